Source: an optimization exercise on an open RTL-to-GDS flow (aim: small area and a short achievable clock period). Production flows keep margins and buffers that such runs may drop. RTL that was checked went through simulation tests only; none was proved equivalent to the original. The runs stand in the order in which they began. Some may have run side by side, so a run need not build on the results above it, and the first need not be the original design. Not every run is shown, and edits may drop behaviour that the tests do not exercise. Function not checked in runs 9 to 18, 21, 25, 27, 29 and 31: the RTL went through the layout flow alone.

--- config.mk ---
export PLATFORM = sky130hd
export DESIGN_NAME = bist
export DESIGN_NICKNAME = bist
export VERILOG_FILES = /design/flow/design.v
export SDC_FILE = /design/flow/constraint.sdc
export NUM_CORES = 4
export LEC_CHECK = 0
export CAP_MARGIN = 20
export CORE_MARGIN = 2
export CORE_UTILIZATION = 45
export SLEW_MARGIN = 20
--- constraint.sdc ---
create_clock -name core_clock -period 5.0 [get_ports {clk}]
set_input_delay 1.0000 -clock core_clock [delete_from_list [all_inputs] [get_ports {clk}]]
set_output_delay 1.0000 -clock core_clock [all_outputs]
set_load 0.01 [all_outputs]
--- design.v ---
module controller (
    input  logic start,
    input  logic rst,
    input  logic clk,
    input  logic cout,
    output logic NbarT,
    output logic ld
);
    typedef enum logic {RESET, TEST} state_t;
    state_t state;
    always_ff @(posedge clk or posedge rst) begin
        if (rst) state <= RESET;
        else begin
            case (state)
                RESET: if (start) state <= TEST;
                TEST: if (cout) state <= RESET;
            endcase
        end
    end
    assign NbarT = (state == TEST);
    assign ld = (state == RESET);
endmodule
module counter #(parameter length = 10) (
    input  logic clk,
    input  logic ld,
    input  logic u_d,
    input  logic cen,
    input  logic [length-1:0] d_in,
    output logic [length-1:0] q,
    output logic cout
);
    always_ff @(posedge clk) begin
        cout <= 0;  
        if (cen) begin
            if (ld) begin
                q <= d_in;
            end else if (u_d) begin
                if (q == {length{1'b1}}) begin
                    cout <= 1;
                    q <= q;  
                end else begin
                    q <= q + 1;
                end
            end else begin
                if (q == {length{1'b0}}) begin
                    cout <= 1;
                    q <= q;  
                end else begin
                    q <= q - 1;
                end
            end
        end
    end
endmodule
module decoder (
    input  logic [2:0] q,
    output logic [7:0] data_t
);
    always_comb begin
        case (q)
            3'b000: data_t = 8'b10101010;
            3'b001: data_t = 8'b01010101;
            3'b010: data_t = 8'b11110000;
            3'b011: data_t = 8'b00001111;
            3'b100: data_t = 8'b00000000;
            3'b101: data_t = 8'b11111111;
            3'b110: data_t = 8'b00110011;
            default: data_t = 8'b11001100;
        endcase
    end
endmodule
module comparator (
    input  logic [7:0] data_t,
    input  logic [7:0] ramout,
    output logic gt,
    output logic eq,
    output logic lt
);
    always_comb begin
        gt = (data_t > ramout);
        eq = (data_t == ramout);
        lt = (data_t < ramout);
    end
endmodule
module multiplexer #(parameter WIDTH = 8) (
    input  logic [WIDTH-1:0] normal_in,
    input  logic [WIDTH-1:0] bist_in,
    input  logic NbarT,
    output logic [WIDTH-1:0] out
);
    assign out = (NbarT) ? bist_in : normal_in;
endmodule
module sram (
    input  logic clk,
    input  logic cs,
    input  logic rwbar,
    input  logic [5:0] ramaddr,
    input  logic [7:0] ramin,
    output logic [7:0] ramout
);
    logic [7:0] ram [0:63];
    logic [5:0] addr_reg;
    always_ff @(posedge clk) begin
        if (cs) begin
            addr_reg <= ramaddr;
            if (!rwbar) begin
                ram[ramaddr] <= ramin;  
            end
        end
    end
    always_comb begin
        if (cs && rwbar)
            ramout = ram[addr_reg];
        else
            ramout = 8'b0;
    end
endmodule
module bist #(parameter size = 6, length = 8) (
    input  logic clk,
    input  logic rst,
    input  logic start,
    input  logic csin,
    input  logic rwbarin,
    input  logic opr,
    input  logic [size-1:0] address,
    input  logic [length-1:0] datain,
    output logic [length-1:0] dataout,
    output logic fail
);
    logic NbarT, ld;
    logic [9:0] count;
    logic cout;
    logic [7:0] data_t;
    logic [7:0] ramout;
    logic gt, eq, lt;
    logic [size-1:0] addr_mux_out;
    logic [length-1:0] data_mux_out;
    logic rwbar_mux, cs_mux, test_rw;
    logic q6_input;
    controller u_ctrl (.start(start), .rst(rst), .clk(clk), .cout(cout), .NbarT(NbarT), .ld(ld));
    counter #(10) u_cnt (.clk(clk), .ld(ld), .u_d(1'b1), .cen(1'b1), .d_in(10'b0), .q(count), .cout(cout));
    decoder u_dec (.q(count[9:7]), .data_t(data_t));
    comparator u_cmp (.data_t(data_t), .ramout(ramout), .gt(gt), .eq(eq), .lt(lt));
    multiplexer #(6) u_mux_addr (.normal_in(address), .bist_in(count[5:0]), .NbarT(NbarT), .out(addr_mux_out));
    multiplexer #(8) u_mux_data (.normal_in(datain), .bist_in(data_t), .NbarT(NbarT), .out(data_mux_out));
    always_ff @(posedge clk or posedge rst) begin
        if (rst)
            q6_input <= 1'b0;
        else
            q6_input <= count[6];
    end
    assign rwbar_mux = (NbarT) ? count[6] : rwbarin;
    assign cs_mux    = (NbarT) ? 1'b1       : csin;
    assign test_rw   = (NbarT) ? q6_input : rwbarin;
    always_ff @(posedge clk or posedge rst) begin
        if (rst) 
            fail <= 0;
        else if (NbarT && opr && test_rw && ~eq)
            fail <= 1;
        else
            fail <= 0;
    end
    sram u_ram (
        .clk(clk),
        .cs(cs_mux),
        .rwbar(rwbar_mux),
        .ramaddr(addr_mux_out),
        .ramin(data_mux_out),
        .ramout(ramout)
    );
    assign dataout = ramout;
endmodule
--- run.sh ---
#!/bin/bash
# synth_recipe.tcl (not shown) runs the flow's synth.tcl, then flattens the netlist and writes it again
# the make line also repeats each setting of config.mk as NAME=value (left out here)
make -C /OpenROAD-flow-scripts/flow DESIGN_CONFIG=/design/flow/config.mk WORK_HOME=/design/flow/orfs CLKGATE_MAP_FILE= SYNTH_SCRIPT=/design/flow/synth_recipe.tcl finish
==> results of run 1 <==
-- metrics by stage --
step	util, %	cells	hold WS [ps]
floorplan	-	1077	381
global placement	48.6	1714	445
detailed placement	48.7	1715	454
CTS	52.2	1811	449
global route	52.3	1813	476
finish	52.3	1813	442
-- final cells by class --
cell class	count	area, sq um
inverter	17	63.8
sequential	538	16000
tap	607	759
clock buffer	65	1410
clock inverter	31	253
fill	3649	22300
timing repair buffer	80	818
multi-input combinational	475	5180
-- how the worst max path moves through the flow --
stage	slack, ps	cells past startpoint	end	start
CTS	330	8	dataout[6]	flip-flop
global route	220	7	dataout[1]	flip-flop
finish	370	8	dataout[6]	flip-flop
floorplan	940	3	u_ram.ram[0][7]	u_cnt.q[7]
global placement	650	6	dataout[3]	csin
detailed placement	570	6	dataout[3]	csin
-- cells by family (layout without fill, tap and decap cells) --
logic type,count (synthesis),in the layout,share of synthesized area [%]
DFF,538,538,74.5
and+or+nand+nor,209,209,4.15
muxes,183,183,16.9
AOI/OAI and AO/OA,69,69,2.21
buffers and inverters,64,193,1.66
xor gates and xnor gates,12,12,0.490
adders and majority gates,2,2,0.117
-- synthesized netlist by cell type, types with 2 or more instances --
| library cell | count | area, sq um |
|---|---|---|
| a211oi_1 | 4 | 30.0 |
| o2bb2ai_1 | 2 | 17.5 |
| o21ai_0 | 10 | 50.1 |
| nor3_1 | 3 | 15.0 |
| a21oi_1 | 17 | 85.1 |
| mux2i_1 | 35 | 350 |
| nand3_1 | 15 | 75.1 |
| nor2_1 | 112 | 420 |
| and3_1 | 5 | 31.3 |
| inv_1 | 11 | 41.3 |
| o211ai_1 | 4 | 30.0 |
| o22ai_1 | 6 | 37.5 |
| buf_6 | 5 | 56.3 |
| dfrtp_1 | 3 | 75.1 |
| nand2_1 | 51 | 191 |
| o21ai_1 | 2 | 10.0 |
| dfxtp_1 | 17 | 340 |
| ha_1 | 2 | 25.0 |
| clkbuf_1 | 12 | 45.0 |
| buf_2 | 10 | 50.1 |
| or2_2 | 3 | 18.8 |
| nand2b_1 | 2 | 12.5 |
| xnor2_1 | 6 | 52.6 |
| clkinv_1 | 3 | 11.3 |
| buf_1 | 6 | 22.5 |
| a22oi_1 | 4 | 30.0 |
| buf_4 | 13 | 97.6 |
| mux2_2 | 6 | 67.6 |
| nor4_1 | 3 | 18.8 |
| inv_2 | 3 | 11.3 |
| a31oi_1 | 5 | 31.3 |
| mux4_2 | 142 | 3200 |
| edfxtp_1 | 518 | 15600 |
| nand4_1 | 3 | 18.8 |
| nand3b_1 | 3 | 22.5 |
| o22a_1 | 2 | 17.5 |
| xor2_1 | 6 | 52.6 |
-- critical path, stage by stage (launching register included) --
cell and delay (ps):
dfxtp_4 510, buf_12 260, buf_12 200, mux4_2 500, mux2i_1 420, a2111oi_0 240, a41oi_2 310, inv_2 90
clkdlybuf4s50_1 490
-- layer usage --
layer	global-route usage, %	up-vias	share of wire (%)
met5	0	-	0
met4	6.21	0	2.9
met3	3.89	79	5.9
met2	32.9	377	48
met1	29.7	5654	43
li1	-	4578	-
==> reports/metrics.cfg, run 1 <==
[logic_synthesis]
synth_cells=1077
netlist_area_sq_um=21400
syn_area_per_cell_sq_um=19.9
async_flop_share_pct=0.558
seq_area_frac_synth_pct=74.5
yosys_warnings=6
syn_nets=1099
synth_ff_type=edfxtp_1
synth_cell_types=60
synth_edf_count=518
ys_seq_elements=538

[sta]
finalSetupViolCount=0
period_share_pct=92.7
max_slew_margin_pct=31.3
finalSetupTns_ps=0
finalHoldViolCount=0
rsz0062_at_grt=no
skew_ps=19.0
slew_violations=0
setup_ws_ps=366
tightest_slew_ps=1030
clock.fmax_mhz=216
min_period_ps=4630

[detailed_routing]
drt_wl_total_um=50300
drtPass1Iterations=5
wire_per_inst_um=27.7
drc=0
via_count=10688
avgViaCountPerCell=5.90
ant_nets=0
drtIter0Drc=1115

[cells_and_area]
post-route-cell-area_sq_um=24500
finish.net_count=1189
drive_gt1_share_pct=24.5
largest_register_ffs=512
n_antenna_cell=0
syn2layout_area_growth_pct=14.2
final_cell_mix=518 x edfxtp_1, 142 x mux4_2, 112 x nor2_1
final_common_cell=edfxtp_1

[grt]
grt_pass1_vias=10793
antenna_found_initial=0
grt_max_degree=65
grt_pass1_wl_um=74300
grt_overflow=0
grt.total_usage_pct=20.8

[place]
dpl_cell_area_sq_um=22800
detailed_place_hpwl_um=32100
pre_cts_ws_ps=574
io_buffer_count=28
place.gp.congestion=0.872

[clock_network]
htree_levels=2
root_buffer=clkbuf_16
cts-hold-fix-buffers=0
cts_repair_resize_count=0
cts_tree=built
cts_setup_buffers=0
clk_latency_ps=600
path_clk_slew_ps=60
numCtsBuffers=55
clk_path_buf_depth=3
cts.sink_count=538

[critical_path]
timing.rr.end=u_ram.ram[45][7]
required_ps=4000
critPathMaxFanout=20
end_kind=output port
r2r_setup_slack_ps=1460
r2r_cells=6
critPathLaunchType=flip-flop
crit_type=flip-flop to output port
cp.arrival_ps=3630
r2r_start=u_ctrl.state

[hold_path]
holdPathStages=1
hold_path_class=flip-flop to flip-flop
worstHoldStart=u_cnt.cout
holdPathEnd=u_ctrl.state

[die]
fp.dieArea_sq_um=49400
die_y_um=222
rows=79
start_util_pct=45.8
io_pins=29
coreArea_sq_um=46800
die_w_um=222

[run_status]
status=timing/DRC/antenna clean

[run]
max_cap_viol_count=0

Power of run 1 is not shown: the default activity estimate is doubtful for this run.
==> run 2, diff against run 1 <==
==> design.v (replaced) <==
module bist #(parameter size = 6, length = 8) (
    input  logic clk,
    input  logic rst,
    input  logic start,
    input  logic csin,
    input  logic rwbarin,
    input  logic opr,
    input  logic [size-1:0] address,
    input  logic [length-1:0] datain,
    output logic [length-1:0] dataout,
    output logic fail
);
    logic        test;       
    logic [9:0]  cnt;        
    logic        cout;       
    logic        h;          
    logic [7:0]  rdata_q;    
    logic [7:0]  mem [0:63];
    logic [7:0] pat;
    always_comb begin
        case (cnt[9:7])
            3'd0: pat = 8'hAA;
            3'd1: pat = 8'h55;
            3'd2: pat = 8'hF0;
            3'd3: pat = 8'h0F;
            3'd4: pat = 8'h00;
            3'd5: pat = 8'hFF;
            3'd6: pat = 8'h33;
            default: pat = 8'hCC;
        endcase
    end
    logic       cs, rw;
    logic [5:0] a;
    logic [7:0] d;
    assign cs = test | csin;
    assign rw = test ? cnt[6] : rwbarin;
    assign a  = test ? cnt[5:0] : address;
    assign d  = test ? pat : datain;
    logic [7:0]  dhi, dlo;
    logic [63:0] sel, wen;
    logic        wr;
    assign wr = cs & ~rw;
    always_comb begin
        for (int i = 0; i < 8; i++) begin
            dhi[i] = (a[5:3] == i[2:0]);
            dlo[i] = (a[2:0] == i[2:0]);
        end
        for (int i = 0; i < 64; i++) begin
            sel[i] = dhi[i/8] & dlo[i%8];
            wen[i] = dhi[i/8] & wr & dlo[i%8];
        end
    end
    logic [7:0] rsel;
    always_comb begin
        rsel = 8'b0;
        for (int i = 0; i < 64; i++)
            rsel = rsel | (mem[i] & {8{sel[i]}});
    end
    always_ff @(posedge clk) begin
        for (int i = 0; i < 64; i++)
            if (wen[i]) mem[i] <= d;
    end
    always_ff @(posedge clk) begin
        if (cs) rdata_q <= rw ? rsel : d;
    end
    assign dataout = (cs & rw) ? rdata_q : 8'b0;
    always_ff @(posedge clk or posedge rst) begin
        if (rst) test <= 1'b0;
        else if (!test) test <= start;
        else if (cout) test <= 1'b0;
    end
    always_ff @(posedge clk) begin
        if (!test) begin
            cnt  <= 10'd0;
            cout <= 1'b0;
        end else begin
            cout <= &cnt;
            if (!(&cnt)) cnt <= cnt + 10'd1;
        end
    end
    always_ff @(posedge clk or posedge rst) begin
        if (rst) begin
            h    <= 1'b0;
            fail <= 1'b0;
        end else begin
            h    <= cnt[6];
            fail <= test & opr & h & (pat != dataout);
        end
    end
endmodule
==> reports/metrics.cfg, run 2 <==
[run_status]
status=timing/DRC/antenna clean  ; unchanged

[detailed_routing]
ant_nets=0  ; unchanged
wire_per_inst_um=40.4  ; was 27.7 um
drt_wl_total_um=85600  ; was 50300 um
via_count=14868  ; was 10.7k
drc=0  ; unchanged
drtIter0Drc=3081  ; was 1115
avgViaCountPerCell=7.01  ; was 5.90
drtPass1Iterations=9  ; was 5

[clock_network]
htree_levels=2  ; unchanged
clk_path_buf_depth=3  ; unchanged
cts-hold-fix-buffers=0  ; unchanged
numCtsBuffers=54  ; was 55
cts_repair_resize_count=0  ; unchanged
cts_setup_buffers=0  ; unchanged
cts.sink_count=534  ; was 538
path_clk_slew_ps=70  ; was 60 ps
cts_tree=built  ; unchanged
clk_latency_ps=620  ; was 600 ps
root_buffer=clkbuf_16  ; unchanged

[logic_synthesis]
seq_area_frac_synth_pct=75.2  ; was 74.5%
syn_area_per_cell_sq_um=15.8  ; was 19.9 sq um
synth_edf_count=520  ; was 518
yosys_warnings=2  ; was 6
synth_top_area_share_pct=73.8  ; was 72.6%
async_flop_share_pct=0.562  ; was 0.558%
synth_area_leader_cell=edfxtp_1  ; unchanged
syn_nets=1357  ; was 1099
synthTopCellsByArea=edfxtp_1 74%, a22oi_1 3.2%, a221oi_1 1.4%, a32oi_1 1.4%, nand4_1 1.4%  ; was edfxtp_1 73%, mux4_2 15%, nor2_1 2.0%, mux2i_1 1.6%, dfxtp_1 1.6%
ys_seq_elements=534  ; was 538
synth_cell_types=67  ; was 60
synth_common_cells=520 x edfxtp_1, 89 x a22oi_1, 72 x nand2_1  ; was 518 x edfxtp_1, 142 x mux4_2, 112 x nor2_1
synth_cells=1335  ; was 1077
yosysMostFrequentCell=edfxtp_1  ; unchanged
synth_ff_type=edfxtp_1  ; unchanged
netlist_area_sq_um=21200  ; was 21400 sq um

[sta]
min_period_ps=4210  ; was 4630 ps
finalHoldViolCount=0  ; unchanged
max_slew_margin_pct=17.6  ; was 31.3%
skew_ps=25.4  ; was 19.0 ps
slew_violations=0  ; unchanged
rsz0062_at_grt=no  ; unchanged
clock.fmax_mhz=238  ; was 216 MHz
finalSetupViolCount=0  ; unchanged
period_share_pct=84.2  ; was 92.7%
tightest_slew_ps=1230  ; was 1030 ps
finalSetupTns_ps=0  ; unchanged

[place]
place.gp.congestion=1.03  ; was 0.872
detailed_place_hpwl_um=59100  ; was 32100 um
io_buffer_count=28  ; unchanged

[critical_path]
critPathLaunchType=primary input  ; was flip-flop
cp_slowest_stage_delay_ps=770  ; was 510 ps
critPathMaxFanout=21  ; was 20
crit_type=primary input to flip-flop  ; was flip-flop to output port
crit_family=simple AND/OR/NAND/NOR gates  ; was buffers and inverters
path_cells=clkdlybuf4s50_1 -> or3_1 -> nand2_1 -> buf_4 -> and3_1 -> a32oi_1 -> nand4_1 -> nor4_2 -> a31oi_1  ; was buf_12 -> buf_12 -> mux4_2 -> mux2i_1 -> a2111oi_0 -> a41oi_2 -> inv_2 -> clkdlybuf4s50_1
end_kind=flip-flop  ; was output port
cp.arrival_ps=4540  ; was 3630 ps
worst-path-buf-inv=2  ; was 4
crit_slowest_cell=nor4_2  ; was dfxtp_4
required_ps=5330  ; was 4000 ps

[cells_and_area]
final-seq-area_sq_um=15900  ; was 16000 sq um
drive_gt1_share_pct=17.1  ; was 24.5%
largest_register_ffs=512  ; unchanged
layout.core_utilization_pct=53.2  ; was 52.3%
final_common_cell=edfxtp_1  ; unchanged
n_antenna_cell=0  ; unchanged
syn2layout_area_growth_pct=16.8  ; was 14.2%
top_register=mem
fill_cells=3808  ; was 3649
finish.net_count=1492  ; was 1189
multi_input_area_sq_um=4860  ; was 5180 sq um
final_cell_mix=520 x edfxtp_1, 136 x buf_4, 89 x a22oi_1  ; was 518 x edfxtp_1, 142 x mux4_2, 112 x nor2_1

[grt]
grt_max_degree=66  ; was 65
grt_pass1_wl_um=117000  ; was 74300 um
grt_pass1_vias=14149  ; was 10.8k
grt_overflow=0  ; unchanged
grt.total_usage_pct=34.7  ; was 20.8%
antenna_found_initial=3  ; was 0

[die]
rows=79  ; unchanged
coreArea_sq_um=46500  ; was 46800 sq um
fp.dieArea_sq_um=48800  ; was 49400 sq um
die_w_um=221  ; was 222 um
start_util_pct=45.5  ; was 45.8%
io_pins=29  ; unchanged
die_y_um=221  ; was 222 um

[run]
max_cap_viol_count=0  ; unchanged

[hold_path]
hold_path_class=flip-flop to flip-flop  ; unchanged

run 2: changes by cell type in the layout (fill, tap and decap cells not counted), moves of 35 or more:
| cell | before | now |
|---|---|---|
| a221oi_1 | 0 | 35 |
| a22oi_1 | 4 | 89 |
| buf_4 | 42 | 136 |
| mux4_2 | 142 | 0 |
| nand4_1 | 3 | 49 |
| nor2_1 | 112 | 70 |
run 2: stage by stage:
step | worst slack (ps) | hold WS, ps | instances | cell area [sq um]
after floorplan | 841 | 367 | 1335 | 21200
after global placement | 80.3 | 390 | 2021 | 23000
after detailed placement | 395 | 410 | 2021 | 23000
after CTS | 1030 | 407 | 2122 | 24700
after global routing | 862 | 441 | 2122 | 24700
final | 791 | 403 | 2122 | 24700
run 2: worst register-to-register path, cell delays in order (launching register included):
cell and delay (ps):
dfrtp_2 700, inv_1 450, a21boi_1 310, and2_0 160
buf_4 420, nand2_1 570, nor2_1 1100
run 2: worst paths after layout:
| check | slack (ps) | startpoint | depth (start not counted) | end |
|---|---|---|---|---|
| worst max-delay path | 790 | address[2] | 9 | rdata_q[4] |
| worst min-delay path | 400 | cout | 1 | test |
| worst max register to register | 900 | test | 6 | mem[27][5] |
| worst min register to register | 400 | cout | 1 | test |
| max in group asynchronous | 4300 | rst | 2 | test |
| min in group asynchronous | 560 | rst | 2 | test |
run 2: cell type report:
type | instances | area share (%)
Clock inverter | 40 | 1.42
Tap cell | 607 | 3.07
Sequential cell | 534 | 64.4
Clock buffer | 61 | 5.57
Multi-Input combinational cell | 697 | 19.7
Inverter | 14 | 0.213
Timing Repair Buffer | 169 | 5.67
run 2: cell families after synthesis:
logic type | Yosys count | synth area share, %
compound gates | 319 | 12.5
xor+xnor | 16 | 0.662
fa+ha+maj | 2 | 0.118
buf+inv | 104 | 2.19
flops | 534 | 75.2
mux | 5 | 0.254
simple gates | 355 | 9.05
run 2: routing by layer:
metal	GRT usage (%)	vias to the layer above	share of wire (%)
li1	-	5797	-
met5	0	-	0.028
met4	21.0	4	7.2
met3	9.16	267	14
met2	50.4	1327	43
met1	47.0	7473	36
Power of run 2 is not shown: the default activity estimate is doubtful for this run.
==> run 3, diff against run 2 <==
==> design.v (replaced) <==
module bist #(parameter size = 6, length = 8) (
    input  logic clk,
    input  logic rst,
    input  logic start,
    input  logic csin,
    input  logic rwbarin,
    input  logic opr,
    input  logic [size-1:0] address,
    input  logic [length-1:0] datain,
    output logic [length-1:0] dataout,
    output logic fail
);
    logic        test;       
    logic [9:0]  cnt;        
    logic        cout;       
    logic        h;          
    logic [7:0]  rdata_q;    
    logic [63:0][7:0] mem;
    logic [7:0] pat;
    always_comb begin
        case (cnt[9:7])
            3'd0: pat = 8'hAA;
            3'd1: pat = 8'h55;
            3'd2: pat = 8'hF0;
            3'd3: pat = 8'h0F;
            3'd4: pat = 8'h00;
            3'd5: pat = 8'hFF;
            3'd6: pat = 8'h33;
            default: pat = 8'hCC;
        endcase
    end
    logic       cs, rw, wr;
    logic [5:0] a;
    logic [7:0] d;
    assign cs = test | csin;
    assign rw = test ? cnt[6] : rwbarin;
    assign wr = cs & ~rw;
    assign a  = test ? cnt[5:0] : address;
    assign d  = test ? pat : datain;
    logic [7:0] lo, hir, hiw;
    always_comb begin
        for (int i = 0; i < 8; i++) begin
            lo[i]  = (a[2:0] == i[2:0]);
            hir[i] = (a[5:3] == i[2:0]) & rw;
            hiw[i] = (a[5:3] == i[2:0]) & wr;
        end
    end
    genvar g, j, b;
    generate
        for (g = 0; g < 8; g++) begin : g_grp
            for (j = 0; j < 8; j++) begin : g_row
                logic we, wen;
                logic [7:0] nxt;
                cell_nand2 u_wen (.a(hiw[g]), .b(lo[j]), .y(wen));
                cell_inv   u_we  (.a(wen), .y(we));
                for (b = 0; b < 8; b++) begin : g_bit
                    cell_ao22 u_hold (.a1(mem[8*g+j][b]), .a2(wen), .b1(d[b]), .b2(we), .y(nxt[b]));
                end
                always_ff @(posedge clk) mem[8*g+j] <= nxt;
            end
        end
    endgenerate
    logic [7:0][7:0] grp;    
    logic [7:0] rdout;
    generate
        for (b = 0; b < 8; b++) begin : g_rbit
            for (g = 0; g < 8; g++) begin : g_rgrp
                logic t0, t1, t2;
                cell_aoi222 u_t0 (.a1(lo[0]), .a2(mem[8*g+0][b]), .b1(lo[1]), .b2(mem[8*g+1][b]),
                                  .c1(lo[2]), .c2(mem[8*g+2][b]), .y(t0));
                cell_aoi222 u_t1 (.a1(lo[3]), .a2(mem[8*g+3][b]), .b1(lo[4]), .b2(mem[8*g+4][b]),
                                  .c1(lo[5]), .c2(mem[8*g+5][b]), .y(t1));
                cell_aoi22  u_t2 (.a1(lo[6]), .a2(mem[8*g+6][b]), .b1(lo[7]), .b2(mem[8*g+7][b]), .y(t2));
                cell_nand3  u_g  (.a(t0), .b(t1), .c(t2), .y(grp[g][b]));
            end
            logic s0, s1, s2;
            cell_aoi222 u_s0 (.a1(hir[0]), .a2(grp[0][b]), .b1(hir[1]), .b2(grp[1][b]),
                              .c1(hir[2]), .c2(grp[2][b]), .y(s0));
            cell_aoi222 u_s1 (.a1(hir[3]), .a2(grp[3][b]), .b1(hir[4]), .b2(grp[4][b]),
                              .c1(hir[5]), .c2(grp[5][b]), .y(s1));
            cell_aoi222 u_s2 (.a1(hir[6]), .a2(grp[6][b]), .b1(hir[7]), .b2(grp[7][b]),
                              .c1(~rw), .c2(d[b]), .y(s2));
            cell_nand3  u_s  (.a(s0), .b(s1), .c(s2), .y(rdout[b]));
        end
    endgenerate
    always_ff @(posedge clk) begin
        if (cs) rdata_q <= rdout;
    end
    logic [7:0] rq_idle, rq_test;
    assign rq_idle = rdata_q & {8{~test}};
    assign rq_test = rdata_q & {8{test & cnt[6]}};
    generate
        for (b = 0; b < 8; b++) begin : g_out
            cell_a31o u_o (.a1(rq_idle[b]), .a2(csin), .a3(rwbarin), .b1(rq_test[b]), .y(dataout[b]));
        end
    endgenerate
    always_ff @(posedge clk or posedge rst) begin
        if (rst) test <= 1'b0;
        else if (!test) test <= start;
        else if (cout) test <= 1'b0;
    end
    always_ff @(posedge clk) begin
        if (!test) begin
            cnt  <= 10'd0;
            cout <= 1'b0;
        end else begin
            cout <= &cnt;
            if (!(&cnt)) cnt <= cnt + 10'd1;
        end
    end
    logic mism;
    assign mism = cnt[6] ? (pat != rdata_q) : (pat != 8'h00);
    always_ff @(posedge clk or posedge rst) begin
        if (rst) begin
            h    <= 1'b0;
            fail <= 1'b0;
        end else begin
            h    <= cnt[6];
            fail <= test & opr & h & mism;
        end
    end
endmodule
module cell_inv (input logic a, output logic y);
    assign y = ~a;
endmodule
module cell_nand2 (input logic a, b, output logic y);
    assign y = ~(a & b);
endmodule
module cell_nand3 (input logic a, b, c, output logic y);
    assign y = ~(a & b & c);
endmodule
module cell_ao22 (input logic a1, a2, b1, b2, output logic y);
    assign y = (a1 & a2) | (b1 & b2);
endmodule
module cell_aoi22 (input logic a1, a2, b1, b2, output logic y);
    assign y = ~((a1 & a2) | (b1 & b2));
endmodule
module cell_aoi222 (input logic a1, a2, b1, b2, c1, c2, output logic y);
    assign y = ~((a1 & a2) | (b1 & b2) | (c1 & c2));
endmodule
module cell_a31o (input logic a1, a2, a3, b1, output logic y);
    assign y = (a1 & a2 & a3) | b1;
endmodule
--- a/config.mk
+++ b/config.mk
@@ -9,3 +9,4 @@
 export CORE_MARGIN = 2
 export CORE_UTILIZATION = 45
 export SLEW_MARGIN = 20
+export SYNTH_HIERARCHICAL = 1
==> reports/metrics.cfg, run 3 <==
[logic_synthesis]
async_flop_share_pct=0.562  ; unchanged
synth_ff_type=dfxtp_1  ; was edfxtp_1
yosys_warnings=7  ; was 2
synthTopCellsByArea=dfxtp_1 53%, a22o_1 23%, a222oi_1 7.7%, a22oi_2 4.1%, nand3_1 1.9%  ; was edfxtp_1 74%, a22oi_1 3.2%, a221oi_1 1.4%, a32oi_1 1.4%, nand4_1 1.4%
netlist_area_sq_um=19600  ; was 21200 sq um
yosysMostFrequentCell=dfxtp_1  ; was edfxtp_1
ys_seq_elements=534  ; unchanged
synth_edf_count=8  ; was 520
synth_area_leader_cell=dfxtp_1  ; was edfxtp_1
syn_area_per_cell_sq_um=11.8  ; was 15.8 sq um
syn_nets=1690  ; was 1357
synth_top_area_share_pct=53.3  ; was 73.8%
synth_cells=1668  ; was 1335
synth_cell_types=46  ; was 67
synth_common_cells=523 x dfxtp_1, 512 x a22o_1, 152 x a222oi_1  ; was 520 x edfxtp_1, 89 x a22oi_1, 72 x nand2_1
seq_area_frac_synth_pct=54.9  ; was 75.2%

[detailed_routing]
ant_nets=0  ; unchanged
drtIter0Drc=2319  ; was 3081
drtPass1Iterations=9  ; unchanged
avgViaCountPerCell=6.56  ; was 7.01
wire_per_inst_um=24.8  ; was 40.4 um
via_count=15882  ; was 14.9k
drc=0  ; unchanged
drt_wl_total_um=60000  ; was 85600 um

[sta]
tightest_slew_ps=1070  ; was 1230 ps
max_slew_margin_pct=26.7  ; was 17.6%
min_period_ps=3980  ; was 4210 ps
setup_ws_ps=1020  ; was 791 ps
finalHoldViolCount=0  ; unchanged
period_share_pct=79.7  ; was 84.2%
slew_violations=0  ; unchanged
skew_ps=10.4  ; was 25.4 ps
finalSetupViolCount=0  ; unchanged
rsz0062_at_grt=no  ; unchanged
clock.fmax_mhz=251  ; was 238 MHz

[critical_path]
cp.arrival_ps=4300  ; was 4540 ps
r2r_start=test  ; unchanged
end_kind=flip-flop  ; unchanged
crit_type=primary input to flip-flop  ; unchanged
critPathMaxFanout=44  ; was 21
critPathLaunchType=primary input  ; unchanged
r2r_setup_slack_ps=1300  ; was 900 ps
required_ps=5320  ; was 5330 ps
r2r_cells=7  ; was 6
critPathLaunch=address[2]  ; unchanged
timing.rr.end=rdata_q[6]  ; was mem[27][5]

[grt]
busiest_layer=met1  ; was met2
grt_max_degree=46  ; was 66
grt.total_usage_pct=25.9  ; was 34.7%
use_met3_pct=5.68  ; was 9.16%
grt_pass1_vias=14852  ; was 14.1k
grt.met1_usage_pct=38.7  ; was 47.0%
antenna_found_initial=1  ; was 3
grt_overflow=0  ; unchanged
use_met2_pct=37.0  ; was 50.4%
grt_pass1_wl_um=91000  ; was 117000 um

[die]
io_pins=29  ; unchanged
die_w_um=213  ; was 221 um
coreArea_sq_um=43100  ; was 46500 sq um
rows=76  ; was 79
die_y_um=213  ; was 221 um
fp.dieArea_sq_um=45400  ; was 48800 sq um
start_util_pct=45.6  ; was 45.5%

[run]
max_cap_viol_count=0  ; unchanged

[clock_network]
cts.sink_count=534  ; unchanged
cts_tree=built  ; unchanged
cts-hold-fix-buffers=0  ; unchanged
clk_latency_ps=590  ; was 620 ps
cts_setup_buffers=0  ; unchanged
root_buffer=clkbuf_16  ; unchanged
numCtsBuffers=54  ; unchanged
path_clk_slew_ps=60  ; was 70 ps
cts_repair_resize_count=0  ; unchanged
clk_path_buf_depth=3  ; unchanged
htree_levels=2  ; unchanged

[cells_and_area]
drive_gt1_share_pct=12.8  ; was 17.1%
final_cell_mix=523 x dfxtp_1, 512 x a22o_1, 152 x a222oi_1  ; was 520 x edfxtp_1, 136 x buf_4, 89 x a22oi_1
n_antenna_cell=0  ; unchanged
final_common_cell=dfxtp_1  ; was edfxtp_1
top_register=mem  ; unchanged
largest_register_ffs=512  ; unchanged
finish.net_count=1812  ; was 1492
syn2layout_area_growth_pct=17.5  ; was 16.8%

[place]
place.gp.congestion=0.857  ; was 1.03
io_buffer_count=28  ; unchanged
pre_cts_ws_ps=399  ; was 395 ps
detailed_place_hpwl_um=38600  ; was 59100 um

[hold_path]
hold_path_class=flip-flop to flip-flop  ; unchanged
holdPathStages=1  ; unchanged
worstHoldStart=cout  ; unchanged
holdPathEnd=test  ; unchanged

[run_status]
status=timing/DRC/antenna clean  ; unchanged

==> run 3: cell types whose count changed after synthesis, moves of 57 or more <==
cell / delta
dfxtp_1: +512
edfxtp_1: -512
a22o_1: +484
a222oi_1: +132
a22oi_1: -89
a22oi_2: +60
inv_1: +57
==> run 3: cells by family after synthesis <==
group / Yosys count / share of synthesized area (%)
compound gates: 768 / 36.0
simple gates: 255 / 6.09
buf+inv: 83 / 1.62
mux: 14 / 0.751
xor+xnor: 12 / 0.535
fa+ha+maj: 2 / 0.127
flops: 534 / 54.9
==> run 3: modules after synthesis, one instance, submodules excluded <==
module | copies in the design | flip-flops and latches
bist | 1 | 534
cell_a31o | 8 | 0
cell_ao22 | 512 | 0
cell_aoi22 | 64 | 0
cell_aoi222 | 152 | 0
cell_inv | 64 | 0
cell_nand2 | 64 | 0
cell_nand3 | 72 | 0
==> run 3: cell type report <==
type                    instances  area, sq um
fillers                      3800        20000
flip-flops and latches        534        10800
multi-input cells            1051         8690
clock buffers                  82         1670
repair buffers                 79          761
well taps                     585          732
inverters                      70          263
clock inverters                19          198
==> run 3: layer usage <==
layer  vias up  part of all wire [%]  wire length, um
li1       7238                     -                -
met1      7831                    46            27800
met2       717                    42            25200
met3        94                   9.3             5570
met4         2                   2.3             1380
met5         -                 0.018               11
==> run 3: through the flow <==
stage | area [sq um] | utilization, % | setup TNS, ps | cells | hold WS, ps
after floorplan | 19700 | - | -5360 | 1668 | 384
after global placement | 21200 | 49.1 | 0 | 2316 | 393
after detailed placement | 21200 | 49.1 | 0 | 2316 | 399
after CTS | 23000 | 53.5 | 0 | 2417 | 401
after global routing | 23100 | 53.6 | 0 | 2420 | 407
final | 23100 | 53.6 | 0 | 2420 | 398
==> run 3: worst max-delay path by stage <==
stage                 endpoint  slack, ps
CTS                 rdata_q[2]       1020
finish              rdata_q[6]       1020
detailed placement  rdata_q[2]        400
global placement    rdata_q[6]        500
global route        rdata_q[6]        860
floorplan              mem[11]        -90
==> run 3: critical path: stages <==
cell             delay, ps
clkdlybuf4s50_1        400
mux2i_1                800
nor2_4                 370
buf_12                 310
a222oi_1               380
nand3_1                130
a222oi_1               730
nand3_1                150
Power of run 3 is not shown: the default activity estimate is doubtful for this run.
==> run 4, diff against run 3 <==
--- a/config.mk
+++ b/config.mk
@@ -8,5 +8,7 @@
 export CAP_MARGIN = 20
 export CORE_MARGIN = 2
 export CORE_UTILIZATION = 45
+export CTS_BUF_LIST = sky130_fd_sc_hd__clkbuf_4 sky130_fd_sc_hd__clkbuf_8
+export SETUP_SLACK_MARGIN = 2.5
 export SLEW_MARGIN = 20
 export SYNTH_HIERARCHICAL = 1
==> reports/metrics.cfg, run 4 <==
[critical_path]
required_ps=5370  ; was 5320 ps
crit_type=flip-flop to flip-flop  ; was primary input to flip-flop
cp_common_cell=buf_6
cp.arrival_ps=3580  ; was 4300 ps
crit_slowest_cell=a222oi_1  ; was mux2i_1
timing.rr.end=rdata_q[7]  ; was rdata_q[6]
critPathMaxFanout=6  ; was 44
cp_slowest_stage_delay_ps=500  ; was 800 ps
path_cells=buf_6 -> mux2i_4 -> buf_6 -> nand2_8 -> nor2_4 -> buf_6 -> buf_8 -> buf_8 -> a222oi_1 -> nand3_1 -> a222oi_1 -> nand3_1  ; was clkdlybuf4s50_1 -> mux2i_1 -> nor2_4 -> buf_12 -> a222oi_1 -> nand3_1 -> a222oi_1 -> nand3_1
r2r_start=test  ; unchanged
critPathLaunchType=flip-flop  ; was primary input
r2r_cells=12  ; was 7
end_kind=flip-flop  ; unchanged
r2r_setup_slack_ps=1800  ; was 1300 ps

[logic_synthesis]
seq_area_frac_synth_pct=54.9  ; unchanged
syn_area_per_cell_sq_um=11.8  ; unchanged
async_flop_share_pct=0.562  ; unchanged
synthTopCellsByArea=dfxtp_1 53%, a22o_1 23%, a222oi_1 7.7%, a22oi_2 4.1%, nand3_1 1.9%  ; unchanged
synth_area_leader_cell=dfxtp_1  ; unchanged
synth_top_area_share_pct=53.3  ; unchanged
yosys_warnings=7  ; unchanged
synth_edf_count=8  ; unchanged
netlist_area_sq_um=19600  ; unchanged
syn_nets=1690  ; unchanged
ys_seq_elements=534  ; unchanged
synth_cell_types=46  ; unchanged
synth_ff_type=dfxtp_1  ; unchanged
synth_cells=1668  ; unchanged
synth_common_cells=523 x dfxtp_1, 512 x a22o_1, 152 x a222oi_1  ; unchanged
yosysMostFrequentCell=dfxtp_1  ; unchanged

[sta]
finalSetupViolCount=0  ; unchanged
period_share_pct=64.1  ; was 79.7%
clock.fmax_mhz=312  ; was 251 MHz
min_period_ps=3200  ; was 3980 ps
max_slew_margin_pct=20.6  ; was 26.7%
slew_violations=0  ; unchanged
rsz0062_at_grt=yes  ; was no
skew_ps=27.7  ; was 10.4 ps
tightest_slew_ps=1180  ; was 1070 ps
finalSetupTns_ps=0  ; unchanged
finalHoldViolCount=0  ; unchanged

[hold_path]
holdPathStages=1  ; unchanged
hold_path_class=flip-flop to flip-flop  ; unchanged
holdPathEnd=test  ; unchanged
worstHoldStart=cout  ; unchanged

[grt]
busiest_layer=met2  ; was met1
grt_pass1_wl_um=103000  ; was 91000 um
grt.met1_usage_pct=43.7  ; was 38.7%
grt_pass1_vias=16024  ; was 14.9k
use_met3_pct=6.59  ; was 5.68%
grt_overflow=0  ; unchanged
grt_max_degree=66  ; was 46
grt.total_usage_pct=30.2  ; was 25.9%
use_met2_pct=43.9  ; was 37.0%
antenna_found_initial=2  ; was 1

[clock_network]
cts.sink_count=534  ; unchanged
numCtsBuffers=90  ; was 54
clk_path_buf_depth=3  ; unchanged
cts-hold-fix-buffers=0  ; unchanged
clk_latency_ps=670  ; was 590 ps
path_clk_slew_ps=60  ; about the same
htree_levels=3  ; was 2
root_buffer=clkbuf_8  ; was clkbuf_16
cts_tree=built  ; unchanged

[die]
fp.dieArea_sq_um=45400  ; unchanged
coreArea_sq_um=43100  ; unchanged
rows=76  ; unchanged
start_util_pct=45.6  ; unchanged
io_pins=29  ; unchanged
die_y_um=213  ; unchanged
die_w_um=213  ; unchanged

[place]
detailed_place_hpwl_um=39300  ; was 38600 um
io_buffer_count=28  ; unchanged
place.gp.congestion=0.858  ; was 0.857
dpl_cell_area_sq_um=21200  ; about the same

[detailed_routing]
wire_per_inst_um=27.4  ; was 24.8 um
drc=0  ; unchanged
ant_nets=0  ; unchanged
drt_wl_total_um=70300  ; was 60000 um
avgViaCountPerCell=6.71  ; was 6.56
drtIter0Drc=2736  ; was 2319
drtPass1Iterations=9  ; unchanged
via_count=17188  ; was 15.9k

[cells_and_area]
finish.net_count=1927  ; was 1812
post-route-cell-area_sq_um=24500  ; was 23100 sq um
largest_register_ffs=512  ; unchanged
final_common_cell=dfxtp_1  ; unchanged
fill_cells=3567  ; was 3800
layout.core_utilization_pct=56.9  ; was 53.6%
syn2layout_area_growth_pct=24.8  ; was 17.5%
final_cell_mix=519 x dfxtp_1, 512 x a22o_1, 152 x a222oi_1  ; was 523 x dfxtp_1, 512 x a22o_1, 152 x a222oi_1
drive_gt1_share_pct=26.6  ; was 12.8%
top_register=mem  ; unchanged

[run_status]
status=timing/DRC/antenna clean  ; unchanged

[run]
max_cap_viol_count=0  ; unchanged

run 4: changes by cell type in the layout (fill, tap and decap cells not counted), sizes merged, moves of 2 or more:
| cell | before | now |
|---|---|---|
| buf | 51 | 116 |
| bufinv | 4 | 2 |
| dlygate4sd2 | 0 | 8 |
| clkinvlp | 1 | 8 |
| clkbuf | 82 | 156 |
| clkdlybuf4s50 | 28 | 14 |
| a21oi | 11 | 14 |
| nor2 | 38 | 41 |
| clkinv | 14 | 5 |
| clkdlybuf4s15 | 0 | 3 |
| diode | 0 | 2 |
| inv | 70 | 64 |
| and3 | 11 | 17 |
run 4: per-module statistics from Yosys (local to each module, per instance), excerpt:
module / flip-flops and latches / times used
cell_nand2: 0 / 64
cell_aoi22: 0 / 64
cell_aoi222: 0 / 152
cell_ao22: 0 / 512
cell_nand3: 0 / 72
cell_a31o: 0 / 8
cell_inv: 0 / 64
run 4: routing by layer:
| metal | vias to the layer above | part of all wire (%) |
|---|---|---|
| met2 | 996 | 42 |
| met5 | - | 0 |
| li1 | 7567 | - |
| met1 | 8473 | 44 |
| met4 | 0 | 3.1 |
| met3 | 152 | 10 |
run 4: worst max-delay path, delay by kind of cell, from the launching register on:
family	cells	cell delay, ps
muxes	1	210
AOI/OAI and AO/OA	2	1000
DFF	1	440
buffers and inverters	5	740
and+or+nand+nor	4	510
run 4: worst max path at each step:
stage | startpoint | to | slack, ps | cells past startpoint
finish | test | rdata_q[7] | 1800 | 12
global route | test | rdata_q[2] | 1770 | 11
CTS | test | rdata_q[4] | 1940 | 9
detailed placement | address[1] | rdata_q[4] | 560 | 8
global placement | address[1] | rdata_q[1] | 520 | 8
floorplan | address[0] | mem[120] | 590 | 5
run 4: final cells by class:
| class | count | area [sq um] | area share (%) |
|---|---|---|---|
| clock inverter | 9 | 101 | 0.413 |
| inverter | 70 | 294 | 1.20 |
| timing repair buffer | 145 | 1580 | 6.46 |
| clock buffer | 152 | 1850 | 7.56 |
| sequential | 534 | 10800 | 44.0 |
| tap | 585 | 732 | 2.98 |
| antenna | 2 | 5.00 | 0.0204 |
| multi-input combinational | 1064 | 9160 | 37.3 |
run 4: cells by family after synthesis:
group / share of synthesized area, %
compound gates: 36.0
xor+xnor: 0.535
fa+ha+maj: 0.127
buf+inv: 1.62
flops: 54.9
mux: 0.751
simple gates: 6.09
run 4: what timing repair did:
item / in CTS / in global routing
endpoints found under the setup margin: 530 / 424
cloned: 18 / 3
gates resized for setup: 114 / 83
pin swaps: 46 / 36
buffers inserted: 42 / 26
run 4: metrics by stage:
step           hold WS (ps)  setup WS, ps  std cells
2_1_floorplan           384           585       1668
3_3_place_gp            388           516       2308
3_5_place_dp            412           565       2309
4_1_cts                 377          1940       2530
5_1_grt                 389          1770       2560
6_report                381          1800       2561
Power of run 4 is not shown: the default activity estimate is doubtful for this run.
==> run 5, diff against run 4 <==
--- a/design.v
+++ b/design.v
@@ -14,7 +14,6 @@
     logic [9:0]  cnt;        
     logic        cout;       
     logic        h;          
-    logic [7:0]  rdata_q;    
     logic [63:0][7:0] mem;
     logic [7:0] pat;
     always_comb begin
@@ -61,34 +60,28 @@
         end
     endgenerate
     logic [7:0][7:0] grp;    
-    logic [7:0] rdout;
+    logic [7:0] rsel, rdn_d, rdata_n;
+    logic [7:0] wd;
+    assign wd = d & {8{~rw}};
     generate
         for (b = 0; b < 8; b++) begin : g_rbit
             for (g = 0; g < 8; g++) begin : g_rgrp
-                logic t0, t1, t2;
-                cell_aoi222 u_t0 (.a1(lo[0]), .a2(mem[8*g+0][b]), .b1(lo[1]), .b2(mem[8*g+1][b]),
-                                  .c1(lo[2]), .c2(mem[8*g+2][b]), .y(t0));
-                cell_aoi222 u_t1 (.a1(lo[3]), .a2(mem[8*g+3][b]), .b1(lo[4]), .b2(mem[8*g+4][b]),
-                                  .c1(lo[5]), .c2(mem[8*g+5][b]), .y(t1));
-                cell_aoi22  u_t2 (.a1(lo[6]), .a2(mem[8*g+6][b]), .b1(lo[7]), .b2(mem[8*g+7][b]), .y(t2));
-                cell_nand3  u_g  (.a(t0), .b(t1), .c(t2), .y(grp[g][b]));
+                logic [7:0] col;
+                for (j = 0; j < 8; j++) begin : g_col
+                    assign col[j] = mem[8*g+j][b];
+                end
+                cell_ao8 u_g (.s(lo), .q(col), .y(grp[b][g]));
             end
-            logic s0, s1, s2;
-            cell_aoi222 u_s0 (.a1(hir[0]), .a2(grp[0][b]), .b1(hir[1]), .b2(grp[1][b]),
-                              .c1(hir[2]), .c2(grp[2][b]), .y(s0));
-            cell_aoi222 u_s1 (.a1(hir[3]), .a2(grp[3][b]), .b1(hir[4]), .b2(grp[4][b]),
-                              .c1(hir[5]), .c2(grp[5][b]), .y(s1));
-            cell_aoi222 u_s2 (.a1(hir[6]), .a2(grp[6][b]), .b1(hir[7]), .b2(grp[7][b]),
-                              .c1(~rw), .c2(d[b]), .y(s2));
-            cell_nand3  u_s  (.a(s0), .b(s1), .c(s2), .y(rdout[b]));
+            cell_ao8  u_s (.s(hir), .q(grp[b]), .y(rsel[b]));
+            cell_nor2 u_n (.a(rsel[b]), .b(wd[b]), .y(rdn_d[b]));
         end
     endgenerate
     always_ff @(posedge clk) begin
-        if (cs) rdata_q <= rdout;
+        if (cs) rdata_n <= rdn_d;
     end
     logic [7:0] rq_idle, rq_test;
-    assign rq_idle = rdata_q & {8{~test}};
-    assign rq_test = rdata_q & {8{test & cnt[6]}};
+    assign rq_idle = ~rdata_n & {8{~test}};
+    assign rq_test = ~rdata_n & {8{test & cnt[6]}};
     generate
         for (b = 0; b < 8; b++) begin : g_out
             cell_a31o u_o (.a1(rq_idle[b]), .a2(csin), .a3(rwbarin), .b1(rq_test[b]), .y(dataout[b]));
@@ -109,7 +102,7 @@
         end
     end
     logic mism;
-    assign mism = cnt[6] ? (pat != rdata_q) : (pat != 8'h00);
+    assign mism = cnt[6] ? (pat != ~rdata_n) : (pat != 8'h00);
     always_ff @(posedge clk or posedge rst) begin
         if (rst) begin
             h    <= 1'b0;
@@ -126,17 +119,14 @@
 module cell_nand2 (input logic a, b, output logic y);
     assign y = ~(a & b);
 endmodule
-module cell_nand3 (input logic a, b, c, output logic y);
-    assign y = ~(a & b & c);
+module cell_nor2 (input logic a, b, output logic y);
+    assign y = ~(a | b);
 endmodule
 module cell_ao22 (input logic a1, a2, b1, b2, output logic y);
     assign y = (a1 & a2) | (b1 & b2);
 endmodule
-module cell_aoi22 (input logic a1, a2, b1, b2, output logic y);
-    assign y = ~((a1 & a2) | (b1 & b2));
-endmodule
-module cell_aoi222 (input logic a1, a2, b1, b2, c1, c2, output logic y);
-    assign y = ~((a1 & a2) | (b1 & b2) | (c1 & c2));
+module cell_ao8 (input logic [7:0] s, q, output logic y);
+    assign y = |(s & q);
 endmodule
 module cell_a31o (input logic a1, a2, a3, b1, output logic y);
     assign y = (a1 & a2 & a3) | b1;
==> reports/metrics.cfg, run 5 <==
[logic_synthesis]
synth_cells=1756  ; was 1668
syn_area_per_cell_sq_um=11.2  ; was 11.8 sq um
synth_cell_types=55  ; was 46
ys_seq_elements=534  ; unchanged
async_flop_share_pct=0.562  ; unchanged
synth_top_area_share_pct=53.3  ; about the same
yosys_warnings=7  ; unchanged
yosysMostFrequentCell=dfxtp_1  ; unchanged
seq_area_frac_synth_pct=54.9  ; about the same
syn_nets=1778  ; was 1690
netlist_area_sq_um=19700  ; was 19600 sq um
synth_edf_count=8  ; unchanged
synthTopCellsByArea=dfxtp_1 53%, a22o_1 23%, a22oi_1 11%, nand4_1 2.4%, nand2_1 1.5%  ; was dfxtp_1 53%, a22o_1 23%, a222oi_1 7.7%, a22oi_2 4.1%, nand3_1 1.9%
synth_area_leader_cell=dfxtp_1  ; unchanged
synth_ff_type=dfxtp_1  ; unchanged
synth_common_cells=523 x dfxtp_1, 512 x a22o_1, 288 x a22oi_1  ; was 523 x dfxtp_1, 512 x a22o_1, 152 x a222oi_1

[cells_and_area]
final_cell_mix=519 x dfxtp_1, 512 x a22o_1, 193 x a22oi_1  ; was 519 x dfxtp_1, 512 x a22o_1, 152 x a222oi_1
n_antenna_cell=0  ; was 2
finish.net_count=2070  ; was 1927
top_register=mem  ; unchanged
drive_gt1_share_pct=30.7  ; was 26.6%
finalNonFillerCells=2697  ; was 2561
final_common_cell=dfxtp_1  ; unchanged
largest_register_ffs=512  ; unchanged
post-route-cell-area_sq_um=26600  ; was 24500 sq um
syn2layout_area_growth_pct=35.4  ; was 24.8%

[sta]
slew_violations=0  ; unchanged
min_period_ps=2960  ; was 3200 ps
fin_hold_ws_ps=470  ; was 381 ps
period_share_pct=59.3  ; was 64.1%
finalSetupTns_ps=0  ; unchanged
clock.fmax_mhz=337  ; was 312 MHz
skew_ps=30.0  ; was 27.7 ps
max_slew_margin_pct=34.5  ; was 20.6%
finalSetupViolCount=0  ; unchanged
rsz0062_at_grt=yes  ; unchanged
finalHoldViolCount=0  ; unchanged
tightest_slew_ps=974  ; was 1180 ps

[clock_network]
clk_path_buf_depth=3  ; unchanged
cts_tree=built  ; unchanged
numCtsBuffers=87  ; was 90
cts-hold-fix-buffers=0  ; unchanged
path_clk_slew_ps=70  ; was 60 ps
root_buffer=clkbuf_8  ; unchanged
htree_levels=3  ; unchanged
cts.sink_count=534  ; unchanged
clk_latency_ps=670  ; about the same

[die]
fp.dieArea_sq_um=45400  ; about the same
die_w_um=213  ; about the same
coreArea_sq_um=43100  ; unchanged
die_y_um=213  ; about the same
io_pins=29  ; unchanged
start_util_pct=45.6  ; about the same
rows=76  ; unchanged

[place]
detailed_place_hpwl_um=40900  ; was 39300 um
io_buffer_count=28  ; unchanged
dp_cells=2390  ; was 2309
place.gp.congestion=0.888  ; was 0.858
dpl_cell_area_sq_um=21300  ; was 21200 sq um

[detailed_routing]
drc=0  ; unchanged
drt_wl_total_um=73700  ; was 70300 um
avgViaCountPerCell=6.61  ; was 6.71
drtIter0Drc=1758  ; was 2736
drtPass1Iterations=5  ; was 9
ant_nets=0  ; unchanged
via_count=17835  ; was 17.2k
wire_per_inst_um=27.3  ; was 27.4 um

[critical_path]
r2r_setup_slack_ps=2040  ; was 1800 ps
end_kind=flip-flop  ; unchanged
critPathLaunch=test  ; unchanged
cp.arrival_ps=3460  ; was 3580 ps
r2r_start=test  ; unchanged
crit_type=flip-flop to flip-flop  ; unchanged
r2r_cells=12  ; unchanged
timing.rr.end=rdata_n[7]  ; was rdata_q[7]
required_ps=5500  ; was 5370 ps
endpoint=rdata_n[7]  ; was rdata_q[7]
critPathLaunchType=flip-flop  ; unchanged
critPathMaxFanout=7  ; was 6

[hold_path]
hold_path_class=flip-flop to flip-flop  ; unchanged

[grt]
grt_pass1_vias=16795  ; was 16.0k
grt_overflow=0  ; unchanged
antenna_found_initial=0  ; was 2
grt_max_degree=52  ; was 66
grt.total_usage_pct=30.6  ; was 30.2%
grt_pass1_wl_um=105000  ; was 103000 um

[run_status]
status=timing/DRC/antenna clean  ; unchanged

[run]
max_cap_viol_count=0  ; unchanged

## run 5: cell count changes in the layout (fill, tap and decap cells not counted), sizes merged, moves of 5 or more
cell	change
inv	+9
a22oi	+224
nand4	+73
nor3	-12
a222oi	-152
clkbuf	-16
buf	+58
and3	-15
clkinv	+10
nand3	-72
nor2	+28
clkinvlp	-5
## run 5: worst max-delay path, stage by stage (launching register included)
cell and delay [ps]:
dfrtp_4 570, buf_12 170, buf_12 120, mux2i_4 270, buf_6 160, nor2_4 90, buf_12 160, clkbuf_16 150
a22oi_2 160, nand4_1 200, a22oi_2 400, nand4_1 150, nor2_1 180
## run 5: layer usage
| metal | track usage, % | routed length (um) | part of all wire (%) |
|---|---|---|---|
| met1 | 41.8 | 31400 | 43 |
| met5 | 0 | 0 | 0 |
| met2 | 46.1 | 32400 | 44 |
| met4 | 14.4 | 3800 | 5.2 |
| met3 | 6.84 | 6090 | 8.3 |
## run 5: layout make-up
type / instances / area [sq um]
fill: 3495 / 16500
sequential: 534 / 10800
multi-input combinational: 1151 / 10300
timing repair buffer: 200 / 2510
clock buffer: 135 / 1710
tap: 585 / 732
inverter: 74 / 405
clock inverter: 18 / 123
## run 5: kinds of logic after synthesis
| family | Yosys count | share of synthesized area, % |
|---|---|---|
| xor gates and xnor gates | 10 | 0.446 |
| DFF | 534 | 54.9 |
| AOI/OAI and AO/OA | 849 | 35.5 |
| and+or+nand+nor | 261 | 6.65 |
| adders and majority gates | 2 | 0.127 |
| muxes | 11 | 0.586 |
| buffers and inverters | 89 | 1.81 |
## run 5: timing repair
action,4_1_cts,5_1_grt
setup buffers,50,72
endpoints found under the setup margin,529,421
hold endpoints to repair,0,0
cloned,13,19
pin swaps,71,70
gates resized for setup,266,231
## run 5: through the flow
stage / setup WS, ps / util (%)
6_report: 2040 / 61.8
5_1_grt: 1960 / 61.8
4_1_cts: 2190 / 57.1
3_5_place_dp: 817 / 49.5
3_3_place_gp: 802 / 49.4
2_1_floorplan: 2020 / -
## run 5: how the worst min path moves through the flow
stage / start / endpoint / slack [ps] / cells after the start
global placement: cout / test / 390 / 1
global route: cout / test / 470 / 1
CTS: cout / test / 400 / 1
floorplan: cnt[6] / h / 330 / 0
detailed placement: cout / test / 390 / 1
finish: cout / test / 470 / 1
## run 5: modules after synthesis, one instance, submodules excluded
module / cells / flops+latches / area, sq um
cell_ao8: 5 / 0 / 36.3
cell_inv: 1 / 0 / 3.75
bist: 740 / 534 / 12000
cell_nand2: 1 / 0 / 3.75
cell_nor2: 1 / 0 / 3.75
cell_a31o: 1 / 0 / 8.76
cell_ao22: 1 / 0 / 8.76
Power of run 5 is not shown: the default activity estimate is doubtful for this run.
==> run 6, diff against run 5 <==
--- a/config.mk
+++ b/config.mk
@@ -9,6 +9,6 @@
 export CORE_MARGIN = 2
 export CORE_UTILIZATION = 45
 export CTS_BUF_LIST = sky130_fd_sc_hd__clkbuf_4 sky130_fd_sc_hd__clkbuf_8
-export SETUP_SLACK_MARGIN = 2.5
+export SETUP_SLACK_MARGIN = 3.0
 export SLEW_MARGIN = 20
 export SYNTH_HIERARCHICAL = 1
==> reports/metrics.cfg, run 6 <==
[run_status]
status=timing/DRC/antenna clean  ; unchanged

[critical_path]
crit_family=flip-flops  ; was buffers and inverters
crit_slowest_cell=dfrtp_4  ; unchanged
critPathLaunch=test  ; unchanged
crit_type=flip-flop to output port  ; was flip-flop to flip-flop
critPathLaunchType=flip-flop  ; unchanged
r2r_start=test  ; unchanged
r2r_cells=12  ; unchanged
cp.arrival_ps=1830  ; was 3460 ps
critPathMaxFanout=6  ; was 7
cp_slowest_stage_delay_ps=510  ; was 570 ps
required_ps=4000  ; was 5500 ps
path_cells=buf_12 -> nand2_8 -> nor2_1 -> a31o_4 -> buf_6  ; was buf_12 -> buf_12 -> mux2i_4 -> buf_6 -> nor2_4 -> buf_12 -> clkbuf_16 -> a22oi_2 -> nand4_1 -> a22oi_2 -> nand4_1 -> nor2_1
worst-path-buf-inv=2  ; was 5
end_kind=output port  ; was flip-flop
cp.depth=5  ; was 12

[place]
io_buffer_count=28  ; unchanged
dp_cells=2396  ; was 2390
dpl_cell_area_sq_um=21400  ; was 21300 sq um
place.gp.congestion=0.855  ; was 0.888
detailed_place_hpwl_um=39400  ; was 40900 um

[cells_and_area]
finish.net_count=2173  ; was 2070
top_register=mem  ; unchanged
largest_register_ffs=512  ; unchanged
post-route-cell-area_sq_um=29200  ; was 26600 sq um
finalNonFillerCells=2799  ; was 2697
final_cell_mix=519 x dfxtp_1, 512 x a22o_1, 153 x a22oi_1  ; was 519 x dfxtp_1, 512 x a22o_1, 193 x a22oi_1
final_common_cell=dfxtp_1  ; unchanged
drive_gt1_share_pct=36.8  ; was 30.7%
syn2layout_area_growth_pct=48.6  ; was 35.4%
n_antenna_cell=0  ; unchanged

[hold_path]
hold_path_class=flip-flop to flip-flop  ; unchanged
worstHoldStart=cout  ; unchanged
holdPathStages=1  ; unchanged

[logic_synthesis]
synth_cell_types=55  ; unchanged
synth_cells=1756  ; unchanged
synthTopCellsByArea=dfxtp_1 53%, a22o_1 23%, a22oi_1 11%, nand4_1 2.4%, nand2_1 1.5%  ; unchanged
yosysMostFrequentCell=dfxtp_1  ; unchanged
synth_edf_count=8  ; unchanged
seq_area_frac_synth_pct=54.9  ; unchanged
ys_seq_elements=534  ; unchanged
synth_common_cells=523 x dfxtp_1, 512 x a22o_1, 288 x a22oi_1  ; unchanged
synth_ff_type=dfxtp_1  ; unchanged
netlist_area_sq_um=19700  ; unchanged
yosys_warnings=7  ; unchanged
syn_area_per_cell_sq_um=11.2  ; unchanged
synth_area_leader_cell=dfxtp_1  ; unchanged
async_flop_share_pct=0.562  ; unchanged
synth_top_area_share_pct=53.3  ; unchanged
syn_nets=1778  ; unchanged

[detailed_routing]
via_count=18718  ; was 17.8k
drc=0  ; unchanged
avgViaCountPerCell=6.69  ; was 6.61
drtPass1Iterations=6  ; was 5
wire_per_inst_um=28.2  ; was 27.3 um
drt_wl_total_um=78900  ; was 73700 um
drtIter0Drc=2143  ; was 1758
ant_nets=0  ; unchanged

[sta]
fin_hold_ws_ps=420  ; was 470 ps
rsz0062_at_grt=yes  ; unchanged
tightest_slew_ps=1220  ; was 974 ps
finalHoldViolCount=0  ; unchanged
min_period_ps=2830  ; was 2960 ps
max_slew_margin_pct=19.0  ; was 34.5%
period_share_pct=56.5  ; was 59.3%
skew_ps=33.1  ; was 30.0 ps
finalSetupViolCount=0  ; unchanged
slew_violations=0  ; unchanged
clock.fmax_mhz=354  ; was 337 MHz
finalSetupTns_ps=0  ; unchanged

[clock_network]
cts-hold-fix-buffers=0  ; unchanged
htree_levels=3  ; unchanged
root_buffer=clkbuf_8  ; unchanged
cts.sink_count=534  ; unchanged
numCtsBuffers=89  ; was 87
clk_path_buf_depth=3  ; unchanged
cts_tree=built  ; unchanged
clk_latency_ps=680  ; was 670 ps
path_clk_slew_ps=60  ; was 70 ps

[grt]
grt_overflow=0  ; unchanged
grt.total_usage_pct=32.4  ; was 30.6%
grt_pass1_vias=17285  ; was 16.8k
antenna_found_initial=1  ; was 0
grt_pass1_wl_um=110000  ; was 105000 um
grt_max_degree=37  ; was 52

[die]
fp.dieArea_sq_um=45400  ; unchanged
rows=76  ; unchanged
coreArea_sq_um=43100  ; unchanged
start_util_pct=45.6  ; unchanged
die_w_um=213  ; unchanged
io_pins=29  ; unchanged
die_y_um=213  ; unchanged

[run]
max_cap_viol_count=0  ; unchanged

-- run 6: changes by cell type in the layout (fill, tap and decap cells not counted), moves of 12 or more --
cell	previous run	this run
nand2_8	32	75
buf_6	26	58
buf_16	8	28
a22oi_1	193	153
inv_6	4	19
a22oi_2	95	135
buf_8	8	21
nand2_2	16	4
inv_2	20	1
-- run 6: path summary, 6_finish.rpt --
path | to | slack, ps
max reg2reg | rdata_n[6] | 2210
max in group asynchronous | test | 4340
min | test | 420
min in group asynchronous | h | 490
max | dataout[1] | 2170
min reg2reg | test | 420
-- run 6: repair_timing --
| item | 4_1_cts | 5_1_grt |
|---|---|---|
| endpoints found under the setup margin | 538 | 531 |
| setup buffers | 105 | 68 |
| resized for setup | 526 | 240 |
| pin swaps | 108 | 132 |
| gates cloned | 32 | 44 |
-- run 6: final cells by class --
cell class	instances	area (sq um)
clock buffers	139	1730
clock inverters	15	100
fillers	3098	13900
inverters	74	502
multi-input cells	1178	11500
flip-flops and latches	534	10800
well taps	585	732
repair buffers	274	3840
-- run 6: cell families after synthesis --
| group | count (synthesis) | share of synthesized area [%] |
|---|---|---|
| mux | 11 | 0.586 |
| buf+inv | 89 | 1.81 |
| simple gates | 261 | 6.65 |
| xor+xnor | 10 | 0.446 |
| flops | 534 | 54.9 |
| compound gates | 849 | 35.5 |
| fa+ha+maj | 2 | 0.127 |
-- run 6: routing by layer --
metal	wire length, um	up-vias	track usage (%)
met5	12	-	0
li1	-	8125	-
met1	32700	9296	45.2
met3	7760	229	6.94
met2	35200	1066	49.1
met4	3330	2	12.5
-- run 6: modules after synthesis, one instance, submodules excluded --
module	times used	flip-flops and latches	cells inside
bist	1	534	740
cell_ao8	72	0	5
cell_a31o	8	0	1
cell_ao22	512	0	1
cell_inv	64	0	1
cell_nand2	64	0	1
cell_nor2	8	0	1
-- run 6: per-stage QoR --
| stage | setup WS [ps] | util (%) |
|---|---|---|
| detailed placement | 938 | 49.7 |
| CTS | 2200 | 62.2 |
| floorplan | 2020 | - |
| global placement | 1000 | 49.7 |
| global route | 2130 | 67.8 |
| finish | 2170 | 67.8 |
Power of run 6 is not shown: the default activity estimate is doubtful for this run.
==> run 7, diff against run 6 <==
--- a/design.v
+++ b/design.v
@@ -28,13 +28,17 @@
             default: pat = 8'hCC;
         endcase
     end
+    logic       idle_a;      
+    logic       idle_o;      
+    logic       trd;         
+    logic       twr;         
     logic       cs, rw, wr;
     logic [5:0] a;
     logic [7:0] d;
     assign cs = test | csin;
-    assign rw = test ? cnt[6] : rwbarin;
-    assign wr = cs & ~rw;
-    assign a  = test ? cnt[5:0] : address;
+    assign rw = trd | (idle_a & rwbarin);
+    assign wr = twr | (idle_a & csin & ~rwbarin);
+    assign a  = idle_a ? address : cnt[5:0];
     assign d  = test ? pat : datain;
     logic [7:0] lo, hir, hiw;
     always_comb begin
@@ -80,18 +84,30 @@
         if (cs) rdata_n <= rdn_d;
     end
     logic [7:0] rq_idle, rq_test;
-    assign rq_idle = ~rdata_n & {8{~test}};
-    assign rq_test = ~rdata_n & {8{test & cnt[6]}};
+    assign rq_idle = ~rdata_n & {8{idle_o}};
+    assign rq_test = ~rdata_n & {8{trd}};
     generate
         for (b = 0; b < 8; b++) begin : g_out
             cell_a31o u_o (.a1(rq_idle[b]), .a2(csin), .a3(rwbarin), .b1(rq_test[b]), .y(dataout[b]));
         end
     endgenerate
+    logic       test_nx;
+    logic [9:0] cnt_nx;
+    assign test_nx = test ? ~cout : start;
+    assign cnt_nx  = !test ? 10'd0 : (&cnt) ? cnt : cnt + 10'd1;
     always_ff @(posedge clk or posedge rst) begin
-        if (rst) test <= 1'b0;
-        else if (!test) test <= start;
-        else if (cout) test <= 1'b0;
+        if (rst) begin
+            test <= 1'b0;
+            trd  <= 1'b0;
+            twr  <= 1'b0;
+        end else begin
+            test <= test_nx;
+            trd  <= test_nx & cnt_nx[6];
+            twr  <= test_nx & ~cnt_nx[6];
+        end
     end
+    cell_dffs u_idle_a (.clk(clk), .set(rst), .d(~test_nx), .q(idle_a));
+    cell_dffs u_idle_o (.clk(clk), .set(rst), .d(~test_nx), .q(idle_o));
     always_ff @(posedge clk) begin
         if (!test) begin
             cnt  <= 10'd0;
@@ -131,3 +147,9 @@
 module cell_a31o (input logic a1, a2, a3, b1, output logic y);
     assign y = (a1 & a2 & a3) | b1;
 endmodule
+module cell_dffs (input logic clk, set, d, output logic q);
+    always_ff @(posedge clk or posedge set) begin
+        if (set) q <= 1'b1;
+        else     q <= d;
+    end
+endmodule
--- a/config.mk
+++ b/config.mk
@@ -9,6 +9,6 @@
 export CORE_MARGIN = 2
 export CORE_UTILIZATION = 45
 export CTS_BUF_LIST = sky130_fd_sc_hd__clkbuf_4 sky130_fd_sc_hd__clkbuf_8
-export SETUP_SLACK_MARGIN = 3.0
+export SETUP_SLACK_MARGIN = 2.0
 export SLEW_MARGIN = 20
 export SYNTH_HIERARCHICAL = 1
==> reports/metrics.cfg, run 7 <==
[logic_synthesis]
yosys_warnings=8  ; was 7
syn_nets=1776  ; was 1778
synth_cells=1754  ; was 1756
synth_xor_area_share_pct=0.658  ; was 0.446%
synth_top_area_share_pct=52.9  ; was 53.3%
yosysMostFrequentCell=dfxtp_1  ; unchanged
syn_area_per_cell_sq_um=11.3  ; was 11.2 sq um
async_flop_share_pct=1.30  ; was 0.562%
synthAdderAreaFrac_pct=0.127  ; about the same
synthTopCellsByArea=dfxtp_1 53%, a22o_1 23%, a22oi_1 11%, nand4_1 2.4%, inv_1 1.5%  ; was dfxtp_1 53%, a22o_1 23%, a22oi_1 11%, nand4_1 2.4%, nand2_1 1.5%
synth_top_family_by_area=compound AO/OA/AOI/OAI gates  ; unchanged
netlist_area_sq_um=19800  ; was 19700 sq um
synth_ff_type=dfxtp_1  ; unchanged
synth_area_leader_cell=dfxtp_1  ; unchanged
synth_common_cells=523 x dfxtp_1, 512 x a22o_1, 288 x a22oi_1  ; unchanged
synth-simple-area-share_pct=6.47  ; was 6.65%
ys_seq_elements=538  ; was 534
synth_compound_area_share_pct=35.5  ; about the same
seq_area_frac_synth_pct=55.1  ; was 54.9%
synth_edf_count=8  ; unchanged
synth_cell_types=50  ; was 55
muxShareOfSynthArea_pct=0.342  ; was 0.586%

[hold_path]
holdPathEnd=h  ; was test
worstHoldStart=cnt[6]  ; was cout
hold_path_class=flip-flop to flip-flop  ; unchanged
holdPathStages=0  ; was 1

[critical_path]
end_kind=flip-flop  ; was output port
timing.rr.end=mem[491]  ; was rdata_n[6]
r2r_setup_slack_ps=2030  ; was 2210 ps
cp.arrival_ps=3530  ; was 1830 ps
r2r_start=u_idle_a.q  ; was test
crit_type=primary input to flip-flop  ; was flip-flop to output port
critPathLaunchType=primary input  ; was flip-flop
r2r_cells=8  ; was 12
required_ps=5520  ; was 4000 ps
critPathMaxFanout=54  ; was 6

[sta]
setup_ws_ps=1990  ; was 2170 ps
min_period_ps=3010  ; was 2830 ps
max_slew_margin_pct=20.8  ; was 19.0%
finalSetupTns_ps=0  ; unchanged
slew_violations=0  ; unchanged
rsz0062_at_grt=yes  ; unchanged
period_share_pct=60.3  ; was 56.5%
clock.fmax_mhz=332  ; was 354 MHz
skew_ps=36.9  ; was 33.1 ps
finalSetupViolCount=0  ; unchanged
finalHoldViolCount=0  ; unchanged
tightest_slew_ps=1190  ; was 1220 ps

[die]
start_util_pct=45.7  ; was 45.6%
die_y_um=214  ; was 213 um
fp.dieArea_sq_um=45600  ; was 45400 sq um
die_w_um=214  ; was 213 um
io_pins=29  ; unchanged
rows=76  ; unchanged
coreArea_sq_um=43300  ; was 43100 sq um

[place]
place.gp.congestion=0.840  ; was 0.855
dpl_cell_area_sq_um=21200  ; was 21400 sq um
pre_cts_ws_ps=1010  ; was 938 ps
detailed_place_hpwl_um=40300  ; was 39400 um
dp_cells=2389  ; was 2396
io_buffer_count=28  ; unchanged

[cells_and_area]
finish.net_count=1936  ; was 2173
finalNonFillerCells=2566  ; was 2799
largest_register_ffs=512  ; unchanged
syn2layout_area_growth_pct=18.4  ; was 48.6%
final_cell_mix=523 x dfxtp_1, 512 x a22o_1, 276 x a22oi_1  ; was 519 x dfxtp_1, 512 x a22o_1, 153 x a22oi_1
fill_cells=3813  ; was 3098
post-route-cell-area_sq_um=23400  ; was 29200 sq um
top_register=mem  ; unchanged
n_antenna_cell=0  ; unchanged
drive_gt1_share_pct=13.1  ; was 36.8%
final_common_cell=dfxtp_1  ; unchanged

[clock_network]
clk_latency_ps=690  ; was 680 ps
cts.sink_count=538  ; was 534
numCtsBuffers=88  ; was 89
htree_levels=3  ; unchanged
clk_path_buf_depth=3  ; unchanged
root_buffer=clkbuf_8  ; unchanged
cts_tree=built  ; unchanged
cts-hold-fix-buffers=0  ; unchanged
path_clk_slew_ps=60  ; about the same

[grt]
grt_pass1_wl_um=97800  ; was 110000 um
grt_pass1_vias=15845  ; was 17.3k
grt_overflow=0  ; unchanged
grt.total_usage_pct=27.9  ; was 32.4%
antenna_found_initial=0  ; was 1
grt_max_degree=66  ; was 37

[detailed_routing]
via_count=16688  ; was 18.7k
drt_wl_total_um=64200  ; was 78900 um
ant_nets=0  ; unchanged
wire_per_inst_um=25.0  ; was 28.2 um
avgViaCountPerCell=6.50  ; was 6.69
drtPass1Iterations=6  ; unchanged
drc=0  ; unchanged
drtIter0Drc=1714  ; was 2143

[run]
max_cap_viol_count=0  ; unchanged

[run_status]
status=timing/DRC/antenna clean  ; unchanged

-- run 7: cell count changes in the layout (fill, tap and decap cells not counted), moves of 19 or more --
cell     delta
inv_1      +69
nand2_8    -75
a22oi_1   +123
buf_4      -51
nand2_4    -28
buf_12     -40
a22oi_2   -123
nor2_4     -19
buf_6      -57
buf_8      -21
nand2_1    +65
buf_16     -28
inv_4      -45
-- run 7: kinds of logic (layout without fill, tap and decap cells) --
family	count (synthesis)	count (layout)
fa+ha+maj	2	2
mux	6	6
flops	538	538
simple gates	250	255
buf+inv	90	312
xor+xnor	14	14
compound gates	854	854
-- run 7: critical path, stage by stage --
cell and delay [ps]:
clkdlybuf4s50_1 590, inv_1 110, a31oi_4 270, nor2_4 150
buf_12 220, a22oi_1 320, nand4_1 200, a22oi_1 320
nand4_1 200, nor2_1 120
-- run 7: worst max-delay path by stage --
stage / slack [ps] / end / from / cells past startpoint
after floorplan: 1980 / mem[0] / address[2] / 5
after global routing: 1960 / rdata_n[0] / address[2] / 10
final: 1990 / rdata_n[4] / address[0] / 10
after detailed placement: 1010 / rdata_n[1] / address[0] / 10
after global placement: 960 / rdata_n[1] / address[0] / 10
after CTS: 1840 / dataout[6] / u_idle_o.q / 3
-- run 7: cell type report --
type | instances | area [sq um] | area share (%)
timing repair buffer | 77 | 781 | 3.33
tap | 585 | 732 | 3.13
multi-input combinational | 1131 | 8800 | 37.6
clock inverter | 18 | 135 | 0.577
clock buffer | 139 | 1780 | 7.61
sequential | 538 | 10900 | 46.5
inverter | 78 | 293 | 1.25
-- run 7: repair_timing --
item                                    4_1_cts  5_1_grt
pin swaps                                     6        4
endpoints found under the setup margin      299      185
buffers inserted                              9        6
cloned                                        5        0
resized for setup                            26       13
-- run 7: Yosys stat by module (local to each module, per instance), excerpt --
module	cells inside	copies in the design	flip-flops and latches	area, sq um
cell_nand2	1	64	0	3.75
cell_nor2	1	8	0	3.75
cell_inv	1	64	0	3.75
cell_ao8	5	72	0	36.3
cell_dffs	2	2	1	30.0
cell_ao22	1	512	0	8.76
cell_a31o	1	8	0	8.76
-- run 7: per-layer routing --
| layer | global-route usage, % | vias up | routed length [um] |
|---|---|---|---|
| li1 | - | 7507 | - |
| met1 | 40.4 | 8355 | 29600 |
| met2 | 41.6 | 704 | 28000 |
| met3 | 5.01 | 122 | 4710 |
| met4 | 10.3 | 0 | 1840 |
| met5 | 0 | - | 0 |
-- run 7: stage by stage --
step	hold WS [ps]	utilization, %
3_5_place_dp	444	49.0
6_report	448	54.1
2_1_floorplan	390	-
5_1_grt	467	54.1
3_3_place_gp	434	49.0
4_1_cts	452	53.9
Power of run 7 is not shown: the default activity estimate is doubtful for this run.
==> run 8, diff against run 7 <==
--- a/config.mk
+++ b/config.mk
@@ -9,6 +9,6 @@
 export CORE_MARGIN = 2
 export CORE_UTILIZATION = 45
 export CTS_BUF_LIST = sky130_fd_sc_hd__clkbuf_4 sky130_fd_sc_hd__clkbuf_8
-export SETUP_SLACK_MARGIN = 2.0
+export SETUP_SLACK_MARGIN = 2.5
 export SLEW_MARGIN = 20
 export SYNTH_HIERARCHICAL = 1
==> reports/metrics.cfg, run 8 <==
[grt]
use_met2_pct=46.4  ; was 41.6%
grt.total_usage_pct=30.4  ; was 27.9%
busiest_layer=met2  ; unchanged
grt_pass1_wl_um=105000  ; was 97800 um
grt.met1_usage_pct=41.9  ; was 40.4%
grt_pass1_vias=16594  ; was 15.8k
grt_max_degree=66  ; unchanged
antenna_found_initial=1  ; was 0
use_met3_pct=7.07  ; was 5.01%
grt_overflow=0  ; unchanged

[die]
fp.dieArea_sq_um=45600  ; unchanged
rows=76  ; unchanged
die_w_um=214  ; unchanged
start_util_pct=45.7  ; unchanged
coreArea_sq_um=43300  ; unchanged
io_pins=29  ; unchanged
die_y_um=214  ; unchanged

[detailed_routing]
drc=0  ; unchanged
drtPass1Iterations=6  ; unchanged
drt_wl_total_um=72100  ; was 64200 um
ant_nets=0  ; unchanged
drtIter0Drc=1920  ; was 1714
wire_per_inst_um=27.5  ; was 25.0 um
avgViaCountPerCell=6.63  ; was 6.50
via_count=17385  ; was 16.7k

[clock_network]
cts-hold-fix-buffers=0  ; unchanged
numCtsBuffers=86  ; was 88
root_buffer=clkbuf_8  ; unchanged
cts.sink_count=538  ; unchanged
path_clk_slew_ps=70  ; was 60 ps
cts_tree=built  ; unchanged
htree_levels=3  ; unchanged
clk_latency_ps=660  ; was 690 ps
clk_path_buf_depth=3  ; unchanged

[logic_synthesis]
netlist_area_sq_um=19800  ; unchanged
synth_cell_types=50  ; unchanged
seq_area_frac_synth_pct=55.1  ; unchanged
synthTopCellsByArea=dfxtp_1 53%, a22o_1 23%, a22oi_1 11%, nand4_1 2.4%, inv_1 1.5%  ; unchanged
async_flop_share_pct=1.30  ; unchanged
synth_cells=1754  ; unchanged
synth_area_leader_cell=dfxtp_1  ; unchanged
syn_nets=1776  ; unchanged
ys_seq_elements=538  ; unchanged
syn_area_per_cell_sq_um=11.3  ; unchanged
synth_ff_type=dfxtp_1  ; unchanged
synth_top_area_share_pct=52.9  ; unchanged
synth_common_cells=523 x dfxtp_1, 512 x a22o_1, 288 x a22oi_1  ; unchanged
yosysMostFrequentCell=dfxtp_1  ; unchanged
yosys_warnings=8  ; unchanged
synth_edf_count=8  ; unchanged

[critical_path]
cp.depth=10  ; unchanged
critPathLaunch=u_idle_a.q  ; was address[0]
cp.arrival_ps=3440  ; was 3530 ps
critPathLaunchType=flip-flop  ; was primary input
r2r_start=u_idle_a.q  ; unchanged
path_cells=buf_12 -> mux2i_4 -> buf_6 -> nor2_4 -> buf_12 -> a22oi_1 -> nand4_1 -> a22oi_2 -> nand4_1 -> nor2_1  ; was clkdlybuf4s50_1 -> inv_1 -> a31oi_4 -> nor2_4 -> buf_12 -> a22oi_1 -> nand4_1 -> a22oi_1 -> nand4_1 -> nor2_1
crit_family=flip-flops  ; was buffers and inverters
r2r_cells=10  ; was 8
required_ps=5520  ; about the same
critPathMaxFanout=17  ; was 54
worst-path-buf-inv=3  ; unchanged
cp_slowest_stage_delay_ps=690  ; was 590 ps
crit_slowest_cell=dfstp_4  ; was clkdlybuf4s50_1
crit_type=flip-flop to flip-flop  ; was primary input to flip-flop
end_kind=flip-flop  ; unchanged

[place]
detailed_place_hpwl_um=40200  ; was 40300 um
io_buffer_count=28  ; unchanged
pre_cts_ws_ps=798  ; was 1010 ps
place.gp.congestion=0.907  ; was 0.840
dp_cells=2385  ; was 2389

[cells_and_area]
finish.net_count=1994  ; was 1936
largest_register_ffs=512  ; unchanged
top_register=mem  ; unchanged
finalNonFillerCells=2622  ; was 2566
final_cell_mix=521 x dfxtp_1, 512 x a22o_1, 227 x a22oi_1  ; was 523 x dfxtp_1, 512 x a22o_1, 276 x a22oi_1
syn2layout_area_growth_pct=25.4  ; was 18.4%
final_common_cell=dfxtp_1  ; unchanged
drive_gt1_share_pct=24.9  ; was 13.1%

[hold_path]
hold_path_class=flip-flop to flip-flop  ; unchanged
holdPathStages=0  ; unchanged
worstHoldStart=cnt[6]  ; unchanged

[sta]
finalHoldViolCount=0  ; unchanged
skew_ps=15.2  ; was 36.9 ps
setup_ws_ps=2070  ; was 1990 ps
max_slew_margin_pct=22.5  ; was 20.8%
min_period_ps=2930  ; was 3010 ps
tightest_slew_ps=1160  ; was 1190 ps
clock.fmax_mhz=342  ; was 332 MHz
period_share_pct=58.5  ; was 60.3%
rsz0062_at_grt=yes  ; unchanged
finalSetupTns_ps=0  ; unchanged
finalSetupViolCount=0  ; unchanged
slew_violations=0  ; unchanged

[run]
max_cap_viol_count=0  ; unchanged

[run_status]
status=timing/DRC/antenna clean  ; unchanged

## run 8: cell counts after synthesis
Identical to the previous run, type by type.
## run 8: area by class of cell
cell class | instances | area, sq um
multi-input cells | 1133 | 9430
clock inverters | 12 | 120
flip-flops and latches | 538 | 10900
diodes | 1 | 2.50
clock buffers | 140 | 1700
repair buffers | 135 | 1590
fillers | 3671 | 18500
inverters | 78 | 330
well taps | 585 | 732
## run 8: metal layers
metal	part of all wire (%)	up-vias
met5	0	-
met1	43	8783
met4	3.6	0
met3	9.0	143
met2	44	805
li1	-	7654
## run 8: path summary, 6_finish.rpt
kind / slack (ps) / to
worst max-delay path: 2070 / rdata_n[5]
worst min-delay path: 460 / h
worst max register to register: 2070 / rdata_n[5]
worst min register to register: 460 / h
max in group asynchronous: 4180 / test
min in group asynchronous: 630 / trd
## run 8: per-module statistics from Yosys, one instance, submodules excluded
| module | cell area [sq um] | flops+latches |
|---|---|---|
| cell_a31o | 8.76 | 0 |
| cell_ao8 | 36.3 | 0 |
| cell_ao22 | 8.76 | 0 |
| cell_inv | 3.75 | 0 |
| cell_nor2 | 3.75 | 0 |
| cell_dffs | 30.0 | 1 |
| cell_nand2 | 3.75 | 0 |
| bist | 12000 | 536 |
## run 8: kinds of logic after synthesis
| kind of cell | Yosys count | share of synthesized area, % |
|---|---|---|
| compound gates | 854 | 35.5 |
| flops | 538 | 55.1 |
| xor+xnor | 14 | 0.658 |
| fa+ha+maj | 2 | 0.127 |
| simple gates | 250 | 6.47 |
| buf+inv | 90 | 1.88 |
| mux | 6 | 0.342 |
## run 8: what timing repair did
action                     4_1_cts  5_1_grt
buffers inserted                42       21
setup endpoints to repair      521      391
cloned                          12        9
pin swaps                       44       41
resized for setup              153      121
## run 8: metrics by stage
stage	hold slack [ps]	utilization, %	area, sq um
3_3_place_gp	440	49.1	21300
6_report	463	57.3	24800
3_5_place_dp	444	49.1	21300
4_1_cts	458	55.6	24100
2_1_floorplan	390	-	20000
5_1_grt	490	57.3	24800
Power of run 8 is not shown: the default activity estimate is doubtful for this run.
==> run 9, diff against run 8 <==
--- a/design.v
+++ b/design.v
@@ -28,17 +28,17 @@
             default: pat = 8'hCC;
         endcase
     end
-    logic       idle_a;      
-    logic       idle_o;      
+    logic       test_a;      
+    logic       test_o;      
     logic       trd;         
     logic       twr;         
     logic       cs, rw, wr;
     logic [5:0] a;
     logic [7:0] d;
     assign cs = test | csin;
-    assign rw = trd | (idle_a & rwbarin);
-    assign wr = twr | (idle_a & csin & ~rwbarin);
-    assign a  = idle_a ? address : cnt[5:0];
+    assign rw = trd | (~test_a & rwbarin);
+    assign wr = twr | (~test_a & csin & ~rwbarin);
+    assign a  = test_a ? cnt[5:0] : address;
     assign d  = test ? pat : datain;
     logic [7:0] lo, hir, hiw;
     always_comb begin
@@ -84,7 +84,7 @@
         if (cs) rdata_n <= rdn_d;
     end
     logic [7:0] rq_idle, rq_test;
-    assign rq_idle = ~rdata_n & {8{idle_o}};
+    assign rq_idle = ~rdata_n & {8{~test_o}};
     assign rq_test = ~rdata_n & {8{trd}};
     generate
         for (b = 0; b < 8; b++) begin : g_out
@@ -106,8 +106,8 @@
             twr  <= test_nx & ~cnt_nx[6];
         end
     end
-    cell_dffs u_idle_a (.clk(clk), .set(rst), .d(~test_nx), .q(idle_a));
-    cell_dffs u_idle_o (.clk(clk), .set(rst), .d(~test_nx), .q(idle_o));
+    cell_dffr u_test_a (.clk(clk), .rst(rst), .d(test_nx), .q(test_a));
+    cell_dffr u_test_o (.clk(clk), .rst(rst), .d(test_nx), .q(test_o));
     always_ff @(posedge clk) begin
         if (!test) begin
             cnt  <= 10'd0;
@@ -147,9 +147,9 @@
 module cell_a31o (input logic a1, a2, a3, b1, output logic y);
     assign y = (a1 & a2 & a3) | b1;
 endmodule
-module cell_dffs (input logic clk, set, d, output logic q);
-    always_ff @(posedge clk or posedge set) begin
-        if (set) q <= 1'b1;
+module cell_dffr (input logic clk, rst, d, output logic q);
+    always_ff @(posedge clk or posedge rst) begin
+        if (rst) q <= 1'b0;
         else     q <= d;
     end
 endmodule
==> flow/run.sh (new file) <==
#!/bin/bash
# Layout flow: the standard ORFS flow (standard.sh), with the port
# buffers made of buf_4 cells instead of the default delay-buffer cells.
set -euo pipefail
bash standard.sh 'BUFFER_PORTS_ARGS=-buffer_cell sky130_fd_sc_hd__buf_4' ${EXTRA_MAKE_ARGS:-} RECOVER_POWER=100 finish > flow_make.log 2>&1
==> standard.sh (new file) <==
#!/bin/bash
# synth_recipe.tcl (not shown) runs the flow's synth.tcl, then flattens the netlist and writes it again
# the make line also repeats each setting of config.mk as NAME=value (left out here)
make -C /OpenROAD-flow-scripts/flow DESIGN_CONFIG=/design/flow/config.mk WORK_HOME=/design/flow/orfs CLKGATE_MAP_FILE= SYNTH_SCRIPT=/design/flow/synth_recipe.tcl "${@:-finish}"
--- a/config.mk
+++ b/config.mk
@@ -9,6 +9,6 @@
 export CORE_MARGIN = 2
 export CORE_UTILIZATION = 45
 export CTS_BUF_LIST = sky130_fd_sc_hd__clkbuf_4 sky130_fd_sc_hd__clkbuf_8
-export SETUP_SLACK_MARGIN = 2.5
+export SETUP_SLACK_MARGIN = 2.0
 export SLEW_MARGIN = 20
 export SYNTH_HIERARCHICAL = 1
removed: run.sh
==> reports/metrics.cfg, run 9 <==
[critical_path]
crit_type=flip-flop to flip-flop  ; unchanged
critPathLaunchType=flip-flop  ; unchanged
endpoint=rdata_n[0]  ; was rdata_n[5]
cp.arrival_ps=4250  ; was 3440 ps
r2r_start=u_test_a.q  ; was u_idle_a.q
r2r_cells=9  ; was 10
required_ps=5420  ; was 5520 ps
critPathMaxFanout=45  ; was 17
critPathLaunch=u_test_a.q  ; was u_idle_a.q
end_kind=flip-flop  ; unchanged
r2r_setup_slack_ps=1170  ; was 2070 ps
timing.rr.end=rdata_n[0]  ; was rdata_n[5]

[sta]
clock.fmax_mhz=261  ; was 342 MHz
finalSetupTns_ps=0  ; unchanged
period_share_pct=76.7  ; was 58.5%
max_slew_margin_pct=-15.9  ; was 22.5%
tightest_slew_ps=1730  ; was 1160 ps
skew_ps=21.3  ; was 15.2 ps
rsz0062_at_grt=no  ; was yes
finalSetupViolCount=0  ; unchanged
slew_violations=14  ; was 0
min_period_ps=3830  ; was 2930 ps
fin_hold_ws_ps=174  ; was 463 ps
finalHoldViolCount=0  ; unchanged

[detailed_routing]
drt_wl_total_um=64300  ; was 72100 um
avgViaCountPerCell=6.54  ; was 6.63
drtIter0Drc=1780  ; was 1920
drc=0  ; unchanged
wire_per_inst_um=25.1  ; was 27.5 um
drtPass1Iterations=6  ; unchanged
via_count=16778  ; was 17.4k
ant_nets=0  ; unchanged

[logic_synthesis]
synth_area_leader_cell=dfxtp_1  ; unchanged
synth_common_cells=523 x dfxtp_1, 512 x a22o_1, 288 x a22oi_1  ; unchanged
synth_top_area_share_pct=53.2  ; was 52.9%
yosys_warnings=8  ; unchanged
synth_cell_types=48  ; was 50
yosysMostFrequentCell=dfxtp_1  ; unchanged
syn_nets=1774  ; was 1776
synth_ff_type=dfxtp_1  ; unchanged
synthTopCellsByArea=dfxtp_1 53%, a22o_1 23%, a22oi_1 11%, nand4_1 2.4%, inv_1 1.4%  ; was dfxtp_1 53%, a22o_1 23%, a22oi_1 11%, nand4_1 2.4%, inv_1 1.5%
syn_area_per_cell_sq_um=11.2  ; was 11.3 sq um
netlist_area_sq_um=19700  ; was 19800 sq um
ys_seq_elements=538  ; unchanged
synth_edf_count=8  ; unchanged
async_flop_share_pct=1.30  ; unchanged
synth_cells=1752  ; was 1754
seq_area_frac_synth_pct=55.3  ; was 55.1%

[cells_and_area]
final_common_cell=dfxtp_1  ; unchanged
top_register=mem  ; unchanged
n_antenna_cell=0  ; was 1
drive_gt1_share_pct=12.0  ; was 24.9%
syn2layout_area_growth_pct=17.3  ; was 25.4%
final_cell_mix=523 x dfxtp_1, 512 x a22o_1, 287 x a22oi_1  ; was 521 x dfxtp_1, 512 x a22o_1, 227 x a22oi_1
largest_register_ffs=512  ; unchanged
finish.net_count=1928  ; was 1994

[run_status]
status=failed layout checks  ; was timing/DRC/antenna clean
violations=max-capacitance violations, max-slew violations

[die]
fp.dieArea_sq_um=45500  ; was 45600 sq um
rows=76  ; unchanged
start_util_pct=45.6  ; was 45.7%
io_pins=29  ; unchanged
die_w_um=213  ; was 214 um
coreArea_sq_um=43200  ; was 43300 sq um
die_y_um=213  ; was 214 um

[grt]
grt_max_degree=73  ; was 66
grt_overflow=0  ; unchanged
grt.total_usage_pct=27.7  ; was 30.4%
grt_pass1_vias=15956  ; was 16.6k
grt_pass1_wl_um=97000  ; was 105000 um
antenna_found_initial=0  ; was 1

[place]
place.gp.congestion=0.871  ; was 0.907
detailed_place_hpwl_um=39800  ; was 40200 um
io_buffer_count=28  ; unchanged

[clock_network]
cts.sink_count=538  ; unchanged
path_clk_slew_ps=70  ; about the same
clk_path_buf_depth=3  ; unchanged
cts-hold-fix-buffers=0  ; unchanged
cts_tree=built  ; unchanged
numCtsBuffers=89  ; was 86
clk_latency_ps=660  ; about the same
htree_levels=3  ; unchanged
root_buffer=clkbuf_8  ; unchanged

[hold_path]
hold_path_class=primary input to asynchronous set/reset pin  ; was flip-flop to flip-flop

[run]
max_cap_viol_count=1  ; was 0

==> run 9: changes by cell type after synthesis, moves of 3 or more <==
cell,change
a31oi_1,-3
and3_1,+3
nand3_1,+4
nor2_1,+7
nor2b_1,-10
nor3_1,+3
nor3b_1,-3
o21ai_0,+3
xnor2_1,-4
xor2_1,+3
==> run 9: how the worst min path moves through the flow <==
| stage | slack [ps] | startpoint | endpoint |
|---|---|---|---|
| 2_1_floorplan | 380 | cnt[6] | h |
| 3_3_place_gp | 420 | cnt[6] | h |
| 3_5_place_dp | 420 | cnt[6] | h |
| 4_1_cts | 150 | rst | u_test_o.q |
| 5_1_grt | 160 | rst | u_test_o.q |
| 6_report | 170 | rst | u_test_o.q |
==> run 9: stage by stage <==
step	instances	instance area (sq um)	util, %	setup slack (ps)
2_1_floorplan	1752	19900	-	1530
3_3_place_gp	2383	21100	49.0	1240
3_5_place_dp	2383	21100	49.0	1210
4_1_cts	2557	23300	54.1	2000
5_1_grt	2564	23100	53.5	1050
6_report	2564	23100	53.5	1170
==> run 9: worst max-delay path, stage by stage, from the launching register on <==
cell and delay (ps):
dfrtp_1 790, mux2i_1 550, clkbuf_1 180, and3_1 1010
buf_12 320, a22oi_1 200, nand4_1 160, a22oi_1 130
nand4_1 150, nor2_1 50
==> run 9: kinds of logic after synthesis <==
kind of cell,Yosys count,synth area share (%)
AOI/OAI and AO/OA,847,35.3
DFF,538,55.3
and+or+nand+nor,259,6.65
xor gates and xnor gates,12,0.534
muxes,7,0.368
buffers and inverters,87,1.77
adders and majority gates,2,0.127
==> run 9: cell type report <==
class / count / area (sq um)
clock inverter: 8 / 93.8
sequential: 538 / 10900
multi-input combinational: 1130 / 8600
timing repair buffer: 71 / 557
inverter: 76 / 287
tap: 585 / 732
fill: 3906 / 20100
clock buffer: 156 / 1950
==> run 9: per-layer routing <==
layer  global-route usage (%)  routed length [um]  vias to the layer above  part of all wire (%)
met3                     4.81                4710                      127                   7.3
met5                        0                   0                        -                     0
li1                         -                   -                     7496                     -
met4                     9.03                1710                        0                   2.7
met2                     42.3               28600                      725                    44
met1                     39.7               29300                     8430                    46
==> run 9: repair_timing <==
action | in CTS | in global routing
setup buffers | 8 | 5
pin swaps | 3 | 2
setup endpoints to repair | 320 | 184
resized for setup | 8 | 8
cloned | 2 | 2
==> run 9: per-module statistics from Yosys, one instance, submodules excluded <==
module / copies in the design / cell area (sq um)
cell_inv: 64 / 3.75
cell_ao8: 72 / 36.3
cell_dffr: 2 / 28.8
cell_ao22: 512 / 8.76
cell_a31o: 8 / 8.76
bist: 1 / 12000
cell_nand2: 64 / 3.75
cell_nor2: 8 / 3.75
Power of run 9 is not shown: the default activity estimate is doubtful for this run.
==> run 10, diff against run 9 <==
==> flow/run.sh (replaced) <==
#!/bin/bash
# Layout flow: the standard ORFS flow (standard.sh), with the port
# buffers made of buf_4 cells instead of the default delay-buffer cells.
set -euo pipefail
bash standard.sh 'BUFFER_PORTS_ARGS=-buffer_cell sky130_fd_sc_hd__buf_4' ${EXTRA_MAKE_ARGS:-} finish > flow_make.log 2>&1
==> reports/metrics.cfg, run 10 <==
[clock_network]
clk_path_buf_depth=3  ; unchanged
clk_latency_ps=660  ; about the same
path_clk_slew_ps=60  ; was 70 ps
cts.sink_count=538  ; unchanged
numCtsBuffers=89  ; unchanged
htree_levels=3  ; unchanged
cts_tree=built  ; unchanged
root_buffer=clkbuf_8  ; unchanged

[detailed_routing]
wirelength_met1_um=29300  ; about the same
ant_nets=0  ; unchanged
via_count=16770  ; about the same
drtPass1Iterations=8  ; was 6
routed.top_layer=met4  ; unchanged
wl_met3_um=4670  ; was 4710 um
route.met2.wl_um=28800  ; was 28600 um
drc=0  ; unchanged
wire_per_inst_um=25.1  ; about the same
drtIter0Drc=1773  ; was 1780
avgViaCountPerCell=6.54  ; about the same
drt_wl_total_um=64500  ; was 64300 um

[critical_path]
crit_type=flip-flop to flip-flop  ; unchanged
critPathLaunchType=flip-flop  ; unchanged
r2r_cells=10  ; was 9
timing.rr.end=rdata_n[3]  ; was rdata_n[0]
end_kind=flip-flop  ; unchanged
cp.arrival_ps=3460  ; was 4250 ps
r2r_start=u_test_a.q  ; unchanged
endpoint=rdata_n[3]  ; was rdata_n[0]
critPathLaunch=u_test_a.q  ; unchanged
required_ps=5520  ; was 5420 ps
critPathMaxFanout=72  ; was 45
r2r_setup_slack_ps=2050  ; was 1170 ps

[cells_and_area]
drive_gt1_share_pct=16.3  ; was 12.0%
final_cell_mix=523 x dfxtp_1, 512 x a22o_1, 287 x a22oi_1  ; unchanged
top_register=mem  ; unchanged
syn2layout_area_growth_pct=19.0  ; was 17.3%
largest_register_ffs=512  ; unchanged
finish.net_count=1928  ; unchanged
final_common_cell=dfxtp_1  ; unchanged
n_antenna_cell=0  ; unchanged

[sta]
finalSetupTns_ps=0  ; unchanged
period_share_pct=59.0  ; was 76.7%
tightest_slew_ps=1090  ; was 1730 ps
slew_violations=0  ; was 14
max_slew_margin_pct=27.3  ; was -15.9%
clock.fmax_mhz=339  ; was 261 MHz
skew_ps=23.8  ; was 21.3 ps
finalHoldViolCount=0  ; unchanged
min_period_ps=2950  ; was 3830 ps
finalSetupViolCount=0  ; unchanged
rsz0062_at_grt=no  ; unchanged

[die]
rows=76  ; unchanged
coreArea_sq_um=43200  ; unchanged
fp.dieArea_sq_um=45500  ; unchanged
start_util_pct=45.6  ; unchanged
io_pins=29  ; unchanged
die_y_um=213  ; unchanged
die_w_um=213  ; unchanged

[run]
max_cap_viol_count=0  ; was 1

[logic_synthesis]
netlist_area_sq_um=19700  ; unchanged
synth_top_area_share_pct=53.2  ; unchanged
ys_seq_elements=538  ; unchanged
seq_area_frac_synth_pct=55.3  ; unchanged
synth_cell_types=48  ; unchanged
synthTopCellsByArea=dfxtp_1 53%, a22o_1 23%, a22oi_1 11%, nand4_1 2.4%, inv_1 1.4%  ; unchanged
synth_edf_count=8  ; unchanged
syn_area_per_cell_sq_um=11.2  ; unchanged
syn_nets=1774  ; unchanged
yosys_warnings=8  ; unchanged
async_flop_share_pct=1.30  ; unchanged
synth_common_cells=523 x dfxtp_1, 512 x a22o_1, 288 x a22oi_1  ; unchanged
synth_cells=1752  ; unchanged
synth_area_leader_cell=dfxtp_1  ; unchanged
synth_ff_type=dfxtp_1  ; unchanged
yosysMostFrequentCell=dfxtp_1  ; unchanged

[grt]
grt.total_usage_pct=27.7  ; unchanged
antenna_found_initial=0  ; unchanged
grt_overflow=0  ; unchanged
grt_max_degree=73  ; unchanged
grt_pass1_wl_um=97000  ; unchanged
grt_pass1_vias=15956  ; unchanged

[hold_path]
hold_path_class=primary input to asynchronous set/reset pin  ; unchanged

[place]
place.gp.congestion=0.871  ; unchanged
io_buffer_count=28  ; unchanged
detailed_place_hpwl_um=39800  ; unchanged

[run_status]
status=timing/DRC/antenna clean  ; was failed layout checks

## run 10: changes by cell type in the layout (fill, tap and decap cells not counted), moves of 3 or more
| cell | change |
|---|---|
| nand2_4 | +16 |
| buf_4 | +19 |
| inv_2 | +32 |
| nor3_1 | -3 |
| nand2_1 | -16 |
| nor2_1 | -4 |
| buf_12 | +3 |
| inv_1 | -32 |
| clkbuf_1 | -21 |
## run 10: routing by layer
metal | up-vias | track usage, %
met5 | - | 0
met4 | 0 | 9.03
met1 | 8376 | 39.7
li1 | 7507 | -
met3 | 121 | 4.81
met2 | 766 | 42.3
## run 10: what timing repair did
action,CTS,global route
hold buffers,0,0
cloned,2,2
gates resized for setup,8,8
pin swaps,3,2
hold endpoints to repair,0,0
setup buffers,8,5
setup endpoints to repair,320,184
## run 10: cell families (layout without fill, tap and decap cells)
logic type | count (synthesis) | after routing | synth area share (%)
adder cells (fa/ha/maj) | 2 | 2 | 0.127
multiplexers | 7 | 7 | 0.368
flip-flops | 538 | 538 | 55.3
XOR/XNOR | 12 | 12 | 0.534
buffers and inverters | 87 | 311 | 1.77
AND/OR/NAND/NOR | 259 | 260 | 6.65
AO/OA/AOI/OAI | 847 | 849 | 35.3
## run 10: how the worst min path moves through the flow
| stage | endpoint | slack [ps] | cells after the start |
|---|---|---|---|
| 3_5_place_dp | h | 420 | 0 |
| 2_1_floorplan | h | 380 | 0 |
| 3_3_place_gp | h | 420 | 0 |
| 5_1_grt | u_test_o.q | 160 | 2 |
| 6_report | u_test_o.q | 190 | 2 |
| 4_1_cts | u_test_o.q | 150 | 2 |
## run 10: critical path: stages (launching register included)
cell     delay [ps]
dfrtp_4         580
mux2i_4         400
buf_4           190
buf_12          120
nor3_4           40
buf_12          220
a22oi_1         450
nand4_1         150
a22oi_1         340
nand4_1         150
nor2_1          110
## run 10: cell type report
type	instances	area, sq um
Fill cell	3856	19700
Sequential cell	538	10900
Multi-Input combinational cell	1130	8810
Clock buffer	156	1950
Tap cell	585	732
Timing Repair Buffer	71	671
Inverter	76	289
Clock inverter	8	93.8
## run 10: through the flow
step	setup WS [ps]	cell area (sq um)	utilization, %	std cells	hold slack (ps)
5_1_grt	2010	23400	54.3	2564	165
6_report	2050	23400	54.3	2564	187
4_1_cts	2000	23300	54.1	2557	150
3_3_place_gp	1240	21100	49.0	2383	419
3_5_place_dp	1210	21100	49.0	2383	422
2_1_floorplan	1530	19900	-	1752	377
## run 10: per-module statistics from Yosys (local to each module, per instance)
| module | cell area (sq um) | flops+latches | copies in the design |
|---|---|---|---|
| cell_ao8 | 36.3 | 0 | 72 |
| cell_ao22 | 8.76 | 0 | 512 |
| bist | 12000 | 536 | 1 |
| cell_nor2 | 3.75 | 0 | 8 |
| cell_inv | 3.75 | 0 | 64 |
| cell_dffr | 28.8 | 1 | 2 |
| cell_nand2 | 3.75 | 0 | 64 |
| cell_a31o | 8.76 | 0 | 8 |
Power of run 10 is not shown: the default activity estimate is doubtful for this run.
==> run 11, diff against run 10 <==
--- a/config.mk
+++ b/config.mk
@@ -8,7 +8,9 @@
 export CAP_MARGIN = 20
 export CORE_MARGIN = 2
 export CORE_UTILIZATION = 45
-export CTS_BUF_LIST = sky130_fd_sc_hd__clkbuf_4 sky130_fd_sc_hd__clkbuf_8
+export CTS_BUF_LIST = sky130_fd_sc_hd__clkbuf_16
+export CTS_CLUSTER_DIAMETER = 80
+export CTS_CLUSTER_SIZE = 30
 export SETUP_SLACK_MARGIN = 2.0
 export SLEW_MARGIN = 20
 export SYNTH_HIERARCHICAL = 1
==> reports/metrics.cfg, run 11 <==
[clock_network]
root_buffer=clkbuf_16  ; was clkbuf_8
cts_tree=built  ; unchanged
cts-hold-fix-buffers=0  ; unchanged
numCtsBuffers=26  ; was 89
clk_latency_ps=610  ; was 660 ps
path_clk_slew_ps=110  ; was 60 ps
clk_path_buf_depth=3  ; unchanged
cts.sink_count=538  ; unchanged
htree_levels=1  ; was 3

[sta]
fin_hold_ws_ps=239  ; was 187 ps
rsz0062_at_grt=yes  ; was no
setup_ws_ps=2090  ; was 2050 ps
clock.fmax_mhz=344  ; was 339 MHz
finalSetupViolCount=0  ; unchanged
finalSetupTns_ps=0  ; unchanged
tightest_slew_ps=1080  ; was 1090 ps
max_slew_margin_pct=27.9  ; was 27.3%
period_share_pct=58.2  ; was 59.0%
slew_violations=0  ; unchanged
min_period_ps=2910  ; was 2950 ps
finalHoldViolCount=0  ; unchanged
skew_ps=25.5  ; was 23.8 ps

[logic_synthesis]
synth_area_leader_cell=dfxtp_1  ; unchanged
synthTopCellsByArea=dfxtp_1 53%, a22o_1 23%, a22oi_1 11%, nand4_1 2.4%, inv_1 1.4%  ; unchanged
synth_common_cells=523 x dfxtp_1, 512 x a22o_1, 288 x a22oi_1  ; unchanged
async_flop_share_pct=1.30  ; unchanged
synth_cells=1752  ; unchanged
seq_area_frac_synth_pct=55.3  ; unchanged
syn_nets=1774  ; unchanged
synth_ff_type=dfxtp_1  ; unchanged
ys_seq_elements=538  ; unchanged
netlist_area_sq_um=19700  ; unchanged
yosys_warnings=8  ; unchanged
synth_cell_types=48  ; unchanged
syn_area_per_cell_sq_um=11.2  ; unchanged
synth_edf_count=8  ; unchanged
synth_top_area_share_pct=53.2  ; unchanged
yosysMostFrequentCell=dfxtp_1  ; unchanged

[cells_and_area]
final_common_cell=dfxtp_1  ; unchanged
post-route-cell-area_sq_um=22300  ; was 23400 sq um
top_register=mem  ; unchanged
final_cell_mix=523 x dfxtp_1, 512 x a22o_1, 287 x a22oi_1  ; unchanged
n_antenna_cell=0  ; unchanged
syn2layout_area_growth_pct=13.1  ; was 19.0%
drive_gt1_share_pct=10.8  ; was 16.3%
finish.net_count=1864  ; was 1928
fill_cells=3937  ; was 3856
largest_register_ffs=512  ; unchanged

[die]
coreArea_sq_um=43200  ; unchanged
die_w_um=213  ; unchanged
start_util_pct=45.6  ; unchanged
rows=76  ; unchanged
io_pins=29  ; unchanged
fp.dieArea_sq_um=45500  ; unchanged
die_y_um=213  ; unchanged

[place]
io_buffer_count=28  ; unchanged
place.gp.congestion=0.871  ; unchanged
detailed_place_hpwl_um=39800  ; unchanged
pre_cts_ws_ps=1210  ; unchanged
dpl_cell_area_sq_um=21100  ; unchanged

[detailed_routing]
drtIter0Drc=1703  ; was 1773
ant_nets=0  ; unchanged
avgViaCountPerCell=6.61  ; was 6.54
via_count=16142  ; was 16.8k
drtPass1Iterations=6  ; was 8
wire_per_inst_um=25.7  ; was 25.1 um
drc=0  ; unchanged
drt_wl_total_um=62700  ; was 64500 um

[grt]
grt.total_usage_pct=26.8  ; was 27.7%
grt_pass1_wl_um=94800  ; was 97000 um
antenna_found_initial=0  ; unchanged
grt_pass1_vias=15184  ; was 16.0k
grt_max_degree=73  ; unchanged
grt_overflow=0  ; unchanged

[critical_path]
crit_type=flip-flop to flip-flop  ; unchanged
required_ps=5460  ; was 5520 ps
critPathLaunchType=flip-flop  ; unchanged
end_kind=flip-flop  ; unchanged
critPathMaxFanout=72  ; unchanged
cp.arrival_ps=3370  ; was 3460 ps

[hold_path]
hold_path_class=primary input to asynchronous set/reset pin  ; unchanged

[run]
max_cap_viol_count=0  ; unchanged

[run_status]
status=timing/DRC/antenna clean  ; unchanged

-- run 11: through the flow --
stage	instances	util [%]
finish	2443	51.6
global route	2443	51.6
CTS	2440	51.4
detailed placement	2383	49.0
global placement	2383	49.0
floorplan	1752	-
-- run 11: per-module statistics from Yosys (local to each module, per instance) --
module      times used  cell area, sq um
cell_dffr            2              28.8
cell_ao22          512              8.76
cell_a31o            8              8.76
bist                 1             12000
cell_ao8            72              36.3
cell_nand2          64              3.75
cell_inv            64              3.75
cell_nor2            8              3.75
-- run 11: area by class of cell --
class / count / area, sq um / share of cell area, %
Tap cell: 585 / 732 / 3.29
Clock inverter: 17 / 193 / 0.865
Timing Repair Buffer: 70 / 679 / 3.05
Clock buffer: 27 / 676 / 3.03
Multi-Input combinational cell: 1130 / 8820 / 39.6
Sequential cell: 538 / 10900 / 48.9
Inverter: 76 / 289 / 1.30
-- run 11: logic make-up (layout without fill, tap and decap cells) --
family                     count (synthesis)  in the layout  share of synthesized area (%)
adders and majority gates                  2              2                          0.127
and+or+nand+nor                          259            260                           6.65
buffers and inverters                     87            190                           1.77
AOI/OAI and AO/OA                        847            849                           35.3
muxes                                      7              7                          0.368
xor gates and xnor gates                  12             12                          0.534
DFF                                      538            538                           55.3
-- run 11: repair_timing --
action                                  CTS  global route
gates cloned                              2             2
setup buffers                            11             1
endpoints found under the setup margin  331           187
pin swaps                                 3             1
resized for setup                         9            11
-- run 11: critical path: stages (launching register included) --
cell	delay (ps)
dfrtp_4	590
mux2i_4	370
buf_4	180
buf_12	110
nor3_4	40
buf_12	220
a22oi_1	440
nand4_1	150
a22oi_1	350
nand4_1	160
nor2_1	130
-- run 11: layer usage --
| metal | GRT usage (%) | wire [um] |
|---|---|---|
| met4 | 6.54 | 1480 |
| met1 | 40.4 | 29600 |
| met2 | 41.2 | 27600 |
| met5 | 0 | 0 |
| met3 | 2.66 | 3910 |
-- run 11: path summary, 6_finish.rpt --
kind                                  from         end  slack [ps]  depth (start not counted)
worst max-delay path            u_test_a.q  rdata_n[3]        2090                         10
worst min-delay path                   rst  u_test_o.q         240                          2
worst max register to register  u_test_a.q  rdata_n[3]        2090                         10
worst min register to register      cnt[6]           h         440                          0
max in group asynchronous              rst        fail        4520                          2
min in group core_clock             cnt[6]           h         440                          0
Power of run 11 is not shown: the default activity estimate is doubtful for this run.
==> run 12, diff against run 11 <==
--- a/config.mk
+++ b/config.mk
@@ -8,9 +8,9 @@
 export CAP_MARGIN = 20
 export CORE_MARGIN = 2
 export CORE_UTILIZATION = 45
-export CTS_BUF_LIST = sky130_fd_sc_hd__clkbuf_16
-export CTS_CLUSTER_DIAMETER = 80
-export CTS_CLUSTER_SIZE = 30
+export CTS_BUF_LIST = sky130_fd_sc_hd__clkbuf_8 sky130_fd_sc_hd__clkbuf_16
+export CTS_CLUSTER_DIAMETER = 60
+export CTS_CLUSTER_SIZE = 20
 export SETUP_SLACK_MARGIN = 2.0
 export SLEW_MARGIN = 20
 export SYNTH_HIERARCHICAL = 1
==> reports/metrics.cfg, run 12 <==
[cells_and_area]
layout.core_utilization_pct=52.7  ; was 51.6%
final_cell_mix=522 x dfxtp_1, 512 x a22o_1, 288 x a22oi_1  ; was 523 x dfxtp_1, 512 x a22o_1, 287 x a22oi_1
largest_register_ffs=512  ; unchanged
syn2layout_area_growth_pct=15.6  ; was 13.1%
n_antenna_cell=0  ; unchanged
finish.net_count=1877  ; was 1864
final_common_cell=dfxtp_1  ; unchanged
drive_gt1_share_pct=11.7  ; was 10.8%
fill_cells=3892  ; was 3937
top_register=mem  ; unchanged

[detailed_routing]
ant_nets=0  ; unchanged
wire_per_inst_um=25.6  ; was 25.7 um
drtIter0Drc=1800  ; was 1703
drc=0  ; unchanged
drt_wl_total_um=63300  ; was 62700 um
via_count=16356  ; was 16.1k
avgViaCountPerCell=6.63  ; was 6.61
drtPass1Iterations=6  ; unchanged

[logic_synthesis]
synthAdderAreaFrac_pct=0.127  ; unchanged
synth_area_leader_cell=dfxtp_1  ; unchanged
synth_cells=1752  ; unchanged
yosysMostFrequentCell=dfxtp_1  ; unchanged
synth_cell_types=48  ; unchanged
synth_top_area_share_pct=53.2  ; unchanged
synth_xor_area_share_pct=0.534  ; unchanged
synth_ff_type=dfxtp_1  ; unchanged
synth_common_cells=523 x dfxtp_1, 512 x a22o_1, 288 x a22oi_1  ; unchanged
synthTopCellsByArea=dfxtp_1 53%, a22o_1 23%, a22oi_1 11%, nand4_1 2.4%, inv_1 1.4%  ; unchanged
seq_area_frac_synth_pct=55.3  ; unchanged
netlist_area_sq_um=19700  ; unchanged
synth-simple-area-share_pct=6.65  ; unchanged
syn_area_per_cell_sq_um=11.2  ; unchanged
ys_seq_elements=538  ; unchanged
syn_nets=1774  ; unchanged
synth_edf_count=8  ; unchanged
synth_compound_area_share_pct=35.3  ; unchanged
yosys_warnings=8  ; unchanged
synth_top_family_by_area=compound AO/OA/AOI/OAI gates  ; unchanged
async_flop_share_pct=1.30  ; unchanged
muxShareOfSynthArea_pct=0.368  ; unchanged

[sta]
clock.fmax_mhz=339  ; was 344 MHz
finalSetupViolCount=0  ; unchanged
min_period_ps=2950  ; was 2910 ps
slew_violations=0  ; unchanged
rsz0062_at_grt=yes  ; unchanged
skew_ps=12.3  ; was 25.5 ps
period_share_pct=59.0  ; was 58.2%
max_slew_margin_pct=26.6  ; was 27.9%
tightest_slew_ps=1100  ; was 1080 ps
finalHoldViolCount=0  ; unchanged
finalSetupTns_ps=0  ; unchanged

[critical_path]
critPathLaunchType=primary input  ; was flip-flop
required_ps=5510  ; was 5460 ps
critPathMaxFanout=10  ; was 72
end_kind=flip-flop  ; unchanged
endpoint=mem[34]  ; was rdata_n[3]
timing.rr.end=mem[34]  ; was rdata_n[3]
cp.arrival_ps=3470  ; was 3370 ps
crit_type=primary input to flip-flop  ; was flip-flop to flip-flop
critPathLaunch=rwbarin  ; was u_test_a.q
r2r_cells=5  ; was 10
r2r_start=u_test_a.q  ; unchanged
r2r_setup_slack_ps=2080  ; was 2090 ps

[clock_network]
numCtsBuffers=40  ; was 26
cts.sink_count=538  ; unchanged
cts-hold-fix-buffers=0  ; unchanged
root_buffer=clkbuf_16  ; unchanged
clk_latency_ps=580  ; was 610 ps
clk_path_buf_depth=3  ; unchanged
path_clk_slew_ps=80  ; was 110 ps
cts_tree=built  ; unchanged
htree_levels=2  ; was 1

[run]
max_cap_viol_count=0  ; unchanged

[grt]
grt.total_usage_pct=27.3  ; was 26.8%
antenna_found_initial=0  ; unchanged
busiest_layer=met2  ; unchanged
grt_pass1_vias=15343  ; was 15.2k
grt_max_degree=73  ; unchanged
grt.met1_usage_pct=40.2  ; was 40.4%
use_met3_pct=3.35  ; was 2.66%
grt_overflow=0  ; unchanged
grt_pass1_wl_um=95400  ; was 94800 um
use_met2_pct=41.8  ; was 41.2%

[die]
io_pins=29  ; unchanged
start_util_pct=45.6  ; unchanged
fp.dieArea_sq_um=45500  ; unchanged
coreArea_sq_um=43200  ; unchanged
rows=76  ; unchanged
die_w_um=213  ; unchanged
die_y_um=213  ; unchanged

[place]
detailed_place_hpwl_um=39800  ; unchanged
place.gp.congestion=0.871  ; unchanged
io_buffer_count=28  ; unchanged

[run_status]
status=timing/DRC/antenna clean  ; unchanged

[hold_path]
hold_path_class=primary input to asynchronous set/reset pin  ; unchanged

run 12: cell counts after synthesis:
Identical to the previous run, type by type.
run 12: modules after synthesis, one instance, submodules excluded:
module,flip-flops and latches,cells
cell_a31o,0,1
cell_nand2,0,1
cell_ao22,0,1
bist,536,732
cell_nor2,0,1
cell_ao8,0,5
cell_inv,0,1
cell_dffr,1,2
run 12: worst min path at each step:
stage | start | end | slack (ps) | cells after the start
after global placement | cnt[6] | h | 420 | 0
after global routing | rst | u_test_o.q | 250 | 2
after floorplan | cnt[6] | h | 380 | 0
final | rst | u_test_o.q | 270 | 2
after CTS | rst | u_test_o.q | 250 | 2
after detailed placement | cnt[6] | h | 420 | 0
run 12: layout make-up:
cell class	count	area (sq um)	area share, %
clock buffers	43	1080	4.73
clock inverters	27	325	1.43
inverters	76	289	1.27
multi-input cells	1129	8790	38.6
flip-flops and latches	538	10900	47.8
well taps	585	732	3.21
repair buffers	70	667	2.93
run 12: per-stage QoR:
stage | setup slack (ps) | instance area (sq um) | hold WS [ps] | cells
after floorplan | 1530 | 19900 | 377 | 1752
after global placement | 1240 | 21100 | 419 | 2383
after detailed placement | 1210 | 21100 | 422 | 2383
after CTS | 2010 | 22700 | 249 | 2463
after global routing | 1930 | 22800 | 254 | 2468
final | 2050 | 22800 | 269 | 2468
run 12: logic make-up after synthesis:
group | after synthesis
compound gates | 847
flops | 538
simple gates | 259
buf+inv | 87
xor+xnor | 12
mux | 7
fa+ha+maj | 2
run 12: what timing repair did:
item | 4_1_cts | 5_1_grt
setup endpoints to repair | 307 | 191
gates cloned | 2 | 1
pin swaps | 3 | 1
setup buffers | 8 | 4
resized for setup | 6 | 10
run 12: worst max-delay path: stages:
cell and delay [ps]:
buf_4 150, inv_1 60, a21oi_1 70, o32a_1 470
nor2_1 760, nand2_1 420, inv_1 340, a22o_1 190
run 12: routing by layer:
metal,wire (um),vias up
li1,-,7370
met1,29300,8238
met2,28200,652
met3,4300,96
met4,1510,0
met5,0,-
Power of run 12 is not shown: the default activity estimate is doubtful for this run.
==> run 13, diff against run 12 <==
--- a/design.v
+++ b/design.v
@@ -15,6 +15,7 @@
     logic        cout;       
     logic        h;          
     logic [63:0][7:0] mem;
+    genvar g, j, b;
     logic [7:0] pat;
     always_comb begin
         case (cnt[9:7])
@@ -28,27 +29,39 @@
             default: pat = 8'hCC;
         endcase
     end
-    logic       test_a;      
+    logic       test_l;      
+    logic       test_h;      
     logic       test_o;      
     logic       trd;         
     logic       twr;         
-    logic       cs, rw, wr;
-    logic [5:0] a;
+    logic       cs, nrw;
     logic [7:0] d;
-    assign cs = test | csin;
-    assign rw = trd | (~test_a & rwbarin);
-    assign wr = twr | (~test_a & csin & ~rwbarin);
-    assign a  = test_a ? cnt[5:0] : address;
-    assign d  = test ? pat : datain;
+    assign cs  = test | csin;
+    assign nrw = twr | (~test_h & ~rwbarin);
+    assign d   = test ? pat : datain;
+    logic [7:0] alo, ahir, ahiw, tlo, thir, thiw;
     logic [7:0] lo, hir, hiw;
     always_comb begin
         for (int i = 0; i < 8; i++) begin
-            lo[i]  = (a[2:0] == i[2:0]);
-            hir[i] = (a[5:3] == i[2:0]) & rw;
-            hiw[i] = (a[5:3] == i[2:0]) & wr;
+            alo[i]  = (address[2:0] == i[2:0]);
+            ahir[i] = (address[5:3] == i[2:0]) & rwbarin;
+            ahiw[i] = (address[5:3] == i[2:0]) & csin & ~rwbarin;
+            tlo[i]  = (cnt[2:0] == i[2:0]);
+            thir[i] = (cnt[5:3] == i[2:0]) & cnt[6];
+            thiw[i] = (cnt[5:3] == i[2:0]) & ~cnt[6];
         end
     end
-    genvar g, j, b;
+    logic [7:0] tlo_x, thir_x, thiw_x;
+    assign tlo_x  = tlo  | {8{~test}};
+    assign thir_x = thir | {8{~test}};
+    assign thiw_x = thiw | {8{~test}};
+    generate
+        for (g = 0; g < 8; g++) begin : g_dec
+            cell_o21a u_lo  (.a1(alo[g]),  .a2(test_l), .b1(tlo_x[g]),  .y(lo[g]));
+            cell_o21a u_hir (.a1(ahir[g]), .a2(test_h), .b1(thir_x[g]), .y(hir[g]));
+            cell_o21a u_hiw (.a1(ahiw[g]), .a2(test_h), .b1(thiw_x[g]), .y(hiw[g]));
+        end
+    endgenerate
     generate
         for (g = 0; g < 8; g++) begin : g_grp
             for (j = 0; j < 8; j++) begin : g_row
@@ -66,7 +79,7 @@
     logic [7:0][7:0] grp;    
     logic [7:0] rsel, rdn_d, rdata_n;
     logic [7:0] wd;
-    assign wd = d & {8{~rw}};
+    assign wd = d & {8{nrw}};
     generate
         for (b = 0; b < 8; b++) begin : g_rbit
             for (g = 0; g < 8; g++) begin : g_rgrp
@@ -106,7 +119,8 @@
             twr  <= test_nx & ~cnt_nx[6];
         end
     end
-    cell_dffr u_test_a (.clk(clk), .rst(rst), .d(test_nx), .q(test_a));
+    cell_dffr u_test_l (.clk(clk), .rst(rst), .d(test_nx), .q(test_l));
+    cell_dffr u_test_h (.clk(clk), .rst(rst), .d(test_nx), .q(test_h));
     cell_dffr u_test_o (.clk(clk), .rst(rst), .d(test_nx), .q(test_o));
     always_ff @(posedge clk) begin
         if (!test) begin
@@ -153,3 +167,6 @@
         else     q <= d;
     end
 endmodule
+module cell_o21a (input logic a1, a2, b1, output logic y);
+    assign y = (a1 | a2) & b1;
+endmodule
==> config.mk (replaced) <==
export PLATFORM = sky130hd
export DESIGN_NAME = bist
export DESIGN_NICKNAME = bist
export VERILOG_FILES = /design/flow/design.v
export SDC_FILE = /design/flow/constraint.sdc
export NUM_CORES = 4
export LEC_CHECK = 0
export CAP_MARGIN = 20
export CORE_MARGIN = 2
export CORE_UTILIZATION = 60
export CTS_BUF_LIST = sky130_fd_sc_hd__clkbuf_16
export CTS_CLUSTER_DIAMETER = 80
export CTS_CLUSTER_SIZE = 30
export PLACE_DENSITY = 0.72
export SETUP_SLACK_MARGIN = 2.0
export SLEW_MARGIN = 20
export SYNTH_HIERARCHICAL = 1
==> reports/metrics.cfg, run 13 <==
[run_status]
status=timing/DRC/antenna clean  ; unchanged

[sta]
max_slew_margin_pct=21.8  ; was 26.6%
skew_ps=10.3  ; was 12.3 ps
min_period_ps=2920  ; was 2950 ps
finalHoldViolCount=0  ; unchanged
slew_violations=0  ; unchanged
finalSetupTns_ps=0  ; unchanged
finalSetupViolCount=0  ; unchanged
rsz0062_at_grt=no  ; was yes
clock.fmax_mhz=342  ; was 339 MHz
period_share_pct=58.4  ; was 59.0%
tightest_slew_ps=1170  ; was 1100 ps

[logic_synthesis]
synth_area_leader_cell=dfxtp_1  ; unchanged
synth_ff_type=dfxtp_1  ; unchanged
synth_top_area_share_pct=52.2  ; was 53.2%
synth_cell_types=50  ; was 48
synth_common_cells=523 x dfxtp_1, 512 x a22o_1, 288 x a22oi_1  ; unchanged
async_flop_share_pct=1.48  ; was 1.30%
yosysMostFrequentCell=dfxtp_1  ; unchanged
yosys_warnings=8  ; unchanged
synth_cells=1800  ; was 1752
syn_nets=1827  ; was 1774
seq_area_frac_synth_pct=54.4  ; was 55.3%
synth_edf_count=8  ; unchanged
netlist_area_sq_um=20100  ; was 19700 sq um
synthTopCellsByArea=dfxtp_1 52%, a22o_1 22%, a22oi_1 11%, nand4_1 2.3%, inv_1 1.5%  ; was dfxtp_1 53%, a22o_1 23%, a22oi_1 11%, nand4_1 2.4%, inv_1 1.4%
syn_area_per_cell_sq_um=11.1  ; was 11.2 sq um
ys_seq_elements=539  ; was 538

[place]
io_buffer_count=28  ; unchanged
detailed_place_hpwl_um=38900  ; was 39800 um
place.gp.congestion=0.951  ; was 0.871
dp_cells=2281  ; was 2383

[cells_and_area]
layout.core_utilization_pct=66.6  ; was 52.7%
drive_gt1_share_pct=6.36  ; was 11.7%
finalNonFillerCells=2313  ; was 2468
largest_register_ffs=512  ; unchanged
top_register=mem  ; unchanged
finish.net_count=1892  ; was 1877
n_antenna_cell=0  ; unchanged
syn2layout_area_growth_pct=8.60  ; was 15.6%
final_cell_mix=522 x dfxtp_1, 512 x a22o_1, 277 x a22oi_1  ; was 522 x dfxtp_1, 512 x a22o_1, 288 x a22oi_1
final_common_cell=dfxtp_1  ; unchanged

[critical_path]
critPathLaunchType=flip-flop  ; was primary input
required_ps=5430  ; was 5510 ps
path_cells=buf_4 -> o21ai_0 -> o21a_2 -> buf_4 -> a22oi_1 -> nand4_1 -> a22oi_2 -> nand4_1 -> nor2_1  ; was buf_4 -> inv_1 -> a21oi_1 -> o32a_1 -> nor2_1 -> nand2_1 -> inv_1 -> a22o_1
critPathMaxFanout=72  ; was 10
crit_slowest_cell=dfrtp_4  ; was nor2_1
end_kind=flip-flop  ; unchanged
cp_slowest_stage_delay_ps=540  ; was 760 ps
cp.arrival_ps=3350  ; was 3470 ps
crit_type=flip-flop to flip-flop  ; was primary input to flip-flop

[hold_path]
hold_path_class=primary input to asynchronous set/reset pin  ; unchanged

[clock_network]
root_buffer=clkbuf_16  ; unchanged
numCtsBuffers=22  ; was 40
cts.sink_count=539  ; was 538
clk_path_buf_depth=3  ; unchanged
clk_latency_ps=570  ; was 580 ps
path_clk_slew_ps=110  ; was 80 ps
htree_levels=1  ; was 2
cts_tree=built  ; unchanged

[die]
fp.dieArea_sq_um=34900  ; was 45500 sq um
start_util_pct=61.3  ; was 45.6%
die_w_um=187  ; was 213 um
io_pins=29  ; unchanged
rows=66  ; was 76
coreArea_sq_um=32700  ; was 43200 sq um
die_y_um=187  ; was 213 um

[detailed_routing]
drc=0  ; unchanged
drt_wl_total_um=59600  ; was 63300 um
drtPass1Iterations=6  ; unchanged
ant_nets=0  ; unchanged
avgViaCountPerCell=7.07  ; was 6.63
wire_per_inst_um=25.8  ; was 25.6 um
via_count=16353  ; about the same
drtIter0Drc=2035  ; was 1800

[grt]
grt_pass1_vias=15273  ; about the same
grt_overflow=0  ; unchanged
grt_pass1_wl_um=91300  ; was 95400 um
grt.total_usage_pct=32.8  ; was 27.3%
grt_max_degree=73  ; unchanged
antenna_found_initial=1  ; was 0

[run]
max_cap_viol_count=0  ; unchanged

## run 13: per-layer routing
metal / global-route usage [%] / part of all wire (%) / vias to the layer above
met5: 0 / 0 / -
met2: 50.3 / 44 / 719
met3: 4.47 / 7.5 / 130
met1: 47.4 / 44 / 8102
li1: - / - / 7402
met4: 12.4 / 4.1 / 0
## run 13: cell type report
type,count,area [sq um]
Tap cell,442,553
Clock inverter,6,40.0
Sequential cell,539,10900
Multi-Input combinational cell,1170,8950
Inverter,80,300
Clock buffer,24,601
Fill cell,2620,10900
Timing Repair Buffer,52,424
## run 13: worst paths after layout
path / startpoint / end / slack [ps] / cells past startpoint
worst min-delay path: rst / u_test_l.q / 290 / 2
min in group core_clock: mem[207] / mem[207] / 490 / 1
worst min register to register: mem[207] / mem[207] / 490 / 1
worst max register to register: test / rdata_n[2] / 2080 / 9
worst max-delay path: test / rdata_n[2] / 2080 / 9
max in group asynchronous: rst / test / 4430 / 2
## run 13: modules after synthesis (local to each module, per instance)
module | cells | area [sq um] | times used
cell_nor2 | 1 | 3.75 | 8
cell_a31o | 1 | 8.76 | 8
cell_inv | 1 | 3.75 | 64
cell_dffr | 2 | 28.8 | 3
cell_nand2 | 1 | 3.75 | 64
bist | 754 | 12100 | 1
cell_o21a | 1 | 7.51 | 24
cell_ao22 | 1 | 8.76 | 512
cell_ao8 | 5 | 36.3 | 72
## run 13: cell families (layout without fill, tap and decap cells)
family / Yosys count / count (layout) / share of synthesized area [%]
flip-flops: 539 / 539 / 54.4
AO/OA/AOI/OAI: 886 / 887 / 36.0
buffers and inverters: 92 / 162 / 1.87
XOR/XNOR: 13 / 13 / 0.568
adder cells (fa/ha/maj): 7 / 7 / 0.437
AND/OR/NAND/NOR: 260 / 260 / 6.60
multiplexers: 3 / 3 / 0.168
## run 13: stage by stage
step / hold WS, ps / setup WS, ps / cell area, sq um
finish: 286 / 2080 / 21800
global route: 274 / 2030 / 21800
CTS: 277 / 2000 / 21700
detailed placement: 471 / 1440 / 21000
global placement: 466 / 1420 / 21000
floorplan: 329 / 2120 / 20100
## run 13: worst max-delay path, delay by kind of cell (launching register included)
kind / cells / cell delay [ps]
and+or+nand+nor: 3 / 510
DFF: 1 / 540
AOI/OAI and AO/OA: 4 / 1050
buffers and inverters: 2 / 640
## run 13: timing repair
action,4_1_cts,5_1_grt
hold buffers,0,0
gates resized for setup,12,11
pin swaps,1,0
setup endpoints to repair,95,100
gates cloned,1,0
setup buffers,0,1
Power of run 13 is not shown: the default activity estimate is doubtful for this run.
==> run 14, diff against run 13 <==
--- a/config.mk
+++ b/config.mk
@@ -7,11 +7,10 @@
 export LEC_CHECK = 0
 export CAP_MARGIN = 20
 export CORE_MARGIN = 2
-export CORE_UTILIZATION = 60
+export CORE_UTILIZATION = 45
 export CTS_BUF_LIST = sky130_fd_sc_hd__clkbuf_16
 export CTS_CLUSTER_DIAMETER = 80
 export CTS_CLUSTER_SIZE = 30
-export PLACE_DENSITY = 0.72
 export SETUP_SLACK_MARGIN = 2.0
 export SLEW_MARGIN = 20
 export SYNTH_HIERARCHICAL = 1
==> reports/metrics.cfg, run 14 <==
[run_status]
status=timing/DRC/antenna clean  ; unchanged

[sta]
finalSetupTns_ps=0  ; unchanged
skew_ps=22.8  ; was 10.3 ps
finalHoldViolCount=0  ; unchanged
max_slew_margin_pct=26.1  ; was 21.8%
finalSetupViolCount=0  ; unchanged
rsz0062_at_grt=no  ; unchanged
clock.fmax_mhz=339  ; was 342 MHz
setup_ws_ps=2050  ; was 2080 ps
tightest_slew_ps=1110  ; was 1170 ps
slew_violations=0  ; unchanged
min_period_ps=2950  ; was 2920 ps
period_share_pct=59.0  ; was 58.4%

[cells_and_area]
drive_gt1_share_pct=7.17  ; was 6.36%
top_register=mem  ; unchanged
syn2layout_area_growth_pct=11.5  ; was 8.60%
n_antenna_cell=0  ; unchanged
layout.core_utilization_pct=50.7  ; was 66.6%
final_common_cell=dfxtp_1  ; unchanged
finish.net_count=1901  ; was 1892
largest_register_ffs=512  ; unchanged
final_cell_mix=522 x dfxtp_1, 512 x a22o_1, 286 x a22oi_1  ; was 522 x dfxtp_1, 512 x a22o_1, 277 x a22oi_1

[logic_synthesis]
yosysMostFrequentCell=dfxtp_1  ; unchanged
netlist_area_sq_um=20100  ; unchanged
yosys_warnings=8  ; unchanged
syn_nets=1827  ; unchanged
synth_area_leader_cell=dfxtp_1  ; unchanged
async_flop_share_pct=1.48  ; unchanged
synthTopCellsByArea=dfxtp_1 52%, a22o_1 22%, a22oi_1 11%, nand4_1 2.3%, inv_1 1.5%  ; unchanged
syn_area_per_cell_sq_um=11.1  ; unchanged
synth_edf_count=8  ; unchanged
synth_top_area_share_pct=52.2  ; unchanged
synth_cells=1800  ; unchanged
ys_seq_elements=539  ; unchanged
synth_cell_types=50  ; unchanged
seq_area_frac_synth_pct=54.4  ; unchanged
synth_common_cells=523 x dfxtp_1, 512 x a22o_1, 288 x a22oi_1  ; unchanged
synth_ff_type=dfxtp_1  ; unchanged

[clock_network]
cts_tree=built  ; unchanged
clk_path_buf_depth=3  ; unchanged
numCtsBuffers=28  ; was 22
root_buffer=clkbuf_16  ; unchanged
htree_levels=1  ; unchanged
cts.sink_count=539  ; unchanged
cts_setup_buffers=0  ; unchanged
clk_latency_ps=610  ; was 570 ps
path_clk_slew_ps=110  ; about the same

[detailed_routing]
ant_nets=0  ; unchanged
drt_wl_total_um=64000  ; was 59600 um
wire_per_inst_um=25.7  ; was 25.8 um
drtIter0Drc=1984  ; was 2035
drtPass1Iterations=6  ; unchanged
via_count=16522  ; was 16.4k
avgViaCountPerCell=6.64  ; was 7.07
drc=0  ; unchanged

[critical_path]
path_cells=o21ai_0 -> o21a_4 -> buf_4 -> a22oi_1 -> nand4_1 -> a22oi_1 -> nand4_1 -> nor2_1  ; was buf_4 -> o21ai_0 -> o21a_2 -> buf_4 -> a22oi_1 -> nand4_1 -> a22oi_2 -> nand4_1 -> nor2_1
crit_type=flip-flop to flip-flop  ; unchanged
r2r_cells=8  ; was 9
cp.arrival_ps=3420  ; was 3350 ps
cp_slowest_stage_delay_ps=700  ; was 540 ps
required_ps=5470  ; was 5430 ps
crit_slowest_cell=dfrtp_2  ; was dfrtp_4
r2r_setup_slack_ps=2050  ; was 2080 ps
critPathMaxFanout=43  ; was 72
end_kind=flip-flop  ; unchanged
timing.rr.end=rdata_n[5]  ; was rdata_n[2]
critPathLaunchType=flip-flop  ; unchanged
r2r_start=test  ; unchanged

[place]
io_buffer_count=28  ; unchanged
pre_cts_ws_ps=1530  ; was 1440 ps
place.gp.congestion=0.891  ; was 0.951
detailed_place_hpwl_um=40200  ; was 38900 um

[die]
io_pins=29  ; unchanged
start_util_pct=45.5  ; was 61.3%
fp.dieArea_sq_um=46300  ; was 34900 sq um
rows=77  ; was 66
coreArea_sq_um=44100  ; was 32700 sq um
die_y_um=215  ; was 187 um
die_w_um=215  ; was 187 um

[hold_path]
hold_path_class=primary input to asynchronous set/reset pin  ; unchanged

[grt]
grt_pass1_wl_um=94300  ; was 91300 um
antenna_found_initial=0  ; was 1
grt.total_usage_pct=25.9  ; was 32.8%
grt_overflow=0  ; unchanged
grt_max_degree=73  ; unchanged
grt_pass1_vias=15141  ; was 15.3k

[run]
max_cap_viol_count=0  ; unchanged

run 14: cell counts after synthesis:
No cell type changed its count.
run 14: worst max path at each step:
| stage | from | to | depth (start not counted) |
|---|---|---|---|
| floorplan | datain[1] | rdata_n[1] | 4 |
| global placement | address[2] | rdata_n[4] | 9 |
| detailed placement | address[1] | rdata_n[6] | 10 |
| CTS | cnt[0] | rdata_n[4] | 10 |
| global route | test | rdata_n[5] | 8 |
| finish | test | rdata_n[5] | 8 |
run 14: worst max-delay path: cells and delay by family (launching register included):
| family | cells | cell delay (ps) |
|---|---|---|
| AOI/OAI and AO/OA | 4 | 1340 |
| buffers and inverters | 1 | 290 |
| DFF | 1 | 700 |
| and+or+nand+nor | 3 | 480 |
run 14: cell type report:
| class | count | area, sq um |
|---|---|---|
| multi-input combinational | 1171 | 8930 |
| clock inverter | 23 | 320 |
| tap | 592 | 741 |
| fill | 3967 | 21800 |
| clock buffer | 29 | 726 |
| inverter | 80 | 304 |
| sequential | 539 | 10900 |
| timing repair buffer | 54 | 425 |
run 14: Yosys stat by module (local to each module, per instance):
module | flops+latches | area [sq um]
cell_nand2 | 0 | 3.75
cell_dffr | 1 | 28.8
cell_o21a | 0 | 7.51
cell_ao8 | 0 | 36.3
bist | 536 | 12100
cell_nor2 | 0 | 3.75
cell_ao22 | 0 | 8.76
cell_a31o | 0 | 8.76
cell_inv | 0 | 3.75
run 14: kinds of logic after synthesis:
logic type	share of synthesized area, %
AO/OA/AOI/OAI	36.0
AND/OR/NAND/NOR	6.60
multiplexers	0.168
flip-flops	54.4
adder cells (fa/ha/maj)	0.437
XOR/XNOR	0.568
buffers and inverters	1.87
run 14: repair_timing:
item | in CTS | in global routing
hold buffers | 0 | 0
endpoints found under the setup margin | 80 | 205
pin swaps | 0 | 1
gates cloned | 0 | 2
resized for setup | 2 | 14
run 14: routing by layer:
layer / vias to the layer above / part of all wire [%] / GRT usage [%]
met2: 744 / 42 / 37.3
met3: 115 / 9.1 / 4.73
met5: - / 0 / 0
met4: 0 / 2.9 / 7.56
met1: 8204 / 46 / 39.2
li1: 7459 / - / -
run 14: per-stage QoR:
step	hold slack, ps	cells	area [sq um]
finish	237	2488	22400
global route	216	2488	22400
CTS	211	2486	22300
detailed placement	471	2434	21200
global placement	466	2434	21200
floorplan	329	1800	20100
Power of run 14 is not shown: the default activity estimate is doubtful for this run.
==> run 15, diff against run 14 <==
--- a/design.v
+++ b/design.v
@@ -29,15 +29,13 @@
             default: pat = 8'hCC;
         endcase
     end
-    logic       test_l;      
-    logic       test_h;      
     logic       test_o;      
     logic       trd;         
     logic       twr;         
     logic       cs, nrw;
     logic [7:0] d;
     assign cs  = test | csin;
-    assign nrw = twr | (~test_h & ~rwbarin);
+    assign nrw = twr | (~test_o & ~rwbarin);
     assign d   = test ? pat : datain;
     logic [7:0] alo, ahir, ahiw, tlo, thir, thiw;
     logic [7:0] lo, hir, hiw;
@@ -51,15 +49,18 @@
             thiw[i] = (cnt[5:3] == i[2:0]) & ~cnt[6];
         end
     end
-    logic [7:0] tlo_x, thir_x, thiw_x;
-    assign tlo_x  = tlo  | {8{~test}};
-    assign thir_x = thir | {8{~test}};
-    assign thiw_x = thiw | {8{~test}};
+    logic t_lo, n_lo, t_hr, n_hr, t_hw, n_hw;
+    cell_dffr u_t_lo (.clk(clk), .rst(rst), .d(test_nx),  .q(t_lo));
+    cell_dffs u_n_lo (.clk(clk), .set(rst), .d(~test_nx), .q(n_lo));
+    cell_dffr u_t_hr (.clk(clk), .rst(rst), .d(test_nx),  .q(t_hr));
+    cell_dffs u_n_hr (.clk(clk), .set(rst), .d(~test_nx), .q(n_hr));
+    cell_dffr u_t_hw (.clk(clk), .rst(rst), .d(test_nx),  .q(t_hw));
+    cell_dffs u_n_hw (.clk(clk), .set(rst), .d(~test_nx), .q(n_hw));
     generate
         for (g = 0; g < 8; g++) begin : g_dec
-            cell_o21a u_lo  (.a1(alo[g]),  .a2(test_l), .b1(tlo_x[g]),  .y(lo[g]));
-            cell_o21a u_hir (.a1(ahir[g]), .a2(test_h), .b1(thir_x[g]), .y(hir[g]));
-            cell_o21a u_hiw (.a1(ahiw[g]), .a2(test_h), .b1(thiw_x[g]), .y(hiw[g]));
+            cell_ao22 u_lo  (.a1(alo[g]),  .a2(n_lo), .b1(tlo[g]),  .b2(t_lo), .y(lo[g]));
+            cell_ao22 u_hir (.a1(ahir[g]), .a2(n_hr), .b1(thir[g]), .b2(t_hr), .y(hir[g]));
+            cell_ao22 u_hiw (.a1(ahiw[g]), .a2(n_hw), .b1(thiw[g]), .b2(t_hw), .y(hiw[g]));
         end
     endgenerate
     generate
@@ -119,8 +120,6 @@
             twr  <= test_nx & ~cnt_nx[6];
         end
     end
-    cell_dffr u_test_l (.clk(clk), .rst(rst), .d(test_nx), .q(test_l));
-    cell_dffr u_test_h (.clk(clk), .rst(rst), .d(test_nx), .q(test_h));
     cell_dffr u_test_o (.clk(clk), .rst(rst), .d(test_nx), .q(test_o));
     always_ff @(posedge clk) begin
         if (!test) begin
@@ -167,6 +166,9 @@
         else     q <= d;
     end
 endmodule
-module cell_o21a (input logic a1, a2, b1, output logic y);
-    assign y = (a1 | a2) & b1;
+module cell_dffs (input logic clk, set, d, output logic q);
+    always_ff @(posedge clk or posedge set) begin
+        if (set) q <= 1'b1;
+        else     q <= d;
+    end
 endmodule
--- a/config.mk
+++ b/config.mk
@@ -7,10 +7,11 @@
 export LEC_CHECK = 0
 export CAP_MARGIN = 20
 export CORE_MARGIN = 2
-export CORE_UTILIZATION = 45
+export CORE_UTILIZATION = 60
 export CTS_BUF_LIST = sky130_fd_sc_hd__clkbuf_16
 export CTS_CLUSTER_DIAMETER = 80
 export CTS_CLUSTER_SIZE = 30
+export PLACE_DENSITY = 0.72
 export SETUP_SLACK_MARGIN = 2.0
 export SLEW_MARGIN = 20
 export SYNTH_HIERARCHICAL = 1
==> reports/metrics.cfg, run 15 <==
[run_status]
status=timing/DRC/antenna clean  ; unchanged

[clock_network]
cts-hold-fix-buffers=0  ; unchanged
path_clk_slew_ps=110  ; about the same
cts_setup_buffers=0  ; unchanged
htree_levels=1  ; unchanged
root_buffer=clkbuf_16  ; unchanged
clk_latency_ps=590  ; was 610 ps
numCtsBuffers=24  ; was 28
cts.sink_count=543  ; was 539
clk_path_buf_depth=3  ; unchanged
cts_tree=built  ; unchanged

[logic_synthesis]
synth_common_cells=536 x a22o_1, 523 x dfxtp_1, 288 x a22oi_1  ; was 523 x dfxtp_1, 512 x a22o_1, 288 x a22oi_1
synth_ff_type=dfxtp_1  ; unchanged
synth_top_area_share_pct=51.7  ; was 52.2%
syn_nets=1830  ; was 1827
syn_area_per_cell_sq_um=11.2  ; was 11.1 sq um
synth_cell_types=53  ; was 50
synth_area_leader_cell=dfxtp_1  ; unchanged
netlist_area_sq_um=20200  ; was 20100 sq um
seq_area_frac_synth_pct=54.4  ; about the same
ys_seq_elements=543  ; was 539
synth_edf_count=8  ; unchanged
async_flop_share_pct=2.21  ; was 1.48%
yosys_warnings=9  ; was 8
synthTopCellsByArea=dfxtp_1 52%, a22o_1 23%, a22oi_1 11%, nand4_1 2.3%, inv_1 1.5%  ; was dfxtp_1 52%, a22o_1 22%, a22oi_1 11%, nand4_1 2.3%, inv_1 1.5%
synth_cells=1803  ; was 1800
yosysMostFrequentCell=a22o_1  ; was dfxtp_1

[die]
coreArea_sq_um=33400  ; was 44100 sq um
rows=67  ; was 77
die_w_um=188  ; was 215 um
io_pins=29  ; unchanged
fp.dieArea_sq_um=35200  ; was 46300 sq um
start_util_pct=60.7  ; was 45.5%
die_y_um=188  ; was 215 um

[sta]
finalHoldViolCount=0  ; unchanged
finalSetupViolCount=0  ; unchanged
tightest_slew_ps=1100  ; was 1110 ps
finalSetupTns_ps=0  ; unchanged
max_slew_margin_pct=26.6  ; was 26.1%
skew_ps=43.5  ; was 22.8 ps
min_period_ps=2940  ; was 2950 ps
clock.fmax_mhz=340  ; was 339 MHz
rsz0062_at_grt=yes  ; was no
period_share_pct=58.9  ; was 59.0%
slew_violations=0  ; unchanged
setup_ws_ps=2060  ; was 2050 ps

[place]
pre_cts_ws_ps=1340  ; was 1530 ps
dpl_cell_area_sq_um=21100  ; was 21200 sq um
detailed_place_hpwl_um=39500  ; was 40200 um
place.gp.congestion=0.934  ; was 0.891
io_buffer_count=28  ; unchanged

[grt]
antenna_found_initial=1  ; was 0
grt_max_degree=66  ; was 73
grt_overflow=0  ; unchanged
grt_pass1_vias=15596  ; was 15.1k
grt.total_usage_pct=33.6  ; was 25.9%
grt_pass1_wl_um=94000  ; was 94300 um

[cells_and_area]
final-seq-area_sq_um=11000  ; was 10900 sq um
drive_gt1_share_pct=6.66  ; was 7.17%
multi_input_area_sq_um=8980  ; was 8930 sq um
post-route-cell-area_sq_um=22000  ; was 22400 sq um
finish.net_count=1894  ; was 1901
final_common_cell=a22o_1  ; was dfxtp_1
final_cell_mix=528 x a22o_1, 523 x dfxtp_1, 280 x a22oi_1  ; was 522 x dfxtp_1, 512 x a22o_1, 286 x a22oi_1
syn2layout_area_growth_pct=8.82  ; was 11.5%
largest_register_ffs=512  ; unchanged
fill_cells=2722  ; was 3967
top_register=mem  ; unchanged

[critical_path]
critPathMaxFanout=24  ; was 43
cp.arrival_ps=3440  ; was 3420 ps
critPathLaunch=cnt[7]  ; was test
r2r_cells=5  ; was 8
critPathLaunchType=flip-flop  ; unchanged
required_ps=5500  ; was 5470 ps
crit_slowest_cell=a21oi_4  ; was dfrtp_2
timing.rr.end=mem[161]  ; was rdata_n[5]
r2r_start=cnt[7]  ; was test
crit_type=flip-flop to flip-flop  ; unchanged
r2r_setup_slack_ps=2060  ; was 2050 ps
end_kind=flip-flop  ; unchanged
cp_slowest_stage_delay_ps=870  ; was 700 ps
path_cells=xnor2_4 -> xnor2_1 -> a21oi_4 -> buf_4 -> a22o_1  ; was o21ai_0 -> o21a_4 -> buf_4 -> a22oi_1 -> nand4_1 -> a22oi_1 -> nand4_1 -> nor2_1

[detailed_routing]
drtPass1Iterations=7  ; was 6
drtIter0Drc=2052  ; was 1984
drt_wl_total_um=61300  ; was 64000 um
via_count=16672  ; was 16.5k
ant_nets=0  ; unchanged
drc=0  ; unchanged
wire_per_inst_um=26.4  ; was 25.7 um
avgViaCountPerCell=7.16  ; was 6.64

[run]
max_cap_viol_count=0  ; unchanged

[hold_path]
hold_path_class=primary input to asynchronous set/reset pin  ; unchanged

run 15: changes by cell type after synthesis, moves of 5 or more:
cell,previous run,this run
a22o_1,512,536
buf_6,3,9
nor2_1,55,63
nor3_1,8,13
o21a_1,24,0
o21ai_0,28,8
run 15: per-module statistics from Yosys, one instance, submodules excluded, a selection:
module / cells inside / flip-flops and latches
cell_dffr: 2 / 1
cell_a31o: 1 / 0
cell_ao22: 1 / 0
cell_inv: 1 / 0
cell_nand2: 1 / 0
cell_nor2: 1 / 0
run 15: area by class of cell:
type	count	share of cell area, %
Clock buffer	25	2.84
Clock inverter	12	0.687
Tap cell	448	2.55
Antenna cell	1	0.0114
Inverter	82	1.40
Multi-Input combinational cell	1166	40.8
Timing Repair Buffer	50	1.72
Sequential cell	543	50.0
run 15: critical path, delay by kind of cell (launching register included):
| family | cells | cell delay (ps) |
|---|---|---|
| buffers and inverters | 1 | 510 |
| flip-flops | 1 | 860 |
| XOR/XNOR | 2 | 420 |
| AO/OA/AOI/OAI | 2 | 1070 |
run 15: metrics by stage:
stage / std cells / hold slack [ps] / utilization, %
2_1_floorplan: 1803 / 413 / -
3_3_place_gp: 2287 / 466 / 63.3
3_5_place_dp: 2287 / 471 / 63.3
4_1_cts: 2324 / 319 / 65.8
5_1_grt: 2327 / 330 / 66.0
6_report: 2327 / 331 / 66.0
run 15: logic make-up (layout without fill, tap and decap cells):
kind of cell | count (synthesis) | count (layout) | synth area share [%]
AO/OA/AOI/OAI | 863 | 865 | 35.1
XOR/XNOR | 13 | 13 | 0.655
adder cells (fa/ha/maj) | 7 | 7 | 0.433
buffers and inverters | 96 | 169 | 2.14
flip-flops | 543 | 543 | 54.4
multiplexers | 3 | 3 | 0.167
other | 0 | 1 | 0
AND/OR/NAND/NOR | 278 | 278 | 7.04
run 15: worst max path at each step:
stage                  to  slack [ps]  depth (start not counted)
2_1_floorplan  rdata_n[4]        2120                          4
3_3_place_gp   rdata_n[7]        1310                         10
3_5_place_dp   rdata_n[7]        1340                         10
4_1_cts        rdata_n[0]        2030                          9
5_1_grt        rdata_n[0]        1990                          9
6_report         mem[161]        2060                          5
run 15: what timing repair did:
action / 4_1_cts / 5_1_grt
pin swaps: 0 / 1
gates resized for setup: 9 / 7
setup endpoints to repair: 8 / 32
gates cloned: 0 / 2
run 15: metal layers:
metal	GRT usage [%]	routed length, um
met5	0	0
met1	48.2	26700
met4	11.8	2510
met2	51.8	26900
met3	5.17	5260
Power of run 15 is not shown: the default activity estimate is doubtful for this run.
==> run 16, diff against run 15 <==
--- a/config.mk
+++ b/config.mk
@@ -7,11 +7,11 @@
 export LEC_CHECK = 0
 export CAP_MARGIN = 20
 export CORE_MARGIN = 2
-export CORE_UTILIZATION = 60
+export CORE_UTILIZATION = 70
 export CTS_BUF_LIST = sky130_fd_sc_hd__clkbuf_16
 export CTS_CLUSTER_DIAMETER = 80
 export CTS_CLUSTER_SIZE = 30
-export PLACE_DENSITY = 0.72
+export PLACE_DENSITY = 0.8
 export SETUP_SLACK_MARGIN = 2.0
 export SLEW_MARGIN = 20
 export SYNTH_HIERARCHICAL = 1
==> reports/metrics.cfg, run 16 <==
[run_status]
status=timing/DRC/antenna clean  ; unchanged

[cells_and_area]
syn2layout_area_growth_pct=7.85  ; was 8.82%
top_register=mem  ; unchanged
final_cell_mix=528 x a22o_1, 522 x dfxtp_1, 287 x a22oi_1  ; was 528 x a22o_1, 523 x dfxtp_1, 280 x a22oi_1
final_common_cell=a22o_1  ; unchanged
largest_register_ffs=512  ; unchanged
layout.core_utilization_pct=76.5  ; was 66.0%
drive_gt1_share_pct=6.08  ; was 6.66%
finish.net_count=1895  ; was 1894

[detailed_routing]
ant_nets=0  ; unchanged
wire_per_inst_um=26.0  ; was 26.4 um
wirelength_met1_um=24400  ; was 26700 um
routed.top_layer=met4  ; unchanged
via_count=16714  ; about the same
drc=0  ; unchanged
avgViaCountPerCell=7.40  ; was 7.16
drt_wl_total_um=58800  ; was 61300 um
wl_met3_um=5580  ; was 5260 um
drtPass1Iterations=6  ; was 7
route.met2.wl_um=27100  ; was 26900 um
drtIter0Drc=2227  ; was 2052

[die]
coreArea_sq_um=28500  ; was 33400 sq um
die_w_um=174  ; was 188 um
die_y_um=174  ; was 188 um
rows=62  ; was 67
fp.dieArea_sq_um=30300  ; was 35200 sq um
io_pins=29  ; unchanged
start_util_pct=70.9  ; was 60.7%

[sta]
period_share_pct=58.9  ; about the same
fin_hold_ws_ps=322  ; was 331 ps
slew_violations=0  ; unchanged
rsz0062_at_grt=no  ; was yes
max_slew_margin_pct=24.3  ; was 26.6%
skew_ps=33.3  ; was 43.5 ps
finalSetupViolCount=0  ; unchanged
finalHoldViolCount=0  ; unchanged
finalSetupTns_ps=0  ; unchanged
min_period_ps=2940  ; about the same
tightest_slew_ps=1130  ; was 1100 ps
clock.fmax_mhz=340  ; about the same

[clock_network]
cts.sink_count=543  ; unchanged
cts_tree=built  ; unchanged
clk_path_buf_depth=3  ; unchanged
numCtsBuffers=22  ; was 24
htree_levels=1  ; unchanged
clk_latency_ps=580  ; was 590 ps
root_buffer=clkbuf_16  ; unchanged
path_clk_slew_ps=120  ; was 110 ps

[run]
max_cap_viol_count=0  ; unchanged

[logic_synthesis]
synth_edf_count=8  ; unchanged
synth_common_cells=536 x a22o_1, 523 x dfxtp_1, 288 x a22oi_1  ; unchanged
synth_area_leader_cell=dfxtp_1  ; unchanged
synth_cells=1803  ; unchanged
synth_top_area_share_pct=51.7  ; unchanged
synth_top_family_by_area=compound AO/OA/AOI/OAI gates  ; unchanged
netlist_area_sq_um=20200  ; unchanged
syn_nets=1830  ; unchanged
syn_area_per_cell_sq_um=11.2  ; unchanged
synthTopCellsByArea=dfxtp_1 52%, a22o_1 23%, a22oi_1 11%, nand4_1 2.3%, inv_1 1.5%  ; unchanged
synth_cell_types=53  ; unchanged
seq_area_frac_synth_pct=54.4  ; unchanged
yosys_warnings=9  ; unchanged
yosysMostFrequentCell=a22o_1  ; unchanged
muxShareOfSynthArea_pct=0.167  ; unchanged
synth-simple-area-share_pct=7.04  ; unchanged
synth_compound_area_share_pct=35.1  ; unchanged
synth_ff_type=dfxtp_1  ; unchanged
synthAdderAreaFrac_pct=0.433  ; unchanged
synth_xor_area_share_pct=0.655  ; unchanged
async_flop_share_pct=2.21  ; unchanged
ys_seq_elements=543  ; unchanged

[grt]
grt_pass1_wl_um=91300  ; was 94000 um
grt_overflow=0  ; unchanged
grt.total_usage_pct=37.8  ; was 33.6%
antenna_found_initial=1  ; unchanged
grt_pass1_vias=15444  ; was 15.6k
grt_max_degree=73  ; was 66

[place]
place.gp.congestion=0.942  ; was 0.934
detailed_place_hpwl_um=38900  ; was 39500 um
io_buffer_count=28  ; unchanged

[critical_path]
end_kind=flip-flop  ; unchanged
required_ps=5430  ; was 5500 ps
critPathMaxFanout=41  ; was 24
crit_type=flip-flop to flip-flop  ; unchanged
cp.arrival_ps=3380  ; was 3440 ps
critPathLaunchType=flip-flop  ; unchanged

[hold_path]
hold_path_class=primary input to asynchronous set/reset pin  ; unchanged

[run 16: cell counts after synthesis]
No cell type changed its count.
[run 16: logic make-up (layout without fill, tap and decap cells)]
group	after synthesis	in the layout
flip-flops	543	543
multiplexers	3	3
AO/OA/AOI/OAI	863	863
AND/OR/NAND/NOR	278	278
adder cells (fa/ha/maj)	7	7
buffers and inverters	96	168
other	0	1
XOR/XNOR	13	13
[run 16: routing by layer]
layer / up-vias / track usage, %
li1: 7421 / -
met1: 8254 / 54.2
met2: 906 / 58.8
met3: 133 / 6.26
met4: 0 / 11.8
met5: - / 0
[run 16: layout make-up]
class / count / area (sq um)
fillers: 1998 / 6720
well taps: 384 / 480
clock buffers: 23 / 576
clock inverters: 8 / 96.3
repair buffers: 55 / 453
multi-input cells: 1164 / 8890
diodes: 1 / 2.50
inverters: 82 / 308
flip-flops and latches: 543 / 11000
[run 16: path summary, 6_finish.rpt]
kind	slack, ps	depth (start not counted)	to	from
max	2060	10	rdata_n[0]	cnt[1]
min	320	2	u_t_hw.q	rst
max reg2reg	2060	10	rdata_n[0]	cnt[1]
min reg2reg	490	1	mem[88]	mem[88]
max in group asynchronous	4440	2	test	rst
min in group core_clock	490	1	mem[88]	mem[88]
[run 16: modules after synthesis, one instance, submodules excluded]
module,copies in the design,flops+latches,cells inside,cell area (sq um)
cell_ao8,72,0,5,36.3
cell_dffs,3,1,2,30.0
cell_inv,64,0,1,3.75
cell_dffr,4,1,2,28.8
cell_nand2,64,0,1,3.75
cell_nor2,8,0,1,3.75
cell_a31o,8,0,1,8.76
bist,1,536,749,12100
cell_ao22,536,0,1,8.76
[run 16: repair_timing]
action | 4_1_cts | 5_1_grt
buffers inserted | 0 | 0
hold buffers | 0 | 0
gates resized for setup | 0 | 7
setup endpoints to repair | 0 | 92
[run 16: worst max-delay path, stage by stage (launching register included)]
cell and delay, ps:
dfxtp_1 400, inv_1 90, ha_1 200, and2b_1 150
a22o_2 470, buf_6 320, a22oi_1 310, nand4_1 300
a22oi_1 290, nand4_1 120, nor2_1 100
[run 16: per-stage QoR]
step                      setup WS, ps  instances  area (sq um)
final                             2060       2260         21800
after detailed placement          1490       2227         21100
after CTS                         2050       2258         21800
after floorplan                   2120       1803         20300
after global placement            1480       2227         21100
after global routing              2010       2260         21800
Power of run 16 is not shown: the default activity estimate is doubtful for this run.
==> run 17, diff against run 16 <==
--- a/design.v
+++ b/design.v
@@ -29,13 +29,14 @@
             default: pat = 8'hCC;
         endcase
     end
-    logic       test_o;      
+    logic       n_o;         
+    logic       en_n;        
     logic       trd;         
     logic       twr;         
     logic       cs, nrw;
     logic [7:0] d;
     assign cs  = test | csin;
-    assign nrw = twr | (~test_o & ~rwbarin);
+    assign nrw = twr | (n_o & ~rwbarin);
     assign d   = test ? pat : datain;
     logic [7:0] alo, ahir, ahiw, tlo, thir, thiw;
     logic [7:0] lo, hir, hiw;
@@ -97,12 +98,11 @@
     always_ff @(posedge clk) begin
         if (cs) rdata_n <= rdn_d;
     end
-    logic [7:0] rq_idle, rq_test;
-    assign rq_idle = ~rdata_n & {8{~test_o}};
-    assign rq_test = ~rdata_n & {8{trd}};
+    cell_dffs  u_n_o (.clk(clk), .set(rst), .d(~test_nx), .q(n_o));
+    cell_a31oi u_en  (.a1(n_o), .a2(csin), .a3(rwbarin), .b1(trd), .y(en_n));
     generate
         for (b = 0; b < 8; b++) begin : g_out
-            cell_a31o u_o (.a1(rq_idle[b]), .a2(csin), .a3(rwbarin), .b1(rq_test[b]), .y(dataout[b]));
+            cell_nor2 u_o (.a(rdata_n[b]), .b(en_n), .y(dataout[b]));
         end
     endgenerate
     logic       test_nx;
@@ -120,7 +120,6 @@
             twr  <= test_nx & ~cnt_nx[6];
         end
     end
-    cell_dffr u_test_o (.clk(clk), .rst(rst), .d(test_nx), .q(test_o));
     always_ff @(posedge clk) begin
         if (!test) begin
             cnt  <= 10'd0;
@@ -157,8 +156,8 @@
 module cell_ao8 (input logic [7:0] s, q, output logic y);
     assign y = |(s & q);
 endmodule
-module cell_a31o (input logic a1, a2, a3, b1, output logic y);
-    assign y = (a1 & a2 & a3) | b1;
+module cell_a31oi (input logic a1, a2, a3, b1, output logic y);
+    assign y = ~((a1 & a2 & a3) | b1);
 endmodule
 module cell_dffr (input logic clk, rst, d, output logic q);
     always_ff @(posedge clk or posedge rst) begin
--- a/config.mk
+++ b/config.mk
@@ -7,11 +7,11 @@
 export LEC_CHECK = 0
 export CAP_MARGIN = 20
 export CORE_MARGIN = 2
-export CORE_UTILIZATION = 70
+export CORE_UTILIZATION = 60
 export CTS_BUF_LIST = sky130_fd_sc_hd__clkbuf_16
 export CTS_CLUSTER_DIAMETER = 80
 export CTS_CLUSTER_SIZE = 30
-export PLACE_DENSITY = 0.8
+export PLACE_DENSITY = 0.72
 export SETUP_SLACK_MARGIN = 2.0
 export SLEW_MARGIN = 20
 export SYNTH_HIERARCHICAL = 1
==> reports/metrics.cfg, run 17 <==
[logic_synthesis]
synth_top_area_share_pct=52.3  ; was 51.7%
synth_common_cells=536 x a22o_1, 523 x dfxtp_1, 288 x a22oi_1  ; unchanged
seq_area_frac_synth_pct=55.1  ; was 54.4%
yosys_warnings=9  ; unchanged
ys_seq_elements=543  ; unchanged
synth_cell_types=43  ; was 53
syn_nets=1806  ; was 1830
syn_area_per_cell_sq_um=11.2  ; about the same
yosysMostFrequentCell=a22o_1  ; unchanged
synth_area_leader_cell=dfxtp_1  ; unchanged
async_flop_share_pct=2.21  ; unchanged
synth_edf_count=8  ; unchanged
synth_cells=1779  ; was 1803
netlist_area_sq_um=20000  ; was 20200 sq um
synth_ff_type=dfxtp_1  ; unchanged
synthTopCellsByArea=dfxtp_1 52%, a22o_1 23%, a22oi_1 11%, nand4_1 2.3%, inv_1 1.5%  ; unchanged

[cells_and_area]
finish.net_count=1872  ; was 1895
drive_gt1_share_pct=6.36  ; was 6.08%
largest_register_ffs=512  ; unchanged
top_register=mem  ; unchanged
final_common_cell=a22o_1  ; unchanged
post-route-cell-area_sq_um=21800  ; about the same
syn2layout_area_growth_pct=8.86  ; was 7.85%
layout.core_utilization_pct=66.6  ; was 76.5%
final_cell_mix=528 x a22o_1, 522 x dfxtp_1, 282 x a22oi_1  ; was 528 x a22o_1, 522 x dfxtp_1, 287 x a22oi_1
n_antenna_cell=0  ; was 1

[detailed_routing]
drtPass1Iterations=6  ; unchanged
via_count=16553  ; was 16.7k
drc=0  ; unchanged
avgViaCountPerCell=7.21  ; was 7.40
drtIter0Drc=2006  ; was 2227
drt_wl_total_um=59200  ; was 58800 um
wire_per_inst_um=25.8  ; was 26.0 um
ant_nets=0  ; unchanged

[place]
dpl_cell_area_sq_um=21000  ; was 21100 sq um
place.gp.congestion=0.931  ; was 0.942
detailed_place_hpwl_um=39000  ; was 38900 um
io_buffer_count=28  ; unchanged

[critical_path]
end_kind=flip-flop  ; unchanged
cp.arrival_ps=3320  ; was 3380 ps
r2r_start=cnt[1]  ; unchanged
required_ps=5450  ; was 5430 ps
path_cells=inv_1 -> ha_1 -> and2_1 -> a22o_4 -> buf_4 -> a22oi_1 -> nand4_1 -> a22oi_1 -> nand4_1 -> nor2_1  ; was inv_1 -> ha_1 -> and2b_1 -> a22o_2 -> buf_6 -> a22oi_1 -> nand4_1 -> a22oi_1 -> nand4_1 -> nor2_1
critPathLaunch=cnt[1]  ; unchanged
critPathMaxFanout=37  ; was 41
crit_type=flip-flop to flip-flop  ; unchanged
r2r_setup_slack_ps=2130  ; was 2060 ps
crit_slowest_cell=dfxtp_1  ; was a22o_2
critPathLaunchType=flip-flop  ; unchanged
cp_slowest_stage_delay_ps=420  ; was 470 ps

[grt]
grt_overflow=0  ; unchanged
grt.total_usage_pct=32.4  ; was 37.8%
grt_pass1_vias=14956  ; was 15.4k
antenna_found_initial=0  ; was 1
grt_max_degree=66  ; was 73
grt_pass1_wl_um=90700  ; was 91300 um

[clock_network]
clk_path_buf_depth=3  ; unchanged
cts-hold-fix-buffers=0  ; unchanged
path_clk_slew_ps=110  ; was 120 ps
cts_setup_buffers=0  ; unchanged
numCtsBuffers=23  ; was 22
cts.sink_count=543  ; unchanged
clk_latency_ps=580  ; about the same
cts_tree=built  ; unchanged
htree_levels=1  ; unchanged
cts_repair_resize_count=9  ; was 0
root_buffer=clkbuf_16  ; unchanged

[sta]
period_share_pct=57.5  ; was 58.9%
max_slew_margin_pct=25.5  ; was 24.3%
min_period_ps=2870  ; was 2940 ps
finalSetupTns_ps=0  ; unchanged
finalSetupViolCount=0  ; unchanged
clock.fmax_mhz=348  ; was 340 MHz
finalHoldViolCount=0  ; unchanged
fin_hold_ws_ps=306  ; was 322 ps
tightest_slew_ps=1110  ; was 1130 ps
skew_ps=33.5  ; was 33.3 ps
rsz0062_at_grt=yes  ; was no
slew_violations=0  ; unchanged

[die]
die_w_um=187  ; was 174 um
rows=66  ; was 62
start_util_pct=61.2  ; was 70.9%
io_pins=29  ; unchanged
fp.dieArea_sq_um=34800  ; was 30300 sq um
die_y_um=187  ; was 174 um
coreArea_sq_um=32700  ; was 28500 sq um

[hold_path]
hold_path_class=primary input to asynchronous set/reset pin  ; unchanged

[run]
max_cap_viol_count=0  ; unchanged

[run_status]
status=timing/DRC/antenna clean  ; unchanged

## run 17: changes by cell type after synthesis, moves of 5 or more
cell | before | now
a21oi_1 | 13 | 8
nor2_1 | 63 | 56
a31o_1 | 8 | 0
buf_6 | 9 | 1
## run 17: area by class of cell
type                            instances  area (sq um)
Clock buffer                           23           576
Clock inverter                         11          90.1
Fill cell                            2617         10900
Inverter                               82           308
Multi-Input combinational cell       1143          8820
Sequential cell                       543         11000
Tap cell                              442           553
Timing Repair Buffer                   52           419
## run 17: kinds of logic (layout without fill, tap and decap cells)
family                   after synthesis  count (layout)  synth area share [%]
multiplexers                           4               4                 0.213
adder cells (fa/ha/maj)                7               7                 0.438
AO/OA/AOI/OAI                        848             848                  35.0
XOR/XNOR                              14              14                 0.613
flip-flops                           543             543                  55.1
AND/OR/NAND/NOR                      270             270                  6.84
buffers and inverters                 93             168                  1.83
## run 17: Yosys stat by module (local to each module, per instance)
module | copies in the design | cells | flops+latches
bist | 1 | 724 | 536
cell_nand2 | 64 | 1 | 0
cell_ao8 | 72 | 5 | 0
cell_nor2 | 16 | 1 | 0
cell_a31oi | 1 | 1 | 0
cell_dffr | 3 | 2 | 1
cell_dffs | 4 | 2 | 1
cell_inv | 64 | 1 | 0
cell_ao22 | 536 | 1 | 0
## run 17: worst max-delay path, delay by kind of cell (launching register included)
family | cells | cell delay (ps)
compound gates | 3 | 1060
simple gates | 4 | 610
buf+inv | 2 | 420
flops | 1 | 420
fa+ha+maj | 1 | 190
## run 17: through the flow
step                      cells  setup WS, ps
after global routing       2296          1960
final                      2296          2130
after floorplan            1779          1860
after global placement     2262          1420
after detailed placement   2262          1410
after CTS                  2296          2060
## run 17: metal layers
metal	wire length, um	part of all wire [%]	track usage [%]	up-vias
li1	-	-	-	7338
met1	26800	45	50.0	8198
met2	24900	42	46.8	905
met3	5820	9.8	5.15	112
met4	1730	2.9	8.97	0
met5	0	0	0	-
## run 17: final timing paths
| path | end | depth (start not counted) |
|---|---|---|
| max | rdata_n[7] | 10 |
| min | u_t_lo.q | 2 |
| max reg2reg | rdata_n[7] | 10 |
| min reg2reg | mem[335] | 1 |
| max in group asynchronous | twr | 2 |
| min in group core_clock | mem[335] | 1 |
Power of run 17 is not shown: the default activity estimate is doubtful for this run.
==> run 18, diff against run 17 <==
--- a/design.v
+++ b/design.v
@@ -11,33 +11,35 @@
     output logic fail
 );
     logic        test;       
-    logic [9:0]  cnt;        
+    logic [7:0]  rlo, rhi;
+    logic [3:0]  cup;
     logic        cout;       
     logic        h;          
     logic [63:0][7:0] mem;
     genvar g, j, b;
-    logic [7:0] pat;
-    always_comb begin
-        case (cnt[9:7])
-            3'd0: pat = 8'hAA;
-            3'd1: pat = 8'h55;
-            3'd2: pat = 8'hF0;
-            3'd3: pat = 8'h0F;
-            3'd4: pat = 8'h00;
-            3'd5: pat = 8'hFF;
-            3'd6: pat = 8'h33;
-            default: pat = 8'hCC;
+    function automatic logic [7:0] pattern(input logic [2:0] p);
+        case (p)
+            3'd0: pattern = 8'hAA;
+            3'd1: pattern = 8'h55;
+            3'd2: pattern = 8'hF0;
+            3'd3: pattern = 8'h0F;
+            3'd4: pattern = 8'h00;
+            3'd5: pattern = 8'hFF;
+            3'd6: pattern = 8'h33;
+            default: pattern = 8'hCC;
         endcase
-    end
+    endfunction
     logic       n_o;         
     logic       en_n;        
     logic       trd;         
     logic       twr;         
+    logic       n_d;         
+    logic [7:0] tpat;        
     logic       cs, nrw;
     logic [7:0] d;
     assign cs  = test | csin;
     assign nrw = twr | (n_o & ~rwbarin);
-    assign d   = test ? pat : datain;
+    assign d   = tpat | (datain & {8{n_d}});
     logic [7:0] alo, ahir, ahiw, tlo, thir, thiw;
     logic [7:0] lo, hir, hiw;
     always_comb begin
@@ -45,9 +47,9 @@
             alo[i]  = (address[2:0] == i[2:0]);
             ahir[i] = (address[5:3] == i[2:0]) & rwbarin;
             ahiw[i] = (address[5:3] == i[2:0]) & csin & ~rwbarin;
-            tlo[i]  = (cnt[2:0] == i[2:0]);
-            thir[i] = (cnt[5:3] == i[2:0]) & cnt[6];
-            thiw[i] = (cnt[5:3] == i[2:0]) & ~cnt[6];
+            tlo[i]  = rlo[i];
+            thir[i] = rhi[i] & cup[0];
+            thiw[i] = rhi[i] & ~cup[0];
         end
     end
     logic t_lo, n_lo, t_hr, n_hr, t_hw, n_hw;
@@ -99,44 +101,61 @@
         if (cs) rdata_n <= rdn_d;
     end
     cell_dffs  u_n_o (.clk(clk), .set(rst), .d(~test_nx), .q(n_o));
+    cell_dffs  u_n_d (.clk(clk), .set(rst), .d(~test_nx), .q(n_d));
     cell_a31oi u_en  (.a1(n_o), .a2(csin), .a3(rwbarin), .b1(trd), .y(en_n));
     generate
         for (b = 0; b < 8; b++) begin : g_out
             cell_nor2 u_o (.a(rdata_n[b]), .b(en_n), .y(dataout[b]));
         end
     endgenerate
+    logic       full;        
     logic       test_nx;
-    logic [9:0] cnt_nx;
+    logic [7:0] rlo_nx, rhi_nx;
+    logic [3:0] cup_nx;
+    assign full    = rlo[7] & rhi[7] & (&cup);
     assign test_nx = test ? ~cout : start;
-    assign cnt_nx  = !test ? 10'd0 : (&cnt) ? cnt : cnt + 10'd1;
+    always_comb begin
+        if (!test) begin
+            rlo_nx = 8'd1;
+            rhi_nx = 8'd1;
+            cup_nx = 4'd0;
+        end else if (full) begin
+            rlo_nx = rlo;
+            rhi_nx = rhi;
+            cup_nx = cup;
+        end else begin
+            rlo_nx = {rlo[6:0], rlo[7]};
+            rhi_nx = rlo[7] ? {rhi[6:0], rhi[7]} : rhi;
+            cup_nx = (rlo[7] & rhi[7]) ? cup + 4'd1 : cup;
+        end
+    end
     always_ff @(posedge clk or posedge rst) begin
         if (rst) begin
             test <= 1'b0;
             trd  <= 1'b0;
             twr  <= 1'b0;
+            tpat <= 8'd0;
         end else begin
             test <= test_nx;
-            trd  <= test_nx & cnt_nx[6];
-            twr  <= test_nx & ~cnt_nx[6];
+            trd  <= test_nx & cup_nx[0];
+            twr  <= test_nx & ~cup_nx[0];
+            tpat <= test_nx ? pattern(cup_nx[3:1]) : 8'd0;
         end
     end
     always_ff @(posedge clk) begin
-        if (!test) begin
-            cnt  <= 10'd0;
-            cout <= 1'b0;
-        end else begin
-            cout <= &cnt;
-            if (!(&cnt)) cnt <= cnt + 10'd1;
-        end
+        rlo  <= rlo_nx;
+        rhi  <= rhi_nx;
+        cup  <= cup_nx;
+        cout <= test & full;
     end
     logic mism;
-    assign mism = cnt[6] ? (pat != ~rdata_n) : (pat != 8'h00);
+    assign mism = cup[0] ? (tpat != ~rdata_n) : (tpat != 8'h00);
     always_ff @(posedge clk or posedge rst) begin
         if (rst) begin
             h    <= 1'b0;
             fail <= 1'b0;
         end else begin
-            h    <= cnt[6];
+            h    <= cup[0];
             fail <= test & opr & h & mism;
         end
     end
==> reports/metrics.cfg, run 18 <==
[place]
dp_cells=2293  ; was 2262
detailed_place_hpwl_um=39400  ; was 39000 um
pre_cts_ws_ps=1410  ; about the same
io_buffer_count=28  ; unchanged
place.gp.congestion=0.877  ; was 0.931

[critical_path]
required_ps=5450  ; about the same
crit_type=primary input to flip-flop  ; was flip-flop to flip-flop
critPathMaxFanout=40  ; was 37
critPathLaunch=address[1]  ; was cnt[1]
r2r_cells=7  ; was 10
end_kind=flip-flop  ; unchanged
cp.arrival_ps=3380  ; was 3320 ps
r2r_setup_slack_ps=2090  ; was 2130 ps
critPathLaunchType=primary input  ; was flip-flop
endpoint=rdata_n[0]  ; was rdata_n[7]
r2r_start=u_n_lo.q  ; was cnt[1]
timing.rr.end=rdata_n[6]  ; was rdata_n[7]

[clock_network]
clk_path_buf_depth=3  ; unchanged
clk_latency_ps=600  ; was 580 ps
cts-hold-fix-buffers=0  ; unchanged
cts_tree=built  ; unchanged
htree_levels=1  ; unchanged
cts.sink_count=562  ; was 543
root_buffer=clkbuf_16  ; unchanged
path_clk_slew_ps=110  ; about the same
numCtsBuffers=25  ; was 23

[cells_and_area]
final_cell_mix=532 x dfxtp_1, 528 x a22o_1, 286 x a22oi_1  ; was 528 x a22o_1, 522 x dfxtp_1, 282 x a22oi_1
top_register=mem  ; unchanged
layout.core_utilization_pct=66.5  ; was 66.6%
final_common_cell=dfxtp_1  ; was a22o_1
drive_gt1_share_pct=6.73  ; was 6.36%
largest_register_ffs=512  ; unchanged
finalNonFillerCells=2337  ; was 2296
finish.net_count=1897  ; was 1872
fill_cells=2704  ; was 2617
syn2layout_area_growth_pct=8.85  ; was 8.86%

[logic_synthesis]
ys_seq_elements=562  ; was 543
synth_area_leader_cell=dfxtp_1  ; unchanged
yosys_warnings=9  ; unchanged
synth_edf_count=8  ; unchanged
synth_cell_types=46  ; was 43
syn_area_per_cell_sq_um=11.4  ; was 11.2 sq um
syn_nets=1829  ; was 1806
netlist_area_sq_um=20500  ; was 20000 sq um
synth_common_cells=536 x a22o_1, 533 x dfxtp_1, 288 x a22oi_1  ; was 536 x a22o_1, 523 x dfxtp_1, 288 x a22oi_1
yosysMostFrequentCell=a22o_1  ; unchanged
async_flop_share_pct=3.74  ; was 2.21%
synth_top_area_share_pct=52.0  ; was 52.3%
seq_area_frac_synth_pct=55.7  ; was 55.1%
synth_ff_type=dfxtp_1  ; unchanged
synth_cells=1804  ; was 1779
synthTopCellsByArea=dfxtp_1 52%, a22o_1 23%, a22oi_1 11%, nand4_1 2.3%, dfrtp_1 2.0%  ; was dfxtp_1 52%, a22o_1 23%, a22oi_1 11%, nand4_1 2.3%, inv_1 1.5%

[detailed_routing]
via_count=16552  ; about the same
drtIter0Drc=2026  ; was 2006
drt_wl_total_um=60800  ; was 59200 um
avgViaCountPerCell=7.08  ; was 7.21
drtPass1Iterations=6  ; unchanged
ant_nets=0  ; unchanged
drc=0  ; unchanged
wire_per_inst_um=26.0  ; was 25.8 um

[die]
start_util_pct=61.1  ; was 61.2%
fp.dieArea_sq_um=35700  ; was 34800 sq um
rows=67  ; was 66
die_y_um=189  ; was 187 um
die_w_um=189  ; was 187 um
io_pins=29  ; unchanged
coreArea_sq_um=33600  ; was 32700 sq um

[hold_path]
hold_path_class=primary input to asynchronous set/reset pin  ; unchanged

[run]
max_cap_viol_count=0  ; unchanged

[sta]
finalSetupViolCount=0  ; unchanged
period_share_pct=58.7  ; was 57.5%
rsz0062_at_grt=no  ; was yes
max_slew_margin_pct=25.7  ; was 25.5%
skew_ps=25.6  ; was 33.5 ps
finalHoldViolCount=0  ; unchanged
clock.fmax_mhz=341  ; was 348 MHz
setup_ws_ps=2070  ; was 2130 ps
tightest_slew_ps=1110  ; about the same
slew_violations=0  ; unchanged
min_period_ps=2930  ; was 2870 ps
finalSetupTns_ps=0  ; unchanged

[grt]
grt.total_usage_pct=33.2  ; was 32.4%
grt_pass1_vias=15541  ; was 15.0k
antenna_found_initial=0  ; unchanged
grt_pass1_wl_um=93900  ; was 90700 um
grt_overflow=0  ; unchanged
grt_max_degree=56  ; was 66

[run_status]
status=timing/DRC/antenna clean  ; unchanged

-- run 18: cell types whose count changed after synthesis, moves of 8 or more --
| cell | delta |
|---|---|
| dfrtp_1 | +8 |
| nor2_1 | -18 |
| dfxtp_1 | +10 |
| nor2b_1 | +10 |
| nand3_1 | +9 |
| nand2_1 | +8 |
-- run 18: logic make-up after synthesis --
family	count (synthesis)	share of synthesized area, %
muxes	7	0.341
AOI/OAI and AO/OA	859	34.8
xor gates and xnor gates	9	0.384
buffers and inverters	90	1.73
DFF	562	55.7
and+or+nand+nor	272	6.75
adders and majority gates	5	0.305
-- run 18: cell type report --
| type | instances | area [sq um] | area share (%) |
|---|---|---|---|
| Sequential cell | 562 | 11400 | 51.2 |
| Multi-Input combinational cell | 1152 | 8800 | 39.4 |
| Clock buffer | 26 | 651 | 2.91 |
| Tap cell | 448 | 561 | 2.51 |
| Timing Repair Buffer | 51 | 415 | 1.86 |
| Inverter | 80 | 300 | 1.34 |
| Clock inverter | 17 | 166 | 0.745 |
| Antenna cell | 1 | 2.50 | 0.0112 |
-- run 18: worst max-delay path, stage by stage --
cell and delay [ps]:
buf_4 130, and3_1 170, a22o_2 520, buf_6 330, a22oi_1 360, nand4_1 220, a22oi_1 360, nand4_1 120
nor2_1 100
-- run 18: layer usage --
metal / up-vias / wire length (um) / share of wire, % / GRT usage, %
met5: - / 0 / 0 / 0
li1: 7453 / - / - / -
met3: 92 / 4420 / 7.3 / 4.15
met4: 0 / 1640 / 2.7 / 8.11
met2: 693 / 27600 / 45 / 51.7
met1: 8314 / 27100 / 45 / 49.3
-- run 18: worst min path at each step --
stage | startpoint | to | slack (ps) | depth (start not counted)
2_1_floorplan | cup[0] | h | 370 | 0
3_3_place_gp | mem[324] | mem[324] | 470 | 1
3_5_place_dp | mem[27] | mem[27] | 470 | 1
4_1_cts | rst | u_t_lo.q | 270 | 2
5_1_grt | rst | u_t_hw.q | 290 | 2
6_report | rst | u_t_lo.q | 290 | 2
-- run 18: modules after synthesis, one instance, submodules excluded --
module      times used  cells inside
cell_dffr            3             2
cell_dffs            5             2
bist                 1           747
cell_ao8            72             5
cell_inv            64             1
cell_ao22          536             1
cell_a31oi           1             1
cell_nand2          64             1
cell_nor2           16             1
-- run 18: timing repair --
action,in CTS,in global routing
endpoints found under the setup margin,15,37
gates resized for setup,2,10
buffers inserted,0,0
hold endpoints to repair,0,0
-- run 18: stage by stage --
step / instance area [sq um] / hold WS, ps
global placement: 21500 / 466
finish: 22300 / 290
CTS: 22300 / 275
floorplan: 20500 / 368
detailed placement: 21500 / 471
global route: 22300 / 289
Power of run 18 is not shown: the default activity estimate is doubtful for this run.
==> run 19, diff against run 18 <==
--- a/design.v
+++ b/design.v
@@ -40,30 +40,30 @@
     assign cs  = test | csin;
     assign nrw = twr | (n_o & ~rwbarin);
     assign d   = tpat | (datain & {8{n_d}});
-    logic [7:0] alo, ahir, ahiw, tlo, thir, thiw;
-    logic [7:0] lo, hir, hiw;
+    logic n_lo, n_hr, n_hw;
+    cell_dffs u_n_lo (.clk(clk), .set(rst), .d(~test_nx), .q(n_lo));
+    cell_dffs u_n_hr (.clk(clk), .set(rst), .d(~test_nx), .q(n_hr));
+    cell_dffs u_n_hw (.clk(clk), .set(rst), .d(~test_nx), .q(n_hw));
+    logic [7:0] alo, ahir, ahiw, thir, thiw;
+    logic [7:0] lo_w, hir, hiw;
+    logic [3:0][7:0] lo_r;
     always_comb begin
         for (int i = 0; i < 8; i++) begin
-            alo[i]  = (address[2:0] == i[2:0]);
-            ahir[i] = (address[5:3] == i[2:0]) & rwbarin;
-            ahiw[i] = (address[5:3] == i[2:0]) & csin & ~rwbarin;
-            tlo[i]  = rlo[i];
+            alo[i]  = (address[2:0] == i[2:0]) & n_lo;
+            ahir[i] = (address[5:3] == i[2:0]) & rwbarin & n_hr;
+            ahiw[i] = (address[5:3] == i[2:0]) & csin & ~rwbarin & n_hw;
             thir[i] = rhi[i] & cup[0];
             thiw[i] = rhi[i] & ~cup[0];
         end
     end
-    logic t_lo, n_lo, t_hr, n_hr, t_hw, n_hw;
-    cell_dffr u_t_lo (.clk(clk), .rst(rst), .d(test_nx),  .q(t_lo));
-    cell_dffs u_n_lo (.clk(clk), .set(rst), .d(~test_nx), .q(n_lo));
-    cell_dffr u_t_hr (.clk(clk), .rst(rst), .d(test_nx),  .q(t_hr));
-    cell_dffs u_n_hr (.clk(clk), .set(rst), .d(~test_nx), .q(n_hr));
-    cell_dffr u_t_hw (.clk(clk), .rst(rst), .d(test_nx),  .q(t_hw));
-    cell_dffs u_n_hw (.clk(clk), .set(rst), .d(~test_nx), .q(n_hw));
     generate
         for (g = 0; g < 8; g++) begin : g_dec
-            cell_ao22 u_lo  (.a1(alo[g]),  .a2(n_lo), .b1(tlo[g]),  .b2(t_lo), .y(lo[g]));
-            cell_ao22 u_hir (.a1(ahir[g]), .a2(n_hr), .b1(thir[g]), .b2(t_hr), .y(hir[g]));
-            cell_ao22 u_hiw (.a1(ahiw[g]), .a2(n_hw), .b1(thiw[g]), .b2(t_hw), .y(hiw[g]));
+            for (j = 0; j < 4; j++) begin : g_lor
+                cell_or2 u_lo_r (.a(alo[g]), .b(rlo[g]), .y(lo_r[j][g]));
+            end
+            cell_or2 u_lo_w (.a(alo[g]),  .b(rlo[g]),  .y(lo_w[g]));
+            cell_or2 u_hir  (.a(ahir[g]), .b(thir[g]), .y(hir[g]));
+            cell_or2 u_hiw  (.a(ahiw[g]), .b(thiw[g]), .y(hiw[g]));
         end
     endgenerate
     generate
@@ -71,7 +71,7 @@
             for (j = 0; j < 8; j++) begin : g_row
                 logic we, wen;
                 logic [7:0] nxt;
-                cell_nand2 u_wen (.a(hiw[g]), .b(lo[j]), .y(wen));
+                cell_nand2 u_wen (.a(hiw[g]), .b(lo_w[j]), .y(wen));
                 cell_inv   u_we  (.a(wen), .y(we));
                 for (b = 0; b < 8; b++) begin : g_bit
                     cell_ao22 u_hold (.a1(mem[8*g+j][b]), .a2(wen), .b1(d[b]), .b2(we), .y(nxt[b]));
@@ -91,7 +91,7 @@
                 for (j = 0; j < 8; j++) begin : g_col
                     assign col[j] = mem[8*g+j][b];
                 end
-                cell_ao8 u_g (.s(lo), .q(col), .y(grp[b][g]));
+                cell_ao8 u_g (.s(lo_r[b/2]), .q(col), .y(grp[b][g]));
             end
             cell_ao8  u_s (.s(hir), .q(grp[b]), .y(rsel[b]));
             cell_nor2 u_n (.a(rsel[b]), .b(wd[b]), .y(rdn_d[b]));
@@ -116,12 +116,12 @@
     assign test_nx = test ? ~cout : start;
     always_comb begin
         if (!test) begin
-            rlo_nx = 8'd1;
-            rhi_nx = 8'd1;
+            rlo_nx = {7'd0, test_nx};
+            rhi_nx = {7'd0, test_nx};
             cup_nx = 4'd0;
         end else if (full) begin
-            rlo_nx = rlo;
-            rhi_nx = rhi;
+            rlo_nx = test_nx ? rlo : 8'd0;
+            rhi_nx = test_nx ? rhi : 8'd0;
             cup_nx = cup;
         end else begin
             rlo_nx = {rlo[6:0], rlo[7]};
@@ -142,9 +142,16 @@
             tpat <= test_nx ? pattern(cup_nx[3:1]) : 8'd0;
         end
     end
+    always_ff @(posedge clk or posedge rst) begin
+        if (rst) begin
+            rlo <= 8'd0;
+            rhi <= 8'd0;
+        end else begin
+            rlo <= rlo_nx;
+            rhi <= rhi_nx;
+        end
+    end
     always_ff @(posedge clk) begin
-        rlo  <= rlo_nx;
-        rhi  <= rhi_nx;
         cup  <= cup_nx;
         cout <= test & full;
     end
@@ -165,6 +172,9 @@
 endmodule
 module cell_nand2 (input logic a, b, output logic y);
     assign y = ~(a & b);
+endmodule
+module cell_or2 (input logic a, b, output logic y);
+    assign y = a | b;
 endmodule
 module cell_nor2 (input logic a, b, output logic y);
     assign y = ~(a | b);
==> reports/metrics.cfg, run 19 <==
[logic_synthesis]
synthTopCellsByArea=dfxtp_1 50%, a22o_1 22%, a22oi_1 11%, dfrtp_1 3.5%, nand4_1 2.3%  ; was dfxtp_1 52%, a22o_1 23%, a22oi_1 11%, nand4_1 2.3%, dfrtp_1 2.0%
synth_cells=1814  ; was 1804
syn_nets=1839  ; was 1829
seq_area_frac_synth_pct=55.8  ; was 55.7%
synth_ff_type=dfxtp_1  ; unchanged
ys_seq_elements=559  ; was 562
synth_edf_count=8  ; unchanged
synth_cell_types=42  ; was 46
async_flop_share_pct=6.08  ; was 3.74%
synth_common_cells=525 x a22o_1, 517 x dfxtp_1, 288 x a22oi_1  ; was 536 x a22o_1, 533 x dfxtp_1, 288 x a22oi_1
netlist_area_sq_um=20500  ; about the same
synth_top_area_share_pct=50.4  ; was 52.0%
yosysMostFrequentCell=a22o_1  ; unchanged
synth_area_leader_cell=dfxtp_1  ; unchanged
yosys_warnings=8  ; was 9
syn_area_per_cell_sq_um=11.3  ; was 11.4 sq um

[sta]
finalSetupTns_ps=0  ; unchanged
period_share_pct=63.3  ; was 58.7%
rsz0062_at_grt=yes  ; was no
finalSetupViolCount=0  ; unchanged
fin_hold_ws_ps=429  ; was 290 ps
setup_ws_ps=1840  ; was 2070 ps
tightest_slew_ps=1290  ; was 1110 ps
clock.fmax_mhz=316  ; was 341 MHz
finalHoldViolCount=0  ; unchanged
min_period_ps=3170  ; was 2930 ps
max_slew_margin_pct=13.9  ; was 25.7%
slew_violations=0  ; unchanged
skew_ps=24.0  ; was 25.6 ps

[grt]
grt_max_degree=55  ; was 56
grt_overflow=0  ; unchanged
grt_pass1_wl_um=107000  ; was 93900 um
grt_pass1_vias=16378  ; was 15.5k
grt.total_usage_pct=39.6  ; was 33.2%
antenna_found_initial=1  ; was 0

[cells_and_area]
n_antenna_cell=0  ; was 1
final_cell_mix=525 x a22o_1, 516 x dfxtp_1, 287 x a22oi_1  ; was 532 x dfxtp_1, 528 x a22o_1, 286 x a22oi_1
final_common_cell=a22o_1  ; was dfxtp_1
top_register=mem  ; unchanged
fill_cells=2651  ; was 2704
largest_register_ffs=512  ; unchanged
syn2layout_area_growth_pct=7.97  ; was 8.85%
finish.net_count=1905  ; was 1897
drive_gt1_share_pct=5.82  ; was 6.73%

[place]
place.gp.congestion=0.989  ; was 0.877
pre_cts_ws_ps=1380  ; was 1410 ps
detailed_place_hpwl_um=47500  ; was 39400 um
io_buffer_count=28  ; unchanged

[run]
max_cap_viol_count=0  ; unchanged

[clock_network]
root_buffer=clkbuf_16  ; unchanged
cts_tree=built  ; unchanged
cts-hold-fix-buffers=0  ; unchanged
clk_path_buf_depth=3  ; unchanged
clk_latency_ps=590  ; was 600 ps
htree_levels=1  ; unchanged
cts.sink_count=559  ; was 562
numCtsBuffers=24  ; was 25
path_clk_slew_ps=120  ; was 110 ps

[die]
die_w_um=189  ; about the same
fp.dieArea_sq_um=35700  ; about the same
rows=67  ; unchanged
die_y_um=189  ; about the same
coreArea_sq_um=33600  ; unchanged
io_pins=29  ; unchanged
start_util_pct=61.1  ; about the same

[detailed_routing]
via_count=17478  ; was 16.6k
ant_nets=0  ; unchanged
wire_per_inst_um=31.2  ; was 26.0 um
drt_wl_total_um=73000  ; was 60800 um
drtIter0Drc=2159  ; was 2026
avgViaCountPerCell=7.47  ; was 7.08
drtPass1Iterations=6  ; unchanged
drc=0  ; unchanged

[critical_path]
end_kind=flip-flop  ; unchanged
critPathMaxFanout=9  ; was 40
required_ps=5440  ; was 5450 ps
r2r_setup_slack_ps=1890  ; was 2090 ps
crit_type=primary input to flip-flop  ; unchanged
critPathLaunchType=primary input  ; unchanged
cp.arrival_ps=3610  ; was 3380 ps

[hold_path]
hold_path_class=primary input to asynchronous set/reset pin  ; unchanged

[run_status]
status=timing/DRC/antenna clean  ; unchanged

run 19: critical path, stage by stage:
cell and delay [ps]:
buf_4 90, nand2b_1 170, nor2_1 100, or2_1 500, buf_4 340, a22oi_1 310
nand4_1 170, a22oi_1 570, nand4_1 180, nor2_1 160
run 19: per-module statistics from Yosys (local to each module, per instance):
module      cell area, sq um  cells inside
bist                   12400           731
cell_a31oi              6.26             1
cell_ao22               8.76             1
cell_ao8                36.3             5
cell_dffs               30.0             2
cell_inv                3.75             1
cell_nand2              3.75             1
cell_nor2               3.75             1
cell_or2                6.26             1
run 19: kinds of logic (layout without fill, tap and decap cells):
group	Yosys count	after routing	synth area share [%]
adders and majority gates	5	5	0.305
buffers and inverters	84	161	1.60
DFF	559	559	55.8
AOI/OAI and AO/OA	840	840	33.8
xor gates and xnor gates	9	9	0.384
muxes	2	2	0.104
and+or+nand+nor	315	315	8.04
run 19: cell type report:
cell class              instances  area, sq um  share of cell area, %
multi-input cells            1171         8790                   39.6
repair buffers                 46          345                   1.56
well taps                     448          561                   2.53
clock buffers                  25          626                   2.82
inverters                      78          298                   1.34
flip-flops and latches        559        11400                   51.7
clock inverters                12          101                  0.457
run 19: worst paths after layout:
| kind | startpoint | endpoint | cells past startpoint |
|---|---|---|---|
| min | rst | u_n_d.q | 2 |
| min in group core_clock | mem[478] | mem[478] | 1 |
| max reg2reg | u_n_lo.q | rdata_n[1] | 8 |
| min reg2reg | mem[478] | mem[478] | 1 |
| max | address[2] | rdata_n[1] | 10 |
| max in group asynchronous | rst | rlo[3] | 2 |
run 19: per-layer routing:
layer  part of all wire, %  vias to the layer above  global-route usage [%]
li1                      -                     7416                       -
met1                    39                     8599                    52.7
met2                    43                     1183                    60.0
met3                    12                      276                    10.5
met4                   6.0                        4                    19.3
met5                 0.099                        -                       0
run 19: what timing repair did:
action                                  4_1_cts  5_1_grt
setup buffers                                 0        0
endpoints found under the setup margin        1       15
gates resized for setup                       1        8
run 19: through the flow:
| stage | area (sq um) | std cells | utilization (%) |
|---|---|---|---|
| 6_report | 22200 | 2339 | 65.9 |
| 5_1_grt | 22200 | 2339 | 65.9 |
| 4_1_cts | 22100 | 2339 | 65.9 |
| 3_5_place_dp | 21400 | 2302 | 63.7 |
| 3_3_place_gp | 21400 | 2302 | 63.7 |
| 2_1_floorplan | 20500 | 1814 | - |
Power of run 19 is not shown: the default activity estimate is doubtful for this run.
==> run 20, diff against run 19 <==
--- a/config.mk
+++ b/config.mk
@@ -12,6 +12,6 @@
 export CTS_CLUSTER_DIAMETER = 80
 export CTS_CLUSTER_SIZE = 30
 export PLACE_DENSITY = 0.72
-export SETUP_SLACK_MARGIN = 2.0
+export SETUP_SLACK_MARGIN = 2.4
 export SLEW_MARGIN = 20
 export SYNTH_HIERARCHICAL = 1
==> reports/metrics.cfg, run 20 <==
[run_status]
status=timing/DRC/antenna clean  ; unchanged

[critical_path]
crit_slowest_cell=or2_2  ; was a22oi_1
path_cells=buf_4 -> nand2_1 -> nor3_1 -> or2_2 -> a22oi_1 -> nand4_1 -> a22oi_2 -> nand4_1 -> nor2_1  ; was buf_4 -> nand2b_1 -> nor2_1 -> or2_1 -> buf_4 -> a22oi_1 -> nand4_1 -> a22oi_1 -> nand4_1 -> nor2_1
crit_type=primary input to flip-flop  ; unchanged
end_kind=flip-flop  ; unchanged
r2r_setup_slack_ps=2330  ; was 1890 ps
required_ps=5440  ; about the same
critPathMaxFanout=16  ; was 9
cp_common_cell=nand4_1
r2r_start=u_n_lo.q  ; unchanged
cp.arrival_ps=3200  ; was 3610 ps
cp_slowest_stage_delay_ps=550  ; was 570 ps
critPathLaunch=address[2]  ; unchanged
critPathLaunchType=primary input  ; unchanged
endpoint=rdata_n[1]  ; unchanged
timing.rr.end=rdata_n[1]  ; unchanged
r2r_cells=8  ; unchanged

[logic_synthesis]
synth_area_leader_cell=dfxtp_1  ; unchanged
yosysMostFrequentCell=a22o_1  ; unchanged
synth_edf_count=8  ; unchanged
yosys_warnings=8  ; unchanged
async_flop_share_pct=6.08  ; unchanged
ys_seq_elements=559  ; unchanged
syn_area_per_cell_sq_um=11.3  ; unchanged
synth_cell_types=42  ; unchanged
netlist_area_sq_um=20500  ; unchanged
seq_area_frac_synth_pct=55.8  ; unchanged
synthTopCellsByArea=dfxtp_1 50%, a22o_1 22%, a22oi_1 11%, dfrtp_1 3.5%, nand4_1 2.3%  ; unchanged
synth_ff_type=dfxtp_1  ; unchanged
syn_nets=1839  ; unchanged
synth_cells=1814  ; unchanged
synth_common_cells=525 x a22o_1, 517 x dfxtp_1, 288 x a22oi_1  ; unchanged
synth_top_area_share_pct=50.4  ; unchanged

[cells_and_area]
largest_register_ffs=512  ; unchanged
top_register=mem  ; unchanged
drive_gt1_share_pct=8.34  ; was 5.82%
finish.net_count=1909  ; was 1905
syn2layout_area_growth_pct=8.83  ; was 7.97%
n_antenna_cell=0  ; unchanged
finalNonFillerCells=2343  ; was 2339
final_cell_mix=525 x a22o_1, 516 x dfxtp_1, 270 x a22oi_1  ; was 525 x a22o_1, 516 x dfxtp_1, 287 x a22oi_1
fill_cells=2641  ; was 2651
final_common_cell=a22o_1  ; unchanged

[grt]
grt_pass1_wl_um=107000  ; about the same
grt.total_usage_pct=39.6  ; about the same
grt_overflow=0  ; unchanged
grt_max_degree=55  ; unchanged
antenna_found_initial=1  ; unchanged
grt_pass1_vias=16406  ; about the same

[clock_network]
root_buffer=clkbuf_16  ; unchanged
numCtsBuffers=24  ; unchanged
cts.sink_count=559  ; unchanged
clk_path_buf_depth=3  ; unchanged
cts_tree=built  ; unchanged
path_clk_slew_ps=120  ; about the same
clk_latency_ps=590  ; about the same
htree_levels=1  ; unchanged

[place]
dp_cells=2302  ; unchanged
detailed_place_hpwl_um=47500  ; unchanged
io_buffer_count=28  ; unchanged
place.gp.congestion=0.989  ; unchanged

[detailed_routing]
drtPass1Iterations=5  ; was 6
drc=0  ; unchanged
avgViaCountPerCell=7.53  ; was 7.47
drtIter0Drc=2303  ; was 2159
via_count=17636  ; was 17.5k
wire_per_inst_um=31.2  ; about the same
ant_nets=0  ; unchanged
drt_wl_total_um=73100  ; was 73000 um

[sta]
rsz0062_at_grt=yes  ; unchanged
finalHoldViolCount=0  ; unchanged
max_slew_margin_pct=24.5  ; was 13.9%
min_period_ps=2760  ; was 3170 ps
tightest_slew_ps=1130  ; was 1290 ps
clock.fmax_mhz=362  ; was 316 MHz
period_share_pct=55.3  ; was 63.3%
finalSetupViolCount=0  ; unchanged
skew_ps=26.9  ; was 24.0 ps
slew_violations=0  ; unchanged
finalSetupTns_ps=0  ; unchanged

[die]
start_util_pct=61.1  ; unchanged
die_w_um=189  ; unchanged
die_y_um=189  ; unchanged
rows=67  ; unchanged
io_pins=29  ; unchanged
fp.dieArea_sq_um=35700  ; unchanged
coreArea_sq_um=33600  ; unchanged

[hold_path]
hold_path_class=primary input to asynchronous set/reset pin  ; unchanged

[run]
max_cap_viol_count=0  ; unchanged

-- run 20: cell counts after synthesis --
No cell type changed its count.
-- run 20: cell families after synthesis --
family | synth area share [%]
compound gates | 33.8
xor+xnor | 0.384
fa+ha+maj | 0.305
buf+inv | 1.60
flops | 55.8
mux | 0.104
simple gates | 8.04
-- run 20: per-layer routing --
layer / GRT usage [%] / wire (um) / up-vias
met5: 0 / 9 / -
li1: - / - / 7424
met4: 18.8 / 4160 / 2
met2: 60.1 / 31800 / 1262
met1: 53.2 / 28600 / 8673
met3: 9.88 / 8540 / 275
-- run 20: worst min-delay path by stage --
stage,from,end,slack (ps),cells after the start
after floorplan,cup[0],h,370,0
after global placement,mem[257],mem[257],470,1
after detailed placement,mem[473],mem[473],470,1
after CTS,rst,u_n_d.q,420,2
after global routing,rst,u_n_d.q,430,2
final,rst,u_n_d.q,430,2
-- run 20: layout make-up --
cell class                      count  area [sq um]  share of cell area, %
Sequential cell                   559         11500                   51.3
Multi-Input combinational cell   1171          8910                   39.9
Clock inverter                     12           101                  0.454
Clock buffer                       25           626                   2.80
Tap cell                          448           561                   2.51
Inverter                           78           298                   1.33
Timing Repair Buffer               50           394                   1.76
-- run 20: critical path, delay by kind of cell --
family / cells / cell delay (ps)
buffers and inverters: 1 / 120
AOI/OAI and AO/OA: 2 / 800
and+or+nand+nor: 6 / 1270
-- run 20: per-module statistics from Yosys (local to each module, per instance) --
module | cells inside | flip-flops and latches
cell_inv | 1 | 0
cell_nor2 | 1 | 0
cell_ao8 | 5 | 0
cell_a31oi | 1 | 0
cell_ao22 | 1 | 0
cell_nand2 | 1 | 0
bist | 731 | 554
cell_or2 | 1 | 0
cell_dffs | 2 | 1
-- run 20: timing repair --
action                                  CTS  global route
hold buffers                              0             0
endpoints found under the setup margin   98           206
buffers inserted                          1             3
pin swaps                                12             6
gates resized for setup                  46            25
-- run 20: stage by stage --
| step | util (%) | instance area (sq um) | worst slack [ps] | hold WS (ps) |
|---|---|---|---|---|
| 5_1_grt | 66.5 | 22300 | 2280 | 428 |
| 3_3_place_gp | 63.7 | 21400 | 1430 | 466 |
| 6_report | 66.5 | 22300 | 2240 | 428 |
| 3_5_place_dp | 63.7 | 21400 | 1380 | 471 |
| 4_1_cts | 66.2 | 22200 | 2320 | 420 |
| 2_1_floorplan | - | 20500 | 2460 | 372 |
Power of run 20 is not shown: the default activity estimate is doubtful for this run.
==> run 21, diff against run 20 <==
--- a/design.v
+++ b/design.v
@@ -30,7 +30,7 @@
         endcase
     endfunction
     logic       n_o;         
-    logic       en_n;        
+    logic [1:0] en_n;        
     logic       trd;         
     logic       twr;         
     logic       n_d;         
@@ -102,10 +102,12 @@
     end
     cell_dffs  u_n_o (.clk(clk), .set(rst), .d(~test_nx), .q(n_o));
     cell_dffs  u_n_d (.clk(clk), .set(rst), .d(~test_nx), .q(n_d));
-    cell_a31oi u_en  (.a1(n_o), .a2(csin), .a3(rwbarin), .b1(trd), .y(en_n));
-    generate
+    generate
+        for (b = 0; b < 2; b++) begin : g_en
+            cell_a31oi u_en (.a1(n_o), .a2(csin), .a3(rwbarin), .b1(trd), .y(en_n[b]));
+        end
         for (b = 0; b < 8; b++) begin : g_out
-            cell_nor2 u_o (.a(rdata_n[b]), .b(en_n), .y(dataout[b]));
+            cell_nor2 u_o (.a(rdata_n[b]), .b(en_n[b/4]), .y(dataout[b]));
         end
     endgenerate
     logic       full;        
--- a/config.mk
+++ b/config.mk
@@ -9,9 +9,9 @@
 export CORE_MARGIN = 2
 export CORE_UTILIZATION = 60
 export CTS_BUF_LIST = sky130_fd_sc_hd__clkbuf_16
-export CTS_CLUSTER_DIAMETER = 80
-export CTS_CLUSTER_SIZE = 30
+export CTS_CLUSTER_DIAMETER = 70
+export CTS_CLUSTER_SIZE = 25
 export PLACE_DENSITY = 0.72
-export SETUP_SLACK_MARGIN = 2.4
+export SETUP_SLACK_MARGIN = 2.7
 export SLEW_MARGIN = 20
 export SYNTH_HIERARCHICAL = 1
==> reports/metrics.cfg, run 21 <==
[sta]
tightest_slew_ps=895  ; was 1130 ps
clock.fmax_mhz=382  ; was 362 MHz
rsz0062_at_grt=yes  ; unchanged
finalSetupTns_ps=0  ; unchanged
fin_hold_ws_ps=401  ; was 428 ps
finalSetupViolCount=0  ; unchanged
slew_violations=0  ; unchanged
min_period_ps=2620  ; was 2760 ps
period_share_pct=52.3  ; was 55.3%
skew_ps=22.6  ; was 26.9 ps
max_slew_margin_pct=40.3  ; was 24.5%
finalHoldViolCount=0  ; unchanged

[die]
rows=67  ; unchanged
die_y_um=189  ; about the same
fp.dieArea_sq_um=35700  ; about the same
start_util_pct=61.1  ; about the same
coreArea_sq_um=33600  ; unchanged
io_pins=29  ; unchanged
die_w_um=189  ; about the same

[logic_synthesis]
ys_seq_elements=559  ; unchanged
synth_top_family_by_area=compound AO/OA/AOI/OAI gates  ; unchanged
synth-simple-area-share_pct=8.04  ; about the same
synth_common_cells=525 x a22o_1, 517 x dfxtp_1, 288 x a22oi_1  ; unchanged
synth_top_area_share_pct=50.4  ; about the same
synth_ff_type=dfxtp_1  ; unchanged
synthTopCellsByArea=dfxtp_1 50%, a22o_1 22%, a22oi_1 11%, dfrtp_1 3.5%, nand4_1 2.3%  ; unchanged
synth_area_leader_cell=dfxtp_1  ; unchanged
syn_area_per_cell_sq_um=11.3  ; about the same
synth_compound_area_share_pct=33.8  ; about the same
synth_cells=1815  ; was 1814
yosys_warnings=8  ; unchanged
synthAdderAreaFrac_pct=0.305  ; about the same
netlist_area_sq_um=20500  ; about the same
seq_area_frac_synth_pct=55.7  ; was 55.8%
synth_edf_count=8  ; unchanged
yosysMostFrequentCell=a22o_1  ; unchanged
synth_xor_area_share_pct=0.384  ; about the same
synth_cell_types=42  ; unchanged
async_flop_share_pct=6.08  ; unchanged
syn_nets=1840  ; was 1839
muxShareOfSynthArea_pct=0.104  ; about the same

[grt]
antenna_found_initial=1  ; unchanged
grt_pass1_wl_um=108000  ; was 107000 um
grt_max_degree=44  ; was 55
grt_pass1_vias=16523  ; was 16.4k
grt_overflow=0  ; unchanged
grt.total_usage_pct=40.0  ; was 39.6%

[critical_path]
crit_type=flip-flop to output port  ; was primary input to flip-flop
cp.arrival_ps=1620  ; was 3200 ps
worst-path-buf-inv=1  ; unchanged
required_ps=4000  ; was 5440 ps
end_kind=output port  ; was flip-flop
path_cells=a31oi_4 -> nor2_1 -> buf_4  ; was buf_4 -> nand2_1 -> nor3_1 -> or2_2 -> a22oi_1 -> nand4_1 -> a22oi_2 -> nand4_1 -> nor2_1
crit_family=flip-flops  ; was simple AND/OR/NAND/NOR gates
crit_slowest_cell=dfstp_2  ; was or2_2
critPathLaunchType=flip-flop  ; was primary input
cp_slowest_stage_delay_ps=600  ; was 550 ps
critPathMaxFanout=4  ; was 16

[clock_network]
cts-hold-fix-buffers=0  ; unchanged
numCtsBuffers=31  ; was 24
cts_tree=built  ; unchanged
clk_latency_ps=620  ; was 590 ps
clk_path_buf_depth=3  ; unchanged
path_clk_slew_ps=100  ; was 120 ps
cts.sink_count=559  ; unchanged
root_buffer=clkbuf_16  ; unchanged
htree_levels=1  ; unchanged

[run_status]
status=timing/DRC/antenna clean  ; unchanged

[cells_and_area]
fill_cells=2498  ; was 2641
final_cell_mix=525 x a22o_1, 515 x dfxtp_1, 201 x a22oi_1  ; was 525 x a22o_1, 516 x dfxtp_1, 270 x a22oi_1
largest_register_ffs=512  ; unchanged
post-route-cell-area_sq_um=23700  ; was 22300 sq um
finish.net_count=1956  ; was 1909
final_common_cell=a22o_1  ; unchanged
finalNonFillerCells=2398  ; was 2343
n_antenna_cell=0  ; unchanged
syn2layout_area_growth_pct=15.5  ; was 8.83%
top_register=mem  ; unchanged
drive_gt1_share_pct=16.7  ; was 8.34%

[run]
max_cap_viol_count=0  ; unchanged

[hold_path]
hold_path_class=primary input to asynchronous set/reset pin  ; unchanged

[detailed_routing]
drt_wl_total_um=77000  ; was 73100 um
drc=0  ; unchanged
drtPass1Iterations=6  ; was 5
avgViaCountPerCell=7.48  ; was 7.53
via_count=17945  ; was 17.6k
ant_nets=0  ; unchanged
wire_per_inst_um=32.1  ; was 31.2 um
drtIter0Drc=2818  ; was 2303

[place]
dpl_cell_area_sq_um=21500  ; was 21400 sq um
io_buffer_count=28  ; unchanged
place.gp.congestion=0.954  ; was 0.989
dp_cells=2296  ; was 2302
detailed_place_hpwl_um=46400  ; was 47500 um

==> run 21: final timing paths <==
kind                          start          to  slack (ps)  depth (start not counted)
hold / removal                  rst    u_n_lo.q         400                          2
min in group core_clock    mem[381]    mem[381]         490                          1
hold reg to reg            mem[381]    mem[381]         490                          1
max in group asynchronous       rst      rhi[7]        4040                          2
setup reg to reg           u_n_lo.q  rdata_n[2]        2620                         10
setup / recovery            u_n_o.q  dataout[5]        2380                          3
==> run 21: timing repair <==
item | 4_1_cts | 5_1_grt
gates cloned | 2 | 9
endpoints found under the setup margin | 550 | 417
gates resized for setup | 63 | 138
pin swaps | 14 | 52
buffers inserted | 10 | 29
==> run 21: area by class of cell <==
cell class	count	area, sq um	share of cell area (%)
flip-flops and latches	559	11500	48.3
repair inverters	1	7.51	0.0316
multi-input cells	1182	9590	40.4
clock buffers	31	776	3.27
inverters	78	302	1.27
repair buffers	78	838	3.53
well taps	448	561	2.36
clock inverters	21	193	0.812
==> run 21: kinds of logic after synthesis <==
| logic type | after synthesis |
|---|---|
| compound gates | 841 |
| flops | 559 |
| simple gates | 315 |
| buf+inv | 84 |
| xor+xnor | 9 |
| fa+ha+maj | 5 |
| mux | 2 |
==> run 21: stage by stage <==
step                worst slack [ps]  utilization [%]
global route                    2340             70.6
finish                          2380             70.6
CTS                             2410             67.7
detailed placement              1630             63.9
global placement                1630             63.9
floorplan                       2660                -
==> run 21: per-module statistics from Yosys, one instance, submodules excluded <==
module      cells inside  copies in the design
bist                 731                     1
cell_a31oi             1                     2
cell_ao22              1                   512
cell_ao8               5                    72
cell_dffs              2                     5
cell_inv               1                    64
cell_nand2             1                    64
cell_nor2              1                    16
cell_or2               1                    56
==> run 21: layer usage <==
layer,wire (um),global-route usage (%),vias to the layer above,share of wire [%]
met2,32800,58.9,1257,43
met3,9800,8.54,281,13
met1,29600,55.7,8845,38
li1,-,-,7562,-
met4,4820,20.5,0,6.3
met5,0,0,-,0
Power of run 21 is not shown: the default activity estimate is doubtful for this run.
==> run 22, diff against run 21 <==
--- a/design.v
+++ b/design.v
@@ -46,7 +46,7 @@
     cell_dffs u_n_hw (.clk(clk), .set(rst), .d(~test_nx), .q(n_hw));
     logic [7:0] alo, ahir, ahiw, thir, thiw;
     logic [7:0] lo_w, hir, hiw;
-    logic [3:0][7:0] lo_r;
+    logic [7:0][7:0] lo_r;
     always_comb begin
         for (int i = 0; i < 8; i++) begin
             alo[i]  = (address[2:0] == i[2:0]) & n_lo;
@@ -58,7 +58,7 @@
     end
     generate
         for (g = 0; g < 8; g++) begin : g_dec
-            for (j = 0; j < 4; j++) begin : g_lor
+            for (j = 0; j < 8; j++) begin : g_lor
                 cell_or2 u_lo_r (.a(alo[g]), .b(rlo[g]), .y(lo_r[j][g]));
             end
             cell_or2 u_lo_w (.a(alo[g]),  .b(rlo[g]),  .y(lo_w[g]));
@@ -91,7 +91,7 @@
                 for (j = 0; j < 8; j++) begin : g_col
                     assign col[j] = mem[8*g+j][b];
                 end
-                cell_ao8 u_g (.s(lo_r[b/2]), .q(col), .y(grp[b][g]));
+                cell_ao8 u_g (.s(lo_r[b]), .q(col), .y(grp[b][g]));
             end
             cell_ao8  u_s (.s(hir), .q(grp[b]), .y(rsel[b]));
             cell_nor2 u_n (.a(rsel[b]), .b(wd[b]), .y(rdn_d[b]));
--- a/config.mk
+++ b/config.mk
@@ -10,8 +10,8 @@
 export CORE_UTILIZATION = 60
 export CTS_BUF_LIST = sky130_fd_sc_hd__clkbuf_16
 export CTS_CLUSTER_DIAMETER = 70
-export CTS_CLUSTER_SIZE = 25
+export CTS_CLUSTER_SIZE = 30
 export PLACE_DENSITY = 0.72
-export SETUP_SLACK_MARGIN = 2.7
+export SETUP_SLACK_MARGIN = 2.55
 export SLEW_MARGIN = 20
 export SYNTH_HIERARCHICAL = 1
==> reports/metrics.cfg, run 22 <==
[cells_and_area]
final-seq-area_sq_um=11500  ; about the same
final_common_cell=a22o_1  ; unchanged
largest_register_ffs=512  ; unchanged
multi_input_area_sq_um=9590  ; about the same
final_cell_mix=525 x a22o_1, 516 x dfxtp_1, 203 x a22oi_1  ; was 525 x a22o_1, 515 x dfxtp_1, 201 x a22oi_1
finish.net_count=1943  ; was 1956
drive_gt1_share_pct=15.5  ; was 16.7%
top_register=mem  ; unchanged
syn2layout_area_growth_pct=12.7  ; was 15.5%
fill_cells=2576  ; was 2498
post-route-cell-area_sq_um=23400  ; was 23700 sq um

[hold_path]
hold_path_class=primary input to asynchronous set/reset pin  ; unchanged

[place]
dpl_cell_area_sq_um=21600  ; was 21500 sq um
detailed_place_hpwl_um=59500  ; was 46400 um
place.gp.congestion=1.11  ; was 0.954
io_buffer_count=28  ; unchanged
pre_cts_ws_ps=1540  ; was 1630 ps

[critical_path]
critPathLaunchType=flip-flop  ; unchanged
path_cells=a31oi_4 -> nor2_1 -> buf_4  ; unchanged
crit_type=flip-flop to output port  ; unchanged
cp.arrival_ps=1630  ; was 1620 ps
crit_family=flip-flops  ; unchanged
cp_slowest_stage_delay_ps=610  ; was 600 ps
crit_slowest_cell=dfstp_2  ; unchanged
worst-path-buf-inv=1  ; unchanged
required_ps=4000  ; about the same
end_kind=output port  ; unchanged
critPathMaxFanout=4  ; unchanged

[logic_synthesis]
synth_cells=1847  ; was 1815
synthTopCellsByArea=dfxtp_1 50%, a22o_1 22%, a22oi_1 10%, dfrtp_1 3.5%, or2_1 2.7%  ; was dfxtp_1 50%, a22o_1 22%, a22oi_1 11%, dfrtp_1 3.5%, nand4_1 2.3%
seq_area_frac_synth_pct=55.2  ; was 55.7%
syn_nets=1872  ; was 1840
synth_cell_types=42  ; unchanged
synth_area_leader_cell=dfxtp_1  ; unchanged
synth_common_cells=525 x a22o_1, 517 x dfxtp_1, 288 x a22oi_1  ; unchanged
syn_area_per_cell_sq_um=11.2  ; was 11.3 sq um
async_flop_share_pct=6.08  ; unchanged
yosys_warnings=8  ; unchanged
synth_top_area_share_pct=49.9  ; was 50.4%
synth_ff_type=dfxtp_1  ; unchanged
ys_seq_elements=559  ; unchanged
netlist_area_sq_um=20700  ; was 20500 sq um
synth_edf_count=8  ; unchanged
yosysMostFrequentCell=a22o_1  ; unchanged

[sta]
min_period_ps=2630  ; was 2620 ps
finalHoldViolCount=0  ; unchanged
period_share_pct=52.5  ; was 52.3%
finalSetupTns_ps=0  ; unchanged
tightest_slew_ps=1070  ; was 895 ps
skew_ps=28.3  ; was 22.6 ps
max_slew_margin_pct=28.8  ; was 40.3%
finalSetupViolCount=0  ; unchanged
slew_violations=0  ; unchanged
rsz0062_at_grt=yes  ; unchanged
setup_ws_ps=2370  ; was 2380 ps
clock.fmax_mhz=381  ; was 382 MHz

[grt]
grt_overflow=0  ; unchanged
grt.total_usage_pct=45.7  ; was 40.0%
grt_pass1_wl_um=119000  ; was 108000 um
grt_pass1_vias=16300  ; was 16.5k
grt_max_degree=66  ; was 44
antenna_found_initial=2  ; was 1

[die]
coreArea_sq_um=34300  ; was 33600 sq um
io_pins=29  ; unchanged
die_w_um=190  ; was 189 um
rows=68  ; was 67
die_y_um=190  ; was 189 um
start_util_pct=60.5  ; was 61.1%
fp.dieArea_sq_um=36100  ; was 35700 sq um

[detailed_routing]
avgViaCountPerCell=7.59  ; was 7.48
wire_per_inst_um=35.3  ; was 32.1 um
ant_nets=0  ; unchanged
via_count=18177  ; was 17.9k
drtPass1Iterations=6  ; unchanged
drtIter0Drc=3028  ; was 2818
drt_wl_total_um=84600  ; was 77000 um
drc=0  ; unchanged

[clock_network]
cts_tree=built  ; unchanged
numCtsBuffers=31  ; unchanged
clk_path_buf_depth=3  ; unchanged
htree_levels=1  ; unchanged
path_clk_slew_ps=110  ; was 100 ps
cts-hold-fix-buffers=0  ; unchanged
clk_latency_ps=640  ; was 620 ps
cts.sink_count=559  ; unchanged
root_buffer=clkbuf_16  ; unchanged

[run_status]
status=timing/DRC/antenna clean  ; unchanged

[run]
max_cap_viol_count=0  ; unchanged

[run 22: changes by cell type in the layout (fill, tap and decap cells not counted), sizes merged]
cell / before / now
buf: 78 / 44
or2: 69 / 91
clkinv: 8 / 13
inv: 90 / 85
diode: 0 / 2
clkinvlp: 2 / 3
[run 22: per-layer routing]
metal	vias up	track usage, %	wire length (um)
li1	7569	-	-
met1	8934	63.7	32800
met2	1411	63.5	34400
met3	261	14.9	12100
met4	2	22.3	5240
met5	-	0	13
[run 22: cells by family (layout without fill, tap and decap cells)]
family	after synthesis	count (layout)	synth area share, %
DFF	559	559	55.2
buffers and inverters	84	176	1.58
other	0	2	0
adders and majority gates	5	5	0.302
xor gates and xnor gates	9	9	0.380
muxes	2	2	0.103
AOI/OAI and AO/OA	841	841	33.5
and+or+nand+nor	347	347	8.92
[run 22: through the flow]
step	utilization (%)	instances	hold WS, ps
3_5_place_dp	63.0	2338	471
3_3_place_gp	63.0	2338	466
6_report	68.2	2396	388
4_1_cts	66.7	2393	384
5_1_grt	68.2	2394	387
2_1_floorplan	-	1847	372
[run 22: Yosys stat by module (local to each module, per instance)]
module      flops+latches  cells inside  copies in the design
bist                  554           731                     1
cell_a31oi              0             1                     2
cell_ao22               0             1                   512
cell_ao8                0             5                    72
cell_dffs               1             2                     5
cell_inv                0             1                    64
cell_nand2              0             1                    64
cell_nor2               0             1                    16
cell_or2                0             1                    88
[run 22: area by class of cell]
class | count | area share [%]
timing repair buffer | 44 | 1.43
clock inverter | 23 | 1.48
multi-input combinational | 1204 | 41.0
antenna | 2 | 0.0214
sequential | 559 | 49.0
clock buffer | 31 | 3.32
inverter | 78 | 1.31
tap | 455 | 2.44
[run 22: path summary, 6_finish.rpt]
kind / start / end / slack, ps / cells past startpoint
min: rst / u_n_lo.q / 390 / 2
max reg2reg: u_n_lo.q / rdata_n[1] / 2430 / 9
max: u_n_o.q / dataout[7] / 2370 / 3
min reg2reg: mem[481] / mem[481] / 500 / 1
max in group asynchronous: rst / rlo[7] / 4100 / 2
min in group core_clock: mem[481] / mem[481] / 500 / 1
[run 22: what timing repair did]
action | CTS | global route
endpoints found under the setup margin | 325 | 436
gates resized for setup | 43 | 160
pin swaps | 8 | 20
buffers inserted | 1 | 1
[run 22: worst register-to-register path, delay by kind of cell (launching register included)]
family / cells / cell delay, ps
DFF: 1 / 580
buffers and inverters: 1 / 190
AOI/OAI and AO/OA: 2 / 300
and+or+nand+nor: 6 / 1250
Power of run 22 is not shown: the default activity estimate is doubtful for this run.
==> run 23, diff against run 22 <==
--- a/config.mk
+++ b/config.mk
@@ -12,6 +12,6 @@
 export CTS_CLUSTER_DIAMETER = 70
 export CTS_CLUSTER_SIZE = 30
 export PLACE_DENSITY = 0.72
-export SETUP_SLACK_MARGIN = 2.55
+export SETUP_SLACK_MARGIN = 2.4
 export SLEW_MARGIN = 20
 export SYNTH_HIERARCHICAL = 1
==> reports/metrics.cfg, run 23 <==
[clock_network]
cts_tree=built  ; unchanged
cts-hold-fix-buffers=0  ; unchanged
clk_latency_ps=620  ; was 640 ps
path_clk_slew_ps=110  ; about the same
htree_levels=1  ; unchanged
numCtsBuffers=30  ; was 31
root_buffer=clkbuf_16  ; unchanged
cts.sink_count=559  ; unchanged
clk_path_buf_depth=3  ; unchanged

[cells_and_area]
finish.net_count=1942  ; was 1943
finalNonFillerCells=2399  ; was 2396
syn2layout_area_growth_pct=11.1  ; was 12.7%
drive_gt1_share_pct=10.8  ; was 15.5%
final_cell_mix=525 x a22o_1, 516 x dfxtp_1, 237 x a22oi_1  ; was 525 x a22o_1, 516 x dfxtp_1, 203 x a22oi_1
top_register=mem  ; unchanged
final_common_cell=a22o_1  ; unchanged
fill_cells=2615  ; was 2576
largest_register_ffs=512  ; unchanged

[detailed_routing]
ant_nets=0  ; unchanged
via_count=18591  ; was 18.2k
drc=0  ; unchanged
drtIter0Drc=3169  ; was 3028
avgViaCountPerCell=7.75  ; was 7.59
wire_per_inst_um=35.8  ; was 35.3 um
drtPass1Iterations=6  ; unchanged
drt_wl_total_um=85900  ; was 84600 um

[die]
start_util_pct=60.5  ; unchanged
die_y_um=190  ; unchanged
fp.dieArea_sq_um=36100  ; unchanged
rows=68  ; unchanged
coreArea_sq_um=34300  ; unchanged
die_w_um=190  ; unchanged
io_pins=29  ; unchanged

[sta]
rsz0062_at_grt=yes  ; unchanged
period_share_pct=56.3  ; was 52.5%
finalSetupViolCount=0  ; unchanged
min_period_ps=2810  ; was 2630 ps
finalHoldViolCount=0  ; unchanged
skew_ps=32.0  ; was 28.3 ps
max_slew_margin_pct=29.6  ; was 28.8%
slew_violations=0  ; unchanged
clock.fmax_mhz=355  ; was 381 MHz
tightest_slew_ps=1060  ; was 1070 ps
setup_ws_ps=2190  ; was 2370 ps
finalSetupTns_ps=0  ; unchanged

[critical_path]
crit_slowest_cell=nor2_1  ; was dfstp_2
path_cells=buf_4 -> nand2b_1 -> nor2_1 -> or2_1 -> a22oi_1 -> nand4_1 -> a22oi_1 -> nand4_1 -> nor2_1  ; was a31oi_4 -> nor2_1 -> buf_4
worst-path-buf-inv=1  ; unchanged
r2r_setup_slack_ps=2210  ; was 2430 ps
endpoint=rdata_n[2]  ; was dataout[7]
r2r_start=u_n_lo.q  ; unchanged
crit_type=primary input to flip-flop  ; was flip-flop to output port
end_kind=flip-flop  ; was output port
cp.depth=9  ; was 3
required_ps=5360  ; was 4000 ps
cp_slowest_stage_delay_ps=510  ; was 610 ps
r2r_cells=8  ; was 9
critPathMaxFanout=9  ; was 4
crit_family=simple AND/OR/NAND/NOR gates  ; was flip-flops
cp.arrival_ps=3170  ; was 1630 ps
timing.rr.end=rdata_n[2]  ; was rdata_n[1]
critPathLaunch=address[2]  ; was u_n_o.q
critPathLaunchType=primary input  ; was flip-flop

[logic_synthesis]
synth_top_area_share_pct=49.9  ; unchanged
synthAdderAreaFrac_pct=0.302  ; unchanged
syn_nets=1872  ; unchanged
synth_top_family_by_area=compound AO/OA/AOI/OAI gates  ; unchanged
yosys_warnings=8  ; unchanged
synth_cells=1847  ; unchanged
syn_area_per_cell_sq_um=11.2  ; unchanged
yosysMostFrequentCell=a22o_1  ; unchanged
synth_compound_area_share_pct=33.5  ; unchanged
synth_xor_area_share_pct=0.380  ; unchanged
synthTopCellsByArea=dfxtp_1 50%, a22o_1 22%, a22oi_1 10%, dfrtp_1 3.5%, or2_1 2.7%  ; unchanged
synth_cell_types=42  ; unchanged
synth_ff_type=dfxtp_1  ; unchanged
netlist_area_sq_um=20700  ; unchanged
synth_area_leader_cell=dfxtp_1  ; unchanged
synth_edf_count=8  ; unchanged
seq_area_frac_synth_pct=55.2  ; unchanged
muxShareOfSynthArea_pct=0.103  ; unchanged
synth-simple-area-share_pct=8.92  ; unchanged
async_flop_share_pct=6.08  ; unchanged
ys_seq_elements=559  ; unchanged
synth_common_cells=525 x a22o_1, 517 x dfxtp_1, 288 x a22oi_1  ; unchanged

[grt]
grt_pass1_wl_um=120000  ; was 119000 um
antenna_found_initial=5  ; was 2
grt_overflow=0  ; unchanged
grt.total_usage_pct=46.1  ; was 45.7%
grt_pass1_vias=16378  ; was 16.3k
grt_max_degree=65  ; was 66

[place]
io_buffer_count=28  ; unchanged
place.gp.congestion=1.12  ; was 1.11
pre_cts_ws_ps=1600  ; was 1540 ps
dp_cells=2339  ; was 2338
detailed_place_hpwl_um=60200  ; was 59500 um

[hold_path]
hold_path_class=primary input to asynchronous set/reset pin  ; unchanged

[run]
max_cap_viol_count=0  ; unchanged

[run_status]
status=timing/DRC/antenna clean  ; unchanged

## run 23: cell counts after synthesis
No cell type changed its count.
## run 23: layer usage
metal	part of all wire (%)	track usage, %	vias up	routed length (um)
li1	-	-	7561	-
met1	37	62.2	9094	32000
met2	41	66.0	1614	35100
met3	14	12.9	320	12000
met4	7.9	26.8	2	6790
met5	0.015	0	-	13
## run 23: area by class of cell
cell class | count | area [sq um] | share of cell area [%]
multi-input cells | 1204 | 9290 | 40.3
clock inverters | 25 | 309 | 1.34
repair buffers | 44 | 334 | 1.45
diodes | 3 | 7.51 | 0.0326
clock buffers | 31 | 776 | 3.37
inverters | 78 | 298 | 1.29
flip-flops and latches | 559 | 11500 | 49.7
well taps | 455 | 569 | 2.47
## run 23: what timing repair did
item	in CTS	in global routing
buffers inserted	0	1
pin swaps	0	15
setup endpoints to repair	68	149
resized for setup	30	64
## run 23: logic make-up after synthesis
group           Yosys count
buf+inv                  84
simple gates            347
xor+xnor                  9
mux                       2
fa+ha+maj                 5
compound gates          841
flops                   559
## run 23: per-stage QoR
stage          utilization [%]  hold WS, ps  instance area, sq um
2_1_floorplan                -          372                 20700
3_3_place_gp              63.0          466                 21600
3_5_place_dp              63.0          471                 21600
4_1_cts                   66.5          403                 22800
5_1_grt                   67.2          422                 23000
6_report                  67.2          421                 23000
## run 23: Yosys stat by module (local to each module, per instance)
module	cells	flops+latches	times used	area [sq um]
cell_dffs	2	1	5	30.0
cell_nor2	1	0	16	3.75
bist	731	554	1	12400
cell_inv	1	0	64	3.75
cell_nand2	1	0	64	3.75
cell_ao22	1	0	512	8.76
cell_or2	1	0	88	6.26
cell_ao8	5	0	72	36.3
cell_a31oi	1	0	2	6.26
## run 23: worst min-delay path by stage
stage	cells past startpoint	to	slack, ps	startpoint
final	2	u_n_hr.q	420	rst
after global routing	2	u_n_hr.q	420	rst
after CTS	2	u_n_hr.q	400	rst
after detailed placement	1	mem[12]	470	mem[12]
after global placement	1	mem[45]	470	mem[45]
after floorplan	0	h	370	cup[0]
Power of run 23 is not shown: the default activity estimate is doubtful for this run.
==> run 24, diff against run 23 <==
--- a/config.mk
+++ b/config.mk
@@ -9,9 +9,9 @@
 export CORE_MARGIN = 2
 export CORE_UTILIZATION = 60
 export CTS_BUF_LIST = sky130_fd_sc_hd__clkbuf_16
-export CTS_CLUSTER_DIAMETER = 70
+export CTS_CLUSTER_DIAMETER = 80
 export CTS_CLUSTER_SIZE = 30
 export PLACE_DENSITY = 0.72
-export SETUP_SLACK_MARGIN = 2.4
+export SETUP_SLACK_MARGIN = 2.7
 export SLEW_MARGIN = 20
 export SYNTH_HIERARCHICAL = 1
==> reports/metrics.cfg, run 24 <==
[sta]
rsz0062_at_grt=yes  ; unchanged
finalSetupTns_ps=0  ; unchanged
skew_ps=38.3  ; was 32.0 ps
min_period_ps=2590  ; was 2810 ps
slew_violations=0  ; unchanged
period_share_pct=51.8  ; was 56.3%
clock.fmax_mhz=386  ; was 355 MHz
tightest_slew_ps=1120  ; was 1060 ps
max_slew_margin_pct=25.3  ; was 29.6%
finalSetupViolCount=0  ; unchanged
finalHoldViolCount=0  ; unchanged

[critical_path]
critPathMaxFanout=4  ; was 9
r2r_setup_slack_ps=2500  ; was 2210 ps
crit_slowest_cell=dfstp_2  ; was nor2_1
crit_type=flip-flop to output port  ; was primary input to flip-flop
cp.arrival_ps=1590  ; was 3170 ps
required_ps=4000  ; was 5360 ps
crit_family=flip-flops  ; was simple AND/OR/NAND/NOR gates
path_cells=a31oi_4 -> nor2_1 -> buf_4  ; was buf_4 -> nand2b_1 -> nor2_1 -> or2_1 -> a22oi_1 -> nand4_1 -> a22oi_1 -> nand4_1 -> nor2_1
r2r_start=rlo[3]  ; was u_n_lo.q
cp_slowest_stage_delay_ps=610  ; was 510 ps
worst-path-buf-inv=1  ; unchanged
critPathLaunchType=flip-flop  ; was primary input
timing.rr.end=rdata_n[0]  ; was rdata_n[2]
end_kind=output port  ; was flip-flop
r2r_cells=6  ; was 8

[cells_and_area]
largest_register_ffs=512  ; unchanged
final_cell_mix=525 x a22o_1, 515 x dfxtp_1, 152 x a22oi_1  ; was 525 x a22o_1, 516 x dfxtp_1, 237 x a22oi_1
multi_input_area_sq_um=10000  ; was 9290 sq um
final_common_cell=a22o_1  ; unchanged
drive_gt1_share_pct=18.6  ; was 10.8%
finish.net_count=1946  ; was 1942
syn2layout_area_growth_pct=14.0  ; was 11.1%
post-route-cell-area_sq_um=23600  ; was 23000 sq um
top_register=mem  ; unchanged
fill_cells=2487  ; was 2615
final-seq-area_sq_um=11500  ; about the same

[clock_network]
clk_path_buf_depth=3  ; unchanged
root_buffer=clkbuf_16  ; unchanged
numCtsBuffers=25  ; was 30
cts_tree=built  ; unchanged
htree_levels=1  ; unchanged
cts-hold-fix-buffers=0  ; unchanged
clk_latency_ps=620  ; about the same
path_clk_slew_ps=110  ; about the same
cts.sink_count=559  ; unchanged

[logic_synthesis]
synth_area_leader_cell=dfxtp_1  ; unchanged
async_flop_share_pct=6.08  ; unchanged
yosys_warnings=8  ; unchanged
seq_area_frac_synth_pct=55.2  ; unchanged
syn_area_per_cell_sq_um=11.2  ; unchanged
synth_cells=1847  ; unchanged
synthTopCellsByArea=dfxtp_1 50%, a22o_1 22%, a22oi_1 10%, dfrtp_1 3.5%, or2_1 2.7%  ; unchanged
synth_cell_types=42  ; unchanged
netlist_area_sq_um=20700  ; unchanged
synth_common_cells=525 x a22o_1, 517 x dfxtp_1, 288 x a22oi_1  ; unchanged
ys_seq_elements=559  ; unchanged
syn_nets=1872  ; unchanged
synth_top_area_share_pct=49.9  ; unchanged
synth_edf_count=8  ; unchanged
yosysMostFrequentCell=a22o_1  ; unchanged
synth_ff_type=dfxtp_1  ; unchanged

[grt]
grt_max_degree=44  ; was 65
grt.total_usage_pct=46.8  ; was 46.1%
antenna_found_initial=6  ; was 5
grt_pass1_wl_um=121000  ; was 120000 um
grt_pass1_vias=16758  ; was 16.4k
grt_overflow=0  ; unchanged

[detailed_routing]
drtPass1Iterations=7  ; was 6
drtIter0Drc=2769  ; was 3169
drt_wl_total_um=86700  ; was 85900 um
via_count=18509  ; was 18.6k
drc=0  ; unchanged
avgViaCountPerCell=7.74  ; was 7.75
wire_per_inst_um=36.3  ; was 35.8 um
ant_nets=0  ; unchanged

[die]
die_w_um=190  ; unchanged
io_pins=29  ; unchanged
start_util_pct=60.5  ; unchanged
coreArea_sq_um=34300  ; unchanged
die_y_um=190  ; unchanged
fp.dieArea_sq_um=36100  ; unchanged
rows=68  ; unchanged

[place]
place.gp.congestion=1.08  ; was 1.12
io_buffer_count=28  ; unchanged
detailed_place_hpwl_um=61800  ; was 60200 um
dpl_cell_area_sq_um=21600  ; about the same

[run_status]
status=timing/DRC/antenna clean  ; unchanged

[hold_path]
hold_path_class=primary input to asynchronous set/reset pin  ; unchanged

[run]
max_cap_viol_count=0  ; unchanged

-- run 24: cell counts after synthesis --
Identical to the previous run, type by type.
-- run 24: kinds of logic after synthesis --
kind of cell | count (synthesis) | share of synthesized area, %
AO/OA/AOI/OAI | 841 | 33.5
flip-flops | 559 | 55.2
AND/OR/NAND/NOR | 347 | 8.92
buffers and inverters | 84 | 1.58
XOR/XNOR | 9 | 0.380
adder cells (fa/ha/maj) | 5 | 0.302
multiplexers | 2 | 0.103
-- run 24: layer usage --
metal / up-vias / GRT usage, % / part of all wire (%)
li1: 7551 / - / -
met2: 1559 / 68.4 / 42
met1: 9076 / 63.5 / 37
met3: 317 / 13.4 / 14
met5: - / 0 / 0.048
met4: 6 / 23.2 / 6.6
-- run 24: cell type report --
class | count | share of cell area (%)
antenna | 2 | 0.0212
clock buffer | 25 | 2.65
clock inverter | 15 | 0.868
inverter | 78 | 1.28
multi-input combinational | 1205 | 42.4
sequential | 559 | 48.5
tap | 455 | 2.41
timing repair buffer | 51 | 1.82
timing repair inverter | 1 | 0.0318
-- run 24: per-stage QoR --
step | hold WS, ps | utilization (%) | instances | setup WS, ps
4_1_cts | 415 | 67.3 | 2376 | 2430
5_1_grt | 438 | 68.9 | 2389 | 2340
6_report | 425 | 68.9 | 2391 | 2410
2_1_floorplan | 372 | - | 1847 | 2680
3_3_place_gp | 466 | 63.1 | 2332 | 1450
3_5_place_dp | 471 | 63.1 | 2332 | 1510
-- run 24: per-module statistics from Yosys, one instance, submodules excluded --
module      copies in the design  cell area [sq um]  flops+latches  cells inside
cell_a31oi                     2               6.26              0             1
cell_ao8                      72               36.3              0             5
cell_nor2                     16               3.75              0             1
cell_nand2                    64               3.75              0             1
cell_or2                      88               6.26              0             1
cell_ao22                    512               8.76              0             1
cell_dffs                      5               30.0              1             2
cell_inv                      64               3.75              0             1
bist                           1              12400            554           731
-- run 24: worst max-delay path by stage --
stage / from / to / slack (ps) / cells past startpoint
after detailed placement: address[1] / rdata_n[0] / 1510 / 9
after global placement: address[1] / rdata_n[0] / 1450 / 9
after CTS: u_n_o.q / dataout[1] / 2430 / 3
final: u_n_o.q / dataout[6] / 2410 / 3
after global routing: u_n_o.q / dataout[6] / 2340 / 3
after floorplan: address[2] / rdata_n[0] / 2680 / 8
-- run 24: timing repair --
item,4_1_cts,5_1_grt
pin swaps,24,34
cloned,1,1
endpoints found under the setup margin,545,413
resized for setup,153,120
setup buffers,3,12
Power of run 24 is not shown: the default activity estimate is doubtful for this run.
==> run 25, diff against run 24 <==
--- a/design.v
+++ b/design.v
@@ -104,7 +104,9 @@
     cell_dffs  u_n_d (.clk(clk), .set(rst), .d(~test_nx), .q(n_d));
     generate
         for (b = 0; b < 2; b++) begin : g_en
-            cell_a31oi u_en (.a1(n_o), .a2(csin), .a3(rwbarin), .b1(trd), .y(en_n[b]));
+            logic nwr;
+            cell_inv   u_nwr (.a(twr), .y(nwr));
+            cell_a31oi u_en  (.a1(nwr), .a2(csin), .a3(rwbarin), .b1(trd), .y(en_n[b]));
         end
         for (b = 0; b < 8; b++) begin : g_out
             cell_nor2 u_o (.a(rdata_n[b]), .b(en_n[b/4]), .y(dataout[b]));
--- a/config.mk
+++ b/config.mk
@@ -9,8 +9,8 @@
 export CORE_MARGIN = 2
 export CORE_UTILIZATION = 60
 export CTS_BUF_LIST = sky130_fd_sc_hd__clkbuf_16
-export CTS_CLUSTER_DIAMETER = 80
-export CTS_CLUSTER_SIZE = 30
+export CTS_CLUSTER_DIAMETER = 70
+export CTS_CLUSTER_SIZE = 25
 export PLACE_DENSITY = 0.72
 export SETUP_SLACK_MARGIN = 2.7
 export SLEW_MARGIN = 20
==> reports/metrics.cfg, run 25 <==
[run_status]
status=timing/DRC/antenna clean  ; unchanged

[detailed_routing]
routed.top_layer=met5  ; unchanged
route.met2.wl_um=35200  ; was 36400 um
wire_per_inst_um=35.9  ; was 36.3 um
ant_nets=0  ; unchanged
drtPass1Iterations=6  ; was 7
drt_wl_total_um=86600  ; was 86700 um
via_count=18706  ; was 18.5k
wl_met3_um=11800  ; was 12100 um
wirelength_met1_um=32700  ; was 32500 um
drc=0  ; unchanged
avgViaCountPerCell=7.77  ; was 7.74
drtIter0Drc=3029  ; was 2769

[grt]
grt_overflow=0  ; unchanged
grt.total_usage_pct=47.1  ; was 46.8%
antenna_found_initial=2  ; was 6
grt_max_degree=44  ; unchanged
grt_pass1_wl_um=123000  ; was 121000 um
grt_pass1_vias=16945  ; was 16.8k

[logic_synthesis]
synth_area_leader_cell=dfxtp_1  ; unchanged
syn_area_per_cell_sq_um=11.2  ; about the same
synth_edf_count=8  ; unchanged
synth_cell_types=42  ; unchanged
synthTopCellsByArea=dfxtp_1 50%, a22o_1 22%, a22oi_1 10%, dfrtp_1 3.5%, or2_1 2.7%  ; unchanged
synth_cells=1849  ; was 1847
syn_nets=1874  ; was 1872
synth_ff_type=dfxtp_1  ; unchanged
synth_common_cells=525 x a22o_1, 517 x dfxtp_1, 288 x a22oi_1  ; unchanged
netlist_area_sq_um=20700  ; about the same
async_flop_share_pct=6.08  ; unchanged
synth_top_area_share_pct=49.9  ; about the same
seq_area_frac_synth_pct=55.2  ; about the same
ys_seq_elements=559  ; unchanged
yosysMostFrequentCell=a22o_1  ; unchanged
yosys_warnings=8  ; unchanged

[place]
detailed_place_hpwl_um=60400  ; was 61800 um
place.gp.congestion=1.06  ; was 1.08
io_buffer_count=28  ; unchanged
dpl_cell_area_sq_um=21700  ; was 21600 sq um

[cells_and_area]
final-seq-area_sq_um=11500  ; about the same
largest_register_ffs=512  ; unchanged
syn2layout_area_growth_pct=16.1  ; was 14.0%
drive_gt1_share_pct=21.9  ; was 18.6%
n_antenna_cell=0  ; was 2
layout.core_utilization_pct=70.2  ; was 68.9%
post-route-cell-area_sq_um=24100  ; was 23600 sq um
fill_cells=2511  ; was 2487
multi_input_area_sq_um=10200  ; was 10000 sq um
finish.net_count=1959  ; was 1946
final_cell_mix=525 x a22o_1, 516 x dfxtp_1, 148 x a22oi_1  ; was 525 x a22o_1, 515 x dfxtp_1, 152 x a22oi_1
final_common_cell=a22o_1  ; unchanged
top_register=mem  ; unchanged

[clock_network]
cts_tree=built  ; unchanged
path_clk_slew_ps=90  ; was 110 ps
clk_latency_ps=550  ; was 620 ps
htree_levels=2  ; was 1
cts.sink_count=559  ; unchanged
root_buffer=clkbuf_16  ; unchanged
numCtsBuffers=34  ; was 25
clk_path_buf_depth=3  ; unchanged

[die]
start_util_pct=60.5  ; about the same
die_y_um=190  ; about the same
coreArea_sq_um=34300  ; unchanged
io_pins=29  ; unchanged
rows=68  ; unchanged
fp.dieArea_sq_um=36100  ; about the same
die_w_um=190  ; about the same

[sta]
clock.fmax_mhz=382  ; was 386 MHz
slew_violations=0  ; unchanged
rsz0062_at_grt=yes  ; unchanged
min_period_ps=2620  ; was 2590 ps
max_slew_margin_pct=41.7  ; was 25.3%
skew_ps=18.1  ; was 38.3 ps
finalSetupTns_ps=0  ; unchanged
finalSetupViolCount=0  ; unchanged
period_share_pct=52.4  ; was 51.8%
finalHoldViolCount=0  ; unchanged
tightest_slew_ps=870  ; was 1120 ps

[critical_path]
crit_type=primary input to flip-flop  ; was flip-flop to output port
path_cells=buf_8 -> nand2b_4 -> buf_4 -> nor2_4 -> or2_4 -> a22oi_2 -> nand4_1 -> a22oi_2 -> nand4_1 -> nor2_1  ; was a31oi_4 -> nor2_1 -> buf_4
crit_slowest_cell=a22oi_2  ; was dfstp_2
cp.arrival_ps=3030  ; was 1590 ps
end_kind=flip-flop  ; was output port
timing.rr.end=rdata_n[3]  ; was rdata_n[0]
critPathMaxFanout=9  ; was 4
r2r_start=u_n_lo.q  ; was rlo[3]
r2r_setup_slack_ps=2550  ; was 2500 ps
required_ps=5400  ; was 4000 ps
critPathLaunchType=primary input  ; was flip-flop
cp_slowest_stage_delay_ps=330  ; was 610 ps
r2r_cells=9  ; was 6

[run]
max_cap_viol_count=0  ; unchanged

[hold_path]
hold_path_class=primary input to asynchronous set/reset pin  ; unchanged

==> run 25: cell types whose count changed after synthesis, sizes merged <==
cell	previous run	this run
inv	77	79
==> run 25: how the worst max path moves through the flow <==
stage,start,endpoint
after floorplan,address[2],rdata_n[0]
after global placement,address[0],rdata_n[2]
after detailed placement,address[0],rdata_n[2]
after CTS,csin,dataout[2]
after global routing,csin,dataout[3]
final,address[2],rdata_n[3]
==> run 25: per-layer routing <==
layer,global-route usage [%],vias to the layer above
li1,-,7600
met1,64.0,9197
met2,66.9,1583
met3,13.1,322
met4,28.0,4
met5,0,-
==> run 25: what timing repair did <==
item,in CTS,in global routing
hold buffers,0,0
setup endpoints to repair,513,484
pin swaps,48,18
cloned,1,1
setup buffers,10,3
resized for setup,262,74
==> run 25: final cells by class <==
class                      count  area share (%)
clock buffer                  35            3.64
clock inverter                21            1.02
inverter                      80            1.33
multi-input combinational   1205            42.2
sequential                   559            47.6
tap                          455            2.36
timing repair buffer          53            1.81
timing repair inverter         1          0.0208
==> run 25: kinds of logic after synthesis <==
group / Yosys count / share of synthesized area (%)
XOR/XNOR: 9 / 0.380
buffers and inverters: 86 / 1.62
flip-flops: 559 / 55.2
adder cells (fa/ha/maj): 5 / 0.302
AND/OR/NAND/NOR: 347 / 8.92
AO/OA/AOI/OAI: 841 / 33.5
multiplexers: 2 / 0.103
==> run 25: through the flow <==
step / instances / setup slack, ps / hold WS, ps
3_5_place_dp: 2338 / 1560 / 471
4_1_cts: 2405 / 2420 / 485
2_1_floorplan: 1849 / 2680 / 372
6_report: 2409 / 2380 / 490
3_3_place_gp: 2338 / 1580 / 466
5_1_grt: 2409 / 2400 / 482
==> run 25: modules after synthesis (local to each module, per instance) <==
module	area, sq um	cells inside
cell_dffs	30.0	2
cell_ao8	36.3	5
cell_or2	6.26	1
cell_inv	3.75	1
bist	12400	731
cell_nor2	3.75	1
cell_ao22	8.76	1
cell_a31oi	6.26	1
cell_nand2	3.75	1
==> run 25: critical path: cells and delay by family <==
kind | cells | cell delay, ps
AOI/OAI and AO/OA | 2 | 590
and+or+nand+nor | 6 | 1190
buffers and inverters | 2 | 240
Power of run 25 is not shown: the default activity estimate is doubtful for this run.
==> run 26, diff against run 25 <==
--- a/design.v
+++ b/design.v
@@ -104,9 +104,7 @@
     cell_dffs  u_n_d (.clk(clk), .set(rst), .d(~test_nx), .q(n_d));
     generate
         for (b = 0; b < 2; b++) begin : g_en
-            logic nwr;
-            cell_inv   u_nwr (.a(twr), .y(nwr));
-            cell_a31oi u_en  (.a1(nwr), .a2(csin), .a3(rwbarin), .b1(trd), .y(en_n[b]));
+            cell_a31oi u_en (.a1(n_o), .a2(csin), .a3(rwbarin), .b1(trd), .y(en_n[b]));
         end
         for (b = 0; b < 8; b++) begin : g_out
             cell_nor2 u_o (.a(rdata_n[b]), .b(en_n[b/4]), .y(dataout[b]));
==> reports/metrics.cfg, run 26 <==
[critical_path]
worst-path-buf-inv=1  ; was 2
crit_family=flip-flops  ; was simple AND/OR/NAND/NOR gates
cp.arrival_ps=1580  ; was 3030 ps
critPathLaunchType=flip-flop  ; was primary input
required_ps=4000  ; was 5400 ps
path_cells=a31oi_4 -> nor2_1 -> buf_4  ; was buf_8 -> nand2b_4 -> buf_4 -> nor2_4 -> or2_4 -> a22oi_2 -> nand4_1 -> a22oi_2 -> nand4_1 -> nor2_1
crit_slowest_cell=dfstp_2  ; was a22oi_2
crit_type=flip-flop to output port  ; was primary input to flip-flop
critPathMaxFanout=4  ; was 9
cp_slowest_stage_delay_ps=600  ; was 330 ps
end_kind=output port  ; was flip-flop

[grt]
grt_pass1_vias=16780  ; was 16.9k
grt.total_usage_pct=46.8  ; was 47.1%
grt_overflow=0  ; unchanged
grt_pass1_wl_um=121000  ; was 123000 um
antenna_found_initial=4  ; was 2
grt_max_degree=44  ; unchanged

[logic_synthesis]
ys_seq_elements=559  ; unchanged
synth_cell_types=42  ; unchanged
syn_area_per_cell_sq_um=11.2  ; about the same
synth_xor_area_share_pct=0.380  ; about the same
synth-simple-area-share_pct=8.92  ; about the same
syn_nets=1872  ; was 1874
synth_area_leader_cell=dfxtp_1  ; unchanged
synthAdderAreaFrac_pct=0.302  ; about the same
yosysMostFrequentCell=a22o_1  ; unchanged
async_flop_share_pct=6.08  ; unchanged
yosys_warnings=8  ; unchanged
muxShareOfSynthArea_pct=0.103  ; about the same
synth_edf_count=8  ; unchanged
synth_common_cells=525 x a22o_1, 517 x dfxtp_1, 288 x a22oi_1  ; unchanged
synth_cells=1847  ; was 1849
synthTopCellsByArea=dfxtp_1 50%, a22o_1 22%, a22oi_1 10%, dfrtp_1 3.5%, or2_1 2.7%  ; unchanged
synth_top_area_share_pct=49.9  ; about the same
seq_area_frac_synth_pct=55.2  ; about the same
synth_top_family_by_area=compound AO/OA/AOI/OAI gates  ; unchanged
synth_compound_area_share_pct=33.5  ; about the same
netlist_area_sq_um=20700  ; about the same
synth_ff_type=dfxtp_1  ; unchanged

[sta]
skew_ps=33.5  ; was 18.1 ps
max_slew_margin_pct=22.4  ; was 41.7%
rsz0062_at_grt=yes  ; unchanged
finalSetupTns_ps=0  ; unchanged
min_period_ps=2580  ; was 2620 ps
finalSetupViolCount=0  ; unchanged
slew_violations=0  ; unchanged
period_share_pct=51.7  ; was 52.4%
tightest_slew_ps=1160  ; was 870 ps
clock.fmax_mhz=387  ; was 382 MHz
finalHoldViolCount=0  ; unchanged

[place]
io_buffer_count=28  ; unchanged
place.gp.congestion=1.08  ; was 1.06
detailed_place_hpwl_um=61800  ; was 60400 um

[die]
start_util_pct=60.5  ; about the same
fp.dieArea_sq_um=36100  ; about the same
rows=68  ; unchanged
die_y_um=190  ; about the same
die_w_um=190  ; about the same
coreArea_sq_um=34300  ; unchanged
io_pins=29  ; unchanged

[clock_network]
cts_tree=built  ; unchanged
numCtsBuffers=30  ; was 34
cts-hold-fix-buffers=0  ; unchanged
clk_latency_ps=630  ; was 550 ps
clk_path_buf_depth=3  ; unchanged
htree_levels=1  ; was 2
cts.sink_count=559  ; unchanged
path_clk_slew_ps=100  ; was 90 ps
root_buffer=clkbuf_16  ; unchanged

[detailed_routing]
drt_wl_total_um=87400  ; was 86600 um
via_count=18520  ; was 18.7k
drtPass1Iterations=8  ; was 6
wire_per_inst_um=36.6  ; was 35.9 um
ant_nets=0  ; unchanged
drtIter0Drc=2849  ; was 3029
drc=0  ; unchanged
avgViaCountPerCell=7.74  ; was 7.77

[run]
max_cap_viol_count=0  ; unchanged

[hold_path]
hold_path_class=primary input to asynchronous set/reset pin  ; unchanged

[run_status]
status=timing/DRC/antenna clean  ; unchanged

[cells_and_area]
layout.core_utilization_pct=69.5  ; was 70.2%
finish.net_count=1948  ; was 1959
drive_gt1_share_pct=19.1  ; was 21.9%
syn2layout_area_growth_pct=14.9  ; was 16.1%
largest_register_ffs=512  ; unchanged
final_cell_mix=525 x a22o_1, 515 x dfxtp_1, 152 x a22oi_2  ; was 525 x a22o_1, 516 x dfxtp_1, 148 x a22oi_1
top_register=mem  ; unchanged
final_common_cell=a22o_1  ; unchanged

-- run 26: cell types whose count changed in the layout (fill, tap and decap cells not counted), moves of 7 or more --
cell / before / now
inv_2: 22 / 8
inv_1: 54 / 71
a22oi_1: 148 / 136
nand2_1: 39 / 74
buf_4: 47 / 40
a22oi_2: 140 / 152
nand2_2: 33 / 2
-- run 26: path summary, 6_finish.rpt --
kind                       depth (start not counted)  slack (ps)  startpoint         end
max                                                3        2420     u_n_o.q  dataout[1]
min                                                2         410         rst     u_n_o.q
max reg2reg                                        9        2580    u_n_lo.q  rdata_n[0]
min reg2reg                                        1         490    mem[454]    mem[454]
min in group core_clock                            1         490    mem[454]    mem[454]
max in group asynchronous                          2        4120         rst      rlo[7]
-- run 26: modules after synthesis, one instance, submodules excluded --
module | copies in the design | cell area [sq um]
cell_a31oi | 2 | 6.26
cell_nor2 | 16 | 3.75
cell_ao8 | 72 | 36.3
cell_inv | 64 | 3.75
cell_nand2 | 64 | 3.75
bist | 1 | 12400
cell_dffs | 5 | 30.0
cell_ao22 | 512 | 8.76
cell_or2 | 88 | 6.26
-- run 26: logic make-up (layout without fill, tap and decap cells) --
family                   after synthesis  count (layout)
buffers and inverters                 84             173
multiplexers                           2               2
adder cells (fa/ha/maj)                5               5
flip-flops                           559             559
AND/OR/NAND/NOR                      347             347
AO/OA/AOI/OAI                        841             841
other                                  0               1
XOR/XNOR                               9               9
-- run 26: repair_timing --
item | in CTS | in global routing
setup buffers | 9 | 4
pin swaps | 32 | 43
setup endpoints to repair | 541 | 430
gates resized for setup | 142 | 134
gates cloned | 1 | 0
-- run 26: area by class of cell --
type | count | area (sq um)
antenna | 1 | 2.50
fill | 2462 | 10500
inverter | 78 | 302
clock buffer | 32 | 801
clock inverter | 13 | 144
timing repair buffer | 49 | 444
multi-input combinational | 1204 | 10100
tap | 455 | 569
sequential | 559 | 11500
timing repair inverter | 1 | 7.51
-- run 26: metal layers --
metal  global-route usage [%]  share of wire, %  vias up
met2                     67.8                41     1621
met3                     13.7                15      315
li1                         -                 -     7558
met1                     63.5                37     9022
met5                        0             0.035        -
met4                     24.1               7.0        4
-- run 26: per-stage QoR --
| stage | worst slack [ps] | instance area, sq um | hold WS, ps | std cells |
|---|---|---|---|---|
| 6_report | 2420 | 23800 | 406 | 2392 |
| 5_1_grt | 2360 | 23800 | 420 | 2391 |
| 4_1_cts | 2410 | 23200 | 397 | 2387 |
| 3_5_place_dp | 1510 | 21600 | 471 | 2332 |
| 3_3_place_gp | 1450 | 21600 | 466 | 2332 |
| 2_1_floorplan | 2680 | 20800 | 372 | 1847 |
Power of run 26 is not shown: the default activity estimate is doubtful for this run.
==> run 27, diff against run 26 <==
--- a/design.v
+++ b/design.v
@@ -29,17 +29,17 @@
             default: pattern = 8'hCC;
         endcase
     endfunction
-    logic       n_o;         
     logic [1:0] en_n;        
     logic       trd;         
     logic       twr;         
     logic       n_d;         
-    logic [7:0] tpat;        
+    logic [7:0] pat;         
     logic       cs, nrw;
     logic [7:0] d;
     assign cs  = test | csin;
-    assign nrw = twr | (n_o & ~rwbarin);
-    assign d   = tpat | (datain & {8{n_d}});
+    assign nrw = twr | (~trd & ~rwbarin);
+    assign pat = pattern(cup[3:1]);
+    assign d   = n_d ? datain : pat;
     logic n_lo, n_hr, n_hw;
     cell_dffs u_n_lo (.clk(clk), .set(rst), .d(~test_nx), .q(n_lo));
     cell_dffs u_n_hr (.clk(clk), .set(rst), .d(~test_nx), .q(n_hr));
@@ -100,11 +100,12 @@
     always_ff @(posedge clk) begin
         if (cs) rdata_n <= rdn_d;
     end
-    cell_dffs  u_n_o (.clk(clk), .set(rst), .d(~test_nx), .q(n_o));
     cell_dffs  u_n_d (.clk(clk), .set(rst), .d(~test_nx), .q(n_d));
     generate
         for (b = 0; b < 2; b++) begin : g_en
-            cell_a31oi u_en (.a1(n_o), .a2(csin), .a3(rwbarin), .b1(trd), .y(en_n[b]));
+            logic nwr;
+            cell_inv   u_nwr (.a(twr), .y(nwr));
+            cell_a31oi u_en  (.a1(nwr), .a2(csin), .a3(rwbarin), .b1(trd), .y(en_n[b]));
         end
         for (b = 0; b < 8; b++) begin : g_out
             cell_nor2 u_o (.a(rdata_n[b]), .b(en_n[b/4]), .y(dataout[b]));
@@ -136,12 +137,10 @@
             test <= 1'b0;
             trd  <= 1'b0;
             twr  <= 1'b0;
-            tpat <= 8'd0;
         end else begin
             test <= test_nx;
             trd  <= test_nx & cup_nx[0];
             twr  <= test_nx & ~cup_nx[0];
-            tpat <= test_nx ? pattern(cup_nx[3:1]) : 8'd0;
         end
     end
     always_ff @(posedge clk or posedge rst) begin
@@ -158,7 +157,7 @@
         cout <= test & full;
     end
     logic mism;
-    assign mism = cup[0] ? (tpat != ~rdata_n) : (tpat != 8'h00);
+    assign mism = cup[0] ? (pat != ~rdata_n) : (pat != 8'h00);
     always_ff @(posedge clk or posedge rst) begin
         if (rst) begin
             h    <= 1'b0;
==> reports/metrics.cfg, run 27 <==
[grt]
grt.total_usage_pct=49.0  ; was 46.8%
grt_max_degree=66  ; was 44
grt_overflow=0  ; unchanged
grt_pass1_wl_um=127000  ; was 121000 um
antenna_found_initial=6  ; was 4
grt_pass1_vias=17258  ; was 16.8k

[logic_synthesis]
synth_top_area_share_pct=50.1  ; was 49.9%
synth_ff_type=dfxtp_1  ; unchanged
yosys_warnings=8  ; unchanged
async_flop_share_pct=4.55  ; was 6.08%
yosysMostFrequentCell=a22o_1  ; unchanged
synthTopCellsByArea=dfxtp_1 50%, a22o_1 22%, a22oi_1 10%, or2_1 2.7%, dfrtp_1 2.5%  ; was dfxtp_1 50%, a22o_1 22%, a22oi_1 10%, dfrtp_1 3.5%, or2_1 2.7%
synth_common_cells=518 x a22o_1, 517 x dfxtp_1, 288 x a22oi_1  ; was 525 x a22o_1, 517 x dfxtp_1, 288 x a22oi_1
seq_area_frac_synth_pct=54.4  ; was 55.2%
synth_area_leader_cell=dfxtp_1  ; unchanged
syn_nets=1874  ; was 1872
ys_seq_elements=550  ; was 559
synth_cells=1852  ; was 1847
synth_edf_count=8  ; unchanged
netlist_area_sq_um=20600  ; was 20700 sq um
syn_area_per_cell_sq_um=11.1  ; was 11.2 sq um
synth_cell_types=54  ; was 42

[detailed_routing]
avgViaCountPerCell=7.87  ; was 7.74
wire_per_inst_um=37.4  ; was 36.6 um
drtPass1Iterations=14  ; was 8
ant_nets=0  ; unchanged
drt_wl_total_um=90500  ; was 87400 um
drc=0  ; unchanged
drtIter0Drc=3095  ; was 2849
via_count=19049  ; was 18.5k

[run_status]
status=timing/DRC/antenna clean  ; unchanged

[clock_network]
cts.sink_count=550  ; was 559
cts_tree=built  ; unchanged
clk_latency_ps=630  ; about the same
root_buffer=clkbuf_16  ; unchanged
htree_levels=1  ; unchanged
path_clk_slew_ps=90  ; was 100 ps
numCtsBuffers=30  ; unchanged
clk_path_buf_depth=3  ; unchanged

[die]
rows=67  ; was 68
start_util_pct=61.3  ; was 60.5%
io_pins=29  ; unchanged
die_w_um=189  ; was 190 um
fp.dieArea_sq_um=35900  ; was 36100 sq um
die_y_um=189  ; was 190 um
coreArea_sq_um=33700  ; was 34300 sq um

[critical_path]
r2r_setup_slack_ps=2410  ; was 2580 ps
r2r_cells=8  ; was 9
critPathMaxFanout=9  ; was 4
critPathLaunchType=flip-flop  ; unchanged
cp.arrival_ps=2980  ; was 1580 ps
r2r_start=u_n_lo.q  ; unchanged
timing.rr.end=rdata_n[6]  ; was rdata_n[0]
end_kind=flip-flop  ; was output port
required_ps=5380  ; was 4000 ps
crit_type=flip-flop to flip-flop  ; was flip-flop to output port

[sta]
max_slew_margin_pct=40.0  ; was 22.4%
clock.fmax_mhz=386  ; was 387 MHz
tightest_slew_ps=897  ; was 1160 ps
skew_ps=18.2  ; was 33.5 ps
finalHoldViolCount=0  ; unchanged
min_period_ps=2590  ; was 2580 ps
slew_violations=0  ; unchanged
finalSetupViolCount=0  ; unchanged
finalSetupTns_ps=0  ; unchanged
period_share_pct=51.8  ; was 51.7%
rsz0062_at_grt=yes  ; unchanged

[place]
detailed_place_hpwl_um=63000  ; was 61800 um
place.gp.congestion=1.12  ; was 1.08
io_buffer_count=28  ; unchanged

[cells_and_area]
drive_gt1_share_pct=23.6  ; was 19.1%
largest_register_ffs=512  ; unchanged
layout.core_utilization_pct=71.2  ; was 69.5%
fill_cells=2361  ; was 2462
syn2layout_area_growth_pct=16.2  ; was 14.9%
final_common_cell=a22o_1  ; unchanged
top_register=mem  ; unchanged
final_cell_mix=518 x a22o_1, 513 x dfxtp_1, 148 x a22oi_1  ; was 525 x a22o_1, 515 x dfxtp_1, 152 x a22oi_2
finish.net_count=1974  ; was 1948

[run]
max_cap_viol_count=0  ; unchanged

[hold_path]
hold_path_class=primary input to asynchronous set/reset pin  ; unchanged

run 27: changes by cell type after synthesis, moves of 6 or more:
cell	previous run	this run
a22o_1	525	518
nand2_1	77	83
dfrtp_1	29	21
a21o_1	8	2
o21ai_0	3	9
a22o_2	0	7
run 27: Yosys stat by module (local to each module, per instance), excerpt:
module | times used | flops+latches | area, sq um
cell_dffs | 4 | 1 | 30.0
cell_inv | 66 | 0 | 3.75
cell_nand2 | 64 | 0 | 3.75
cell_or2 | 88 | 0 | 6.26
cell_a31oi | 2 | 0 | 6.26
cell_ao22 | 512 | 0 | 8.76
cell_ao8 | 72 | 0 | 36.3
run 27: cell families (layout without fill, tap and decap cells):
logic type | after synthesis | in the layout | synth area share (%)
xor gates and xnor gates | 15 | 15 | 0.636
AOI/OAI and AO/OA | 844 | 845 | 33.8
muxes | 4 | 4 | 0.224
adders and majority gates | 2 | 2 | 0.121
and+or+nand+nor | 350 | 352 | 9.21
buffers and inverters | 87 | 201 | 1.65
DFF | 550 | 550 | 54.4
other | 0 | 4 | 0
run 27: worst max-delay path: stages, from the launching register on:
cell	delay (ps)
dfstp_2	610
nand2b_4	110
nor3_4	350
or2_1	470
a22oi_1	270
nand4_1	170
a22oi_1	120
nand4_1	190
nor2_1	60
run 27: how the worst max path moves through the flow:
stage | from | to | slack (ps) | depth (start not counted)
after floorplan | address[2] | rdata_n[1] | 2680 | 8
after global placement | address[0] | rdata_n[6] | 1500 | 9
after detailed placement | address[0] | rdata_n[6] | 1480 | 9
after CTS | csin | dataout[1] | 2450 | 4
after global routing | trd | dataout[1] | 2410 | 3
final | u_n_lo.q | rdata_n[6] | 2410 | 8
run 27: what timing repair did:
item	CTS	global route
gates resized for setup	214	114
gates cloned	3	1
hold buffers	0	0
pin swaps	39	29
setup endpoints to repair	519	433
buffers inserted	20	7
run 27: layout make-up:
type	instances	area, sq um	area share [%]
antenna	4	10.0	0.0417
clock inverter	18	163	0.678
clock buffer	31	776	3.23
sequential	550	11200	46.8
multi-input combinational	1218	10300	42.9
tap	448	561	2.34
inverter	76	295	1.23
timing repair buffer	76	679	2.83
run 27: layer usage:
metal | up-vias | wire length, um | track usage, % | share of wire [%]
met3 | 414 | 12900 | 15.1 | 14
li1 | 7664 | - | - | -
met5 | - | 13 | 0 | 0.014
met2 | 1733 | 36900 | 70.4 | 41
met4 | 2 | 7660 | 30.5 | 8.5
met1 | 9236 | 33000 | 64.4 | 36
run 27: through the flow:
step / hold slack [ps] / setup WS (ps) / instance area, sq um / cells
after global routing: 399 / 2410 / 24000 / 2417
after global placement: 466 / 1500 / 21700 / 2337
after detailed placement: 471 / 1480 / 21700 / 2337
after CTS: 395 / 2450 / 23600 / 2409
after floorplan: 356 / 2680 / 20800 / 1852
final: 395 / 2410 / 24000 / 2421
Power of run 27 is not shown: the default activity estimate is doubtful for this run.
==> run 28, diff against run 27 <==
--- a/design.v
+++ b/design.v
@@ -29,17 +29,17 @@
             default: pattern = 8'hCC;
         endcase
     endfunction
+    logic       n_o;         
     logic [1:0] en_n;        
     logic       trd;         
     logic       twr;         
     logic       n_d;         
-    logic [7:0] pat;         
+    logic [7:0] tpat;        
     logic       cs, nrw;
     logic [7:0] d;
     assign cs  = test | csin;
-    assign nrw = twr | (~trd & ~rwbarin);
-    assign pat = pattern(cup[3:1]);
-    assign d   = n_d ? datain : pat;
+    assign nrw = twr | (n_o & ~rwbarin);
+    assign d   = tpat | (datain & {8{n_d}});
     logic n_lo, n_hr, n_hw;
     cell_dffs u_n_lo (.clk(clk), .set(rst), .d(~test_nx), .q(n_lo));
     cell_dffs u_n_hr (.clk(clk), .set(rst), .d(~test_nx), .q(n_hr));
@@ -100,12 +100,11 @@
     always_ff @(posedge clk) begin
         if (cs) rdata_n <= rdn_d;
     end
+    cell_dffs  u_n_o (.clk(clk), .set(rst), .d(~test_nx), .q(n_o));
     cell_dffs  u_n_d (.clk(clk), .set(rst), .d(~test_nx), .q(n_d));
     generate
         for (b = 0; b < 2; b++) begin : g_en
-            logic nwr;
-            cell_inv   u_nwr (.a(twr), .y(nwr));
-            cell_a31oi u_en  (.a1(nwr), .a2(csin), .a3(rwbarin), .b1(trd), .y(en_n[b]));
+            cell_a31oi u_en (.a1(n_o), .a2(csin), .a3(rwbarin), .b1(trd), .y(en_n[b]));
         end
         for (b = 0; b < 8; b++) begin : g_out
             cell_nor2 u_o (.a(rdata_n[b]), .b(en_n[b/4]), .y(dataout[b]));
@@ -137,10 +136,12 @@
             test <= 1'b0;
             trd  <= 1'b0;
             twr  <= 1'b0;
+            tpat <= 8'd0;
         end else begin
             test <= test_nx;
             trd  <= test_nx & cup_nx[0];
             twr  <= test_nx & ~cup_nx[0];
+            tpat <= test_nx ? pattern(cup_nx[3:1]) : 8'd0;
         end
     end
     always_ff @(posedge clk or posedge rst) begin
@@ -157,7 +158,7 @@
         cout <= test & full;
     end
     logic mism;
-    assign mism = cup[0] ? (pat != ~rdata_n) : (pat != 8'h00);
+    assign mism = cup[0] ? (tpat != ~rdata_n) : (tpat != 8'h00);
     always_ff @(posedge clk or posedge rst) begin
         if (rst) begin
             h    <= 1'b0;
--- a/config.mk
+++ b/config.mk
@@ -7,11 +7,11 @@
 export LEC_CHECK = 0
 export CAP_MARGIN = 20
 export CORE_MARGIN = 2
-export CORE_UTILIZATION = 60
+export CORE_UTILIZATION = 70
 export CTS_BUF_LIST = sky130_fd_sc_hd__clkbuf_16
 export CTS_CLUSTER_DIAMETER = 70
 export CTS_CLUSTER_SIZE = 25
-export PLACE_DENSITY = 0.72
+export PLACE_DENSITY = 0.82
 export SETUP_SLACK_MARGIN = 2.7
 export SLEW_MARGIN = 20
 export SYNTH_HIERARCHICAL = 1
==> reports/metrics.cfg, run 28 <==
[logic_synthesis]
syn_area_per_cell_sq_um=11.2  ; was 11.1 sq um
synth_top_area_share_pct=49.9  ; was 50.1%
syn_nets=1872  ; was 1874
yosysMostFrequentCell=a22o_1  ; unchanged
synthTopCellsByArea=dfxtp_1 50%, a22o_1 22%, a22oi_1 10%, dfrtp_1 3.5%, or2_1 2.7%  ; was dfxtp_1 50%, a22o_1 22%, a22oi_1 10%, or2_1 2.7%, dfrtp_1 2.5%
synth_cell_types=42  ; was 54
netlist_area_sq_um=20700  ; was 20600 sq um
async_flop_share_pct=6.08  ; was 4.55%
ys_seq_elements=559  ; was 550
synth_edf_count=8  ; unchanged
synth_cells=1847  ; was 1852
yosys_warnings=8  ; unchanged
synth_ff_type=dfxtp_1  ; unchanged
synth_area_leader_cell=dfxtp_1  ; unchanged
synth_common_cells=525 x a22o_1, 517 x dfxtp_1, 288 x a22oi_1  ; was 518 x a22o_1, 517 x dfxtp_1, 288 x a22oi_1
seq_area_frac_synth_pct=55.2  ; was 54.4%

[critical_path]
critPathLaunch=u_n_lo.q  ; unchanged
crit_type=flip-flop to flip-flop  ; unchanged
critPathLaunchType=flip-flop  ; unchanged
path_cells=nand2b_4 -> nor3_4 -> or2_1 -> a22oi_1 -> nand4_1 -> a22oi_2 -> nand4_1 -> nor2_1  ; was nand2b_4 -> nor3_4 -> or2_1 -> a22oi_1 -> nand4_1 -> a22oi_1 -> nand4_1 -> nor2_1
timing.rr.end=rdata_n[6]  ; unchanged
cp_common_cell=nand4_1
r2r_cells=8  ; unchanged
worst-path-buf-inv=0  ; unchanged
cp_slowest_stage_delay_ps=600  ; was 610 ps
cp.arrival_ps=3080  ; was 2980 ps
critPathMaxFanout=9  ; unchanged
crit_family=simple AND/OR/NAND/NOR gates  ; unchanged
required_ps=5360  ; was 5380 ps
r2r_setup_slack_ps=2280  ; was 2410 ps
r2r_start=u_n_lo.q  ; unchanged
crit_slowest_cell=dfstp_2  ; unchanged
end_kind=flip-flop  ; unchanged

[clock_network]
root_buffer=clkbuf_16  ; unchanged
cts_tree=built  ; unchanged
cts-hold-fix-buffers=0  ; unchanged
numCtsBuffers=31  ; was 30
clk_latency_ps=600  ; was 630 ps
cts.sink_count=559  ; was 550
path_clk_slew_ps=90  ; about the same
htree_levels=1  ; unchanged
clk_path_buf_depth=3  ; unchanged

[sta]
max_slew_margin_pct=28.1  ; was 40.0%
finalSetupTns_ps=0  ; unchanged
finalHoldViolCount=0  ; unchanged
finalSetupViolCount=0  ; unchanged
period_share_pct=54.4  ; was 51.8%
tightest_slew_ps=1080  ; was 897 ps
slew_violations=0  ; unchanged
skew_ps=20.2  ; was 18.2 ps
fin_hold_ws_ps=463  ; was 395 ps
rsz0062_at_grt=yes  ; unchanged
clock.fmax_mhz=367  ; was 386 MHz
min_period_ps=2720  ; was 2590 ps

[detailed_routing]
via_count=19398  ; was 19.0k
wire_per_inst_um=37.0  ; was 37.4 um
ant_nets=0  ; unchanged
drc=0  ; unchanged
drtIter0Drc=4406  ; was 3095
drt_wl_total_um=86400  ; was 90500 um
avgViaCountPerCell=8.30  ; was 7.87
drtPass1Iterations=11  ; was 14

[run_status]
status=timing/DRC/antenna clean  ; unchanged

[place]
io_buffer_count=28  ; unchanged
dpl_cell_area_sq_um=21600  ; was 21700 sq um
detailed_place_hpwl_um=57800  ; was 63000 um
dp_cells=2269  ; was 2337
place.gp.congestion=1.08  ; was 1.12

[die]
fp.dieArea_sq_um=31000  ; was 35900 sq um
die_w_um=176  ; was 189 um
start_util_pct=70.5  ; was 61.3%
coreArea_sq_um=29400  ; was 33700 sq um
die_y_um=176  ; was 189 um
rows=63  ; was 67
io_pins=29  ; unchanged

[grt]
grt_overflow=0  ; unchanged
grt_max_degree=65  ; was 66
grt_pass1_vias=17663  ; was 17.3k
grt.total_usage_pct=53.2  ; was 49.0%
antenna_found_initial=7  ; was 6
grt_pass1_wl_um=121000  ; was 127000 um

[run]
max_cap_viol_count=0  ; unchanged

[cells_and_area]
drive_gt1_share_pct=16.0  ; was 23.6%
finalNonFillerCells=2338  ; was 2421
top_register=mem  ; unchanged
final_cell_mix=525 x a22o_1, 515 x dfxtp_1, 202 x a22oi_1  ; was 518 x a22o_1, 513 x dfxtp_1, 148 x a22oi_1
final_common_cell=a22o_1  ; unchanged
syn2layout_area_growth_pct=12.9  ; was 16.2%
finish.net_count=1956  ; was 1974
largest_register_ffs=512  ; unchanged
post-route-cell-area_sq_um=23400  ; was 24000 sq um

[hold_path]
hold_path_class=primary input to asynchronous set/reset pin  ; unchanged

[run 28: cell types whose count changed in the layout (fill, tap and decap cells not counted), sizes merged, moves of 4 or more]
cell,delta
a21o,+5
buf,-21
dfrtp,+8
nand2,-7
nand4,+4
nor3,+4
o21ai,-4
xnor2,-5
[run 28: worst register-to-register path, delay by kind of cell (launching register included)]
kind	cells	cell delay, ps
AOI/OAI and AO/OA	2	390
DFF	1	600
and+or+nand+nor	6	1500
[run 28: worst max-delay path by stage]
stage,end,depth (start not counted)
after floorplan,rdata_n[0],8
after global placement,rdata_n[6],9
after detailed placement,rdata_n[6],9
after CTS,dataout[7],3
after global routing,rdata_n[6],9
final,rdata_n[6],8
[run 28: cell families (layout without fill, tap and decap cells)]
| logic type | Yosys count | in the layout | synth area share (%) |
|---|---|---|---|
| buffers and inverters | 84 | 179 | 1.58 |
| other | 0 | 5 | 0 |
| adder cells (fa/ha/maj) | 5 | 5 | 0.302 |
| flip-flops | 559 | 559 | 55.2 |
| XOR/XNOR | 9 | 9 | 0.380 |
| multiplexers | 2 | 2 | 0.103 |
| AO/OA/AOI/OAI | 841 | 841 | 33.5 |
| AND/OR/NAND/NOR | 347 | 348 | 8.92 |
[run 28: area by class of cell]
class	count	area, sq um
repair buffers	56	468
diodes	5	12.5
multi-input cells	1205	9700
flip-flops and latches	559	11500
clock buffers	32	801
inverters	78	302
clock inverters	13	194
well taps	390	488
fillers	1661	5980
[run 28: repair_timing]
| action | 4_1_cts | 5_1_grt |
|---|---|---|
| buffers inserted | 4 | 14 |
| pin swaps | 38 | 26 |
| endpoints found under the hold margin | 0 | 0 |
| setup endpoints to repair | 538 | 441 |
| gates cloned | 1 | 0 |
| resized for setup | 144 | 60 |
[run 28: per-stage QoR]
stage	setup WS, ps	utilization, %
6_report	2280	79.7
5_1_grt	2280	79.6
4_1_cts	2430	78.7
3_3_place_gp	1520	73.4
3_5_place_dp	1500	73.4
2_1_floorplan	2680	-
[run 28: routing by layer]
metal / track usage, % / routed length, um / vias up
met4: 34.6 / 7880 / 8
met1: 65.9 / 28900 / 9246
met3: 21.3 / 14300 / 488
li1: - / - / 7587
met5: 4.17 / 127 / -
met2: 76.5 / 35200 / 2069
[run 28: Yosys stat by module, one instance, submodules excluded]
module	copies in the design	flip-flops and latches	cells inside	area, sq um
cell_inv	64	0	1	3.75
cell_nor2	16	0	1	3.75
cell_ao22	512	0	1	8.76
cell_nand2	64	0	1	3.75
cell_dffs	5	1	2	30.0
cell_a31oi	2	0	1	6.26
bist	1	554	731	12400
cell_ao8	72	0	5	36.3
cell_or2	88	0	1	6.26
Power of run 28 is not shown: the default activity estimate is doubtful for this run.
==> run 29, diff against run 28 <==
--- a/design.v
+++ b/design.v
@@ -29,17 +29,16 @@
             default: pattern = 8'hCC;
         endcase
     endfunction
-    logic       n_o;         
-    logic [1:0] en_n;        
     logic       trd;         
     logic       twr;         
     logic       n_d;         
-    logic [7:0] tpat;        
+    logic [7:0] pat;         
     logic       cs, nrw;
     logic [7:0] d;
     assign cs  = test | csin;
-    assign nrw = twr | (n_o & ~rwbarin);
-    assign d   = tpat | (datain & {8{n_d}});
+    assign nrw = twr | (~trd & ~rwbarin);
+    assign pat = pattern(cup[3:1]);
+    assign d   = n_d ? datain : pat;
     logic n_lo, n_hr, n_hw;
     cell_dffs u_n_lo (.clk(clk), .set(rst), .d(~test_nx), .q(n_lo));
     cell_dffs u_n_hr (.clk(clk), .set(rst), .d(~test_nx), .q(n_hr));
@@ -100,14 +99,14 @@
     always_ff @(posedge clk) begin
         if (cs) rdata_n <= rdn_d;
     end
-    cell_dffs  u_n_o (.clk(clk), .set(rst), .d(~test_nx), .q(n_o));
-    cell_dffs  u_n_d (.clk(clk), .set(rst), .d(~test_nx), .q(n_d));
+    cell_dffs u_n_d (.clk(clk), .set(rst), .d(~test_nx), .q(n_d));
     generate
-        for (b = 0; b < 2; b++) begin : g_en
-            cell_a31oi u_en (.a1(n_o), .a2(csin), .a3(rwbarin), .b1(trd), .y(en_n[b]));
-        end
         for (b = 0; b < 8; b++) begin : g_out
-            cell_nor2 u_o (.a(rdata_n[b]), .b(en_n[b/4]), .y(dataout[b]));
+            logic p, q_n, r_n;
+            cell_nor2   u_p (.a(rdata_n[b]), .b(twr), .y(p));
+            cell_nand3  u_q (.a(csin), .b(rwbarin), .c(p), .y(q_n));
+            cell_nand2b u_r (.a_n(rdata_n[b]), .b(trd), .y(r_n));
+            cell_nand2  u_o (.a(q_n), .b(r_n), .y(dataout[b]));
         end
     endgenerate
     logic       full;        
@@ -136,12 +135,10 @@
             test <= 1'b0;
             trd  <= 1'b0;
             twr  <= 1'b0;
-            tpat <= 8'd0;
         end else begin
             test <= test_nx;
             trd  <= test_nx & cup_nx[0];
             twr  <= test_nx & ~cup_nx[0];
-            tpat <= test_nx ? pattern(cup_nx[3:1]) : 8'd0;
         end
     end
     always_ff @(posedge clk or posedge rst) begin
@@ -158,7 +155,7 @@
         cout <= test & full;
     end
     logic mism;
-    assign mism = cup[0] ? (tpat != ~rdata_n) : (tpat != 8'h00);
+    assign mism = cup[0] ? (pat != ~rdata_n) : (pat != 8'h00);
     always_ff @(posedge clk or posedge rst) begin
         if (rst) begin
             h    <= 1'b0;
@@ -187,14 +184,11 @@
 module cell_ao8 (input logic [7:0] s, q, output logic y);
     assign y = |(s & q);
 endmodule
-module cell_a31oi (input logic a1, a2, a3, b1, output logic y);
-    assign y = ~((a1 & a2 & a3) | b1);
+module cell_nand3 (input logic a, b, c, output logic y);
+    assign y = ~(a & b & c);
 endmodule
-module cell_dffr (input logic clk, rst, d, output logic q);
-    always_ff @(posedge clk or posedge rst) begin
-        if (rst) q <= 1'b0;
-        else     q <= d;
-    end
+module cell_nand2b (input logic a_n, b, output logic y);
+    assign y = a_n | ~b;
 endmodule
 module cell_dffs (input logic clk, set, d, output logic q);
     always_ff @(posedge clk or posedge set) begin
--- a/config.mk
+++ b/config.mk
@@ -7,11 +7,11 @@
 export LEC_CHECK = 0
 export CAP_MARGIN = 20
 export CORE_MARGIN = 2
-export CORE_UTILIZATION = 70
+export CORE_UTILIZATION = 60
 export CTS_BUF_LIST = sky130_fd_sc_hd__clkbuf_16
 export CTS_CLUSTER_DIAMETER = 70
 export CTS_CLUSTER_SIZE = 25
-export PLACE_DENSITY = 0.82
+export PLACE_DENSITY = 0.72
 export SETUP_SLACK_MARGIN = 2.7
 export SLEW_MARGIN = 20
 export SYNTH_HIERARCHICAL = 1
==> reports/metrics.cfg, run 29 <==
[run_status]
status=timing/DRC/antenna clean  ; unchanged

[logic_synthesis]
seq_area_frac_synth_pct=54.1  ; was 55.2%
synthTopCellsByArea=dfxtp_1 50%, a22o_1 22%, a22oi_1 10%, or2_1 2.7%, dfrtp_1 2.5%  ; was dfxtp_1 50%, a22o_1 22%, a22oi_1 10%, dfrtp_1 3.5%, or2_1 2.7%
ys_seq_elements=550  ; was 559
synth_cell_types=54  ; was 42
synth_cells=1872  ; was 1847
synth_ff_type=dfxtp_1  ; unchanged
yosysMostFrequentCell=a22o_1  ; unchanged
yosys_warnings=8  ; unchanged
syn_nets=1894  ; was 1872
synth_edf_count=8  ; unchanged
synth_top_area_share_pct=49.9  ; about the same
syn_area_per_cell_sq_um=11.1  ; was 11.2 sq um
synth_common_cells=518 x a22o_1, 517 x dfxtp_1, 288 x a22oi_1  ; was 525 x a22o_1, 517 x dfxtp_1, 288 x a22oi_1
async_flop_share_pct=4.55  ; was 6.08%
synth_area_leader_cell=dfxtp_1  ; unchanged
netlist_area_sq_um=20700  ; about the same

[clock_network]
path_clk_slew_ps=100  ; was 90 ps
cts.sink_count=550  ; was 559
root_buffer=clkbuf_16  ; unchanged
htree_levels=1  ; unchanged
clk_path_buf_depth=3  ; unchanged
cts_tree=built  ; unchanged
cts-hold-fix-buffers=0  ; unchanged
numCtsBuffers=31  ; unchanged
clk_latency_ps=620  ; was 600 ps

[die]
rows=68  ; was 63
die_w_um=190  ; was 176 um
start_util_pct=60.5  ; was 70.5%
fp.dieArea_sq_um=36100  ; was 31000 sq um
coreArea_sq_um=34300  ; was 29400 sq um
io_pins=29  ; unchanged
die_y_um=190  ; was 176 um

[detailed_routing]
drt_wl_total_um=85200  ; was 86400 um
wl_met3_um=12500  ; was 14300 um
avgViaCountPerCell=7.62  ; was 8.30
wire_per_inst_um=35.1  ; was 37.0 um
ant_nets=0  ; unchanged
drc=0  ; unchanged
drtIter0Drc=2972  ; was 4406
wirelength_met1_um=32100  ; was 28900 um
route.met2.wl_um=34400  ; was 35200 um
via_count=18519  ; was 19.4k
routed.top_layer=met5  ; unchanged
drtPass1Iterations=6  ; was 11

[sta]
min_period_ps=2670  ; was 2720 ps
slew_violations=0  ; unchanged
finalSetupViolCount=0  ; unchanged
tightest_slew_ps=801  ; was 1080 ps
clock.fmax_mhz=375  ; was 367 MHz
period_share_pct=53.3  ; was 54.4%
skew_ps=21.0  ; was 20.2 ps
max_slew_margin_pct=46.6  ; was 28.1%
rsz0062_at_grt=yes  ; unchanged
finalSetupTns_ps=0  ; unchanged
finalHoldViolCount=0  ; unchanged

[grt]
grt.total_usage_pct=46.4  ; was 53.2%
grt_pass1_wl_um=121000  ; about the same
grt_overflow=0  ; unchanged
grt_max_degree=66  ; was 65
antenna_found_initial=3  ; was 7
grt_pass1_vias=16844  ; was 17.7k

[cells_and_area]
drive_gt1_share_pct=19.4  ; was 16.0%
fill_cells=2519  ; was 1661
final_common_cell=a22o_1  ; unchanged
finish.net_count=1974  ; was 1956
syn2layout_area_growth_pct=14.4  ; was 12.9%
final_cell_mix=518 x a22o_1, 513 x dfxtp_1, 168 x a22oi_1  ; was 525 x a22o_1, 515 x dfxtp_1, 202 x a22oi_1
largest_register_ffs=512  ; unchanged
top_register=mem  ; unchanged

[place]
detailed_place_hpwl_um=58700  ; was 57800 um
place.gp.congestion=1.06  ; was 1.08
io_buffer_count=28  ; unchanged

[critical_path]
crit_slowest_cell=a22oi_1  ; was dfstp_2
critPathLaunchType=primary input  ; was flip-flop
crit_type=primary input to flip-flop  ; was flip-flop to flip-flop
cp.arrival_ps=3150  ; was 3080 ps
end_kind=flip-flop  ; unchanged
critPathMaxFanout=8  ; was 9
r2r_start=u_n_lo.q  ; unchanged
critPathLaunch=address[2]  ; was u_n_lo.q
cp_slowest_stage_delay_ps=530  ; was 600 ps
path_cells=buf_4 -> nand2b_4 -> nor3_4 -> or2_2 -> a22oi_1 -> nand4_1 -> a22oi_1 -> nand4_1 -> nor2_1  ; was nand2b_4 -> nor3_4 -> or2_1 -> a22oi_1 -> nand4_1 -> a22oi_2 -> nand4_1 -> nor2_1
crit_family=simple AND/OR/NAND/NOR gates  ; unchanged
required_ps=5480  ; was 5360 ps
worst-path-buf-inv=1  ; was 0

[run]
max_cap_viol_count=0  ; unchanged

[hold_path]
hold_path_class=primary input to asynchronous set/reset pin  ; unchanged

-- run 29: final timing paths --
path / to / slack (ps) / cells after the start
worst max-delay path: rdata_n[3] / 2330 / 9
worst min-delay path: u_n_d.q / 410 / 2
worst max register to register: rdata_n[3] / 2420 / 8
worst min register to register: mem[317] / 490 / 1
max in group asynchronous: twr / 3910 / 2
min in group core_clock: mem[317] / 490 / 1
-- run 29: modules after synthesis (local to each module, per instance) --
module       cells  cell area [sq um]
cell_dffs        2               30.0
bist           736              12300
cell_ao22        1               8.76
cell_nand2       1               3.75
cell_inv         1               3.75
cell_nand3       1               5.00
cell_ao8         5               36.3
cell_nand2b      1               6.26
cell_nor2        1               3.75
cell_or2         1               6.26
-- run 29: timing repair --
| item | 4_1_cts | 5_1_grt |
|---|---|---|
| buffers inserted | 11 | 5 |
| cloned | 1 | 0 |
| gates resized for setup | 164 | 87 |
| pin swaps | 9 | 27 |
| setup endpoints to repair | 530 | 253 |
-- run 29: worst reg2reg max path: cells and delay by family (launching register included) --
family | cells | cell delay (ps)
compound gates | 2 | 400
flops | 1 | 620
simple gates | 6 | 1320
-- run 29: routing by layer --
metal	global-route usage (%)	vias up
met2	64.9	1519
met5	0	-
met3	13.9	297
met1	64.2	9034
li1	-	7667
met4	25.3	2
-- run 29: cell type report --
class	count	area, sq um	share of cell area, %
Sequential cell	550	11200	47.3
Timing Repair Buffer	57	469	1.98
Inverter	74	278	1.17
Tap cell	455	569	2.40
Clock inverter	22	221	0.933
Antenna cell	1	2.50	0.0105
Clock buffer	32	801	3.37
Multi-Input combinational cell	1238	10200	42.8
-- run 29: cell families after synthesis --
group	Yosys count	share of synthesized area, %
and+or+nand+nor	374	9.74
xor gates and xnor gates	15	0.633
buffers and inverters	85	1.60
adders and majority gates	2	0.121
DFF	550	54.1
muxes	4	0.223
AOI/OAI and AO/OA	842	33.6
-- run 29: stage by stage --
step	hold slack, ps	cell area, sq um	instances	setup slack, ps	util, %
floorplan	356	20900	1872	2680	-
global placement	466	21700	2357	1670	63.2
detailed placement	471	21700	2357	1680	63.2
CTS	405	23400	2423	2430	68.3
global route	401	23700	2428	2370	69.2
finish	409	23700	2429	2330	69.2
Power of run 29 is not shown: the default activity estimate is doubtful for this run.
==> run 30, diff against run 29 <==
--- a/design.v
+++ b/design.v
@@ -44,8 +44,8 @@
     cell_dffs u_n_hr (.clk(clk), .set(rst), .d(~test_nx), .q(n_hr));
     cell_dffs u_n_hw (.clk(clk), .set(rst), .d(~test_nx), .q(n_hw));
     logic [7:0] alo, ahir, ahiw, thir, thiw;
-    logic [7:0] lo_w, hir, hiw;
-    logic [7:0][7:0] lo_r;
+    logic [7:0] hir, hiw;
+    logic [7:0][7:0] lo_g;   
     always_comb begin
         for (int i = 0; i < 8; i++) begin
             alo[i]  = (address[2:0] == i[2:0]) & n_lo;
@@ -58,9 +58,8 @@
     generate
         for (g = 0; g < 8; g++) begin : g_dec
             for (j = 0; j < 8; j++) begin : g_lor
-                cell_or2 u_lo_r (.a(alo[g]), .b(rlo[g]), .y(lo_r[j][g]));
+                cell_or2 u_lo (.a(alo[j]), .b(rlo[j]), .y(lo_g[g][j]));
             end
-            cell_or2 u_lo_w (.a(alo[g]),  .b(rlo[g]),  .y(lo_w[g]));
             cell_or2 u_hir  (.a(ahir[g]), .b(thir[g]), .y(hir[g]));
             cell_or2 u_hiw  (.a(ahiw[g]), .b(thiw[g]), .y(hiw[g]));
         end
@@ -70,7 +69,7 @@
             for (j = 0; j < 8; j++) begin : g_row
                 logic we, wen;
                 logic [7:0] nxt;
-                cell_nand2 u_wen (.a(hiw[g]), .b(lo_w[j]), .y(wen));
+                cell_nand2 u_wen (.a(hiw[g]), .b(lo_g[g][j]), .y(wen));
                 cell_inv   u_we  (.a(wen), .y(we));
                 for (b = 0; b < 8; b++) begin : g_bit
                     cell_ao22 u_hold (.a1(mem[8*g+j][b]), .a2(wen), .b1(d[b]), .b2(we), .y(nxt[b]));
@@ -90,7 +89,7 @@
                 for (j = 0; j < 8; j++) begin : g_col
                     assign col[j] = mem[8*g+j][b];
                 end
-                cell_ao8 u_g (.s(lo_r[b]), .q(col), .y(grp[b][g]));
+                cell_ao8 u_g (.s(lo_g[g]), .q(col), .y(grp[b][g]));
             end
             cell_ao8  u_s (.s(hir), .q(grp[b]), .y(rsel[b]));
             cell_nor2 u_n (.a(rsel[b]), .b(wd[b]), .y(rdn_d[b]));
==> reports/metrics.cfg, run 30 <==
[sta]
finalHoldViolCount=0  ; unchanged
setup_ws_ps=2470  ; was 2330 ps
finalSetupTns_ps=0  ; unchanged
rsz0062_at_grt=yes  ; unchanged
tightest_slew_ps=961  ; was 801 ps
clock.fmax_mhz=395  ; was 375 MHz
slew_violations=0  ; unchanged
period_share_pct=50.6  ; was 53.3%
min_period_ps=2530  ; was 2670 ps
max_slew_margin_pct=35.9  ; was 46.6%
finalSetupViolCount=0  ; unchanged
skew_ps=25.6  ; was 21.0 ps

[logic_synthesis]
synth_ff_type=dfxtp_1  ; unchanged
synth_cells=1864  ; was 1872
synth_cell_types=54  ; unchanged
synthTopCellsByArea=dfxtp_1 50%, a22o_1 22%, a22oi_1 10%, dfrtp_1 2.5%, or2_1 2.4%  ; was dfxtp_1 50%, a22o_1 22%, a22oi_1 10%, or2_1 2.7%, dfrtp_1 2.5%
yosys_warnings=8  ; unchanged
async_flop_share_pct=4.55  ; unchanged
syn_nets=1886  ; was 1894
synth_area_leader_cell=dfxtp_1  ; unchanged
synth_edf_count=8  ; unchanged
ys_seq_elements=550  ; unchanged
synth_top_area_share_pct=50.0  ; was 49.9%
syn_area_per_cell_sq_um=11.1  ; about the same
netlist_area_sq_um=20700  ; about the same
synth_common_cells=518 x a22o_1, 517 x dfxtp_1, 288 x a22oi_1  ; unchanged
seq_area_frac_synth_pct=54.2  ; was 54.1%
yosysMostFrequentCell=a22o_1  ; unchanged

[die]
fp.dieArea_sq_um=36000  ; was 36100 sq um
coreArea_sq_um=34300  ; unchanged
die_y_um=190  ; about the same
die_w_um=190  ; about the same
io_pins=29  ; unchanged
start_util_pct=60.4  ; was 60.5%
rows=68  ; unchanged

[grt]
grt.met1_usage_pct=53.0  ; was 64.2%
grt.total_usage_pct=35.8  ; was 46.4%
grt_overflow=0  ; unchanged
grt_pass1_wl_um=99700  ; was 121000 um
antenna_found_initial=1  ; was 3
busiest_layer=met2  ; unchanged
grt_pass1_vias=15918  ; was 16.8k
use_met2_pct=53.7  ; was 64.9%
use_met3_pct=5.13  ; was 13.9%
grt_max_degree=66  ; unchanged

[hold_path]
hold_path_class=primary input to asynchronous set/reset pin  ; unchanged

[detailed_routing]
drtPass1Iterations=6  ; unchanged
wire_per_inst_um=27.7  ; was 35.1 um
ant_nets=0  ; unchanged
drc=0  ; unchanged
drt_wl_total_um=67800  ; was 85200 um
via_count=17589  ; was 18.5k
avgViaCountPerCell=7.20  ; was 7.62
drtIter0Drc=2045  ; was 2972

[critical_path]
critPathMaxFanout=3  ; was 8
path_cells=nor2_1 -> nand3_1 -> nand2_1 -> buf_4  ; was buf_4 -> nand2b_4 -> nor3_4 -> or2_2 -> a22oi_1 -> nand4_1 -> a22oi_1 -> nand4_1 -> nor2_1
cp.arrival_ps=1530  ; was 3150 ps
r2r_setup_slack_ps=2680  ; was 2420 ps
crit_slowest_cell=edfxtp_1  ; was a22oi_1
crit_type=flip-flop to output port  ; was primary input to flip-flop
required_ps=4000  ; was 5480 ps
end_kind=output port  ; was flip-flop
critPathLaunchType=flip-flop  ; was primary input
worst-path-buf-inv=1  ; unchanged
cp_slowest_stage_delay_ps=520  ; was 530 ps
crit_family=flip-flops  ; was simple AND/OR/NAND/NOR gates

[cells_and_area]
final_cell_mix=518 x a22o_1, 513 x dfxtp_1, 175 x a22oi_1  ; was 518 x a22o_1, 513 x dfxtp_1, 168 x a22oi_1
largest_register_ffs=512  ; unchanged
drive_gt1_share_pct=20.2  ; was 19.4%
finalNonFillerCells=2443  ; was 2429
syn2layout_area_growth_pct=15.9  ; was 14.4%
finish.net_count=1989  ; was 1974
top_register=mem  ; unchanged
final_common_cell=a22o_1  ; unchanged
post-route-cell-area_sq_um=24000  ; was 23700 sq um

[clock_network]
root_buffer=clkbuf_16  ; unchanged
cts_tree=built  ; unchanged
htree_levels=1  ; unchanged
clk_latency_ps=600  ; was 620 ps
clk_path_buf_depth=3  ; unchanged
numCtsBuffers=30  ; was 31
path_clk_slew_ps=100  ; about the same
cts-hold-fix-buffers=0  ; unchanged
cts.sink_count=550  ; unchanged

[place]
dpl_cell_area_sq_um=21700  ; about the same
place.gp.congestion=1.01  ; was 1.06
pre_cts_ws_ps=1690  ; was 1680 ps
dp_cells=2350  ; was 2357
io_buffer_count=28  ; unchanged
detailed_place_hpwl_um=42200  ; was 58700 um

[run]
max_cap_viol_count=0  ; unchanged

[run_status]
status=timing/DRC/antenna clean  ; unchanged

## run 30: cell types whose count changed after synthesis
cell   previous run  this run
or2_1            88        80
## run 30: logic make-up after synthesis
kind of cell,synth area share [%]
AO/OA/AOI/OAI,33.7
AND/OR/NAND/NOR,9.52
flip-flops,54.2
adder cells (fa/ha/maj),0.121
buffers and inverters,1.61
XOR/XNOR,0.635
multiplexers,0.224
## run 30: per-layer routing
layer | part of all wire [%] | vias to the layer above
met5 | 0 | -
met4 | 3.9 | 0
met2 | 44 | 977
met3 | 9.7 | 172
li1 | - | 7704
met1 | 43 | 8736
## run 30: per-stage QoR
stage / util (%) / hold WS (ps)
2_1_floorplan: - / 356
3_5_place_dp: 63.4 / 471
5_1_grt: 69.9 / 409
6_report: 69.9 / 415
3_3_place_gp: 63.3 / 466
4_1_cts: 68.2 / 405
## run 30: final cells by class
| class | count | area (sq um) |
|---|---|---|
| clock buffer | 31 | 776 |
| sequential | 550 | 11200 |
| multi-input combinational | 1244 | 10200 |
| clock inverter | 20 | 243 |
| inverter | 74 | 278 |
| tap | 455 | 569 |
| timing repair buffer | 67 | 626 |
| fill | 2586 | 10300 |
| antenna | 2 | 5.00 |
## run 30: repair_timing
action | CTS | global route
gates cloned | 4 | 12
pin swaps | 12 | 67
setup buffers | 16 | 8
endpoints found under the setup margin | 504 | 393
resized for setup | 107 | 119
## run 30: worst paths after layout
path                            startpoint          to  cells after the start
worst max register to register    u_n_lo.q  rdata_n[5]                      9
worst min-delay path                   rst    u_n_hr.q                      2
min in group core_clock            mem[99]     mem[99]                      1
worst max-delay path            rdata_n[7]  dataout[7]                      4
worst min register to register     mem[99]     mem[99]                      1
max in group asynchronous              rst         twr                      2
## run 30: modules after synthesis (local to each module, per instance)
module | times used | cells
bist | 1 | 736
cell_ao22 | 512 | 1
cell_ao8 | 72 | 5
cell_dffs | 4 | 2
cell_inv | 64 | 1
cell_nand2 | 72 | 1
cell_nand2b | 8 | 1
cell_nand3 | 8 | 1
cell_nor2 | 16 | 1
cell_or2 | 80 | 1
Power of run 30 is not shown: the default activity estimate is doubtful for this run.
==> run 31, diff against run 30 <==
--- a/design.v
+++ b/design.v
@@ -79,7 +79,7 @@
         end
     endgenerate
     logic [7:0][7:0] grp;    
-    logic [7:0] rsel, rdn_d, rdata_n;
+    logic [7:0] rsel, rdq_d, rdata_q;
     logic [7:0] wd;
     assign wd = d & {8{nrw}};
     generate
@@ -92,20 +92,20 @@
                 cell_ao8 u_g (.s(lo_g[g]), .q(col), .y(grp[b][g]));
             end
             cell_ao8  u_s (.s(hir), .q(grp[b]), .y(rsel[b]));
-            cell_nor2 u_n (.a(rsel[b]), .b(wd[b]), .y(rdn_d[b]));
+            cell_or2  u_n (.a(rsel[b]), .b(wd[b]), .y(rdq_d[b]));
         end
     endgenerate
     always_ff @(posedge clk) begin
-        if (cs) rdata_n <= rdn_d;
+        if (cs) rdata_q <= rdq_d;
     end
     cell_dffs u_n_d (.clk(clk), .set(rst), .d(~test_nx), .q(n_d));
     generate
         for (b = 0; b < 8; b++) begin : g_out
-            logic p, q_n, r_n;
-            cell_nor2   u_p (.a(rdata_n[b]), .b(twr), .y(p));
-            cell_nand3  u_q (.a(csin), .b(rwbarin), .c(p), .y(q_n));
-            cell_nand2b u_r (.a_n(rdata_n[b]), .b(trd), .y(r_n));
-            cell_nand2  u_o (.a(q_n), .b(r_n), .y(dataout[b]));
+            logic ntw, q_n, r_n;
+            cell_inv   u_t (.a(twr), .y(ntw));
+            cell_nand4 u_q (.a(csin), .b(rwbarin), .c(rdata_q[b]), .d(ntw), .y(q_n));
+            cell_nand2 u_r (.a(rdata_q[b]), .b(trd), .y(r_n));
+            cell_nand2 u_o (.a(q_n), .b(r_n), .y(dataout[b]));
         end
     endgenerate
     logic       full;        
@@ -154,7 +154,7 @@
         cout <= test & full;
     end
     logic mism;
-    assign mism = cup[0] ? (pat != ~rdata_n) : (pat != 8'h00);
+    assign mism = cup[0] ? (pat != rdata_q) : (pat != 8'h00);
     always_ff @(posedge clk or posedge rst) begin
         if (rst) begin
             h    <= 1'b0;
@@ -183,11 +183,8 @@
 module cell_ao8 (input logic [7:0] s, q, output logic y);
     assign y = |(s & q);
 endmodule
-module cell_nand3 (input logic a, b, c, output logic y);
-    assign y = ~(a & b & c);
-endmodule
-module cell_nand2b (input logic a_n, b, output logic y);
-    assign y = a_n | ~b;
+module cell_nand4 (input logic a, b, c, d, output logic y);
+    assign y = ~(a & b & c & d);
 endmodule
 module cell_dffs (input logic clk, set, d, output logic q);
     always_ff @(posedge clk or posedge set) begin
--- a/config.mk
+++ b/config.mk
@@ -12,6 +12,6 @@
 export CTS_CLUSTER_DIAMETER = 70
 export CTS_CLUSTER_SIZE = 25
 export PLACE_DENSITY = 0.72
-export SETUP_SLACK_MARGIN = 2.7
+export SETUP_SLACK_MARGIN = 2.5
 export SLEW_MARGIN = 20
 export SYNTH_HIERARCHICAL = 1
==> reports/metrics.cfg, run 31 <==
[logic_synthesis]
netlist_area_sq_um=20700  ; about the same
synth_edf_count=8  ; unchanged
synth_top_area_share_pct=49.9  ; was 50.0%
synthTopCellsByArea=dfxtp_1 50%, a22o_1 22%, a22oi_1 10%, or2_1 2.7%, dfrtp_1 2.5%  ; was dfxtp_1 50%, a22o_1 22%, a22oi_1 10%, dfrtp_1 2.5%, or2_1 2.4%
syn_area_per_cell_sq_um=11.1  ; about the same
yosysMostFrequentCell=a22o_1  ; unchanged
synth_ff_type=dfxtp_1  ; unchanged
synth_cells=1869  ; was 1864
synth_area_leader_cell=dfxtp_1  ; unchanged
seq_area_frac_synth_pct=54.2  ; about the same
async_flop_share_pct=4.55  ; unchanged
synth_common_cells=525 x a22o_1, 517 x dfxtp_1, 288 x a22oi_1  ; was 518 x a22o_1, 517 x dfxtp_1, 288 x a22oi_1
synth_cell_types=57  ; was 54
syn_nets=1891  ; was 1886
ys_seq_elements=550  ; unchanged
yosys_warnings=8  ; unchanged

[die]
coreArea_sq_um=34300  ; unchanged
rows=68  ; unchanged
start_util_pct=60.4  ; about the same
die_w_um=190  ; about the same
die_y_um=190  ; about the same
fp.dieArea_sq_um=36000  ; about the same
io_pins=29  ; unchanged

[cells_and_area]
final_cell_mix=525 x a22o_1, 513 x dfxtp_1, 228 x a22oi_1  ; was 518 x a22o_1, 513 x dfxtp_1, 175 x a22oi_1
top_register=mem  ; unchanged
drive_gt1_share_pct=15.1  ; was 20.2%
finish.net_count=1987  ; was 1989
final_common_cell=a22o_1  ; unchanged
final-seq-area_sq_um=11200  ; about the same
fill_cells=2648  ; was 2586
multi_input_area_sq_um=9820  ; was 10200 sq um
syn2layout_area_growth_pct=14.0  ; was 15.9%
largest_register_ffs=512  ; unchanged

[detailed_routing]
avgViaCountPerCell=7.17  ; was 7.20
drtPass1Iterations=6  ; unchanged
wire_per_inst_um=27.7  ; about the same
ant_nets=0  ; unchanged
via_count=17514  ; was 17.6k
drtIter0Drc=2186  ; was 2045
drt_wl_total_um=67700  ; was 67800 um
drc=0  ; unchanged

[place]
place.gp.congestion=0.936  ; was 1.01
pre_cts_ws_ps=1500  ; was 1690 ps
io_buffer_count=28  ; unchanged
detailed_place_hpwl_um=43500  ; was 42200 um

[run_status]
status=timing/DRC/antenna clean  ; unchanged

[critical_path]
path_cells=buf_8 -> nand2b_4 -> nor3_4 -> buf_6 -> or2_4 -> a22oi_2 -> nand4_1 -> a22oi_2 -> nand4_1 -> or2_1  ; was nor2_1 -> nand3_1 -> nand2_1 -> buf_4
critPathLaunchType=primary input  ; was flip-flop
end_kind=flip-flop  ; was output port
required_ps=5370  ; was 4000 ps
crit_type=primary input to flip-flop  ; was flip-flop to output port
cp_slowest_stage_delay_ps=400  ; was 520 ps
cp.arrival_ps=2980  ; was 1530 ps
critPathMaxFanout=5  ; was 3
crit_slowest_cell=a22oi_2  ; was edfxtp_1

[sta]
clock.fmax_mhz=383  ; was 395 MHz
min_period_ps=2610  ; was 2530 ps
period_share_pct=52.2  ; was 50.6%
skew_ps=16.4  ; was 25.6 ps
slew_violations=0  ; unchanged
finalSetupViolCount=0  ; unchanged
max_slew_margin_pct=26.9  ; was 35.9%
finalHoldViolCount=0  ; unchanged
tightest_slew_ps=1100  ; was 961 ps
setup_ws_ps=2390  ; was 2470 ps
rsz0062_at_grt=yes  ; unchanged
finalSetupTns_ps=0  ; unchanged

[grt]
grt_pass1_vias=16002  ; was 15.9k
antenna_found_initial=5  ; was 1
grt.total_usage_pct=36.6  ; was 35.8%
grt_overflow=0  ; unchanged
grt_pass1_wl_um=101000  ; was 99700 um
grt_max_degree=66  ; unchanged

[clock_network]
numCtsBuffers=31  ; was 30
clk_latency_ps=620  ; was 600 ps
root_buffer=clkbuf_16  ; unchanged
cts-hold-fix-buffers=0  ; unchanged
htree_levels=1  ; unchanged
path_clk_slew_ps=90  ; was 100 ps
cts_tree=built  ; unchanged
clk_path_buf_depth=3  ; unchanged
cts.sink_count=550  ; unchanged

[run]
max_cap_viol_count=0  ; unchanged

[hold_path]
hold_path_class=primary input to asynchronous set/reset pin  ; unchanged

run 31: changes by cell type after synthesis, moves of 8 or more:
cell | previous run | this run
or2_1 | 80 | 88
nand2_1 | 91 | 100
nand3_1 | 12 | 1
inv_1 | 72 | 81
nor2_1 | 44 | 28
nand4_1 | 73 | 82
run 31: Yosys stat by module, one instance, submodules excluded:
module / cells / flip-flops and latches / times used / area (sq um)
cell_dffs: 2 / 1 / 4 / 30.0
cell_ao22: 1 / 0 / 512 / 8.76
bist: 741 / 546 / 1 / 12300
cell_nand2: 1 / 0 / 80 / 3.75
cell_ao8: 5 / 0 / 72 / 36.3
cell_inv: 1 / 0 / 72 / 3.75
cell_or2: 1 / 0 / 88 / 6.26
cell_nand4: 1 / 0 / 8 / 6.26
run 31: per-layer routing:
| metal | track usage, % | vias up | part of all wire, % |
|---|---|---|---|
| met3 | 7.05 | 172 | 10 |
| met2 | 53.8 | 959 | 43 |
| met1 | 53.8 | 8665 | 43 |
| met4 | 12.5 | 0 | 3.7 |
| li1 | - | 7718 | - |
| met5 | 0 | - | 0 |
run 31: through the flow:
| stage | cell area (sq um) | std cells | hold slack, ps | util (%) |
|---|---|---|---|---|
| global placement | 21800 | 2358 | 466 | 63.5 |
| CTS | 23400 | 2435 | 402 | 68.4 |
| detailed placement | 21800 | 2361 | 471 | 63.7 |
| global route | 23600 | 2443 | 406 | 68.9 |
| finish | 23600 | 2444 | 414 | 68.9 |
| floorplan | 20900 | 1869 | 356 | - |
run 31: layout make-up:
cell class | count | share of cell area [%]
flip-flops and latches | 550 | 47.6
diodes | 4 | 0.0424
clock buffers | 31 | 3.28
inverters | 84 | 1.35
well taps | 455 | 2.41
multi-input cells | 1233 | 41.6
clock inverters | 22 | 1.11
repair buffers | 65 | 2.67
run 31: repair_timing:
item                       in CTS  in global routing
resized for setup             100                 47
buffers inserted               10                  5
pin swaps                      44                 28
setup endpoints to repair     346                156
gates cloned                   11                  0
run 31: cells by family after synthesis:
group | share of synthesized area [%]
compound gates | 33.8
xor+xnor | 0.507
buf+inv | 1.81
fa+ha+maj | 0.121
mux | 0.175
flops | 54.2
simple gates | 9.42
run 31: final timing paths:
check | start | to | slack, ps | depth (start not counted)
setup / recovery | address[2] | rdata_q[6] | 2390 | 10
hold / removal | rst | u_n_hr.q | 410 | 2
setup reg to reg | rlo[2] | rdata_q[7] | 2470 | 6
hold reg to reg | mem[127] | mem[127] | 490 | 1
max in group asynchronous | rst | trd | 3770 | 2
min in group core_clock | mem[127] | mem[127] | 490 | 1
run 31: worst max-delay path: cells and delay by family:
kind,cells,cell delay (ps)
buffers and inverters,2,240
and+or+nand+nor,6,1180
AOI/OAI and AO/OA,2,560
Power of run 31 is not shown: the default activity estimate is doubtful for this run.
==> run 32, diff against run 31 <==
--- a/design.v
+++ b/design.v
@@ -79,7 +79,7 @@
         end
     endgenerate
     logic [7:0][7:0] grp;    
-    logic [7:0] rsel, rdq_d, rdata_q;
+    logic [7:0] rsel, rdn_d, rdata_n;
     logic [7:0] wd;
     assign wd = d & {8{nrw}};
     generate
@@ -92,20 +92,20 @@
                 cell_ao8 u_g (.s(lo_g[g]), .q(col), .y(grp[b][g]));
             end
             cell_ao8  u_s (.s(hir), .q(grp[b]), .y(rsel[b]));
-            cell_or2  u_n (.a(rsel[b]), .b(wd[b]), .y(rdq_d[b]));
+            cell_nor2 u_n (.a(rsel[b]), .b(wd[b]), .y(rdn_d[b]));
         end
     endgenerate
     always_ff @(posedge clk) begin
-        if (cs) rdata_q <= rdq_d;
+        if (cs) rdata_n <= rdn_d;
     end
     cell_dffs u_n_d (.clk(clk), .set(rst), .d(~test_nx), .q(n_d));
     generate
         for (b = 0; b < 8; b++) begin : g_out
-            logic ntw, q_n, r_n;
-            cell_inv   u_t (.a(twr), .y(ntw));
-            cell_nand4 u_q (.a(csin), .b(rwbarin), .c(rdata_q[b]), .d(ntw), .y(q_n));
-            cell_nand2 u_r (.a(rdata_q[b]), .b(trd), .y(r_n));
-            cell_nand2 u_o (.a(q_n), .b(r_n), .y(dataout[b]));
+            logic p, q_n, r_n;
+            cell_nor2   u_p (.a(rdata_n[b]), .b(twr), .y(p));
+            cell_nand3  u_q (.a(csin), .b(rwbarin), .c(p), .y(q_n));
+            cell_nand2b u_r (.a_n(rdata_n[b]), .b(trd), .y(r_n));
+            cell_nand2  u_o (.a(q_n), .b(r_n), .y(dataout[b]));
         end
     endgenerate
     logic       full;        
@@ -154,7 +154,7 @@
         cout <= test & full;
     end
     logic mism;
-    assign mism = cup[0] ? (pat != rdata_q) : (pat != 8'h00);
+    assign mism = cup[0] ? (pat != ~rdata_n) : (pat != 8'h00);
     always_ff @(posedge clk or posedge rst) begin
         if (rst) begin
             h    <= 1'b0;
@@ -183,8 +183,11 @@
 module cell_ao8 (input logic [7:0] s, q, output logic y);
     assign y = |(s & q);
 endmodule
-module cell_nand4 (input logic a, b, c, d, output logic y);
-    assign y = ~(a & b & c & d);
+module cell_nand3 (input logic a, b, c, output logic y);
+    assign y = ~(a & b & c);
+endmodule
+module cell_nand2b (input logic a_n, b, output logic y);
+    assign y = a_n | ~b;
 endmodule
 module cell_dffs (input logic clk, set, d, output logic q);
     always_ff @(posedge clk or posedge set) begin
--- a/config.mk
+++ b/config.mk
@@ -9,8 +9,8 @@
 export CORE_MARGIN = 2
 export CORE_UTILIZATION = 60
 export CTS_BUF_LIST = sky130_fd_sc_hd__clkbuf_16
-export CTS_CLUSTER_DIAMETER = 70
-export CTS_CLUSTER_SIZE = 25
+export CTS_CLUSTER_DIAMETER = 75
+export CTS_CLUSTER_SIZE = 28
 export PLACE_DENSITY = 0.72
 export SETUP_SLACK_MARGIN = 2.5
 export SLEW_MARGIN = 20
==> reports/metrics.cfg, run 32 <==
[grt]
grt_max_degree=66  ; unchanged
grt_pass1_wl_um=96900  ; was 101000 um
grt_pass1_vias=15597  ; was 16.0k
antenna_found_initial=2  ; was 5
grt.total_usage_pct=34.7  ; was 36.6%
grt_overflow=0  ; unchanged

[cells_and_area]
final_common_cell=a22o_1  ; unchanged
post-route-cell-area_sq_um=23200  ; was 23600 sq um
finish.net_count=1982  ; was 1987
drive_gt1_share_pct=13.4  ; was 15.1%
final_cell_mix=518 x a22o_1, 514 x dfxtp_1, 232 x a22oi_1  ; was 525 x a22o_1, 513 x dfxtp_1, 228 x a22oi_1
top_register=mem  ; unchanged
largest_register_ffs=512  ; unchanged
syn2layout_area_growth_pct=12.1  ; was 14.0%

[sta]
clock.fmax_mhz=383  ; about the same
skew_ps=22.7  ; was 16.4 ps
finalSetupViolCount=0  ; unchanged
setup_ws_ps=2390  ; about the same
max_slew_margin_pct=26.2  ; was 26.9%
tightest_slew_ps=1110  ; was 1100 ps
finalSetupTns_ps=0  ; unchanged
period_share_pct=52.3  ; was 52.2%
slew_violations=0  ; unchanged
rsz0062_at_grt=yes  ; unchanged
finalHoldViolCount=0  ; unchanged
min_period_ps=2610  ; about the same

[clock_network]
cts_tree=built  ; unchanged
numCtsBuffers=25  ; was 31
clk_path_buf_depth=3  ; unchanged
cts.sink_count=550  ; unchanged
cts-hold-fix-buffers=0  ; unchanged
htree_levels=1  ; unchanged
path_clk_slew_ps=110  ; was 90 ps
root_buffer=clkbuf_16  ; unchanged
clk_latency_ps=580  ; was 620 ps

[place]
io_buffer_count=28  ; unchanged
dpl_cell_area_sq_um=21700  ; was 21800 sq um
detailed_place_hpwl_um=42300  ; was 43500 um
place.gp.congestion=0.955  ; was 0.936
pre_cts_ws_ps=1580  ; was 1500 ps

[logic_synthesis]
synth_area_leader_cell=dfxtp_1  ; unchanged
synth_cell_types=54  ; was 57
synth-simple-area-share_pct=9.52  ; was 9.42%
syn_area_per_cell_sq_um=11.1  ; about the same
synth_ff_type=dfxtp_1  ; unchanged
synthAdderAreaFrac_pct=0.121  ; about the same
muxShareOfSynthArea_pct=0.224  ; was 0.175%
synth_cells=1864  ; was 1869
ys_seq_elements=550  ; unchanged
synth_top_area_share_pct=50.0  ; was 49.9%
netlist_area_sq_um=20700  ; about the same
synthTopCellsByArea=dfxtp_1 50%, a22o_1 22%, a22oi_1 10%, dfrtp_1 2.5%, or2_1 2.4%  ; was dfxtp_1 50%, a22o_1 22%, a22oi_1 10%, or2_1 2.7%, dfrtp_1 2.5%
seq_area_frac_synth_pct=54.2  ; about the same
async_flop_share_pct=4.55  ; unchanged
synth_top_family_by_area=compound AO/OA/AOI/OAI gates  ; unchanged
synth_xor_area_share_pct=0.635  ; was 0.507%
yosysMostFrequentCell=a22o_1  ; unchanged
synth_edf_count=8  ; unchanged
synth_compound_area_share_pct=33.7  ; was 33.8%
yosys_warnings=8  ; unchanged
syn_nets=1886  ; was 1891
synth_common_cells=518 x a22o_1, 517 x dfxtp_1, 288 x a22oi_1  ; was 525 x a22o_1, 517 x dfxtp_1, 288 x a22oi_1

[die]
io_pins=29  ; unchanged
start_util_pct=60.4  ; about the same
rows=68  ; unchanged
coreArea_sq_um=34300  ; unchanged
fp.dieArea_sq_um=36000  ; about the same
die_w_um=190  ; about the same
die_y_um=190  ; about the same

[detailed_routing]
drc=0  ; unchanged
ant_nets=0  ; unchanged
drtPass1Iterations=6  ; unchanged
drtIter0Drc=2253  ; was 2186
avgViaCountPerCell=7.02  ; was 7.17
wire_per_inst_um=26.6  ; was 27.7 um
drt_wl_total_um=64600  ; was 67700 um
via_count=17053  ; was 17.5k

[critical_path]
cp_common_cell=nand4_1
required_ps=5450  ; was 5370 ps
end_kind=flip-flop  ; unchanged
path_cells=or2_1 -> a22oi_1 -> nand4_1 -> a22oi_2 -> nand4_1 -> nor2_1  ; was buf_8 -> nand2b_4 -> nor3_4 -> buf_6 -> or2_4 -> a22oi_2 -> nand4_1 -> a22oi_2 -> nand4_1 -> or2_1
critPathMaxFanout=10  ; was 5
cp.arrival_ps=3060  ; was 2980 ps
critPathLaunchType=flip-flop  ; was primary input
cp_slowest_stage_delay_ps=640  ; was 400 ps
crit_type=flip-flop to flip-flop  ; was primary input to flip-flop
r2r_setup_slack_ps=2390  ; was 2470 ps
crit_slowest_cell=dfrtp_1  ; was a22oi_2
critPathLaunch=rlo[0]  ; was address[2]
r2r_start=rlo[0]  ; was rlo[2]

[run]
max_cap_viol_count=0  ; unchanged

[run_status]
status=timing/DRC/antenna clean  ; unchanged

[hold_path]
hold_path_class=primary input to asynchronous set/reset pin  ; unchanged

[run 32: routing by layer]
layer / share of wire (%) / global-route usage (%)
met1: 44 / 52.2
met2: 44 / 51.3
met3: 9.9 / 6.14
met4: 2.9 / 9.90
met5: 0 / 0
[run 32: worst paths after layout]
check	to	cells after the start
setup / recovery	rdata_n[4]	6
hold / removal	u_n_hr.q	2
setup reg to reg	rdata_n[4]	6
hold reg to reg	mem[98]	1
max in group asynchronous	twr	2
min in group core_clock	mem[98]	1
[run 32: timing repair]
action | CTS | global route
setup endpoints to repair | 323 | 308
resized for setup | 41 | 95
pin swaps | 7 | 29
buffers inserted | 18 | 9
cloned | 2 | 3
[run 32: cell type report]
| type | instances | area, sq um |
|---|---|---|
| multi-input cells | 1234 | 9720 |
| flip-flops and latches | 550 | 11200 |
| inverters | 74 | 278 |
| fillers | 2680 | 11100 |
| well taps | 455 | 569 |
| clock inverters | 13 | 149 |
| repair buffers | 75 | 618 |
| diodes | 2 | 5.00 |
| clock buffers | 25 | 626 |
[run 32: cell families (layout without fill, tap and decap cells)]
family	Yosys count	count (layout)
adder cells (fa/ha/maj)	2	2
XOR/XNOR	15	15
AO/OA/AOI/OAI	842	844
AND/OR/NAND/NOR	366	369
flip-flops	550	550
other	0	2
multiplexers	4	4
buffers and inverters	85	187
[run 32: Yosys stat by module (local to each module, per instance), excerpt]
module	flip-flops and latches	copies in the design
cell_ao22	0	512
cell_ao8	0	72
cell_nand3	0	8
cell_or2	0	80
cell_nand2b	0	8
cell_inv	0	64
[run 32: per-stage QoR]
step           util [%]  std cells  hold slack, ps
6_report           67.6       2428             452
5_1_grt            67.6       2428             445
4_1_cts            66.4       2414             447
3_5_place_dp       63.1       2356             471
3_3_place_gp       63.1       2356             466
2_1_floorplan         -       1864             356
[run 32: critical path, delay by kind of cell, from the launching register on]
kind / cells / cell delay (ps)
flops: 1 / 640
compound gates: 2 / 810
simple gates: 4 / 1020
Power of run 32 is not shown: the default activity estimate is doubtful for this run.
==> run 33, diff against run 32 <==
--- a/config.mk
+++ b/config.mk
@@ -9,8 +9,8 @@
 export CORE_MARGIN = 2
 export CORE_UTILIZATION = 60
 export CTS_BUF_LIST = sky130_fd_sc_hd__clkbuf_16
-export CTS_CLUSTER_DIAMETER = 75
-export CTS_CLUSTER_SIZE = 28
+export CTS_CLUSTER_DIAMETER = 70
+export CTS_CLUSTER_SIZE = 25
 export PLACE_DENSITY = 0.72
 export SETUP_SLACK_MARGIN = 2.5
 export SLEW_MARGIN = 20
==> reports/metrics.cfg, run 33 <==
[hold_path]
hold_path_class=primary input to asynchronous set/reset pin  ; unchanged

[sta]
skew_ps=14.4  ; was 22.7 ps
min_period_ps=2530  ; was 2610 ps
clock.fmax_mhz=396  ; was 383 MHz
finalSetupTns_ps=0  ; unchanged
finalHoldViolCount=0  ; unchanged
slew_violations=0  ; unchanged
period_share_pct=50.5  ; was 52.3%
tightest_slew_ps=929  ; was 1110 ps
rsz0062_at_grt=yes  ; unchanged
finalSetupViolCount=0  ; unchanged
max_slew_margin_pct=37.8  ; was 26.2%

[logic_synthesis]
synth_area_leader_cell=dfxtp_1  ; unchanged
synthTopCellsByArea=dfxtp_1 50%, a22o_1 22%, a22oi_1 10%, dfrtp_1 2.5%, or2_1 2.4%  ; unchanged
ys_seq_elements=550  ; unchanged
synth_edf_count=8  ; unchanged
synth_top_area_share_pct=50.0  ; unchanged
netlist_area_sq_um=20700  ; unchanged
async_flop_share_pct=4.55  ; unchanged
synth_common_cells=518 x a22o_1, 517 x dfxtp_1, 288 x a22oi_1  ; unchanged
synth_cells=1864  ; unchanged
seq_area_frac_synth_pct=54.2  ; unchanged
yosys_warnings=8  ; unchanged
syn_nets=1886  ; unchanged
syn_area_per_cell_sq_um=11.1  ; unchanged
yosysMostFrequentCell=a22o_1  ; unchanged
synth_ff_type=dfxtp_1  ; unchanged
synth_cell_types=54  ; unchanged

[grt]
grt_max_degree=66  ; unchanged
grt_pass1_vias=15672  ; was 15.6k
grt_pass1_wl_um=97200  ; was 96900 um
grt_overflow=0  ; unchanged
grt.total_usage_pct=34.9  ; was 34.7%
antenna_found_initial=2  ; unchanged

[critical_path]
cp.arrival_ps=2970  ; was 3060 ps
critPathLaunchType=primary input  ; was flip-flop
required_ps=5450  ; about the same
critPathMaxFanout=8  ; was 10
end_kind=flip-flop  ; unchanged
crit_type=primary input to flip-flop  ; was flip-flop to flip-flop

[clock_network]
root_buffer=clkbuf_16  ; unchanged
cts_tree=built  ; unchanged
numCtsBuffers=29  ; was 25
clk_path_buf_depth=3  ; unchanged
clk_latency_ps=590  ; was 580 ps
path_clk_slew_ps=90  ; was 110 ps
cts.sink_count=550  ; unchanged
htree_levels=1  ; unchanged

[die]
rows=68  ; unchanged
fp.dieArea_sq_um=36000  ; unchanged
die_w_um=190  ; unchanged
io_pins=29  ; unchanged
die_y_um=190  ; unchanged
coreArea_sq_um=34300  ; unchanged
start_util_pct=60.4  ; unchanged

[detailed_routing]
drt_wl_total_um=65200  ; was 64600 um
wire_per_inst_um=26.8  ; was 26.6 um
avgViaCountPerCell=7.07  ; was 7.02
drtIter0Drc=1925  ; was 2253
ant_nets=0  ; unchanged
via_count=17222  ; was 17.1k
drtPass1Iterations=6  ; unchanged
drc=0  ; unchanged

[cells_and_area]
top_register=mem  ; unchanged
final_common_cell=a22o_1  ; unchanged
finish.net_count=1986  ; was 1982
drive_gt1_share_pct=13.4  ; about the same
final_cell_mix=518 x a22o_1, 513 x dfxtp_1, 232 x a22oi_1  ; was 518 x a22o_1, 514 x dfxtp_1, 232 x a22oi_1
largest_register_ffs=512  ; unchanged
syn2layout_area_growth_pct=12.5  ; was 12.1%

[place]
detailed_place_hpwl_um=42300  ; unchanged
io_buffer_count=28  ; unchanged
place.gp.congestion=0.955  ; unchanged

[run_status]
status=timing/DRC/antenna clean  ; unchanged

[run]
max_cap_viol_count=0  ; unchanged

-- run 33: area by class of cell --
type / count / area [sq um]
fill: 2649 / 11000
inverter: 74 / 282
sequential: 550 / 11200
tap: 455 / 569
antenna: 4 / 10.0
timing repair buffer: 74 / 583
clock buffer: 30 / 751
multi-input combinational: 1235 / 9700
clock inverter: 13 / 141
-- run 33: critical path, stage by stage --
cell	delay, ps
buf_4	150
nand2b_4	140
nor2_2	70
buf_6	170
or2_4	270
buf_4	140
a22oi_1	200
nand4_1	180
a22oi_2	340
nand4_1	160
nor2_2	150
-- run 33: kinds of logic (layout without fill, tap and decap cells) --
group | count (synthesis) | after routing | synth area share, %
AOI/OAI and AO/OA | 842 | 845 | 33.7
xor gates and xnor gates | 15 | 15 | 0.635
adders and majority gates | 2 | 2 | 0.121
buffers and inverters | 85 | 191 | 1.61
DFF | 550 | 550 | 54.2
muxes | 4 | 4 | 0.224
other | 0 | 4 | 0
and+or+nand+nor | 366 | 369 | 9.52
-- run 33: layer usage --
| layer | routed length (um) | global-route usage, % | vias up |
|---|---|---|---|
| li1 | - | - | 7668 |
| met1 | 28200 | 52.1 | 8474 |
| met2 | 28100 | 51.1 | 951 |
| met3 | 6680 | 6.64 | 129 |
| met4 | 2150 | 10.8 | 0 |
| met5 | 0 | 0 | - |
-- run 33: timing repair --
action	4_1_cts	5_1_grt
pin swaps	9	18
setup endpoints to repair	321	226
endpoints found under the hold margin	0	0
cloned	2	4
hold buffers	0	0
setup buffers	22	4
gates resized for setup	43	76
-- run 33: worst paths after layout --
kind / startpoint / to / slack (ps) / depth (start not counted)
min reg2reg: mem[355] / mem[355] / 490 / 1
max in group asynchronous: rst / twr / 3840 / 2
max reg2reg: rlo[2] / rdata_n[3] / 2480 / 7
min: rst / u_n_hw.q / 470 / 2
min in group core_clock: mem[355] / mem[355] / 490 / 1
max: address[0] / rdata_n[3] / 2470 / 11
-- run 33: metrics by stage --
| step | instance area [sq um] | hold WS [ps] | utilization (%) | cells | setup WS, ps |
|---|---|---|---|---|---|
| after floorplan | 20800 | 356 | - | 1864 | 2330 |
| after global placement | 21700 | 466 | 63.1 | 2356 | 1640 |
| after detailed placement | 21700 | 471 | 63.1 | 2356 | 1580 |
| after CTS | 22900 | 450 | 66.9 | 2423 | 2460 |
| after global routing | 23300 | 455 | 67.9 | 2432 | 2400 |
| final | 23300 | 466 | 67.9 | 2435 | 2470 |
-- run 33: Yosys stat by module, one instance, submodules excluded, excerpt --
module,times used,area (sq um),flip-flops and latches
cell_inv,64,3.75,0
cell_ao8,72,36.3,0
cell_ao22,512,8.76,0
cell_nand2b,8,6.26,0
cell_nand3,8,5.00,0
bist,1,12300,546
cell_dffs,4,30.0,1
Power of run 33 is not shown: the default activity estimate is doubtful for this run.
==> run 34, diff against run 33 <==
--- a/config.mk
+++ b/config.mk
@@ -11,7 +11,7 @@
 export CTS_BUF_LIST = sky130_fd_sc_hd__clkbuf_16
 export CTS_CLUSTER_DIAMETER = 70
 export CTS_CLUSTER_SIZE = 25
-export PLACE_DENSITY = 0.72
+export PLACE_DENSITY = 0.8
 export SETUP_SLACK_MARGIN = 2.5
 export SLEW_MARGIN = 20
 export SYNTH_HIERARCHICAL = 1
==> reports/metrics.cfg, run 34 <==
[place]
detailed_place_hpwl_um=41700  ; was 42300 um
io_buffer_count=28  ; unchanged
place.gp.congestion=1.04  ; was 0.955

[clock_network]
clk_path_buf_depth=3  ; unchanged
cts_tree=built  ; unchanged
path_clk_slew_ps=100  ; was 90 ps
htree_levels=1  ; unchanged
numCtsBuffers=30  ; was 29
cts.sink_count=550  ; unchanged
root_buffer=clkbuf_16  ; unchanged
clk_latency_ps=610  ; was 590 ps
cts-hold-fix-buffers=0  ; unchanged

[logic_synthesis]
syn_nets=1886  ; unchanged
yosys_warnings=8  ; unchanged
synth_ff_type=dfxtp_1  ; unchanged
yosysMostFrequentCell=a22o_1  ; unchanged
synth_common_cells=518 x a22o_1, 517 x dfxtp_1, 288 x a22oi_1  ; unchanged
async_flop_share_pct=4.55  ; unchanged
synth_top_area_share_pct=50.0  ; unchanged
seq_area_frac_synth_pct=54.2  ; unchanged
synthTopCellsByArea=dfxtp_1 50%, a22o_1 22%, a22oi_1 10%, dfrtp_1 2.5%, or2_1 2.4%  ; unchanged
synth_cell_types=54  ; unchanged
syn_area_per_cell_sq_um=11.1  ; unchanged
synth_area_leader_cell=dfxtp_1  ; unchanged
netlist_area_sq_um=20700  ; unchanged
synth_cells=1864  ; unchanged
synth_edf_count=8  ; unchanged
ys_seq_elements=550  ; unchanged

[detailed_routing]
wire_per_inst_um=27.3  ; was 26.8 um
drtPass1Iterations=8  ; was 6
ant_nets=0  ; unchanged
drc=0  ; unchanged
drt_wl_total_um=66400  ; was 65200 um
drtIter0Drc=2477  ; was 1925
avgViaCountPerCell=7.18  ; was 7.07
via_count=17455  ; was 17.2k

[sta]
clock.fmax_mhz=398  ; was 396 MHz
tightest_slew_ps=1040  ; was 929 ps
min_period_ps=2510  ; was 2530 ps
max_slew_margin_pct=30.2  ; was 37.8%
fin_hold_ws_ps=439  ; was 466 ps
slew_violations=0  ; unchanged
finalSetupViolCount=0  ; unchanged
period_share_pct=50.3  ; was 50.5%
finalHoldViolCount=0  ; unchanged
finalSetupTns_ps=0  ; unchanged
skew_ps=22.9  ; was 14.4 ps
rsz0062_at_grt=yes  ; unchanged

[die]
fp.dieArea_sq_um=36000  ; unchanged
rows=68  ; unchanged
start_util_pct=60.4  ; unchanged
io_pins=29  ; unchanged
die_w_um=190  ; unchanged
die_y_um=190  ; unchanged
coreArea_sq_um=34300  ; unchanged

[run_status]
status=timing/DRC/antenna clean  ; unchanged

[critical_path]
r2r_setup_slack_ps=2530  ; was 2480 ps
r2r_start=rlo[7]  ; was rlo[2]
required_ps=4000  ; was 5450 ps
timing.rr.end=rdata_n[0]  ; was rdata_n[3]
r2r_cells=6  ; was 7
cp.arrival_ps=1510  ; was 2970 ps
critPathLaunchType=flip-flop  ; was primary input
critPathMaxFanout=9  ; was 8
end_kind=output port  ; was flip-flop
crit_type=flip-flop to output port  ; was primary input to flip-flop

[grt]
antenna_found_initial=4  ; was 2
grt.total_usage_pct=35.9  ; was 34.9%
grt_pass1_wl_um=99800  ; was 97200 um
grt_max_degree=66  ; unchanged
grt_overflow=0  ; unchanged
grt_pass1_vias=16321  ; was 15.7k

[run]
max_cap_viol_count=0  ; unchanged

[cells_and_area]
syn2layout_area_growth_pct=12.1  ; was 12.5%
drive_gt1_share_pct=12.0  ; was 13.4%
layout.core_utilization_pct=67.7  ; was 67.9%
final_common_cell=a22o_1  ; unchanged
top_register=mem  ; unchanged
largest_register_ffs=512  ; unchanged
finish.net_count=1976  ; was 1986
final_cell_mix=518 x a22o_1, 513 x dfxtp_1, 241 x a22oi_1  ; was 518 x a22o_1, 513 x dfxtp_1, 232 x a22oi_1

[hold_path]
hold_path_class=primary input to asynchronous set/reset pin  ; unchanged

[run 34: area by class of cell]
cell class                      count  area, sq um
Antenna cell                        5         12.5
Clock buffer                       31          776
Clock inverter                     19          195
Fill cell                        2583        11100
Inverter                           74          278
Multi-Input combinational cell   1234         9620
Sequential cell                   550        11200
Tap cell                          455          569
Timing Repair Buffer               64          529
[run 34: Yosys stat by module (local to each module, per instance)]
module / copies in the design / flops+latches / cell area, sq um / cells inside
bist: 1 / 546 / 12300 / 736
cell_ao8: 72 / 0 / 36.3 / 5
cell_dffs: 4 / 1 / 30.0 / 2
cell_ao22: 512 / 0 / 8.76 / 1
cell_nand2b: 8 / 0 / 6.26 / 1
cell_or2: 80 / 0 / 6.26 / 1
cell_nand3: 8 / 0 / 5.00 / 1
cell_inv: 64 / 0 / 3.75 / 1
cell_nand2: 72 / 0 / 3.75 / 1
cell_nor2: 16 / 0 / 3.75 / 1
[run 34: how the worst max path moves through the flow]
stage / startpoint / endpoint / slack, ps / depth (start not counted)
final: twr / dataout[0] / 2490 / 4
after global placement: address[1] / rdata_n[1] / 1700 / 10
after global routing: twr / dataout[0] / 2410 / 4
after floorplan: cup[3] / rdata_n[3] / 2330 / 7
after CTS: cup[1] / mem[261] / 2470 / 7
after detailed placement: address[0] / rdata_n[1] / 1700 / 10
[run 34: what timing repair did]
action / 4_1_cts / 5_1_grt
gates resized for setup: 34 / 61
pin swaps: 6 / 5
setup endpoints to repair: 312 / 276
setup buffers: 14 / 2
cloned: 4 / 1
[run 34: worst max-delay path, cell delays in order (launching register included)]
cell and delay, ps:
dfrtp_2 490, nor2_1 130, nand3_1 90, nand2_1 90, buf_4 120
[run 34: kinds of logic (layout without fill, tap and decap cells)]
logic type               count (synthesis)  after routing  share of synthesized area, %
AO/OA/AOI/OAI                          842            847                          33.7
XOR/XNOR                                15             15                         0.635
adder cells (fa/ha/maj)                  2              2                         0.121
buffers and inverters                   85            188                          1.61
flip-flops                             550            550                          54.2
multiplexers                             4              4                         0.224
other                                    0              5                             0
AND/OR/NAND/NOR                        366            366                          9.52
[run 34: metal layers]
layer  global-route usage [%]  routed length, um  vias to the layer above  part of all wire, %
met5                        0                  0                        -                    0
met4                     17.0               3230                        0                  4.9
met3                     7.21               7820                      222                   12
met2                     53.7              28800                     1126                   43
met1                     50.1              26600                     8434                   40
li1                         -                  -                     7673                    -
[run 34: metrics by stage]
step                cell area [sq um]  setup slack (ps)  instances
floorplan                       20800              2330       1864
global placement                21700              1700       2356
detailed placement              21700              1700       2356
CTS                             22900              2470       2424
global route                    23200              2410       2430
finish                          23200              2490       2432
Power of run 34 is not shown: the default activity estimate is doubtful for this run.
==> run 35, diff against run 34 <==
--- a/config.mk
+++ b/config.mk
@@ -11,7 +11,7 @@
 export CTS_BUF_LIST = sky130_fd_sc_hd__clkbuf_16
 export CTS_CLUSTER_DIAMETER = 70
 export CTS_CLUSTER_SIZE = 25
-export PLACE_DENSITY = 0.8
+export PLACE_DENSITY = 0.88
 export SETUP_SLACK_MARGIN = 2.5
 export SLEW_MARGIN = 20
 export SYNTH_HIERARCHICAL = 1
==> reports/metrics.cfg, run 35 <==
[clock_network]
cts-hold-fix-buffers=0  ; unchanged
cts.sink_count=550  ; unchanged
clk_latency_ps=580  ; was 610 ps
path_clk_slew_ps=100  ; about the same
clk_path_buf_depth=3  ; unchanged
numCtsBuffers=29  ; was 30
root_buffer=clkbuf_16  ; unchanged
htree_levels=1  ; unchanged
cts_tree=built  ; unchanged

[detailed_routing]
via_count=17718  ; was 17.5k
drtPass1Iterations=7  ; was 8
wire_per_inst_um=26.8  ; was 27.3 um
drtIter0Drc=2301  ; was 2477
avgViaCountPerCell=7.33  ; was 7.18
ant_nets=0  ; unchanged
drc=0  ; unchanged
drt_wl_total_um=64900  ; was 66400 um

[sta]
skew_ps=13.3  ; was 22.9 ps
setup_ws_ps=2390  ; was 2490 ps
rsz0062_at_grt=yes  ; unchanged
finalSetupViolCount=0  ; unchanged
min_period_ps=2610  ; was 2510 ps
tightest_slew_ps=1220  ; was 1040 ps
finalSetupTns_ps=0  ; unchanged
finalHoldViolCount=0  ; unchanged
period_share_pct=52.2  ; was 50.3%
max_slew_margin_pct=18.1  ; was 30.2%
clock.fmax_mhz=383  ; was 398 MHz
slew_violations=0  ; unchanged

[place]
io_buffer_count=28  ; unchanged
dpl_cell_area_sq_um=21700  ; about the same
dp_cells=2352  ; was 2356
place.gp.congestion=0.991  ; was 1.04
pre_cts_ws_ps=1690  ; was 1700 ps
detailed_place_hpwl_um=41100  ; was 41700 um

[critical_path]
critPathMaxFanout=9  ; unchanged
end_kind=flip-flop  ; was output port
crit_type=primary input to flip-flop  ; was flip-flop to output port
cp.arrival_ps=3060  ; was 1510 ps
crit_slowest_cell=a22oi_1  ; was dfrtp_2
critPathLaunchType=primary input  ; was flip-flop
required_ps=5450  ; was 4000 ps
path_cells=buf_4 -> nand2b_4 -> nor3_4 -> buf_12 -> or2_1 -> a22oi_1 -> nand4_1 -> a22oi_1 -> nand4_1 -> nor2_1  ; was nor2_1 -> nand3_1 -> nand2_1 -> buf_4
cp_slowest_stage_delay_ps=370  ; was 490 ps

[cells_and_area]
finish.net_count=1968  ; was 1976
finalNonFillerCells=2417  ; was 2432
syn2layout_area_growth_pct=11.9  ; was 12.1%
largest_register_ffs=512  ; unchanged
final_common_cell=a22o_1  ; unchanged
post-route-cell-area_sq_um=23200  ; about the same
fill_cells=2485  ; was 2583
final_cell_mix=518 x a22o_1, 514 x dfxtp_1, 234 x a22oi_1  ; was 518 x a22o_1, 513 x dfxtp_1, 241 x a22oi_1
n_antenna_cell=0  ; was 5
drive_gt1_share_pct=12.4  ; was 12.0%
top_register=mem  ; unchanged

[logic_synthesis]
yosys_warnings=8  ; unchanged
syn_nets=1886  ; unchanged
async_flop_share_pct=4.55  ; unchanged
netlist_area_sq_um=20700  ; unchanged
synthTopCellsByArea=dfxtp_1 50%, a22o_1 22%, a22oi_1 10%, dfrtp_1 2.5%, or2_1 2.4%  ; unchanged
syn_area_per_cell_sq_um=11.1  ; unchanged
yosysMostFrequentCell=a22o_1  ; unchanged
synth_common_cells=518 x a22o_1, 517 x dfxtp_1, 288 x a22oi_1  ; unchanged
synth_ff_type=dfxtp_1  ; unchanged
synth_edf_count=8  ; unchanged
synth_top_area_share_pct=50.0  ; unchanged
synth_area_leader_cell=dfxtp_1  ; unchanged
synth_cells=1864  ; unchanged
ys_seq_elements=550  ; unchanged
seq_area_frac_synth_pct=54.2  ; unchanged
synth_cell_types=54  ; unchanged

[grt]
grt.met1_usage_pct=49.0  ; was 50.1%
grt_pass1_wl_um=97600  ; was 99800 um
grt_max_degree=66  ; unchanged
use_met3_pct=8.17  ; was 7.21%
grt.total_usage_pct=34.8  ; was 35.9%
grt_overflow=0  ; unchanged
use_met2_pct=51.1  ; was 53.7%
antenna_found_initial=2  ; was 4
grt_pass1_vias=16346  ; about the same
busiest_layer=met2  ; unchanged

[run_status]
status=timing/DRC/antenna clean  ; unchanged

[die]
rows=68  ; unchanged
fp.dieArea_sq_um=36000  ; unchanged
start_util_pct=60.4  ; unchanged
die_y_um=190  ; unchanged
die_w_um=190  ; unchanged
io_pins=29  ; unchanged
coreArea_sq_um=34300  ; unchanged

[hold_path]
hold_path_class=primary input to asynchronous set/reset pin  ; unchanged

[run]
max_cap_viol_count=0  ; unchanged

==> run 35: per-layer routing <==
metal / part of all wire, % / vias to the layer above
met4: 4.9 / 2
met1: 40 / 8670
met2: 42 / 1185
met5: 0.020 / -
met3: 12 / 233
li1: - / 7628
==> run 35: path summary, 6_finish.rpt <==
check | to | start | cells after the start | slack, ps
setup / recovery | rdata_n[5] | address[2] | 10 | 2390
hold / removal | u_n_hr.q | rst | 2 | 450
setup reg to reg | rdata_n[4] | rlo[5] | 6 | 2480
hold reg to reg | mem[399] | mem[399] | 1 | 490
max in group asynchronous | twr | rst | 2 | 3790
min in group core_clock | mem[399] | mem[399] | 1 | 490
==> run 35: through the flow <==
step,utilization [%],hold slack (ps)
2_1_floorplan,-,356
3_3_place_gp,63.1,466
3_5_place_dp,63.1,471
4_1_cts,66.9,443
5_1_grt,67.6,454
6_report,67.6,447
==> run 35: cells by family after synthesis <==
| group | Yosys count | share of synthesized area [%] |
|---|---|---|
| buffers and inverters | 85 | 1.61 |
| multiplexers | 4 | 0.224 |
| flip-flops | 550 | 54.2 |
| AO/OA/AOI/OAI | 842 | 33.7 |
| adder cells (fa/ha/maj) | 2 | 0.121 |
| XOR/XNOR | 15 | 0.635 |
| AND/OR/NAND/NOR | 366 | 9.52 |
==> run 35: timing repair <==
item,4_1_cts,5_1_grt
hold endpoints to repair,0,0
buffers inserted,10,5
resized for setup,63,53
gates cloned,3,0
endpoints found under the setup margin,377,270
pin swaps,6,3
==> run 35: final cells by class <==
class                      instances  area [sq um]  area share, %
inverter                          74           278           1.20
clock inverter                    18           194          0.837
timing repair buffer              59           508           2.19
multi-input combinational       1232          9660           41.7
clock buffer                      29           726           3.13
tap                              455           569           2.46
sequential                       550         11200           48.5
==> run 35: Yosys stat by module (local to each module, per instance), excerpt <==
| module | cells | cell area [sq um] | flops+latches |
|---|---|---|---|
| bist | 736 | 12300 | 546 |
| cell_nand3 | 1 | 5.00 | 0 |
| cell_ao22 | 1 | 8.76 | 0 |
| cell_nand2b | 1 | 6.26 | 0 |
| cell_inv | 1 | 3.75 | 0 |
| cell_nor2 | 1 | 3.75 | 0 |
| cell_dffs | 2 | 30.0 | 1 |
| cell_nand2 | 1 | 3.75 | 0 |
| cell_ao8 | 5 | 36.3 | 0 |
==> run 35: critical path, delay by kind of cell <==
family | cells | cell delay [ps]
simple gates | 6 | 1080
compound gates | 2 | 720
buf+inv | 2 | 260
Power of run 35 is not shown: the default activity estimate is doubtful for this run.
==> run 36, diff against run 35 <==
--- a/config.mk
+++ b/config.mk
@@ -10,8 +10,8 @@
 export CORE_UTILIZATION = 60
 export CTS_BUF_LIST = sky130_fd_sc_hd__clkbuf_16
 export CTS_CLUSTER_DIAMETER = 70
-export CTS_CLUSTER_SIZE = 25
-export PLACE_DENSITY = 0.88
+export CTS_CLUSTER_SIZE = 30
+export PLACE_DENSITY = 0.8
 export SETUP_SLACK_MARGIN = 2.5
 export SLEW_MARGIN = 20
 export SYNTH_HIERARCHICAL = 1
==> reports/metrics.cfg, run 36 <==
[run_status]
status=timing/DRC/antenna clean  ; unchanged

[sta]
finalHoldViolCount=0  ; unchanged
finalSetupTns_ps=0  ; unchanged
finalSetupViolCount=0  ; unchanged
rsz0062_at_grt=yes  ; unchanged
clock.fmax_mhz=395  ; was 383 MHz
min_period_ps=2530  ; was 2610 ps
tightest_slew_ps=1200  ; was 1220 ps
slew_violations=0  ; unchanged
max_slew_margin_pct=19.8  ; was 18.1%
skew_ps=32.6  ; was 13.3 ps
period_share_pct=50.7  ; was 52.2%

[clock_network]
root_buffer=clkbuf_16  ; unchanged
htree_levels=1  ; unchanged
clk_path_buf_depth=3  ; unchanged
clk_latency_ps=620  ; was 580 ps
numCtsBuffers=29  ; unchanged
cts-hold-fix-buffers=0  ; unchanged
path_clk_slew_ps=120  ; was 100 ps
cts_tree=built  ; unchanged
cts.sink_count=550  ; unchanged

[logic_synthesis]
synth_cell_types=54  ; unchanged
synthTopCellsByArea=dfxtp_1 50%, a22o_1 22%, a22oi_1 10%, dfrtp_1 2.5%, or2_1 2.4%  ; unchanged
synth_cells=1864  ; unchanged
netlist_area_sq_um=20700  ; unchanged
synth_top_area_share_pct=50.0  ; unchanged
synth_area_leader_cell=dfxtp_1  ; unchanged
yosysMostFrequentCell=a22o_1  ; unchanged
ys_seq_elements=550  ; unchanged
synth_edf_count=8  ; unchanged
seq_area_frac_synth_pct=54.2  ; unchanged
syn_area_per_cell_sq_um=11.1  ; unchanged
yosys_warnings=8  ; unchanged
synth_ff_type=dfxtp_1  ; unchanged
async_flop_share_pct=4.55  ; unchanged
synth_common_cells=518 x a22o_1, 517 x dfxtp_1, 288 x a22oi_1  ; unchanged
syn_nets=1886  ; unchanged

[critical_path]
crit_family=simple AND/OR/NAND/NOR gates  ; unchanged
cp.arrival_ps=3000  ; was 3060 ps
end_kind=flip-flop  ; unchanged
critPathMaxFanout=9  ; unchanged
cp_slowest_stage_delay_ps=320  ; was 370 ps
crit_slowest_cell=a22oi_1  ; unchanged
path_cells=buf_4 -> nand2b_2 -> nor2_1 -> buf_4 -> or2_4 -> a22oi_1 -> nand4_1 -> a22oi_2 -> nand4_1 -> nor2_1  ; was buf_4 -> nand2b_4 -> nor3_4 -> buf_12 -> or2_1 -> a22oi_1 -> nand4_1 -> a22oi_1 -> nand4_1 -> nor2_1
critPathLaunchType=primary input  ; unchanged
required_ps=5460  ; was 5450 ps
worst-path-buf-inv=2  ; unchanged
crit_type=primary input to flip-flop  ; unchanged

[grt]
grt_pass1_wl_um=101000  ; was 97600 um
grt_pass1_vias=16360  ; was 16.3k
antenna_found_initial=4  ; was 2
grt_max_degree=66  ; unchanged
grt_overflow=0  ; unchanged
grt.total_usage_pct=36.2  ; was 34.8%

[die]
io_pins=29  ; unchanged
rows=68  ; unchanged
die_y_um=190  ; unchanged
coreArea_sq_um=34300  ; unchanged
die_w_um=190  ; unchanged
fp.dieArea_sq_um=36000  ; unchanged
start_util_pct=60.4  ; unchanged

[cells_and_area]
fill_cells=2568  ; was 2485
finish.net_count=1974  ; was 1968
final-seq-area_sq_um=11200  ; about the same
final_common_cell=a22o_1  ; unchanged
top_register=mem  ; unchanged
syn2layout_area_growth_pct=12.5  ; was 11.9%
drive_gt1_share_pct=12.7  ; was 12.4%
final_cell_mix=518 x a22o_1, 513 x dfxtp_1, 231 x a22oi_1  ; was 518 x a22o_1, 514 x dfxtp_1, 234 x a22oi_1
multi_input_area_sq_um=9650  ; was 9660 sq um
largest_register_ffs=512  ; unchanged

[detailed_routing]
avgViaCountPerCell=7.24  ; was 7.33
drt_wl_total_um=66400  ; was 64900 um
wire_per_inst_um=27.3  ; was 26.8 um
drtIter0Drc=2681  ; was 2301
via_count=17596  ; was 17.7k
ant_nets=0  ; unchanged
drc=0  ; unchanged
drtPass1Iterations=11  ; was 7

[place]
io_buffer_count=28  ; unchanged
detailed_place_hpwl_um=41700  ; was 41100 um
place.gp.congestion=1.04  ; was 0.991

[hold_path]
hold_path_class=primary input to asynchronous set/reset pin  ; unchanged

[run]
max_cap_viol_count=0  ; unchanged

## run 36: per-layer routing
metal	vias up	wire, um	global-route usage (%)
met5	-	22	0
met4	4	3340	17.0
met3	232	7570	7.60
met2	1090	28700	53.4
met1	8600	26800	50.8
li1	7670	-	-
## run 36: Yosys stat by module, one instance, submodules excluded, a selection
module	flip-flops and latches	cells inside	area (sq um)	times used
cell_inv	0	1	3.75	64
cell_dffs	1	2	30.0	4
cell_nor2	0	1	3.75	16
cell_nand3	0	1	5.00	8
cell_nand2	0	1	3.75	72
cell_ao8	0	5	36.3	72
cell_ao22	0	1	8.76	512
## run 36: cell type report
cell class | instances | share of cell area, %
Sequential cell | 550 | 48.3
Multi-Input combinational cell | 1234 | 41.5
Clock buffer | 29 | 3.12
Tap cell | 455 | 2.45
Timing Repair Buffer | 63 | 2.19
Clock inverter | 23 | 1.30
Inverter | 74 | 1.19
Antenna cell | 3 | 0.0323
## run 36: through the flow
stage	setup slack (ps)	cell area, sq um	hold slack [ps]	util (%)	cells
final	2470	23300	430	67.9	2431
after CTS	2490	23000	418	67.1	2426
after global routing	2410	23300	419	67.9	2430
after detailed placement	1700	21700	471	63.2	2356
after global placement	1700	21700	466	63.2	2356
after floorplan	2330	20800	356	-	1864
## run 36: final timing paths
path | slack, ps | depth (start not counted) | to | from
max in group asynchronous | 3720 | 2 | twr | rst
worst min register to register | 490 | 1 | mem[329] | mem[329]
worst max-delay path | 2470 | 10 | rdata_n[1] | address[2]
worst min-delay path | 430 | 2 | u_n_d.q | rst
worst max register to register | 2510 | 6 | rdata_n[1] | rlo[7]
min in group core_clock | 490 | 1 | mem[329] | mem[329]
## run 36: cells by family after synthesis
kind of cell / Yosys count / synth area share, %
AO/OA/AOI/OAI: 842 / 33.7
flip-flops: 550 / 54.2
AND/OR/NAND/NOR: 366 / 9.52
buffers and inverters: 85 / 1.61
XOR/XNOR: 15 / 0.635
multiplexers: 4 / 0.224
adder cells (fa/ha/maj): 2 / 0.121
## run 36: repair_timing
item,4_1_cts,5_1_grt
pin swaps,7,11
setup buffers,13,2
resized for setup,39,68
setup endpoints to repair,309,303
gates cloned,5,0
Power of run 36 is not shown: the default activity estimate is doubtful for this run.
==> run 37, diff against run 36 <==
--- a/config.mk
+++ b/config.mk
@@ -10,8 +10,8 @@
 export CORE_UTILIZATION = 60
 export CTS_BUF_LIST = sky130_fd_sc_hd__clkbuf_16
 export CTS_CLUSTER_DIAMETER = 70
-export CTS_CLUSTER_SIZE = 30
+export CTS_CLUSTER_SIZE = 25
 export PLACE_DENSITY = 0.8
-export SETUP_SLACK_MARGIN = 2.5
+export SETUP_SLACK_MARGIN = 2.6
 export SLEW_MARGIN = 20
 export SYNTH_HIERARCHICAL = 1
==> reports/metrics.cfg, run 37 <==
[critical_path]
r2r_setup_slack_ps=2620  ; was 2510 ps
timing.rr.end=rdata_n[3]  ; was rdata_n[1]
worst-path-buf-inv=1  ; was 2
critPathMaxFanout=3  ; was 9
required_ps=4000  ; was 5460 ps
crit_type=flip-flop to output port  ; was primary input to flip-flop
r2r_start=rlo[5]  ; was rlo[7]
crit_slowest_cell=edfxtp_1  ; was a22oi_1
r2r_cells=6  ; unchanged
path_cells=nor2_1 -> nand3_1 -> nand2_1 -> buf_4  ; was buf_4 -> nand2b_2 -> nor2_1 -> buf_4 -> or2_4 -> a22oi_1 -> nand4_1 -> a22oi_2 -> nand4_1 -> nor2_1
end_kind=output port  ; was flip-flop
cp.arrival_ps=1470  ; was 3000 ps
crit_family=flip-flops  ; was simple AND/OR/NAND/NOR gates
critPathLaunchType=flip-flop  ; was primary input
cp_slowest_stage_delay_ps=480  ; was 320 ps
critPathLaunch=rdata_n[7]  ; was address[2]

[cells_and_area]
top_register=mem  ; unchanged
final-seq-area_sq_um=11200  ; unchanged
final_cell_mix=518 x a22o_1, 513 x dfxtp_1, 208 x a22oi_1  ; was 518 x a22o_1, 513 x dfxtp_1, 231 x a22oi_1
syn2layout_area_growth_pct=12.7  ; was 12.5%
finish.net_count=1974  ; unchanged
final_common_cell=a22o_1  ; unchanged
layout.core_utilization_pct=68.0  ; was 67.9%
finalNonFillerCells=2423  ; was 2431
largest_register_ffs=512  ; unchanged
drive_gt1_share_pct=14.1  ; was 12.7%
fill_cells=2564  ; was 2568
multi_input_area_sq_um=9830  ; was 9650 sq um

[run]
max_cap_viol_count=0  ; unchanged

[logic_synthesis]
synth_edf_count=8  ; unchanged
synth_ff_type=dfxtp_1  ; unchanged
synth_area_leader_cell=dfxtp_1  ; unchanged
synthTopCellsByArea=dfxtp_1 50%, a22o_1 22%, a22oi_1 10%, dfrtp_1 2.5%, or2_1 2.4%  ; unchanged
synth_top_area_share_pct=50.0  ; unchanged
seq_area_frac_synth_pct=54.2  ; unchanged
syn_area_per_cell_sq_um=11.1  ; unchanged
netlist_area_sq_um=20700  ; unchanged
synth_cell_types=54  ; unchanged
async_flop_share_pct=4.55  ; unchanged
synth_common_cells=518 x a22o_1, 517 x dfxtp_1, 288 x a22oi_1  ; unchanged
ys_seq_elements=550  ; unchanged
synth_cells=1864  ; unchanged
yosys_warnings=8  ; unchanged
syn_nets=1886  ; unchanged
yosysMostFrequentCell=a22o_1  ; unchanged

[clock_network]
cts.sink_count=550  ; unchanged
clk_path_buf_depth=3  ; unchanged
numCtsBuffers=28  ; was 29
clk_latency_ps=590  ; was 620 ps
root_buffer=clkbuf_16  ; unchanged
htree_levels=1  ; unchanged
path_clk_slew_ps=100  ; was 120 ps
cts_tree=built  ; unchanged

[sta]
finalSetupTns_ps=0  ; unchanged
min_period_ps=2470  ; was 2530 ps
rsz0062_at_grt=yes  ; unchanged
skew_ps=15.2  ; was 32.6 ps
clock.fmax_mhz=405  ; was 395 MHz
finalSetupViolCount=0  ; unchanged
period_share_pct=49.3  ; was 50.7%
tightest_slew_ps=928  ; was 1200 ps
finalHoldViolCount=0  ; unchanged
fin_hold_ws_ps=462  ; was 430 ps
max_slew_margin_pct=38.1  ; was 19.8%
slew_violations=0  ; unchanged

[die]
rows=68  ; unchanged
io_pins=29  ; unchanged
coreArea_sq_um=34300  ; unchanged
fp.dieArea_sq_um=36000  ; unchanged
start_util_pct=60.4  ; unchanged
die_w_um=190  ; unchanged
die_y_um=190  ; unchanged

[grt]
grt_max_degree=66  ; unchanged
grt_pass1_wl_um=96400  ; was 101000 um
grt_pass1_vias=16023  ; was 16.4k
grt.total_usage_pct=34.4  ; was 36.2%
antenna_found_initial=1  ; was 4
grt_overflow=0  ; unchanged

[place]
dp_cells=2353  ; was 2356
io_buffer_count=28  ; unchanged
detailed_place_hpwl_um=40900  ; was 41700 um
place.gp.congestion=0.986  ; was 1.04

[detailed_routing]
drc=0  ; unchanged
avgViaCountPerCell=7.17  ; was 7.24
via_count=17377  ; was 17.6k
ant_nets=0  ; unchanged
wire_per_inst_um=26.5  ; was 27.3 um
drt_wl_total_um=64300  ; was 66400 um
drtIter0Drc=2287  ; was 2681
drtPass1Iterations=6  ; was 11

[hold_path]
hold_path_class=primary input to asynchronous set/reset pin  ; unchanged

[run_status]
status=timing/DRC/antenna clean  ; unchanged

## run 37: cell types whose count changed in the layout (fill, tap and decap cells not counted), sizes merged, moves of 2 or more
cell / change
or2: +3
diode: -2
inv: -6
o21ai: -2
## run 37: how the worst max path moves through the flow
stage / end / slack [ps] / depth (start not counted)
3_5_place_dp: rdata_n[4] / 1720 / 9
3_3_place_gp: rdata_n[5] / 1690 / 9
5_1_grt: dataout[7] / 2470 / 4
4_1_cts: dataout[7] / 2530 / 4
6_report: dataout[7] / 2530 / 4
2_1_floorplan: rdata_n[0] / 2600 / 7
## run 37: logic make-up (layout without fill, tap and decap cells)
| kind of cell | count (synthesis) | in the layout | synth area share [%] |
|---|---|---|---|
| buf+inv | 85 | 183 | 1.61 |
| xor+xnor | 15 | 15 | 0.635 |
| other cells | 0 | 1 | 0 |
| compound gates | 842 | 844 | 33.7 |
| fa+ha+maj | 2 | 2 | 0.121 |
| simple gates | 366 | 369 | 9.52 |
| flops | 550 | 550 | 54.2 |
| mux | 4 | 4 | 0.224 |
## run 37: modules after synthesis, one instance, submodules excluded, a selection
module	times used	flip-flops and latches
cell_ao22	512	0
cell_or2	80	0
bist	1	546
cell_inv	64	0
cell_nand2b	8	0
cell_ao8	72	0
## run 37: repair_timing
item                                    in CTS  in global routing
buffers inserted                            14                  5
gates resized for setup                     95                 60
hold buffers                                 0                  0
hold endpoints to repair                     0                  0
endpoints found under the setup margin     336                301
pin swaps                                    8                 14
gates cloned                                 1                  4
## run 37: final cells by class
cell class | instances | share of cell area [%]
well taps | 455 | 2.44
repair buffers | 64 | 2.41
multi-input cells | 1234 | 42.2
diodes | 1 | 0.0107
clock buffers | 29 | 3.11
inverters | 74 | 1.19
clock inverters | 16 | 0.510
flip-flops and latches | 550 | 48.2
## run 37: metrics by stage
step	worst slack (ps)	area (sq um)
finish	2530	23300
global route	2470	23300
CTS	2530	23000
detailed placement	1720	21600
global placement	1690	21600
floorplan	2600	20800
## run 37: worst reg2reg max path, cell delays in order (launching register included)
cell and delay (ps):
dfrtp_1 720, or2_4 490, a22oi_2 340, nand4_1 160, a22oi_1 300, nand4_1 140, nor2_1 110
## run 37: routing by layer
layer / vias to the layer above / part of all wire [%] / global-route usage [%]
met4: 0 / 3.8 / 14.2
met1: 8550 / 42 / 48.5
met3: 147 / 10 / 7.38
met2: 1040 / 44 / 51.6
met5: - / 0 / 0
li1: 7640 / - / -
Power of run 37 is not shown: the default activity estimate is doubtful for this run.
==> run 38, diff against run 37 <==
--- a/config.mk
+++ b/config.mk
@@ -12,6 +12,6 @@
 export CTS_CLUSTER_DIAMETER = 70
 export CTS_CLUSTER_SIZE = 25
 export PLACE_DENSITY = 0.8
-export SETUP_SLACK_MARGIN = 2.6
+export SETUP_SLACK_MARGIN = 2.7
 export SLEW_MARGIN = 20
 export SYNTH_HIERARCHICAL = 1
==> reports/metrics.cfg, run 38 <==
[clock_network]
path_clk_slew_ps=100  ; about the same
cts_tree=built  ; unchanged
cts.sink_count=550  ; unchanged
clk_latency_ps=590  ; about the same
htree_levels=1  ; unchanged
cts-hold-fix-buffers=0  ; unchanged
clk_path_buf_depth=3  ; unchanged
root_buffer=clkbuf_16  ; unchanged
numCtsBuffers=27  ; was 28

[sta]
period_share_pct=50.6  ; was 49.3%
tightest_slew_ps=1180  ; was 928 ps
finalSetupTns_ps=0  ; unchanged
min_period_ps=2530  ; was 2470 ps
clock.fmax_mhz=395  ; was 405 MHz
finalHoldViolCount=0  ; unchanged
finalSetupViolCount=0  ; unchanged
slew_violations=0  ; unchanged
max_slew_margin_pct=20.6  ; was 38.1%
skew_ps=19.6  ; was 15.2 ps
fin_hold_ws_ps=466  ; was 462 ps
rsz0062_at_grt=yes  ; unchanged

[critical_path]
end_kind=output port  ; unchanged
critPathLaunchType=flip-flop  ; unchanged
worst-path-buf-inv=2  ; was 1
critPathMaxFanout=4  ; was 3
path_cells=buf_6 -> nor2_2 -> nand3_1 -> nand2_1 -> buf_4  ; was nor2_1 -> nand3_1 -> nand2_1 -> buf_4
crit_family=flip-flops  ; unchanged
cp.arrival_ps=1530  ; was 1470 ps
crit_type=flip-flop to output port  ; unchanged
crit_slowest_cell=dfrtp_2  ; was edfxtp_1
cp_slowest_stage_delay_ps=460  ; was 480 ps
required_ps=4000  ; about the same

[logic_synthesis]
synthTopCellsByArea=dfxtp_1 50%, a22o_1 22%, a22oi_1 10%, dfrtp_1 2.5%, or2_1 2.4%  ; unchanged
synth_xor_area_share_pct=0.635  ; unchanged
syn_nets=1886  ; unchanged
synth_edf_count=8  ; unchanged
netlist_area_sq_um=20700  ; unchanged
yosys_warnings=8  ; unchanged
synth_common_cells=518 x a22o_1, 517 x dfxtp_1, 288 x a22oi_1  ; unchanged
async_flop_share_pct=4.55  ; unchanged
yosysMostFrequentCell=a22o_1  ; unchanged
synth_top_family_by_area=compound AO/OA/AOI/OAI gates  ; unchanged
synth_cell_types=54  ; unchanged
ys_seq_elements=550  ; unchanged
synth_area_leader_cell=dfxtp_1  ; unchanged
synth_cells=1864  ; unchanged
muxShareOfSynthArea_pct=0.224  ; unchanged
syn_area_per_cell_sq_um=11.1  ; unchanged
seq_area_frac_synth_pct=54.2  ; unchanged
synth-simple-area-share_pct=9.52  ; unchanged
synth_compound_area_share_pct=33.7  ; unchanged
synthAdderAreaFrac_pct=0.121  ; unchanged
synth_top_area_share_pct=50.0  ; unchanged
synth_ff_type=dfxtp_1  ; unchanged

[die]
die_y_um=190  ; unchanged
start_util_pct=60.4  ; unchanged
io_pins=29  ; unchanged
coreArea_sq_um=34300  ; unchanged
rows=68  ; unchanged
fp.dieArea_sq_um=36000  ; unchanged
die_w_um=190  ; unchanged

[place]
dpl_cell_area_sq_um=21700  ; was 21600 sq um
io_buffer_count=28  ; unchanged
detailed_place_hpwl_um=40700  ; was 40900 um
place.gp.congestion=0.945  ; was 0.986

[detailed_routing]
drt_wl_total_um=66500  ; was 64300 um
drtIter0Drc=2401  ; was 2287
wire_per_inst_um=27.2  ; was 26.5 um
via_count=17852  ; was 17.4k
avgViaCountPerCell=7.30  ; was 7.17
drc=0  ; unchanged
ant_nets=0  ; unchanged
drtPass1Iterations=11  ; was 6

[run_status]
status=timing/DRC/antenna clean  ; unchanged

[grt]
grt.total_usage_pct=35.2  ; was 34.4%
grt_max_degree=66  ; unchanged
grt_pass1_vias=16433  ; was 16.0k
antenna_found_initial=5  ; was 1
grt_overflow=0  ; unchanged
grt_pass1_wl_um=99000  ; was 96400 um

[cells_and_area]
drive_gt1_share_pct=18.0  ; was 14.1%
post-route-cell-area_sq_um=23700  ; was 23300 sq um
syn2layout_area_growth_pct=14.7  ; was 12.7%
finish.net_count=1997  ; was 1974
largest_register_ffs=512  ; unchanged
layout.core_utilization_pct=69.2  ; was 68.0%
top_register=mem  ; unchanged
final_common_cell=a22o_1  ; unchanged
final_cell_mix=518 x a22o_1, 513 x dfxtp_1, 193 x a22oi_1  ; was 518 x a22o_1, 513 x dfxtp_1, 208 x a22oi_1

[run]
max_cap_viol_count=0  ; unchanged

[hold_path]
hold_path_class=primary input to asynchronous set/reset pin  ; unchanged

run 38: timing repair:
| item | CTS | global route |
|---|---|---|
| gates resized for setup | 118 | 81 |
| buffers inserted | 18 | 15 |
| cloned | 11 | 6 |
| pin swaps | 47 | 69 |
| endpoints found under the setup margin | 425 | 173 |
run 38: path summary, 6_finish.rpt:
check / start / end / slack, ps / cells after the start
setup / recovery: twr / dataout[7] / 2470 / 5
hold / removal: rst / u_n_hw.q / 470 / 2
setup reg to reg: rlo[2] / rdata_n[2] / 2610 / 7
hold reg to reg: mem[418] / mem[418] / 490 / 1
max in group asynchronous: rst / twr / 3680 / 2
min in group core_clock: mem[418] / mem[418] / 490 / 1
run 38: layer usage:
layer  track usage, %  wire (um)  up-vias
met2             53.2      29000     1151
met5                0         26        -
li1                 -          -     7717
met3             6.70       7390      250
met4             14.3       3120        4
met1             49.7      26900     8730
run 38: area by class of cell:
type	instances	area, sq um
Clock buffer	27	676
Sequential cell	550	11200
Fill cell	2483	10600
Multi-Input combinational cell	1244	10100
Antenna cell	3	7.51
Tap cell	455	569
Timing Repair Buffer	78	726
Inverter	74	278
Clock inverter	15	119
run 38: logic make-up (layout without fill, tap and decap cells):
group | count (synthesis) | after routing
flip-flops | 550 | 550
AO/OA/AOI/OAI | 842 | 848
other | 0 | 3
multiplexers | 4 | 4
adder cells (fa/ha/maj) | 2 | 2
XOR/XNOR | 15 | 15
buffers and inverters | 85 | 194
AND/OR/NAND/NOR | 366 | 375
run 38: per-stage QoR:
step           cells  setup slack, ps
2_1_floorplan   1864             2700
3_3_place_gp    2351             1760
3_5_place_dp    2351             1740
4_1_cts         2422             2470
5_1_grt         2443             2400
6_report        2446             2470
run 38: Yosys stat by module (local to each module, per instance):
module / cells inside / cell area [sq um] / copies in the design / flip-flops and latches
bist: 736 / 12300 / 1 / 546
cell_ao22: 1 / 8.76 / 512 / 0
cell_ao8: 5 / 36.3 / 72 / 0
cell_dffs: 2 / 30.0 / 4 / 1
cell_inv: 1 / 3.75 / 64 / 0
cell_nand2: 1 / 3.75 / 72 / 0
cell_nand2b: 1 / 6.26 / 8 / 0
cell_nand3: 1 / 5.00 / 8 / 0
cell_nor2: 1 / 3.75 / 16 / 0
cell_or2: 1 / 6.26 / 80 / 0
Power of run 38 is not shown: the default activity estimate is doubtful for this run.

==> what the ideal ports hide <==
In the flow no input, the clock included, has a driving cell. The finished layouts below were timed again as built, in two steps.
Step 1 sets driving cells, clkbuf_16 on the clock port and buf_2 on the other inputs (assumed; they add their load-dependent delay and slew).
Step 2 times the ports against the registers' clock, not the clock port: input delays grow and output delays shrink by t, the midpoint of the rising clock arrivals with the driver on.
a / b / c = no drivers / after step 1 / after step 2; a / b = the first two.
run	shift t [ns]	setup slack, ns	clock arrival spread, ns	worst data-port slew with drivers (ns)	pins driven straight from the clock port
run 1	0.647	0.366 / 0.309 / 0.504	0.020 / 0.020	0.05	1
run 2	0.667	0.791 / 0.819 / 0.152	0.026 / 0.026	0.05	1
run 3	0.641	1.017 / 1.044 / 0.403	0.011 / 0.011	0.05	1
run 4	0.716	1.795 / 1.795 / 1.126	0.029 / 0.028	0.07	1
run 5	0.703	2.036 / 2.036 / 1.460	0.033 / 0.033	0.05	1
run 6	0.720	2.174 / 2.121 / 1.664	0.036 / 0.036	0.04	1
run 7	0.720	1.987 / 2.000 / 1.280	0.037 / 0.037	0.07	1
run 8	0.708	2.074 / 2.074 / 1.448	0.019 / 0.020	0.06	1
run 9	0.701	1.167 / 1.167 / 0.973	0.023 / 0.024	0.04	1
run 10	0.704	2.052 / 2.052 / 1.613	0.027 / 0.027	0.04	1
run 11	0.647	2.090 / 2.090 / 1.670	0.029 / 0.029	0.04	1
run 12	0.631	2.048 / 2.078 / 1.449	0.015 / 0.015	0.04	1
run 13	0.617	2.078 / 2.078 / 1.688	0.014 / 0.014	0.08	1
run 14	0.653	2.048 / 2.048 / 1.558	0.022 / 0.023	0.10	1
run 15	0.622	2.057 / 2.057 / 1.572	0.044 / 0.044	0.10	1
run 16	0.617	2.055 / 2.055 / 1.532	0.035 / 0.036	0.10	1
run 17	0.615	2.125 / 2.125 / 1.577	0.034 / 0.035	0.07	1
run 18	0.641	2.067 / 2.087 / 1.447	0.026 / 0.026	0.04	1
run 19	0.629	1.835 / 1.863 / 1.233	0.026 / 0.025	0.08	1
run 20	0.629	2.236 / 2.266 / 1.637	0.031 / 0.031	0.07	1
run 21	0.667	2.383 / 2.327 / 1.872	0.022 / 0.023	0.08	1
run 22	0.679	2.374 / 2.316 / 1.749	0.033 / 0.032	0.04	1
run 23	0.662	2.186 / 2.208 / 1.555	0.035 / 0.036	0.04	1
run 24	0.655	2.411 / 2.355 / 1.793	0.039 / 0.039	0.06	1
run 25	0.601	2.379 / 2.375 / 1.775	0.021 / 0.021	0.08	1
run 26	0.666	2.416 / 2.360 / 1.826	0.035 / 0.034	0.05	1
run 27	0.678	2.408 / 2.391 / 1.742	0.022 / 0.023	0.07	1
run 28	0.649	2.279 / 2.279 / 1.635	0.025 / 0.025	0.08	1
run 29	0.671	2.334 / 2.351 / 1.681	0.020 / 0.021	0.07	1
run 30	0.643	2.468 / 2.414 / 2.008	0.029 / 0.028	0.12	1
run 31	0.666	2.391 / 2.342 / 1.722	0.018 / 0.018	0.10	1
run 32	0.621	2.386 / 2.386 / 1.796	0.023 / 0.023	0.08	1
run 33	0.633	2.473 / 2.431 / 1.860	0.016 / 0.017	0.08	1
run 34	0.655	2.486 / 2.431 / 1.878	0.024 / 0.025	0.10	1
run 35	0.633	2.391 / 2.417 / 1.784	0.015 / 0.014	0.09	1
run 36	0.657	2.467 / 2.429 / 1.842	0.034 / 0.033	0.11	1
run 37	0.637	2.533 / 2.479 / 1.955	0.017 / 0.017	0.10	1
run 38	0.631	2.470 / 2.418 / 1.931	0.020 / 0.021	0.11	1
The setup slack of run 7, which loses most, moves by +0.013 ns with the drivers and by -0.707 ns with both steps.
